What follows belongs to an exercise in optimizing a design on an open flow for small area, a short achievable clock period and few clock cycles per item; a production flow would make more cautious choices. RTL that was checked went through simulation tests only; none was proved equivalent to the original. Order is by start time. A run may have started before the one above it ended, and the first run may already hold edits. Not every run is shown, and edits may drop behaviour that the tests do not exercise. No functional check of the RTL was part of runs 12 and 13. No activity file was given, so power comes from the tool's default toggle rates.

[flow/run.sh]
#!/bin/bash
# synth_recipe.tcl (not shown) runs the flow's synth.tcl, then flattens the netlist and writes it again
# the make line also repeats each setting of config.mk as NAME=value (left out here)
make -C /OpenROAD-flow-scripts/flow DESIGN_CONFIG=/design/flow/config.mk WORK_HOME=/design/flow/orfs CLKGATE_MAP_FILE= SYNTH_SCRIPT=/design/flow/synth_recipe.tcl finish
[flow/constraint.sdc]
create_clock -name core_clock -period 15.0 [get_ports {clk}]
set_input_delay 3.0000 -clock core_clock [delete_from_list [all_inputs] [get_ports {clk}]]
set_output_delay 3.0000 -clock core_clock [all_outputs]
set_load 0.01 [all_outputs]
[flow/config.mk]
export PLATFORM = sky130hd
export DESIGN_NAME = SNN
export DESIGN_NICKNAME = SNN
export VERILOG_FILES = /design/flow/design.v
export SDC_FILE = /design/flow/constraint.sdc
export NUM_CORES = 4
export LEC_CHECK = 0
export CAP_MARGIN = 20
export CORE_MARGIN = 2
export CORE_UTILIZATION = 40
export SLEW_MARGIN = 20
[flow/design.v]
module SNN(
	clk,
	rst_n,
	in_valid,
	img,
	ker,
	weight,
	out_valid,
	out_data
);
input clk;
input rst_n;
input in_valid;
input [7:0] img;
input [7:0] ker;
input [7:0] weight;
output reg out_valid;
output reg [9:0] out_data;
integer i;
reg [6:0] fsm_cnt_r, fsm_cnt_w;
reg [7:0] img_r [0:17];
reg [7:0] img_w [0:17];
reg [7:0] ker_r [0:8];
reg [7:0] ker_w [0:8];
reg [7:0] weight_r [0:3];
reg [7:0] weight_w [0:3];
reg [4:0] in_img_pr;
always @(*) begin
	if(fsm_cnt_r == 75) begin
		fsm_cnt_w = 0;
	end
	else if(in_valid || fsm_cnt_r != 0) begin
		fsm_cnt_w = fsm_cnt_r + 1;
	end
	else begin 
		fsm_cnt_w = fsm_cnt_r;
	end
end
always @(posedge clk, negedge rst_n) begin
	if(!rst_n) begin
		fsm_cnt_r <= 0;
	end
	else begin
		fsm_cnt_r <= fsm_cnt_w;
	end
end
always @(*) begin
	case(fsm_cnt_r)
		0, 18, 36, 54: in_img_pr = 0;
		1, 19, 37, 55: in_img_pr = 1;
		2, 20, 38, 56: in_img_pr = 2;
		3, 21, 39, 57: in_img_pr = 3;
		4, 22, 40, 58: in_img_pr = 4;
		5, 23, 41, 59: in_img_pr = 5;
		6, 24, 42, 60: in_img_pr = 6;
		7, 25, 43, 61: in_img_pr = 7;
		8, 26, 44, 62: in_img_pr = 8;
		9, 27, 45, 63: in_img_pr = 9;
		10, 28, 46, 64: in_img_pr = 10;
		11, 29, 47, 65: in_img_pr = 11;
		12, 30, 48, 66: in_img_pr = 12;
		13, 31, 49, 67: in_img_pr = 13;
		14, 32, 50, 68: in_img_pr = 14;
		15, 33, 51, 69: in_img_pr = 15;
		16, 34, 52, 70: in_img_pr = 16;
		17, 35, 53, 71: in_img_pr = 17;
		default:  in_img_pr = 0;
	endcase
end
always @(*) begin
	for(i=0; i<18; i=i+1) img_w[i] = img_r[i];
	if(in_valid) begin
		img_w[in_img_pr] = img;
	end
end
always @(*) begin
	for(i=0; i<9; i=i+1) begin
		if(fsm_cnt_r == i && in_valid) begin
			ker_w[i] = ker;
		end
		else begin
			ker_w[i] = ker_r[i];
		end
	end
end
always @(*) begin
	for(i=0; i<4; i=i+1) begin
		if(fsm_cnt_r == i && in_valid) begin
			weight_w[i] = weight;
		end
		else begin
			weight_w[i] = weight_r[i];
		end
	end
end
always @(posedge clk, negedge rst_n) begin
	if(!rst_n) begin
		for(i=0; i<18; i=i+1) img_r[i] <= 0;
		for(i=0; i<9; i=i+1) ker_r[i] <= 0;
		for(i=0; i<4; i=i+1) weight_r[i] <= 0;
	end
	else begin
		for(i=0; i<18; i=i+1) img_r[i] <= img_w[i];
		for(i=0; i<9; i=i+1) ker_r[i] <= ker_w[i];
		for(i=0; i<4; i=i+1) weight_r[i] <= weight_w[i];
	end
end
reg [4:0] conv_pr;
reg [7:0] conv_multi_in [0:8];
wire [15:0] conv_multi [0:8];
wire [16:0] conv_add_1 [0:3];
wire [17:0] conv_add_2 [0:1];
wire [18:0] conv_add_3;
reg [19:0] conv_r, conv_w;
reg [2:0] conv_cnt6_r, conv_cnt6_w;
reg conv_flg_r;
wire conv_flg_w;
always @(*) begin
	if(fsm_cnt_r > 49) begin
		conv_pr =  fsm_cnt_r - 50;
	end
	else begin
		conv_pr = fsm_cnt_r - 14;
	end
end
always @(*) begin
    case(conv_pr) 
		0: conv_multi_in[0] = img_r[0];
        1: conv_multi_in[0] = img_r[1];
        2: conv_multi_in[0] = img_r[2];
        3: conv_multi_in[0] = img_r[3];
        6: conv_multi_in[0] = img_r[6];
        7: conv_multi_in[0] = img_r[7];
        8: conv_multi_in[0] = img_r[8];
        9: conv_multi_in[0] = img_r[9];
        12: conv_multi_in[0] = img_r[12];
        13: conv_multi_in[0] = img_r[13];
        14: conv_multi_in[0] = img_r[14];
        15: conv_multi_in[0] = img_r[15];
		18: conv_multi_in[0] = img_r[0];
        19: conv_multi_in[0] = img_r[1];
        20: conv_multi_in[0] = img_r[2];
        21: conv_multi_in[0] = img_r[3];
		22: conv_multi_in[0] = img_r[0];
		23: conv_multi_in[0] = img_r[1];
		24: conv_multi_in[0] = img_r[0];
		25: conv_multi_in[0] = img_r[1];
		26: conv_multi_in[0] = img_r[0];
		27: conv_multi_in[0] = img_r[1];
		28: conv_multi_in[0] = img_r[0];
		29: conv_multi_in[0] = img_r[1];
		30: conv_multi_in[0] = img_r[0];
		31: conv_multi_in[0] = img_r[1];
		default: conv_multi_in[0] = 0;
    endcase
end
always @(*) begin
    case(conv_pr) 
		0: conv_multi_in[1] = img_r[1];
        1: conv_multi_in[1] = img_r[2];
        2: conv_multi_in[1] = img_r[3];
        3: conv_multi_in[1] = img_r[4];
        6: conv_multi_in[1] = img_r[7];
        7: conv_multi_in[1] = img_r[8];
        8: conv_multi_in[1] = img_r[9];
        9: conv_multi_in[1] = img_r[10];
        12: conv_multi_in[1] = img_r[13];
        13: conv_multi_in[1] = img_r[14];
        14: conv_multi_in[1] = img_r[15];
        15: conv_multi_in[1] = img_r[16];
		18: conv_multi_in[1] = img_r[1];
        19: conv_multi_in[1] = img_r[2];
        20: conv_multi_in[1] = img_r[3];
        21: conv_multi_in[1] = img_r[4];
		22: conv_multi_in[1] = img_r[1];
		23: conv_multi_in[1] = img_r[2];
		24: conv_multi_in[1] = img_r[1];
		25: conv_multi_in[1] = img_r[2];
		26: conv_multi_in[1] = img_r[1];
		27: conv_multi_in[1] = img_r[2];
		28: conv_multi_in[1] = img_r[1];
		29: conv_multi_in[1] = img_r[2];
		30: conv_multi_in[1] = img_r[1];
		31: conv_multi_in[1] = img_r[2];
		default: conv_multi_in[1] = 0;
    endcase
end
always @(*) begin
    case(conv_pr) 
		0: conv_multi_in[2] = img_r[2];
        1: conv_multi_in[2] = img_r[3];
        2: conv_multi_in[2] = img_r[4];
        3: conv_multi_in[2] = img_r[5];
        6: conv_multi_in[2] = img_r[8];
        7: conv_multi_in[2] = img_r[9];
        8: conv_multi_in[2] = img_r[10];
        9: conv_multi_in[2] = img_r[11];
        12: conv_multi_in[2] = img_r[14];
        13: conv_multi_in[2] = img_r[15];
        14: conv_multi_in[2] = img_r[16];
        15: conv_multi_in[2] = img_r[17];
		18: conv_multi_in[2] = img_r[2];
        19: conv_multi_in[2] = img_r[3];
        20: conv_multi_in[2] = img_r[4];
        21: conv_multi_in[2] = img_r[5];
		22: conv_multi_in[2] = img_r[2];
		23: conv_multi_in[2] = img_r[3];
		24: conv_multi_in[2] = img_r[2];
		25: conv_multi_in[2] = img_r[3];
		26: conv_multi_in[2] = img_r[2];
		27: conv_multi_in[2] = img_r[3];
		28: conv_multi_in[2] = img_r[2];
		29: conv_multi_in[2] = img_r[3];
		30: conv_multi_in[2] = img_r[2];
		31: conv_multi_in[2] = img_r[3];
		default: conv_multi_in[2] = 0;
    endcase
end
always @(*) begin
    case(conv_pr) 
		0: conv_multi_in[3] = img_r[6];
        1: conv_multi_in[3] = img_r[7];
        2: conv_multi_in[3] = img_r[8];
        3: conv_multi_in[3] = img_r[9];
        6: conv_multi_in[3] = img_r[12];
        7: conv_multi_in[3] = img_r[13];
        8: conv_multi_in[3] = img_r[14];
        9: conv_multi_in[3] = img_r[15];
        12: conv_multi_in[3] = img_r[0];
        13: conv_multi_in[3] = img_r[1];
        14: conv_multi_in[3] = img_r[2];
        15: conv_multi_in[3] = img_r[3];
		18: conv_multi_in[3] = img_r[6];
        19: conv_multi_in[3] = img_r[7];
        20: conv_multi_in[3] = img_r[8];
        21: conv_multi_in[3] = img_r[9];
		22: conv_multi_in[3] = img_r[6];
		23: conv_multi_in[3] = img_r[7];
		24: conv_multi_in[3] = img_r[6];
		25: conv_multi_in[3] = img_r[7];
		26: conv_multi_in[3] = img_r[6];
		27: conv_multi_in[3] = img_r[7];
		28: conv_multi_in[3] = img_r[6];
		29: conv_multi_in[3] = img_r[7];
		30: conv_multi_in[3] = img_r[6];
		31: conv_multi_in[3] = img_r[7];
		default: conv_multi_in[3] = 0;
    endcase
end
always @(*) begin
    case(conv_pr) 
		0: conv_multi_in[4] = img_r[7];
        1: conv_multi_in[4] = img_r[8];
        2: conv_multi_in[4] = img_r[9];
        3: conv_multi_in[4] = img_r[10];
        6: conv_multi_in[4] = img_r[13];
        7: conv_multi_in[4] = img_r[14];
        8: conv_multi_in[4] = img_r[15];
        9: conv_multi_in[4] = img_r[16];
        12: conv_multi_in[4] = img_r[1];
        13: conv_multi_in[4] = img_r[2];
        14: conv_multi_in[4] = img_r[3];
        15: conv_multi_in[4] = img_r[4];
		18: conv_multi_in[4] = img_r[7];
        19: conv_multi_in[4] = img_r[8];
        20: conv_multi_in[4] = img_r[9];
        21: conv_multi_in[4] = img_r[10];
		22: conv_multi_in[4] = img_r[7];
		23: conv_multi_in[4] = img_r[8];
		24: conv_multi_in[4] = img_r[7];
		25: conv_multi_in[4] = img_r[8];
		26: conv_multi_in[4] = img_r[7];
		27: conv_multi_in[4] = img_r[8];
		28: conv_multi_in[4] = img_r[7];
		29: conv_multi_in[4] = img_r[8];
		30: conv_multi_in[4] = img_r[7];
		31: conv_multi_in[4] = img_r[8];
		default: conv_multi_in[4] = 0;
    endcase
end
always @(*) begin
    case(conv_pr) 
		0: conv_multi_in[5] = img_r[8];
        1: conv_multi_in[5] = img_r[9];
        2: conv_multi_in[5] = img_r[10];
        3: conv_multi_in[5] = img_r[11];
        6: conv_multi_in[5] = img_r[14];
        7: conv_multi_in[5] = img_r[15];
        8: conv_multi_in[5] = img_r[16];
        9: conv_multi_in[5] = img_r[17];
        12: conv_multi_in[5] = img_r[2];
        13: conv_multi_in[5] = img_r[3];
        14: conv_multi_in[5] = img_r[4];
        15: conv_multi_in[5] = img_r[5];
		18: conv_multi_in[5] = img_r[8];
        19: conv_multi_in[5] = img_r[9];
        20: conv_multi_in[5] = img_r[10];
        21: conv_multi_in[5] = img_r[11];
		22: conv_multi_in[5] = img_r[8];
		23: conv_multi_in[5] = img_r[9];
		24: conv_multi_in[5] = img_r[8];
		25: conv_multi_in[5] = img_r[9];
		26: conv_multi_in[5] = img_r[8];
		27: conv_multi_in[5] = img_r[9];
		28: conv_multi_in[5] = img_r[8];
		29: conv_multi_in[5] = img_r[9];
		30: conv_multi_in[5] = img_r[8];
		31: conv_multi_in[5] = img_r[9];
		default: conv_multi_in[5] = 0;
    endcase
end
always @(*) begin
    case(conv_pr) 
		0: conv_multi_in[6] = img_r[12];
        1: conv_multi_in[6] = img_r[13];
        2: conv_multi_in[6] = img_r[14];
        3: conv_multi_in[6] = img_r[15];
        6: conv_multi_in[6] = img_r[0];
        7: conv_multi_in[6] = img_r[1];
        8: conv_multi_in[6] = img_r[2];
        9: conv_multi_in[6] = img_r[3];
        12: conv_multi_in[6] = img_r[6];
        13: conv_multi_in[6] = img_r[7];
        14: conv_multi_in[6] = img_r[8];
        15: conv_multi_in[6] = img_r[9];
		18: conv_multi_in[6] = img_r[12];
        19: conv_multi_in[6] = img_r[13];
        20: conv_multi_in[6] = img_r[14];
        21: conv_multi_in[6] = img_r[15];
		22: conv_multi_in[6] = img_r[12];
		23: conv_multi_in[6] = img_r[13];
		24: conv_multi_in[6] = img_r[12];
		25: conv_multi_in[6] = img_r[13];
		26: conv_multi_in[6] = img_r[12];
		27: conv_multi_in[6] = img_r[13];
		28: conv_multi_in[6] = img_r[12];
		29: conv_multi_in[6] = img_r[13];
		30: conv_multi_in[6] = img_r[12];
		31: conv_multi_in[6] = img_r[13];
		default: conv_multi_in[6] = 0;
    endcase
end
always @(*) begin
    case(conv_pr) 
		0: conv_multi_in[7] = img_r[13];
        1: conv_multi_in[7] = img_r[14];
        2: conv_multi_in[7] = img_r[15];
        3: conv_multi_in[7] = img_r[16];
        6: conv_multi_in[7] = img_r[1];
        7: conv_multi_in[7] = img_r[2];
        8: conv_multi_in[7] = img_r[3];
        9: conv_multi_in[7] = img_r[4];
        12: conv_multi_in[7] = img_r[7];
        13: conv_multi_in[7] = img_r[8];
        14: conv_multi_in[7] = img_r[9];
        15: conv_multi_in[7] = img_r[10];
		18: conv_multi_in[7] = img_r[13];
        19: conv_multi_in[7] = img_r[14];
        20: conv_multi_in[7] = img_r[15];
        21: conv_multi_in[7] = img_r[16];
		22: conv_multi_in[7] = img_r[13];
		23: conv_multi_in[7] = img_r[14];
		24: conv_multi_in[7] = img_r[13];
		25: conv_multi_in[7] = img_r[14];
		26: conv_multi_in[7] = img_r[13];
		27: conv_multi_in[7] = img_r[14];
		28: conv_multi_in[7] = img_r[13];
		29: conv_multi_in[7] = img_r[14];
		30: conv_multi_in[7] = img_r[13];
		31: conv_multi_in[7] = img_r[14];
		default: conv_multi_in[7] = 0;
    endcase
end
always @(*) begin
	conv_multi_in[8] = img;
end
assign conv_multi[0] = conv_multi_in[0] * ker_r[0];
assign conv_multi[1] = conv_multi_in[1] * ker_r[1];
assign conv_multi[2] = conv_multi_in[2] * ker_r[2];
assign conv_multi[3] = conv_multi_in[3] * ker_r[3];
assign conv_multi[4] = conv_multi_in[4] * ker_r[4];
assign conv_multi[5] = conv_multi_in[5] * ker_r[5];
assign conv_multi[6] = conv_multi_in[6] * ker_r[6];
assign conv_multi[7] = conv_multi_in[7] * ker_r[7];
assign conv_multi[8] = conv_multi_in[8] * ker_r[8];
assign conv_add_1[0] = conv_multi[0] + conv_multi[1];
assign conv_add_1[1] = conv_multi[2] + conv_multi[3];
assign conv_add_1[2] = conv_multi[4] + conv_multi[5];
assign conv_add_1[3] = conv_multi[6] + conv_multi[7];
assign conv_add_2[0] = conv_add_1[0] + conv_add_1[1];
assign conv_add_2[1] = conv_add_1[2] + conv_add_1[3];
assign conv_add_3    = conv_add_2[0] + conv_add_2[1];
always @(*) begin
	if(conv_cnt6_r == 5) begin
		conv_cnt6_w = 0;
	end
	else if(in_valid) begin
		conv_cnt6_w = conv_cnt6_r + 1;
	end
	else begin
		conv_cnt6_w = conv_cnt6_r;
	end
end
assign conv_flg_w = (conv_cnt6_r == 2 || conv_cnt6_r == 3 || conv_cnt6_r == 4 || conv_cnt6_r == 5);
always @(*) begin
	if(((fsm_cnt_r > 13 && fsm_cnt_r < 36) || (fsm_cnt_r > 49 && fsm_cnt_r < 72)) && (conv_cnt6_r == 2 || conv_cnt6_r == 3 || conv_cnt6_r == 4 || conv_cnt6_r == 5)) begin
		conv_w = conv_add_3 + conv_multi[8];
	end
	else begin
		conv_w = conv_r;
	end
end
always @(posedge clk, negedge rst_n) begin
	if(!rst_n) begin
		conv_cnt6_r <= 0;
		conv_flg_r <= 0;
	end
	else begin
		conv_cnt6_r <= conv_cnt6_w;
		conv_flg_r <= conv_flg_w;
	end
end
always @(posedge clk, negedge rst_n) begin
	if(!rst_n) begin
		conv_r <= 0;
	end
	else begin
		conv_r <= conv_w;
	end
end
wire [7:0] quan_div_1;
reg [2:0] pool_cnt_r, pool_cnt_w;
reg [7:0] pool_r [0:1];
reg [7:0] pool_w [0:1];
reg pool_flg_r, pool_flg_w;
assign quan_div_1 = conv_r / 2295;
always @(*) begin
	if(conv_flg_r) begin
		pool_cnt_w = pool_cnt_r + 1;
	end
	else begin
		pool_cnt_w = pool_cnt_r;
	end
end
always @(*) begin
	for(i=0; i<2; i=i+1) pool_w[i] = pool_r[i];
	if((fsm_cnt_r > 14 && fsm_cnt_r < 38) || (fsm_cnt_r > 50 && fsm_cnt_r < 74)) begin
		case(pool_cnt_r)
			0: begin
				if(pool_flg_r == 0)  begin
					pool_w[0] = quan_div_1;
				end
			end 
			2: pool_w[1] = quan_div_1;
			1, 4, 5: begin
				if(conv_flg_r && (quan_div_1 > pool_r[0])) begin
					pool_w[0] = quan_div_1;
				end
			end
			3, 6, 7: begin
				if(quan_div_1 > pool_r[1]) begin
					pool_w[1] = quan_div_1;
				end
			end
		endcase
	end
end
always @(*) begin
	if(pool_cnt_r == 5 || pool_cnt_r == 6 || pool_cnt_r == 7 || (pool_cnt_r == 0 && (conv_cnt6_r == 1 || fsm_cnt_r == 73))) begin
		pool_flg_w = 1;
	end
	else begin
		pool_flg_w = 0;
	end
end
always @(posedge clk, negedge rst_n) begin
	if(!rst_n) begin
		pool_cnt_r <= 0;
	end
	else begin
		pool_cnt_r <= pool_cnt_w;
	end
end
always @(posedge clk, negedge rst_n) begin
	if(!rst_n) begin
		for(i=0; i<2; i=i+1) pool_r[i] <= 0;
	end
	else begin
		for(i=0; i<2; i=i+1) pool_r[i] <= pool_w[i];
	end
end
always @(posedge clk, negedge rst_n) begin
	if(!rst_n) begin
		pool_flg_r <= 0;
	end
	else begin
		pool_flg_r <= pool_flg_w;
	end
end
reg [2:0] fc_cnt_r, fc_cnt_w;
reg [7:0] fc_multi_in1, fc_multi_in2;
wire [15:0] fc_add_in1;
reg [15:0] fc_add_in2;
wire [16:0] fc_add;
reg [16:0] fc_tmp_r [0:1];
reg [16:0] fc_tmp_w [0:1];
always @(*) begin
	if(((fsm_cnt_r > 15 && fsm_cnt_r < 39) || fsm_cnt_r > 58) && pool_flg_r) begin
		fc_cnt_w = fc_cnt_r + 1;
	end
	else begin
		fc_cnt_w = fc_cnt_r;
	end
end
always @(*) begin
	case(fc_cnt_r)
		0, 1, 4, 5: fc_multi_in1 = pool_r[0];
		2, 3, 6, 7: fc_multi_in1 = pool_r[1];
	endcase
end
always @(*) begin
	case(fc_cnt_r)
		0, 4: fc_multi_in2 = weight_r[0];
		1, 5: fc_multi_in2 = weight_r[1];
		2, 6: fc_multi_in2 = weight_r[2];
		3, 7: fc_multi_in2 = weight_r[3];
	endcase
end
assign fc_add_in1 = fc_multi_in1 * fc_multi_in2;
always @(*) begin
	case(fc_cnt_r)
		0, 1, 4, 5: fc_add_in2 = 0;
		2, 6: fc_add_in2 = fc_tmp_r[0];
		3, 7: fc_add_in2 = fc_tmp_r[1];
	endcase
end
assign fc_add = fc_add_in1 + fc_add_in2;
always @(*) begin
	for(i=0; i<2; i=i+1) fc_tmp_w[i] = fc_tmp_r[i];
	case(fc_cnt_r)
		0, 2, 4, 6: fc_tmp_w[0] = fc_add;
		1, 3, 5, 7: fc_tmp_w[1] = fc_add;
	endcase
end
always @(posedge clk, negedge rst_n) begin
	if(!rst_n) begin
		fc_cnt_r <= 0;
		for(i=0; i<2; i=i+1) fc_tmp_r[i] <= 0;
	end
	else begin
		fc_cnt_r <= fc_cnt_w;
		for(i=0; i<2; i=i+1) fc_tmp_r[i] <= fc_tmp_w[i];
	end
end
wire [7:0] quan_div_2;
reg [1:0] quan2_cnt_r, quan2_cnt_w;
reg [7:0] sub_1_r [0:3];
reg [7:0] sub_1_w [0:3];
assign quan_div_2 = fc_add / 510;
always @(*) begin
	case(fc_cnt_r)
		2, 3, 6, 7: quan2_cnt_w = quan2_cnt_r + 1;
		0, 1, 4, 5: quan2_cnt_w = quan2_cnt_r;
	endcase
end
always @(*) begin
	for(i=0; i<4; i=i+1) sub_1_w[i] = sub_1_r[i];
	if(fsm_cnt_r < 39) begin
		sub_1_w[quan2_cnt_r] = quan_div_2;
	end
end
always @(posedge clk, negedge rst_n) begin
	if(!rst_n) begin
		quan2_cnt_r <= 0;
		for(i=0; i<4; i=i+1) sub_1_r[i] <= 0;
	end
	else begin
		quan2_cnt_r <= quan2_cnt_w;
		for(i=0; i<4; i=i+1) sub_1_r[i] <= sub_1_w[i];
	end
end
reg [7:0] dist_cmp_in1, dist_cmp_in2;
reg [7:0] dist_sub_in1, dist_sub_in2;
wire [7:0] dist_sub;
wire [9:0] dist_add;
reg [9:0] dist_tmp_r, dist_tmp_w;
always @(*) begin
	case(fc_cnt_r)
		2: dist_cmp_in1 = sub_1_r[0];
		3: dist_cmp_in1 = sub_1_r[1];
		6: dist_cmp_in1 = sub_1_r[2];
		7: dist_cmp_in1 = sub_1_r[3];
		default: dist_cmp_in1 = sub_1_r[0];
	endcase
end
always @(*) begin
	dist_cmp_in2 = quan_div_2;
end
always @(*) begin
	if(dist_cmp_in1 > dist_cmp_in2) begin
		dist_sub_in1 = dist_cmp_in1;
		dist_sub_in2 = dist_cmp_in2;
	end
	else begin
		dist_sub_in1 = dist_cmp_in2;
		dist_sub_in2 = dist_cmp_in1;
	end
end
assign dist_sub = dist_sub_in1 - dist_sub_in2;
assign dist_add = dist_sub + dist_tmp_r;
always @(*) begin
	case(fc_cnt_r)
		7: dist_tmp_w = 0;
		2, 3, 6: dist_tmp_w = dist_add;
		default: dist_tmp_w = dist_tmp_r;
	endcase
end
always @(posedge clk, negedge rst_n) begin
	if(!rst_n) begin
		dist_tmp_r <= 0;
	end
	else begin
		dist_tmp_r <= dist_tmp_w;
	end
end
reg [9:0] act_tmp;
reg out_valid_w;
reg [9:0] out_data_w;
always @(*) begin
	if(dist_add < 16) begin
		act_tmp = 0;
	end
	else begin
		act_tmp = dist_add;
	end
end
always @(*) begin
	if(fsm_cnt_r == 74) begin
		out_valid_w = 1;
		out_data_w = act_tmp;
	end
	else begin
		out_valid_w = 0;
		out_data_w = 0;
	end
end
always @(posedge clk, negedge rst_n) begin
	if(!rst_n) begin
		out_valid <= 0;
		out_data <= 0;
	end
	else begin
		out_valid <= out_valid_w;
		out_data <= out_data_w;
	end
end
endmodule
==> impl_summary.log, run 1 <==
INFO  metric outcome = complete, no violations
INFO  metric worst-slew-pin-transition = 1.12 ns
INFO  metric synthMostInstantiatedCell = sky130_fd_sc_hd__inv_1
INFO  metric path_max_fanout = 7
INFO  metric number_of_standard_cells_after_synthesis = 5393
INFO  metric groute.usage.overall = 23.7%
INFO  metric clockBufferDepth = 3
INFO  metric cts_root_buffer = sky130_fd_sc_hd__clkbuf_16
INFO  metric fp.dieArea = 0.128 mm^2
INFO  metric drt_wl_total = 152 mm
INFO  metric cp_most_frequent_cell = sky130_fd_sc_hd__buf_4
INFO  metric routabilityCongestion = 0.919
INFO  metric fin_crit_sh = 96.2%
INFO  metric syn_area = 0.0503 mm^2
INFO  metric synth_area_per_cell = 9.32 um^2
INFO  metric worstSetupEndpointType = register
INFO  metric synth-async-reset-ratio = 100%
INFO  metric hold_ws = 0.480 ns
INFO  metric cp_slowest_stage_delay = 0.55 ns
INFO  metric wire_length_of_the_first_global_routing_pass = 239 mm
INFO  metric post_drt_via_cell_ratio = 5.59
INFO  metric worst_hold_startpoint = fc_tmp_r[0][5]
INFO  metric setup_viol_count_final = 0
INFO  metric tritoncts.num_buffers = 49
INFO  metric path_clk_slew = 0.06 ns
INFO  metric timing.critical_path.from = fc_cnt_r[1]
INFO  metric synth-edff-count = 0
INFO  metric first_iter_violations = 3728
INFO  metric final_antenna_net_count = 0
INFO  metric worst-setup-path-type = register to register
INFO  metric drc_errors = 0
INFO  metric routed_length_per_placed_instance = 20.7 um
INFO  metric detail_route.first_pass.iterations = 6
INFO  metric effective_utilization_at_floorplan = 40.2%
INFO  metric final_net_count = 6645
INFO  metric die_h = 358 um
INFO  metric synth.top_cells.by_area = sky130_fd_sc_hd__fa_1, sky130_fd_sc_hd__dfrtp_1, sky130_fd_sc_hd__ha_1
INFO  metric grt_overflow = 0
INFO  metric fin_util = 46.6%
INFO  metric portion_of_synthesized_cell_area_occupied_by_the_leading_cell_type = 23.7%
INFO  metric ys_ff_latch = 389
INFO  metric layout-area-overhead-vs-synth = 16.0%
INFO  metric io_pins = 38
INFO  metric critical_path_required = 15.51 ns
INFO  metric port_buffers = 37
INFO  metric yosys_warnings = 14
INFO  metric cts_tree = built
INFO  metric core.rowCount = 130
INFO  metric synth.cells.most_frequent = sky130_fd_sc_hd__inv_1, sky130_fd_sc_hd__fa_1, sky130_fd_sc_hd__dfrtp_1
INFO  metric grt_start_max_net_pins = 94
INFO  metric core-area = 0.125 mm^2
INFO  metric grt_pass1_vias = 41000
INFO  metric cap_violations = 0
INFO  metric critical_path_arrival = 14.93 ns
INFO  metric dieWidth = 358 um
INFO  metric r2r-start = fc_cnt_r[1]
INFO  metric clock_skew = 0.0728 ns
INFO  metric clock_latency = 0.69 ns
INFO  metric number_of_library_cell_types_mapped_by_synthesis = 118
INFO  metric crit_slowest_cell = sky130_fd_sc_hd__or4_4
INFO  metric timing.final.max_slew_violations = 0
INFO  metric netlist.top_cell.by_area = sky130_fd_sc_hd__fa_1
INFO  metric synth.yosys.seq_area_share = 19.4%
INFO  metric slew_margin_rel = 25.2%
INFO  metric min_period = 14.42 ns
INFO  metric number_of_antenna_violations_at_the_first_check_in_global_routing = 4
INFO  metric crit_path_start_kind = register
INFO  metric cts.htree.levels = 2
INFO  metric clock.fmax = 69.3 MHz
INFO  metric cts_num_sinks = 389
INFO  metric final_hold_violation_count = 0
INFO  metric post-dp-hpwl = 118 mm
INFO  metric postSynth.topFlopCell = sky130_fd_sc_hd__dfrtp_1
INFO  metric worst_hold_path_type = register to register
INFO  metric layout-drive-gt1-share = 19.2%
INFO  metric fill_cells = 11800
INFO  metric vias = 41100
[cell type report]
cell class	instances	area, um^2	share of cell area (%)
Inverter	764	2870	4.92
Multi-Input combinational cell	3982	37900	65.1
Sequential cell	389	9730	16.7
Tap cell	1650	2060	3.54
Clock buffer	56	1310	2.25
Antenna cell	1	2.50	0.00429
Clock inverter	36	603	1.03
Timing Repair Buffer	482	3780	6.48
[placed cells by master (no fill, tap or decap), types with 14 or more instances in the layout]
cell and n:
sky130_fd_sc_hd__o21bai_1 22, sky130_fd_sc_hd__o21a_1 21, sky130_fd_sc_hd__a211oi_2 19, sky130_fd_sc_hd__and2_1 65
sky130_fd_sc_hd__a211oi_1 62, sky130_fd_sc_hd__mux2i_1 25, sky130_fd_sc_hd__nor2_1 215, sky130_fd_sc_hd__ha_1 339
sky130_fd_sc_hd__buf_4 431, sky130_fd_sc_hd__a21o_1 32, sky130_fd_sc_hd__dfrtp_1 389, sky130_fd_sc_hd__or2_2 21
sky130_fd_sc_hd__a21oi_1 144, sky130_fd_sc_hd__fa_1 590, sky130_fd_sc_hd__nor2b_1 290, sky130_fd_sc_hd__a22oi_1 335
sky130_fd_sc_hd__nand4_1 22, sky130_fd_sc_hd__nand2_1 287, sky130_fd_sc_hd__clkdlybuf4s50_1 36, sky130_fd_sc_hd__o21ai_0 141
sky130_fd_sc_hd__nand2b_1 268, sky130_fd_sc_hd__a31oi_1 29, sky130_fd_sc_hd__inv_1 745, sky130_fd_sc_hd__nor3_1 29
sky130_fd_sc_hd__mux2_2 267, sky130_fd_sc_hd__nand3b_1 19, sky130_fd_sc_hd__o21ai_1 25, sky130_fd_sc_hd__and3_1 14
sky130_fd_sc_hd__inv_2 16, sky130_fd_sc_hd__nand3_1 177, sky130_fd_sc_hd__xor2_1 24, sky130_fd_sc_hd__xnor2_1 58
sky130_fd_sc_hd__clkbuf_16 49, sky130_fd_sc_hd__a211o_1 14
[final timing paths]
| check | slack, ns | end | cells past startpoint |
|---|---|---|---|
| max | 0.58 | out_data[0] | 73 |
| min | 0.48 | fc_tmp_r[0][5] | 2 |
| max reg2reg | 0.58 | out_data[0] | 73 |
| min reg2reg | 0.48 | fc_tmp_r[0][5] | 2 |
| max in group asynchronous | 10.20 | out_data[3] | 3 |
| min in group asynchronous | 2.31 | ker_r[7][1] | 1 |
[per-layer routing]
| layer | vias up | part of all wire, % | track usage (%) |
|---|---|---|---|
| met3 | 245 | 6.7 | 3.71 |
| met2 | 1420 | 46 | 37.6 |
| met5 | - | 0 | 0 |
| met1 | 20700 | 44 | 33.4 |
| li1 | 18800 | - | - |
| met4 | 0 | 3.2 | 7.18 |
[sequential cells by signal, summed over array words and instances, names as in the netlist, 3 cells and up]
register / count
fsm_cnt_r: 7
out_data: 10
dist_tmp_r: 10
sub_1_r: 32
pool_r: 16
conv_r: 20
fc_tmp_r: 32
weight_r: 32
img_r: 144
ker_r: 72
conv_cnt6_r: 3
pool_cnt_r: 3
fc_cnt_r: 3
[worst max-delay path, delay by kind of cell (launching register included)]
family | cells | cell delay, ns
multiplexers | 2 | 0.42
adder cells (fa/ha/maj) | 10 | 3.31
buffers and inverters | 14 | 1.67
AO/OA/AOI/OAI | 26 | 4.44
flip-flops | 1 | 0.41
AND/OR/NAND/NOR | 18 | 3.62
XOR/XNOR | 3 | 0.41
[what timing repair did]
| item | in CTS | in global routing |
|---|---|---|
| hold buffers | 0 | 0 |
| gates resized for setup | 46 | 215 |
| setup buffers | 1 | 32 |
| setup endpoints to repair | 15 | 18 |
| hold endpoints to repair | 0 | 0 |
| pin swaps | 9 | 115 |
| gates cloned | 0 | 0 |
[metrics by stage]
stage,cells,setup WS (ns),TNS [ns],cell area [um^2]
2_1_floorplan,5393,0.0849,0,50300
4_1_cts,7327,0.00904,0,57100
6_report,7360,0.576,0,58300
3_5_place_dp,7234,-0.593,-5.80,54900
3_3_place_gp,7234,-0.336,-2.55,54900
5_1_grt,7359,-0.169,-0.929,58300
[cell families after synthesis]
| kind of cell | synth area share [%] |
|---|---|
| compound gates | 15.4 |
| xor+xnor | 1.67 |
| fa+ha+maj | 32.7 |
| buf+inv | 7.79 |
| flops | 19.4 |
| mux | 6.59 |
| simple gates | 16.5 |
Testbench counts, summed over its fixed seeds: cycles 24,320, items 320.
Power of run 1 is not shown: the default activity estimate is doubtful for this run.
## Run 2: large edit since run 1, in outline
flow/design.v: 657 -> 1531 lines; modules unchanged: 0
  SNN: edited, 657 -> 1523 lines, shown in part
  FA: new, 4 lines
  HAN: new, 4 lines
==> module SNN, changes in run 2, first 84 of 2176 lines <==
@@ -1,657 +1,1523 @@
 module SNN(
-	clk,
-	rst_n,
-	in_valid,
-	img,
-	ker,
-	weight,
-	out_valid,
-	out_data
+	input clk,
+	input rst_n,
+	input in_valid,
+	input [7:0] img,
+	input [7:0] ker,
+	input [7:0] weight,
+	output reg out_valid,
+	output reg [9:0] out_data
 );
-input clk;
-input rst_n;
-input in_valid;
-input [7:0] img;
-input [7:0] ker;
-input [7:0] weight;
-output reg out_valid;
-output reg [9:0] out_data;
-integer i;
-reg [6:0] fsm_cnt_r, fsm_cnt_w;
-reg [7:0] img_r [0:17];
-reg [7:0] img_w [0:17];
-reg [7:0] ker_r [0:8];
-reg [7:0] ker_w [0:8];
-reg [7:0] weight_r [0:3];
-reg [7:0] weight_w [0:3];
-reg [4:0] in_img_pr;
-always @(*) begin
-	if(fsm_cnt_r == 75) begin
-		fsm_cnt_w = 0;
-	end
-	else if(in_valid || fsm_cnt_r != 0) begin
-		fsm_cnt_w = fsm_cnt_r + 1;
-	end
-	else begin 
-		fsm_cnt_w = fsm_cnt_r;
-	end
-end
-always @(posedge clk, negedge rst_n) begin
-	if(!rst_n) begin
-		fsm_cnt_r <= 0;
-	end
-	else begin
-		fsm_cnt_r <= fsm_cnt_w;
-	end
-end
-always @(*) begin
-	case(fsm_cnt_r)
-		0, 18, 36, 54: in_img_pr = 0;
-		1, 19, 37, 55: in_img_pr = 1;
-		2, 20, 38, 56: in_img_pr = 2;
-		3, 21, 39, 57: in_img_pr = 3;
-		4, 22, 40, 58: in_img_pr = 4;
-		5, 23, 41, 59: in_img_pr = 5;
-		6, 24, 42, 60: in_img_pr = 6;
-		7, 25, 43, 61: in_img_pr = 7;
-		8, 26, 44, 62: in_img_pr = 8;
-		9, 27, 45, 63: in_img_pr = 9;
-		10, 28, 46, 64: in_img_pr = 10;
-		11, 29, 47, 65: in_img_pr = 11;
-		12, 30, 48, 66: in_img_pr = 12;
-		13, 31, 49, 67: in_img_pr = 13;
-		14, 32, 50, 68: in_img_pr = 14;
-		15, 33, 51, 69: in_img_pr = 15;
-		16, 34, 52, 70: in_img_pr = 16;
-		17, 35, 53, 71: in_img_pr = 17;
-		default:  in_img_pr = 0;
-	endcase
-end
-always @(*) begin
-	for(i=0; i<18; i=i+1) img_w[i] = img_r[i];
-	if(in_valid) begin
-		img_w[in_img_pr] = img;
-	end
-end
==> module FA as of run 2 <==
module FA(input a, input b, input c, output s, output co);
  assign s = a ^ b ^ c;
  assign co = (a & b) | (a & c) | (b & c);
endmodule
==> module HAN as of run 2 <==
module HAN(input a, input b, output s, output co);
  assign s = ~(a ^ b);
  assign co = a | b;
endmodule
--- a/flow/config.mk
+++ b/flow/config.mk
@@ -7,5 +7,6 @@
 export LEC_CHECK = 0
 export CAP_MARGIN = 20
 export CORE_MARGIN = 2
-export CORE_UTILIZATION = 40
+export CORE_UTILIZATION = 55
 export SLEW_MARGIN = 20
+export SYNTH_HIERARCHICAL = 1
==> run 2 against run 1 <==
Compared with the run above: still clean; via count decreased by 46%; critical path depth decreased by 52; cell count decreased by 44%; global-route usage increased by 1.5 points; die area decreased by 47%; wire length decreased by 47%; maximum frequency increased by 130%; synthesized area decreased by 28%; critical path type unchanged.
==> impl_summary.log, run 2 <==
INFO  metric final_net_count = 4080
INFO  metric dieWidth = 260 um
INFO  metric clock_skew = 0.0227 ns
INFO  metric worst_hold_path_type = register to register
INFO  metric drt_wl_total = 81.1 mm
INFO  metric cts_root_buffer = sky130_fd_sc_hd__clkbuf_16
INFO  metric synth_area_per_cell = 11.1 um^2
INFO  metric layout_setup_ws = 8.63 ns
INFO  metric min_period = 6.37 ns
INFO  metric crit_family = simple AND/OR/NAND/NOR gates
INFO  metric power_density = 154 mW/mm^2
INFO  metric setup_total_negative_slack = 0 ns
INFO  metric met1_length = 32.9 mm
INFO  metric fill_cells = 5444
INFO  metric post_cts.repair.setup_buffers = 0
INFO  metric worstSetupEndpointType = register
INFO  metric register_area = 0.0116 mm^2
INFO  metric layout-area-overhead-vs-synth = 7.38%
INFO  metric rsz_0062_raised_after_global_routing = no
INFO  metric io_pins = 38
INFO  metric die_h = 260 um
INFO  metric cts_num_sinks = 495
INFO  metric cp_num_buf_inv = 3
INFO  metric effective_utilization_at_floorplan = 55.3%
INFO  metric grt_start_max_net_pins = 34
INFO  metric dp_worst_setup_slack = 8.67 ns
INFO  metric outcome = complete, no violations
INFO  metric cap_violations = 0
INFO  metric post_cts_resized = 0
INFO  metric wl_met3 = 3.71 mm
INFO  metric layout-drive-gt1-share = 4.53%
INFO  metric final_hold_violation_count = 0
INFO  metric fp.dieArea = 0.0678 mm^2
INFO  metric post-dp-hpwl = 65.3 mm
INFO  metric cellLeakagePower = 16.0 nW
INFO  metric clockBufferDepth = 3
INFO  metric route.met2.wl = 41.1 mm
INFO  metric critical_path_arrival = 6.68 ns
INFO  metric post_drt_via_cell_ratio = 5.39
INFO  metric worst-slew-pin-transition = 0.920 ns
INFO  metric drc_errors = 0
INFO  metric groute.usage.overall = 25.3%
INFO  metric path_max_fanout = 15
INFO  metric clock_latency = 0.61 ns
INFO  metric grt_pass1_vias = 24500
INFO  metric clock.fmax = 157 MHz
INFO  metric yosys_warnings = 7
INFO  metric routed_length_per_placed_instance = 19.8 um
INFO  metric antenna_cells_inserted = 0
INFO  metric detail_route.first_pass.iterations = 5
INFO  metric cts.htree.levels = 2
INFO  metric setup_viol_count_final = 0
INFO  metric critical_path_required = 15.31 ns
INFO  metric combined_area_of_the_multi_input_logic_cells = 0.0224 mm^2
INFO  metric grt_overflow = 0
INFO  metric number_of_standard_cells_after_synthesis = 3249
INFO  metric wire_length_of_the_first_global_routing_pass = 132 mm
INFO  metric first_iter_violations = 1414
INFO  metric worst-setup-path-type = register to register
INFO  metric fin_crit_sh = 42.5%
INFO  metric core-area = 0.0654 mm^2
INFO  metric number_of_antenna_violations_at_the_first_check_in_global_routing = 0
INFO  metric timing.final.max_slew_violations = 0
INFO  metric path_clk_slew = 0.06 ns
INFO  metric layout_common_cells = sky130_fd_sc_hd__nand2_1, sky130_fd_sc_hd__fa_1, sky130_fd_sc_hd__inv_1, sky130_fd_sc_hd__dfxtp_1, sky130_fd_sc_hd__ha_1
INFO  metric vias = 22000
INFO  metric cts_tree = built
INFO  metric core.rowCount = 94
INFO  metric timing.critical_path.cells = inv_1, ha_1, a21boi_2, xnor2_1, o21ai_1, xnor2_1, ha_1, xor2_1, a311oi_1, nor2_1, nor2_1, o211ai_1, mux2i_1, nor4_4, and2_1, inv_1, ha_1, or3_1, or4_1, a211oi_1, buf_4
INFO  metric final_common_cell = sky130_fd_sc_hd__nand2_1
INFO  metric port_buffers = 37
INFO  metric slew_margin_rel = 38.5%
INFO  metric worst_ir_drop_vdd = 130 uV
INFO  metric highest-signal-layer = met4
INFO  metric final_antenna_net_count = 0
INFO  metric syn_area = 0.0362 mm^2
INFO  metric crit_slowest_cell = sky130_fd_sc_hd__dfstp_2
INFO  metric cp_slowest_stage_delay = 0.73 ns
INFO  metric cts-hold-fix-buffers = 0
INFO  metric tritoncts.num_buffers = 53
INFO  metric crit_path_start_kind = register
INFO  metric routabilityCongestion = 0.864
INFO  metric cp_most_frequent_cell = sky130_fd_sc_hd__ha_1
run 2: cell count changes in the layout (fill, tap and decap cells not counted), moves of 100 or more:
cell	before	now
sky130_fd_sc_hd__dfrtp_1	389	12
sky130_fd_sc_hd__inv_1	745	409
sky130_fd_sc_hd__edfxtp_1	0	162
sky130_fd_sc_hd__nand2b_1	268	5
sky130_fd_sc_hd__dfxtp_1	0	314
sky130_fd_sc_hd__buf_4	431	4
sky130_fd_sc_hd__nor2_1	215	74
sky130_fd_sc_hd__nand3_1	177	27
sky130_fd_sc_hd__ha_1	339	217
sky130_fd_sc_hd__nor2b_1	290	13
sky130_fd_sc_hd__a22oi_1	335	0
sky130_fd_sc_hd__nand2_1	287	760
sky130_fd_sc_hd__o21ai_0	141	41
sky130_fd_sc_hd__mux2_2	267	22
run 2: cell type report:
class / count / share of cell area (%)
multi-input combinational: 2177 / 57.6
sequential: 495 / 30.0
inverter: 410 / 3.96
clock buffer: 68 / 3.75
tap: 864 / 2.78
timing repair buffer: 41 / 1.03
clock inverter: 32 / 0.925
run 2: final timing paths:
check	depth (start not counted)	end	start	slack, ns
min reg2reg	0	sr9[0]	sr8[0]	0.32
min in group asynchronous	1	out_data[5]	rst_n	2.88
max	21	pm0[0]	s[4]	8.63
min	0	sr9[0]	sr8[0]	0.32
max reg2reg	21	pm0[0]	s[4]	8.63
max in group asynchronous	1	vld_r	rst_n	11.60
run 2: where the power goes:
| group | internal (W) | total, W | switching, W |
|---|---|---|---|
| registers | 0.00167 | 0.00187 | 0.000205 |
| clock network | 0.000810 | 0.00136 | 0.000551 |
| logic | 0.00129 | 0.00273 | 0.00144 |
| total | 0.00377 | 0.00596 | 0.00220 |
run 2: metrics by stage:
stage / utilization [%] / instances / cell area [um^2] / hold slack (ns) / total power (W)
after floorplan: - / 3255 / 36200 / 0.310 / 0.00387
final: 59.4 / 4087 / 38800 / 0.318 / 0.00596
after global placement: 56.6 / 3987 / 37000 / 0.315 / 0.00457
after detailed placement: 56.6 / 3987 / 37000 / 0.312 / 0.00466
after global routing: 59.4 / 4087 / 38800 / 0.329 / 0.00655
after CTS: 59.4 / 4087 / 38800 / 0.311 / 0.00607
run 2: per-layer routing:
layer	GRT usage (%)	vias up
met5	0	-
met4	9.92	0
met3	3.17	174
met2	43.5	628
met1	32.7	11300
li1	-	9909
Testbench counts for the RTL of run 2, summed over its fixed seeds: cycles 26,560, items 320.
--- run 3: outline of the changes from run 2 ---
flow/design.v: 1531 -> 1559 lines; modules unchanged: 1
  SNN: edited, 1523 -> 1555 lines, shown in part
  removed: HAN
==> module SNN as of run 3, first 63 of 1555 lines <==
module SNN(
	input clk,
	input rst_n,
	input in_valid,
	input [7:0] img,
	input [7:0] ker,
	input [7:0] weight,
	output reg out_valid,
	output reg [9:0] out_data
);
localparam [6:0] IDLE = 7'd127;
localparam [6:0] LAST = 7'd81;    
reg [6:0] s;
reg vld_r;
always @(posedge clk or negedge rst_n) begin
	if (!rst_n) begin
		s <= IDLE;
		vld_r <= 1'b0;
	end else begin
		vld_r <= in_valid;
		if (s == IDLE) s <= vld_r ? 7'd1 : IDLE;
		else if (s == LAST) s <= IDLE;
		else s <= s + 7'd1;
	end
end
wire first = (s == IDLE) & vld_r;
reg [7:0] sr0, sr1, sr2, sr3, sr4, sr5, sr6, sr7, sr8, sr9, sr10, sr11, sr12;
always @(posedge clk) begin
	sr0 <= img; sr1 <= sr0; sr2 <= sr1; sr3 <= sr2; sr4 <= sr3; sr5 <= sr4;
	sr6 <= sr5; sr7 <= sr6; sr8 <= sr7; sr9 <= sr8; sr10 <= sr9; sr11 <= sr10; sr12 <= sr11;
end
reg [7:0] k0, k1, k2, k3, k4, k5, k6, k7, k8;
reg [7:0] w0, w1, w2, w3;
wire idle0 = (s == IDLE) & ~vld_r;
always @(posedge clk) begin
	if (idle0) k0 <= ker;
	if (first) k1 <= ker;
	if (s == 7'd1) k2 <= ker;
	if (s == 7'd2) k3 <= ker;
	if (s == 7'd3) k4 <= ker;
	if (s == 7'd4) k5 <= ker;
	if (s == 7'd5) k6 <= ker;
	if (s == 7'd6) k7 <= ker;
	if (s == 7'd7) k8 <= ker;
	if (idle0) w0 <= weight;
	if (first) w1 <= weight;
	if (s == 7'd1) w2 <= weight;
	if (s == 7'd2) w3 <= weight;
end
reg [19:0] r1a, r1b, r2a, r2b, r3a, r3b;
reg [7:0] pm0, pm1;
reg [7:0] fwa, fwb;
wire t1_pp0_0_0 = ~(sr12[0] & k0[0]);
wire t1_pp0_0_1 = ~(sr12[0] & k0[1]);
wire t1_pp0_0_2 = ~(sr12[0] & k0[2]);
wire t1_pp0_0_3 = ~(sr12[0] & k0[3]);
wire t1_pp0_0_4 = ~(sr12[0] & k0[4]);
wire t1_pp0_0_5 = ~(sr12[0] & k0[5]);
wire t1_pp0_0_6 = ~(sr12[0] & k0[6]);
wire t1_pp0_0_7 = ~(sr12[0] & k0[7]);
wire t1_pp0_1_0 = ~(sr12[1] & k0[0]);
wire t1_pp0_1_1 = ~(sr12[1] & k0[1]);
wire t1_pp0_1_2 = ~(sr12[1] & k0[2]);
==> run 3 against run 2 <==
Compared with the run above: still clean on timing, DRC and antenna; cell count fell by 7.8%; critical path depth fell by 2; synthesized area fell by 3.0%; sequential share of layout area rose by 1.7 points; final area fell by 2.3%; wire length fell by 7.3%; first-iteration DRC count rose by 4.7%; via count fell by 7.3%; utilization rose by 0.75 points; critical path type unchanged; critical endpoint is now out_data[2]; highest routed layer unchanged.
==> impl_summary.log, run 3 <==
INFO  metric synth.top_cells.by_area = sky130_fd_sc_hd__fa_1, sky130_fd_sc_hd__dfxtp_1, sky130_fd_sc_hd__edfxtp_1
INFO  metric clock_skew = 0.0280 ns
INFO  metric register_area = 0.0120 mm^2
INFO  metric synth-async-reset-ratio = 4.48%
INFO  metric final_net_count = 3748
INFO  metric ys_ff_latch = 513
INFO  metric synth-edff-count = 162
INFO  metric grt_overflow = 0
INFO  metric layout_top_registers = cs (20), r2a (20), r3a (20)
INFO  metric power_density = 178 mW/mm^2
INFO  metric fp.dieArea = 0.0658 mm^2
INFO  metric worstSetupEndpointType = register
INFO  metric layout_common_cells = sky130_fd_sc_hd__nand2_1, sky130_fd_sc_hd__fa_1, sky130_fd_sc_hd__dfxtp_1, sky130_fd_sc_hd__edfxtp_1, sky130_fd_sc_hd__inv_1
INFO  metric crit_path_start_kind = register
INFO  metric cts-hold-fix-buffers = 0
INFO  metric fill_cells = 5143
INFO  metric cts_num_sinks = 513
INFO  metric timing.critical_path.from = gq0[0]
INFO  metric grt_start_max_net_pins = 33
INFO  metric cp_num_buf_inv = 2
INFO  metric final_hold_violation_count = 0
INFO  metric wire_length_of_the_first_global_routing_pass = 124 mm
INFO  metric first_iter_violations = 1481
INFO  metric yosys_warnings = 7
INFO  metric layout-area-overhead-vs-synth = 8.11%
INFO  metric post_cts.repair.setup_buffers = 0
INFO  metric clockBufferDepth = 3
INFO  metric path_clk_slew = 0.06 ns
INFO  metric grt_pass1_vias = 22700
INFO  metric synthMostInstantiatedCell = sky130_fd_sc_hd__nand2_1
INFO  metric clock.fmax = 218 MHz
INFO  metric cp_slowest_stage_delay = 0.43 ns
INFO  metric placedInstanceArea = 0.0360 mm^2
INFO  metric path_max_fanout = 7
INFO  metric critical_path_arrival = 5.07 ns
INFO  metric vias = 20400
INFO  metric post-dp-hpwl = 61.0 mm
INFO  metric groute.usage.overall = 24.1%
INFO  metric outcome = complete, no violations
INFO  metric routed_length_per_placed_instance = 19.9 um
INFO  metric rr_worst_depth = 19
INFO  metric number_of_library_cell_types_mapped_by_synthesis = 63
INFO  metric worst-setup-path-type = register to register
INFO  metric final_antenna_net_count = 0
INFO  metric effective_utilization_at_floorplan = 55.6%
INFO  metric synth.yosys.seq_area_share = 34.2%
INFO  metric synth.cells.most_frequent = sky130_fd_sc_hd__nand2_1, sky130_fd_sc_hd__fa_1, sky130_fd_sc_hd__dfxtp_1
INFO  metric crit_slowest_cell = sky130_fd_sc_hd__o41ai_4
INFO  metric fin_crit_sh = 30.6%
INFO  metric rrSetupSlack = 10.40 ns
INFO  metric number_of_standard_cells_after_synthesis = 2920
INFO  metric cts.htree.levels = 2
INFO  metric timing.critical_path.cells = inv_1, ha_1, inv_1, fa_1, a21o_1, a21oi_1, nor2_1, o21ai_0, a21oi_1, mux2i_1, xnor2_1, ha_1, and3_1, a221o_1, o21a_1, o211a_1, a211o_1, o41ai_4, nor2b_1
INFO  metric critical_path_required = 15.47 ns
INFO  metric rsz_0062_raised_after_global_routing = no
INFO  metric setup_viol_count_final = 0
INFO  metric cp_num_cells = 19
INFO  metric postSynth.topFlopCell = sky130_fd_sc_hd__dfxtp_1
INFO  metric worst_ir_drop_vdd = 149 uV
INFO  metric core.rowCount = 92
INFO  metric synth_area_per_cell = 12.0 um^2
INFO  metric number_of_antenna_violations_at_the_first_check_in_global_routing = 1
INFO  metric detail_route.first_pass.iterations = 6
INFO  metric routabilityCongestion = 0.880
INFO  metric dieWidth = 257 um
INFO  metric timing.final.max_slew_violations = 0
INFO  metric worst-slew-pin-transition = 1.09 ns
INFO  metric layout-drive-gt1-share = 4.69%
INFO  metric port_buffers = 37
INFO  metric io_pins = 38
INFO  metric worst_hold_path_type = register to register
INFO  metric portion_of_synthesized_cell_area_occupied_by_the_leading_cell_type = 39.9%
INFO  metric slew_margin_rel = 27.3%
INFO  metric clock_latency = 0.63 ns
INFO  metric min_period = 4.60 ns
INFO  metric syn_area = 0.0351 mm^2
INFO  metric antenna_cells_inserted = 0
INFO  metric r2r-start = gq0[0]
INFO  metric cap_violations = 0
INFO  metric setup_total_negative_slack = 0 ns
INFO  metric worstReg2RegEnd = out_data[2]
INFO  metric tritoncts.num_buffers = 54
INFO  metric fin_total_pwr = 0.00676 W
INFO  metric post_cts_resized = 0
INFO  metric combined_area_of_the_multi_input_logic_cells = 0.0220 mm^2
INFO  metric die_h = 257 um
INFO  metric netlist.top_cell.by_area = sky130_fd_sc_hd__fa_1
INFO  metric final_instance_area = 0.0379 mm^2
INFO  metric cellLeakagePower = 14.6 nW
INFO  metric worstSetupEndpoint = out_data[2]
INFO  metric post_drt_via_cell_ratio = 5.42
INFO  metric crit_family = compound AO/OA/AOI/OAI gates
INFO  metric cts_root_buffer = sky130_fd_sc_hd__clkbuf_16
INFO  metric final_common_cell = sky130_fd_sc_hd__nand2_1
INFO  metric drc_errors = 0
INFO  metric core-area = 0.0631 mm^2
INFO  metric cts_tree = built
INFO  metric drt_wl_total = 75.1 mm
-- run 3: how the worst min path moves through the flow --
stage                start      end  slack, ns  cells after the start
finish              sr3[7]   sr4[7]       0.32                      0
CTS                 sr3[6]   sr4[6]       0.32                      0
global route        sr3[6]   sr4[6]       0.33                      0
detailed placement  sr3[6]   sr4[6]       0.31                      0
floorplan           sr9[0]  sr10[0]       0.31                      0
global placement    sr4[1]   sr5[1]       0.31                      0
-- run 3: modules after synthesis, one instance, submodules excluded --
module,times used,area [um^2],cells,flip-flops and latches
SNN,1,21500,2242,513
FA,678,20.0,1,0
-- run 3: cell type report --
class,instances,area share [%]
Multi-Input combinational cell,2108,57.9
Timing Repair Buffer,40,1.02
Tap cell,846,2.79
Clock buffer,68,3.94
Sequential cell,513,31.7
Inverter,158,1.56
Clock inverter,34,1.12
-- run 3: worst reg2reg max path, delay by kind of cell (launching register included) --
| kind | cells | cell delay (ns) |
|---|---|---|
| muxes | 1 | 0.20 |
| buffers and inverters | 2 | 0.13 |
| DFF | 1 | 0.39 |
| adders and majority gates | 3 | 0.91 |
| xor gates and xnor gates | 1 | 0.17 |
| and+or+nand+nor | 3 | 0.34 |
| AOI/OAI and AO/OA | 9 | 2.34 |
-- run 3: kinds of logic after synthesis --
logic type      Yosys count  synth area share, %
compound gates          182                 3.32
xor+xnor                 77                 1.92
fa+ha+maj               846                 45.1
buf+inv                 344                 3.68
flops                   513                 34.2
mux                      27                0.831
other cells               1               0.0107
simple gates            930                 10.9
-- run 3: per-layer routing --
| layer | part of all wire, % | global-route usage [%] | wire, um |
|---|---|---|---|
| met3 | 5.2 | 3.86 | 3940 |
| met2 | 50 | 40.2 | 37800 |
| met5 | 0 | 0 | 0 |
| met1 | 41 | 32.6 | 30900 |
| met4 | 3.3 | 7.96 | 2500 |
-- run 3: power breakdown --
part | switching (W) | leakage (nW) | internal, W
Combinational | 0.00183 | 9.16 | 0.00153
Sequential | 0.000213 | 4.51 | 0.00176
Clock | 0.000582 | 0.928 | 0.000838
-- run 3: per-stage QoR --
step | util, % | hold slack [ns] | worst slack, ns | std cells
after global routing | 60.1 | 0.327 | 10.03 | 3767
after floorplan | - | 0.310 | 10.80 | 2965
after CTS | 60.1 | 0.324 | 10.39 | 3767
final | 60.1 | 0.324 | 10.40 | 3767
after global placement | 57.1 | 0.313 | 10.53 | 3665
after detailed placement | 57.1 | 0.312 | 10.43 | 3665
Testbench counts for the RTL of run 3, summed over its fixed seeds: cycles 26,560, items 320.
==> run 4: changes to the inputs <==
--- a/flow/design.v
+++ b/flow/design.v
@@ -9,7 +9,7 @@
 	output reg [9:0] out_data
 );
 localparam [6:0] IDLE = 7'd127;
-localparam [6:0] LAST = 7'd81;    
+localparam [6:0] LAST = 7'd79;    
 reg [6:0] s;
 reg vld_r;
 always @(posedge clk or negedge rst_n) begin
@@ -380,38 +380,38 @@
 wire t1_271, t1_272; FA ut1_271 (t1_219, t1_221, t1_223, t1_271, t1_272);
 wire t1_273, t1_274; FA ut1_273 (t1_220, t1_222, t1_224, t1_273, t1_274);
 wire t1_275, t1_276; FA ut1_275 (t1_pp0_7_7, t1_pp1_7_7, t1_pp2_7_7, t1_275, t1_276);
-wire t1_277, t1_278; FA ut1_277 (t1_225, t1_pp1_1_0, t1_pp2_0_1, t1_277, t1_278);
-wire t1_279, t1_280; FA ut1_279 (t1_226, t1_227, t1_pp2_1_1, t1_279, t1_280);
-wire t1_281, t1_282; FA ut1_281 (t1_228, t1_229, t1_231, t1_281, t1_282);
-wire t1_283, t1_284; FA ut1_283 (t1_230, t1_232, t1_233, t1_283, t1_284);
-wire t1_285, t1_286; FA ut1_285 (t1_234, t1_236, t1_237, t1_285, t1_286);
-wire t1_287, t1_288; FA ut1_287 (t1_238, t1_240, t1_241, t1_287, t1_288);
-wire t1_289, t1_290; FA ut1_289 (t1_242, t1_244, t1_245, t1_289, t1_290);
-wire t1_291, t1_292; FA ut1_291 (t1_246, t1_248, t1_249, t1_291, t1_292);
-wire t1_293, t1_294; FA ut1_293 (t1_250, t1_252, t1_253, t1_293, t1_294);
-wire t1_295, t1_296; FA ut1_295 (t1_254, t1_256, t1_257, t1_295, t1_296);
-wire t1_297, t1_298; FA ut1_297 (t1_258, t1_260, t1_261, t1_297, t1_298);
-wire t1_299, t1_300; FA ut1_299 (t1_262, t1_264, t1_265, t1_299, t1_300);
-wire t1_301, t1_302; FA ut1_301 (t1_266, t1_268, t1_269, t1_301, t1_302);
-wire t1_303, t1_304; FA ut1_303 (t1_270, t1_272, t1_273, t1_303, t1_304);
-wire t1_305, t1_306; FA ut1_305 (t1_pp0_0_0, t1_pp1_0_0, t1_pp2_0_0, t1_305, t1_306);
-wire t1_307, t1_308; FA ut1_307 (t1_277, t1_pp2_1_0, 1'b1, t1_307, t1_308);
-wire t1_309, t1_310; FA ut1_309 (t1_278, t1_279, t1_pp2_2_0, t1_309, t1_310);
-wire t1_311, t1_312; FA ut1_311 (t1_280, t1_281, 1'b1, t1_311, t1_312);
-wire t1_313, t1_314; FA ut1_313 (t1_282, t1_283, t1_235, t1_313, t1_314);
-wire t1_315, t1_316; FA ut1_315 (t1_284, t1_285, t1_239, t1_315, t1_316);
-wire t1_317, t1_318; FA ut1_317 (t1_286, t1_287, t1_243, t1_317, t1_318);
-wire t1_319, t1_320; FA ut1_319 (t1_288, t1_289, t1_247, t1_319, t1_320);
-wire t1_321, t1_322; FA ut1_321 (t1_290, t1_291, t1_251, t1_321, t1_322);
-wire t1_323, t1_324; FA ut1_323 (t1_292, t1_293, t1_255, t1_323, t1_324);
-wire t1_325, t1_326; FA ut1_325 (t1_294, t1_295, t1_259, t1_325, t1_326);
-wire t1_327, t1_328; FA ut1_327 (t1_296, t1_297, t1_263, t1_327, t1_328);
-wire t1_329, t1_330; FA ut1_329 (t1_298, t1_299, t1_267, t1_329, t1_330);
-wire t1_331, t1_332; FA ut1_331 (t1_300, t1_301, t1_271, t1_331, t1_332);
-wire t1_333, t1_334; FA ut1_333 (t1_302, t1_303, t1_275, t1_333, t1_334);
-wire t1_335, t1_336; FA ut1_335 (t1_304, t1_274, t1_276, t1_335, t1_336);
-wire [19:0] t1_a = {1'b1, 1'b1, 1'b1, t1_336, t1_334, t1_332, t1_330, t1_328, t1_326, t1_324, t1_322, t1_320, t1_318, t1_316, t1_314, t1_312, t1_310, t1_308, t1_306, t1_305};
-wire [19:0] t1_b = {1'b1, 1'b1, 1'b1, 1'b1, t1_335, t1_333, t1_331, t1_329, t1_327, t1_325, t1_323, t1_321, t1_319, t1_317, t1_315, t1_313, t1_311, t1_309, t1_307, 1'b1};
+wire t1_277, t1_278; FA ut1_277 (t1_pp0_0_0, t1_pp1_0_0, t1_pp2_0_0, t1_277, t1_278);
+wire t1_279, t1_280; FA ut1_279 (t1_225, t1_pp1_1_0, t1_pp2_0_1, t1_279, t1_280);
+wire t1_281, t1_282; FA ut1_281 (t1_226, t1_227, t1_pp2_1_1, t1_281, t1_282);
+wire t1_283, t1_284; FA ut1_283 (t1_228, t1_229, t1_231, t1_283, t1_284);
+wire t1_285, t1_286; FA ut1_285 (t1_230, t1_232, t1_233, t1_285, t1_286);
+wire t1_287, t1_288; FA ut1_287 (t1_234, t1_236, t1_237, t1_287, t1_288);
+wire t1_289, t1_290; FA ut1_289 (t1_238, t1_240, t1_241, t1_289, t1_290);
+wire t1_291, t1_292; FA ut1_291 (t1_242, t1_244, t1_245, t1_291, t1_292);
+wire t1_293, t1_294; FA ut1_293 (t1_246, t1_248, t1_249, t1_293, t1_294);
+wire t1_295, t1_296; FA ut1_295 (t1_250, t1_252, t1_253, t1_295, t1_296);
+wire t1_297, t1_298; FA ut1_297 (t1_254, t1_256, t1_257, t1_297, t1_298);
+wire t1_299, t1_300; FA ut1_299 (t1_258, t1_260, t1_261, t1_299, t1_300);
+wire t1_301, t1_302; FA ut1_301 (t1_262, t1_264, t1_265, t1_301, t1_302);
+wire t1_303, t1_304; FA ut1_303 (t1_266, t1_268, t1_269, t1_303, t1_304);
+wire t1_305, t1_306; FA ut1_305 (t1_270, t1_272, t1_273, t1_305, t1_306);
+wire t1_307, t1_308; FA ut1_307 (t1_278, t1_279, t1_pp2_1_0, t1_307, t1_308);
+wire t1_309, t1_310; FA ut1_309 (t1_280, t1_281, t1_pp2_2_0, t1_309, t1_310);
+wire t1_311, t1_312; FA ut1_311 (t1_282, t1_283, 1'b1, t1_311, t1_312);
+wire t1_313, t1_314; FA ut1_313 (t1_284, t1_285, t1_235, t1_313, t1_314);
+wire t1_315, t1_316; FA ut1_315 (t1_286, t1_287, t1_239, t1_315, t1_316);
+wire t1_317, t1_318; FA ut1_317 (t1_288, t1_289, t1_243, t1_317, t1_318);
+wire t1_319, t1_320; FA ut1_319 (t1_290, t1_291, t1_247, t1_319, t1_320);
+wire t1_321, t1_322; FA ut1_321 (t1_292, t1_293, t1_251, t1_321, t1_322);
+wire t1_323, t1_324; FA ut1_323 (t1_294, t1_295, t1_255, t1_323, t1_324);
+wire t1_325, t1_326; FA ut1_325 (t1_296, t1_297, t1_259, t1_325, t1_326);
+wire t1_327, t1_328; FA ut1_327 (t1_298, t1_299, t1_263, t1_327, t1_328);
+wire t1_329, t1_330; FA ut1_329 (t1_300, t1_301, t1_267, t1_329, t1_330);
+wire t1_331, t1_332; FA ut1_331 (t1_302, t1_303, t1_271, t1_331, t1_332);
+wire t1_333, t1_334; FA ut1_333 (t1_304, t1_305, t1_275, t1_333, t1_334);
+wire t1_335, t1_336; FA ut1_335 (t1_306, t1_274, t1_276, t1_335, t1_336);
+wire [19:0] t1_a = {1'b1, 1'b1, 1'b1, t1_336, t1_334, t1_332, t1_330, t1_328, t1_326, t1_324, t1_322, t1_320, t1_318, t1_316, t1_314, t1_312, t1_310, t1_308, t1_307, t1_277};
+wire [19:0] t1_b = {1'b1, 1'b1, 1'b1, 1'b1, t1_335, t1_333, t1_331, t1_329, t1_327, t1_325, t1_323, t1_321, t1_319, t1_317, t1_315, t1_313, t1_311, t1_309, 1'b1, 1'b0};
 wire t2_pp0_0_0 = ~(sr7[0] & k3[0]);
 wire t2_pp0_0_1 = ~(sr7[0] & k3[1]);
 wire t2_pp0_0_2 = ~(sr7[0] & k3[2]);
@@ -1425,71 +1425,769 @@
 wire tf_177, tf_178; FA utf_177 (tf_144, tf_146, tf_147, tf_177, tf_178);
 wire tf_179, tf_180; FA utf_179 (tf_148, tf_150, tf_151, tf_179, tf_180);
 wire tf_181, tf_182; FA utf_181 (tf_152, tf_154, tf_pp0_7_7, tf_181, tf_182);
-wire tf_183, tf_184; FA utf_183 (tf_156, tf_157, tf_pp1_2_0, tf_183, tf_184);
-wire tf_185, tf_186; FA utf_185 (tf_158, tf_159, 1'b1, tf_185, tf_186);
-wire tf_187, tf_188; FA utf_187 (tf_160, tf_161, tf_117, tf_187, tf_188);
-wire tf_189, tf_190; FA utf_189 (tf_162, tf_163, tf_121, tf_189, tf_190);
-wire tf_191, tf_192; FA utf_191 (tf_164, tf_165, tf_125, tf_191, tf_192);
-wire tf_193, tf_194; FA utf_193 (tf_166, tf_167, tf_129, tf_193, tf_194);
-wire tf_195, tf_196; FA utf_195 (tf_168, tf_169, tf_133, tf_195, tf_196);
-wire tf_197, tf_198; FA utf_197 (tf_170, tf_171, tf_137, tf_197, tf_198);
-wire tf_199, tf_200; FA utf_199 (tf_172, tf_173, tf_141, tf_199, tf_200);
-wire tf_201, tf_202; FA utf_201 (tf_174, tf_175, tf_145, tf_201, tf_202);
-wire tf_203, tf_204; FA utf_203 (tf_176, tf_177, tf_149, tf_203, tf_204);
-wire tf_205, tf_206; FA utf_205 (tf_178, tf_179, tf_153, tf_205, tf_206);
-wire tf_207, tf_208; FA utf_207 (tf_180, tf_181, tf_pp1_7_7, tf_207, tf_208);
-wire [16:0] tf_a = {1'b1, tf_208, tf_206, tf_204, tf_202, tf_200, tf_198, tf_196, tf_194, tf_192, tf_190, tf_188, tf_186, tf_184, tf_183, tf_155, tf_pp0_0_0};
-wire [16:0] tf_b = {1'b1, tf_182, tf_207, tf_205, tf_203, tf_201, tf_199, tf_197, tf_195, tf_193, tf_191, tf_189, tf_187, tf_185, 1'b1, tf_pp1_1_0, tf_pp1_0_0};
+wire tf_183, tf_184; FA utf_183 (tf_pp0_0_0, tf_pp1_0_0, 1'b0, tf_183, tf_184);
+wire tf_185, tf_186; FA utf_185 (tf_155, tf_pp1_1_0, 1'b1, tf_185, tf_186);
+wire tf_187, tf_188; FA utf_187 (tf_156, tf_157, tf_pp1_2_0, tf_187, tf_188);
+wire tf_189, tf_190; FA utf_189 (tf_158, tf_159, 1'b1, tf_189, tf_190);
+wire tf_191, tf_192; FA utf_191 (tf_160, tf_161, tf_117, tf_191, tf_192);
+wire tf_193, tf_194; FA utf_193 (tf_162, tf_163, tf_121, tf_193, tf_194);
+wire tf_195, tf_196; FA utf_195 (tf_164, tf_165, tf_125, tf_195, tf_196);
+wire tf_197, tf_198; FA utf_197 (tf_166, tf_167, tf_129, tf_197, tf_198);
+wire tf_199, tf_200; FA utf_199 (tf_168, tf_169, tf_133, tf_199, tf_200);
+wire tf_201, tf_202; FA utf_201 (tf_170, tf_171, tf_137, tf_201, tf_202);
+wire tf_203, tf_204; FA utf_203 (tf_172, tf_173, tf_141, tf_203, tf_204);
+wire tf_205, tf_206; FA utf_205 (tf_174, tf_175, tf_145, tf_205, tf_206);
+wire tf_207, tf_208; FA utf_207 (tf_176, tf_177, tf_149, tf_207, tf_208);
+wire tf_209, tf_210; FA utf_209 (tf_178, tf_179, tf_153, tf_209, tf_210);
+wire tf_211, tf_212; FA utf_211 (tf_180, tf_181, tf_pp1_7_7, tf_211, tf_212);
+wire [16:0] tf_a = {1'b1, tf_212, tf_210, tf_208, tf_206, tf_204, tf_202, tf_200, tf_198, tf_196, tf_194, tf_192, tf_190, tf_188, tf_186, tf_184, tf_183};
+wire [16:0] tf_b = {1'b1, tf_182, tf_211, tf_209, tf_207, tf_205, tf_203, tf_201, tf_199, tf_197, tf_195, tf_193, tf_191, tf_189, tf_187, tf_185, 1'b1};
 always @(posedge clk) begin
 	r1a <= t1_a; r1b <= t1_b;
 	r2a <= t2_a; r2b <= t2_b;
 	r3a <= t3_a; r3b <= t3_b;
 end
-reg [19:0] cs;
-reg [11:0] ys;
+reg [11:0] ys_n;
 reg [7:0] qs;
-wire [27:0] ysum = {cs, 8'd0} + {8'd0, cs} + {16'd0, cs[19:8]} + 28'd9;
-wire [21:0] qsum = {ys, 9'd0} + {7'd0, ys, 3'd0} + ~{4'd0, ys, 6'd0} + ~{10'd0, ys} + 22'd257;
+wire ay_c1 = ~(r3a[0] | r3b[0]);
+wire ay_c2 = ~(r3a[1] | r3b[1]);
+wire ay_c3 = ~(r3a[2] | r3b[2]);
+wire ay_c4 = ~(r3a[3] | r3b[3]);
+wire ay_c5 = ~(r3a[4] | r3b[4]);
+wire ay_c6 = ~(r3a[5] | r3b[5]);
+wire ay_c7 = ~(r3a[6] | r3b[6]);
+wire ay_c8 = ~(r3a[7] | r3b[7]);
+wire ay_c9 = ~(r3a[8] | r3b[8]);
+wire ay_c10 = ~(r3a[9] | r3b[9]);
+wire ay_c11 = ~(r3a[10] | r3b[10]);
+wire ay_c12 = ~(r3a[11] | r3b[11]);
+wire ay_c13 = ~(r3a[12] | r3b[12]);
+wire ay_c14 = ~(r3a[13] | r3b[13]);
+wire ay_c15 = ~(r3a[14] | r3b[14]);
+wire ay_c16 = r3a[0] ^ r3b[0];
+wire ay_c17 = r3a[1] ^ r3b[1];
+wire ay_c18 = r3a[2] ^ r3b[2];
+wire ay_c19 = r3a[3] ^ r3b[3];
+wire ay_c20 = r3a[4] ^ r3b[4];
+wire ay_c21 = r3a[5] ^ r3b[5];
+wire ay_c22 = r3a[6] ^ r3b[6];
+wire ay_c23 = r3a[7] ^ r3b[7];
+wire ay_c24 = r3a[8] ^ r3b[8];
+wire ay_c25 = r3a[9] ^ r3b[9];
+wire ay_c26 = r3a[10] ^ r3b[10];
+wire ay_c27 = r3a[11] ^ r3b[11];
+wire ay_c28 = r3a[12] ^ r3b[12];
+wire ay_c29 = r3a[13] ^ r3b[13];
+wire ay_c30 = r3a[14] ^ r3b[14];
+wire ay_c31 = ay_c2 | (ay_c17 & ay_c1);
+wire ay_c32 = ay_c17 & ay_c16;
+wire ay_c33 = ay_c4 | (ay_c19 & ay_c3);
+wire ay_c34 = ay_c19 & ay_c18;
+wire ay_c35 = ay_c6 | (ay_c21 & ay_c5);
+wire ay_c36 = ay_c21 & ay_c20;
+wire ay_c37 = ay_c3 | (ay_c18 & ay_c31);
+wire ay_c38 = ay_c18 & ay_c32;
+wire ay_c39 = ay_c33 | (ay_c34 & ay_c31);
+wire ay_c40 = ay_c34 & ay_c32;
+wire ay_c41 = ay_c7 | (ay_c22 & ay_c35);
+wire ay_c42 = ay_c22 & ay_c36;
+wire ay_c43 = ay_c5 | (ay_c20 & ay_c39);
+wire ay_c44 = ay_c20 & ay_c40;
+wire ay_c45 = ay_c35 | (ay_c36 & ay_c39);
+wire ay_c46 = ay_c36 & ay_c40;
+wire ay_c47 = ay_c41 | (ay_c42 & ay_c39);
+wire ay_c48 = ay_c42 & ay_c40;
+wire ay_c49 = ay_c2 | (ay_c17 & ay_c1);
+wire ay_c50 = ay_c17 & ay_c16;
+wire ay_c51 = ay_c4 | (ay_c19 & ay_c3);
+wire ay_c52 = ay_c19 & ay_c18;
+wire ay_c53 = ay_c6 | (ay_c21 & ay_c5);
+wire ay_c54 = ay_c21 & ay_c20;
+wire ay_c55 = ay_c8 | (ay_c23 & ay_c7);
+wire ay_c56 = ay_c23 & ay_c22;
+wire ay_c57 = ay_c10 | (ay_c25 & ay_c9);
+wire ay_c58 = ay_c25 & ay_c24;
+wire ay_c59 = ay_c12 | (ay_c27 & ay_c11);
+wire ay_c60 = ay_c27 & ay_c26;
+wire ay_c61 = ay_c14 | (ay_c29 & ay_c13);
+wire ay_c62 = ay_c29 & ay_c28;
+wire ay_c63 = ay_c3 | (ay_c18 & ay_c49);
+wire ay_c64 = ay_c18 & ay_c50;
+wire ay_c65 = ay_c51 | (ay_c52 & ay_c49);
+wire ay_c66 = ay_c52 & ay_c50;
+wire ay_c67 = ay_c7 | (ay_c22 & ay_c53);
+wire ay_c68 = ay_c22 & ay_c54;
+wire ay_c69 = ay_c55 | (ay_c56 & ay_c53);
+wire ay_c70 = ay_c56 & ay_c54;
+wire ay_c71 = ay_c11 | (ay_c26 & ay_c57);
+wire ay_c72 = ay_c26 & ay_c58;
+wire ay_c73 = ay_c59 | (ay_c60 & ay_c57);
+wire ay_c74 = ay_c60 & ay_c58;
+wire ay_c75 = ay_c15 | (ay_c30 & ay_c61);
+wire ay_c76 = ay_c30 & ay_c62;
+wire ay_c77 = ay_c5 | (ay_c20 & ay_c65);
+wire ay_c78 = ay_c20 & ay_c66;
+wire ay_c79 = ay_c53 | (ay_c54 & ay_c65);
+wire ay_c80 = ay_c54 & ay_c66;
+wire ay_c81 = ay_c67 | (ay_c68 & ay_c65);
+wire ay_c82 = ay_c68 & ay_c66;
+wire ay_c83 = ay_c69 | (ay_c70 & ay_c65);
+wire ay_c84 = ay_c70 & ay_c66;
+wire ay_c85 = ay_c13 | (ay_c28 & ay_c73);
+wire ay_c86 = ay_c28 & ay_c74;
+wire ay_c87 = ay_c61 | (ay_c62 & ay_c73);
+wire ay_c88 = ay_c62 & ay_c74;
+wire ay_c89 = ay_c75 | (ay_c76 & ay_c73);
+wire ay_c90 = ay_c76 & ay_c74;
+wire ay_c91 = ay_c9 | (ay_c24 & ay_c83);
+wire ay_c92 = ay_c24 & ay_c84;
+wire ay_c93 = ay_c57 | (ay_c58 & ay_c83);
+wire ay_c94 = ay_c58 & ay_c84;
+wire ay_c95 = ay_c71 | (ay_c72 & ay_c83);
+wire ay_c96 = ay_c72 & ay_c84;
+wire ay_c97 = ay_c73 | (ay_c74 & ay_c83);
+wire ay_c98 = ay_c74 & ay_c84;
+wire ay_c99 = ay_c85 | (ay_c86 & ay_c83);
+wire ay_c100 = ay_c86 & ay_c84;
+wire ay_c101 = ay_c87 | (ay_c88 & ay_c83);
+wire ay_c102 = ay_c88 & ay_c84;
+wire ay_c103 = ay_c89 | (ay_c90 & ay_c83);
+wire ay_c104 = ay_c90 & ay_c84;
+wire ay_c105 = ~ay_c47;
+wire ay_1, ay_2; FA uay_1 (r3a[7], r3a[15], r3b[7], ay_1, ay_2);
+wire ay_3, ay_4; FA uay_3 (r3a[0], r3a[8], r3a[16], ay_3, ay_4);
+wire ay_5, ay_6; FA uay_5 (r3b[0], r3b[8], r3b[16], ay_5, ay_6);
+wire ay_7, ay_8; FA uay_7 (r3a[1], r3a[9], r3a[17], ay_7, ay_8);
+wire ay_9, ay_10; FA uay_9 (r3b[1], r3b[9], r3b[17], ay_9, ay_10);
+wire ay_11, ay_12; FA uay_11 (r3a[2], r3a[10], r3a[18], ay_11, ay_12);
+wire ay_13, ay_14; FA uay_13 (r3b[2], r3b[10], r3b[18], ay_13, ay_14);
+wire ay_15, ay_16; FA uay_15 (r3a[3], r3a[11], r3a[19], ay_15, ay_16);
+wire ay_17, ay_18; FA uay_17 (r3b[3], r3b[11], r3b[19], ay_17, ay_18);
+wire ay_19, ay_20; FA uay_19 (r3a[4], r3a[12], r3b[4], ay_19, ay_20);
+wire ay_21, ay_22; FA uay_21 (r3a[5], r3a[13], r3b[5], ay_21, ay_22);
+wire ay_23, ay_24; FA uay_23 (r3a[6], r3a[14], r3b[6], ay_23, ay_24);
+wire ay_25, ay_26; FA uay_25 (r3a[7], r3a[15], r3b[7], ay_25, ay_26);
+wire ay_27, ay_28; FA uay_27 (r3a[8], r3a[16], r3b[8], ay_27, ay_28);
+wire ay_29, ay_30; FA uay_29 (r3a[9], r3a[17], r3b[9], ay_29, ay_30);
+wire ay_31, ay_32; FA uay_31 (r3a[10], r3a[18], r3b[10], ay_31, ay_32);
+wire ay_33, ay_34; FA uay_33 (r3a[11], r3a[19], r3b[11], ay_33, ay_34);
+wire ay_35, ay_36; FA uay_35 (ay_4, ay_6, ay_7, ay_35, ay_36);
+wire ay_37, ay_38; FA uay_37 (ay_8, ay_10, ay_11, ay_37, ay_38);
+wire ay_39, ay_40; FA uay_39 (ay_12, ay_14, ay_15, ay_39, ay_40);
+wire ay_41, ay_42; FA uay_41 (ay_16, ay_18, ay_19, ay_41, ay_42);
+wire ay_43, ay_44; FA uay_43 (ay_20, ay_21, r3b[13], ay_43, ay_44);
+wire ay_45, ay_46; FA uay_45 (ay_22, ay_23, r3b[14], ay_45, ay_46);
+wire ay_47, ay_48; FA uay_47 (ay_24, ay_25, r3b[15], ay_47, ay_48);
+wire ay_49, ay_50; FA uay_49 (ay_26, ay_27, r3b[16], ay_49, ay_50);
+wire ay_51, ay_52; FA uay_51 (ay_28, ay_29, r3b[17], ay_51, ay_52);
+wire ay_53, ay_54; FA uay_53 (ay_30, ay_31, r3b[18], ay_53, ay_54);
+wire ay_55, ay_56; FA uay_55 (ay_32, ay_33, r3b[19], ay_55, ay_56);
+wire ay_57, ay_58; FA uay_57 (ay_34, r3a[12], r3b[12], ay_57, ay_58);
+wire ay_59, ay_60; FA uay_59 (ay_1, r3b[15], ay_c105, ay_59, ay_60);
+wire ay_61, ay_62; FA uay_61 (ay_2, ay_3, ay_5, ay_61, ay_62);
+wire ay_63, ay_64; FA uay_63 (ay_35, ay_9, 1'b1, ay_63, ay_64);
+wire ay_65, ay_66; FA uay_65 (ay_36, ay_37, ay_13, ay_65, ay_66);
+wire ay_67, ay_68; FA uay_67 (ay_38, ay_39, ay_17, ay_67, ay_68);
+wire ay_69, ay_70; FA uay_69 (ay_40, ay_41, r3b[12], ay_69, ay_70);
+wire ay_71, ay_72; FA uay_71 (ay_42, ay_43, 1'b1, ay_71, ay_72);
+wire ay_73, ay_74; FA uay_73 (ay_44, ay_45, 1'b1, ay_73, ay_74);
+wire ay_75, ay_76; FA uay_75 (ay_46, ay_47, 1'b1, ay_75, ay_76);
+wire ay_77, ay_78; FA uay_77 (ay_48, ay_49, 1'b1, ay_77, ay_78);
+wire ay_79, ay_80; FA uay_79 (ay_50, ay_51, 1'b1, ay_79, ay_80);
+wire ay_81, ay_82; FA uay_81 (ay_52, ay_53, 1'b1, ay_81, ay_82);
+wire ay_83, ay_84; FA uay_83 (ay_54, ay_55, 1'b1, ay_83, ay_84);
+wire ay_85, ay_86; FA uay_85 (ay_56, ay_57, 1'b1, ay_85, ay_86);
+wire ay_87, ay_88; FA uay_87 (ay_58, r3a[13], r3b[13], ay_87, ay_88);
+wire ay_89, ay_90; FA uay_89 (r3a[14], r3b[14], 1'b1, ay_89, ay_90);
+wire ay_91, ay_92; FA uay_91 (r3a[15], r3b[15], 1'b1, ay_91, ay_92);
+wire ay_93, ay_94; FA uay_93 (r3a[16], r3b[16], 1'b1, ay_93, ay_94);
+wire ay_95, ay_96; FA uay_95 (r3a[17], r3b[17], 1'b1, ay_95, ay_96);
+wire ay_97, ay_98; FA uay_97 (r3a[18], r3b[18], 1'b1, ay_97, ay_98);
+wire ay_99, ay_100; FA uay_99 (r3a[19], r3b[19], 1'b1, ay_99, ay_100);
+wire ay_c106 = ~ay_59;
+wire ay_c107 = ~(ay_60 | ay_61);
+wire ay_c108 = ay_60 ^ ay_61;
+wire ay_c109 = ~(ay_62 | ay_63);
+wire ay_c110 = ay_62 ^ ay_63;
+wire ay_c111 = ~(ay_64 | ay_65);
+wire ay_c112 = ay_64 ^ ay_65;
+wire ay_c113 = ~(ay_66 | ay_67);
+wire ay_c114 = ay_66 ^ ay_67;
+wire ay_c115 = ~(ay_68 | ay_69);
+wire ay_c116 = ay_68 ^ ay_69;
+wire ay_c117 = ~(ay_70 | ay_71);
+wire ay_c118 = ay_70 ^ ay_71;
+wire ay_c119 = ~(ay_72 | ay_73);
+wire ay_c120 = ay_72 ^ ay_73;
+wire ay_c121 = ~(ay_74 | ay_75);
+wire ay_c122 = ay_74 ^ ay_75;
+wire ay_c123 = ~(ay_76 | ay_77);
+wire ay_c124 = ay_76 ^ ay_77;
+wire ay_c125 = ~(ay_78 | ay_79);
+wire ay_c126 = ay_78 ^ ay_79;
+wire ay_c127 = ~(ay_80 | ay_81);
+wire ay_c128 = ay_80 ^ ay_81;
+wire ay_c129 = ~(ay_82 | ay_83);
+wire ay_c130 = ay_82 ^ ay_83;
+wire ay_c131 = ~(ay_84 | ay_85);
+wire ay_c132 = ay_84 ^ ay_85;
+wire ay_c133 = ~(ay_86 | ay_87);
+wire ay_c134 = ay_86 ^ ay_87;
+wire ay_c135 = ~(ay_88 | ay_89);
+wire ay_c136 = ay_88 ^ ay_89;
+wire ay_c137 = ~(ay_90 | ay_91);
+wire ay_c138 = ay_90 ^ ay_91;
+wire ay_c139 = ~(ay_92 | ay_93);
+wire ay_c140 = ay_92 ^ ay_93;
+wire ay_c141 = ~(ay_94 | ay_95);
+wire ay_c142 = ay_94 ^ ay_95;
+wire ay_c143 = ~(ay_96 | ay_97);
+wire ay_c144 = ay_96 ^ ay_97;
+wire ay_c145 = ~(ay_98 | ay_99);
+wire ay_c146 = ay_98 ^ ay_99;
+wire ay_c147 = 1'b0 | (ay_c106 & ay_c103);
+wire ay_c148 = ay_c107 | (ay_c108 & ay_c147);
+wire ay_c149 = ay_c108 & ay_c106;
+wire ay_c150 = ay_c111 | (ay_c112 & ay_c109);
+wire ay_c151 = ay_c112 & ay_c110;
+wire ay_c152 = ay_c115 | (ay_c116 & ay_c113);
+wire ay_c153 = ay_c116 & ay_c114;
+wire ay_c154 = ay_c119 | (ay_c120 & ay_c117);
+wire ay_c155 = ay_c120 & ay_c118;
+wire ay_c156 = ay_c123 | (ay_c124 & ay_c121);
+wire ay_c157 = ay_c124 & ay_c122;
+wire ay_c158 = ay_c127 | (ay_c128 & ay_c125);
+wire ay_c159 = ay_c128 & ay_c126;
+wire ay_c160 = ay_c131 | (ay_c132 & ay_c129);
+wire ay_c161 = ay_c132 & ay_c130;
+wire ay_c162 = ay_c135 | (ay_c136 & ay_c133);
+wire ay_c163 = ay_c136 & ay_c134;
+wire ay_c164 = ay_c139 | (ay_c140 & ay_c137);
+wire ay_c165 = ay_c140 & ay_c138;
+wire ay_c166 = ay_c143 | (ay_c144 & ay_c141);
+wire ay_c167 = ay_c144 & ay_c142;
+wire ay_c168 = ay_c150 | (ay_c151 & ay_c148);
+wire ay_c169 = ay_c151 & ay_c149;
+wire ay_c170 = ay_c154 | (ay_c155 & ay_c152);
+wire ay_c171 = ay_c155 & ay_c153;
+wire ay_c172 = ay_c158 | (ay_c159 & ay_c156);
+wire ay_c173 = ay_c159 & ay_c157;
+wire ay_c174 = ay_c162 | (ay_c163 & ay_c160);
+wire ay_c175 = ay_c163 & ay_c161;
+wire ay_c176 = ay_c166 | (ay_c167 & ay_c164);
+wire ay_c177 = ay_c167 & ay_c165;
+wire ay_c178 = ay_c170 | (ay_c171 & ay_c168);
+wire ay_c179 = ay_c171 & ay_c169;
+wire ay_c180 = ay_c174 | (ay_c175 & ay_c172);
+wire ay_c181 = ay_c175 & ay_c173;
+wire ay_c182 = ay_c180 | (ay_c181 & ay_c178);
+wire ay_c183 = ay_c181 & ay_c179;
+wire ay_c184 = ay_c172 | (ay_c173 & ay_c178);
+wire ay_c185 = ay_c173 & ay_c179;
+wire ay_c186 = ay_c176 | (ay_c177 & ay_c182);
+wire ay_c187 = ay_c177 & ay_c183;
+wire ay_c188 = ay_c152 | (ay_c153 & ay_c168);
+wire ay_c189 = ay_c153 & ay_c169;
+wire ay_c190 = ay_c156 | (ay_c157 & ay_c178);
+wire ay_c191 = ay_c157 & ay_c179;
+wire ay_c192 = ay_c160 | (ay_c161 & ay_c184);
+wire ay_c193 = ay_c161 & ay_c185;
+wire ay_c194 = ay_c164 | (ay_c165 & ay_c182);
+wire ay_c195 = ay_c165 & ay_c183;
+wire ay_c196 = ay_c109 | (ay_c110 & ay_c148);
+wire ay_c197 = ay_c110 & ay_c149;
+wire ay_c198 = ay_c113 | (ay_c114 & ay_c168);
+wire ay_c199 = ay_c114 & ay_c169;
+wire ay_c200 = ay_c117 | (ay_c118 & ay_c188);
+wire ay_c201 = ay_c118 & ay_c189;
+wire ay_c202 = ay_c121 | (ay_c122 & ay_c178);
+wire ay_c203 = ay_c122 & ay_c179;
+wire ay_c204 = ay_c125 | (ay_c126 & ay_c190);
+wire ay_c205 = ay_c126 & ay_c191;
+wire ay_c206 = ay_c129 | (ay_c130 & ay_c184);
+wire ay_c207 = ay_c130 & ay_c185;
+wire ay_c208 = ay_c133 | (ay_c134 & ay_c192);
+wire ay_c209 = ay_c134 & ay_c193;
+wire ay_c210 = ay_c137 | (ay_c138 & ay_c182);
+wire ay_c211 = ay_c138 & ay_c183;
+wire ay_c212 = ay_c141 | (ay_c142 & ay_c194);
+wire ay_c213 = ay_c142 & ay_c195;
+wire ay_c214 = ay_c145 | (ay_c146 & ay_c186);
+wire ay_c215 = ay_c146 & ay_c187;
+wire ay_c216 = ay_c106 ^ ay_c103;
+wire ay_c217 = ay_c108 ^ ay_c147;
+wire ay_c218 = ay_c110 ^ ay_c148;
+wire ay_c219 = ay_c112 ^ ay_c196;
+wire ay_c220 = ay_c114 ^ ay_c168;
+wire ay_c221 = ay_c116 ^ ay_c198;
+wire ay_c222 = ay_c118 ^ ay_c188;
+wire ay_c223 = ay_c120 ^ ay_c200;
+wire ay_c224 = ay_c122 ^ ay_c178;
+wire ay_c225 = ay_c124 ^ ay_c202;
+wire ay_c226 = ay_c126 ^ ay_c190;
+wire ay_c227 = ay_c128 ^ ay_c204;
+wire ay_c228 = ay_c130 ^ ay_c184;
+wire ay_c229 = ay_c132 ^ ay_c206;
+wire ay_c230 = ay_c134 ^ ay_c192;
+wire ay_c231 = ay_c136 ^ ay_c208;
+wire ay_c232 = ay_c138 ^ ay_c182;
+wire ay_c233 = ay_c140 ^ ay_c210;
+wire ay_c234 = ay_c142 ^ ay_c194;
+wire ay_c235 = ay_c144 ^ ay_c212;
+wire ay_c236 = ay_c146 ^ ay_c186;
+wire [11:0] ysum = {ay_c236, ay_c235, ay_c234, ay_c233, ay_c232, ay_c231, ay_c230, ay_c229, ay_c228, ay_c227, ay_c226, ay_c225};
+wire aq_c1 = ~ys_n[0];
+wire aq_c2 = ~ys_n[1];
+wire aq_c3 = ~ys_n[2];
+wire aq_c4 = ~ys_n[3];
+wire aq_c5 = ~ys_n[4];
+wire aq_c6 = ~ys_n[5];
+wire aq_c7 = ~ys_n[6];
+wire aq_c8 = ~ys_n[7];
+wire aq_c9 = ~ys_n[8];
+wire aq_c10 = ~ys_n[9];
+wire aq_c11 = ~ys_n[10];
+wire aq_c12 = ~ys_n[11];
+wire aq_1, aq_2; FA uaq_1 (ys_n[3], aq_c1, aq_c7, aq_1, aq_2);
+wire aq_3, aq_4; FA uaq_3 (ys_n[4], aq_c2, aq_c8, aq_3, aq_4);
+wire aq_5, aq_6; FA uaq_5 (ys_n[5], aq_c3, aq_c9, aq_5, aq_6);
+wire aq_7, aq_8; FA uaq_7 (ys_n[0], ys_n[6], aq_c4, aq_7, aq_8);
+wire aq_9, aq_10; FA uaq_9 (ys_n[1], ys_n[7], aq_c5, aq_9, aq_10);
+wire aq_11, aq_12; FA uaq_11 (ys_n[2], ys_n[8], aq_c6, aq_11, aq_12);
+wire aq_13, aq_14; FA uaq_13 (ys_n[3], ys_n[9], aq_c7, aq_13, aq_14);
+wire aq_15, aq_16; FA uaq_15 (ys_n[4], ys_n[10], aq_c8, aq_15, aq_16);
+wire aq_17, aq_18; FA uaq_17 (ys_n[5], ys_n[11], aq_c9, aq_17, aq_18);
+wire aq_19, aq_20; FA uaq_19 (ys_n[6], aq_c10, 1'b0, aq_19, aq_20);
+wire aq_21, aq_22; FA uaq_21 (ys_n[7], aq_c11, 1'b0, aq_21, aq_22);
+wire aq_23, aq_24; FA uaq_23 (ys_n[8], aq_c12, 1'b0, aq_23, aq_24);
+wire aq_25, aq_26; FA uaq_25 (aq_4, aq_5, 1'b0, aq_25, aq_26);
+wire aq_27, aq_28; FA uaq_27 (aq_6, aq_7, aq_c10, aq_27, aq_28);
+wire aq_29, aq_30; FA uaq_29 (aq_8, aq_9, aq_c11, aq_29, aq_30);
+wire aq_31, aq_32; FA uaq_31 (aq_10, aq_11, aq_c12, aq_31, aq_32);
+wire aq_33, aq_34; FA uaq_33 (aq_12, aq_13, 1'b0, aq_33, aq_34);
+wire aq_35, aq_36; FA uaq_35 (aq_14, aq_15, 1'b0, aq_35, aq_36);
+wire aq_37, aq_38; FA uaq_37 (aq_16, aq_17, 1'b0, aq_37, aq_38);
+wire aq_39, aq_40; FA uaq_39 (aq_18, aq_19, 1'b1, aq_39, aq_40);
+wire aq_41, aq_42; FA uaq_41 (aq_20, aq_21, 1'b1, aq_41, aq_42);
+wire aq_43, aq_44; FA uaq_43 (aq_22, aq_23, 1'b1, aq_43, aq_44);
+wire aq_45, aq_46; FA uaq_45 (aq_24, ys_n[9], 1'b1, aq_45, aq_46);
+wire aq_47, aq_48; FA uaq_47 (ys_n[10], 1'b0, 1'b1, aq_47, aq_48);
+wire aq_c13 = ~aq_c1;
+wire aq_c14 = ~aq_c2;
+wire aq_c15 = ~aq_c3;
+wire aq_c16 = ~(ys_n[0] | aq_c4);
+wire aq_c17 = ys_n[0] ^ aq_c4;
+wire aq_c18 = ~(ys_n[1] | aq_c5);
+wire aq_c19 = ys_n[1] ^ aq_c5;
+wire aq_c20 = ~(ys_n[2] | aq_c6);
+wire aq_c21 = ys_n[2] ^ aq_c6;
+wire aq_c22 = ~(aq_1 | 1'b0);
+wire aq_c23 = aq_1 ^ 1'b0;
+wire aq_c24 = ~(aq_2 | aq_3);
+wire aq_c25 = aq_2 ^ aq_3;
+wire aq_c26 = ~aq_25;
+wire aq_c27 = ~(aq_26 | aq_27);
+wire aq_c28 = aq_26 ^ aq_27;
+wire aq_c29 = ~(aq_28 | aq_29);
+wire aq_c30 = aq_28 ^ aq_29;
+wire aq_c31 = ~(aq_30 | aq_31);
+wire aq_c32 = aq_30 ^ aq_31;
+wire aq_c33 = ~(aq_32 | aq_33);
+wire aq_c34 = aq_32 ^ aq_33;
+wire aq_c35 = ~(aq_34 | aq_35);
+wire aq_c36 = aq_34 ^ aq_35;
+wire aq_c37 = ~(aq_36 | aq_37);
+wire aq_c38 = aq_36 ^ aq_37;
+wire aq_c39 = ~(aq_38 | aq_39);
+wire aq_c40 = aq_38 ^ aq_39;
+wire aq_c41 = ~(aq_40 | aq_41);
+wire aq_c42 = aq_40 ^ aq_41;
+wire aq_c43 = ~(aq_42 | aq_43);
+wire aq_c44 = aq_42 ^ aq_43;
+wire aq_c45 = ~(aq_44 | aq_45);
+wire aq_c46 = aq_44 ^ aq_45;
+wire aq_c47 = ~(aq_46 | aq_47);
+wire aq_c48 = aq_46 ^ aq_47;
+wire aq_c49 = 1'b0 | (aq_c14 & 1'b0);
+wire aq_c50 = aq_c14 & aq_c13;
+wire aq_c51 = aq_c16 | (aq_c17 & 1'b0);
+wire aq_c52 = aq_c17 & aq_c15;
+wire aq_c53 = aq_c20 | (aq_c21 & aq_c18);
+wire aq_c54 = aq_c21 & aq_c19;
+wire aq_c55 = aq_c24 | (aq_c25 & aq_c22);
+wire aq_c56 = aq_c25 & aq_c23;
+wire aq_c57 = aq_c27 | (aq_c28 & 1'b0);
+wire aq_c58 = aq_c28 & aq_c26;
+wire aq_c59 = aq_c31 | (aq_c32 & aq_c29);
+wire aq_c60 = aq_c32 & aq_c30;
+wire aq_c61 = aq_c35 | (aq_c36 & aq_c33);
+wire aq_c62 = aq_c36 & aq_c34;
+wire aq_c63 = aq_c39 | (aq_c40 & aq_c37);
+wire aq_c64 = aq_c40 & aq_c38;
+wire aq_c65 = aq_c43 | (aq_c44 & aq_c41);
+wire aq_c66 = aq_c44 & aq_c42;
+wire aq_c67 = aq_c47 | (aq_c48 & aq_c45);
+wire aq_c68 = aq_c48 & aq_c46;
+wire aq_c69 = aq_c51 | (aq_c52 & aq_c49);
+wire aq_c70 = aq_c52 & aq_c50;
+wire aq_c71 = aq_c55 | (aq_c56 & aq_c53);
+wire aq_c72 = aq_c56 & aq_c54;
+wire aq_c73 = aq_c59 | (aq_c60 & aq_c57);
+wire aq_c74 = aq_c60 & aq_c58;
+wire aq_c75 = aq_c63 | (aq_c64 & aq_c61);
+wire aq_c76 = aq_c64 & aq_c62;
+wire aq_c77 = aq_c67 | (aq_c68 & aq_c65);
+wire aq_c78 = aq_c68 & aq_c66;
+wire aq_c79 = aq_c71 | (aq_c72 & aq_c69);
+wire aq_c80 = aq_c72 & aq_c70;
+wire aq_c81 = aq_c75 | (aq_c76 & aq_c73);
+wire aq_c82 = aq_c76 & aq_c74;
+wire aq_c83 = aq_c81 | (aq_c82 & aq_c79);
+wire aq_c84 = aq_c82 & aq_c80;
+wire aq_c85 = aq_c73 | (aq_c74 & aq_c79);
+wire aq_c86 = aq_c74 & aq_c80;
+wire aq_c87 = aq_c77 | (aq_c78 & aq_c83);
+wire aq_c88 = aq_c78 & aq_c84;
+wire aq_c89 = aq_c53 | (aq_c54 & aq_c69);
+wire aq_c90 = aq_c54 & aq_c70;
+wire aq_c91 = aq_c57 | (aq_c58 & aq_c79);
+wire aq_c92 = aq_c58 & aq_c80;
+wire aq_c93 = aq_c61 | (aq_c62 & aq_c85);
+wire aq_c94 = aq_c62 & aq_c86;
+wire aq_c95 = aq_c65 | (aq_c66 & aq_c83);
+wire aq_c96 = aq_c66 & aq_c84;
+wire aq_c97 = 1'b0 | (aq_c15 & aq_c49);
+wire aq_c98 = aq_c15 & aq_c50;
+wire aq_c99 = aq_c18 | (aq_c19 & aq_c69);
+wire aq_c100 = aq_c19 & aq_c70;
+wire aq_c101 = aq_c22 | (aq_c23 & aq_c89);
+wire aq_c102 = aq_c23 & aq_c90;
+wire aq_c103 = 1'b0 | (aq_c26 & aq_c79);
+wire aq_c104 = aq_c26 & aq_c80;
+wire aq_c105 = aq_c29 | (aq_c30 & aq_c91);
+wire aq_c106 = aq_c30 & aq_c92;
+wire aq_c107 = aq_c33 | (aq_c34 & aq_c85);
+wire aq_c108 = aq_c34 & aq_c86;
+wire aq_c109 = aq_c37 | (aq_c38 & aq_c93);
+wire aq_c110 = aq_c38 & aq_c94;
+wire aq_c111 = aq_c41 | (aq_c42 & aq_c83);
+wire aq_c112 = aq_c42 & aq_c84;
+wire aq_c113 = aq_c45 | (aq_c46 & aq_c95);
+wire aq_c114 = aq_c46 & aq_c96;
+wire aq_c115 = aq_c15 ^ aq_c49;
+wire aq_c116 = aq_c17 ^ aq_c97;
+wire aq_c117 = aq_c19 ^ aq_c69;
+wire aq_c118 = aq_c21 ^ aq_c99;
+wire aq_c119 = aq_c23 ^ aq_c89;
+wire aq_c120 = aq_c25 ^ aq_c101;
+wire aq_c121 = aq_c26 ^ aq_c79;
+wire aq_c122 = aq_c28 ^ aq_c103;
+wire aq_c123 = aq_c30 ^ aq_c91;
+wire aq_c124 = aq_c32 ^ aq_c105;
+wire aq_c125 = aq_c34 ^ aq_c85;
+wire aq_c126 = aq_c36 ^ aq_c107;
+wire aq_c127 = aq_c38 ^ aq_c93;
+wire aq_c128 = aq_c40 ^ aq_c109;
+wire aq_c129 = aq_c42 ^ aq_c83;
+wire aq_c130 = aq_c44 ^ aq_c111;
+wire aq_c131 = aq_c46 ^ aq_c95;
+wire aq_c132 = aq_c48 ^ aq_c113;
+wire [7:0] qsum = {aq_c132, aq_c131, aq_c130, aq_c129, aq_c128, aq_c127, aq_c126, aq_c125};
+wire ag_c1 = ~(rfa[0] | rfb[0]);
+wire ag_c2 = ~(rfa[1] | rfb[1]);
+wire ag_c3 = ~(rfa[2] | rfb[2]);
+wire ag_c4 = ~(rfa[3] | rfb[3]);
+wire ag_c5 = ~(rfa[4] | rfb[4]);
+wire ag_c6 = ~(rfa[5] | rfb[5]);
+wire ag_c7 = ~(rfa[6] | rfb[6]);
+wire ag_c8 = ~(rfa[7] | rfb[7]);
+wire ag_c9 = ~(rfa[8] | rfb[8]);
+wire ag_c10 = ~(rfa[9] | rfb[9]);
+wire ag_c11 = ~(rfa[10] | rfb[10]);
+wire ag_c12 = ~(rfa[11] | rfb[11]);
+wire ag_c13 = ~(rfa[12] | rfb[12]);
+wire ag_c14 = ~(rfa[13] | rfb[13]);
+wire ag_c15 = ~(rfa[14] | rfb[14]);
+wire ag_c16 = ~(rfa[15] | rfb[15]);
+wire ag_c17 = ~(rfa[16] | rfb[16]);
+wire ag_c18 = rfa[0] ^ rfb[0];
+wire ag_c19 = rfa[1] ^ rfb[1];
+wire ag_c20 = rfa[2] ^ rfb[2];
+wire ag_c21 = rfa[3] ^ rfb[3];
+wire ag_c22 = rfa[4] ^ rfb[4];
+wire ag_c23 = rfa[5] ^ rfb[5];
+wire ag_c24 = rfa[6] ^ rfb[6];
+wire ag_c25 = rfa[7] ^ rfb[7];
+wire ag_c26 = rfa[8] ^ rfb[8];
+wire ag_c27 = rfa[9] ^ rfb[9];
+wire ag_c28 = rfa[10] ^ rfb[10];
+wire ag_c29 = rfa[11] ^ rfb[11];
+wire ag_c30 = rfa[12] ^ rfb[12];
+wire ag_c31 = rfa[13] ^ rfb[13];
+wire ag_c32 = rfa[14] ^ rfb[14];
+wire ag_c33 = rfa[15] ^ rfb[15];
+wire ag_c34 = rfa[16] ^ rfb[16];
+wire ag_c35 = ag_c2 | (ag_c19 & ag_c1);
+wire ag_c36 = ag_c19 & ag_c18;
+wire ag_c37 = ag_c4 | (ag_c21 & ag_c3);
+wire ag_c38 = ag_c21 & ag_c20;
+wire ag_c39 = ag_c6 | (ag_c23 & ag_c5);
+wire ag_c40 = ag_c23 & ag_c22;
+wire ag_c41 = ag_c8 | (ag_c25 & ag_c7);
+wire ag_c42 = ag_c25 & ag_c24;
+wire ag_c43 = ag_c3 | (ag_c20 & ag_c35);
+wire ag_c44 = ag_c20 & ag_c36;
+wire ag_c45 = ag_c37 | (ag_c38 & ag_c35);
+wire ag_c46 = ag_c38 & ag_c36;
+wire ag_c47 = ag_c7 | (ag_c24 & ag_c39);
+wire ag_c48 = ag_c24 & ag_c40;
+wire ag_c49 = ag_c41 | (ag_c42 & ag_c39);
+wire ag_c50 = ag_c42 & ag_c40;
+wire ag_c51 = ag_c5 | (ag_c22 & ag_c45);
+wire ag_c52 = ag_c22 & ag_c46;
+wire ag_c53 = ag_c39 | (ag_c40 & ag_c45);
+wire ag_c54 = ag_c40 & ag_c46;
+wire ag_c55 = ag_c47 | (ag_c48 & ag_c45);
+wire ag_c56 = ag_c48 & ag_c46;
+wire ag_c57 = ag_c49 | (ag_c50 & ag_c45);
+wire ag_c58 = ag_c50 & ag_c46;
+wire ag_c59 = ag_c2 | (ag_c19 & ag_c1);
+wire ag_c60 = ag_c19 & ag_c18;
+wire ag_c61 = ag_c4 | (ag_c21 & ag_c3);
+wire ag_c62 = ag_c21 & ag_c20;
+wire ag_c63 = ag_c6 | (ag_c23 & ag_c5);
+wire ag_c64 = ag_c23 & ag_c22;
+wire ag_c65 = ag_c8 | (ag_c25 & ag_c7);
+wire ag_c66 = ag_c25 & ag_c24;
+wire ag_c67 = ag_c10 | (ag_c27 & ag_c9);
+wire ag_c68 = ag_c27 & ag_c26;
+wire ag_c69 = ag_c12 | (ag_c29 & ag_c11);
+wire ag_c70 = ag_c29 & ag_c28;
+wire ag_c71 = ag_c14 | (ag_c31 & ag_c13);
+wire ag_c72 = ag_c31 & ag_c30;
+wire ag_c73 = ag_c16 | (ag_c33 & ag_c15);
+wire ag_c74 = ag_c33 & ag_c32;
+wire ag_c75 = ag_c3 | (ag_c20 & ag_c59);
+wire ag_c76 = ag_c20 & ag_c60;
+wire ag_c77 = ag_c61 | (ag_c62 & ag_c59);
+wire ag_c78 = ag_c62 & ag_c60;
+wire ag_c79 = ag_c7 | (ag_c24 & ag_c63);
+wire ag_c80 = ag_c24 & ag_c64;
+wire ag_c81 = ag_c65 | (ag_c66 & ag_c63);
+wire ag_c82 = ag_c66 & ag_c64;
+wire ag_c83 = ag_c11 | (ag_c28 & ag_c67);
+wire ag_c84 = ag_c28 & ag_c68;
+wire ag_c85 = ag_c69 | (ag_c70 & ag_c67);
+wire ag_c86 = ag_c70 & ag_c68;
+wire ag_c87 = ag_c15 | (ag_c32 & ag_c71);
+wire ag_c88 = ag_c32 & ag_c72;
+wire ag_c89 = ag_c73 | (ag_c74 & ag_c71);
+wire ag_c90 = ag_c74 & ag_c72;
+wire ag_c91 = ag_c5 | (ag_c22 & ag_c77);
+wire ag_c92 = ag_c22 & ag_c78;
+wire ag_c93 = ag_c63 | (ag_c64 & ag_c77);
+wire ag_c94 = ag_c64 & ag_c78;
+wire ag_c95 = ag_c79 | (ag_c80 & ag_c77);
+wire ag_c96 = ag_c80 & ag_c78;
+wire ag_c97 = ag_c81 | (ag_c82 & ag_c77);
+wire ag_c98 = ag_c82 & ag_c78;
+wire ag_c99 = ag_c13 | (ag_c30 & ag_c85);
+wire ag_c100 = ag_c30 & ag_c86;
+wire ag_c101 = ag_c71 | (ag_c72 & ag_c85);
+wire ag_c102 = ag_c72 & ag_c86;
+wire ag_c103 = ag_c87 | (ag_c88 & ag_c85);
+wire ag_c104 = ag_c88 & ag_c86;
+wire ag_c105 = ag_c89 | (ag_c90 & ag_c85);
+wire ag_c106 = ag_c90 & ag_c86;
+wire ag_c107 = ag_c9 | (ag_c26 & ag_c97);
+wire ag_c108 = ag_c26 & ag_c98;
+wire ag_c109 = ag_c67 | (ag_c68 & ag_c97);
+wire ag_c110 = ag_c68 & ag_c98;
+wire ag_c111 = ag_c83 | (ag_c84 & ag_c97);
+wire ag_c112 = ag_c84 & ag_c98;
+wire ag_c113 = ag_c85 | (ag_c86 & ag_c97);
+wire ag_c114 = ag_c86 & ag_c98;
+wire ag_c115 = ag_c99 | (ag_c100 & ag_c97);
+wire ag_c116 = ag_c100 & ag_c98;
+wire ag_c117 = ag_c101 | (ag_c102 & ag_c97);
+wire ag_c118 = ag_c102 & ag_c98;
+wire ag_c119 = ag_c103 | (ag_c104 & ag_c97);
+wire ag_c120 = ag_c104 & ag_c98;
+wire ag_c121 = ag_c105 | (ag_c106 & ag_c97);
+wire ag_c122 = ag_c106 & ag_c98;
+wire ag_c123 = ag_c34 ^ ag_c121;
+wire ag_c124 = ~ag_c57;
+wire ag_1, ag_2; FA uag_1 (rfa[0], rfa[8], rfb[0], ag_1, ag_2);
+wire ag_3, ag_4; FA uag_3 (rfa[1], rfa[9], rfb[1], ag_3, ag_4);
+wire ag_5, ag_6; FA uag_5 (rfa[2], rfa[10], rfb[2], ag_5, ag_6);
+wire ag_7, ag_8; FA uag_7 (rfa[3], rfa[11], rfb[3], ag_7, ag_8);
+wire ag_9, ag_10; FA uag_9 (rfa[4], rfa[12], rfb[4], ag_9, ag_10);
+wire ag_11, ag_12; FA uag_11 (rfa[5], rfa[13], rfb[5], ag_11, ag_12);
+wire ag_13, ag_14; FA uag_13 (rfa[6], rfa[14], rfb[6], ag_13, ag_14);
+wire ag_15, ag_16; FA uag_15 (rfa[7], rfa[15], rfb[7], ag_15, ag_16);
+wire ag_17, ag_18; FA uag_17 (rfa[8], rfa[16], rfb[8], ag_17, ag_18);
+wire ag_19, ag_20; FA uag_19 (ag_1, rfb[8], ag_c124, ag_19, ag_20);
+wire ag_21, ag_22; FA uag_21 (ag_2, ag_3, rfb[9], ag_21, ag_22);
+wire ag_23, ag_24; FA uag_23 (ag_4, ag_5, rfb[10], ag_23, ag_24);
+wire ag_25, ag_26; FA uag_25 (ag_6, ag_7, rfb[11], ag_25, ag_26);
+wire ag_27, ag_28; FA uag_27 (ag_8, ag_9, rfb[12], ag_27, ag_28);
+wire ag_29, ag_30; FA uag_29 (ag_10, ag_11, rfb[13], ag_29, ag_30);
+wire ag_31, ag_32; FA uag_31 (ag_12, ag_13, rfb[14], ag_31, ag_32);
+wire ag_33, ag_34; FA uag_33 (ag_14, ag_15, rfb[15], ag_33, ag_34);
+wire ag_35, ag_36; FA uag_35 (ag_16, ag_17, rfb[16], ag_35, ag_36);
+wire ag_37, ag_38; FA uag_37 (ag_18, rfa[9], rfb[9], ag_37, ag_38);
+wire ag_39, ag_40; FA uag_39 (rfa[10], rfb[10], 1'b1, ag_39, ag_40);
+wire ag_41, ag_42; FA uag_41 (rfa[11], rfb[11], 1'b1, ag_41, ag_42);
+wire ag_43, ag_44; FA uag_43 (rfa[12], rfb[12], 1'b1, ag_43, ag_44);
+wire ag_45, ag_46; FA uag_45 (rfa[13], rfb[13], 1'b1, ag_45, ag_46);
+wire ag_47, ag_48; FA uag_47 (rfa[14], rfb[14], 1'b1, ag_47, ag_48);
+wire ag_49, ag_50; FA uag_49 (rfa[15], rfb[15], 1'b1, ag_49, ag_50);
+wire ag_51, ag_52; FA uag_51 (rfa[16], rfb[16], 1'b1, ag_51, ag_52);
+wire ag_c125 = ~ag_19;
+wire ag_c126 = ~(ag_20 | ag_21);
+wire ag_c127 = ag_20 ^ ag_21;
+wire ag_c128 = ~(ag_22 | ag_23);
+wire ag_c129 = ag_22 ^ ag_23;
+wire ag_c130 = ~(ag_24 | ag_25);
+wire ag_c131 = ag_24 ^ ag_25;
+wire ag_c132 = ~(ag_26 | ag_27);
+wire ag_c133 = ag_26 ^ ag_27;
+wire ag_c134 = ~(ag_28 | ag_29);
+wire ag_c135 = ag_28 ^ ag_29;
+wire ag_c136 = ~(ag_30 | ag_31);
+wire ag_c137 = ag_30 ^ ag_31;
+wire ag_c138 = ~(ag_32 | ag_33);
+wire ag_c139 = ag_32 ^ ag_33;
+wire ag_c140 = ~(ag_34 | ag_35);
+wire ag_c141 = ag_34 ^ ag_35;
+wire ag_c142 = ~(ag_36 | ag_37);
+wire ag_c143 = ag_36 ^ ag_37;
+wire ag_c144 = ~(ag_38 | ag_39);
+wire ag_c145 = ag_38 ^ ag_39;
+wire ag_c146 = ~(ag_40 | ag_41);
+wire ag_c147 = ag_40 ^ ag_41;
+wire ag_c148 = ~(ag_42 | ag_43);
+wire ag_c149 = ag_42 ^ ag_43;
+wire ag_c150 = ~(ag_44 | ag_45);
+wire ag_c151 = ag_44 ^ ag_45;
+wire ag_c152 = ~(ag_46 | ag_47);
+wire ag_c153 = ag_46 ^ ag_47;
+wire ag_c154 = ~(ag_48 | ag_49);
+wire ag_c155 = ag_48 ^ ag_49;
+wire ag_c156 = ~(ag_50 | ag_51);
+wire ag_c157 = ag_50 ^ ag_51;
+wire ag_c158 = 1'b0 | (ag_c125 & ag_c123);
+wire ag_c159 = ag_c126 | (ag_c127 & ag_c158);
+wire ag_c160 = ag_c127 & ag_c125;
+wire ag_c161 = ag_c130 | (ag_c131 & ag_c128);
+wire ag_c162 = ag_c131 & ag_c129;
+wire ag_c163 = ag_c134 | (ag_c135 & ag_c132);
+wire ag_c164 = ag_c135 & ag_c133;
+wire ag_c165 = ag_c138 | (ag_c139 & ag_c136);
+wire ag_c166 = ag_c139 & ag_c137;
+wire ag_c167 = ag_c142 | (ag_c143 & ag_c140);
+wire ag_c168 = ag_c143 & ag_c141;
+wire ag_c169 = ag_c146 | (ag_c147 & ag_c144);
+wire ag_c170 = ag_c147 & ag_c145;
+wire ag_c171 = ag_c150 | (ag_c151 & ag_c148);
+wire ag_c172 = ag_c151 & ag_c149;
+wire ag_c173 = ag_c154 | (ag_c155 & ag_c152);
+wire ag_c174 = ag_c155 & ag_c153;
+wire ag_c175 = ag_c161 | (ag_c162 & ag_c159);
+wire ag_c176 = ag_c162 & ag_c160;
+wire ag_c177 = ag_c165 | (ag_c166 & ag_c163);
+wire ag_c178 = ag_c166 & ag_c164;
+wire ag_c179 = ag_c169 | (ag_c170 & ag_c167);
+wire ag_c180 = ag_c170 & ag_c168;
+wire ag_c181 = ag_c173 | (ag_c174 & ag_c171);
+wire ag_c182 = ag_c174 & ag_c172;
+wire ag_c183 = ag_c177 | (ag_c178 & ag_c175);
+wire ag_c184 = ag_c178 & ag_c176;
+wire ag_c185 = ag_c181 | (ag_c182 & ag_c179);
+wire ag_c186 = ag_c182 & ag_c180;
+wire ag_c187 = ag_c185 | (ag_c186 & ag_c183);
+wire ag_c188 = ag_c186 & ag_c184;
+wire ag_c189 = ag_c179 | (ag_c180 & ag_c183);
+wire ag_c190 = ag_c180 & ag_c184;
+wire ag_c191 = ag_c163 | (ag_c164 & ag_c175);
+wire ag_c192 = ag_c164 & ag_c176;
+wire ag_c193 = ag_c167 | (ag_c168 & ag_c183);
+wire ag_c194 = ag_c168 & ag_c184;
+wire ag_c195 = ag_c171 | (ag_c172 & ag_c189);
+wire ag_c196 = ag_c172 & ag_c190;
+wire ag_c197 = ag_c128 | (ag_c129 & ag_c159);
+wire ag_c198 = ag_c129 & ag_c160;
+wire ag_c199 = ag_c132 | (ag_c133 & ag_c175);
+wire ag_c200 = ag_c133 & ag_c176;
+wire ag_c201 = ag_c136 | (ag_c137 & ag_c191);
+wire ag_c202 = ag_c137 & ag_c192;
+wire ag_c203 = ag_c140 | (ag_c141 & ag_c183);
+wire ag_c204 = ag_c141 & ag_c184;
+wire ag_c205 = ag_c144 | (ag_c145 & ag_c193);
+wire ag_c206 = ag_c145 & ag_c194;
+wire ag_c207 = ag_c148 | (ag_c149 & ag_c189);
+wire ag_c208 = ag_c149 & ag_c190;
+wire ag_c209 = ag_c152 | (ag_c153 & ag_c195);
+wire ag_c210 = ag_c153 & ag_c196;
+wire ag_c211 = ag_c156 | (ag_c157 & ag_c187);
+wire ag_c212 = ag_c157 & ag_c188;
+wire ag_c213 = ag_c125 ^ ag_c123;
+wire ag_c214 = ag_c127 ^ ag_c158;
+wire ag_c215 = ag_c129 ^ ag_c159;
+wire ag_c216 = ag_c131 ^ ag_c197;
+wire ag_c217 = ag_c133 ^ ag_c175;
+wire ag_c218 = ag_c135 ^ ag_c199;
+wire ag_c219 = ag_c137 ^ ag_c191;
+wire ag_c220 = ag_c139 ^ ag_c201;
+wire ag_c221 = ag_c141 ^ ag_c183;
+wire ag_c222 = ag_c143 ^ ag_c203;
+wire ag_c223 = ag_c145 ^ ag_c193;
+wire ag_c224 = ag_c147 ^ ag_c205;
+wire ag_c225 = ag_c149 ^ ag_c189;
+wire ag_c226 = ag_c151 ^ ag_c207;
+wire ag_c227 = ag_c153 ^ ag_c195;
+wire ag_c228 = ag_c155 ^ ag_c209;
+wire ag_c229 = ag_c157 ^ ag_c187;
+wire [7:0] gsum = {ag_c229, ag_c228, ag_c227, ag_c226, ag_c225, ag_c224, ag_c223, ag_c222};
 always @(posedge clk) begin
-	cs <= ~r3a + ~r3b;
-	ys <= ysum[27:16];
-	qs <= qsum[19:12];
+	ys_n <= ~ysum;
+	qs <= qsum;
 end
 reg pool_v0, pool_v1, pool_f;
 always @(*) begin
 	case (s)
-		7'd17: {pool_v0, pool_v1, pool_f} = 3'b101;
-		7'd18: {pool_v0, pool_v1, pool_f} = 3'b100;
-		7'd19: {pool_v0, pool_v1, pool_f} = 3'b011;
-		7'd20: {pool_v0, pool_v1, pool_f} = 3'b010;
+		7'd16: {pool_v0, pool_v1, pool_f} = 3'b101;
+		7'd17: {pool_v0, pool_v1, pool_f} = 3'b100;
+		7'd18: {pool_v0, pool_v1, pool_f} = 3'b011;
+		7'd19: {pool_v0, pool_v1, pool_f} = 3'b010;
+		7'd22: {pool_v0, pool_v1, pool_f} = 3'b100;
 		7'd23: {pool_v0, pool_v1, pool_f} = 3'b100;
-		7'd24: {pool_v0, pool_v1, pool_f} = 3'b100;
+		7'd24: {pool_v0, pool_v1, pool_f} = 3'b010;
 		7'd25: {pool_v0, pool_v1, pool_f} = 3'b010;
-		7'd26: {pool_v0, pool_v1, pool_f} = 3'b010;
-		7'd29: {pool_v0, pool_v1, pool_f} = 3'b101;
-		7'd30: {pool_v0, pool_v1, pool_f} = 3'b100;
-		7'd31: {pool_v0, pool_v1, pool_f} = 3'b011;
-		7'd32: {pool_v0, pool_v1, pool_f} = 3'b010;
+		7'd28: {pool_v0, pool_v1, pool_f} = 3'b101;
+		7'd29: {pool_v0, pool_v1, pool_f} = 3'b100;
+		7'd30: {pool_v0, pool_v1, pool_f} = 3'b011;
+		7'd31: {pool_v0, pool_v1, pool_f} = 3'b010;
+		7'd34: {pool_v0, pool_v1, pool_f} = 3'b100;
 		7'd35: {pool_v0, pool_v1, pool_f} = 3'b100;
-		7'd36: {pool_v0, pool_v1, pool_f} = 3'b100;
+		7'd36: {pool_v0, pool_v1, pool_f} = 3'b010;
 		7'd37: {pool_v0, pool_v1, pool_f} = 3'b010;
-		7'd38: {pool_v0, pool_v1, pool_f} = 3'b010;
-		7'd53: {pool_v0, pool_v1, pool_f} = 3'b101;
-		7'd54: {pool_v0, pool_v1, pool_f} = 3'b100;
-		7'd55: {pool_v0, pool_v1, pool_f} = 3'b011;
-		7'd56: {pool_v0, pool_v1, pool_f} = 3'b010;
+		7'd52: {pool_v0, pool_v1, pool_f} = 3'b101;
+		7'd53: {pool_v0, pool_v1, pool_f} = 3'b100;
+		7'd54: {pool_v0, pool_v1, pool_f} = 3'b011;
+		7'd55: {pool_v0, pool_v1, pool_f} = 3'b010;
+		7'd58: {pool_v0, pool_v1, pool_f} = 3'b100;
 		7'd59: {pool_v0, pool_v1, pool_f} = 3'b100;
-		7'd60: {pool_v0, pool_v1, pool_f} = 3'b100;
+		7'd60: {pool_v0, pool_v1, pool_f} = 3'b010;
 		7'd61: {pool_v0, pool_v1, pool_f} = 3'b010;
-		7'd62: {pool_v0, pool_v1, pool_f} = 3'b010;
-		7'd65: {pool_v0, pool_v1, pool_f} = 3'b101;
-		7'd66: {pool_v0, pool_v1, pool_f} = 3'b100;
-		7'd67: {pool_v0, pool_v1, pool_f} = 3'b011;
-		7'd68: {pool_v0, pool_v1, pool_f} = 3'b010;
+		7'd64: {pool_v0, pool_v1, pool_f} = 3'b101;
+		7'd65: {pool_v0, pool_v1, pool_f} = 3'b100;
+		7'd66: {pool_v0, pool_v1, pool_f} = 3'b011;
+		7'd67: {pool_v0, pool_v1, pool_f} = 3'b010;
+		7'd70: {pool_v0, pool_v1, pool_f} = 3'b100;
 		7'd71: {pool_v0, pool_v1, pool_f} = 3'b100;
-		7'd72: {pool_v0, pool_v1, pool_f} = 3'b100;
+		7'd72: {pool_v0, pool_v1, pool_f} = 3'b010;
 		7'd73: {pool_v0, pool_v1, pool_f} = 3'b010;
-		7'd74: {pool_v0, pool_v1, pool_f} = 3'b010;
 		default: {pool_v0, pool_v1, pool_f} = 3'b000;
 	endcase
 end
@@ -1503,40 +2201,40 @@
 	if (pv0) pm0 <= (pfirst || qs > pm0) ? qs : pm0;
 	if (pv1) pm1 <= (pfirst || qs > pm1) ? qs : pm1;
 end
-wire fc_even_n = (s == 7'd27) || (s == 7'd39) || (s == 7'd63) || (s == 7'd75);
+wire fc_even_n = (s == 7'd26) || (s == 7'd38) || (s == 7'd62) || (s == 7'd74);
 always @(posedge clk) begin
 	fwa <= fc_even_n ? w0 : w1;
 	fwb <= fc_even_n ? w2 : w3;
 end
 reg [16:0] rfa, rfb;
-reg [16:0] fs;
 reg [7:0] gs;
-wire [15:0] fh = fs[16:1];
-wire [24:0] gsum = {1'b0, fh, 8'd0} + {9'd0, fh} + 25'd256;
 always @(posedge clk) begin
 	rfa <= tf_a; rfb <= tf_b;
-	fs <= ~rfa + ~rfb;
-	gs <= gsum[23:16];
+	gs <= gsum;
 end
 reg [7:0] gq0, gq1, gq2, gq3;
 reg [9:0] dacc;
-wire g_v_n = (s == 7'd30) || (s == 7'd31) || (s == 7'd42) || (s == 7'd43) ||
-             (s == 7'd66) || (s == 7'd67) || (s == 7'd78) || (s == 7'd79);
+wire g_v_n = (s == 7'd28) || (s == 7'd29) || (s == 7'd40) || (s == 7'd41) ||
+             (s == 7'd64) || (s == 7'd65) || (s == 7'd76) || (s == 7'd77);
 reg g_v, g_img1, g_first, fin;
 always @(posedge clk or negedge rst_n) begin
 	if (!rst_n) begin
 		g_v <= 1'b0; g_img1 <= 1'b0; g_first <= 1'b0; fin <= 1'b0;
 	end else begin
 		g_v <= g_v_n;
-		g_img1 <= g_v_n && (s >= 7'd66) && (s != IDLE);
-		g_first <= (s == 7'd66);
-		fin <= (s == 7'd79);
+		g_img1 <= g_v_n && (s >= 7'd64) && (s != IDLE);
+		g_first <= (s == 7'd64);
+		fin <= (s == 7'd77);
 	end
 end
-wire [8:0] d1 = {1'b0, gq0} - {1'b0, gs};
-wire [8:0] d2 = {1'b0, gs} - {1'b0, gq0};
-wire [7:0] dabs = d1[8] ? d2[7:0] : d1[7:0];
-wire [9:0] dnew = (g_first ? 10'd0 : dacc) + {2'd0, dabs};
+wire [9:0] dbase = g_first ? 10'd0 : dacc;
+wire [9:0] dp = dbase + {2'd0, gq0} - {2'd0, gs};
+wire [9:0] dm = dbase + {2'd0, gs} - {2'd0, gq0};
+wire dge = gq0 >= gs;
+wire [9:0] dnew = dge ? dp : dm;
+wire big_p = dp[9:4] != 6'd0;
+wire big_m = dm[9:4] != 6'd0;
+wire dbig = dge ? big_p : big_m;
 always @(posedge clk) begin
 	if (g_v) begin
 		gq0 <= gq1; gq1 <= gq2; gq2 <= gq3; gq3 <= gs;
@@ -1549,7 +2247,7 @@
 		out_data <= 10'd0;
 	end else begin
 		out_valid <= fin;
-		out_data <= (fin && (dnew[9:4] != 6'd0)) ? dnew : 10'd0;
+		out_data <= (fin && dbig) ? dnew : 10'd0;
 	end
 end
 endmodule
==> run 4 against run 3 <==
Compared with the run above: sequential share of layout area decreased by 2.5 points; largest cell class unchanged; still clean on timing, DRC and antenna; flip-flop and latch count decreased by 37; cell count increased by 0.82%; non-clock buffer count increased by 1.
==> impl_summary.log, run 4 <==
INFO  metric syn_area = 0.0357 mm^2
INFO  metric rsz_0062_raised_after_global_routing = no
INFO  metric timing.final.max_slew_violations = 0
INFO  metric clock_skew = 0.0344 ns
INFO  metric synth.cells.most_frequent = sky130_fd_sc_hd__fa_1, sky130_fd_sc_hd__nand2_1, sky130_fd_sc_hd__dfxtp_1
INFO  metric final_hold_violation_count = 0
INFO  metric layout_setup_ws = 10.49 ns
INFO  metric post_drt_via_cell_ratio = 5.39
INFO  metric cts_num_sinks = 476
INFO  metric detail_route.first_pass.iterations = 7
INFO  metric antenna_cells_inserted = 0
INFO  metric netlist.top_cell.by_area = sky130_fd_sc_hd__fa_1
INFO  metric clock_latency = 0.61 ns
INFO  metric post_cts_resized = 0
INFO  metric dp_worst_setup_slack = 10.54 ns
INFO  metric die_h = 259 um
INFO  metric worst-slew-pin-transition = 1.02 ns
INFO  metric post_cts.repair.setup_buffers = 0
INFO  metric grt_overflow = 0
INFO  metric drc_errors = 0
INFO  metric rr_worst_depth = 12
INFO  metric number_of_library_cell_types_mapped_by_synthesis = 63
INFO  metric ys_ff_latch = 476
INFO  metric final_common_cell = sky130_fd_sc_hd__fa_1
INFO  metric synth-async-reset-ratio = 4.83%
INFO  metric outcome = complete, no violations
INFO  metric setup_viol_count_final = 0
INFO  metric final_antenna_net_count = 0
INFO  metric path_max_fanout = 4
INFO  metric first_iter_violations = 1248
INFO  metric cts.htree.levels = 2
INFO  metric layout_top_registers = r2a (20), r3a (20)
INFO  metric drt_wl_total = 81.3 mm
INFO  metric final_net_count = 3858
INFO  metric synth.yosys.seq_area_share = 31.6%
INFO  metric layout-drive-gt1-share = 4.89%
INFO  metric clockBufferDepth = 3
INFO  metric grt_pass1_vias = 23500
INFO  metric yosys_warnings = 7
INFO  metric grt_start_max_net_pins = 33
INFO  metric rrSetupSlack = 10.49 ns
INFO  metric fill_cells = 5168
INFO  metric post-dp-hpwl = 67.0 mm
INFO  metric fin_crit_sh = 30.0%
INFO  metric synth.top_cells.by_area = sky130_fd_sc_hd__fa_1, sky130_fd_sc_hd__dfxtp_1, sky130_fd_sc_hd__edfxtp_1
INFO  metric synth_area_per_cell = 12.3 um^2
INFO  metric synthMostInstantiatedCell = sky130_fd_sc_hd__fa_1
INFO  metric number_of_antenna_violations_at_the_first_check_in_global_routing = 1
INFO  metric path_clk_slew = 0.07 ns
INFO  metric worstHoldPathCells = 0
INFO  metric number_of_standard_cells_after_synthesis = 2901
INFO  metric min_period = 4.51 ns
INFO  metric layout_common_cells = sky130_fd_sc_hd__fa_1, sky130_fd_sc_hd__nand2_1, sky130_fd_sc_hd__dfxtp_1, sky130_fd_sc_hd__inv_1, sky130_fd_sc_hd__edfxtp_1
INFO  metric io_pins = 38
INFO  metric fp.dieArea = 0.0669 mm^2
INFO  metric vias = 20500
INFO  metric cts_root_buffer = sky130_fd_sc_hd__clkbuf_16
INFO  metric routabilityCongestion = 0.905
INFO  metric cts_tree = built
INFO  metric groute.usage.overall = 25.8%
INFO  metric core-area = 0.0643 mm^2
INFO  metric dieWidth = 259 um
INFO  metric portion_of_synthesized_cell_area_occupied_by_the_leading_cell_type = 45.3%
INFO  metric core.rowCount = 93
INFO  metric power_density = 199 mW/mm^2
INFO  metric critical_path_arrival = 5.00 ns
INFO  metric timing.critical_path.from = r3a[13]
INFO  metric worst-setup-path-type = register to register
INFO  metric tritoncts.num_buffers = 53
INFO  metric cellLeakagePower = 15.0 nW
INFO  metric slew_margin_rel = 31.9%
INFO  metric postSynth.topFlopCell = sky130_fd_sc_hd__dfxtp_1
INFO  metric setup_total_negative_slack = 0 ns
INFO  metric critical_path_required = 15.49 ns
INFO  metric worstSetupEndpoint = ys_n[5]
INFO  metric layout-area-overhead-vs-synth = 8.25%
INFO  metric routed_length_per_placed_instance = 21.4 um
INFO  metric worst_hold_path_type = register to register
INFO  metric crit_path_start_kind = register
INFO  metric clock.fmax = 222 MHz
INFO  metric worstSetupEndpointType = register
INFO  metric worstReg2RegEnd = ys_n[5]
INFO  metric port_buffers = 37
INFO  metric synth-edff-count = 162
INFO  metric worst_ir_drop_vdd = 253 uV
INFO  metric r2r-start = r3a[13]
INFO  metric effective_utilization_at_floorplan = 55.4%
INFO  metric wire_length_of_the_first_global_routing_pass = 131 mm
INFO  metric cts-hold-fix-buffers = 0
INFO  metric cap_violations = 0
run 4: cell types whose count changed after synthesis, sizes merged, moves of 10 or more:
cell and delta:
xnor2 -25, nor2 -15, ha -22, inv +68, a21oi -17, dfxtp -37
nor2b -12, xor2 -10, fa +109, nor3 -10
run 4: how the worst min path moves through the flow:
stage / start / endpoint
after floorplan: sr9[0] / sr10[0]
after global placement: sr8[4] / sr9[4]
after detailed placement: sr4[6] / sr5[6]
after CTS: sr9[3] / sr10[3]
after global routing: sr9[3] / sr10[3]
final: sr9[3] / sr10[3]
run 4: cell type report:
class                      instances  area [um^2]  area share (%)
sequential                       476        11300            29.2
clock inverter                    34          378           0.978
inverter                         226          848            2.20
clock buffer                      66         1470            3.80
timing repair buffer              41          400            1.04
tap                              855         1070            2.77
multi-input combinational       2100        23200            60.0
run 4: power breakdown:
| part | switching, W | internal, W |
|---|---|---|
| Clock | 0.000564 | 0.000791 |
| Combinational | 0.00237 | 0.00207 |
| Sequential | 0.000248 | 0.00165 |
run 4: through the flow:
stage / instance area, um^2 / hold WS (ns) / std cells / total power (W) / util [%]
after global placement: 36800 / 0.313 / 3698 / 0.00630 / 57.1
after CTS: 38600 / 0.289 / 3798 / 0.00784 / 60.0
after floorplan: 36000 / 0.310 / 2988 / 0.00510 / -
after global routing: 38600 / 0.312 / 3798 / 0.00858 / 60.0
after detailed placement: 36800 / 0.313 / 3698 / 0.00646 / 57.2
final: 38600 / 0.305 / 3798 / 0.00769 / 60.0
run 4: worst max-delay path, stage by stage (launching register included):
cell                       delay, ns
sky130_fd_sc_hd__dfxtp_1        0.55
sky130_fd_sc_hd__fa_1           0.53
sky130_fd_sc_hd__fa_1           0.49
sky130_fd_sc_hd__fa_1           0.51
sky130_fd_sc_hd__inv_1          0.04
sky130_fd_sc_hd__ha_1           0.26
sky130_fd_sc_hd__o21ai_0        0.23
sky130_fd_sc_hd__o22ai_1        0.12
sky130_fd_sc_hd__a211oi_1       0.50
sky130_fd_sc_hd__o21ai_0        0.28
sky130_fd_sc_hd__a21o_1         0.23
sky130_fd_sc_hd__a21oi_1        0.19
sky130_fd_sc_hd__fa_1           0.43
run 4: metal layers:
layer	wire length (um)	share of wire [%]	up-vias	global-route usage, %
met5	0	0	-	0
met2	42400	52	559	45.2
met1	32500	40	11000	33.6
met3	3830	4.7	139	3.36
li1	-	-	8839	-
met4	2540	3.1	0	8.14
run 4: kinds of logic (layout without fill, tap and decap cells):
family | count (synthesis) | in the layout | synth area share [%]
AO/OA/AOI/OAI | 140 | 140 | 2.57
XOR/XNOR | 42 | 42 | 1.03
adder cells (fa/ha/maj) | 933 | 933 | 49.7
buffers and inverters | 412 | 367 | 4.34
flip-flops | 476 | 476 | 31.6
multiplexers | 26 | 26 | 0.817
other | 2 | 89 | 0.0210
AND/OR/NAND/NOR | 870 | 870 | 9.90
run 4: modules after synthesis, one instance, submodules excluded:
module  flops+latches  area, um^2  cells inside  copies in the design
SNN               476       20100          2121                     1
FA                  0        20.0             1                   780
Testbench counts for the RTL of run 4, summed over its fixed seeds: cycles 25,920, items 320.
==> run 5: changes to the inputs <==
==> flow/flow/run.sh (new file) <==
#!/bin/bash
set -euo pipefail
export BUFFER_PORTS_ARGS="-buffer_cell sky130_fd_sc_hd__buf_4"
bash standard.sh > standard_flow.log 2>&1
==> flow/standard.sh (new file) <==
#!/bin/bash
# synth_recipe.tcl (not shown) runs the flow's synth.tcl, then flattens the netlist and writes it again
# the make line also repeats each setting of config.mk as NAME=value (left out here)
make -C /OpenROAD-flow-scripts/flow DESIGN_CONFIG=/design/flow/config.mk WORK_HOME=/design/flow/orfs CLKGATE_MAP_FILE= SYNTH_SCRIPT=/design/flow/synth_recipe.tcl "${@:-finish}"
removed: flow/run.sh
==> run 5 against run 4 <==
Compared with the run above: highest routed layer unchanged; sequential power barely moved; still clean; wire length fell by 1.0%; sequential share of layout area rose by 0.12 points; synthesized area did not move; power fell by 0.98%.
==> impl_summary.log, run 5 <==
INFO  metric routed_length_per_placed_instance = 21.2 um
INFO  metric cap_violations = 0
INFO  metric clockBufferDepth = 3
INFO  metric wire_length_of_the_first_global_routing_pass = 130 mm
INFO  metric grt_pass1_vias = 23700
INFO  metric worst_ir_drop_vdd = 200 uV
INFO  metric detail_route.first_pass.iterations = 5
INFO  metric worstHoldPathCells = 0
INFO  metric rrSetupSlack = 10.61 ns
INFO  metric post_cts.repair.setup_buffers = 0
INFO  metric synthMostInstantiatedCell = sky130_fd_sc_hd__fa_1
INFO  metric first_iter_violations = 1308
INFO  metric drt_wl_total = 80.5 mm
INFO  metric number_of_standard_cells_after_synthesis = 2901
INFO  metric outcome = complete, no violations
INFO  metric worstHoldEndpoint = sr5[1]
INFO  metric worst_hold_startpoint = sr4[1]
INFO  metric synth.cells.most_frequent = sky130_fd_sc_hd__fa_1, sky130_fd_sc_hd__nand2_1, sky130_fd_sc_hd__dfxtp_1
INFO  metric final_hold_violation_count = 0
INFO  metric number_of_library_cell_types_mapped_by_synthesis = 63
INFO  metric power_density = 198 mW/mm^2
INFO  metric crit_path_start_kind = register
INFO  metric final_antenna_net_count = 0
INFO  metric port_buffers = 37
INFO  metric post_drt_via_cell_ratio = 5.38
INFO  metric worstSetupEndpointType = register
INFO  metric cts_root_buffer = sky130_fd_sc_hd__clkbuf_16
INFO  metric clock_skew = 0.0272 ns
INFO  metric layout_common_cells = sky130_fd_sc_hd__fa_1, sky130_fd_sc_hd__nand2_1, sky130_fd_sc_hd__dfxtp_1, sky130_fd_sc_hd__inv_1, sky130_fd_sc_hd__edfxtp_1
INFO  metric rsz_0062_raised_after_global_routing = no
INFO  metric final_common_cell = sky130_fd_sc_hd__fa_1
INFO  metric routabilityCongestion = 0.919
INFO  metric grt_start_max_net_pins = 33
INFO  metric layout-drive-gt1-share = 5.75%
INFO  metric clock.fmax = 228 MHz
INFO  metric yosys_warnings = 7
INFO  metric postSynth.topFlopCell = sky130_fd_sc_hd__dfxtp_1
INFO  metric layout_top_registers = r2a (20), r3a (20)
INFO  metric cts_num_sinks = 476
INFO  metric fin_util = 59.8%
INFO  metric synth-edff-count = 162
INFO  metric synth_area_per_cell = 12.3 um^2
INFO  metric r2r-start = r3a[13]
INFO  metric timing.final.max_slew_violations = 0
INFO  metric min_period = 4.39 ns
INFO  metric worstReg2RegEnd = ys_n[9]
INFO  metric path_clk_slew = 0.06 ns
INFO  metric timing.critical_path.from = r3a[13]
INFO  metric synth.top_cells.by_area = sky130_fd_sc_hd__fa_1, sky130_fd_sc_hd__dfxtp_1, sky130_fd_sc_hd__edfxtp_1
INFO  metric hold_ws = 0.313 ns
INFO  metric final_net_count = 3856
INFO  metric tritoncts.num_buffers = 52
INFO  metric die_h = 259 um
INFO  metric cts-hold-fix-buffers = 0
INFO  metric post_cts_resized = 0
INFO  metric setup_total_negative_slack = 0 ns
INFO  metric critical_path_required = 15.56 ns
INFO  metric io_pins = 38
INFO  metric slew_margin_rel = 33.3%
INFO  metric setup_viol_count_final = 0
INFO  metric post-dp-hpwl = 66.4 mm
INFO  metric cellLeakagePower = 15.0 nW
INFO  metric fin_crit_sh = 29.3%
INFO  metric path_max_fanout = 3
INFO  metric fill_cells = 5270
INFO  metric synth.yosys.seq_area_share = 31.6%
INFO  metric syn_area = 0.0357 mm^2
INFO  metric portion_of_synthesized_cell_area_occupied_by_the_leading_cell_type = 45.3%
INFO  metric effective_utilization_at_floorplan = 55.4%
INFO  metric core.rowCount = 93
INFO  metric dp_cells = 3697
INFO  metric core-area = 0.0643 mm^2
INFO  metric ys_ff_latch = 476
INFO  metric groute.usage.overall = 25.6%
INFO  metric worst_hold_path_type = register to register
INFO  metric vias = 20400
INFO  metric synth-async-reset-ratio = 4.83%
INFO  metric cts_tree = built
INFO  metric dieWidth = 259 um
INFO  metric layout-area-overhead-vs-synth = 7.82%
INFO  metric number_of_antenna_violations_at_the_first_check_in_global_routing = 1
INFO  metric clock_latency = 0.62 ns
INFO  metric worst-slew-pin-transition = 1.00 ns
INFO  metric post_layout_nonfiller_instances = 3795
INFO  metric fp.dieArea = 0.0669 mm^2
INFO  metric cts.htree.levels = 2
INFO  metric critical_path_arrival = 4.95 ns
INFO  metric netlist.top_cell.by_area = sky130_fd_sc_hd__fa_1
INFO  metric worst-setup-path-type = register to register
INFO  metric grt_overflow = 0
INFO  metric drc_errors = 0
INFO  metric rr_worst_depth = 13
INFO  metric antenna_cells_inserted = 0
==> run 5: cell families (layout without fill, tap and decap cells) <==
kind of cell               count (synthesis)  after routing  synth area share (%)
other                                      2             89                0.0210
xor gates and xnor gates                  42             42                  1.03
and+or+nand+nor                          870            870                  9.90
AOI/OAI and AO/OA                        140            140                  2.57
DFF                                      476            476                  31.6
muxes                                     26             26                 0.817
adders and majority gates                933            933                  49.7
buffers and inverters                    412            364                  4.34
==> run 5: critical path: stages, from the launching register on <==
cell,delay [ns]
sky130_fd_sc_hd__dfxtp_1,0.54
sky130_fd_sc_hd__fa_1,0.52
sky130_fd_sc_hd__fa_1,0.49
sky130_fd_sc_hd__fa_1,0.51
sky130_fd_sc_hd__inv_1,0.04
sky130_fd_sc_hd__ha_1,0.26
sky130_fd_sc_hd__o21ai_0,0.11
sky130_fd_sc_hd__a21oi_1,0.13
sky130_fd_sc_hd__o21ai_0,0.13
sky130_fd_sc_hd__or2_2,0.34
sky130_fd_sc_hd__o311ai_0,0.56
sky130_fd_sc_hd__and2_1,0.23
sky130_fd_sc_hd__fa_1,0.41
sky130_fd_sc_hd__inv_1,0.06
==> run 5: worst max-delay path by stage <==
stage                    to  slack [ns]  cells after the start
floorplan            r2b[6]       10.87                      9
global placement    ys_n[7]       10.60                     12
detailed placement  ys_n[9]       10.57                     13
CTS                 ys_n[9]       10.56                     13
global route        ys_n[5]       10.30                     12
finish              ys_n[9]       10.61                     13
==> run 5: per-layer routing <==
| metal | global-route usage, % | part of all wire [%] | up-vias |
|---|---|---|---|
| met3 | 4.83 | 5.9 | 148 |
| met4 | 8.49 | 3.4 | 0 |
| met1 | 32.2 | 39 | 10800 |
| met2 | 44.7 | 52 | 606 |
| met5 | 0 | 0 | - |
| li1 | - | - | 8848 |
==> run 5: power by group <==
part	total, W	internal (W)	leakage, nW	switching [W]
logic	0.00439	0.00205	9.92	0.00234
registers	0.00190	0.00165	4.20	0.000246
clock network	0.00133	0.000796	0.876	0.000535
==> run 5: area by class of cell <==
class / instances / area, um^2 / area share, %
multi-input combinational: 2100 / 23200 / 60.3
sequential: 476 / 11300 / 29.3
clock buffer: 64 / 1420 / 3.69
inverter: 226 / 848 / 2.21
timing repair buffer: 40 / 300 / 0.781
tap: 855 / 1070 / 2.78
clock inverter: 34 / 373 / 0.969
==> run 5: per-module statistics from Yosys, one instance, submodules excluded <==
module,area (um^2),flip-flops and latches
SNN,20100,476
FA,20.0,0
==> run 5: per-stage QoR <==
stage               cell area (um^2)  worst slack, ns  power [W]
detailed placement             36700            10.57    0.00641
CTS                            38500            10.56    0.00778
global route                   38500            10.30    0.00851
finish                         38500            10.61    0.00762
floorplan                      36000            10.87    0.00510
global placement               36700            10.60    0.00624
==> run 6: changes to the inputs <==
==> flow/flow/run.sh (replaced) <==
#!/bin/bash
set -euo pipefail
export BUFFER_PORTS_ARGS="-buffer_cell sky130_fd_sc_hd__buf_4"
export SETUP_SLACK_MARGIN=11
bash standard.sh > standard_flow.log 2>&1
==> run 6 against run 5 <==
Compared with the run above: utilization rose by 3.1 points; cell count rose by 2.8%; sequential share of layout area decreased by 1.1 points; synthesized area is the same; flip-flop and latch count unchanged; final area increased by 5.2%; largest cell class unchanged; wire length is 2.0% higher; clock skew is 0.0021 ns lower; register-to-register slack gained 0.23 ns; still clean; critical endpoint is now r1b[8]; clock power is 4% higher; synthesized cell count stayed put; sequential power hardly changed.
==> impl_summary.log, run 6 <==
INFO  metric outcome = complete, no violations
INFO  metric postSynth.topFlopCell = sky130_fd_sc_hd__dfxtp_1
INFO  metric antenna_cells_inserted = 0
INFO  metric post-dp-hpwl = 65.5 mm
INFO  metric clock_skew = 0.0251 ns
INFO  metric final_antenna_net_count = 0
INFO  metric register_area = 0.0114 mm^2
INFO  metric routabilityCongestion = 0.902
INFO  metric p_clk_share = 16.1%
INFO  metric routed_length_per_placed_instance = 21.0 um
INFO  metric rr_worst_depth = 9
INFO  metric layout_top_registers = r2a (20), r3a (20)
INFO  metric slew_margin_rel = 28.8%
INFO  metric fp.dieArea = 0.0669 mm^2
INFO  metric p_seq_share = 22.3%
INFO  metric layout-area-overhead-vs-synth = 13.4%
INFO  metric final_net_count = 3961
INFO  metric number_of_library_cell_types_mapped_by_synthesis = 63
INFO  metric crit_family = adder cells
INFO  metric fin_crit_sh = 27.8%
INFO  metric setup_viol_count_final = 0
INFO  metric synth-async-reset-ratio = 4.83%
INFO  metric timing.critical_path.cells = buf_4, nand2_2, fa_1, fa_2, fa_1, fa_2, fa_2, fa_1, fa_2
INFO  metric switching_component_of_the_power = 0.00352 W
INFO  metric detail_route.first_pass.iterations = 5
INFO  metric cap_violations = 0
INFO  metric worst-slew-pin-transition = 1.07 ns
INFO  metric fill_cells = 4959
INFO  metric synth.yosys.seq_area_share = 31.6%
INFO  metric crit_path_start_kind = register
INFO  metric cts.htree.levels = 2
INFO  metric clockBufferDepth = 3
INFO  metric worst_hold_startpoint = sr4[6]
INFO  metric io_pins = 38
INFO  metric effective_utilization_at_floorplan = 55.4%
INFO  metric synth-edff-count = 162
INFO  metric yosys_warnings = 7
INFO  metric vias = 20900
INFO  metric path_max_fanout = 5
INFO  metric rrSetupSlack = 10.83 ns
INFO  metric placedInstanceArea = 0.0367 mm^2
INFO  metric worstReg2RegEnd = r1b[8]
INFO  metric core.rowCount = 93
INFO  metric cell_internal_pwr = 0.00505 W
INFO  metric number_of_standard_cells_after_synthesis = 2901
INFO  metric grt_pass1_vias = 23800
INFO  metric number_of_antenna_violations_at_the_first_check_in_global_routing = 1
INFO  metric timing.final.max_slew_violations = 0
INFO  metric layout_common_cells = sky130_fd_sc_hd__nand2_1, sky130_fd_sc_hd__fa_1, sky130_fd_sc_hd__inv_1, sky130_fd_sc_hd__dfxtp_1, sky130_fd_sc_hd__fa_2
INFO  metric worstSetupEndpointType = register
INFO  metric die_h = 259 um
INFO  metric cts_num_sinks = 476
INFO  metric netlist.top_cell.by_area = sky130_fd_sc_hd__fa_1
INFO  metric worstHoldEndpoint = sr5[6]
INFO  metric post_drt_via_cell_ratio = 5.37
INFO  metric grt_start_max_net_pins = 33
INFO  metric grt_overflow = 0
INFO  metric cp_slowest_stage_delay = 0.58 ns
INFO  metric worst_hold_path_type = register to register
INFO  metric synth.cells.most_frequent = sky130_fd_sc_hd__fa_1, sky130_fd_sc_hd__nand2_1, sky130_fd_sc_hd__dfxtp_1
INFO  metric synth_area_per_cell = 12.3 um^2
INFO  metric cts-hold-fix-buffers = 0
INFO  metric wire_length_of_the_first_global_routing_pass = 131 mm
INFO  metric first_iter_violations = 1269
INFO  metric path_clk_slew = 0.06 ns
INFO  metric dieWidth = 259 um
INFO  metric portion_of_synthesized_cell_area_occupied_by_the_leading_cell_type = 45.3%
INFO  metric cts_tree = built
INFO  metric crit_slowest_cell = sky130_fd_sc_hd__fa_2
INFO  metric final_hold_violation_count = 0
INFO  metric drc_errors = 0
INFO  metric power_density = 212 mW/mm^2
INFO  metric cellLeakagePower = 15.6 nW
INFO  metric netSwitchingFraction = 41.1%
INFO  metric core-area = 0.0643 mm^2
INFO  metric layout-drive-gt1-share = 19.5%
INFO  metric worst_ir_drop_vdd = 375 uV
INFO  metric setup_total_negative_slack = 0 ns
INFO  metric critical_path_required = 15.54 ns
INFO  metric synthMostInstantiatedCell = sky130_fd_sc_hd__fa_1
INFO  metric port_buffers = 37
INFO  metric final_common_cell = sky130_fd_sc_hd__nand2_1
INFO  metric critical_path_arrival = 4.70 ns
INFO  metric combPwrFrac = 61.6%
INFO  metric groute.usage.overall = 25.7%
INFO  metric final_instance_area = 0.0405 mm^2
INFO  metric drt_wl_total = 82.1 mm
INFO  metric synth.top_cells.by_area = sky130_fd_sc_hd__fa_1, sky130_fd_sc_hd__dfxtp_1, sky130_fd_sc_hd__edfxtp_1
INFO  metric r2r-start = k0[5]
INFO  metric clock_latency = 0.62 ns
INFO  metric ys_ff_latch = 476
INFO  metric combined_area_of_the_multi_input_logic_cells = 0.0240 mm^2
INFO  metric cp_num_buf_inv = 1
INFO  metric clock.fmax = 240 MHz
INFO  metric cts_root_buffer = sky130_fd_sc_hd__clkbuf_16
INFO  metric syn_area = 0.0357 mm^2
INFO  metric cp_most_frequent_cell = sky130_fd_sc_hd__fa_2
INFO  metric min_period = 4.17 ns
INFO  metric worst-setup-path-type = register to register
INFO  metric worstHoldPathCells = 0
INFO  metric rsz_0062_raised_after_global_routing = yes
INFO  metric tritoncts.num_buffers = 52
[run 6: cell counts after synthesis]
No cell type changed its count.
[run 6: power by group through the flow]
| stage | registers, W | clock network [W] | logic (W) |
|---|---|---|---|
| after floorplan | 0.00180 | 0 | 0.00330 |
| after global placement | 0.00194 | 0 | 0.00438 |
| after detailed placement | 0.00194 | 0 | 0.00455 |
| after CTS | 0.00192 | 0.00142 | 0.00485 |
| after global routing | 0.00194 | 0.00147 | 0.00606 |
| final | 0.00192 | 0.00138 | 0.00528 |
[run 6: Yosys stat by module (local to each module, per instance)]
module  area, um^2  flip-flops and latches  times used
SNN          20100                     476           1
FA            20.0                       0         780
[run 6: final cells by class]
cell class | count | share of cell area, %
clock buffers | 72 | 3.90
inverters | 226 | 2.10
multi-input cells | 2100 | 59.2
flip-flops and latches | 476 | 28.2
clock inverters | 26 | 0.788
repair buffers | 145 | 3.10
well taps | 855 | 2.64
[run 6: cell families after synthesis]
family	count (synthesis)	share of synthesized area [%]
AND/OR/NAND/NOR	870	9.90
buffers and inverters	412	4.34
AO/OA/AOI/OAI	140	2.57
other	2	0.0210
flip-flops	476	31.6
adder cells (fa/ha/maj)	933	49.7
multiplexers	26	0.817
XOR/XNOR	42	1.03
[run 6: layer usage]
| layer | global-route usage (%) | share of wire (%) | vias up |
|---|---|---|---|
| li1 | - | - | 9048 |
| met1 | 34.3 | 40 | 11200 |
| met2 | 44.8 | 52 | 600 |
| met3 | 3.67 | 5.5 | 106 |
| met4 | 6.68 | 2.1 | 0 |
| met5 | 0 | 0 | - |
[run 6: worst max-delay path by stage]
stage | cells past startpoint | endpoint | from
final | 9 | r1b[8] | k0[5]
after global routing | 8 | r1b[9] | k0[5]
after CTS | 8 | r1b[8] | k0[1]
after detailed placement | 8 | r1b[9] | k0[7]
after global placement | 8 | r1b[9] | k0[7]
after floorplan | 9 | r2b[6] | k3[5]
[run 6: metrics by stage]
step	util (%)	hold WS [ns]	cells	power, W	setup WS (ns)
after global placement	57.0	0.315	3698	0.00632	10.70
final	62.9	0.325	3900	0.00858	10.83
after detailed placement	57.0	0.313	3698	0.00649	10.62
after floorplan	-	0.310	2988	0.00510	10.99
after global routing	62.9	0.324	3900	0.00946	10.73
after CTS	61.7	0.324	3869	0.00818	10.85
[run 6: what timing repair did]
| item | in CTS | in global routing |
|---|---|---|
| buffers inserted | 73 | 31 |
| endpoints found under the setup margin | 85 | 102 |
| resized for setup | 237 | 150 |
| pin swaps | 131 | 132 |
==> run 7: changes to the inputs <==
==> flow/flow/run.sh (replaced) <==
#!/bin/bash
set -euo pipefail
export BUFFER_PORTS_ARGS="-buffer_cell sky130_fd_sc_hd__buf_4"
bash standard.sh > standard_flow.log 2>&1
--- a/flow/config.mk
+++ b/flow/config.mk
@@ -7,6 +7,6 @@
 export LEC_CHECK = 0
 export CAP_MARGIN = 20
 export CORE_MARGIN = 2
-export CORE_UTILIZATION = 55
+export CORE_UTILIZATION = 70
 export SLEW_MARGIN = 20
 export SYNTH_HIERARCHICAL = 1
==> run 7 against run 6 <==
Compared with the run above: power down 11%; register-to-register slack worse by 0.44 ns; worst setup slack got worse by 0.44 ns; critical endpoint is now ys_n[5]; highest routed layer unchanged; die area is 21% lower; final area shrank 5.7%; worst hold slack worse by 0.013 ns; largest power group unchanged; non-clock buffer count decreased by 106; clock-buffer cell count down 8.
==> impl_summary.log, run 7 <==
INFO  metric outcome = complete, no violations
INFO  metric core-area = 0.0503 mm^2
INFO  metric syn_area = 0.0357 mm^2
INFO  metric timing.critical_path.cells = fa_1, fa_1, fa_1, inv_1, ha_1, o21ai_0, o22ai_1, a211oi_1, o21ai_0, a21o_1, a21oi_1, fa_1
INFO  metric synthMostInstantiatedCell = sky130_fd_sc_hd__fa_1
INFO  metric path_clk_slew = 0.07 ns
INFO  metric postSynth.topFlopCell = sky130_fd_sc_hd__dfxtp_1
INFO  metric critical_path_required = 15.49 ns
INFO  metric synth-async-reset-ratio = 4.83%
INFO  metric combined_area_of_the_multi_input_logic_cells = 0.0232 mm^2
INFO  metric groute.usage.overall = 32.3%
INFO  metric fin_crit_sh = 30.7%
INFO  metric worst_hold_path_type = register to register
INFO  metric cts_num_sinks = 476
INFO  metric netlist.top_cell.by_area = sky130_fd_sc_hd__fa_1
INFO  metric register_area = 0.0113 mm^2
INFO  metric worst-slew-pin-transition = 1.07 ns
INFO  metric rr_worst_depth = 12
INFO  metric layout_common_cells = sky130_fd_sc_hd__fa_1, sky130_fd_sc_hd__nand2_1, sky130_fd_sc_hd__dfxtp_1, sky130_fd_sc_hd__inv_1, sky130_fd_sc_hd__edfxtp_1
INFO  metric drt_wl_total = 79.1 mm
INFO  metric synth-edff-count = 162
INFO  metric worstSetupEndpointType = register
INFO  metric power_density = 200 mW/mm^2
INFO  metric crit_slowest_cell = sky130_fd_sc_hd__a211oi_1
INFO  metric dieWidth = 230 um
INFO  metric synth.yosys.seq_area_share = 31.6%
INFO  metric yosys_warnings = 7
INFO  metric rsz_0062_raised_after_global_routing = no
INFO  metric crit_path_start_kind = register
INFO  metric post-dp-hpwl = 64.0 mm
INFO  metric clock_skew = 0.0299 ns
INFO  metric number_of_antenna_violations_at_the_first_check_in_global_routing = 1
INFO  metric core.rowCount = 82
INFO  metric routed_length_per_placed_instance = 21.9 um
INFO  metric post_cts_resized = 0
INFO  metric final_antenna_net_count = 0
INFO  metric cts-hold-fix-buffers = 0
INFO  metric drc_errors = 0
INFO  metric layout-drive-gt1-share = 6.00%
INFO  metric detail_route.first_pass.iterations = 6
INFO  metric final_net_count = 3854
INFO  metric grt_start_max_net_pins = 33
INFO  metric number_of_standard_cells_after_synthesis = 2901
INFO  metric cts_tree = built
INFO  metric layout_top_registers = r2a (20), r3a (20)
INFO  metric io_pins = 38
INFO  metric ys_ff_latch = 476
INFO  metric cts.htree.levels = 2
INFO  metric path_max_fanout = 4
INFO  metric tritoncts.num_buffers = 51
INFO  metric effective_utilization_at_floorplan = 71.0%
INFO  metric grt_pass1_vias = 24000
INFO  metric cp_slowest_stage_delay = 0.58 ns
INFO  metric synth.top_cells.by_area = sky130_fd_sc_hd__fa_1, sky130_fd_sc_hd__dfxtp_1, sky130_fd_sc_hd__edfxtp_1
INFO  metric first_iter_violations = 1547
INFO  metric cts_root_buffer = sky130_fd_sc_hd__clkbuf_16
INFO  metric wire_length_of_the_first_global_routing_pass = 129 mm
INFO  metric timing.critical_path.from = r3a[13]
INFO  metric fin_total_pwr = 0.00761 W
INFO  metric routabilityCongestion = 0.975
INFO  metric fp.dieArea = 0.0528 mm^2
INFO  metric setup_viol_count_final = 0
INFO  metric final_hold_violation_count = 0
INFO  metric synth.cells.most_frequent = sky130_fd_sc_hd__fa_1, sky130_fd_sc_hd__nand2_1, sky130_fd_sc_hd__dfxtp_1
INFO  metric cap_violations = 0
INFO  metric post_cts.repair.setup_buffers = 0
INFO  metric worst_ir_drop_vdd = 195 uV
INFO  metric worst-setup-path-type = register to register
INFO  metric critical_path_arrival = 5.09 ns
INFO  metric fill_cells = 3198
INFO  metric antenna_cells_inserted = 0
INFO  metric clock.fmax = 217 MHz
INFO  metric worst_hold_startpoint = sr8[3]
INFO  metric min_period = 4.61 ns
INFO  metric setup_total_negative_slack = 0 ns
INFO  metric post_drt_via_cell_ratio = 5.80
INFO  metric slew_margin_rel = 27.9%
INFO  metric clockBufferDepth = 3
INFO  metric cp_most_frequent_cell = sky130_fd_sc_hd__fa_1
INFO  metric clock_latency = 0.61 ns
INFO  metric synth_area_per_cell = 12.3 um^2
INFO  metric die_h = 230 um
INFO  metric portion_of_synthesized_cell_area_occupied_by_the_leading_cell_type = 45.3%
INFO  metric vias = 20900
INFO  metric number_of_library_cell_types_mapped_by_synthesis = 63
INFO  metric layout-area-overhead-vs-synth = 6.95%
INFO  metric timing.final.max_slew_violations = 0
INFO  metric r2r-start = r3a[13]
INFO  metric worstHoldPathCells = 0
INFO  metric final_common_cell = sky130_fd_sc_hd__fa_1
INFO  metric cellLeakagePower = 15.0 nW
INFO  metric port_buffers = 37
INFO  metric grt_overflow = 0
==> run 7: cell counts after synthesis <==
No cell type changed its count.
==> run 7: cell type report <==
type	count	share of cell area, %
Tap cell	672	2.20
Clock inverter	30	0.728
Inverter	226	2.22
Multi-Input combinational cell	2100	60.8
Timing Repair Buffer	39	0.767
Sequential cell	476	29.5
Clock buffer	64	3.76
==> run 7: per-stage QoR <==
stage	setup WS [ns]	hold WS (ns)	cells	utilization [%]	area, um^2
CTS	10.39	0.321	3607	75.9	38200
global placement	10.61	0.311	3513	72.5	36400
global route	10.01	0.331	3607	75.9	38200
detailed placement	10.45	0.312	3513	72.5	36400
floorplan	10.87	0.310	2988	-	36000
finish	10.39	0.312	3607	75.9	38200
==> run 7: path summary, 6_finish.rpt <==
| path | end | slack [ns] |
|---|---|---|
| worst max-delay path | ys_n[5] | 10.39 |
| worst min-delay path | sr9[3] | 0.31 |
| worst max register to register | ys_n[5] | 10.39 |
| worst min register to register | sr9[3] | 0.31 |
| max in group asynchronous | s[6] | 12.36 |
| min in group asynchronous | out_data[4] | 2.30 |
==> run 7: cells by family after synthesis <==
group                      count (synthesis)  share of synthesized area, %
AOI/OAI and AO/OA                        140                          2.57
muxes                                     26                         0.817
adders and majority gates                933                          49.7
DFF                                      476                          31.6
and+or+nand+nor                          870                          9.90
other                                      2                        0.0210
xor gates and xnor gates                  42                          1.03
buffers and inverters                    412                          4.34
==> run 7: power by group <==
part,switching (W),internal (W)
Clock,0.000548,0.000738
Sequential,0.000246,0.00165
Combinational,0.00237,0.00206
==> run 7: per-module statistics from Yosys, one instance, submodules excluded <==
module / times used / cells inside / cell area (um^2) / flops+latches
SNN: 1 / 2121 / 20100 / 476
FA: 780 / 1 / 20.0 / 0
==> run 7: worst max-delay path, delay by kind of cell (launching register included) <==
family | cells | cell delay [ns]
AO/OA/AOI/OAI | 6 | 1.77
adder cells (fa/ha/maj) | 5 | 2.18
buffers and inverters | 1 | 0.04
flip-flops | 1 | 0.49
==> run 7: routing by layer <==
metal  up-vias  track usage, %  routed length, um  part of all wire, %
met3       206            5.79               5360                  6.8
met4         0            13.2               3390                  4.3
met1     11000            41.8              29700                   38
li1       8819               -                  -                    -
met5         -               0                  0                    0
met2       858            54.7              40700                   51
==> run 8: changes to the inputs <==
==> flow/flow/run.sh (replaced) <==
#!/bin/bash
set -euo pipefail
export BUFFER_PORTS_ARGS="-buffer_cell sky130_fd_sc_hd__buf_4"
export SETUP_SLACK_MARGIN=10.6
bash standard.sh > standard_flow.log 2>&1
--- a/flow/config.mk
+++ b/flow/config.mk
@@ -7,6 +7,6 @@
 export LEC_CHECK = 0
 export CAP_MARGIN = 20
 export CORE_MARGIN = 2
-export CORE_UTILIZATION = 70
+export CORE_UTILIZATION = 55
 export SLEW_MARGIN = 20
 export SYNTH_HIERARCHICAL = 1
==> run 8 against run 7 <==
Compared with the run above: clock power increased by 3%; maximum frequency increased by 6.9%; wire length increased by 1.9%; power increased by 0.41%; combinational power about the same; register-to-register slack improved by 0.30 ns; via count decreased by 2.0%; sequential share of layout area decreased by 0.34 points; die area increased by 27%; critical path depth decreased by 4; worst hold slack about the same; final area increased by 1.5%.
==> impl_summary.log, run 8 <==
INFO  metric worstReg2RegEnd = r3b[9]
INFO  metric cts-hold-fix-buffers = 0
INFO  metric vias = 20500
INFO  metric clockBufferDepth = 3
INFO  metric core.rowCount = 93
INFO  metric worstHoldPathCells = 0
INFO  metric die_h = 259 um
INFO  metric worst-slew-pin-transition = 0.990 ns
INFO  metric combined_area_of_the_multi_input_logic_cells = 0.0232 mm^2
INFO  metric ys_ff_latch = 476
INFO  metric clock.fmax = 232 MHz
INFO  metric setup_total_negative_slack = 0 ns
INFO  metric cap_violations = 0
INFO  metric cts_tree = built
INFO  metric layout_top_registers = r2a (20), r3a (20)
INFO  metric effective_utilization_at_floorplan = 55.4%
INFO  metric grt_pass1_vias = 23700
INFO  metric worst_hold_startpoint = sr4[1]
INFO  metric worst-setup-path-type = register to register
INFO  metric port_buffers = 37
INFO  metric synth.top_cells.by_area = sky130_fd_sc_hd__fa_1, sky130_fd_sc_hd__dfxtp_1, sky130_fd_sc_hd__edfxtp_1
INFO  metric groute.usage.overall = 25.6%
INFO  metric power_density = 197 mW/mm^2
INFO  metric portion_of_synthesized_cell_area_occupied_by_the_leading_cell_type = 45.3%
INFO  metric first_iter_violations = 1269
INFO  metric crit_path_start_kind = register
INFO  metric routed_length_per_placed_instance = 21.1 um
INFO  metric routabilityCongestion = 0.919
INFO  metric rrSetupSlack = 10.69 ns
INFO  metric detail_route.first_pass.iterations = 5
INFO  metric number_of_antenna_violations_at_the_first_check_in_global_routing = 1
INFO  metric clock_skew = 0.0272 ns
INFO  metric postSynth.topFlopCell = sky130_fd_sc_hd__dfxtp_1
INFO  metric rr_worst_depth = 8
INFO  metric register_area = 0.0113 mm^2
INFO  metric synthMostInstantiatedCell = sky130_fd_sc_hd__fa_1
INFO  metric yosys_warnings = 7
INFO  metric final_common_cell = sky130_fd_sc_hd__fa_1
INFO  metric layout-drive-gt1-share = 7.62%
INFO  metric fill_cells = 5253
INFO  metric wire_length_of_the_first_global_routing_pass = 130 mm
INFO  metric cts_root_buffer = sky130_fd_sc_hd__clkbuf_16
INFO  metric rsz_0062_raised_after_global_routing = yes
INFO  metric post-dp-hpwl = 66.4 mm
INFO  metric cellLeakagePower = 15.1 nW
INFO  metric final_hold_violation_count = 0
INFO  metric setup_viol_count_final = 0
INFO  metric number_of_standard_cells_after_synthesis = 2901
INFO  metric worst_ir_drop_vdd = 200 uV
INFO  metric tritoncts.num_buffers = 52
INFO  metric fp.dieArea = 0.0669 mm^2
INFO  metric grt_start_max_net_pins = 33
INFO  metric final_antenna_net_count = 0
INFO  metric grt_overflow = 0
INFO  metric synth.yosys.seq_area_share = 31.6%
INFO  metric fin_crit_sh = 28.7%
INFO  metric number_of_library_cell_types_mapped_by_synthesis = 63
INFO  metric synth.cells.most_frequent = sky130_fd_sc_hd__fa_1, sky130_fd_sc_hd__nand2_1, sky130_fd_sc_hd__dfxtp_1
INFO  metric hold_ws = 0.312 ns
INFO  metric min_period = 4.31 ns
INFO  metric io_pins = 38
INFO  metric worst_hold_path_type = register to register
INFO  metric post_drt_via_cell_ratio = 5.37
INFO  metric synth_area_per_cell = 12.3 um^2
INFO  metric core-area = 0.0643 mm^2
INFO  metric antenna_cells_inserted = 0
INFO  metric layout-area-overhead-vs-synth = 8.54%
INFO  metric clock_latency = 0.62 ns
INFO  metric drt_wl_total = 80.7 mm
INFO  metric synth-edff-count = 162
INFO  metric critical_path_arrival = 4.80 ns
INFO  metric outcome = complete, no violations
INFO  metric final_net_count = 3880
INFO  metric cts_num_sinks = 476
INFO  metric worstSetupEndpointType = register
INFO  metric r2r-start = sr0[1]
INFO  metric synth-async-reset-ratio = 4.83%
INFO  metric critical_path_required = 15.49 ns
INFO  metric drc_errors = 0
INFO  metric netlist.top_cell.by_area = sky130_fd_sc_hd__fa_1
INFO  metric path_max_fanout = 9
INFO  metric path_clk_slew = 0.06 ns
INFO  metric worstHoldEndpoint = sr5[1]
INFO  metric cts.htree.levels = 2
INFO  metric dieWidth = 259 um
INFO  metric syn_area = 0.0357 mm^2
INFO  metric timing.final.max_slew_violations = 0
INFO  metric layout_common_cells = sky130_fd_sc_hd__fa_1, sky130_fd_sc_hd__nand2_1, sky130_fd_sc_hd__dfxtp_1, sky130_fd_sc_hd__inv_1, sky130_fd_sc_hd__edfxtp_1
INFO  metric slew_margin_rel = 34.0%
## run 8: how the worst max path moves through the flow
stage | from | endpoint | slack [ns] | depth (start not counted)
after global placement | r3a[13] | ys_n[7] | 10.60 | 12
after global routing | rfb[3] | gs[6] | 10.52 | 19
after detailed placement | r3a[13] | ys_n[9] | 10.57 | 13
after floorplan | sr7[0] | r2b[6] | 10.87 | 9
final | sr0[1] | r3b[9] | 10.69 | 8
after CTS | rfa[5] | gs[6] | 10.62 | 19
## run 8: worst max-delay path: stages, from the launching register on
cell                      delay [ns]
sky130_fd_sc_hd__dfxtp_1        0.63
sky130_fd_sc_hd__nand2_1        0.13
sky130_fd_sc_hd__fa_1           0.49
sky130_fd_sc_hd__fa_1           0.52
sky130_fd_sc_hd__fa_1           0.58
sky130_fd_sc_hd__fa_1           0.46
sky130_fd_sc_hd__fa_1           0.43
sky130_fd_sc_hd__fa_1           0.55
sky130_fd_sc_hd__fa_1           0.42
## run 8: timing repair
item	4_1_cts	5_1_grt
setup buffers	0	24
setup endpoints to repair	4	31
resized for setup	2	34
pin swaps	0	2
## run 8: kinds of logic after synthesis
group | share of synthesized area [%]
xor+xnor | 1.03
mux | 0.817
fa+ha+maj | 49.7
buf+inv | 4.34
other cells | 0.0210
compound gates | 2.57
flops | 31.6
simple gates | 9.90
## run 8: layout make-up
type	instances	area share, %
sequential	476	29.2
multi-input combinational	2100	59.9
clock buffer	64	3.67
clock inverter	34	0.963
inverter	226	2.19
tap	855	2.76
timing repair buffer	64	1.31
## run 8: modules after synthesis, one instance, submodules excluded
module / area (um^2) / cells inside / flops+latches
SNN: 20100 / 2121 / 476
FA: 20.0 / 1 / 0
## run 8: through the flow
step	worst slack (ns)	power, W	instance area (um^2)	utilization (%)	cells
CTS	10.62	0.00780	38500	59.8	3795
global placement	10.60	0.00624	36700	57.0	3697
finish	10.69	0.00764	38700	60.2	3819
detailed placement	10.57	0.00641	36700	57.0	3697
floorplan	10.87	0.00510	36000	-	2988
global route	10.52	0.00855	38700	60.2	3819
## run 8: report_power, final
part	leakage, nW	switching [W]	internal, W	total [W]
registers	4.20	0.000246	0.00165	0.00190
logic	10.0	0.00235	0.00207	0.00441
clock network	0.876	0.000536	0.000796	0.00133
total	15.1	0.00313	0.00451	0.00764
## run 8: routing by layer
layer / global-route usage, % / part of all wire [%] / vias to the layer above / routed length, um
met5: 0 / 0 / - / 0
met4: 8.49 / 3.3 / 0 / 2650
met3: 4.83 / 5.6 / 140 / 4530
met2: 44.7 / 52 / 567 / 42000
met1: 32.2 / 39 / 10900 / 31500
li1: - / - / 8897 / -
## Run 9: large edit since run 8, in outline
flow/design.v: 2257 -> 2038 lines; modules unchanged: 1
  SNN: edited, 2253 -> 2034 lines, shown in part
==> module SNN, changes in run 9, first 41 of 1080 lines <==
@@ -48,8 +48,10 @@
 	if (s == 7'd2) w3 <= weight;
 end
 reg [19:0] r1a, r1b, r2a, r2b, r3a, r3b;
-reg [7:0] pm0, pm1;
-reg [7:0] fwa, fwb;
+reg [7:0] opa, opb, ka, kb, kc;
+reg fcz;
+wire [19:0] r2ga = {r2a[19:1] | {19{fcz}}, r2a[0] & ~fcz};
+wire [19:0] r2gb = r2b | {20{fcz}};
 wire t1_pp0_0_0 = ~(sr12[0] & k0[0]);
 wire t1_pp0_0_1 = ~(sr12[0] & k0[1]);
 wire t1_pp0_0_2 = ~(sr12[0] & k0[2]);
@@ -809,198 +811,198 @@
 wire t2_405, t2_406; FA ut2_405 (r1a[19], r1b[19], 1'b1, t2_405, t2_406);
 wire [19:0] t2_a = {t2_404, t2_402, t2_400, t2_398, t2_396, t2_394, t2_392, t2_390, t2_388, t2_386, t2_384, t2_382, t2_380, t2_378, t2_376, t2_374, t2_372, t2_370, t2_368, t2_367};
 wire [19:0] t2_b = {t2_405, t2_403, t2_401, t2_399, t2_397, t2_395, t2_393, t2_391, t2_389, t2_387, t2_385, t2_383, t2_381, t2_379, t2_377, t2_375, t2_373, t2_371, t2_369, 1'b1};
-wire t3_pp0_0_0 = ~(sr2[0] & k6[0]);
-wire t3_pp0_0_1 = ~(sr2[0] & k6[1]);
-wire t3_pp0_0_2 = ~(sr2[0] & k6[2]);
-wire t3_pp0_0_3 = ~(sr2[0] & k6[3]);
-wire t3_pp0_0_4 = ~(sr2[0] & k6[4]);
-wire t3_pp0_0_5 = ~(sr2[0] & k6[5]);
-wire t3_pp0_0_6 = ~(sr2[0] & k6[6]);
-wire t3_pp0_0_7 = ~(sr2[0] & k6[7]);
-wire t3_pp0_1_0 = ~(sr2[1] & k6[0]);
-wire t3_pp0_1_1 = ~(sr2[1] & k6[1]);
-wire t3_pp0_1_2 = ~(sr2[1] & k6[2]);
-wire t3_pp0_1_3 = ~(sr2[1] & k6[3]);
-wire t3_pp0_1_4 = ~(sr2[1] & k6[4]);
-wire t3_pp0_1_5 = ~(sr2[1] & k6[5]);
-wire t3_pp0_1_6 = ~(sr2[1] & k6[6]);
-wire t3_pp0_1_7 = ~(sr2[1] & k6[7]);
-wire t3_pp0_2_0 = ~(sr2[2] & k6[0]);
-wire t3_pp0_2_1 = ~(sr2[2] & k6[1]);
-wire t3_pp0_2_2 = ~(sr2[2] & k6[2]);
-wire t3_pp0_2_3 = ~(sr2[2] & k6[3]);
-wire t3_pp0_2_4 = ~(sr2[2] & k6[4]);
-wire t3_pp0_2_5 = ~(sr2[2] & k6[5]);
-wire t3_pp0_2_6 = ~(sr2[2] & k6[6]);
-wire t3_pp0_2_7 = ~(sr2[2] & k6[7]);
==> run 9 against run 8 <==
Compared with the run above: maximum frequency is 0.25% lower; worst setup slack worse by 0.011 ns; sequential share of layout area is 1.7 points higher; via count is 1.0% lower; non-clock buffer count is 4 higher; cell count is 1.9% lower; highest routed layer is now met5; die area is 3.9% lower; final area is 3.3% lower; utilization is 0.51 points higher; clock skew is 0.034 ns higher; register-to-register slack hardly changed.
==> impl_summary.log, run 9 <==
INFO  metric clock.fmax = 231 MHz
INFO  metric grt_pass1_vias = 22700
INFO  metric drc_errors = 0
INFO  metric critical_path_arrival = 4.83 ns
INFO  metric rr_worst_depth = 8
INFO  metric number_of_standard_cells_after_synthesis = 2830
INFO  metric routabilityCongestion = 0.940
INFO  metric setup_total_negative_slack = 0 ns
INFO  metric r2r-start = sr7[4]
INFO  metric layout_top_registers = r2a (20), r3a (20)
INFO  metric ys_ff_latch = 488
INFO  metric io_pins = 38
INFO  metric core.rowCount = 91
INFO  metric wire_length_of_the_first_global_routing_pass = 130 mm
INFO  metric final_common_cell = sky130_fd_sc_hd__fa_1
INFO  metric timing.final.max_slew_violations = 0
INFO  metric yosys_warnings = 7
INFO  metric netlist.top_cell.by_area = sky130_fd_sc_hd__fa_1
INFO  metric cts_tree = built
INFO  metric path_max_fanout = 9
INFO  metric post_drt_via_cell_ratio = 5.42
INFO  metric first_iter_violations = 1262
INFO  metric layout-drive-gt1-share = 9.46%
INFO  metric setup_viol_count_final = 0
INFO  metric min_period = 4.32 ns
INFO  metric number_of_antenna_violations_at_the_first_check_in_global_routing = 3
INFO  metric die_h = 254 um
INFO  metric dp_cells = 3613
INFO  metric effective_utilization_at_floorplan = 55.5%
INFO  metric outcome = complete, no violations
INFO  metric synth-async-reset-ratio = 4.71%
INFO  metric worst_hold_startpoint = sr8[4]
INFO  metric synth.cells.most_frequent = sky130_fd_sc_hd__fa_1, sky130_fd_sc_hd__nand2_1, sky130_fd_sc_hd__dfxtp_1
INFO  metric detail_route.first_pass.iterations = 5
INFO  metric worstHoldEndpoint = sr9[4]
INFO  metric fp.dieArea = 0.0643 mm^2
INFO  metric syn_area = 0.0343 mm^2
INFO  metric final_antenna_net_count = 0
INFO  metric clock_latency = 0.65 ns
INFO  metric cts-hold-fix-buffers = 0
INFO  metric grt_start_max_net_pins = 41
INFO  metric cap_violations = 0
INFO  metric worstReg2RegEnd = r2b[11]
INFO  metric post-dp-hpwl = 65.6 mm
INFO  metric synth-edff-count = 162
INFO  metric worstSetupEndpointType = register
INFO  metric core-area = 0.0617 mm^2
INFO  metric tritoncts.num_buffers = 56
INFO  metric layout-area-overhead-vs-synth = 9.27%
INFO  metric cts_num_sinks = 488
INFO  metric grt_overflow = 0
INFO  metric crit_path_start_kind = register
INFO  metric vias = 20300
INFO  metric final_net_count = 3715
INFO  metric layout_common_cells = sky130_fd_sc_hd__fa_1, sky130_fd_sc_hd__nand2_1, sky130_fd_sc_hd__dfxtp_1, sky130_fd_sc_hd__inv_1, sky130_fd_sc_hd__edfxtp_1
INFO  metric fin_crit_sh = 28.8%
INFO  metric portion_of_synthesized_cell_area_occupied_by_the_leading_cell_type = 41.0%
INFO  metric synth.top_cells.by_area = sky130_fd_sc_hd__fa_1, sky130_fd_sc_hd__dfxtp_1, sky130_fd_sc_hd__edfxtp_1
INFO  metric synthMostInstantiatedCell = sky130_fd_sc_hd__fa_1
INFO  metric groute.usage.overall = 27.0%
INFO  metric slew_margin_rel = 30.2%
INFO  metric port_buffers = 37
INFO  metric postSynth.topFlopCell = sky130_fd_sc_hd__dfxtp_1
INFO  metric rrSetupSlack = 10.68 ns
INFO  metric final_hold_violation_count = 0
INFO  metric synth_area_per_cell = 12.1 um^2
INFO  metric number_of_library_cell_types_mapped_by_synthesis = 65
INFO  metric clockBufferDepth = 3
INFO  metric routed_length_per_placed_instance = 22.0 um
INFO  metric cts.htree.levels = 2
INFO  metric drt_wl_total = 82.6 mm
INFO  metric worst-setup-path-type = register to register
INFO  metric worstHoldPathCells = 0
INFO  metric clock_skew = 0.0614 ns
INFO  metric dieWidth = 254 um
INFO  metric path_clk_slew = 0.06 ns
INFO  metric rsz_0062_raised_after_global_routing = yes
INFO  metric post_layout_nonfiller_instances = 3745
INFO  metric worst-slew-pin-transition = 1.05 ns
INFO  metric worst_hold_path_type = register to register
INFO  metric cts_root_buffer = sky130_fd_sc_hd__clkbuf_16
INFO  metric critical_path_required = 15.51 ns
INFO  metric synth.yosys.seq_area_share = 33.6%
-- run 9: cell count changes in the layout (fill, tap and decap cells not counted), moves of 14 or more --
cell / change
sky130_fd_sc_hd__dfxtp_2: +14
sky130_fd_sc_hd__fa_1: -107
sky130_fd_sc_hd__or2_2: +36
sky130_fd_sc_hd__mux2i_1: +35
sky130_fd_sc_hd__o21ai_0: +18
sky130_fd_sc_hd__nand2_1: -117
sky130_fd_sc_hd__mux2_2: -17
-- run 9: modules after synthesis, one instance, submodules excluded --
module	area, um^2	cells inside	copies in the design	flip-flops and latches
FA	20.0	1	674	0
SNN	20800	2156	1	488
-- run 9: worst max-delay path by stage --
| stage | from | endpoint | cells past startpoint |
|---|---|---|---|
| after detailed placement | r3a[13] | ys_n[9] | 15 |
| after global placement | r3a[13] | ys_n[9] | 15 |
| after floorplan | sr7[0] | r2b[6] | 9 |
| after CTS | sr0[1] | r3b[9] | 8 |
| after global routing | r3a[5] | ys_n[9] | 15 |
| final | sr7[4] | r2b[11] | 8 |
-- run 9: what timing repair did --
| item | in CTS | in global routing |
|---|---|---|
| endpoints found under the setup margin | 1 | 40 |
| resized for setup | 1 | 49 |
| setup buffers | 0 | 24 |
| endpoints found under the hold margin | 0 | 0 |
| cloned | 0 | 0 |
| pin swaps | 0 | 2 |
-- run 9: routing by layer --
layer	track usage [%]	wire [um]
met1	33.8	32500
met2	47.2	41900
met3	4.14	4440
met4	11.2	3730
met5	0	12
-- run 9: cell families (layout without fill, tap and decap cells) --
family | after synthesis | after routing | share of synthesized area (%)
simple gates | 833 | 833 | 10.4
compound gates | 186 | 186 | 3.52
flops | 488 | 488 | 33.6
other cells | 2 | 78 | 0.0219
xor+xnor | 40 | 40 | 1.02
mux | 44 | 44 | 1.31
fa+ha+maj | 830 | 830 | 45.7
buf+inv | 407 | 409 | 4.46
-- run 9: layout make-up --
cell class,instances,area (um^2)
antenna,2,5.00
clock buffer,82,1610
clock inverter,24,280
fill,5055,24300
inverter,235,882
multi-input combinational,2009,21500
sequential,488,11600
tap,837,1050
timing repair buffer,68,510
-- run 9: through the flow --
step	setup WS (ns)	hold WS (ns)	util [%]	cell area (um^2)
2_1_floorplan	10.87	0.310	-	34600
3_3_place_gp	10.65	0.311	57.2	35300
3_5_place_dp	10.64	0.312	57.2	35300
4_1_cts	10.61	0.317	60.3	37200
5_1_grt	10.59	0.316	60.7	37500
6_report	10.68	0.315	60.7	37500
-- run 9: worst max-delay path, stage by stage, from the launching register on --
cell,delay [ns]
sky130_fd_sc_hd__dfxtp_1,0.57
sky130_fd_sc_hd__nand2_1,0.15
sky130_fd_sc_hd__fa_1,0.50
sky130_fd_sc_hd__fa_1,0.59
sky130_fd_sc_hd__fa_1,0.47
sky130_fd_sc_hd__fa_1,0.52
sky130_fd_sc_hd__fa_1,0.41
sky130_fd_sc_hd__fa_1,0.56
sky130_fd_sc_hd__fa_1,0.42
Testbench counts for the RTL of run 9, summed over its fixed seeds: cycles 25,920, items 320.
Power of run 9 is not shown: the default activity estimate is doubtful for this run.
==> run 10: changes to the inputs <==
==> flow/flow/run.sh (replaced) <==
#!/bin/bash
set -euo pipefail
export BUFFER_PORTS_ARGS="-buffer_cell sky130_fd_sc_hd__buf_4"
export SETUP_SLACK_MARGIN=11
bash standard.sh > standard_flow.log 2>&1
==> run 10 against run 9 <==
Compared with the run above: largest cell class unchanged; wire length rose by 5.9%; clock skew rose by 0.0029 ns; first-iteration DRC count rose by 12%.
==> impl_summary.log, run 10 <==
INFO  metric fp.dieArea = 0.0643 mm^2
INFO  metric layout_common_cells = sky130_fd_sc_hd__nand2_1, sky130_fd_sc_hd__fa_1, sky130_fd_sc_hd__inv_1, sky130_fd_sc_hd__dfxtp_1, sky130_fd_sc_hd__fa_2
INFO  metric clock_skew = 0.0643 ns
INFO  metric cts_tree = built
INFO  metric cap_violations = 0
INFO  metric worst-slew-pin-transition = 1.09 ns
INFO  metric use_met1 = 36.8%
INFO  metric worst-setup-path-type = register to register
INFO  metric clock.fmax = 238 MHz
INFO  metric synth.top_cells.by_area = sky130_fd_sc_hd__fa_1, sky130_fd_sc_hd__dfxtp_1, sky130_fd_sc_hd__edfxtp_1
INFO  metric cp_most_frequent_cell = sky130_fd_sc_hd__fa_2
INFO  metric clockBufferDepth = 3
INFO  metric cp_slowest_stage_delay = 0.57 ns
INFO  metric detail_route.first_pass.iterations = 5
INFO  metric synth-async-reset-ratio = 4.71%
INFO  metric final_net_count = 3779
INFO  metric synth-edff-count = 162
INFO  metric groute.usage.overall = 28.6%
INFO  metric final_common_cell = sky130_fd_sc_hd__nand2_1
INFO  metric met3_usage = 3.86%
INFO  metric layout-area-overhead-vs-synth = 13.5%
INFO  metric clock_latency = 0.65 ns
INFO  metric number_of_antenna_violations_at_the_first_check_in_global_routing = 4
INFO  metric number_of_library_cell_types_mapped_by_synthesis = 65
INFO  metric yosys_warnings = 7
INFO  metric port_buffers = 37
INFO  metric min_period = 4.21 ns
INFO  metric wire_length_of_the_first_global_routing_pass = 136 mm
INFO  metric cts_root_buffer = sky130_fd_sc_hd__clkbuf_16
INFO  metric routed_length_per_placed_instance = 23.0 um
INFO  metric grt_pass1_vias = 23500
INFO  metric crit_slowest_cell = sky130_fd_sc_hd__fa_2
INFO  metric cts.htree.levels = 2
INFO  metric cp_num_buf_inv = 2
INFO  metric grt_overflow = 0
INFO  metric vias = 20800
INFO  metric synth_area_per_cell = 12.1 um^2
INFO  metric worstSetupEndpointType = register
INFO  metric die_h = 254 um
INFO  metric dieWidth = 254 um
INFO  metric grt_start_max_net_pins = 40
INFO  metric core.rowCount = 91
INFO  metric critical_path_arrival = 4.68 ns
INFO  metric netlist.top_cell.by_area = sky130_fd_sc_hd__fa_1
INFO  metric layout_top_registers = r2a (20), r3a (20)
INFO  metric routabilityCongestion = 0.970
INFO  metric core-area = 0.0617 mm^2
INFO  metric cts_num_sinks = 488
INFO  metric synthMostInstantiatedCell = sky130_fd_sc_hd__fa_1
INFO  metric final_antenna_net_count = 0
INFO  metric post_drt_via_cell_ratio = 5.47
INFO  metric syn_area = 0.0343 mm^2
INFO  metric post-dp-hpwl = 68.1 mm
INFO  metric critical_path_required = 15.48 ns
INFO  metric placedInstanceArea = 0.0353 mm^2
INFO  metric effective_utilization_at_floorplan = 55.5%
INFO  metric timing.final.max_slew_violations = 0
INFO  metric number_of_standard_cells_after_synthesis = 2830
INFO  metric path_clk_slew = 0.06 ns
INFO  metric postSynth.topFlopCell = sky130_fd_sc_hd__dfxtp_1
INFO  metric ys_ff_latch = 488
INFO  metric rsz_0062_raised_after_global_routing = yes
INFO  metric first_iter_violations = 1409
INFO  metric grt_util_met2 = 49.9%
INFO  metric io_pins = 38
INFO  metric drc_errors = 0
INFO  metric setup_total_negative_slack = 0 ns
INFO  metric portion_of_synthesized_cell_area_occupied_by_the_leading_cell_type = 41.0%
INFO  metric busiest_layer = met2
INFO  metric tritoncts.num_buffers = 53
INFO  metric slew_margin_rel = 27.2%
INFO  metric timing.critical_path.cells = buf_6, buf_6, nand2_4, fa_2, fa_2, fa_2, fa_2, fa_2, fa_2, fa_2
INFO  metric final_instance_area = 0.0389 mm^2
INFO  metric antenna_cells_inserted = 0
INFO  metric outcome = complete, no violations
INFO  metric fin_crit_sh = 28.0%
INFO  metric drt_wl_total = 87.4 mm
INFO  metric crit_family = adder cells
INFO  metric synth.cells.most_frequent = sky130_fd_sc_hd__fa_1, sky130_fd_sc_hd__nand2_1, sky130_fd_sc_hd__dfxtp_1
INFO  metric setup_viol_count_final = 0
INFO  metric worst_hold_path_type = register to register
INFO  metric crit_path_start_kind = register
INFO  metric layout-drive-gt1-share = 20.8%
INFO  metric path_max_fanout = 3
INFO  metric synth.yosys.seq_area_share = 33.6%
INFO  metric final_hold_violation_count = 0
[run 10: cell types whose count changed in the layout (fill, tap and decap cells not counted), moves of 8 or more]
cell and delta:
sky130_fd_sc_hd__dfxtp_2 -10, sky130_fd_sc_hd__buf_6 +24, sky130_fd_sc_hd__buf_4 +42, sky130_fd_sc_hd__fa_1 -190
sky130_fd_sc_hd__clkbuf_1 -8, sky130_fd_sc_hd__nand2_4 +11, sky130_fd_sc_hd__nand2_2 +14, sky130_fd_sc_hd__fa_2 +190
sky130_fd_sc_hd__nand2_1 -25, sky130_fd_sc_hd__dfxtp_4 +52, sky130_fd_sc_hd__dfxtp_1 -42
[run 10: Yosys stat by module (local to each module, per instance)]
module  cells inside  flip-flops and latches  copies in the design  area (um^2)
SNN             2156                     488                     1        20800
FA                 1                       0                   674         20.0
[run 10: worst register-to-register path, cell delays in order, from the launching register on]
cell and delay [ns]:
sky130_fd_sc_hd__edfxtp_1 0.40, sky130_fd_sc_hd__buf_6 0.14, sky130_fd_sc_hd__buf_6 0.11, sky130_fd_sc_hd__nand2_4 0.04
sky130_fd_sc_hd__fa_2 0.54, sky130_fd_sc_hd__fa_2 0.45, sky130_fd_sc_hd__fa_2 0.55, sky130_fd_sc_hd__fa_2 0.44
sky130_fd_sc_hd__fa_2 0.36, sky130_fd_sc_hd__fa_2 0.57, sky130_fd_sc_hd__fa_2 0.43
[run 10: final timing paths]
path	startpoint	end	slack (ns)	cells after the start
max	k3[5]	r2b[6]	10.79	10
min	sr2[7]	sr3[7]	0.32	0
max reg2reg	k3[5]	r2b[6]	10.79	10
min reg2reg	sr2[7]	sr3[7]	0.32	0
max in group asynchronous	rst_n	g_first	12.43	1
min in group asynchronous	rst_n	vld_r	2.26	1
[run 10: routing by layer]
layer	wire length [um]	vias to the layer above	share of wire, %
met4	3590	0	4.1
li1	-	8971	-
met1	34300	11000	39
met5	0	-	0
met3	4720	196	5.4
met2	44800	681	51
[run 10: cell families (layout without fill, tap and decap cells)]
family	count (synthesis)	in the layout	share of synthesized area [%]
buf+inv	407	470	4.46
compound gates	186	186	3.52
other cells	2	76	0.0219
mux	44	44	1.31
simple gates	833	833	10.4
flops	488	488	33.6
xor+xnor	40	40	1.02
fa+ha+maj	830	830	45.7
[run 10: what timing repair did]
action | 4_1_cts | 5_1_grt
gates resized for setup | 293 | 121
setup endpoints to repair | 97 | 85
pin swaps | 153 | 78
gates cloned | 0 | 0
buffers inserted | 76 | 16
hold buffers | 0 | 0
[run 10: layout make-up]
| cell class | count | area (um^2) |
|---|---|---|
| Clock inverter | 29 | 327 |
| Inverter | 235 | 882 |
| Clock buffer | 71 | 1530 |
| Timing Repair Buffer | 135 | 1120 |
| Fill cell | 4755 | 22800 |
| Tap cell | 837 | 1050 |
| Multi-Input combinational cell | 2009 | 22300 |
| Sequential cell | 488 | 11800 |
[run 10: through the flow]
step / util, % / cells / worst slack (ns) / hold slack [ns]
after floorplan: - / 2904 / 10.99 / 0.310
after global placement: 57.2 / 3612 / 10.54 / 0.313
after detailed placement: 57.2 / 3612 / 10.54 / 0.312
after CTS: 62.2 / 3788 / 10.84 / 0.323
after global routing: 63.1 / 3804 / 10.71 / 0.330
final: 63.1 / 3804 / 10.79 / 0.321
Power of run 10 is not shown: the default activity estimate is doubtful for this run.
==> run 11: changes to the inputs <==
--- a/flow/design.v
+++ b/flow/design.v
@@ -47,11 +47,13 @@
 	if (s == 7'd1) w2 <= weight;
 	if (s == 7'd2) w3 <= weight;
 end
-reg [19:0] r1a, r1b, r2a, r2b, r3a, r3b;
+reg [17:0] r1a, r1b;
+reg [18:0] r2a, r2b;
+reg [19:0] r3a, r3b;
 reg [7:0] opa, opb, ka, kb, kc;
 reg fcz;
-wire [19:0] r2ga = {r2a[19:1] | {19{fcz}}, r2a[0] & ~fcz};
-wire [19:0] r2gb = r2b | {20{fcz}};
+wire [18:0] r2ga = {r2a[18:1] | {18{fcz}}, r2a[0] & ~fcz};
+wire [18:0] r2gb = r2b | {19{fcz}};
 wire t1_pp0_0_0 = ~(sr12[0] & k0[0]);
 wire t1_pp0_0_1 = ~(sr12[0] & k0[1]);
 wire t1_pp0_0_2 = ~(sr12[0] & k0[2]);
@@ -412,8 +414,8 @@
 wire t1_331, t1_332; FA ut1_331 (t1_302, t1_303, t1_271, t1_331, t1_332);
 wire t1_333, t1_334; FA ut1_333 (t1_304, t1_305, t1_275, t1_333, t1_334);
 wire t1_335, t1_336; FA ut1_335 (t1_306, t1_274, t1_276, t1_335, t1_336);
-wire [19:0] t1_a = {1'b1, 1'b1, 1'b1, t1_336, t1_334, t1_332, t1_330, t1_328, t1_326, t1_324, t1_322, t1_320, t1_318, t1_316, t1_314, t1_312, t1_310, t1_308, t1_307, t1_277};
-wire [19:0] t1_b = {1'b1, 1'b1, 1'b1, 1'b1, t1_335, t1_333, t1_331, t1_329, t1_327, t1_325, t1_323, t1_321, t1_319, t1_317, t1_315, t1_313, t1_311, t1_309, 1'b1, 1'b0};
+wire [17:0] t1_a = {1'b1, t1_336, t1_334, t1_332, t1_330, t1_328, t1_326, t1_324, t1_322, t1_320, t1_318, t1_316, t1_314, t1_312, t1_310, t1_308, t1_307, t1_277};
+wire [17:0] t1_b = {1'b1, 1'b1, t1_335, t1_333, t1_331, t1_329, t1_327, t1_325, t1_323, t1_321, t1_319, t1_317, t1_315, t1_313, t1_311, t1_309, 1'b1, 1'b0};
 wire t2_pp0_0_0 = ~(sr7[0] & k3[0]);
 wire t2_pp0_0_1 = ~(sr7[0] & k3[1]);
 wire t2_pp0_0_2 = ~(sr7[0] & k3[2]);
@@ -807,10 +809,8 @@
 wire t2_397, t2_398; FA ut2_397 (t2_362, t2_363, r1b[15], t2_397, t2_398);
 wire t2_399, t2_400; FA ut2_399 (t2_364, t2_365, 1'b1, t2_399, t2_400);
 wire t2_401, t2_402; FA ut2_401 (t2_366, r1a[17], r1b[17], t2_401, t2_402);
-wire t2_403, t2_404; FA ut2_403 (r1a[18], r1b[18], 1'b1, t2_403, t2_404);
-wire t2_405, t2_406; FA ut2_405 (r1a[19], r1b[19], 1'b1, t2_405, t2_406);
-wire [19:0] t2_a = {t2_404, t2_402, t2_400, t2_398, t2_396, t2_394, t2_392, t2_390, t2_388, t2_386, t2_384, t2_382, t2_380, t2_378, t2_376, t2_374, t2_372, t2_370, t2_368, t2_367};
-wire [19:0] t2_b = {t2_405, t2_403, t2_401, t2_399, t2_397, t2_395, t2_393, t2_391, t2_389, t2_387, t2_385, t2_383, t2_381, t2_379, t2_377, t2_375, t2_373, t2_371, t2_369, 1'b1};
+wire [18:0] t2_a = {t2_402, t2_400, t2_398, t2_396, t2_394, t2_392, t2_390, t2_388, t2_386, t2_384, t2_382, t2_380, t2_378, t2_376, t2_374, t2_372, t2_370, t2_368, t2_367};
+wire [18:0] t2_b = {1'b1, t2_401, t2_399, t2_397, t2_395, t2_393, t2_391, t2_389, t2_387, t2_385, t2_383, t2_381, t2_379, t2_377, t2_375, t2_373, t2_371, t2_369, 1'b1};
 wire t3_pp0_0_0 = ~(opa[0] & ka[0]);
 wire t3_pp0_0_1 = ~(opa[0] & ka[1]);
 wire t3_pp0_0_2 = ~(opa[0] & ka[2]);
@@ -1205,9 +1205,8 @@
 wire t3_399, t3_400; FA ut3_399 (t3_364, t3_365, 1'b1, t3_399, t3_400);
 wire t3_401, t3_402; FA ut3_401 (t3_366, r2ga[17], r2gb[17], t3_401, t3_402);
 wire t3_403, t3_404; FA ut3_403 (r2ga[18], r2gb[18], 1'b1, t3_403, t3_404);
-wire t3_405, t3_406; FA ut3_405 (r2ga[19], r2gb[19], 1'b1, t3_405, t3_406);
 wire [19:0] t3_a = {t3_404, t3_402, t3_400, t3_398, t3_396, t3_394, t3_392, t3_390, t3_388, t3_386, t3_384, t3_382, t3_380, t3_378, t3_376, t3_374, t3_372, t3_370, t3_368, t3_367};
-wire [19:0] t3_b = {t3_405, t3_403, t3_401, t3_399, t3_397, t3_395, t3_393, t3_391, t3_389, t3_387, t3_385, t3_383, t3_381, t3_379, t3_377, t3_375, t3_373, t3_371, t3_369, 1'b1};
+wire [19:0] t3_b = {1'b1, t3_403, t3_401, t3_399, t3_397, t3_395, t3_393, t3_391, t3_389, t3_387, t3_385, t3_383, t3_381, t3_379, t3_377, t3_375, t3_373, t3_371, t3_369, 1'b1};
 always @(posedge clk) begin
 	r1a <= t1_a; r1b <= t1_b;
 	r2a <= t2_a; r2b <= t2_b;
@@ -1973,10 +1972,10 @@
 	if (pv2) pm2 <= (pfirst || qs > pm2) ? qs : pm2;
 	pm3 <= pm3_nx;
 end
-wire fcl = (s == 7'd29) || (s == 7'd30) || (s == 7'd38) || (s == 7'd39) ||
-           (s == 7'd65) || (s == 7'd66) || (s == 7'd74) || (s == 7'd75);
+wire fcl = (s == 7'd29) || (s == 7'd36) || (s == 7'd38) || (s == 7'd39) ||
+           (s == 7'd65) || (s == 7'd72) || (s == 7'd74) || (s == 7'd75);
 wire fc_row1 = (s == 7'd38) || (s == 7'd39) || (s == 7'd74) || (s == 7'd75);
-wire fc_odd = (s == 7'd30) || (s == 7'd39) || (s == 7'd66) || (s == 7'd75);
+wire fc_odd = (s == 7'd36) || (s == 7'd39) || (s == 7'd72) || (s == 7'd75);
 always @(posedge clk) begin
 	fcz <= fcl;
 	if (fcl) begin
@@ -1995,15 +1994,15 @@
 end
 reg [7:0] gq0, gq1, gq2, gq3;
 reg [9:0] dacc;
-wire g_v_n = (s == 7'd31) || (s == 7'd32) || (s == 7'd40) || (s == 7'd41) ||
-             (s == 7'd67) || (s == 7'd68) || (s == 7'd76) || (s == 7'd77);
-reg g_v, g_img1, g_first, fin;
+wire ins_n = (s == 7'd31) || (s == 7'd38) || (s == 7'd40) || (s == 7'd41);
+wire acc_n = (s == 7'd67) || (s == 7'd74) || (s == 7'd76) || (s == 7'd77);
+reg g_ins, g_img1, g_first, fin;
 always @(posedge clk or negedge rst_n) begin
 	if (!rst_n) begin
-		g_v <= 1'b0; g_img1 <= 1'b0; g_first <= 1'b0; fin <= 1'b0;
+		g_ins <= 1'b0; g_img1 <= 1'b0; g_first <= 1'b0; fin <= 1'b0;
 	end else begin
-		g_v <= g_v_n;
-		g_img1 <= g_v_n && (s >= 7'd67) && (s != IDLE);
+		g_ins <= ins_n;
+		g_img1 <= acc_n;
 		g_first <= (s == 7'd67);
 		fin <= (s == 7'd77);
 	end
@@ -2017,9 +2016,7 @@
 wire big_m = dm[9:4] != 6'd0;
 wire dbig = dge ? big_p : big_m;
 always @(posedge clk) begin
-	if (g_v) begin
-		gq0 <= gq1; gq1 <= gq2; gq2 <= gq3; gq3 <= gs;
-	end
+	gq0 <= gq1; gq1 <= gq2; gq2 <= gq3; gq3 <= g_ins ? gs : gq0;
 	if (g_img1) dacc <= dnew;
 end
 always @(posedge clk or negedge rst_n) begin
==> flow/flow/run.sh (replaced) <==
#!/bin/bash
set -euo pipefail
export BUFFER_PORTS_ARGS="-buffer_cell sky130_fd_sc_hd__buf_4"
export SETUP_SLACK_MARGIN=10.6
bash standard.sh > standard_flow.log 2>&1
==> run 11 against run 10 <==
Compared with the run above: clock-buffer cell count increased by 5; register-to-register slack got worse by 0.12 ns; wire length decreased by 5.1%; final area decreased by 4.6%; first-iteration DRC count increased by 3.4%; critical path type unchanged; critical endpoint is now r2b[9]; largest cell class unchanged.
==> impl_summary.log, run 11 <==
INFO  metric outcome = complete, no violations
INFO  metric layout_common_cells = sky130_fd_sc_hd__fa_1, sky130_fd_sc_hd__nand2_1, sky130_fd_sc_hd__dfxtp_1, sky130_fd_sc_hd__inv_1, sky130_fd_sc_hd__edfxtp_1
INFO  metric cts_root_buffer = sky130_fd_sc_hd__clkbuf_16
INFO  metric antenna_cells_inserted = 0
INFO  metric path_max_fanout = 9
INFO  metric effective_utilization_at_floorplan = 55.4%
INFO  metric synth.cells.most_frequent = sky130_fd_sc_hd__fa_1, sky130_fd_sc_hd__nand2_1, sky130_fd_sc_hd__dfxtp_1
INFO  metric timing.final.max_slew_violations = 0
INFO  metric combined_area_of_the_multi_input_logic_cells = 0.0217 mm^2
INFO  metric synth_area_per_cell = 11.9 um^2
INFO  metric grt_start_max_net_pins = 43
INFO  metric post_synth_xor_area_fraction = 0.927%
INFO  metric layout_top_registers = r3a (20), r2a (19), r3b (18)
INFO  metric synth-adder-area-share = 45.9%
INFO  metric flip_flop_count_of_the_largest_register_after_layout = 20
INFO  metric final_antenna_net_count = 0
INFO  metric routed_length_per_placed_instance = 22.4 um
INFO  metric number_of_standard_cells_after_synthesis = 2846
INFO  metric post_drt_via_cell_ratio = 5.49
INFO  metric grt_overflow = 0
INFO  metric postSynth.topFlopCell = sky130_fd_sc_hd__dfxtp_1
INFO  metric synth_simple_gate_area_share = 10.8%
INFO  metric io_pins = 38
INFO  metric clock.fmax = 231 MHz
INFO  metric timing.critical_path.cells = nand2_1, fa_1, fa_1, fa_1, fa_1, fa_1, fa_1, fa_1
INFO  metric fp.dieArea = 0.0638 mm^2
INFO  metric registers.top_by_ff_count = r3a
INFO  metric wire_length_of_the_first_global_routing_pass = 130 mm
INFO  metric layout-drive-gt1-share = 10.1%
INFO  metric yosys_warnings = 7
INFO  metric clockBufferDepth = 3
INFO  metric final_hold_violation_count = 0
INFO  metric worst_hold_path_type = register to register
INFO  metric port_buffers = 37
INFO  metric path_clk_slew = 0.06 ns
INFO  metric vias = 20300
INFO  metric detail_route.first_pass.iterations = 5
INFO  metric clock_latency = 0.65 ns
INFO  metric syn_area = 0.0340 mm^2
INFO  metric fin_crit_sh = 28.8%
INFO  metric critical_path_required = 15.48 ns
INFO  metric cp_most_frequent_cell = sky130_fd_sc_hd__fa_1
INFO  metric clock_skew = 0.0521 ns
INFO  metric synth-edff-count = 130
INFO  metric critical_path_arrival = 4.80 ns
INFO  metric hold_ws = 0.325 ns
INFO  metric layout_setup_ws = 10.68 ns
INFO  metric dominant_combinational_cell_family_by_area_after_synthesis = adder cells
INFO  metric fin_util = 60.5%
INFO  metric synth.top_cells.by_area = sky130_fd_sc_hd__fa_1, sky130_fd_sc_hd__dfxtp_1, sky130_fd_sc_hd__edfxtp_1
INFO  metric synth.yosys.seq_area_share = 32.7%
INFO  metric worst-slew-pin-transition = 1.07 ns
INFO  metric core-area = 0.0614 mm^2
INFO  metric cts.htree.levels = 2
INFO  metric synth-compound-area-share = 4.08%
INFO  metric die_h = 253 um
INFO  metric crit_path_start_kind = register
INFO  metric crit_slowest_cell = sky130_fd_sc_hd__dfxtp_1
INFO  metric portion_of_synthesized_cell_area_occupied_by_the_leading_cell_type = 41.2%
INFO  metric worst-setup-path-type = register to register
INFO  metric rsz_0062_raised_after_global_routing = yes
INFO  metric worstSetupEndpointType = register
INFO  metric dieWidth = 253 um
INFO  metric cts-hold-fix-buffers = 0
INFO  metric cap_violations = 0
INFO  metric dp_worst_setup_slack = 10.42 ns
INFO  metric setup_viol_count_final = 0
INFO  metric drt_wl_total = 83.0 mm
INFO  metric number_of_library_cell_types_mapped_by_synthesis = 70
INFO  metric setup_total_negative_slack = 0 ns
INFO  metric grt_pass1_vias = 22700
INFO  metric slew_margin_rel = 28.5%
INFO  metric cts_tree = built
INFO  metric cts_num_sinks = 484
INFO  metric fill_cells = 4922
INFO  metric drc_errors = 0
INFO  metric register_area = 0.0112 mm^2
INFO  metric cp_slowest_stage_delay = 0.59 ns
INFO  metric synth.area.mux_share = 1.29%
INFO  metric netlist.top_cell.by_area = sky130_fd_sc_hd__fa_1
INFO  metric post-dp-hpwl = 67.3 mm
INFO  metric final_common_cell = sky130_fd_sc_hd__fa_1
INFO  metric layout-area-overhead-vs-synth = 9.16%
INFO  metric ys_ff_latch = 484
INFO  metric synthMostInstantiatedCell = sky130_fd_sc_hd__fa_1
INFO  metric tritoncts.num_buffers = 54
INFO  metric first_iter_violations = 1457
INFO  metric core.rowCount = 91
INFO  metric synth-async-reset-ratio = 4.75%
INFO  metric groute.usage.overall = 27.2%
INFO  metric routabilityCongestion = 0.949
INFO  metric min_period = 4.32 ns
INFO  metric final_net_count = 3721
INFO  metric number_of_antenna_violations_at_the_first_check_in_global_routing = 1
run 11: cell types whose count changed after synthesis, moves of 13 or more:
cell / previous run / this run
sky130_fd_sc_hd__inv_1: 235 / 220
sky130_fd_sc_hd__edfxtp_1: 162 / 130
sky130_fd_sc_hd__dfxtp_1: 303 / 331
sky130_fd_sc_hd__mux2_2: 8 / 21
sky130_fd_sc_hd__nand2_1: 617 / 643
sky130_fd_sc_hd__mux2i_1: 36 / 18
run 11: worst paths after layout:
kind                                to  slack (ns)    from  depth (start not counted)
max                             r2b[9]       10.68  sr7[5]                          8
min                             sr4[4]        0.33  sr3[4]                          0
min in group asynchronous        vld_r        2.26   rst_n                          1
max in group asynchronous  out_data[0]       12.42   rst_n                          1
max reg2reg                     r2b[9]       10.68  sr7[5]                          8
min reg2reg                     sr4[4]        0.33  sr3[4]                          0
run 11: repair_timing:
item	in CTS	in global routing
gates resized for setup	7	45
setup buffers	0	23
endpoints found under the setup margin	11	42
cloned	0	0
pin swaps	0	1
hold endpoints to repair	0	0
run 11: cell families (layout without fill, tap and decap cells):
| group | after synthesis | after routing |
|---|---|---|
| AND/OR/NAND/NOR | 863 | 863 |
| XOR/XNOR | 36 | 36 |
| AO/OA/AOI/OAI | 205 | 205 |
| flip-flops | 484 | 484 |
| other | 2 | 73 |
| adder cells (fa/ha/maj) | 827 | 827 |
| buffers and inverters | 389 | 385 |
| multiplexers | 40 | 40 |
run 11: final cells by class:
type / instances / area share, %
Inverter: 221 / 2.24
Clock buffer: 76 / 4.26
Timing Repair Buffer: 62 / 1.25
Multi-Input combinational cell: 2044 / 58.5
Tap cell: 790 / 2.66
Sequential cell: 484 / 30.1
Clock inverter: 26 / 0.951
run 11: modules after synthesis (local to each module, per instance):
module / cells / cell area (um^2)
FA: 1 / 20.0
SNN: 2175 / 20600
run 11: critical path: cells and delay by family, from the launching register on:
| family | cells | cell delay, ns |
|---|---|---|
| fa+ha+maj | 7 | 3.42 |
| flops | 1 | 0.59 |
| simple gates | 1 | 0.17 |
run 11: per-stage QoR:
| step | cell area (um^2) | std cells |
|---|---|---|
| after floorplan | 34300 | 2917 |
| after global placement | 34900 | 3578 |
| after detailed placement | 34900 | 3578 |
| after CTS | 36900 | 3680 |
| after global routing | 37100 | 3703 |
| final | 37100 | 3703 |
run 11: layer usage:
layer	global-route usage (%)	vias to the layer above	part of all wire, %
met5	0	-	0
met4	7.98	0	2.9
met3	3.43	133	4.6
met2	48.0	596	52
met1	35.3	10700	41
li1	-	8865	-
Testbench counts for the RTL of run 11, summed over its fixed seeds: cycles 25,920, items 320.
Power of run 11 is not shown: the default activity estimate is doubtful for this run.
==> run 12: changes to the inputs <==
--- a/flow/design.v
+++ b/flow/design.v
@@ -333,22 +333,22 @@
 wire t1_169, t1_170; FA ut1_169 (t1_pp2_2_2, t1_pp2_3_1, t1_pp2_4_0, t1_169, t1_170);
 wire t1_171, t1_172; FA ut1_171 (t1_90, t1_92, t1_94, t1_171, t1_172);
 wire t1_173, t1_174; FA ut1_173 (t1_95, t1_97, t1_99, t1_173, t1_174);
-wire t1_175, t1_176; FA ut1_175 (t1_101, t1_pp2_5_0, 1'b1, t1_175, t1_176);
+wire t1_175, t1_176; XNM ut1_175 (t1_101, t1_pp2_5_0, t1_175); ORM ut1_176 (t1_101, t1_pp2_5_0, t1_176);
 wire t1_177, t1_178; FA ut1_177 (t1_96, t1_98, t1_100, t1_177, t1_178);
 wire t1_179, t1_180; FA ut1_179 (t1_102, t1_103, t1_105, t1_179, t1_180);
-wire t1_181, t1_182; FA ut1_181 (t1_107, t1_109, 1'b1, t1_181, t1_182);
+wire t1_181, t1_182; XNM ut1_181 (t1_107, t1_109, t1_181); ORM ut1_182 (t1_107, t1_109, t1_182);
 wire t1_183, t1_184; FA ut1_183 (t1_104, t1_106, t1_108, t1_183, t1_184);
 wire t1_185, t1_186; FA ut1_185 (t1_110, t1_111, t1_113, t1_185, t1_186);
-wire t1_187, t1_188; FA ut1_187 (t1_115, t1_117, 1'b1, t1_187, t1_188);
+wire t1_187, t1_188; XNM ut1_187 (t1_115, t1_117, t1_187); ORM ut1_188 (t1_115, t1_117, t1_188);
 wire t1_189, t1_190; FA ut1_189 (t1_112, t1_114, t1_116, t1_189, t1_190);
 wire t1_191, t1_192; FA ut1_191 (t1_118, t1_119, t1_121, t1_191, t1_192);
-wire t1_193, t1_194; FA ut1_193 (t1_123, t1_125, 1'b1, t1_193, t1_194);
+wire t1_193, t1_194; XNM ut1_193 (t1_123, t1_125, t1_193); ORM ut1_194 (t1_123, t1_125, t1_194);
 wire t1_195, t1_196; FA ut1_195 (t1_120, t1_122, t1_124, t1_195, t1_196);
 wire t1_197, t1_198; FA ut1_197 (t1_126, t1_127, t1_129, t1_197, t1_198);
 wire t1_199, t1_200; FA ut1_199 (t1_131, t1_133, t1_pp2_7_2, t1_199, t1_200);
 wire t1_201, t1_202; FA ut1_201 (t1_128, t1_130, t1_132, t1_201, t1_202);
 wire t1_203, t1_204; FA ut1_203 (t1_134, t1_135, t1_137, t1_203, t1_204);
-wire t1_205, t1_206; FA ut1_205 (t1_139, t1_141, 1'b1, t1_205, t1_206);
+wire t1_205, t1_206; XNM ut1_205 (t1_139, t1_141, t1_205); ORM ut1_206 (t1_139, t1_141, t1_206);
 wire t1_207, t1_208; FA ut1_207 (t1_136, t1_138, t1_140, t1_207, t1_208);
 wire t1_209, t1_210; FA ut1_209 (t1_142, t1_143, t1_145, t1_209, t1_210);
 wire t1_211, t1_212; FA ut1_211 (t1_147, t1_149, t1_pp2_7_4, t1_211, t1_212);
@@ -363,7 +363,7 @@
 wire t1_229, t1_230; FA ut1_229 (t1_158, t1_160, t1_161, t1_229, t1_230);
 wire t1_231, t1_232; FA ut1_231 (t1_163, t1_pp2_2_1, t1_pp2_3_0, t1_231, t1_232);
 wire t1_233, t1_234; FA ut1_233 (t1_162, t1_164, t1_165, t1_233, t1_234);
-wire t1_235, t1_236; FA ut1_235 (t1_167, t1_169, 1'b1, t1_235, t1_236);
+wire t1_235, t1_236; XNM ut1_235 (t1_167, t1_169, t1_235); ORM ut1_236 (t1_167, t1_169, t1_236);
 wire t1_237, t1_238; FA ut1_237 (t1_166, t1_168, t1_170, t1_237, t1_238);
 wire t1_239, t1_240; FA ut1_239 (t1_171, t1_173, t1_175, t1_239, t1_240);
 wire t1_241, t1_242; FA ut1_241 (t1_172, t1_174, t1_176, t1_241, t1_242);
@@ -401,7 +401,7 @@
 wire t1_305, t1_306; FA ut1_305 (t1_270, t1_272, t1_273, t1_305, t1_306);
 wire t1_307, t1_308; FA ut1_307 (t1_278, t1_279, t1_pp2_1_0, t1_307, t1_308);
 wire t1_309, t1_310; FA ut1_309 (t1_280, t1_281, t1_pp2_2_0, t1_309, t1_310);
-wire t1_311, t1_312; FA ut1_311 (t1_282, t1_283, 1'b1, t1_311, t1_312);
+wire t1_311, t1_312; XNM ut1_311 (t1_282, t1_283, t1_311); ORM ut1_312 (t1_282, t1_283, t1_312);
 wire t1_313, t1_314; FA ut1_313 (t1_284, t1_285, t1_235, t1_313, t1_314);
 wire t1_315, t1_316; FA ut1_315 (t1_286, t1_287, t1_239, t1_315, t1_316);
 wire t1_317, t1_318; FA ut1_317 (t1_288, t1_289, t1_243, t1_317, t1_318);
@@ -716,25 +716,25 @@
 wire t2_211, t2_212; FA ut2_211 (t2_pp2_3_0, r1a[3], r1b[3], t2_211, t2_212);
 wire t2_213, t2_214; FA ut2_213 (t2_124, t2_126, t2_127, t2_213, t2_214);
 wire t2_215, t2_216; FA ut2_215 (t2_129, t2_131, t2_pp2_4_0, t2_215, t2_216);
-wire t2_217, t2_218; FA ut2_217 (r1a[4], r1b[4], 1'b1, t2_217, t2_218);
+wire t2_217, t2_218; XNM ut2_217 (r1a[4], r1b[4], t2_217); ORM ut2_218 (r1a[4], r1b[4], t2_218);
 wire t2_219, t2_220; FA ut2_219 (t2_128, t2_130, t2_132, t2_219, t2_220);
 wire t2_221, t2_222; FA ut2_221 (t2_133, t2_135, t2_137, t2_221, t2_222);
-wire t2_223, t2_224; FA ut2_223 (t2_139, r1b[5], 1'b1, t2_223, t2_224);
+wire t2_223, t2_224; XNM ut2_223 (t2_139, r1b[5], t2_223); ORM ut2_224 (t2_139, r1b[5], t2_224);
 wire t2_225, t2_226; FA ut2_225 (t2_134, t2_136, t2_138, t2_225, t2_226);
 wire t2_227, t2_228; FA ut2_227 (t2_140, t2_141, t2_143, t2_227, t2_228);
-wire t2_229, t2_230; FA ut2_229 (t2_145, t2_147, 1'b1, t2_229, t2_230);
+wire t2_229, t2_230; XNM ut2_229 (t2_145, t2_147, t2_229); ORM ut2_230 (t2_145, t2_147, t2_230);
 wire t2_231, t2_232; FA ut2_231 (t2_142, t2_144, t2_146, t2_231, t2_232);
 wire t2_233, t2_234; FA ut2_233 (t2_148, t2_149, t2_151, t2_233, t2_234);
-wire t2_235, t2_236; FA ut2_235 (t2_153, t2_155, 1'b1, t2_235, t2_236);
+wire t2_235, t2_236; XNM ut2_235 (t2_153, t2_155, t2_235); ORM ut2_236 (t2_153, t2_155, t2_236);
 wire t2_237, t2_238; FA ut2_237 (t2_150, t2_152, t2_154, t2_237, t2_238);
 wire t2_239, t2_240; FA ut2_239 (t2_156, t2_157, t2_159, t2_239, t2_240);
-wire t2_241, t2_242; FA ut2_241 (t2_161, t2_163, 1'b1, t2_241, t2_242);
+wire t2_241, t2_242; XNM ut2_241 (t2_161, t2_163, t2_241); ORM ut2_242 (t2_161, t2_163, t2_242);
 wire t2_243, t2_244; FA ut2_243 (t2_158, t2_160, t2_162, t2_243, t2_244);
 wire t2_245, t2_246; FA ut2_245 (t2_164, t2_165, t2_167, t2_245, t2_246);
 wire t2_247, t2_248; FA ut2_247 (t2_169, t2_171, r1b[9], t2_247, t2_248);
 wire t2_249, t2_250; FA ut2_249 (t2_166, t2_168, t2_170, t2_249, t2_250);
 wire t2_251, t2_252; FA ut2_251 (t2_172, t2_173, t2_175, t2_251, t2_252);
-wire t2_253, t2_254; FA ut2_253 (t2_177, t2_179, 1'b1, t2_253, t2_254);
+wire t2_253, t2_254; XNM ut2_253 (t2_177, t2_179, t2_253); ORM ut2_254 (t2_177, t2_179, t2_254);
 wire t2_255, t2_256; FA ut2_255 (t2_174, t2_176, t2_178, t2_255, t2_256);
 wire t2_257, t2_258; FA ut2_257 (t2_180, t2_181, t2_183, t2_257, t2_258);
 wire t2_259, t2_260; FA ut2_259 (t2_185, t2_187, r1b[11], t2_259, t2_260);
@@ -752,7 +752,7 @@
 wire t2_283, t2_284; FA ut2_283 (t2_202, t2_203, t2_205, t2_283, t2_284);
 wire t2_285, t2_286; FA ut2_285 (t2_pp2_2_0, r1a[2], r1b[2], t2_285, t2_286);
 wire t2_287, t2_288; FA ut2_287 (t2_204, t2_206, t2_207, t2_287, t2_288);
-wire t2_289, t2_290; FA ut2_289 (t2_209, t2_211, 1'b1, t2_289, t2_290);
+wire t2_289, t2_290; XNM ut2_289 (t2_209, t2_211, t2_289); ORM ut2_290 (t2_209, t2_211, t2_290);
 wire t2_291, t2_292; FA ut2_291 (t2_208, t2_210, t2_212, t2_291, t2_292);
 wire t2_293, t2_294; FA ut2_293 (t2_213, t2_215, t2_217, t2_293, t2_294);
 wire t2_295, t2_296; FA ut2_295 (t2_214, t2_216, t2_218, t2_295, t2_296);
@@ -793,7 +793,7 @@
 wire t2_365, t2_366; FA ut2_365 (t2_336, r1a[16], r1b[16], t2_365, t2_366);
 wire t2_367, t2_368; FA ut2_367 (t2_277, r1a[0], r1b[0], t2_367, t2_368);
 wire t2_369, t2_370; FA ut2_369 (t2_278, t2_279, t2_281, t2_369, t2_370);
-wire t2_371, t2_372; FA ut2_371 (t2_337, t2_285, 1'b1, t2_371, t2_372);
+wire t2_371, t2_372; XNM ut2_371 (t2_337, t2_285, t2_371); ORM ut2_372 (t2_337, t2_285, t2_372);
 wire t2_373, t2_374; FA ut2_373 (t2_338, t2_339, t2_289, t2_373, t2_374);
 wire t2_375, t2_376; FA ut2_375 (t2_340, t2_341, t2_293, t2_375, t2_376);
 wire t2_377, t2_378; FA ut2_377 (t2_342, t2_343, t2_297, t2_377, t2_378);
@@ -807,7 +807,7 @@
 wire t2_393, t2_394; FA ut2_393 (t2_358, t2_359, t2_329, t2_393, t2_394);
 wire t2_395, t2_396; FA ut2_395 (t2_360, t2_361, t2_333, t2_395, t2_396);
 wire t2_397, t2_398; FA ut2_397 (t2_362, t2_363, r1b[15], t2_397, t2_398);
-wire t2_399, t2_400; FA ut2_399 (t2_364, t2_365, 1'b1, t2_399, t2_400);
+wire t2_399, t2_400; XNM ut2_399 (t2_364, t2_365, t2_399); ORM ut2_400 (t2_364, t2_365, t2_400);
 wire t2_401, t2_402; FA ut2_401 (t2_366, r1a[17], r1b[17], t2_401, t2_402);
 wire [18:0] t2_a = {t2_402, t2_400, t2_398, t2_396, t2_394, t2_392, t2_390, t2_388, t2_386, t2_384, t2_382, t2_380, t2_378, t2_376, t2_374, t2_372, t2_370, t2_368, t2_367};
 wire [18:0] t2_b = {1'b1, t2_401, t2_399, t2_397, t2_395, t2_393, t2_391, t2_389, t2_387, t2_385, t2_383, t2_381, t2_379, t2_377, t2_375, t2_373, t2_371, t2_369, 1'b1};
@@ -1111,25 +1111,25 @@
 wire t3_211, t3_212; FA ut3_211 (t3_pp2_3_0, r2ga[3], r2gb[3], t3_211, t3_212);
 wire t3_213, t3_214; FA ut3_213 (t3_124, t3_126, t3_127, t3_213, t3_214);
 wire t3_215, t3_216; FA ut3_215 (t3_129, t3_131, t3_pp2_4_0, t3_215, t3_216);
-wire t3_217, t3_218; FA ut3_217 (r2ga[4], r2gb[4], 1'b1, t3_217, t3_218);
+wire t3_217, t3_218; XNM ut3_217 (r2ga[4], r2gb[4], t3_217); ORM ut3_218 (r2ga[4], r2gb[4], t3_218);
 wire t3_219, t3_220; FA ut3_219 (t3_128, t3_130, t3_132, t3_219, t3_220);
 wire t3_221, t3_222; FA ut3_221 (t3_133, t3_135, t3_137, t3_221, t3_222);
-wire t3_223, t3_224; FA ut3_223 (t3_139, r2gb[5], 1'b1, t3_223, t3_224);
+wire t3_223, t3_224; XNM ut3_223 (t3_139, r2gb[5], t3_223); ORM ut3_224 (t3_139, r2gb[5], t3_224);
 wire t3_225, t3_226; FA ut3_225 (t3_134, t3_136, t3_138, t3_225, t3_226);
 wire t3_227, t3_228; FA ut3_227 (t3_140, t3_141, t3_143, t3_227, t3_228);
-wire t3_229, t3_230; FA ut3_229 (t3_145, t3_147, 1'b1, t3_229, t3_230);
+wire t3_229, t3_230; XNM ut3_229 (t3_145, t3_147, t3_229); ORM ut3_230 (t3_145, t3_147, t3_230);
 wire t3_231, t3_232; FA ut3_231 (t3_142, t3_144, t3_146, t3_231, t3_232);
 wire t3_233, t3_234; FA ut3_233 (t3_148, t3_149, t3_151, t3_233, t3_234);
-wire t3_235, t3_236; FA ut3_235 (t3_153, t3_155, 1'b1, t3_235, t3_236);
+wire t3_235, t3_236; XNM ut3_235 (t3_153, t3_155, t3_235); ORM ut3_236 (t3_153, t3_155, t3_236);
 wire t3_237, t3_238; FA ut3_237 (t3_150, t3_152, t3_154, t3_237, t3_238);
 wire t3_239, t3_240; FA ut3_239 (t3_156, t3_157, t3_159, t3_239, t3_240);
-wire t3_241, t3_242; FA ut3_241 (t3_161, t3_163, 1'b1, t3_241, t3_242);
+wire t3_241, t3_242; XNM ut3_241 (t3_161, t3_163, t3_241); ORM ut3_242 (t3_161, t3_163, t3_242);
 wire t3_243, t3_244; FA ut3_243 (t3_158, t3_160, t3_162, t3_243, t3_244);
 wire t3_245, t3_246; FA ut3_245 (t3_164, t3_165, t3_167, t3_245, t3_246);
 wire t3_247, t3_248; FA ut3_247 (t3_169, t3_171, r2gb[9], t3_247, t3_248);
 wire t3_249, t3_250; FA ut3_249 (t3_166, t3_168, t3_170, t3_249, t3_250);
 wire t3_251, t3_252; FA ut3_251 (t3_172, t3_173, t3_175, t3_251, t3_252);
-wire t3_253, t3_254; FA ut3_253 (t3_177, t3_179, 1'b1, t3_253, t3_254);
+wire t3_253, t3_254; XNM ut3_253 (t3_177, t3_179, t3_253); ORM ut3_254 (t3_177, t3_179, t3_254);
 wire t3_255, t3_256; FA ut3_255 (t3_174, t3_176, t3_178, t3_255, t3_256);
 wire t3_257, t3_258; FA ut3_257 (t3_180, t3_181, t3_183, t3_257, t3_258);
 wire t3_259, t3_260; FA ut3_259 (t3_185, t3_187, r2gb[11], t3_259, t3_260);
@@ -1147,7 +1147,7 @@
 wire t3_283, t3_284; FA ut3_283 (t3_202, t3_203, t3_205, t3_283, t3_284);
 wire t3_285, t3_286; FA ut3_285 (t3_pp2_2_0, r2ga[2], r2gb[2], t3_285, t3_286);
 wire t3_287, t3_288; FA ut3_287 (t3_204, t3_206, t3_207, t3_287, t3_288);
-wire t3_289, t3_290; FA ut3_289 (t3_209, t3_211, 1'b1, t3_289, t3_290);
+wire t3_289, t3_290; XNM ut3_289 (t3_209, t3_211, t3_289); ORM ut3_290 (t3_209, t3_211, t3_290);
 wire t3_291, t3_292; FA ut3_291 (t3_208, t3_210, t3_212, t3_291, t3_292);
 wire t3_293, t3_294; FA ut3_293 (t3_213, t3_215, t3_217, t3_293, t3_294);
 wire t3_295, t3_296; FA ut3_295 (t3_214, t3_216, t3_218, t3_295, t3_296);
@@ -1188,7 +1188,7 @@
 wire t3_365, t3_366; FA ut3_365 (t3_336, r2ga[16], r2gb[16], t3_365, t3_366);
 wire t3_367, t3_368; FA ut3_367 (t3_277, r2ga[0], r2gb[0], t3_367, t3_368);
 wire t3_369, t3_370; FA ut3_369 (t3_278, t3_279, t3_281, t3_369, t3_370);
-wire t3_371, t3_372; FA ut3_371 (t3_337, t3_285, 1'b1, t3_371, t3_372);
+wire t3_371, t3_372; XNM ut3_371 (t3_337, t3_285, t3_371); ORM ut3_372 (t3_337, t3_285, t3_372);
 wire t3_373, t3_374; FA ut3_373 (t3_338, t3_339, t3_289, t3_373, t3_374);
 wire t3_375, t3_376; FA ut3_375 (t3_340, t3_341, t3_293, t3_375, t3_376);
 wire t3_377, t3_378; FA ut3_377 (t3_342, t3_343, t3_297, t3_377, t3_378);
@@ -1202,9 +1202,9 @@
 wire t3_393, t3_394; FA ut3_393 (t3_358, t3_359, t3_329, t3_393, t3_394);
 wire t3_395, t3_396; FA ut3_395 (t3_360, t3_361, t3_333, t3_395, t3_396);
 wire t3_397, t3_398; FA ut3_397 (t3_362, t3_363, r2gb[15], t3_397, t3_398);
-wire t3_399, t3_400; FA ut3_399 (t3_364, t3_365, 1'b1, t3_399, t3_400);
+wire t3_399, t3_400; XNM ut3_399 (t3_364, t3_365, t3_399); ORM ut3_400 (t3_364, t3_365, t3_400);
 wire t3_401, t3_402; FA ut3_401 (t3_366, r2ga[17], r2gb[17], t3_401, t3_402);
-wire t3_403, t3_404; FA ut3_403 (r2ga[18], r2gb[18], 1'b1, t3_403, t3_404);
+wire t3_403, t3_404; XNM ut3_403 (r2ga[18], r2gb[18], t3_403); ORM ut3_404 (r2ga[18], r2gb[18], t3_404);
 wire [19:0] t3_a = {t3_404, t3_402, t3_400, t3_398, t3_396, t3_394, t3_392, t3_390, t3_388, t3_386, t3_384, t3_382, t3_380, t3_378, t3_376, t3_374, t3_372, t3_370, t3_368, t3_367};
 wire [19:0] t3_b = {1'b1, t3_403, t3_401, t3_399, t3_397, t3_395, t3_393, t3_391, t3_389, t3_387, t3_385, t3_383, t3_381, t3_379, t3_377, t3_375, t3_373, t3_371, t3_369, 1'b1};
 always @(posedge clk) begin
@@ -1351,25 +1351,25 @@
 wire ay_57, ay_58; FA uay_57 (ay_34, r3a[12], r3b[12], ay_57, ay_58);
 wire ay_59, ay_60; FA uay_59 (ay_1, r3b[15], ay_c105, ay_59, ay_60);
 wire ay_61, ay_62; FA uay_61 (ay_2, ay_3, ay_5, ay_61, ay_62);
-wire ay_63, ay_64; FA uay_63 (ay_35, ay_9, 1'b1, ay_63, ay_64);
+wire ay_63, ay_64; XNM uay_63 (ay_35, ay_9, ay_63); ORM uay_64 (ay_35, ay_9, ay_64);
 wire ay_65, ay_66; FA uay_65 (ay_36, ay_37, ay_13, ay_65, ay_66);
 wire ay_67, ay_68; FA uay_67 (ay_38, ay_39, ay_17, ay_67, ay_68);
 wire ay_69, ay_70; FA uay_69 (ay_40, ay_41, r3b[12], ay_69, ay_70);
-wire ay_71, ay_72; FA uay_71 (ay_42, ay_43, 1'b1, ay_71, ay_72);
-wire ay_73, ay_74; FA uay_73 (ay_44, ay_45, 1'b1, ay_73, ay_74);
-wire ay_75, ay_76; FA uay_75 (ay_46, ay_47, 1'b1, ay_75, ay_76);
-wire ay_77, ay_78; FA uay_77 (ay_48, ay_49, 1'b1, ay_77, ay_78);
-wire ay_79, ay_80; FA uay_79 (ay_50, ay_51, 1'b1, ay_79, ay_80);
-wire ay_81, ay_82; FA uay_81 (ay_52, ay_53, 1'b1, ay_81, ay_82);
-wire ay_83, ay_84; FA uay_83 (ay_54, ay_55, 1'b1, ay_83, ay_84);
-wire ay_85, ay_86; FA uay_85 (ay_56, ay_57, 1'b1, ay_85, ay_86);
+wire ay_71, ay_72; XNM uay_71 (ay_42, ay_43, ay_71); ORM uay_72 (ay_42, ay_43, ay_72);
+wire ay_73, ay_74; XNM uay_73 (ay_44, ay_45, ay_73); ORM uay_74 (ay_44, ay_45, ay_74);
+wire ay_75, ay_76; XNM uay_75 (ay_46, ay_47, ay_75); ORM uay_76 (ay_46, ay_47, ay_76);
+wire ay_77, ay_78; XNM uay_77 (ay_48, ay_49, ay_77); ORM uay_78 (ay_48, ay_49, ay_78);
+wire ay_79, ay_80; XNM uay_79 (ay_50, ay_51, ay_79); ORM uay_80 (ay_50, ay_51, ay_80);
+wire ay_81, ay_82; XNM uay_81 (ay_52, ay_53, ay_81); ORM uay_82 (ay_52, ay_53, ay_82);
+wire ay_83, ay_84; XNM uay_83 (ay_54, ay_55, ay_83); ORM uay_84 (ay_54, ay_55, ay_84);
+wire ay_85, ay_86; XNM uay_85 (ay_56, ay_57, ay_85); ORM uay_86 (ay_56, ay_57, ay_86);
 wire ay_87, ay_88; FA uay_87 (ay_58, r3a[13], r3b[13], ay_87, ay_88);
-wire ay_89, ay_90; FA uay_89 (r3a[14], r3b[14], 1'b1, ay_89, ay_90);
-wire ay_91, ay_92; FA uay_91 (r3a[15], r3b[15], 1'b1, ay_91, ay_92);
-wire ay_93, ay_94; FA uay_93 (r3a[16], r3b[16], 1'b1, ay_93, ay_94);
-wire ay_95, ay_96; FA uay_95 (r3a[17], r3b[17], 1'b1, ay_95, ay_96);
-wire ay_97, ay_98; FA uay_97 (r3a[18], r3b[18], 1'b1, ay_97, ay_98);
-wire ay_99, ay_100; FA uay_99 (r3a[19], r3b[19], 1'b1, ay_99, ay_100);
+wire ay_89, ay_90; XNM uay_89 (r3a[14], r3b[14], ay_89); ORM uay_90 (r3a[14], r3b[14], ay_90);
+wire ay_91, ay_92; XNM uay_91 (r3a[15], r3b[15], ay_91); ORM uay_92 (r3a[15], r3b[15], ay_92);
+wire ay_93, ay_94; XNM uay_93 (r3a[16], r3b[16], ay_93); ORM uay_94 (r3a[16], r3b[16], ay_94);
+wire ay_95, ay_96; XNM uay_95 (r3a[17], r3b[17], ay_95); ORM uay_96 (r3a[17], r3b[17], ay_96);
+wire ay_97, ay_98; XNM uay_97 (r3a[18], r3b[18], ay_97); ORM uay_98 (r3a[18], r3b[18], ay_98);
+wire ay_99, ay_100; XNM uay_99 (r3a[19], r3b[19], ay_99); ORM uay_100 (r3a[19], r3b[19], ay_100);
 wire ay_c106 = ~ay_59;
 wire ay_c107 = ~(ay_60 | ay_61);
 wire ay_c108 = ay_60 ^ ay_61;
@@ -1523,21 +1523,21 @@
 wire aq_13, aq_14; FA uaq_13 (ys_n[3], ys_n[9], aq_c7, aq_13, aq_14);
 wire aq_15, aq_16; FA uaq_15 (ys_n[4], ys_n[10], aq_c8, aq_15, aq_16);
 wire aq_17, aq_18; FA uaq_17 (ys_n[5], ys_n[11], aq_c9, aq_17, aq_18);
-wire aq_19, aq_20; FA uaq_19 (ys_n[6], aq_c10, 1'b0, aq_19, aq_20);
-wire aq_21, aq_22; FA uaq_21 (ys_n[7], aq_c11, 1'b0, aq_21, aq_22);
-wire aq_23, aq_24; FA uaq_23 (ys_n[8], aq_c12, 1'b0, aq_23, aq_24);
-wire aq_25, aq_26; FA uaq_25 (aq_4, aq_5, 1'b0, aq_25, aq_26);
+wire aq_19, aq_20; XRM uaq_19 (ys_n[6], aq_c10, aq_19); ANM uaq_20 (ys_n[6], aq_c10, aq_20);
+wire aq_21, aq_22; XRM uaq_21 (ys_n[7], aq_c11, aq_21); ANM uaq_22 (ys_n[7], aq_c11, aq_22);
+wire aq_23, aq_24; XRM uaq_23 (ys_n[8], aq_c12, aq_23); ANM uaq_24 (ys_n[8], aq_c12, aq_24);
+wire aq_25, aq_26; XRM uaq_25 (aq_4, aq_5, aq_25); ANM uaq_26 (aq_4, aq_5, aq_26);
 wire aq_27, aq_28; FA uaq_27 (aq_6, aq_7, aq_c10, aq_27, aq_28);
 wire aq_29, aq_30; FA uaq_29 (aq_8, aq_9, aq_c11, aq_29, aq_30);
 wire aq_31, aq_32; FA uaq_31 (aq_10, aq_11, aq_c12, aq_31, aq_32);
-wire aq_33, aq_34; FA uaq_33 (aq_12, aq_13, 1'b0, aq_33, aq_34);
-wire aq_35, aq_36; FA uaq_35 (aq_14, aq_15, 1'b0, aq_35, aq_36);
-wire aq_37, aq_38; FA uaq_37 (aq_16, aq_17, 1'b0, aq_37, aq_38);
-wire aq_39, aq_40; FA uaq_39 (aq_18, aq_19, 1'b1, aq_39, aq_40);
-wire aq_41, aq_42; FA uaq_41 (aq_20, aq_21, 1'b1, aq_41, aq_42);
-wire aq_43, aq_44; FA uaq_43 (aq_22, aq_23, 1'b1, aq_43, aq_44);
-wire aq_45, aq_46; FA uaq_45 (aq_24, ys_n[9], 1'b1, aq_45, aq_46);
-wire aq_47, aq_48; FA uaq_47 (ys_n[10], 1'b0, 1'b1, aq_47, aq_48);
+wire aq_33, aq_34; XRM uaq_33 (aq_12, aq_13, aq_33); ANM uaq_34 (aq_12, aq_13, aq_34);
+wire aq_35, aq_36; XRM uaq_35 (aq_14, aq_15, aq_35); ANM uaq_36 (aq_14, aq_15, aq_36);
+wire aq_37, aq_38; XRM uaq_37 (aq_16, aq_17, aq_37); ANM uaq_38 (aq_16, aq_17, aq_38);
+wire aq_39, aq_40; XNM uaq_39 (aq_18, aq_19, aq_39); ORM uaq_40 (aq_18, aq_19, aq_40);
+wire aq_41, aq_42; XNM uaq_41 (aq_20, aq_21, aq_41); ORM uaq_42 (aq_20, aq_21, aq_42);
+wire aq_43, aq_44; XNM uaq_43 (aq_22, aq_23, aq_43); ORM uaq_44 (aq_22, aq_23, aq_44);
+wire aq_45, aq_46; XNM uaq_45 (aq_24, ys_n[9], aq_45); ORM uaq_46 (aq_24, ys_n[9], aq_46);
+wire aq_47 = ~ys_n[10];
 wire aq_c13 = ~aq_c1;
 wire aq_c14 = ~aq_c2;
 wire aq_c15 = ~aq_c3;
@@ -1802,13 +1802,13 @@
 wire ag_33, ag_34; FA uag_33 (ag_14, ag_15, r3b[15], ag_33, ag_34);
 wire ag_35, ag_36; FA uag_35 (ag_16, ag_17, r3b[16], ag_35, ag_36);
 wire ag_37, ag_38; FA uag_37 (ag_18, r3a[9], r3b[9], ag_37, ag_38);
-wire ag_39, ag_40; FA uag_39 (r3a[10], r3b[10], 1'b1, ag_39, ag_40);
-wire ag_41, ag_42; FA uag_41 (r3a[11], r3b[11], 1'b1, ag_41, ag_42);
-wire ag_43, ag_44; FA uag_43 (r3a[12], r3b[12], 1'b1, ag_43, ag_44);
-wire ag_45, ag_46; FA uag_45 (r3a[13], r3b[13], 1'b1, ag_45, ag_46);
-wire ag_47, ag_48; FA uag_47 (r3a[14], r3b[14], 1'b1, ag_47, ag_48);
-wire ag_49, ag_50; FA uag_49 (r3a[15], r3b[15], 1'b1, ag_49, ag_50);
-wire ag_51, ag_52; FA uag_51 (r3a[16], r3b[16], 1'b1, ag_51, ag_52);
+wire ag_39, ag_40; XNM uag_39 (r3a[10], r3b[10], ag_39); ORM uag_40 (r3a[10], r3b[10], ag_40);
+wire ag_41, ag_42; XNM uag_41 (r3a[11], r3b[11], ag_41); ORM uag_42 (r3a[11], r3b[11], ag_42);
+wire ag_43, ag_44; XNM uag_43 (r3a[12], r3b[12], ag_43); ORM uag_44 (r3a[12], r3b[12], ag_44);
+wire ag_45, ag_46; XNM uag_45 (r3a[13], r3b[13], ag_45); ORM uag_46 (r3a[13], r3b[13], ag_46);
+wire ag_47, ag_48; XNM uag_47 (r3a[14], r3b[14], ag_47); ORM uag_48 (r3a[14], r3b[14], ag_48);
+wire ag_49, ag_50; XNM uag_49 (r3a[15], r3b[15], ag_49); ORM uag_50 (r3a[15], r3b[15], ag_50);
+wire ag_51, ag_52; XNM uag_51 (r3a[16], r3b[16], ag_51); ORM uag_52 (r3a[16], r3b[16], ag_52);
 wire ag_c125 = ~ag_19;
 wire ag_c126 = ~(ag_20 | ag_21);
 wire ag_c127 = ag_20 ^ ag_21;
@@ -1958,18 +1958,22 @@
 		default: {pool_v0, pool_v1, pool_v2, pool_v3, pool_f} = 5'b00000;
 	endcase
 end
-reg pv0, pv1, pv2, pv3, pfirst;
+reg pv, pfirst;
+reg [1:0] pidx;
 always @(posedge clk) begin
-	pv0 <= pool_v0; pv1 <= pool_v1; pv2 <= pool_v2; pv3 <= pool_v3;
+	pv <= pool_v0 | pool_v1 | pool_v2 | pool_v3;
+	pidx <= {pool_v2 | pool_v3, pool_v1 | pool_v3};
 	pfirst <= pool_f;
 end
 reg [7:0] pm0, pm1, pm2, pm3;
-wire [7:0] pm1_nx = (pv1 && (pfirst || qs > pm1)) ? qs : pm1;
-wire [7:0] pm3_nx = (pv3 && (pfirst || qs > pm3)) ? qs : pm3;
+wire [7:0] pcur = pidx[1] ? (pidx[0] ? pm3 : pm2) : (pidx[0] ? pm1 : pm0);
+wire [7:0] pnew = (pfirst || qs > pcur) ? qs : pcur;
+wire [7:0] pm1_nx = (pv && pidx == 2'd1) ? pnew : pm1;
+wire [7:0] pm3_nx = (pv && pidx == 2'd3) ? pnew : pm3;
 always @(posedge clk) begin
-	if (pv0) pm0 <= (pfirst || qs > pm0) ? qs : pm0;
+	if (pv && pidx == 2'd0) pm0 <= pnew;
 	pm1 <= pm1_nx;
-	if (pv2) pm2 <= (pfirst || qs > pm2) ? qs : pm2;
+	if (pv && pidx == 2'd2) pm2 <= pnew;
 	pm3 <= pm3_nx;
 end
 wire fcl = (s == 7'd29) || (s == 7'd36) || (s == 7'd38) || (s == 7'd39) ||
@@ -2033,3 +2037,15 @@
   assign s = a ^ b ^ c;
   assign co = (a & b) | (a & c) | (b & c);
 endmodule
+module XNM(input a, input b, output y);
+  assign y = ~(a ^ b);
+endmodule
+module ORM(input a, input b, output y);
+  assign y = a | b;
+endmodule
+module XRM(input a, input b, output y);
+  assign y = a ^ b;
+endmodule
+module ANM(input a, input b, output y);
+  assign y = a & b;
+endmodule
--- a/flow/config.mk
+++ b/flow/config.mk
@@ -8,5 +8,8 @@
 export CAP_MARGIN = 20
 export CORE_MARGIN = 2
 export CORE_UTILIZATION = 55
+export CTS_BUF_LIST = sky130_fd_sc_hd__clkbuf_8 sky130_fd_sc_hd__clkbuf_16
+export CTS_CLUSTER_DIAMETER = 80
+export CTS_CLUSTER_SIZE = 25
 export SLEW_MARGIN = 20
 export SYNTH_HIERARCHICAL = 1
==> run 12 against run 11 <==
Compared with the run above: final area shrank 4.1%; non-clock buffer count shrank 10; largest cell class unchanged; wire length shrank 3.0%; synthesized cell count grew 0.91%; global-route usage shrank 0.27 points; first-iteration DRC count shrank 25%; critical path depth is the same; maximum frequency shrank 0.20%; clock-buffer cell count shrank 40; still clean.
==> impl_summary.log, run 12 <==
INFO  metric worstHoldPathCells = 0
INFO  metric portion_of_synthesized_cell_area_occupied_by_the_leading_cell_type = 38.2%
INFO  metric worst_hold_path_type = register to register
INFO  metric clock_latency = 0.60 ns
INFO  metric fill_cells = 4977
INFO  metric timing.final.max_slew_violations = 0
INFO  metric worst-slew-pin-transition = 1.08 ns
INFO  metric grt_pass1_vias = 22300
INFO  metric setup_viol_count_final = 0
INFO  metric rsz_0062_raised_after_global_routing = yes
INFO  metric io_pins = 38
INFO  metric slew_margin_rel = 28.1%
INFO  metric clock.fmax = 231 MHz
INFO  metric fin_crit_sh = 28.9%
INFO  metric first_iter_violations = 1096
INFO  metric synth.cells.most_frequent = sky130_fd_sc_hd__nand2_1, sky130_fd_sc_hd__fa_1, sky130_fd_sc_hd__dfxtp_1
INFO  metric rr_worst_depth = 8
INFO  metric synthMostInstantiatedCell = sky130_fd_sc_hd__nand2_1
INFO  metric port_buffers = 37
INFO  metric worstHoldEndpoint = gq1[2]
INFO  metric synth.area.mux_share = 1.92%
INFO  metric postSynth.topFlopCell = sky130_fd_sc_hd__dfxtp_1
INFO  metric crit_slowest_cell = sky130_fd_sc_hd__dfxtp_1
INFO  metric fp.dieArea = 0.0629 mm^2
INFO  metric synth-async-reset-ratio = 4.76%
INFO  metric synth_simple_gate_area_share = 12.0%
INFO  metric r2r-start = kc[7]
INFO  metric cp_slowest_stage_delay = 0.63 ns
INFO  metric setup_total_negative_slack = 0 ns
INFO  metric core.rowCount = 90
INFO  metric layout_common_cells = sky130_fd_sc_hd__nand2_1, sky130_fd_sc_hd__fa_1, sky130_fd_sc_hd__dfxtp_1, sky130_fd_sc_hd__inv_1, sky130_fd_sc_hd__edfxtp_1
INFO  metric layout-area-overhead-vs-synth = 6.25%
INFO  metric min_period = 4.33 ns
INFO  metric post_drt_via_cell_ratio = 5.54
INFO  metric final_common_cell = sky130_fd_sc_hd__nand2_1
INFO  metric number_of_standard_cells_after_synthesis = 2872
INFO  metric routabilityCongestion = 0.931
INFO  metric dominant_combinational_cell_family_by_area_after_synthesis = adder cells
INFO  metric die_h = 251 um
INFO  metric vias = 20000
INFO  metric layout_top_registers = r3a (20), r2a (19), r3b (18)
INFO  metric worstReg2RegEnd = r3b[11]
INFO  metric worst-setup-path-type = register to register
INFO  metric syn_area = 0.0335 mm^2
INFO  metric outcome = complete, no violations
INFO  metric cp_num_buf_inv = 0
INFO  metric synth_area_per_cell = 11.7 um^2
INFO  metric synth-compound-area-share = 4.00%
INFO  metric drc_errors = 0
INFO  metric final_net_count = 3564
INFO  metric number_of_library_cell_types_mapped_by_synthesis = 70
INFO  metric flip_flop_count_of_the_largest_register_after_layout = 20
INFO  metric path_max_fanout = 8
INFO  metric core-area = 0.0602 mm^2
INFO  metric synth.top_cells.by_area = sky130_fd_sc_hd__fa_1, sky130_fd_sc_hd__dfxtp_1, sky130_fd_sc_hd__edfxtp_1
INFO  metric netlist.top_cell.by_area = sky130_fd_sc_hd__fa_1
INFO  metric final_hold_violation_count = 0
INFO  metric cts_root_buffer = sky130_fd_sc_hd__clkbuf_16
INFO  metric synth-edff-count = 130
INFO  metric cts_num_sinks = 483
INFO  metric critical_path_required = 15.44 ns
INFO  metric timing.critical_path.cells = nand2_1, fa_1, fa_1, fa_1, fa_1, fa_1, fa_1, fa_1
INFO  metric cp_most_frequent_cell = sky130_fd_sc_hd__fa_1
INFO  metric dieWidth = 251 um
INFO  metric rrSetupSlack = 10.67 ns
INFO  metric critical_path_arrival = 4.77 ns
INFO  metric routed_length_per_placed_instance = 22.3 um
INFO  metric post-dp-hpwl = 65.1 mm
INFO  metric effective_utilization_at_floorplan = 55.6%
INFO  metric placedInstanceArea = 0.0341 mm^2
INFO  metric registers.top_by_ff_count = r3a
INFO  metric post_synth_xor_area_fraction = 2.56%
INFO  metric grt_overflow = 0
INFO  metric final_instance_area = 0.0356 mm^2
INFO  metric crit_family = adder cells
INFO  metric cts.htree.levels = 2
INFO  metric layout-drive-gt1-share = 7.98%
INFO  metric path_clk_slew = 0.10 ns
INFO  metric fin_util = 59.1%
INFO  metric worstSetupEndpointType = register
INFO  metric synth.yosys.seq_area_share = 33.1%
INFO  metric grt_start_max_net_pins = 53
INFO  metric clock_skew = 0.0453 ns
INFO  metric tritoncts.num_buffers = 35
INFO  metric cap_violations = 0
INFO  metric cts_tree = built
INFO  metric yosys_warnings = 7
INFO  metric synth-adder-area-share = 42.1%
INFO  metric groute.usage.overall = 26.9%
INFO  metric number_of_antenna_violations_at_the_first_check_in_global_routing = 2
INFO  metric drt_wl_total = 80.5 mm
INFO  metric dp_cells = 3528
INFO  metric post_layout_nonfiller_instances = 3604
INFO  metric ys_ff_latch = 483
INFO  metric worst_hold_startpoint = gq2[2]
INFO  metric detail_route.first_pass.iterations = 5
INFO  metric final_antenna_net_count = 0
INFO  metric wire_length_of_the_first_global_routing_pass = 128 mm
INFO  metric crit_path_start_kind = register
INFO  metric clockBufferDepth = 3
[run 12: cell families (layout without fill, tap and decap cells)]
kind of cell	count (synthesis)	after routing
multiplexers	53	53
other	2	14
AND/OR/NAND/NOR	907	907
AO/OA/AOI/OAI	203	203
adder cells (fa/ha/maj)	743	743
flip-flops	483	483
buffers and inverters	383	321
XOR/XNOR	98	98
[run 12: metal layers]
metal | track usage [%] | up-vias | routed length [um]
met4 | 11.1 | 0 | 3450
met1 | 34.4 | 10400 | 32800
met5 | 0 | - | 0
met2 | 46.9 | 543 | 40800
met3 | 3.28 | 176 | 3420
li1 | - | 8827 | -
[run 12: timing repair]
item,in CTS,in global routing
endpoints found under the hold margin,0,0
hold buffers,0,0
setup buffers,0,11
gates resized for setup,3,42
endpoints found under the setup margin,5,39
pin swaps,0,2
[run 12: worst max-delay path by stage]
stage	depth (start not counted)	end	start	slack, ns
2_1_floorplan	9	r2b[6]	sr7[0]	10.87
3_3_place_gp	14	gs[5]	r3a[3]	10.60
5_1_grt	8	r3a[14]	opb[1]	10.60
6_report	8	r3b[11]	kc[7]	10.67
4_1_cts	8	r3b[11]	sr0[1]	10.60
3_5_place_dp	8	r3b[7]	opa[0]	10.57
[run 12: area by class of cell]
cell class,count,area (um^2),area share [%]
Sequential cell,483,11100,31.3
Clock inverter,28,375,1.05
Multi-Input combinational cell,2017,21000,59.0
Tap cell,782,978,2.75
Inverter,205,769,2.16
Timing Repair Buffer,52,403,1.13
Clock buffer,36,901,2.53
Antenna cell,1,2.50,0.00703
[run 12: through the flow]
step                      hold slack (ns)  setup slack (ns)
after floorplan                     0.310             10.87
after global placement              0.311             10.60
after detailed placement            0.312             10.57
after CTS                           0.331             10.60
after global routing                0.333             10.60
final                               0.328             10.67
[run 12: Yosys stat by module, one instance, submodules excluded]
| module | times used | cell area, um^2 | flip-flops and latches |
|---|---|---|---|
| ORM | 50 | 6.26 | 0 |
| ANM | 7 | 6.26 | 0 |
| XRM | 7 | 8.76 | 0 |
| SNN | 1 | 20400 | 483 |
| FA | 611 | 20.0 | 0 |
| XNM | 52 | 8.76 | 0 |
Power of run 12 is not shown: the default activity estimate is doubtful for this run.
==> run 13: changes to the inputs <==
--- a/flow/config.mk
+++ b/flow/config.mk
@@ -8,8 +8,8 @@
 export CAP_MARGIN = 20
 export CORE_MARGIN = 2
 export CORE_UTILIZATION = 55
-export CTS_BUF_LIST = sky130_fd_sc_hd__clkbuf_8 sky130_fd_sc_hd__clkbuf_16
-export CTS_CLUSTER_DIAMETER = 80
-export CTS_CLUSTER_SIZE = 25
+export CTS_BUF_LIST = sky130_fd_sc_hd__clkbuf_8
+export CTS_CLUSTER_DIAMETER = 60
+export CTS_CLUSTER_SIZE = 20
 export SLEW_MARGIN = 20
 export SYNTH_HIERARCHICAL = 1
==> run 13 against run 12 <==
Compared with the run above: still clean; first-iteration DRC count rose by 4.1%; maximum frequency fell by 0.23%; critical path depth fell by 1; cell count rose by 0.33%; global-route usage fell by 0.11 points; non-clock buffer count did not move; sequential share of layout area rose by 0.31 points; highest routed layer unchanged.
==> impl_summary.log, run 13 <==
INFO  metric fill_cells = 5006
INFO  metric worstReg2RegEnd = r3a[14]
INFO  metric worst-setup-path-type = register to register
INFO  metric final_antenna_net_count = 0
INFO  metric path_max_fanout = 11
INFO  metric slew_margin_rel = 28.9%
INFO  metric cap_violations = 0
INFO  metric layout-area-overhead-vs-synth = 5.25%
INFO  metric synth.cells.most_frequent = sky130_fd_sc_hd__nand2_1, sky130_fd_sc_hd__fa_1, sky130_fd_sc_hd__dfxtp_1
INFO  metric final_hold_violation_count = 0
INFO  metric r2r-start = sr0[4]
INFO  metric worstSetupEndpointType = register
INFO  metric clockBufferDepth = 3
INFO  metric grt_start_max_net_pins = 53
INFO  metric post_drt_via_cell_ratio = 5.52
INFO  metric fin_crit_sh = 28.9%
INFO  metric met3_usage = 3.22%
INFO  metric syn_area = 0.0335 mm^2
INFO  metric final_common_cell = sky130_fd_sc_hd__nand2_1
INFO  metric layout-drive-gt1-share = 8.44%
INFO  metric wire_length_of_the_first_global_routing_pass = 127 mm
INFO  metric synth.yosys.seq_area_share = 33.1%
INFO  metric cts.htree.levels = 2
INFO  metric drt_wl_total = 80.3 mm
INFO  metric grt_overflow = 0
INFO  metric synthMostInstantiatedCell = sky130_fd_sc_hd__nand2_1
INFO  metric synth-edff-count = 130
INFO  metric cts_root_buffer = sky130_fd_sc_hd__clkbuf_8
INFO  metric worst_hold_startpoint = sr4[1]
INFO  metric core.rowCount = 90
INFO  metric vias = 20000
INFO  metric tritoncts.num_buffers = 41
INFO  metric busiest_layer = met2
INFO  metric flip_flop_count_of_the_largest_register_after_layout = 20
INFO  metric number_of_antenna_violations_at_the_first_check_in_global_routing = 3
INFO  metric routabilityCongestion = 0.931
INFO  metric cts_num_sinks = 483
INFO  metric io_pins = 38
INFO  metric yosys_warnings = 7
INFO  metric fp.dieArea = 0.0629 mm^2
INFO  metric worst_hold_path_type = register to register
INFO  metric layout_common_cells = sky130_fd_sc_hd__nand2_1, sky130_fd_sc_hd__fa_1, sky130_fd_sc_hd__dfxtp_1, sky130_fd_sc_hd__inv_1, sky130_fd_sc_hd__edfxtp_1
INFO  metric rr_worst_depth = 7
INFO  metric drc_errors = 0
INFO  metric registers.top_by_ff_count = r3a
INFO  metric grt_pass1_vias = 22400
INFO  metric clock_skew = 0.0794 ns
INFO  metric detail_route.first_pass.iterations = 5
INFO  metric rsz_0062_raised_after_global_routing = yes
INFO  metric worstHoldEndpoint = sr5[1]
INFO  metric synth-async-reset-ratio = 4.76%
INFO  metric post-dp-hpwl = 65.1 mm
INFO  metric layout_top_registers = r3a (20), r2a (19), r3b (18)
INFO  metric grt_util_met2 = 46.8%
INFO  metric effective_utilization_at_floorplan = 55.6%
INFO  metric critical_path_arrival = 4.80 ns
INFO  metric first_iter_violations = 1141
INFO  metric cts_tree = built
INFO  metric number_of_standard_cells_after_synthesis = 2872
INFO  metric core-area = 0.0602 mm^2
INFO  metric worst-slew-pin-transition = 1.07 ns
INFO  metric postSynth.topFlopCell = sky130_fd_sc_hd__dfxtp_1
INFO  metric outcome = complete, no violations
INFO  metric setup_total_negative_slack = 0 ns
INFO  metric critical_path_required = 15.46 ns
INFO  metric worstHoldPathCells = 0
INFO  metric min_period = 4.34 ns
INFO  metric clock_latency = 0.68 ns
INFO  metric path_clk_slew = 0.11 ns
INFO  metric use_met1 = 34.1%
INFO  metric rrSetupSlack = 10.66 ns
INFO  metric synth_area_per_cell = 11.7 um^2
INFO  metric timing.final.max_slew_violations = 0
INFO  metric crit_path_start_kind = register
INFO  metric clock.fmax = 230 MHz
INFO  metric portion_of_synthesized_cell_area_occupied_by_the_leading_cell_type = 38.2%
INFO  metric port_buffers = 37
INFO  metric die_h = 251 um
INFO  metric number_of_library_cell_types_mapped_by_synthesis = 70
INFO  metric netlist.top_cell.by_area = sky130_fd_sc_hd__fa_1
INFO  metric ys_ff_latch = 483
INFO  metric final_net_count = 3570
INFO  metric setup_viol_count_final = 0
INFO  metric routed_length_per_placed_instance = 22.2 um
INFO  metric groute.usage.overall = 26.8%
INFO  metric synth.top_cells.by_area = sky130_fd_sc_hd__fa_1, sky130_fd_sc_hd__dfxtp_1, sky130_fd_sc_hd__edfxtp_1
INFO  metric dieWidth = 251 um
run 13: cell counts after synthesis:
No cell type changed its count.
run 13: per-stage QoR:
step                setup slack (ns)  std cells  util [%]  hold slack (ns)  instance area (um^2)
floorplan                      10.87       2883         -            0.310                 33500
global placement               10.60       3528      56.7            0.311                 34100
detailed placement             10.57       3528      56.7            0.312                 34100
CTS                            10.60       3603      58.2            0.328                 35100
global route                   10.57       3615      58.5            0.337                 35200
finish                         10.66       3616      58.5            0.333                 35200
run 13: worst max path at each step:
stage          startpoint  endpoint  slack [ns]  cells after the start
6_report           sr0[4]   r3a[14]       10.66                      7
5_1_grt           r3a[12]  ys_n[10]       10.57                     15
4_1_cts           r3a[11]  ys_n[10]       10.60                     15
3_5_place_dp       opa[0]    r3b[7]       10.57                      8
3_3_place_gp       r3a[3]     gs[5]       10.60                     14
2_1_floorplan      sr7[0]    r2b[6]       10.87                      9
run 13: cell type report:
class | instances | area (um^2) | share of cell area (%)
Clock inverter | 32 | 352 | 0.997
Sequential cell | 483 | 11100 | 31.6
Inverter | 205 | 769 | 2.18
Timing Repair Buffer | 52 | 390 | 1.11
Antenna cell | 2 | 5.00 | 0.0142
Tap cell | 782 | 978 | 2.78
Multi-Input combinational cell | 2017 | 21000 | 59.6
Clock buffer | 43 | 592 | 1.68
run 13: metal layers:
metal / vias up / wire (um)
li1: 8832 / -
met1: 10400 / 32600
met2: 560 / 40900
met3: 169 / 3480
met4: 0 / 3340
met5: - / 0
run 13: kinds of logic (layout without fill, tap and decap cells):
group           count (synthesis)  in the layout  share of synthesized area (%)
simple gates                  907            907                           12.0
fa+ha+maj                     743            743                           42.1
flops                         483            483                           33.1
buf+inv                       383            332                           4.33
compound gates                203            203                           4.00
xor+xnor                       98             98                           2.56
mux                            53             53                           1.92
other cells                     2             15                         0.0224
run 13: critical path, stage by stage, from the launching register on:
cell	delay [ns]
sky130_fd_sc_hd__dfxtp_1	0.92
sky130_fd_sc_hd__nand2_1	0.18
sky130_fd_sc_hd__fa_1	0.55
sky130_fd_sc_hd__fa_1	0.46
sky130_fd_sc_hd__fa_1	0.52
sky130_fd_sc_hd__fa_1	0.44
sky130_fd_sc_hd__fa_1	0.52
sky130_fd_sc_hd__fa_1	0.50
run 13: per-module statistics from Yosys (local to each module, per instance):
module / times used / flip-flops and latches
ANM: 7 / 0
FA: 611 / 0
ORM: 50 / 0
SNN: 1 / 483
XNM: 52 / 0
XRM: 7 / 0
run 13: timing repair:
action / 4_1_cts / 5_1_grt
setup endpoints to repair: 2 / 37
pin swaps: 0 / 2
setup buffers: 0 / 11
resized for setup: 2 / 49
hold buffers: 0 / 0
Power of run 13 is not shown: the default activity estimate is doubtful for this run.
==> run 14: too many edits to list; what changed since run 13 <==
flow/design.v: 2051 -> 2051 lines; modules unchanged: 5
  SNN: edited, 2035 -> 2035 lines, shown in part
==> module SNN as of run 14, first 64 of 2035 lines <==
module SNN(
	input clk,
	input rst_n,
	input in_valid,
	input [7:0] img,
	input [7:0] ker,
	input [7:0] weight,
	output reg out_valid,
	output reg [9:0] out_data
);
localparam [6:0] IDLE = 7'd127;
localparam [6:0] LAST = 7'd79;    
reg [6:0] s;
reg vld_r;
always @(posedge clk or negedge rst_n) begin
	if (!rst_n) begin
		s <= IDLE;
		vld_r <= 1'b0;
	end else begin
		vld_r <= in_valid;
		if (s == IDLE) s <= vld_r ? 7'd1 : IDLE;
		else if (s == LAST) s <= IDLE;
		else s <= s + 7'd1;
	end
end
wire first = (s == IDLE) & vld_r;
reg [7:0] sr0, sr1, sr2, sr3, sr4, sr5, sr6, sr7, sr8, sr9, sr10, sr11, sr12;
always @(posedge clk) begin
	sr0 <= img; sr1 <= sr0; sr2 <= sr1; sr3 <= sr2; sr4 <= sr3; sr5 <= sr4;
	sr6 <= sr5; sr7 <= sr6; sr8 <= sr7; sr9 <= sr8; sr10 <= sr9; sr11 <= sr10; sr12 <= sr11;
end
reg [7:0] k0, k1, k2, k3, k4, k5, k6, k7, k8;
reg [7:0] w0, w1, w2, w3;
wire idle0 = (s == IDLE) & ~vld_r;
always @(posedge clk) begin
	if (idle0) k0 <= ker;
	if (first) k1 <= ker;
	if (s == 7'd1) k2 <= ker;
	if (s == 7'd2) k3 <= ker;
	if (s == 7'd3) k4 <= ker;
	if (s == 7'd4) k5 <= ker;
	if (s == 7'd5) k6 <= ker;
	if (s == 7'd6) k7 <= ker;
	if (s == 7'd7) k8 <= ker;
	if (idle0) w0 <= weight;
	if (first) w1 <= weight;
	if (s == 7'd1) w2 <= weight;
	if (s == 7'd2) w3 <= weight;
end
reg [17:0] r1a, r1b;
reg [18:0] r2a, r2b;
reg [19:0] r3a, r3b;
reg [7:0] opa, opb, ka, kb, kc;
reg fcz;
wire [18:0] r2ga = {r2a[18:1] | {18{fcz}}, r2a[0] & ~fcz};
wire [18:0] r2gb = r2b | {19{fcz}};
wire t1_pp0_0_0 = ~(sr12[0] & k0[0]);
wire t1_pp0_0_1 = ~(sr12[0] & k0[1]);
wire t1_pp0_0_2 = ~(sr12[0] & k0[2]);
wire t1_pp0_0_3 = ~(sr12[0] & k0[3]);
wire t1_pp0_0_4 = ~(sr12[0] & k0[4]);
wire t1_pp0_0_5 = ~(sr12[0] & k0[5]);
wire t1_pp0_0_6 = ~(sr12[0] & k0[6]);
wire t1_pp0_0_7 = ~(sr12[0] & k0[7]);
--- a/flow/config.mk
+++ b/flow/config.mk
@@ -8,8 +8,8 @@
 export CAP_MARGIN = 20
 export CORE_MARGIN = 2
 export CORE_UTILIZATION = 55
-export CTS_BUF_LIST = sky130_fd_sc_hd__clkbuf_8
-export CTS_CLUSTER_DIAMETER = 60
-export CTS_CLUSTER_SIZE = 20
+export CTS_BUF_LIST = sky130_fd_sc_hd__clkbuf_8 sky130_fd_sc_hd__clkbuf_16
+export CTS_CLUSTER_DIAMETER = 80
+export CTS_CLUSTER_SIZE = 25
 export SLEW_MARGIN = 20
 export SYNTH_HIERARCHICAL = 1
==> run 14 against run 13 <==
Compared with the run above: non-clock buffer count is 11 lower; first-iteration DRC count grew 6.8%; utilization is 0.11 points higher; worst setup slack improved by 0.11 ns; critical path depth up 1; synthesized area increased by 0.31%; register-to-register slack improved by 0.11 ns.
==> impl_summary.log, run 14 <==
INFO  metric outcome = complete, no violations
INFO  metric io_pins = 38
INFO  metric worstReg2RegEnd = r2b[10]
INFO  metric path_max_fanout = 9
INFO  metric cp_slowest_stage_delay = 0.64 ns
INFO  metric grt_pass1_vias = 22000
INFO  metric synth.cells.most_frequent = sky130_fd_sc_hd__nand2_1, sky130_fd_sc_hd__fa_1, sky130_fd_sc_hd__dfxtp_1
INFO  metric timing.final.max_slew_violations = 0
INFO  metric dominant_combinational_cell_family_by_area_after_synthesis = adder cells
INFO  metric groute.usage.overall = 27.1%
INFO  metric synth.top_cells.by_area = sky130_fd_sc_hd__fa_1, sky130_fd_sc_hd__dfxtp_1, sky130_fd_sc_hd__edfxtp_1
INFO  metric rr_worst_depth = 8
INFO  metric clock.fmax = 236 MHz
INFO  metric post_synth_xor_area_fraction = 2.66%
INFO  metric routabilityCongestion = 0.932
INFO  metric grt_start_max_net_pins = 59
INFO  metric synth-compound-area-share = 3.85%
INFO  metric layout_common_cells = sky130_fd_sc_hd__nand2_1, sky130_fd_sc_hd__fa_1, sky130_fd_sc_hd__dfxtp_1, sky130_fd_sc_hd__inv_1, sky130_fd_sc_hd__edfxtp_1
INFO  metric postSynth.topFlopCell = sky130_fd_sc_hd__dfxtp_1
INFO  metric rsz_0062_raised_after_global_routing = no
INFO  metric synth.area.mux_share = 2.44%
INFO  metric crit_path_start_kind = register
INFO  metric synth.yosys.seq_area_share = 33.1%
INFO  metric dieWidth = 251 um
INFO  metric synth-edff-count = 130
INFO  metric fill_cells = 4994
INFO  metric cap_violations = 0
INFO  metric wire_length_of_the_first_global_routing_pass = 129 mm
INFO  metric post_drt_via_cell_ratio = 5.56
INFO  metric portion_of_synthesized_cell_area_occupied_by_the_leading_cell_type = 38.0%
INFO  metric post-dp-hpwl = 66.2 mm
INFO  metric antenna_cells_inserted = 0
INFO  metric final_net_count = 3531
INFO  metric r2r-start = sr7[3]
INFO  metric netlist.top_cell.by_area = sky130_fd_sc_hd__fa_1
INFO  metric synth-adder-area-share = 41.9%
INFO  metric hold_ws = 0.326 ns
INFO  metric registers.top_by_ff_count = r3a
INFO  metric drc_errors = 0
INFO  metric port_buffers = 37
INFO  metric cp_most_frequent_cell = sky130_fd_sc_hd__fa_1
INFO  metric layout_top_registers = r3a (20), r2a (19), r3b (18)
INFO  metric worst-setup-path-type = register to register
INFO  metric cts_root_buffer = sky130_fd_sc_hd__clkbuf_16
INFO  metric syn_area = 0.0336 mm^2
INFO  metric critical_path_required = 15.50 ns
INFO  metric flip_flop_count_of_the_largest_register_after_layout = 20
INFO  metric fp.dieArea = 0.0631 mm^2
INFO  metric crit_family = adder cells
INFO  metric number_of_library_cell_types_mapped_by_synthesis = 80
INFO  metric layout-drive-gt1-share = 7.32%
INFO  metric crit_slowest_cell = sky130_fd_sc_hd__dfxtp_1
INFO  metric synth_simple_gate_area_share = 11.9%
INFO  metric path_clk_slew = 0.10 ns
INFO  metric fin_crit_sh = 28.2%
INFO  metric synth-async-reset-ratio = 4.75%
INFO  metric setup_viol_count_final = 0
INFO  metric number_of_standard_cells_after_synthesis = 2849
INFO  metric cts-hold-fix-buffers = 0
INFO  metric yosys_warnings = 7
INFO  metric setup_total_negative_slack = 0 ns
INFO  metric tritoncts.num_buffers = 31
INFO  metric number_of_antenna_violations_at_the_first_check_in_global_routing = 2
INFO  metric worst-slew-pin-transition = 1.10 ns
INFO  metric worstSetupEndpointType = register
INFO  metric worstSetupEndpoint = r2b[10]
INFO  metric final_hold_violation_count = 0
INFO  metric layout-area-overhead-vs-synth = 5.31%
INFO  metric cts_tree = built
INFO  metric vias = 19900
INFO  metric drt_wl_total = 82.1 mm
INFO  metric ys_ff_latch = 484
INFO  metric synthMostInstantiatedCell = sky130_fd_sc_hd__nand2_1
INFO  metric effective_utilization_at_floorplan = 55.7%
INFO  metric rrSetupSlack = 10.77 ns
INFO  metric core-area = 0.0604 mm^2
INFO  metric first_iter_violations = 1219
INFO  metric critical_path_arrival = 4.73 ns
INFO  metric clockBufferDepth = 3
INFO  metric core.rowCount = 90
INFO  metric worst_hold_path_type = register to register
INFO  metric slew_margin_rel = 27.0%
INFO  metric routed_length_per_placed_instance = 23.0 um
INFO  metric synth_area_per_cell = 11.8 um^2
INFO  metric clock_skew = 0.0353 ns
INFO  metric die_h = 251 um
INFO  metric timing.critical_path.from = sr7[3]
INFO  metric clock_latency = 0.63 ns
INFO  metric timing.critical_path.cells = nand2_1, fa_1, fa_1, fa_1, fa_1, fa_1, fa_1, fa_1
INFO  metric cp_num_cells = 8
INFO  metric final_antenna_net_count = 0
INFO  metric detail_route.first_pass.iterations = 5
INFO  metric min_period = 4.23 ns
INFO  metric grt_overflow = 0
INFO  metric cts_num_sinks = 484
INFO  metric cts.htree.levels = 1
INFO  metric final_common_cell = sky130_fd_sc_hd__nand2_1
INFO  metric cp_num_buf_inv = 0
[run 14: worst min-delay path by stage]
stage	startpoint	to	cells after the start
3_5_place_dp	sr8[1]	sr9[1]	0
3_3_place_gp	gq3[4]	gq2[4]	0
4_1_cts	gq3[4]	gq2[4]	0
5_1_grt	sr3[3]	sr4[3]	0
6_report	sr2[1]	sr3[1]	0
2_1_floorplan	gq1[0]	gq0[0]	0
[run 14: Yosys stat by module, one instance, submodules excluded]
| module | copies in the design | area (um^2) | cells inside | flip-flops and latches |
|---|---|---|---|---|
| SNN | 1 | 20500 | 2120 | 484 |
| FA | 609 | 20.0 | 1 | 0 |
| XNM | 52 | 8.76 | 1 | 0 |
| XRM | 9 | 8.76 | 1 | 0 |
| ANM | 9 | 6.26 | 1 | 0 |
| ORM | 50 | 6.26 | 1 | 0 |
[run 14: kinds of logic (layout without fill, tap and decap cells)]
| family | Yosys count | count (layout) |
|---|---|---|
| AND/OR/NAND/NOR | 890 | 890 |
| flip-flops | 484 | 484 |
| adder cells (fa/ha/maj) | 742 | 742 |
| multiplexers | 65 | 65 |
| other | 1 | 12 |
| buffers and inverters | 374 | 301 |
| XOR/XNOR | 102 | 102 |
| AO/OA/AOI/OAI | 191 | 191 |
[run 14: timing repair]
| item | in CTS | in global routing |
|---|---|---|
| setup buffers | 0 | 0 |
| endpoints found under the setup margin | 0 | 8 |
| gates resized for setup | 0 | 5 |
[run 14: per-stage QoR]
step           cells  cell area [um^2]  util, %  setup WS (ns)
2_1_floorplan   2860             33600        -          11.07
3_3_place_gp    3511             34300     56.8          10.80
3_5_place_dp    3511             34300     56.8          10.78
4_1_cts         3569             35400     58.6          10.75
5_1_grt         3569             35400     58.6          10.65
6_report        3569             35400     58.6          10.77
[run 14: metal layers]
metal	share of wire, %	GRT usage (%)	vias up
li1	-	-	8723
met1	41	34.9	10500
met4	2.9	7.06	0
met5	0	0	-
met3	4.4	3.29	124
met2	52	48.6	528
[run 14: worst register-to-register path, stage by stage, from the launching register on]
cell and delay [ns]:
sky130_fd_sc_hd__dfxtp_1 0.64, sky130_fd_sc_hd__nand2_1 0.15, sky130_fd_sc_hd__fa_1 0.60, sky130_fd_sc_hd__fa_1 0.45, sky130_fd_sc_hd__fa_1 0.43, sky130_fd_sc_hd__fa_1 0.49
sky130_fd_sc_hd__fa_1 0.40, sky130_fd_sc_hd__fa_1 0.52, sky130_fd_sc_hd__fa_1 0.42
[run 14: layout make-up]
| cell class | instances | area, um^2 | area share, % |
|---|---|---|---|
| well taps | 782 | 978 | 2.77 |
| multi-input cells | 2002 | 21100 | 59.7 |
| flip-flops and latches | 484 | 11100 | 31.4 |
| repair buffers | 41 | 308 | 0.870 |
| inverters | 202 | 758 | 2.14 |
| clock inverters | 26 | 310 | 0.877 |
| clock buffers | 32 | 801 | 2.26 |
Testbench counts for the RTL of run 14, summed over its fixed seeds: cycles 25,920, items 320.
Power of run 14 is not shown: the default activity estimate is doubtful for this run.
==> run 15: changes to the inputs <==
==> flow/flow/run.sh (replaced) <==
#!/bin/bash
set -euo pipefail
export BUFFER_PORTS_ARGS="-buffer_cell sky130_fd_sc_hd__buf_4"
export SETUP_SLACK_MARGIN=10.85
bash standard.sh > standard_flow.log 2>&1
==> run 15 against run 14 <==
Compared with the run above: worst hold slack better by 0.00094 ns; flip-flop and latch count stayed put; global-route usage hardly changed; first-iteration DRC count is 0.41% higher; still clean on timing, DRC and antenna; final area is 1.4% higher.
==> impl_summary.log, run 15 <==
INFO  metric outcome = complete, no violations
INFO  metric cts_root_buffer = sky130_fd_sc_hd__clkbuf_16
INFO  metric cts.htree.levels = 1
INFO  metric layout-area-overhead-vs-synth = 6.80%
INFO  metric crit_family = flip-flops
INFO  metric portion_of_synthesized_cell_area_occupied_by_the_leading_cell_type = 38.0%
INFO  metric number_of_library_cell_types_mapped_by_synthesis = 80
INFO  metric cts_tree = built
INFO  metric cap_violations = 0
INFO  metric crit_slowest_cell = sky130_fd_sc_hd__dfrtp_1
INFO  metric synthMostInstantiatedCell = sky130_fd_sc_hd__nand2_1
INFO  metric slew_margin_rel = 25.9%
INFO  metric rsz_0062_raised_after_global_routing = yes
INFO  metric routed_length_per_placed_instance = 22.8 um
INFO  metric layout_setup_ws = 10.86 ns
INFO  metric cp_num_buf_inv = 1
INFO  metric synth_area_per_cell = 11.8 um^2
INFO  metric post_drt_via_cell_ratio = 5.54
INFO  metric cts_num_sinks = 484
INFO  metric layout_top_registers = r3a (20), r2a (19), r3b (18)
INFO  metric die_h = 251 um
INFO  metric registers.top_by_ff_count = r3a
INFO  metric timing.final.max_slew_violations = 0
INFO  metric postSynth.topFlopCell = sky130_fd_sc_hd__dfxtp_1
INFO  metric dieWidth = 251 um
INFO  metric worst_hold_path_type = register to register
INFO  metric crit_path_start_kind = register
INFO  metric post-dp-hpwl = 66.2 mm
INFO  metric clock.fmax = 242 MHz
INFO  metric syn_area = 0.0336 mm^2
INFO  metric layout-drive-gt1-share = 10.9%
INFO  metric final_common_cell = sky130_fd_sc_hd__nand2_1
INFO  metric effective_utilization_at_floorplan = 55.7%
INFO  metric min_period = 4.14 ns
INFO  metric fin_crit_sh = 27.6%
INFO  metric layout_common_cells = sky130_fd_sc_hd__nand2_1, sky130_fd_sc_hd__fa_1, sky130_fd_sc_hd__dfxtp_1, sky130_fd_sc_hd__inv_1, sky130_fd_sc_hd__edfxtp_1
INFO  metric antenna_cells_inserted = 0
INFO  metric path_max_fanout = 1
INFO  metric groute.usage.overall = 27.1%
INFO  metric critical_path_required = 12.00 ns
INFO  metric yosys_warnings = 7
INFO  metric post_layout_nonfiller_instances = 3610
INFO  metric tritoncts.num_buffers = 31
INFO  metric core-area = 0.0604 mm^2
INFO  metric cp_slowest_stage_delay = 0.40 ns
INFO  metric routabilityCongestion = 0.932
INFO  metric grt_start_max_net_pins = 59
INFO  metric drt_wl_total = 82.4 mm
INFO  metric netlist.top_cell.by_area = sky130_fd_sc_hd__fa_1
INFO  metric clockBufferDepth = 3
INFO  metric dominant_combinational_cell_family_by_area_after_synthesis = adder cells
INFO  metric synth.top_cells.by_area = sky130_fd_sc_hd__fa_1, sky130_fd_sc_hd__dfxtp_1, sky130_fd_sc_hd__edfxtp_1
INFO  metric setup_viol_count_final = 0
INFO  metric core.rowCount = 90
INFO  metric path_clk_slew = 0.10 ns
INFO  metric setup_total_negative_slack = 0 ns
INFO  metric final_hold_violation_count = 0
INFO  metric fp.dieArea = 0.0631 mm^2
INFO  metric clock_latency = 0.63 ns
INFO  metric post_synth_xor_area_fraction = 2.66%
INFO  metric final_net_count = 3572
INFO  metric flip_flop_count_of_the_largest_register_after_layout = 20
INFO  metric dp_cells = 3511
INFO  metric clock_skew = 0.0346 ns
INFO  metric critical_path_arrival = 1.14 ns
INFO  metric grt_overflow = 0
INFO  metric worst-setup-path-type = register to output port
INFO  metric cts-hold-fix-buffers = 0
INFO  metric number_of_standard_cells_after_synthesis = 2849
INFO  metric io_pins = 38
INFO  metric final_antenna_net_count = 0
INFO  metric synth.yosys.seq_area_share = 33.1%
INFO  metric worstSetupEndpointType = output port
INFO  metric drc_errors = 0
INFO  metric number_of_antenna_violations_at_the_first_check_in_global_routing = 2
INFO  metric synth-compound-area-share = 3.85%
INFO  metric grt_pass1_vias = 22100
INFO  metric first_iter_violations = 1224
INFO  metric synth-adder-area-share = 41.9%
INFO  metric port_buffers = 37
INFO  metric synth-async-reset-ratio = 4.75%
INFO  metric synth_simple_gate_area_share = 11.9%
INFO  metric detail_route.first_pass.iterations = 5
INFO  metric dp_worst_setup_slack = 10.78 ns
INFO  metric synth-edff-count = 130
INFO  metric synth.cells.most_frequent = sky130_fd_sc_hd__nand2_1, sky130_fd_sc_hd__fa_1, sky130_fd_sc_hd__dfxtp_1
INFO  metric worst-slew-pin-transition = 1.11 ns
INFO  metric vias = 20000
INFO  metric timing.critical_path.cells = buf_6
INFO  metric ys_ff_latch = 484
INFO  metric wire_length_of_the_first_global_routing_pass = 129 mm
INFO  metric synth.area.mux_share = 2.44%
-- run 15: layer usage --
metal	vias up	wire, um	part of all wire (%)	GRT usage, %
met1	10600	33300	40	34.9
met4	0	2440	3.0	7.14
met5	-	0	0	0
met3	128	3680	4.5	3.43
met2	524	42900	52	48.5
li1	8806	-	-	-
-- run 15: cell type report --
| class | instances | area [um^2] |
|---|---|---|
| fill | 4970 | 24500 |
| multi-input combinational | 2002 | 21100 |
| sequential | 484 | 11200 |
| tap | 782 | 978 |
| clock buffer | 32 | 801 |
| inverter | 202 | 758 |
| timing repair buffer | 82 | 691 |
| clock inverter | 26 | 310 |
-- run 15: cells by family (layout without fill, tap and decap cells) --
kind of cell | count (synthesis) | after routing
flops | 484 | 484
xor+xnor | 102 | 102
fa+ha+maj | 742 | 742
compound gates | 191 | 191
buf+inv | 374 | 342
other cells | 1 | 12
mux | 65 | 65
simple gates | 890 | 890
-- run 15: Yosys stat by module, one instance, submodules excluded --
module / copies in the design / cells / cell area (um^2) / flops+latches
ANM: 9 / 1 / 6.26 / 0
FA: 609 / 1 / 20.0 / 0
ORM: 50 / 1 / 6.26 / 0
SNN: 1 / 2120 / 20500 / 484
XNM: 52 / 1 / 8.76 / 0
XRM: 9 / 1 / 8.76 / 0
-- run 15: path summary, 6_finish.rpt --
path | from | to | slack (ns) | cells after the start
min in group asynchronous | rst_n | out_data[6] | 2.27 | 1
max in group asynchronous | rst_n | s[2] | 12.45 | 1
min | sr2[1] | sr3[1] | 0.33 | 0
max reg2reg | k3[6] | r2b[10] | 10.92 | 9
max | out_data[0] | out_data[0] | 10.86 | 1
min reg2reg | sr2[1] | sr3[1] | 0.33 | 0
-- run 15: per-stage QoR --
step / hold WS (ns) / utilization (%) / instance area (um^2)
2_1_floorplan: 0.310 / - / 33600
3_3_place_gp: 0.311 / 56.8 / 34300
3_5_place_dp: 0.312 / 56.8 / 34300
4_1_cts: 0.334 / 58.7 / 35500
5_1_grt: 0.335 / 59.4 / 35900
6_report: 0.327 / 59.4 / 35900
-- run 15: what timing repair did --
action / 4_1_cts / 5_1_grt
cloned: 0 / 0
gates resized for setup: 17 / 67
setup endpoints to repair: 22 / 50
pin swaps: 0 / 3
buffers inserted: 6 / 35
Power of run 15 is not shown: the default activity estimate is doubtful for this run.
==> run 16: changes to the inputs <==
--- a/flow/design.v
+++ b/flow/design.v
@@ -1370,138 +1370,140 @@
 wire ay_95, ay_96; XNM uay_95 (r3a[17], r3b[17], ay_95); ORM uay_96 (r3a[17], r3b[17], ay_96);
 wire ay_97, ay_98; XNM uay_97 (r3a[18], r3b[18], ay_97); ORM uay_98 (r3a[18], r3b[18], ay_98);
 wire ay_99, ay_100; XNM uay_99 (r3a[19], r3b[19], ay_99); ORM uay_100 (r3a[19], r3b[19], ay_100);
-wire ay_c106 = ~ay_59;
-wire ay_c107 = ~(ay_60 | ay_61);
-wire ay_c108 = ay_60 ^ ay_61;
-wire ay_c109 = ~(ay_62 | ay_63);
-wire ay_c110 = ay_62 ^ ay_63;
-wire ay_c111 = ~(ay_64 | ay_65);
-wire ay_c112 = ay_64 ^ ay_65;
-wire ay_c113 = ~(ay_66 | ay_67);
-wire ay_c114 = ay_66 ^ ay_67;
-wire ay_c115 = ~(ay_68 | ay_69);
-wire ay_c116 = ay_68 ^ ay_69;
-wire ay_c117 = ~(ay_70 | ay_71);
-wire ay_c118 = ay_70 ^ ay_71;
-wire ay_c119 = ~(ay_72 | ay_73);
-wire ay_c120 = ay_72 ^ ay_73;
-wire ay_c121 = ~(ay_74 | ay_75);
-wire ay_c122 = ay_74 ^ ay_75;
-wire ay_c123 = ~(ay_76 | ay_77);
-wire ay_c124 = ay_76 ^ ay_77;
-wire ay_c125 = ~(ay_78 | ay_79);
-wire ay_c126 = ay_78 ^ ay_79;
-wire ay_c127 = ~(ay_80 | ay_81);
-wire ay_c128 = ay_80 ^ ay_81;
-wire ay_c129 = ~(ay_82 | ay_83);
-wire ay_c130 = ay_82 ^ ay_83;
-wire ay_c131 = ~(ay_84 | ay_85);
-wire ay_c132 = ay_84 ^ ay_85;
-wire ay_c133 = ~(ay_86 | ay_87);
-wire ay_c134 = ay_86 ^ ay_87;
-wire ay_c135 = ~(ay_88 | ay_89);
-wire ay_c136 = ay_88 ^ ay_89;
-wire ay_c137 = ~(ay_90 | ay_91);
-wire ay_c138 = ay_90 ^ ay_91;
-wire ay_c139 = ~(ay_92 | ay_93);
-wire ay_c140 = ay_92 ^ ay_93;
-wire ay_c141 = ~(ay_94 | ay_95);
-wire ay_c142 = ay_94 ^ ay_95;
-wire ay_c143 = ~(ay_96 | ay_97);
-wire ay_c144 = ay_96 ^ ay_97;
-wire ay_c145 = ~(ay_98 | ay_99);
-wire ay_c146 = ay_98 ^ ay_99;
-wire ay_c147 = 1'b0 | (ay_c106 & ay_c103);
-wire ay_c148 = ay_c107 | (ay_c108 & ay_c147);
-wire ay_c149 = ay_c108 & ay_c106;
-wire ay_c150 = ay_c111 | (ay_c112 & ay_c109);
-wire ay_c151 = ay_c112 & ay_c110;
-wire ay_c152 = ay_c115 | (ay_c116 & ay_c113);
-wire ay_c153 = ay_c116 & ay_c114;
-wire ay_c154 = ay_c119 | (ay_c120 & ay_c117);
-wire ay_c155 = ay_c120 & ay_c118;
-wire ay_c156 = ay_c123 | (ay_c124 & ay_c121);
-wire ay_c157 = ay_c124 & ay_c122;
-wire ay_c158 = ay_c127 | (ay_c128 & ay_c125);
-wire ay_c159 = ay_c128 & ay_c126;
-wire ay_c160 = ay_c131 | (ay_c132 & ay_c129);
-wire ay_c161 = ay_c132 & ay_c130;
-wire ay_c162 = ay_c135 | (ay_c136 & ay_c133);
-wire ay_c163 = ay_c136 & ay_c134;
-wire ay_c164 = ay_c139 | (ay_c140 & ay_c137);
-wire ay_c165 = ay_c140 & ay_c138;
-wire ay_c166 = ay_c143 | (ay_c144 & ay_c141);
-wire ay_c167 = ay_c144 & ay_c142;
-wire ay_c168 = ay_c150 | (ay_c151 & ay_c148);
-wire ay_c169 = ay_c151 & ay_c149;
-wire ay_c170 = ay_c154 | (ay_c155 & ay_c152);
-wire ay_c171 = ay_c155 & ay_c153;
-wire ay_c172 = ay_c158 | (ay_c159 & ay_c156);
-wire ay_c173 = ay_c159 & ay_c157;
-wire ay_c174 = ay_c162 | (ay_c163 & ay_c160);
-wire ay_c175 = ay_c163 & ay_c161;
-wire ay_c176 = ay_c166 | (ay_c167 & ay_c164);
-wire ay_c177 = ay_c167 & ay_c165;
-wire ay_c178 = ay_c170 | (ay_c171 & ay_c168);
-wire ay_c179 = ay_c171 & ay_c169;
-wire ay_c180 = ay_c174 | (ay_c175 & ay_c172);
-wire ay_c181 = ay_c175 & ay_c173;
-wire ay_c182 = ay_c180 | (ay_c181 & ay_c178);
-wire ay_c183 = ay_c181 & ay_c179;
-wire ay_c184 = ay_c172 | (ay_c173 & ay_c178);
-wire ay_c185 = ay_c173 & ay_c179;
-wire ay_c186 = ay_c176 | (ay_c177 & ay_c182);
-wire ay_c187 = ay_c177 & ay_c183;
-wire ay_c188 = ay_c152 | (ay_c153 & ay_c168);
-wire ay_c189 = ay_c153 & ay_c169;
-wire ay_c190 = ay_c156 | (ay_c157 & ay_c178);
-wire ay_c191 = ay_c157 & ay_c179;
-wire ay_c192 = ay_c160 | (ay_c161 & ay_c184);
-wire ay_c193 = ay_c161 & ay_c185;
-wire ay_c194 = ay_c164 | (ay_c165 & ay_c182);
-wire ay_c195 = ay_c165 & ay_c183;
-wire ay_c196 = ay_c109 | (ay_c110 & ay_c148);
-wire ay_c197 = ay_c110 & ay_c149;
-wire ay_c198 = ay_c113 | (ay_c114 & ay_c168);
-wire ay_c199 = ay_c114 & ay_c169;
-wire ay_c200 = ay_c117 | (ay_c118 & ay_c188);
-wire ay_c201 = ay_c118 & ay_c189;
-wire ay_c202 = ay_c121 | (ay_c122 & ay_c178);
-wire ay_c203 = ay_c122 & ay_c179;
-wire ay_c204 = ay_c125 | (ay_c126 & ay_c190);
-wire ay_c205 = ay_c126 & ay_c191;
-wire ay_c206 = ay_c129 | (ay_c130 & ay_c184);
-wire ay_c207 = ay_c130 & ay_c185;
-wire ay_c208 = ay_c133 | (ay_c134 & ay_c192);
-wire ay_c209 = ay_c134 & ay_c193;
-wire ay_c210 = ay_c137 | (ay_c138 & ay_c182);
-wire ay_c211 = ay_c138 & ay_c183;
-wire ay_c212 = ay_c141 | (ay_c142 & ay_c194);
-wire ay_c213 = ay_c142 & ay_c195;
-wire ay_c214 = ay_c145 | (ay_c146 & ay_c186);
-wire ay_c215 = ay_c146 & ay_c187;
-wire ay_c216 = ay_c106 ^ ay_c103;
-wire ay_c217 = ay_c108 ^ ay_c147;
-wire ay_c218 = ay_c110 ^ ay_c148;
-wire ay_c219 = ay_c112 ^ ay_c196;
-wire ay_c220 = ay_c114 ^ ay_c168;
-wire ay_c221 = ay_c116 ^ ay_c198;
-wire ay_c222 = ay_c118 ^ ay_c188;
-wire ay_c223 = ay_c120 ^ ay_c200;
-wire ay_c224 = ay_c122 ^ ay_c178;
-wire ay_c225 = ay_c124 ^ ay_c202;
-wire ay_c226 = ay_c126 ^ ay_c190;
-wire ay_c227 = ay_c128 ^ ay_c204;
-wire ay_c228 = ay_c130 ^ ay_c184;
-wire ay_c229 = ay_c132 ^ ay_c206;
-wire ay_c230 = ay_c134 ^ ay_c192;
-wire ay_c231 = ay_c136 ^ ay_c208;
-wire ay_c232 = ay_c138 ^ ay_c182;
-wire ay_c233 = ay_c140 ^ ay_c210;
-wire ay_c234 = ay_c142 ^ ay_c194;
-wire ay_c235 = ay_c144 ^ ay_c212;
-wire ay_c236 = ay_c146 ^ ay_c186;
-wire [11:0] ysum = {ay_c236, ay_c235, ay_c234, ay_c233, ay_c232, ay_c231, ay_c230, ay_c229, ay_c228, ay_c227, ay_c226, ay_c225};
+wire ay_c106 = ay_59 & 1'b1;
+wire ay_c107 = ay_60 & ay_61;
+wire ay_c108 = ay_62 & ay_63;
+wire ay_c109 = ay_64 & ay_65;
+wire ay_c110 = ay_66 & ay_67;
+wire ay_c111 = ay_68 & ay_69;
+wire ay_c112 = ay_70 & ay_71;
+wire ay_c113 = ay_72 & ay_73;
+wire ay_c114 = ay_74 & ay_75;
+wire ay_c115 = ay_76 & ay_77;
+wire ay_c116 = ay_78 & ay_79;
+wire ay_c117 = ay_80 & ay_81;
+wire ay_c118 = ay_82 & ay_83;
+wire ay_c119 = ay_84 & ay_85;
+wire ay_c120 = ay_86 & ay_87;
+wire ay_c121 = ay_88 & ay_89;
+wire ay_c122 = ay_90 & ay_91;
+wire ay_c123 = ay_92 & ay_93;
+wire ay_c124 = ay_94 & ay_95;
+wire ay_c125 = ay_96 & ay_97;
+wire ay_c126 = ay_98 & ay_99;
+wire ay_c127 = ay_59 ^ 1'b1;
+wire ay_c128 = ay_60 ^ ay_61;
+wire ay_c129 = ay_62 ^ ay_63;
+wire ay_c130 = ay_64 ^ ay_65;
+wire ay_c131 = ay_66 ^ ay_67;
+wire ay_c132 = ay_68 ^ ay_69;
+wire ay_c133 = ay_70 ^ ay_71;
+wire ay_c134 = ay_72 ^ ay_73;
+wire ay_c135 = ay_74 ^ ay_75;
+wire ay_c136 = ay_76 ^ ay_77;
+wire ay_c137 = ay_78 ^ ay_79;
+wire ay_c138 = ay_80 ^ ay_81;
+wire ay_c139 = ay_82 ^ ay_83;
+wire ay_c140 = ay_84 ^ ay_85;
+wire ay_c141 = ay_86 ^ ay_87;
+wire ay_c142 = ay_88 ^ ay_89;
+wire ay_c143 = ay_90 ^ ay_91;
+wire ay_c144 = ay_92 ^ ay_93;
+wire ay_c145 = ay_94 ^ ay_95;
+wire ay_c146 = ay_96 ^ ay_97;
+wire ay_c147 = ay_98 ^ ay_99;
+wire ay_c148 = ~ay_c103;
+wire ay_c149 = ay_c106 | (ay_c127 & ay_c148);
+wire ay_c150 = ay_c107 | (ay_c128 & ay_c149);
+wire ay_c151 = ay_c128 & ay_c127;
+wire ay_c152 = ay_c109 | (ay_c130 & ay_c108);
+wire ay_c153 = ay_c130 & ay_c129;
+wire ay_c154 = ay_c111 | (ay_c132 & ay_c110);
+wire ay_c155 = ay_c132 & ay_c131;
+wire ay_c156 = ay_c113 | (ay_c134 & ay_c112);
+wire ay_c157 = ay_c134 & ay_c133;
+wire ay_c158 = ay_c115 | (ay_c136 & ay_c114);
+wire ay_c159 = ay_c136 & ay_c135;
+wire ay_c160 = ay_c117 | (ay_c138 & ay_c116);
+wire ay_c161 = ay_c138 & ay_c137;
+wire ay_c162 = ay_c119 | (ay_c140 & ay_c118);
+wire ay_c163 = ay_c140 & ay_c139;
+wire ay_c164 = ay_c121 | (ay_c142 & ay_c120);
+wire ay_c165 = ay_c142 & ay_c141;
+wire ay_c166 = ay_c123 | (ay_c144 & ay_c122);
+wire ay_c167 = ay_c144 & ay_c143;
+wire ay_c168 = ay_c125 | (ay_c146 & ay_c124);
+wire ay_c169 = ay_c146 & ay_c145;
+wire ay_c170 = ay_c152 | (ay_c153 & ay_c150);
+wire ay_c171 = ay_c153 & ay_c151;
+wire ay_c172 = ay_c156 | (ay_c157 & ay_c154);
+wire ay_c173 = ay_c157 & ay_c155;
+wire ay_c174 = ay_c160 | (ay_c161 & ay_c158);
+wire ay_c175 = ay_c161 & ay_c159;
+wire ay_c176 = ay_c164 | (ay_c165 & ay_c162);
+wire ay_c177 = ay_c165 & ay_c163;
+wire ay_c178 = ay_c168 | (ay_c169 & ay_c166);
+wire ay_c179 = ay_c169 & ay_c167;
+wire ay_c180 = ay_c172 | (ay_c173 & ay_c170);
+wire ay_c181 = ay_c173 & ay_c171;
+wire ay_c182 = ay_c176 | (ay_c177 & ay_c174);
+wire ay_c183 = ay_c177 & ay_c175;
+wire ay_c184 = ay_c182 | (ay_c183 & ay_c180);
+wire ay_c185 = ay_c183 & ay_c181;
+wire ay_c186 = ay_c174 | (ay_c175 & ay_c180);
+wire ay_c187 = ay_c175 & ay_c181;
+wire ay_c188 = ay_c178 | (ay_c179 & ay_c184);
+wire ay_c189 = ay_c179 & ay_c185;
+wire ay_c190 = ay_c154 | (ay_c155 & ay_c170);
+wire ay_c191 = ay_c155 & ay_c171;
+wire ay_c192 = ay_c158 | (ay_c159 & ay_c180);
+wire ay_c193 = ay_c159 & ay_c181;
+wire ay_c194 = ay_c162 | (ay_c163 & ay_c186);
+wire ay_c195 = ay_c163 & ay_c187;
+wire ay_c196 = ay_c166 | (ay_c167 & ay_c184);
+wire ay_c197 = ay_c167 & ay_c185;
+wire ay_c198 = ay_c108 | (ay_c129 & ay_c150);
+wire ay_c199 = ay_c129 & ay_c151;
+wire ay_c200 = ay_c110 | (ay_c131 & ay_c170);
+wire ay_c201 = ay_c131 & ay_c171;
+wire ay_c202 = ay_c112 | (ay_c133 & ay_c190);
+wire ay_c203 = ay_c133 & ay_c191;
+wire ay_c204 = ay_c114 | (ay_c135 & ay_c180);
+wire ay_c205 = ay_c135 & ay_c181;
+wire ay_c206 = ay_c116 | (ay_c137 & ay_c192);
+wire ay_c207 = ay_c137 & ay_c193;
+wire ay_c208 = ay_c118 | (ay_c139 & ay_c186);
+wire ay_c209 = ay_c139 & ay_c187;
+wire ay_c210 = ay_c120 | (ay_c141 & ay_c194);
+wire ay_c211 = ay_c141 & ay_c195;
+wire ay_c212 = ay_c122 | (ay_c143 & ay_c184);
+wire ay_c213 = ay_c143 & ay_c185;
+wire ay_c214 = ay_c124 | (ay_c145 & ay_c196);
+wire ay_c215 = ay_c145 & ay_c197;
+wire ay_c216 = ay_c126 | (ay_c147 & ay_c188);
+wire ay_c217 = ay_c147 & ay_c189;
+wire ay_c218 = ~(ay_c127 ^ ay_c148);
+wire ay_c219 = ~(ay_c128 ^ ay_c149);
+wire ay_c220 = ~(ay_c129 ^ ay_c150);
+wire ay_c221 = ~(ay_c130 ^ ay_c198);
+wire ay_c222 = ~(ay_c131 ^ ay_c170);
+wire ay_c223 = ~(ay_c132 ^ ay_c200);
+wire ay_c224 = ~(ay_c133 ^ ay_c190);
+wire ay_c225 = ~(ay_c134 ^ ay_c202);
+wire ay_c226 = ~(ay_c135 ^ ay_c180);
+wire ay_c227 = ~(ay_c136 ^ ay_c204);
+wire ay_c228 = ~(ay_c137 ^ ay_c192);
+wire ay_c229 = ~(ay_c138 ^ ay_c206);
+wire ay_c230 = ~(ay_c139 ^ ay_c186);
+wire ay_c231 = ~(ay_c140 ^ ay_c208);
+wire ay_c232 = ~(ay_c141 ^ ay_c194);
+wire ay_c233 = ~(ay_c142 ^ ay_c210);
+wire ay_c234 = ~(ay_c143 ^ ay_c184);
+wire ay_c235 = ~(ay_c144 ^ ay_c212);
+wire ay_c236 = ~(ay_c145 ^ ay_c196);
+wire ay_c237 = ~(ay_c146 ^ ay_c214);
+wire ay_c238 = ~(ay_c147 ^ ay_c188);
+wire [11:0] ysum = {ay_c238, ay_c237, ay_c236, ay_c235, ay_c234, ay_c233, ay_c232, ay_c231, ay_c230, ay_c229, ay_c228, ay_c227};
 wire aq_c1 = ~ys_n[0];
 wire aq_c2 = ~ys_n[1];
 wire aq_c3 = ~ys_n[2];
@@ -1538,127 +1540,134 @@
 wire aq_43, aq_44; XNM uaq_43 (aq_22, aq_23, aq_43); ORM uaq_44 (aq_22, aq_23, aq_44);
 wire aq_45, aq_46; XNM uaq_45 (ys_n[9], aq_24, aq_45); ORM uaq_46 (ys_n[9], aq_24, aq_46);
 wire aq_47 = ~ys_n[10];
-wire aq_c13 = ~aq_c1;
-wire aq_c14 = ~aq_c2;
-wire aq_c15 = ~aq_c3;
-wire aq_c16 = ~(ys_n[0] | aq_c4);
-wire aq_c17 = ys_n[0] ^ aq_c4;
-wire aq_c18 = ~(ys_n[1] | aq_c5);
-wire aq_c19 = ys_n[1] ^ aq_c5;
-wire aq_c20 = ~(ys_n[2] | aq_c6);
-wire aq_c21 = ys_n[2] ^ aq_c6;
-wire aq_c22 = ~(aq_c7 | aq_1);
-wire aq_c23 = aq_c7 ^ aq_1;
-wire aq_c24 = ~(aq_2 | aq_3);
-wire aq_c25 = aq_2 ^ aq_3;
-wire aq_c26 = ~aq_25;
-wire aq_c27 = ~(aq_26 | aq_27);
-wire aq_c28 = aq_26 ^ aq_27;
-wire aq_c29 = ~(aq_28 | aq_29);
-wire aq_c30 = aq_28 ^ aq_29;
-wire aq_c31 = ~(aq_30 | aq_31);
-wire aq_c32 = aq_30 ^ aq_31;
-wire aq_c33 = ~(aq_32 | aq_33);
-wire aq_c34 = aq_32 ^ aq_33;
-wire aq_c35 = ~(aq_34 | aq_35);
-wire aq_c36 = aq_34 ^ aq_35;
-wire aq_c37 = ~(aq_36 | aq_37);
-wire aq_c38 = aq_36 ^ aq_37;
-wire aq_c39 = ~(aq_38 | aq_39);
-wire aq_c40 = aq_38 ^ aq_39;
-wire aq_c41 = ~(aq_40 | aq_41);
-wire aq_c42 = aq_40 ^ aq_41;
-wire aq_c43 = ~(aq_42 | aq_43);
-wire aq_c44 = aq_42 ^ aq_43;
-wire aq_c45 = ~(aq_44 | aq_45);
-wire aq_c46 = aq_44 ^ aq_45;
-wire aq_c47 = ~(aq_46 | aq_47);
-wire aq_c48 = aq_46 ^ aq_47;
-wire aq_c49 = 1'b0 | (aq_c14 & 1'b0);
-wire aq_c50 = aq_c14 & aq_c13;
-wire aq_c51 = aq_c16 | (aq_c17 & 1'b0);
-wire aq_c52 = aq_c17 & aq_c15;
-wire aq_c53 = aq_c20 | (aq_c21 & aq_c18);
-wire aq_c54 = aq_c21 & aq_c19;
-wire aq_c55 = aq_c24 | (aq_c25 & aq_c22);
-wire aq_c56 = aq_c25 & aq_c23;
-wire aq_c57 = aq_c27 | (aq_c28 & 1'b0);
-wire aq_c58 = aq_c28 & aq_c26;
-wire aq_c59 = aq_c31 | (aq_c32 & aq_c29);
-wire aq_c60 = aq_c32 & aq_c30;
-wire aq_c61 = aq_c35 | (aq_c36 & aq_c33);
-wire aq_c62 = aq_c36 & aq_c34;
-wire aq_c63 = aq_c39 | (aq_c40 & aq_c37);
-wire aq_c64 = aq_c40 & aq_c38;
-wire aq_c65 = aq_c43 | (aq_c44 & aq_c41);
-wire aq_c66 = aq_c44 & aq_c42;
-wire aq_c67 = aq_c47 | (aq_c48 & aq_c45);
-wire aq_c68 = aq_c48 & aq_c46;
-wire aq_c69 = aq_c51 | (aq_c52 & aq_c49);
-wire aq_c70 = aq_c52 & aq_c50;
-wire aq_c71 = aq_c55 | (aq_c56 & aq_c53);
-wire aq_c72 = aq_c56 & aq_c54;
-wire aq_c73 = aq_c59 | (aq_c60 & aq_c57);
-wire aq_c74 = aq_c60 & aq_c58;
-wire aq_c75 = aq_c63 | (aq_c64 & aq_c61);
-wire aq_c76 = aq_c64 & aq_c62;
-wire aq_c77 = aq_c67 | (aq_c68 & aq_c65);
-wire aq_c78 = aq_c68 & aq_c66;
-wire aq_c79 = aq_c71 | (aq_c72 & aq_c69);
-wire aq_c80 = aq_c72 & aq_c70;
-wire aq_c81 = aq_c75 | (aq_c76 & aq_c73);
-wire aq_c82 = aq_c76 & aq_c74;
-wire aq_c83 = aq_c81 | (aq_c82 & aq_c79);
-wire aq_c84 = aq_c82 & aq_c80;
-wire aq_c85 = aq_c73 | (aq_c74 & aq_c79);
-wire aq_c86 = aq_c74 & aq_c80;
-wire aq_c87 = aq_c77 | (aq_c78 & aq_c83);
-wire aq_c88 = aq_c78 & aq_c84;
-wire aq_c89 = aq_c53 | (aq_c54 & aq_c69);
-wire aq_c90 = aq_c54 & aq_c70;
-wire aq_c91 = aq_c57 | (aq_c58 & aq_c79);
-wire aq_c92 = aq_c58 & aq_c80;
-wire aq_c93 = aq_c61 | (aq_c62 & aq_c85);
-wire aq_c94 = aq_c62 & aq_c86;
-wire aq_c95 = aq_c65 | (aq_c66 & aq_c83);
-wire aq_c96 = aq_c66 & aq_c84;
-wire aq_c97 = 1'b0 | (aq_c15 & aq_c49);
-wire aq_c98 = aq_c15 & aq_c50;
-wire aq_c99 = aq_c18 | (aq_c19 & aq_c69);
-wire aq_c100 = aq_c19 & aq_c70;
-wire aq_c101 = aq_c22 | (aq_c23 & aq_c89);
-wire aq_c102 = aq_c23 & aq_c90;
-wire aq_c103 = 1'b0 | (aq_c26 & aq_c79);
-wire aq_c104 = aq_c26 & aq_c80;
-wire aq_c105 = aq_c29 | (aq_c30 & aq_c91);
-wire aq_c106 = aq_c30 & aq_c92;
-wire aq_c107 = aq_c33 | (aq_c34 & aq_c85);
-wire aq_c108 = aq_c34 & aq_c86;
-wire aq_c109 = aq_c37 | (aq_c38 & aq_c93);
-wire aq_c110 = aq_c38 & aq_c94;
-wire aq_c111 = aq_c41 | (aq_c42 & aq_c83);
-wire aq_c112 = aq_c42 & aq_c84;
-wire aq_c113 = aq_c45 | (aq_c46 & aq_c95);
-wire aq_c114 = aq_c46 & aq_c96;
-wire aq_c115 = aq_c15 ^ aq_c49;
-wire aq_c116 = aq_c17 ^ aq_c97;
-wire aq_c117 = aq_c19 ^ aq_c69;
-wire aq_c118 = aq_c21 ^ aq_c99;
-wire aq_c119 = aq_c23 ^ aq_c89;
-wire aq_c120 = aq_c25 ^ aq_c101;
-wire aq_c121 = aq_c26 ^ aq_c79;
-wire aq_c122 = aq_c28 ^ aq_c103;
-wire aq_c123 = aq_c30 ^ aq_c91;
-wire aq_c124 = aq_c32 ^ aq_c105;
-wire aq_c125 = aq_c34 ^ aq_c85;
-wire aq_c126 = aq_c36 ^ aq_c107;
-wire aq_c127 = aq_c38 ^ aq_c93;
-wire aq_c128 = aq_c40 ^ aq_c109;
-wire aq_c129 = aq_c42 ^ aq_c83;
-wire aq_c130 = aq_c44 ^ aq_c111;
-wire aq_c131 = aq_c46 ^ aq_c95;
-wire aq_c132 = aq_c48 ^ aq_c113;
-wire [7:0] qsum = {aq_c132, aq_c131, aq_c130, aq_c129, aq_c128, aq_c127, aq_c126, aq_c125};
+wire aq_c13 = aq_c1 & 1'b1;
+wire aq_c14 = aq_c2 & 1'b1;
+wire aq_c15 = aq_c3 & 1'b1;
+wire aq_c16 = ys_n[0] & aq_c4;
+wire aq_c17 = ys_n[1] & aq_c5;
+wire aq_c18 = ys_n[2] & aq_c6;
+wire aq_c19 = aq_c7 & aq_1;
+wire aq_c20 = aq_2 & aq_3;
+wire aq_c21 = aq_25 & 1'b1;
+wire aq_c22 = aq_26 & aq_27;
+wire aq_c23 = aq_28 & aq_29;
+wire aq_c24 = aq_30 & aq_31;
+wire aq_c25 = aq_32 & aq_33;
+wire aq_c26 = aq_34 & aq_35;
+wire aq_c27 = aq_36 & aq_37;
+wire aq_c28 = aq_38 & aq_39;
+wire aq_c29 = aq_40 & aq_41;
+wire aq_c30 = aq_42 & aq_43;
+wire aq_c31 = aq_44 & aq_45;
+wire aq_c32 = aq_46 & aq_47;
+wire aq_c33 = aq_c1 ^ 1'b1;
+wire aq_c34 = aq_c2 ^ 1'b1;
+wire aq_c35 = aq_c3 ^ 1'b1;
+wire aq_c36 = ys_n[0] ^ aq_c4;
+wire aq_c37 = ys_n[1] ^ aq_c5;
+wire aq_c38 = ys_n[2] ^ aq_c6;
+wire aq_c39 = aq_c7 ^ aq_1;
+wire aq_c40 = aq_2 ^ aq_3;
+wire aq_c41 = aq_25 ^ 1'b1;
+wire aq_c42 = aq_26 ^ aq_27;
+wire aq_c43 = aq_28 ^ aq_29;
+wire aq_c44 = aq_30 ^ aq_31;
+wire aq_c45 = aq_32 ^ aq_33;
+wire aq_c46 = aq_34 ^ aq_35;
+wire aq_c47 = aq_36 ^ aq_37;
+wire aq_c48 = aq_38 ^ aq_39;
+wire aq_c49 = aq_40 ^ aq_41;
+wire aq_c50 = aq_42 ^ aq_43;
+wire aq_c51 = aq_44 ^ aq_45;
+wire aq_c52 = aq_46 ^ aq_47;
+wire aq_c53 = aq_c13 | (aq_c33 & 1'b1);
+wire aq_c54 = aq_c14 | (aq_c34 & aq_c53);
+wire aq_c55 = aq_c34 & aq_c33;
+wire aq_c56 = aq_c16 | (aq_c36 & aq_c15);
+wire aq_c57 = aq_c36 & aq_c35;
+wire aq_c58 = aq_c18 | (aq_c38 & aq_c17);
+wire aq_c59 = aq_c38 & aq_c37;
+wire aq_c60 = aq_c20 | (aq_c40 & aq_c19);
+wire aq_c61 = aq_c40 & aq_c39;
+wire aq_c62 = aq_c22 | (aq_c42 & aq_c21);
+wire aq_c63 = aq_c42 & aq_c41;
+wire aq_c64 = aq_c24 | (aq_c44 & aq_c23);
+wire aq_c65 = aq_c44 & aq_c43;
+wire aq_c66 = aq_c26 | (aq_c46 & aq_c25);
+wire aq_c67 = aq_c46 & aq_c45;
+wire aq_c68 = aq_c28 | (aq_c48 & aq_c27);
+wire aq_c69 = aq_c48 & aq_c47;
+wire aq_c70 = aq_c30 | (aq_c50 & aq_c29);
+wire aq_c71 = aq_c50 & aq_c49;
+wire aq_c72 = aq_c32 | (aq_c52 & aq_c31);
+wire aq_c73 = aq_c52 & aq_c51;
+wire aq_c74 = aq_c56 | (aq_c57 & aq_c54);
+wire aq_c75 = aq_c57 & aq_c55;
+wire aq_c76 = aq_c60 | (aq_c61 & aq_c58);
+wire aq_c77 = aq_c61 & aq_c59;
+wire aq_c78 = aq_c64 | (aq_c65 & aq_c62);
+wire aq_c79 = aq_c65 & aq_c63;
+wire aq_c80 = aq_c68 | (aq_c69 & aq_c66);
+wire aq_c81 = aq_c69 & aq_c67;
+wire aq_c82 = aq_c72 | (aq_c73 & aq_c70);
+wire aq_c83 = aq_c73 & aq_c71;
+wire aq_c84 = aq_c76 | (aq_c77 & aq_c74);
+wire aq_c85 = aq_c77 & aq_c75;
+wire aq_c86 = aq_c80 | (aq_c81 & aq_c78);
+wire aq_c87 = aq_c81 & aq_c79;
+wire aq_c88 = aq_c86 | (aq_c87 & aq_c84);
+wire aq_c89 = aq_c87 & aq_c85;
+wire aq_c90 = aq_c78 | (aq_c79 & aq_c84);
+wire aq_c91 = aq_c79 & aq_c85;
+wire aq_c92 = aq_c82 | (aq_c83 & aq_c88);
+wire aq_c93 = aq_c83 & aq_c89;
+wire aq_c94 = aq_c58 | (aq_c59 & aq_c74);
+wire aq_c95 = aq_c59 & aq_c75;
+wire aq_c96 = aq_c62 | (aq_c63 & aq_c84);
+wire aq_c97 = aq_c63 & aq_c85;
+wire aq_c98 = aq_c66 | (aq_c67 & aq_c90);
+wire aq_c99 = aq_c67 & aq_c91;
+wire aq_c100 = aq_c70 | (aq_c71 & aq_c88);
+wire aq_c101 = aq_c71 & aq_c89;
+wire aq_c102 = aq_c15 | (aq_c35 & aq_c54);
+wire aq_c103 = aq_c35 & aq_c55;
+wire aq_c104 = aq_c17 | (aq_c37 & aq_c74);
+wire aq_c105 = aq_c37 & aq_c75;
+wire aq_c106 = aq_c19 | (aq_c39 & aq_c94);
+wire aq_c107 = aq_c39 & aq_c95;
+wire aq_c108 = aq_c21 | (aq_c41 & aq_c84);
+wire aq_c109 = aq_c41 & aq_c85;
+wire aq_c110 = aq_c23 | (aq_c43 & aq_c96);
+wire aq_c111 = aq_c43 & aq_c97;
+wire aq_c112 = aq_c25 | (aq_c45 & aq_c90);
+wire aq_c113 = aq_c45 & aq_c91;
+wire aq_c114 = aq_c27 | (aq_c47 & aq_c98);
+wire aq_c115 = aq_c47 & aq_c99;
+wire aq_c116 = aq_c29 | (aq_c49 & aq_c88);
+wire aq_c117 = aq_c49 & aq_c89;
+wire aq_c118 = aq_c31 | (aq_c51 & aq_c100);
+wire aq_c119 = aq_c51 & aq_c101;
+wire aq_c120 = ~(aq_c33 ^ 1'b1);
+wire aq_c121 = ~(aq_c34 ^ aq_c53);
+wire aq_c122 = ~(aq_c35 ^ aq_c54);
+wire aq_c123 = ~(aq_c36 ^ aq_c102);
+wire aq_c124 = ~(aq_c37 ^ aq_c74);
+wire aq_c125 = ~(aq_c38 ^ aq_c104);
+wire aq_c126 = ~(aq_c39 ^ aq_c94);
+wire aq_c127 = ~(aq_c40 ^ aq_c106);
+wire aq_c128 = ~(aq_c41 ^ aq_c84);
+wire aq_c129 = ~(aq_c42 ^ aq_c108);
+wire aq_c130 = ~(aq_c43 ^ aq_c96);
+wire aq_c131 = ~(aq_c44 ^ aq_c110);
+wire aq_c132 = ~(aq_c45 ^ aq_c90);
+wire aq_c133 = ~(aq_c46 ^ aq_c112);
+wire aq_c134 = ~(aq_c47 ^ aq_c98);
+wire aq_c135 = ~(aq_c48 ^ aq_c114);
+wire aq_c136 = ~(aq_c49 ^ aq_c88);
+wire aq_c137 = ~(aq_c50 ^ aq_c116);
+wire aq_c138 = ~(aq_c51 ^ aq_c100);
+wire aq_c139 = ~(aq_c52 ^ aq_c118);
+wire [7:0] qsum = {aq_c139, aq_c138, aq_c137, aq_c136, aq_c135, aq_c134, aq_c133, aq_c132};
 wire ag_c1 = ~(r3a[0] | r3b[0]);
 wire ag_c2 = ~(r3a[1] | r3b[1]);
 wire ag_c3 = ~(r3a[2] | r3b[2]);
@@ -1809,112 +1818,114 @@
 wire ag_47, ag_48; XNM uag_47 (r3a[14], r3b[14], ag_47); ORM uag_48 (r3a[14], r3b[14], ag_48);
 wire ag_49, ag_50; XNM uag_49 (r3a[15], r3b[15], ag_49); ORM uag_50 (r3a[15], r3b[15], ag_50);
 wire ag_51, ag_52; XNM uag_51 (r3a[16], r3b[16], ag_51); ORM uag_52 (r3a[16], r3b[16], ag_52);
-wire ag_c125 = ~ag_19;
-wire ag_c126 = ~(ag_20 | ag_21);
-wire ag_c127 = ag_20 ^ ag_21;
-wire ag_c128 = ~(ag_22 | ag_23);
-wire ag_c129 = ag_22 ^ ag_23;
-wire ag_c130 = ~(ag_24 | ag_25);
-wire ag_c131 = ag_24 ^ ag_25;
-wire ag_c132 = ~(ag_26 | ag_27);
-wire ag_c133 = ag_26 ^ ag_27;
-wire ag_c134 = ~(ag_28 | ag_29);
-wire ag_c135 = ag_28 ^ ag_29;
-wire ag_c136 = ~(ag_30 | ag_31);
-wire ag_c137 = ag_30 ^ ag_31;
-wire ag_c138 = ~(ag_32 | ag_33);
-wire ag_c139 = ag_32 ^ ag_33;
-wire ag_c140 = ~(ag_34 | ag_35);
-wire ag_c141 = ag_34 ^ ag_35;
-wire ag_c142 = ~(ag_36 | ag_37);
-wire ag_c143 = ag_36 ^ ag_37;
-wire ag_c144 = ~(ag_38 | ag_39);
-wire ag_c145 = ag_38 ^ ag_39;
-wire ag_c146 = ~(ag_40 | ag_41);
-wire ag_c147 = ag_40 ^ ag_41;
-wire ag_c148 = ~(ag_42 | ag_43);
-wire ag_c149 = ag_42 ^ ag_43;
-wire ag_c150 = ~(ag_44 | ag_45);
-wire ag_c151 = ag_44 ^ ag_45;
-wire ag_c152 = ~(ag_46 | ag_47);
-wire ag_c153 = ag_46 ^ ag_47;
-wire ag_c154 = ~(ag_48 | ag_49);
-wire ag_c155 = ag_48 ^ ag_49;
-wire ag_c156 = ~(ag_50 | ag_51);
-wire ag_c157 = ag_50 ^ ag_51;
-wire ag_c158 = 1'b0 | (ag_c125 & ag_c123);
-wire ag_c159 = ag_c126 | (ag_c127 & ag_c158);
-wire ag_c160 = ag_c127 & ag_c125;
-wire ag_c161 = ag_c130 | (ag_c131 & ag_c128);
-wire ag_c162 = ag_c131 & ag_c129;
-wire ag_c163 = ag_c134 | (ag_c135 & ag_c132);
-wire ag_c164 = ag_c135 & ag_c133;
-wire ag_c165 = ag_c138 | (ag_c139 & ag_c136);
-wire ag_c166 = ag_c139 & ag_c137;
-wire ag_c167 = ag_c142 | (ag_c143 & ag_c140);
-wire ag_c168 = ag_c143 & ag_c141;
-wire ag_c169 = ag_c146 | (ag_c147 & ag_c144);
-wire ag_c170 = ag_c147 & ag_c145;
-wire ag_c171 = ag_c150 | (ag_c151 & ag_c148);
-wire ag_c172 = ag_c151 & ag_c149;
-wire ag_c173 = ag_c154 | (ag_c155 & ag_c152);
-wire ag_c174 = ag_c155 & ag_c153;
-wire ag_c175 = ag_c161 | (ag_c162 & ag_c159);
-wire ag_c176 = ag_c162 & ag_c160;
-wire ag_c177 = ag_c165 | (ag_c166 & ag_c163);
-wire ag_c178 = ag_c166 & ag_c164;
-wire ag_c179 = ag_c169 | (ag_c170 & ag_c167);
-wire ag_c180 = ag_c170 & ag_c168;
-wire ag_c181 = ag_c173 | (ag_c174 & ag_c171);
-wire ag_c182 = ag_c174 & ag_c172;
-wire ag_c183 = ag_c177 | (ag_c178 & ag_c175);
-wire ag_c184 = ag_c178 & ag_c176;
-wire ag_c185 = ag_c181 | (ag_c182 & ag_c179);
-wire ag_c186 = ag_c182 & ag_c180;
-wire ag_c187 = ag_c185 | (ag_c186 & ag_c183);
-wire ag_c188 = ag_c186 & ag_c184;
-wire ag_c189 = ag_c179 | (ag_c180 & ag_c183);
-wire ag_c190 = ag_c180 & ag_c184;
-wire ag_c191 = ag_c163 | (ag_c164 & ag_c175);
-wire ag_c192 = ag_c164 & ag_c176;
-wire ag_c193 = ag_c167 | (ag_c168 & ag_c183);
-wire ag_c194 = ag_c168 & ag_c184;
-wire ag_c195 = ag_c171 | (ag_c172 & ag_c189);
-wire ag_c196 = ag_c172 & ag_c190;
-wire ag_c197 = ag_c128 | (ag_c129 & ag_c159);
-wire ag_c198 = ag_c129 & ag_c160;
-wire ag_c199 = ag_c132 | (ag_c133 & ag_c175);
-wire ag_c200 = ag_c133 & ag_c176;
-wire ag_c201 = ag_c136 | (ag_c137 & ag_c191);
-wire ag_c202 = ag_c137 & ag_c192;
-wire ag_c203 = ag_c140 | (ag_c141 & ag_c183);
-wire ag_c204 = ag_c141 & ag_c184;
-wire ag_c205 = ag_c144 | (ag_c145 & ag_c193);
-wire ag_c206 = ag_c145 & ag_c194;
-wire ag_c207 = ag_c148 | (ag_c149 & ag_c189);
-wire ag_c208 = ag_c149 & ag_c190;
-wire ag_c209 = ag_c152 | (ag_c153 & ag_c195);
-wire ag_c210 = ag_c153 & ag_c196;
-wire ag_c211 = ag_c156 | (ag_c157 & ag_c187);
-wire ag_c212 = ag_c157 & ag_c188;
-wire ag_c213 = ag_c125 ^ ag_c123;
-wire ag_c214 = ag_c127 ^ ag_c158;
-wire ag_c215 = ag_c129 ^ ag_c159;
-wire ag_c216 = ag_c131 ^ ag_c197;
-wire ag_c217 = ag_c133 ^ ag_c175;
-wire ag_c218 = ag_c135 ^ ag_c199;
-wire ag_c219 = ag_c137 ^ ag_c191;
-wire ag_c220 = ag_c139 ^ ag_c201;
-wire ag_c221 = ag_c141 ^ ag_c183;
-wire ag_c222 = ag_c143 ^ ag_c203;
-wire ag_c223 = ag_c145 ^ ag_c193;
-wire ag_c224 = ag_c147 ^ ag_c205;
-wire ag_c225 = ag_c149 ^ ag_c189;
-wire ag_c226 = ag_c151 ^ ag_c207;
-wire ag_c227 = ag_c153 ^ ag_c195;
-wire ag_c228 = ag_c155 ^ ag_c209;
-wire ag_c229 = ag_c157 ^ ag_c187;
-wire [7:0] gsum = {ag_c229, ag_c228, ag_c227, ag_c226, ag_c225, ag_c224, ag_c223, ag_c222};
+wire ag_c125 = ag_19 & 1'b1;
+wire ag_c126 = ag_20 & ag_21;
+wire ag_c127 = ag_22 & ag_23;
+wire ag_c128 = ag_24 & ag_25;
+wire ag_c129 = ag_26 & ag_27;
+wire ag_c130 = ag_28 & ag_29;
+wire ag_c131 = ag_30 & ag_31;
+wire ag_c132 = ag_32 & ag_33;
+wire ag_c133 = ag_34 & ag_35;
+wire ag_c134 = ag_36 & ag_37;
+wire ag_c135 = ag_38 & ag_39;
+wire ag_c136 = ag_40 & ag_41;
+wire ag_c137 = ag_42 & ag_43;
+wire ag_c138 = ag_44 & ag_45;
+wire ag_c139 = ag_46 & ag_47;
+wire ag_c140 = ag_48 & ag_49;
+wire ag_c141 = ag_50 & ag_51;
+wire ag_c142 = ag_19 ^ 1'b1;
+wire ag_c143 = ag_20 ^ ag_21;
+wire ag_c144 = ag_22 ^ ag_23;
+wire ag_c145 = ag_24 ^ ag_25;
+wire ag_c146 = ag_26 ^ ag_27;
+wire ag_c147 = ag_28 ^ ag_29;
+wire ag_c148 = ag_30 ^ ag_31;
+wire ag_c149 = ag_32 ^ ag_33;
+wire ag_c150 = ag_34 ^ ag_35;
+wire ag_c151 = ag_36 ^ ag_37;
+wire ag_c152 = ag_38 ^ ag_39;
+wire ag_c153 = ag_40 ^ ag_41;
+wire ag_c154 = ag_42 ^ ag_43;
+wire ag_c155 = ag_44 ^ ag_45;
+wire ag_c156 = ag_46 ^ ag_47;
+wire ag_c157 = ag_48 ^ ag_49;
+wire ag_c158 = ag_50 ^ ag_51;
+wire ag_c159 = ~ag_c123;
+wire ag_c160 = ag_c125 | (ag_c142 & ag_c159);
+wire ag_c161 = ag_c126 | (ag_c143 & ag_c160);
+wire ag_c162 = ag_c143 & ag_c142;
+wire ag_c163 = ag_c128 | (ag_c145 & ag_c127);
+wire ag_c164 = ag_c145 & ag_c144;
+wire ag_c165 = ag_c130 | (ag_c147 & ag_c129);
+wire ag_c166 = ag_c147 & ag_c146;
+wire ag_c167 = ag_c132 | (ag_c149 & ag_c131);
+wire ag_c168 = ag_c149 & ag_c148;
+wire ag_c169 = ag_c134 | (ag_c151 & ag_c133);
+wire ag_c170 = ag_c151 & ag_c150;
+wire ag_c171 = ag_c136 | (ag_c153 & ag_c135);
+wire ag_c172 = ag_c153 & ag_c152;
+wire ag_c173 = ag_c138 | (ag_c155 & ag_c137);
+wire ag_c174 = ag_c155 & ag_c154;
+wire ag_c175 = ag_c140 | (ag_c157 & ag_c139);
+wire ag_c176 = ag_c157 & ag_c156;
+wire ag_c177 = ag_c163 | (ag_c164 & ag_c161);
+wire ag_c178 = ag_c164 & ag_c162;
+wire ag_c179 = ag_c167 | (ag_c168 & ag_c165);
+wire ag_c180 = ag_c168 & ag_c166;
+wire ag_c181 = ag_c171 | (ag_c172 & ag_c169);
+wire ag_c182 = ag_c172 & ag_c170;
+wire ag_c183 = ag_c175 | (ag_c176 & ag_c173);
+wire ag_c184 = ag_c176 & ag_c174;
+wire ag_c185 = ag_c179 | (ag_c180 & ag_c177);
+wire ag_c186 = ag_c180 & ag_c178;
+wire ag_c187 = ag_c183 | (ag_c184 & ag_c181);
+wire ag_c188 = ag_c184 & ag_c182;
+wire ag_c189 = ag_c187 | (ag_c188 & ag_c185);
+wire ag_c190 = ag_c188 & ag_c186;
+wire ag_c191 = ag_c181 | (ag_c182 & ag_c185);
+wire ag_c192 = ag_c182 & ag_c186;
+wire ag_c193 = ag_c165 | (ag_c166 & ag_c177);
+wire ag_c194 = ag_c166 & ag_c178;
+wire ag_c195 = ag_c169 | (ag_c170 & ag_c185);
+wire ag_c196 = ag_c170 & ag_c186;
+wire ag_c197 = ag_c173 | (ag_c174 & ag_c191);
+wire ag_c198 = ag_c174 & ag_c192;
+wire ag_c199 = ag_c127 | (ag_c144 & ag_c161);
+wire ag_c200 = ag_c144 & ag_c162;
+wire ag_c201 = ag_c129 | (ag_c146 & ag_c177);
+wire ag_c202 = ag_c146 & ag_c178;
+wire ag_c203 = ag_c131 | (ag_c148 & ag_c193);
+wire ag_c204 = ag_c148 & ag_c194;
+wire ag_c205 = ag_c133 | (ag_c150 & ag_c185);
+wire ag_c206 = ag_c150 & ag_c186;
+wire ag_c207 = ag_c135 | (ag_c152 & ag_c195);
+wire ag_c208 = ag_c152 & ag_c196;
+wire ag_c209 = ag_c137 | (ag_c154 & ag_c191);
+wire ag_c210 = ag_c154 & ag_c192;
+wire ag_c211 = ag_c139 | (ag_c156 & ag_c197);
+wire ag_c212 = ag_c156 & ag_c198;
+wire ag_c213 = ag_c141 | (ag_c158 & ag_c189);
+wire ag_c214 = ag_c158 & ag_c190;
+wire ag_c215 = ~(ag_c142 ^ ag_c159);
+wire ag_c216 = ~(ag_c143 ^ ag_c160);
+wire ag_c217 = ~(ag_c144 ^ ag_c161);
+wire ag_c218 = ~(ag_c145 ^ ag_c199);
+wire ag_c219 = ~(ag_c146 ^ ag_c177);
+wire ag_c220 = ~(ag_c147 ^ ag_c201);
+wire ag_c221 = ~(ag_c148 ^ ag_c193);
+wire ag_c222 = ~(ag_c149 ^ ag_c203);
+wire ag_c223 = ~(ag_c150 ^ ag_c185);
+wire ag_c224 = ~(ag_c151 ^ ag_c205);
+wire ag_c225 = ~(ag_c152 ^ ag_c195);
+wire ag_c226 = ~(ag_c153 ^ ag_c207);
+wire ag_c227 = ~(ag_c154 ^ ag_c191);
+wire ag_c228 = ~(ag_c155 ^ ag_c209);
+wire ag_c229 = ~(ag_c156 ^ ag_c197);
+wire ag_c230 = ~(ag_c157 ^ ag_c211);
+wire ag_c231 = ~(ag_c158 ^ ag_c189);
+wire [7:0] gsum = {ag_c231, ag_c230, ag_c229, ag_c228, ag_c227, ag_c226, ag_c225, ag_c224};
 always @(posedge clk) begin
 	ys_n <= ~ysum;
 	qs <= qsum;
==> flow/flow/run.sh (replaced) <==
#!/bin/bash
set -euo pipefail
export BUFFER_PORTS_ARGS="-buffer_cell sky130_fd_sc_hd__buf_4"
export SETUP_SLACK_MARGIN=10.85
export CTS_ARGS="-sink_clustering_enable -repair_clock_nets -dont_use_dummy_load -sink_clustering_size 25 -sink_clustering_max_diameter 80 -buf_list {sky130_fd_sc_hd__clkbuf_8 sky130_fd_sc_hd__clkbuf_16}"
bash standard.sh > standard_flow.log 2>&1
==> run 16 against run 15 <==
Compared with the run above: cell count down 3.2%; maximum frequency up 1.1%; register-to-register slack about the same; worst hold slack worse by 0.043 ns; first-iteration DRC count up 17%; global-route usage up 1.2 points; clock skew up 0.073 ns.
==> impl_summary.log, run 16 <==
INFO  metric worst-setup-path-type = register to output port
INFO  metric tritoncts.num_buffers = 34
INFO  metric yosys_warnings = 7
INFO  metric syn_area = 0.0332 mm^2
INFO  metric registers.top_by_ff_count = r3a
INFO  metric core.rowCount = 90
INFO  metric synth_area_per_cell = 12.0 um^2
INFO  metric timing.final.max_slew_violations = 0
INFO  metric layout_top_registers = r3a (20), r2a (19), r3b (18)
INFO  metric final_antenna_net_count = 0
INFO  metric crit_path_start_kind = register
INFO  metric outcome = complete, no violations
INFO  metric die_h = 250 um
INFO  metric vias = 19700
INFO  metric core-area = 0.0600 mm^2
INFO  metric final_net_count = 3484
INFO  metric routed_length_per_placed_instance = 24.2 um
INFO  metric layout-area-overhead-vs-synth = 6.03%
INFO  metric slew_margin_rel = 40.0%
INFO  metric grt_pass1_vias = 22100
INFO  metric rrSetupSlack = 10.93 ns
INFO  metric flip_flop_count_of_the_largest_register_after_layout = 20
INFO  metric routabilityCongestion = 0.914
INFO  metric io_pins = 38
INFO  metric synth.top_cells.by_area = sky130_fd_sc_hd__fa_1, sky130_fd_sc_hd__dfxtp_1, sky130_fd_sc_hd__edfxtp_1
INFO  metric min_period = 4.09 ns
INFO  metric cts_tree = built
INFO  metric dieWidth = 250 um
INFO  metric setup_total_negative_slack = 0 ns
INFO  metric first_iter_violations = 1427
INFO  metric effective_utilization_at_floorplan = 55.3%
INFO  metric synth.yosys.seq_area_share = 33.5%
INFO  metric cts.htree.levels = 2
INFO  metric layout_common_cells = sky130_fd_sc_hd__fa_1, sky130_fd_sc_hd__nand2_1, sky130_fd_sc_hd__dfxtp_1, sky130_fd_sc_hd__edfxtp_1, sky130_fd_sc_hd__inv_1
INFO  metric number_of_library_cell_types_mapped_by_synthesis = 70
INFO  metric hold_ws = 0.284 ns
INFO  metric cp_num_buf_inv = 1
INFO  metric wire_length_of_the_first_global_routing_pass = 131 mm
INFO  metric cp_slowest_stage_delay = 0.39 ns
INFO  metric setup_viol_count_final = 0
INFO  metric final_common_cell = sky130_fd_sc_hd__fa_1
INFO  metric fp.dieArea = 0.0623 mm^2
INFO  metric critical_path_required = 12.00 ns
INFO  metric worst-slew-pin-transition = 0.896 ns
INFO  metric antenna_cells_inserted = 0
INFO  metric drc_errors = 0
INFO  metric drt_wl_total = 84.5 mm
INFO  metric clock_latency = 0.60 ns
INFO  metric netlist.top_cell.by_area = sky130_fd_sc_hd__fa_1
INFO  metric layout-drive-gt1-share = 10.5%
INFO  metric synth.cells.most_frequent = sky130_fd_sc_hd__fa_1, sky130_fd_sc_hd__nand2_1, sky130_fd_sc_hd__dfxtp_1
INFO  metric final_hold_violation_count = 0
INFO  metric crit_family = flip-flops
INFO  metric synthMostInstantiatedCell = sky130_fd_sc_hd__fa_1
INFO  metric worstSetupEndpointType = output port
INFO  metric post-dp-hpwl = 68.3 mm
INFO  metric fill_cells = 4926
INFO  metric post_drt_via_cell_ratio = 5.64
INFO  metric ys_ff_latch = 484
INFO  metric path_max_fanout = 1
INFO  metric rsz_0062_raised_after_global_routing = yes
INFO  metric critical_path_arrival = 1.09 ns
INFO  metric synth-edff-count = 130
INFO  metric cts_num_sinks = 484
INFO  metric clock.fmax = 244 MHz
INFO  metric crit_slowest_cell = sky130_fd_sc_hd__dfrtp_1
INFO  metric port_buffers = 37
INFO  metric postSynth.topFlopCell = sky130_fd_sc_hd__dfxtp_1
INFO  metric groute.usage.overall = 28.2%
INFO  metric clock_skew = 0.107 ns
INFO  metric path_clk_slew = 0.09 ns
INFO  metric cap_violations = 0
INFO  metric timing.critical_path.cells = buf_4
INFO  metric number_of_antenna_violations_at_the_first_check_in_global_routing = 4
INFO  metric number_of_standard_cells_after_synthesis = 2765
INFO  metric cts_root_buffer = sky130_fd_sc_hd__clkbuf_16
INFO  metric detail_route.first_pass.iterations = 6
INFO  metric synth-async-reset-ratio = 4.75%
INFO  metric fin_crit_sh = 27.3%
INFO  metric worst_hold_path_type = register to register
INFO  metric portion_of_synthesized_cell_area_occupied_by_the_leading_cell_type = 38.5%
INFO  metric grt_start_max_net_pins = 58
INFO  metric clockBufferDepth = 3
INFO  metric grt_overflow = 0
INFO  metric cts-hold-fix-buffers = 0
==> run 16: cell types whose count changed after synthesis, moves of 11 or more <==
cell	before	now
sky130_fd_sc_hd__inv_1	201	115
sky130_fd_sc_hd__o21ai_0	56	17
sky130_fd_sc_hd__o21ai_1	6	42
sky130_fd_sc_hd__nor2_1	19	41
sky130_fd_sc_hd__mux2_1	3	18
sky130_fd_sc_hd__mux2i_1	26	38
sky130_fd_sc_hd__nand2_1	641	630
sky130_fd_sc_hd__nand3_1	20	9
==> run 16: per-module statistics from Yosys (local to each module, per instance) <==
| module | cell area (um^2) | copies in the design | flip-flops and latches | cells inside |
|---|---|---|---|---|
| XRM | 8.76 | 9 | 0 | 1 |
| FA | 20.0 | 609 | 0 | 1 |
| XNM | 8.76 | 52 | 0 | 1 |
| SNN | 20100 | 1 | 484 | 2036 |
| ANM | 6.26 | 9 | 0 | 1 |
| ORM | 6.26 | 50 | 0 | 1 |
==> run 16: repair_timing <==
| action | in CTS | in global routing |
|---|---|---|
| endpoints found under the setup margin | 14 | 45 |
| resized for setup | 24 | 78 |
| pin swaps | 0 | 2 |
| buffers inserted | 0 | 32 |
| gates cloned | 0 | 0 |
==> run 16: cell families (layout without fill, tap and decap cells) <==
family          count (synthesis)  count (layout)  share of synthesized area [%]
other cells                     1              12                         0.0113
compound gates                184             184                           3.67
mux                            75              75                           2.68
xor+xnor                       99              99                           2.61
buf+inv                       290             226                           3.29
fa+ha+maj                     743             743                           42.5
flops                         484             484                           33.5
simple gates                  889             889                           11.8
==> run 16: final timing paths <==
| path | from | end | cells past startpoint |
|---|---|---|---|
| min reg2reg | gq1[7] | gq0[7] | 0 |
| max reg2reg | sr12[2] | r1b[10] | 8 |
| max | out_data[5] | out_data[5] | 1 |
| min | gq1[7] | gq0[7] | 0 |
| min in group asynchronous | rst_n | vld_r | 1 |
| max in group asynchronous | rst_n | s[2] | 1 |
==> run 16: layer usage <==
| metal | global-route usage [%] | up-vias | wire, um |
|---|---|---|---|
| met3 | 3.94 | 192 | 4520 |
| li1 | - | 8578 | - |
| met4 | 11.4 | 4 | 3710 |
| met5 | 0 | - | 27 |
| met2 | 50.1 | 663 | 43500 |
| met1 | 35.0 | 10300 | 32700 |
==> run 16: stage by stage <==
step,util [%],std cells,worst slack (ns),cell area (um^2)
6_report,58.6,3494,10.91,35200
5_1_grt,58.6,3494,10.81,35200
4_1_cts,57.9,3462,10.82,34800
3_5_place_dp,56.4,3428,10.66,33900
3_3_place_gp,56.4,3428,10.68,33900
2_1_floorplan,-,2776,10.95,33200
==> run 16: final cells by class <==
cell class	count	area [um^2]	share of cell area (%)
timing repair buffer	75	576	1.64
sequential	484	11200	31.9
clock buffer	34	851	2.42
inverter	117	439	1.25
multi-input combinational	2002	21100	60.0
tap	782	978	2.78
Testbench counts for the RTL of run 16, summed over its fixed seeds: cycles 25,920, items 320.
Power of run 16 is not shown: the default activity estimate is doubtful for this run.
==> run 17: changes to the inputs <==
==> flow/flow/run.sh (replaced) <==
#!/bin/bash
set -euo pipefail
export BUFFER_PORTS_ARGS="-buffer_cell sky130_fd_sc_hd__buf_4"
export SETUP_SLACK_MARGIN=11.05
export CTS_ARGS="-sink_clustering_enable -repair_clock_nets -dont_use_dummy_load -sink_clustering_size 25 -sink_clustering_max_diameter 80 -buf_list {sky130_fd_sc_hd__clkbuf_8 sky130_fd_sc_hd__clkbuf_16}"
bash standard.sh > standard_flow.log 2>&1
==> run 17 against run 16 <==
Compared with the run above: still clean; worst setup slack worse by 0.038 ns; final area up 3.2%; register-to-register slack worse by 0.06 ns; global-route usage about the same; critical path depth up 12; highest routed layer unchanged.
==> impl_summary.log, run 17 <==
INFO  metric ys_ff_latch = 484
INFO  metric cts_tree = built
INFO  metric outcome = complete, no violations
INFO  metric flip_flop_count_of_the_largest_register_after_layout = 20
INFO  metric setup_total_negative_slack = 0 ns
INFO  metric timing.final.max_slew_violations = 0
INFO  metric worst-setup-path-type = register to register
INFO  metric min_period = 4.13 ns
INFO  metric routed_length_per_placed_instance = 23.9 um
INFO  metric worst_hold_startpoint = sr2[7]
INFO  metric grt_start_max_net_pins = 58
INFO  metric port_buffers = 37
INFO  metric dp_worst_setup_slack = 10.65 ns
INFO  metric drc_errors = 0
INFO  metric cts.htree.levels = 1
INFO  metric clockBufferDepth = 3
INFO  metric timing.critical_path.from = r3a[10]
INFO  metric critical_path_required = 15.45 ns
INFO  metric syn_area = 0.0332 mm^2
INFO  metric grt_pass1_vias = 22500
INFO  metric final_hold_violation_count = 0
INFO  metric path_max_fanout = 5
INFO  metric first_iter_violations = 1246
INFO  metric fin_crit_sh = 27.5%
INFO  metric synth-edff-count = 130
INFO  metric clock_skew = 0.0924 ns
INFO  metric synth.yosys.seq_area_share = 33.5%
INFO  metric layout-drive-gt1-share = 17.3%
INFO  metric registers.top_by_ff_count = r3a
INFO  metric critical_path_arrival = 4.58 ns
INFO  metric core-area = 0.0600 mm^2
INFO  metric number_of_antenna_violations_at_the_first_check_in_global_routing = 2
INFO  metric yosys_warnings = 7
INFO  metric fp.dieArea = 0.0623 mm^2
INFO  metric worst-slew-pin-transition = 0.911 ns
INFO  metric layout-area-overhead-vs-synth = 9.46%
INFO  metric post_layout_nonfiller_instances = 3575
INFO  metric effective_utilization_at_floorplan = 55.3%
INFO  metric synth_area_per_cell = 12.0 um^2
INFO  metric post_drt_via_cell_ratio = 5.65
INFO  metric synthMostInstantiatedCell = sky130_fd_sc_hd__fa_1
INFO  metric routabilityCongestion = 0.951
INFO  metric die_h = 250 um
INFO  metric detail_route.first_pass.iterations = 5
INFO  metric worstSetupEndpointType = register
INFO  metric crit_path_start_kind = register
INFO  metric number_of_library_cell_types_mapped_by_synthesis = 70
INFO  metric synth.cells.most_frequent = sky130_fd_sc_hd__fa_1, sky130_fd_sc_hd__nand2_1, sky130_fd_sc_hd__dfxtp_1
INFO  metric post-dp-hpwl = 67.9 mm
INFO  metric final_common_cell = sky130_fd_sc_hd__nand2_1
INFO  metric layout_top_registers = r3a (20), r2a (19), r3b (18)
INFO  metric slew_margin_rel = 39.0%
INFO  metric cts_root_buffer = sky130_fd_sc_hd__clkbuf_16
INFO  metric rsz_0062_raised_after_global_routing = yes
INFO  metric grt_overflow = 0
INFO  metric postSynth.topFlopCell = sky130_fd_sc_hd__dfxtp_1
INFO  metric groute.usage.overall = 28.2%
INFO  metric tritoncts.num_buffers = 31
INFO  metric clock_latency = 0.64 ns
INFO  metric portion_of_synthesized_cell_area_occupied_by_the_leading_cell_type = 38.5%
INFO  metric r2r-start = r3a[10]
INFO  metric wire_length_of_the_first_global_routing_pass = 132 mm
INFO  metric layout_common_cells = sky130_fd_sc_hd__nand2_1, sky130_fd_sc_hd__fa_1, sky130_fd_sc_hd__dfxtp_1, sky130_fd_sc_hd__buf_4, sky130_fd_sc_hd__edfxtp_1
INFO  metric final_net_count = 3562
INFO  metric layout_setup_ws = 10.87 ns
INFO  metric synth-async-reset-ratio = 4.75%
INFO  metric setup_viol_count_final = 0
INFO  metric fill_cells = 4754
INFO  metric final_antenna_net_count = 0
INFO  metric netlist.top_cell.by_area = sky130_fd_sc_hd__fa_1
INFO  metric fin_util = 60.5%
INFO  metric io_pins = 38
INFO  metric clock.fmax = 242 MHz
INFO  metric vias = 20200
INFO  metric drt_wl_total = 85.5 mm
INFO  metric core.rowCount = 90
INFO  metric synth.top_cells.by_area = sky130_fd_sc_hd__fa_1, sky130_fd_sc_hd__dfxtp_1, sky130_fd_sc_hd__edfxtp_1
INFO  metric cap_violations = 0
INFO  metric cts_num_sinks = 484
INFO  metric number_of_standard_cells_after_synthesis = 2765
INFO  metric dp_cells = 3428
INFO  metric dieWidth = 250 um
INFO  metric worst_hold_path_type = register to register
INFO  metric path_clk_slew = 0.09 ns
[run 17: cell counts after synthesis]
No cell type changed its count.
[run 17: routing by layer]
layer,part of all wire (%),up-vias,track usage [%]
met5,0.0094,-,0
li1,-,8742,-
met4,4.6,2,10.9
met2,52,663,50.0
met1,39,10600,35.8
met3,4.4,190,3.10
[run 17: final cells by class]
class                      count  area (um^2)  area share (%)
antenna                        3         7.51          0.0207
clock buffer                  31          776            2.14
inverter                     117          439            1.21
multi-input combinational   2002        21500            59.1
sequential                   484        11300            31.3
tap                          782          978            2.70
timing repair buffer         156         1280            3.53
[run 17: through the flow]
step / instance area [um^2] / hold slack [ns]
finish: 36300 / 0.317
global route: 36300 / 0.322
CTS: 35600 / 0.315
detailed placement: 33900 / 0.312
global placement: 33900 / 0.310
floorplan: 33200 / 0.310
[run 17: timing repair]
action / in CTS / in global routing
resized for setup: 178 / 111
endpoints found under the setup margin: 66 / 85
hold buffers: 0 / 0
setup buffers: 71 / 42
pin swaps: 31 / 69
[run 17: logic make-up (layout without fill, tap and decap cells)]
family / Yosys count / count (layout) / synth area share (%)
AOI/OAI and AO/OA: 184 / 184 / 3.67
and+or+nand+nor: 889 / 889 / 11.8
DFF: 484 / 484 / 33.5
other: 1 / 15 / 0.0113
xor gates and xnor gates: 99 / 99 / 2.61
muxes: 75 / 75 / 2.68
adders and majority gates: 743 / 743 / 42.5
buffers and inverters: 290 / 304 / 3.29
[run 17: worst paths after layout]
path / end / slack [ns] / cells past startpoint
max: ys_n[10] / 10.87 / 13
min: sr3[7] / 0.32 / 0
max reg2reg: ys_n[10] / 10.87 / 13
min reg2reg: sr3[7] / 0.32 / 0
max in group asynchronous: s[1] / 12.41 / 1
min in group asynchronous: vld_r / 2.30 / 1
[run 17: worst max-delay path: stages (launching register included)]
cell and delay, ns:
sky130_fd_sc_hd__dfxtp_4 0.36, sky130_fd_sc_hd__fa_2 0.57, sky130_fd_sc_hd__fa_1 0.45, sky130_fd_sc_hd__fa_2 0.58, sky130_fd_sc_hd__ha_4 0.21, sky130_fd_sc_hd__a21oi_2 0.13
sky130_fd_sc_hd__o21ai_2 0.08, sky130_fd_sc_hd__a221oi_2 0.27, sky130_fd_sc_hd__a21bo_2 0.29, sky130_fd_sc_hd__a22o_4 0.26, sky130_fd_sc_hd__a41oi_2 0.20, sky130_fd_sc_hd__nand2b_1 0.11
sky130_fd_sc_hd__fa_2 0.34, sky130_fd_sc_hd__xor2_1 0.16
[run 17: Yosys stat by module, one instance, submodules excluded]
module  cell area (um^2)  times used  flip-flops and latches
SNN                20100           1                     484
ORM                 6.26          50                       0
ANM                 6.26           9                       0
XRM                 8.76           9                       0
FA                  20.0         609                       0
XNM                 8.76          52                       0
Power of run 17 is not shown: the default activity estimate is doubtful for this run.
==> run 18: changes to the inputs <==
==> flow/flow/run.sh (replaced) <==
#!/bin/bash
set -euo pipefail
export BUFFER_PORTS_ARGS="-buffer_cell sky130_fd_sc_hd__buf_4"
export SETUP_SLACK_MARGIN=10.85
export CTS_ARGS="-sink_clustering_enable -repair_clock_nets -dont_use_dummy_load -sink_clustering_size 25 -sink_clustering_max_diameter 80 -buf_list {sky130_fd_sc_hd__clkbuf_8 sky130_fd_sc_hd__clkbuf_16}"
bash standard.sh > standard_flow.log 2>&1
--- a/flow/config.mk
+++ b/flow/config.mk
@@ -7,7 +7,7 @@
 export LEC_CHECK = 0
 export CAP_MARGIN = 20
 export CORE_MARGIN = 2
-export CORE_UTILIZATION = 55
+export CORE_UTILIZATION = 45
 export CTS_BUF_LIST = sky130_fd_sc_hd__clkbuf_8 sky130_fd_sc_hd__clkbuf_16
 export CTS_CLUSTER_DIAMETER = 80
 export CTS_CLUSTER_SIZE = 25
==> run 18 against run 17 <==
Compared with the run above: worst hold slack worse by 0.043 ns; clock skew is 0.016 ns lower; synthesized area stayed put; die area is 22% higher; critical path type unchanged; cell count is 2.7% higher; synthesized cell count stayed put; register-to-register slack better by 0.04 ns.
==> impl_summary.log, run 18 <==
INFO  metric cts_root_buffer = sky130_fd_sc_hd__clkbuf_16
INFO  metric synth.yosys.seq_area_share = 33.5%
INFO  metric cts.htree.levels = 2
INFO  metric ys_ff_latch = 484
INFO  metric yosys_warnings = 7
INFO  metric layout-drive-gt1-share = 10.4%
INFO  metric netlist.top_cell.by_area = sky130_fd_sc_hd__fa_1
INFO  metric layout-area-overhead-vs-synth = 6.80%
INFO  metric grt_pass1_vias = 22000
INFO  metric core.rowCount = 99
INFO  metric final_antenna_net_count = 0
INFO  metric effective_utilization_at_floorplan = 45.5%
INFO  metric io_pins = 38
INFO  metric number_of_standard_cells_after_synthesis = 2765
INFO  metric number_of_library_cell_types_mapped_by_synthesis = 70
INFO  metric worst_hold_path_type = register to register
INFO  metric post-dp-hpwl = 64.3 mm
INFO  metric wire_length_of_the_first_global_routing_pass = 127 mm
INFO  metric final_hold_violation_count = 0
INFO  metric path_clk_slew = 0.10 ns
INFO  metric drc_errors = 0
INFO  metric clock_skew = 0.0761 ns
INFO  metric routabilityCongestion = 0.907
INFO  metric drt_wl_total = 80.9 mm
INFO  metric portion_of_synthesized_cell_area_occupied_by_the_leading_cell_type = 38.5%
INFO  metric grt_start_max_net_pins = 57
INFO  metric flip_flop_count_of_the_largest_register_after_layout = 20
INFO  metric number_of_antenna_violations_at_the_first_check_in_global_routing = 3
INFO  metric worstSetupEndpointType = register
INFO  metric outcome = complete, no violations
INFO  metric synth.top_cells.by_area = sky130_fd_sc_hd__fa_1, sky130_fd_sc_hd__dfxtp_1, sky130_fd_sc_hd__edfxtp_1
INFO  metric cts_num_sinks = 484
INFO  metric routed_length_per_placed_instance = 22.0 um
INFO  metric cts-hold-fix-buffers = 0
INFO  metric layout_common_cells = sky130_fd_sc_hd__fa_1, sky130_fd_sc_hd__nand2_1, sky130_fd_sc_hd__dfxtp_1, sky130_fd_sc_hd__edfxtp_1, sky130_fd_sc_hd__inv_1
INFO  metric worst-setup-path-type = register to register
INFO  metric cts_tree = built
INFO  metric port_buffers = 37
INFO  metric clock.fmax = 244 MHz
INFO  metric crit_path_start_kind = register
INFO  metric syn_area = 0.0332 mm^2
INFO  metric die_h = 275 um
INFO  metric groute.usage.overall = 22.3%
INFO  metric tritoncts.num_buffers = 35
INFO  metric fill_cells = 6451
INFO  metric setup_total_negative_slack = 0 ns
INFO  metric dieWidth = 275 um
INFO  metric clock_latency = 0.59 ns
INFO  metric registers.top_by_ff_count = r3a
INFO  metric first_iter_violations = 1408
INFO  metric fin_util = 48.5%
INFO  metric detail_route.first_pass.iterations = 5
INFO  metric setup_viol_count_final = 0
INFO  metric path_max_fanout = 8
INFO  metric critical_path_arrival = 4.55 ns
INFO  metric critical_path_required = 15.46 ns
INFO  metric core-area = 0.0730 mm^2
INFO  metric final_common_cell = sky130_fd_sc_hd__fa_1
INFO  metric fin_crit_sh = 27.3%
INFO  metric rsz_0062_raised_after_global_routing = yes
INFO  metric synth-async-reset-ratio = 4.75%
INFO  metric cap_violations = 0
INFO  metric fp.dieArea = 0.0759 mm^2
INFO  metric grt_overflow = 0
INFO  metric final_net_count = 3485
INFO  metric slew_margin_rel = 28.8%
INFO  metric synthMostInstantiatedCell = sky130_fd_sc_hd__fa_1
INFO  metric min_period = 4.09 ns
INFO  metric layout_top_registers = r3a (20), r2a (19), r3b (18)
INFO  metric worst-slew-pin-transition = 1.07 ns
INFO  metric synth_area_per_cell = 12.0 um^2
INFO  metric synth-edff-count = 130
INFO  metric vias = 19700
INFO  metric post_drt_via_cell_ratio = 5.36
INFO  metric postSynth.topFlopCell = sky130_fd_sc_hd__dfxtp_1
INFO  metric timing.final.max_slew_violations = 0
INFO  metric synth.cells.most_frequent = sky130_fd_sc_hd__fa_1, sky130_fd_sc_hd__nand2_1, sky130_fd_sc_hd__dfxtp_1
INFO  metric clockBufferDepth = 3
-- run 18: cell counts after synthesis --
Identical to the previous run, type by type.
-- run 18: what timing repair did --
action | CTS | global route
setup endpoints to repair | 23 | 37
setup buffers | 9 | 27
pin swaps | 0 | 10
gates resized for setup | 21 | 82
-- run 18: cell type report --
type	count	area [um^2]	area share, %
inverters	117	439	1.24
multi-input cells	2002	21100	59.6
well taps	959	1200	3.39
flip-flops and latches	484	11200	31.7
clock buffers	35	876	2.47
repair buffers	75	564	1.59
diodes	1	2.50	0.00707
-- run 18: through the flow --
stage	instances	hold WS, ns	setup slack, ns	instance area [um^2]
after floorplan	2776	0.310	10.95	33200
after global placement	3601	0.311	10.69	34100
after detailed placement	3601	0.312	10.55	34100
after CTS	3645	0.273	10.77	35000
after global routing	3672	0.272	10.77	35400
final	3673	0.273	10.91	35400
-- run 18: routing by layer --
metal / GRT usage (%) / vias to the layer above / share of wire [%]
met5: 0 / - / 0
met4: 8.69 / 0 / 4.0
met3: 3.37 / 179 / 5.2
met2: 39.9 / 603 / 52
met1: 27.1 / 10300 / 39
li1: - / 8588 / -
-- run 18: cell families (layout without fill, tap and decap cells) --
family                   count (synthesis)  count (layout)  share of synthesized area (%)
buffers and inverters                  290             227                           3.29
adder cells (fa/ha/maj)                743             743                           42.5
XOR/XNOR                                99              99                           2.61
multiplexers                            75              75                           2.68
other                                    1              13                         0.0113
AND/OR/NAND/NOR                        889             889                           11.8
AO/OA/AOI/OAI                          184             184                           3.67
flip-flops                             484             484                           33.5
-- run 18: path summary, 6_finish.rpt --
kind	start	to	slack [ns]	cells after the start
setup / recovery	k0[2]	r1b[10]	10.91	8
min in group asynchronous	rst_n	fin	2.29	1
setup reg to reg	k0[2]	r1b[10]	10.91	8
hold / removal	sr3[4]	sr4[4]	0.27	0
max in group asynchronous	rst_n	s[2]	12.42	1
hold reg to reg	sr3[4]	sr4[4]	0.27	0
-- run 18: critical path, stage by stage (launching register included) --
cell and delay, ns:
sky130_fd_sc_hd__edfxtp_1 0.58, sky130_fd_sc_hd__nand2_1 0.13, sky130_fd_sc_hd__fa_1 0.53, sky130_fd_sc_hd__fa_1 0.45
sky130_fd_sc_hd__fa_1 0.43, sky130_fd_sc_hd__fa_1 0.53, sky130_fd_sc_hd__fa_1 0.40, sky130_fd_sc_hd__fa_1 0.51
sky130_fd_sc_hd__fa_1 0.40
-- run 18: Yosys stat by module, one instance, submodules excluded --
module / copies in the design / area (um^2) / cells / flip-flops and latches
SNN: 1 / 20100 / 2036 / 484
FA: 609 / 20.0 / 1 / 0
XNM: 52 / 8.76 / 1 / 0
XRM: 9 / 8.76 / 1 / 0
ANM: 9 / 6.26 / 1 / 0
ORM: 50 / 6.26 / 1 / 0
Power of run 18 is not shown: the default activity estimate is doubtful for this run.
==> run 19: changes to the inputs <==
--- a/flow/config.mk
+++ b/flow/config.mk
@@ -7,7 +7,7 @@
 export LEC_CHECK = 0
 export CAP_MARGIN = 20
 export CORE_MARGIN = 2
-export CORE_UTILIZATION = 45
+export CORE_UTILIZATION = 65
 export CTS_BUF_LIST = sky130_fd_sc_hd__clkbuf_8 sky130_fd_sc_hd__clkbuf_16
 export CTS_CLUSTER_DIAMETER = 80
 export CTS_CLUSTER_SIZE = 25
==> run 19 against run 18 <==
Compared with the run above: critical endpoint is now out_data[0]; critical path type is now register to output port; worst setup slack got worse by 0.029 ns; flip-flop and latch count unchanged; highest routed layer is now met5; via count rose by 2.6%.
==> impl_summary.log, run 19 <==
INFO  metric outcome = complete, no violations
INFO  metric rrSetupSlack = 10.89 ns
INFO  metric synth-adder-area-share = 42.5%
INFO  metric timing.final.max_slew_violations = 0
INFO  metric wire_length_of_the_first_global_routing_pass = 131 mm
INFO  metric post_layout_nonfiller_instances = 3401
INFO  metric worst-slew-pin-transition = 0.910 ns
INFO  metric cts-hold-fix-buffers = 0
INFO  metric final_common_cell = sky130_fd_sc_hd__fa_1
INFO  metric cp_slowest_stage_delay = 0.40 ns
INFO  metric crit_family = flip-flops
INFO  metric dp_cells = 3318
INFO  metric synth.yosys.seq_area_share = 33.5%
INFO  metric drc_errors = 0
INFO  metric crit_slowest_cell = sky130_fd_sc_hd__dfrtp_1
INFO  metric critical_path_arrival = 1.12 ns
INFO  metric registers.top_by_ff_count = r3a
INFO  metric synth-async-reset-ratio = 4.75%
INFO  metric synth.top_cells.by_area = sky130_fd_sc_hd__fa_1, sky130_fd_sc_hd__dfxtp_1, sky130_fd_sc_hd__edfxtp_1
INFO  metric core-area = 0.0503 mm^2
INFO  metric layout-area-overhead-vs-synth = 5.90%
INFO  metric final_net_count = 3501
INFO  metric clock.fmax = 243 MHz
INFO  metric core.rowCount = 82
INFO  metric drt_wl_total = 83.1 mm
INFO  metric fp.dieArea = 0.0528 mm^2
INFO  metric final_antenna_net_count = 0
INFO  metric synth.area.mux_share = 2.68%
INFO  metric first_iter_violations = 1463
INFO  metric cts_num_sinks = 484
INFO  metric fin_crit_sh = 27.5%
INFO  metric postSynth.topFlopCell = sky130_fd_sc_hd__dfxtp_1
INFO  metric portion_of_synthesized_cell_area_occupied_by_the_leading_cell_type = 38.5%
INFO  metric setup_total_negative_slack = 0 ns
INFO  metric met3_usage = 4.99%
INFO  metric worst-setup-path-type = register to output port
INFO  metric detail_route.first_pass.iterations = 5
INFO  metric crit_path_start_kind = register
INFO  metric grt_overflow = 0
INFO  metric final_hold_violation_count = 0
INFO  metric synth_simple_gate_area_share = 11.8%
INFO  metric grt_start_max_net_pins = 58
INFO  metric vias = 20200
INFO  metric worst_hold_path_type = register to register
INFO  metric effective_utilization_at_floorplan = 66.0%
INFO  metric clock_latency = 0.63 ns
INFO  metric cp_num_buf_inv = 1
INFO  metric slew_margin_rel = 39.3%
INFO  metric min_period = 4.12 ns
INFO  metric groute.usage.overall = 33.1%
INFO  metric flip_flop_count_of_the_largest_register_after_layout = 20
INFO  metric cts.htree.levels = 1
INFO  metric layout_top_registers = r3a (20), r2a (19), r3b (18)
INFO  metric cap_violations = 0
INFO  metric syn_area = 0.0332 mm^2
INFO  metric clock_skew = 0.0658 ns
INFO  metric synth-edff-count = 130
INFO  metric io_pins = 38
INFO  metric routed_length_per_placed_instance = 24.4 um
INFO  metric use_met1 = 41.2%
INFO  metric fin_util = 69.9%
INFO  metric synth-compound-area-share = 3.67%
INFO  metric grt_pass1_vias = 22500
INFO  metric cts_root_buffer = sky130_fd_sc_hd__clkbuf_16
INFO  metric post-dp-hpwl = 66.4 mm
INFO  metric port_buffers = 37
INFO  metric post_drt_via_cell_ratio = 5.94
INFO  metric number_of_standard_cells_after_synthesis = 2765
INFO  metric dieWidth = 230 um
INFO  metric die_h = 230 um
INFO  metric rsz_0062_raised_after_global_routing = yes
INFO  metric synthMostInstantiatedCell = sky130_fd_sc_hd__fa_1
INFO  metric setup_viol_count_final = 0
INFO  metric netlist.top_cell.by_area = sky130_fd_sc_hd__fa_1
INFO  metric ys_ff_latch = 484
INFO  metric routabilityCongestion = 0.941
INFO  metric worstSetupEndpointType = output port
INFO  metric synth.cells.most_frequent = sky130_fd_sc_hd__fa_1, sky130_fd_sc_hd__nand2_1, sky130_fd_sc_hd__dfxtp_1
INFO  metric cts_tree = built
INFO  metric busiest_layer = met2
INFO  metric number_of_library_cell_types_mapped_by_synthesis = 70
INFO  metric path_clk_slew = 0.09 ns
INFO  metric timing.critical_path.cells = buf_6
INFO  metric synth_area_per_cell = 12.0 um^2
INFO  metric post_synth_xor_area_fraction = 2.61%
INFO  metric yosys_warnings = 7
INFO  metric clockBufferDepth = 3
INFO  metric path_max_fanout = 1
INFO  metric dominant_combinational_cell_family_by_area_after_synthesis = adder cells
INFO  metric critical_path_required = 12.00 ns
INFO  metric number_of_antenna_violations_at_the_first_check_in_global_routing = 1
INFO  metric layout_common_cells = sky130_fd_sc_hd__fa_1, sky130_fd_sc_hd__nand2_1, sky130_fd_sc_hd__dfxtp_1, sky130_fd_sc_hd__edfxtp_1, sky130_fd_sc_hd__inv_1
INFO  metric tritoncts.num_buffers = 29
INFO  metric grt_util_met2 = 58.2%
INFO  metric layout-drive-gt1-share = 11.4%
INFO  metric antenna_cells_inserted = 0
## run 19: final cells by class
type                    instances  area (um^2)
clock buffers                  29          726
fillers                      3597        15200
inverters                     117          439
multi-input cells            2002        21100
flip-flops and latches        484        11200
well taps                     672          841
repair buffers                 97          739
## run 19: per-module statistics from Yosys (local to each module, per instance)
module	flip-flops and latches	area, um^2	times used
ORM	0	6.26	50
XNM	0	8.76	52
XRM	0	8.76	9
FA	0	20.0	609
SNN	484	20100	1
ANM	0	6.26	9
## run 19: kinds of logic (layout without fill, tap and decap cells)
logic type / Yosys count / count (layout)
buffers and inverters: 290 / 243
xor gates and xnor gates: 99 / 99
muxes: 75 / 75
other: 1 / 12
and+or+nand+nor: 889 / 889
AOI/OAI and AO/OA: 184 / 184
DFF: 484 / 484
adders and majority gates: 743 / 743
## run 19: layer usage
metal	routed length (um)	up-vias
met5	14	-
met2	42300	842
li1	-	8600
met3	5230	241
met4	4580	2
met1	31000	10500
## run 19: through the flow
| stage | instance area (um^2) | worst slack, ns | hold slack, ns |
|---|---|---|---|
| floorplan | 33200 | 10.95 | 0.310 |
| finish | 35100 | 10.88 | 0.293 |
| global placement | 33700 | 10.70 | 0.310 |
| detailed placement | 33700 | 10.57 | 0.312 |
| CTS | 34600 | 10.76 | 0.289 |
| global route | 35100 | 10.79 | 0.288 |
## run 19: what timing repair did
action,4_1_cts,5_1_grt
pin swaps,0,11
resized for setup,31,88
buffers inserted,5,49
endpoints found under the setup margin,20,46
## run 19: worst reg2reg max path: stages (launching register included)
cell	delay (ns)
sky130_fd_sc_hd__dfxtp_1	0.51
sky130_fd_sc_hd__nand2_1	0.15
sky130_fd_sc_hd__fa_1	0.57
sky130_fd_sc_hd__fa_1	0.44
sky130_fd_sc_hd__fa_1	0.47
sky130_fd_sc_hd__fa_1	0.48
sky130_fd_sc_hd__fa_1	0.40
sky130_fd_sc_hd__fa_1	0.52
sky130_fd_sc_hd__fa_1	0.46
## run 19: worst paths after layout
kind | from | endpoint | cells after the start
max | out_data[0] | out_data[0] | 1
min | gq1[7] | gq0[7] | 0
max reg2reg | kb[6] | r3b[9] | 8
min reg2reg | gq1[7] | gq0[7] | 0
max in group asynchronous | rst_n | s[6] | 1
min in group asynchronous | rst_n | out_data[5] | 1
Power of run 19 is not shown: the default activity estimate is doubtful for this run.
==> run 20: changes to the inputs <==
==> flow/run.sh (new file) <==
#!/bin/bash
# synth_recipe.tcl (not shown) runs the flow's synth.tcl, then flattens the netlist and writes it again
# the make line also repeats each setting of config.mk as NAME=value (left out here)
make -C /OpenROAD-flow-scripts/flow DESIGN_CONFIG=/design/flow/config.mk WORK_HOME=/design/flow/orfs CLKGATE_MAP_FILE= SYNTH_SCRIPT=/design/flow/synth_recipe.tcl finish
--- a/flow/config.mk
+++ b/flow/config.mk
@@ -7,7 +7,7 @@
 export LEC_CHECK = 0
 export CAP_MARGIN = 20
 export CORE_MARGIN = 2
-export CORE_UTILIZATION = 65
+export CORE_UTILIZATION = 55
 export CTS_BUF_LIST = sky130_fd_sc_hd__clkbuf_8 sky130_fd_sc_hd__clkbuf_16
 export CTS_CLUSTER_DIAMETER = 80
 export CTS_CLUSTER_SIZE = 25
removed: flow/flow/run.sh
removed: flow/standard.sh
==> run 20 against run 19 <==
Compared with the run above: global-route usage is 4.8 points lower; clock-buffer cell count increased by 3; utilization shrank 11 points.
==> impl_summary.log, run 20 <==
INFO  metric final_common_cell = sky130_fd_sc_hd__fa_1
INFO  metric cap_violations = 0
INFO  metric timing.final.max_slew_violations = 0
INFO  metric fp.dieArea = 0.0623 mm^2
INFO  metric synthMostInstantiatedCell = sky130_fd_sc_hd__fa_1
INFO  metric cts_root_buffer = sky130_fd_sc_hd__clkbuf_16
INFO  metric post_drt_via_cell_ratio = 5.64
INFO  metric clock_latency = 0.64 ns
INFO  metric clock_skew = 0.0381 ns
INFO  metric number_of_standard_cells_after_synthesis = 2765
INFO  metric final_net_count = 3451
INFO  metric effective_utilization_at_floorplan = 55.3%
INFO  metric post_cts_resized = 0
INFO  metric antenna_cells_inserted = 0
INFO  metric flip_flop_count_of_the_largest_register_after_layout = 20
INFO  metric synth.cells.most_frequent = sky130_fd_sc_hd__fa_1, sky130_fd_sc_hd__nand2_1, sky130_fd_sc_hd__dfxtp_1
INFO  metric first_iter_violations = 1253
INFO  metric synth-async-reset-ratio = 4.75%
INFO  metric worstSetupEndpointType = output port
INFO  metric cp_num_cells = 1
INFO  metric worstReg2RegEnd = ys_n[10]
INFO  metric crit_family = buffers and inverters
INFO  metric routed_length_per_placed_instance = 24.2 um
INFO  metric fin_crit_sh = 30.1%
INFO  metric worst-setup-path-type = register to output port
INFO  metric worstHoldEndpoint = sr10[0]
INFO  metric worst_hold_path_type = register to register
INFO  metric cts_tree = built
INFO  metric postSynth.topFlopCell = sky130_fd_sc_hd__dfxtp_1
INFO  metric layout_top_registers = r3a (20), r2a (19), r3b (18)
INFO  metric layout-drive-gt1-share = 5.10%
INFO  metric worstHoldPathCells = 0
INFO  metric core-area = 0.0600 mm^2
INFO  metric core.rowCount = 90
INFO  metric grt_start_max_net_pins = 58
INFO  metric netlist.top_cell.by_area = sky130_fd_sc_hd__fa_1
INFO  metric setup_total_negative_slack = 0 ns
INFO  metric crit_path_start_kind = register
INFO  metric use_met1 = 35.2%
INFO  metric setup_viol_count_final = 0
INFO  metric critical_path_required = 12.00 ns
INFO  metric fill_cells = 4961
INFO  metric number_of_library_cell_types_mapped_by_synthesis = 70
INFO  metric syn_area = 0.0332 mm^2
INFO  metric worst-slew-pin-transition = 0.907 ns
INFO  metric synth.yosys.seq_area_share = 33.5%
INFO  metric final_hold_violation_count = 0
INFO  metric post-dp-hpwl = 68.2 mm
INFO  metric post_cts.repair.setup_buffers = 0
INFO  metric grt_overflow = 0
INFO  metric cts-hold-fix-buffers = 0
INFO  metric drt_wl_total = 84.5 mm
INFO  metric busiest_layer = met2
INFO  metric grt_pass1_vias = 22200
INFO  metric synth_area_per_cell = 12.0 um^2
INFO  metric registers.top_by_ff_count = r3a
INFO  metric synth-edff-count = 130
INFO  metric rsz_0062_raised_after_global_routing = no
INFO  metric groute.usage.overall = 28.3%
INFO  metric die_h = 250 um
INFO  metric io_pins = 38
INFO  metric clockBufferDepth = 3
INFO  metric cp_num_buf_inv = 1
INFO  metric rrSetupSlack = 10.57 ns
INFO  metric cts.htree.levels = 1
INFO  metric path_clk_slew = 0.10 ns
INFO  metric port_buffers = 37
INFO  metric vias = 19700
INFO  metric outcome = complete, no violations
INFO  metric cp_slowest_stage_delay = 0.55 ns
INFO  metric tritoncts.num_buffers = 31
INFO  metric crit_slowest_cell = sky130_fd_sc_hd__clkdlybuf4s50_1
INFO  metric grt_util_met2 = 50.4%
INFO  metric dieWidth = 250 um
INFO  metric min_period = 4.52 ns
INFO  metric ys_ff_latch = 484
INFO  metric routabilityCongestion = 0.934
INFO  metric final_antenna_net_count = 0
INFO  metric slew_margin_rel = 39.5%
INFO  metric clock.fmax = 221 MHz
INFO  metric layout-area-overhead-vs-synth = 5.79%
INFO  metric yosys_warnings = 7
INFO  metric r2r-start = r3a[3]
INFO  metric number_of_antenna_violations_at_the_first_check_in_global_routing = 0
INFO  metric portion_of_synthesized_cell_area_occupied_by_the_leading_cell_type = 38.5%
INFO  metric drc_errors = 0
INFO  metric layout_common_cells = sky130_fd_sc_hd__fa_1, sky130_fd_sc_hd__nand2_1, sky130_fd_sc_hd__dfxtp_1, sky130_fd_sc_hd__edfxtp_1, sky130_fd_sc_hd__inv_1
INFO  metric wire_length_of_the_first_global_routing_pass = 132 mm
INFO  metric detail_route.first_pass.iterations = 11
INFO  metric path_max_fanout = 1
INFO  metric rr_worst_depth = 17
INFO  metric synth.top_cells.by_area = sky130_fd_sc_hd__fa_1, sky130_fd_sc_hd__dfxtp_1, sky130_fd_sc_hd__edfxtp_1
INFO  metric timing.critical_path.cells = clkdlybuf4s50_1
INFO  metric cts_num_sinks = 484
INFO  metric met3_usage = 3.54%
INFO  metric critical_path_arrival = 1.52 ns
INFO  metric worst_hold_startpoint = sr9[0]
==> run 20: cell counts after synthesis <==
No cell type changed its count.
==> run 20: per-layer routing <==
| layer | wire length (um) | vias up | share of wire [%] |
|---|---|---|---|
| met5 | 0 | - | 0 |
| met4 | 4030 | 0 | 4.8 |
| met3 | 4230 | 192 | 5.0 |
| met2 | 43600 | 670 | 52 |
| met1 | 32600 | 10300 | 39 |
| li1 | - | 8539 | - |
==> run 20: cells by family after synthesis <==
| kind of cell | after synthesis | synth area share, % |
|---|---|---|
| simple gates | 889 | 11.8 |
| fa+ha+maj | 743 | 42.5 |
| flops | 484 | 33.5 |
| buf+inv | 290 | 3.29 |
| compound gates | 184 | 3.67 |
| xor+xnor | 99 | 2.61 |
| mux | 75 | 2.68 |
| other cells | 1 | 0.0113 |
==> run 20: cell type report <==
cell class | instances | area [um^2] | share of cell area, %
well taps | 782 | 978 | 2.79
flip-flops and latches | 484 | 11100 | 31.7
clock inverters | 26 | 329 | 0.938
multi-input cells | 2002 | 21000 | 59.9
clock buffers | 32 | 790 | 2.25
inverters | 117 | 439 | 1.25
repair buffers | 45 | 425 | 1.21
==> run 20: per-stage QoR <==
| step | instance area (um^2) | hold slack, ns | setup WS (ns) | cells | utilization [%] |
|---|---|---|---|---|---|
| 5_1_grt | 35100 | 0.335 | 10.13 | 3488 | 58.4 |
| 3_5_place_dp | 34000 | 0.312 | 10.62 | 3430 | 56.6 |
| 6_report | 35100 | 0.328 | 10.48 | 3488 | 58.4 |
| 4_1_cts | 35100 | 0.329 | 10.44 | 3488 | 58.5 |
| 2_1_floorplan | 33200 | 0.310 | 10.95 | 2776 | - |
| 3_3_place_gp | 34000 | 0.311 | 10.72 | 3430 | 56.6 |
==> run 20: how the worst max path moves through the flow <==
stage	slack, ns	endpoint	startpoint
6_report	10.48	out_data[8]	out_data[8]
5_1_grt	10.13	ys_n[10]	r3a[2]
4_1_cts	10.44	out_data[3]	out_data[3]
3_5_place_dp	10.62	ys_n[10]	r3a[2]
3_3_place_gp	10.72	ys_n[10]	r3a[2]
2_1_floorplan	10.95	ys_n[10]	r3a[10]
==> run 20: modules after synthesis, one instance, submodules excluded <==
| module | copies in the design | cell area [um^2] |
|---|---|---|
| SNN | 1 | 20100 |
| ANM | 9 | 6.26 |
| XNM | 52 | 8.76 |
| ORM | 50 | 6.26 |
| FA | 609 | 20.0 |
| XRM | 9 | 8.76 |
Power of run 20 is not shown: the default activity estimate is doubtful for this run.
==> run 21: changes to the inputs <==
--- a/flow/design.v
+++ b/flow/design.v
@@ -8,7 +8,7 @@
 	output reg out_valid,
 	output reg [9:0] out_data
 );
-localparam [6:0] IDLE = 7'd127;
+localparam [6:0] IDLE = 7'd0;
 localparam [6:0] LAST = 7'd79;    
 reg [6:0] s;
 reg vld_r;
@@ -2023,13 +2023,11 @@
 	end
 end
 wire [9:0] dbase = g_first ? 10'd0 : dacc;
-wire [9:0] dp = dbase + {2'd0, gq0} - {2'd0, gs};
-wire [9:0] dm = dbase + {2'd0, gs} - {2'd0, gq0};
-wire dge = gq0 >= gs;
-wire [9:0] dnew = dge ? dp : dm;
-wire big_p = dp[9:4] != 6'd0;
-wire big_m = dm[9:4] != 6'd0;
-wire dbig = dge ? big_p : big_m;
+wire [8:0] de = {1'b0, gq0} - {1'b0, gs};
+wire dneg = de[8];
+wire [7:0] dmag = de[7:0] ^ {8{dneg}};
+wire [9:0] dnew = dbase + {2'd0, dmag} + {9'd0, dneg};
+wire dbig = dnew[9:4] != 6'd0;
 always @(posedge clk) begin
 	gq0 <= gq1; gq1 <= gq2; gq2 <= gq3; gq3 <= g_ins ? gs : gq0;
 	if (g_img1) dacc <= dnew;
==> flow/flow/run.sh (new file) <==
#!/bin/bash
set -euo pipefail
export BUFFER_PORTS_ARGS="-buffer_cell sky130_fd_sc_hd__buf_4"
export SETUP_SLACK_MARGIN=10.85
export CTS_ARGS="-sink_clustering_enable -repair_clock_nets -dont_use_dummy_load -sink_clustering_size 25 -sink_clustering_max_diameter 80 -buf_list {sky130_fd_sc_hd__clkbuf_8 sky130_fd_sc_hd__clkbuf_16}"
bash standard.sh > standard_flow.log 2>&1
==> flow/standard.sh (new file) <==
#!/bin/bash
# synth_recipe.tcl (not shown) runs the flow's synth.tcl, then flattens the netlist and writes it again
# the make line also repeats each setting of config.mk as NAME=value (left out here)
make -C /OpenROAD-flow-scripts/flow DESIGN_CONFIG=/design/flow/config.mk WORK_HOME=/design/flow/orfs CLKGATE_MAP_FILE= SYNTH_SCRIPT=/design/flow/synth_recipe.tcl "${@:-finish}"
removed: flow/run.sh
==> run 21 against run 20 <==
Compared with the run above: still clean; global-route usage shrank 0.76 points; synthesized cell count shrank 3.6%; worst setup slack gained 0.40 ns; utilization grew 1.4 points; register-to-register slack gained 0.31 ns; clock skew grew 0.0082 ns; synthesized area shrank 2.4%; worst hold slack lost 0.028 ns; non-clock buffer count grew 62; sequential share of layout area grew 0.70 points; die area shrank 2.3%; critical endpoint is now r1b[10]; largest cell class unchanged; highest routed layer unchanged.
==> impl_summary.log, run 21 <==
INFO  metric critical_path_required = 15.48 ns
INFO  metric synth-async-reset-ratio = 4.75%
INFO  metric syn_area = 0.0324 mm^2
INFO  metric cap_violations = 0
INFO  metric effective_utilization_at_floorplan = 55.9%
INFO  metric setup_total_negative_slack = 0 ns
INFO  metric drc_errors = 0
INFO  metric portion_of_synthesized_cell_area_occupied_by_the_leading_cell_type = 38.5%
INFO  metric slew_margin_rel = 26.0%
INFO  metric post_synth_xor_area_fraction = 2.68%
INFO  metric path_max_fanout = 9
INFO  metric placedInstanceArea = 0.0331 mm^2
INFO  metric io_pins = 38
INFO  metric synth-adder-area-share = 42.1%
INFO  metric routabilityCongestion = 0.906
INFO  metric timing.critical_path.cells = nand2_1, fa_1, fa_1, fa_1, fa_1, fa_1, fa_1, fa_1
INFO  metric cts.htree.levels = 1
INFO  metric crit_slowest_cell = sky130_fd_sc_hd__dfxtp_1
INFO  metric core-area = 0.0579 mm^2
INFO  metric layout-drive-gt1-share = 12.4%
INFO  metric timing.final.max_slew_violations = 0
INFO  metric worst_hold_path_type = register to register
INFO  metric number_of_library_cell_types_mapped_by_synthesis = 70
INFO  metric drt_wl_total = 79.9 mm
INFO  metric worst-slew-pin-transition = 1.11 ns
INFO  metric final_common_cell = sky130_fd_sc_hd__nand2_1
INFO  metric groute.usage.overall = 27.5%
INFO  metric die_h = 247 um
INFO  metric wire_length_of_the_first_global_routing_pass = 125 mm
INFO  metric layout_top_registers = r3a (20), r2a (19), r3b (18)
INFO  metric cts_num_sinks = 484
INFO  metric worstSetupEndpointType = register
INFO  metric synth_simple_gate_area_share = 11.8%
INFO  metric first_iter_violations = 1186
INFO  metric dieWidth = 247 um
INFO  metric synth.yosys.seq_area_share = 34.3%
INFO  metric synth.top_cells.by_area = sky130_fd_sc_hd__fa_1, sky130_fd_sc_hd__dfxtp_1, sky130_fd_sc_hd__edfxtp_1
INFO  metric grt_start_max_net_pins = 59
INFO  metric min_period = 4.12 ns
INFO  metric fp.dieArea = 0.0608 mm^2
INFO  metric setup_viol_count_final = 0
INFO  metric cts_tree = built
INFO  metric cts-hold-fix-buffers = 0
INFO  metric ys_ff_latch = 484
INFO  metric clock.fmax = 243 MHz
INFO  metric rsz_0062_raised_after_global_routing = yes
INFO  metric final_antenna_net_count = 0
INFO  metric detail_route.first_pass.iterations = 5
INFO  metric post-dp-hpwl = 63.5 mm
INFO  metric flip_flop_count_of_the_largest_register_after_layout = 20
INFO  metric registers.top_by_ff_count = r3a
INFO  metric synth-edff-count = 130
INFO  metric vias = 19100
INFO  metric netlist.top_cell.by_area = sky130_fd_sc_hd__fa_1
INFO  metric postSynth.topFlopCell = sky130_fd_sc_hd__dfxtp_1
INFO  metric routed_length_per_placed_instance = 23.4 um
INFO  metric grt_overflow = 0
INFO  metric crit_path_start_kind = register
INFO  metric synthMostInstantiatedCell = sky130_fd_sc_hd__nand2_1
INFO  metric worst-setup-path-type = register to register
INFO  metric layout_common_cells = sky130_fd_sc_hd__nand2_1, sky130_fd_sc_hd__fa_1, sky130_fd_sc_hd__dfxtp_1, sky130_fd_sc_hd__edfxtp_1, sky130_fd_sc_hd__buf_4
INFO  metric synth.cells.most_frequent = sky130_fd_sc_hd__nand2_1, sky130_fd_sc_hd__fa_1, sky130_fd_sc_hd__dfxtp_1
INFO  metric core.rowCount = 88
INFO  metric final_net_count = 3390
INFO  metric synth_area_per_cell = 12.1 um^2
INFO  metric crit_family = adder cells
INFO  metric synth.area.mux_share = 2.38%
INFO  metric post_drt_via_cell_ratio = 5.60
INFO  metric clock_latency = 0.60 ns
INFO  metric fill_cells = 4732
INFO  metric cp_slowest_stage_delay = 0.58 ns
INFO  metric cts_root_buffer = sky130_fd_sc_hd__clkbuf_16
INFO  metric yosys_warnings = 7
INFO  metric synth-compound-area-share = 3.71%
INFO  metric layout-area-overhead-vs-synth = 7.14%
INFO  metric final_instance_area = 0.0347 mm^2
INFO  metric number_of_standard_cells_after_synthesis = 2665
INFO  metric port_buffers = 37
INFO  metric outcome = complete, no violations
INFO  metric cp_num_buf_inv = 0
INFO  metric tritoncts.num_buffers = 29
INFO  metric final_hold_violation_count = 0
INFO  metric number_of_antenna_violations_at_the_first_check_in_global_routing = 0
INFO  metric antenna_cells_inserted = 0
INFO  metric clock_skew = 0.0463 ns
INFO  metric critical_path_arrival = 4.59 ns
INFO  metric grt_pass1_vias = 21200
INFO  metric clockBufferDepth = 3
INFO  metric path_clk_slew = 0.09 ns
INFO  metric fin_crit_sh = 27.4%
INFO  metric cp_most_frequent_cell = sky130_fd_sc_hd__fa_1
INFO  metric dominant_combinational_cell_family_by_area_after_synthesis = adder cells
[run 21: cell count changes after synthesis, moves of 8 or more]
cell / previous run / this run
sky130_fd_sc_hd__nor2b_1: 7 / 24
sky130_fd_sc_hd__mux2_1: 18 / 8
sky130_fd_sc_hd__inv_1: 115 / 90
sky130_fd_sc_hd__nor2_1: 41 / 33
sky130_fd_sc_hd__o21ai_1: 42 / 11
sky130_fd_sc_hd__o21ai_0: 17 / 45
sky130_fd_sc_hd__mux2_2: 11 / 22
sky130_fd_sc_hd__fa_1: 637 / 623
sky130_fd_sc_hd__mux2i_1: 38 / 24
sky130_fd_sc_hd__ha_1: 106 / 93
sky130_fd_sc_hd__a31oi_1: 1 / 9
sky130_fd_sc_hd__or3b_1: 0 / 8
sky130_fd_sc_hd__a21oi_1: 41 / 28
[run 21: layer usage]
metal / GRT usage, % / vias to the layer above / share of wire [%]
li1: - / 8338 / -
met1: 35.3 / 10100 / 40
met4: 9.87 / 0 / 4.0
met5: 0 / - / 0
met3: 2.94 / 149 / 4.1
met2: 48.6 / 563 / 52
[run 21: path summary, 6_finish.rpt]
| kind | start | to | slack (ns) | cells past startpoint |
|---|---|---|---|---|
| max reg2reg | sr11[2] | r1b[10] | 10.88 | 8 |
| min reg2reg | gq3[4] | gq2[4] | 0.30 | 0 |
| min in group asynchronous | rst_n | out_data[2] | 2.29 | 1 |
| max in group asynchronous | rst_n | out_data[4] | 12.45 | 1 |
| max | sr11[2] | r1b[10] | 10.88 | 8 |
| min | gq3[4] | gq2[4] | 0.30 | 0 |
[run 21: area by class of cell]
cell class | instances | area, um^2 | share of cell area [%]
multi-input cells | 1934 | 20600 | 59.3
inverters | 91 | 342 | 0.985
repair buffers | 107 | 858 | 2.47
flip-flops and latches | 484 | 11200 | 32.4
clock buffers | 29 | 726 | 2.09
well taps | 765 | 957 | 2.76
[run 21: Yosys stat by module, one instance, submodules excluded]
module	times used	cell area (um^2)	cells	flip-flops and latches
ANM	9	6.26	1	0
FA	609	20.0	1	0
ORM	50	6.26	1	0
SNN	1	19300	1936	484
XNM	52	8.76	1	0
XRM	9	8.76	1	0
[run 21: cells by family (layout without fill, tap and decap cells)]
| group | Yosys count | after routing |
|---|---|---|
| AND/OR/NAND/NOR | 873 | 873 |
| adder cells (fa/ha/maj) | 716 | 716 |
| flip-flops | 484 | 484 |
| buffers and inverters | 258 | 227 |
| AO/OA/AOI/OAI | 171 | 171 |
| XOR/XNOR | 99 | 99 |
| multiplexers | 63 | 63 |
| other | 1 | 12 |
[run 21: through the flow]
stage / worst slack (ns) / util [%] / hold WS [ns] / std cells
2_1_floorplan: 10.91 / - / 0.310 / 2676
3_3_place_gp: 10.45 / 57.1 / 0.310 / 3315
3_5_place_dp: 10.32 / 57.1 / 0.312 / 3315
4_1_cts: 10.85 / 59.0 / 0.305 / 3372
5_1_grt: 10.76 / 59.9 / 0.298 / 3410
6_report: 10.88 / 59.9 / 0.300 / 3410
[run 21: what timing repair did]
item	4_1_cts	5_1_grt
gates resized for setup	65	79
endpoints found under the hold margin	0	0
cloned	0	0
setup endpoints to repair	34	57
setup buffers	28	38
pin swaps	14	28
Testbench counts for the RTL of run 21, summed over its fixed seeds: cycles 25,920, items 320.
Power of run 21 is left out: the tool's default activity adds up to more than one toggle a clock period on the data nets, which glitch-free logic cannot reach.
==> run 22: changes to the inputs <==
--- a/flow/design.v
+++ b/flow/design.v
@@ -1214,7 +1214,6 @@
 end
 reg [11:0] ys_n;
 reg [7:0] qs;
-reg [7:0] gs;
 wire ay_c1 = ~(r3a[0] | r3b[0]);
 wire ay_c2 = ~(r3a[1] | r3b[1]);
 wire ay_c3 = ~(r3a[2] | r3b[2]);
@@ -1668,269 +1667,11 @@
 wire aq_c138 = ~(aq_c51 ^ aq_c100);
 wire aq_c139 = ~(aq_c52 ^ aq_c118);
 wire [7:0] qsum = {aq_c139, aq_c138, aq_c137, aq_c136, aq_c135, aq_c134, aq_c133, aq_c132};
-wire ag_c1 = ~(r3a[0] | r3b[0]);
-wire ag_c2 = ~(r3a[1] | r3b[1]);
-wire ag_c3 = ~(r3a[2] | r3b[2]);
-wire ag_c4 = ~(r3a[3] | r3b[3]);
-wire ag_c5 = ~(r3a[4] | r3b[4]);
-wire ag_c6 = ~(r3a[5] | r3b[5]);
-wire ag_c7 = ~(r3a[6] | r3b[6]);
-wire ag_c8 = ~(r3a[7] | r3b[7]);
-wire ag_c9 = ~(r3a[8] | r3b[8]);
-wire ag_c10 = ~(r3a[9] | r3b[9]);
-wire ag_c11 = ~(r3a[10] | r3b[10]);
-wire ag_c12 = ~(r3a[11] | r3b[11]);
-wire ag_c13 = ~(r3a[12] | r3b[12]);
-wire ag_c14 = ~(r3a[13] | r3b[13]);
-wire ag_c15 = ~(r3a[14] | r3b[14]);
-wire ag_c16 = ~(r3a[15] | r3b[15]);
-wire ag_c17 = ~(r3a[16] | r3b[16]);
-wire ag_c18 = r3a[0] ^ r3b[0];
-wire ag_c19 = r3a[1] ^ r3b[1];
-wire ag_c20 = r3a[2] ^ r3b[2];
-wire ag_c21 = r3a[3] ^ r3b[3];
-wire ag_c22 = r3a[4] ^ r3b[4];
-wire ag_c23 = r3a[5] ^ r3b[5];
-wire ag_c24 = r3a[6] ^ r3b[6];
-wire ag_c25 = r3a[7] ^ r3b[7];
-wire ag_c26 = r3a[8] ^ r3b[8];
-wire ag_c27 = r3a[9] ^ r3b[9];
-wire ag_c28 = r3a[10] ^ r3b[10];
-wire ag_c29 = r3a[11] ^ r3b[11];
-wire ag_c30 = r3a[12] ^ r3b[12];
-wire ag_c31 = r3a[13] ^ r3b[13];
-wire ag_c32 = r3a[14] ^ r3b[14];
-wire ag_c33 = r3a[15] ^ r3b[15];
-wire ag_c34 = r3a[16] ^ r3b[16];
-wire ag_c35 = ag_c2 | (ag_c19 & ag_c1);
-wire ag_c36 = ag_c19 & ag_c18;
-wire ag_c37 = ag_c4 | (ag_c21 & ag_c3);
-wire ag_c38 = ag_c21 & ag_c20;
-wire ag_c39 = ag_c6 | (ag_c23 & ag_c5);
-wire ag_c40 = ag_c23 & ag_c22;
-wire ag_c41 = ag_c8 | (ag_c25 & ag_c7);
-wire ag_c42 = ag_c25 & ag_c24;
-wire ag_c43 = ag_c3 | (ag_c20 & ag_c35);
-wire ag_c44 = ag_c20 & ag_c36;
-wire ag_c45 = ag_c37 | (ag_c38 & ag_c35);
-wire ag_c46 = ag_c38 & ag_c36;
-wire ag_c47 = ag_c7 | (ag_c24 & ag_c39);
-wire ag_c48 = ag_c24 & ag_c40;
-wire ag_c49 = ag_c41 | (ag_c42 & ag_c39);
-wire ag_c50 = ag_c42 & ag_c40;
-wire ag_c51 = ag_c5 | (ag_c22 & ag_c45);
-wire ag_c52 = ag_c22 & ag_c46;
-wire ag_c53 = ag_c39 | (ag_c40 & ag_c45);
-wire ag_c54 = ag_c40 & ag_c46;
-wire ag_c55 = ag_c47 | (ag_c48 & ag_c45);
-wire ag_c56 = ag_c48 & ag_c46;
-wire ag_c57 = ag_c49 | (ag_c50 & ag_c45);
-wire ag_c58 = ag_c50 & ag_c46;
-wire ag_c59 = ag_c2 | (ag_c19 & ag_c1);
-wire ag_c60 = ag_c19 & ag_c18;
-wire ag_c61 = ag_c4 | (ag_c21 & ag_c3);
-wire ag_c62 = ag_c21 & ag_c20;
-wire ag_c63 = ag_c6 | (ag_c23 & ag_c5);
-wire ag_c64 = ag_c23 & ag_c22;
-wire ag_c65 = ag_c8 | (ag_c25 & ag_c7);
-wire ag_c66 = ag_c25 & ag_c24;
-wire ag_c67 = ag_c10 | (ag_c27 & ag_c9);
-wire ag_c68 = ag_c27 & ag_c26;
-wire ag_c69 = ag_c12 | (ag_c29 & ag_c11);
-wire ag_c70 = ag_c29 & ag_c28;
-wire ag_c71 = ag_c14 | (ag_c31 & ag_c13);
-wire ag_c72 = ag_c31 & ag_c30;
-wire ag_c73 = ag_c16 | (ag_c33 & ag_c15);
-wire ag_c74 = ag_c33 & ag_c32;
-wire ag_c75 = ag_c3 | (ag_c20 & ag_c59);
-wire ag_c76 = ag_c20 & ag_c60;
-wire ag_c77 = ag_c61 | (ag_c62 & ag_c59);
-wire ag_c78 = ag_c62 & ag_c60;
-wire ag_c79 = ag_c7 | (ag_c24 & ag_c63);
-wire ag_c80 = ag_c24 & ag_c64;
-wire ag_c81 = ag_c65 | (ag_c66 & ag_c63);
-wire ag_c82 = ag_c66 & ag_c64;
-wire ag_c83 = ag_c11 | (ag_c28 & ag_c67);
-wire ag_c84 = ag_c28 & ag_c68;
-wire ag_c85 = ag_c69 | (ag_c70 & ag_c67);
-wire ag_c86 = ag_c70 & ag_c68;
-wire ag_c87 = ag_c15 | (ag_c32 & ag_c71);
-wire ag_c88 = ag_c32 & ag_c72;
-wire ag_c89 = ag_c73 | (ag_c74 & ag_c71);
-wire ag_c90 = ag_c74 & ag_c72;
-wire ag_c91 = ag_c5 | (ag_c22 & ag_c77);
-wire ag_c92 = ag_c22 & ag_c78;
-wire ag_c93 = ag_c63 | (ag_c64 & ag_c77);
-wire ag_c94 = ag_c64 & ag_c78;
-wire ag_c95 = ag_c79 | (ag_c80 & ag_c77);
-wire ag_c96 = ag_c80 & ag_c78;
-wire ag_c97 = ag_c81 | (ag_c82 & ag_c77);
-wire ag_c98 = ag_c82 & ag_c78;
-wire ag_c99 = ag_c13 | (ag_c30 & ag_c85);
-wire ag_c100 = ag_c30 & ag_c86;
-wire ag_c101 = ag_c71 | (ag_c72 & ag_c85);
-wire ag_c102 = ag_c72 & ag_c86;
-wire ag_c103 = ag_c87 | (ag_c88 & ag_c85);
-wire ag_c104 = ag_c88 & ag_c86;
-wire ag_c105 = ag_c89 | (ag_c90 & ag_c85);
-wire ag_c106 = ag_c90 & ag_c86;
-wire ag_c107 = ag_c9 | (ag_c26 & ag_c97);
-wire ag_c108 = ag_c26 & ag_c98;
-wire ag_c109 = ag_c67 | (ag_c68 & ag_c97);
-wire ag_c110 = ag_c68 & ag_c98;
-wire ag_c111 = ag_c83 | (ag_c84 & ag_c97);
-wire ag_c112 = ag_c84 & ag_c98;
-wire ag_c113 = ag_c85 | (ag_c86 & ag_c97);
-wire ag_c114 = ag_c86 & ag_c98;
-wire ag_c115 = ag_c99 | (ag_c100 & ag_c97);
-wire ag_c116 = ag_c100 & ag_c98;
-wire ag_c117 = ag_c101 | (ag_c102 & ag_c97);
-wire ag_c118 = ag_c102 & ag_c98;
-wire ag_c119 = ag_c103 | (ag_c104 & ag_c97);
-wire ag_c120 = ag_c104 & ag_c98;
-wire ag_c121 = ag_c105 | (ag_c106 & ag_c97);
-wire ag_c122 = ag_c106 & ag_c98;
-wire ag_c123 = ag_c34 ^ ag_c121;
-wire ag_c124 = ~ag_c57;
-wire ag_1, ag_2; FA uag_1 (r3a[0], r3a[8], r3b[0], ag_1, ag_2);
-wire ag_3, ag_4; FA uag_3 (r3a[1], r3a[9], r3b[1], ag_3, ag_4);
-wire ag_5, ag_6; FA uag_5 (r3a[2], r3a[10], r3b[2], ag_5, ag_6);
-wire ag_7, ag_8; FA uag_7 (r3a[3], r3a[11], r3b[3], ag_7, ag_8);
-wire ag_9, ag_10; FA uag_9 (r3a[4], r3a[12], r3b[4], ag_9, ag_10);
-wire ag_11, ag_12; FA uag_11 (r3a[5], r3a[13], r3b[5], ag_11, ag_12);
-wire ag_13, ag_14; FA uag_13 (r3a[6], r3a[14], r3b[6], ag_13, ag_14);
-wire ag_15, ag_16; FA uag_15 (r3a[7], r3a[15], r3b[7], ag_15, ag_16);
-wire ag_17, ag_18; FA uag_17 (r3a[8], r3a[16], r3b[8], ag_17, ag_18);
-wire ag_19, ag_20; FA uag_19 (r3b[8], ag_1, ag_c124, ag_19, ag_20);
-wire ag_21, ag_22; FA uag_21 (r3b[9], ag_2, ag_3, ag_21, ag_22);
-wire ag_23, ag_24; FA uag_23 (r3b[10], ag_4, ag_5, ag_23, ag_24);
-wire ag_25, ag_26; FA uag_25 (r3b[11], ag_6, ag_7, ag_25, ag_26);
-wire ag_27, ag_28; FA uag_27 (r3b[12], ag_8, ag_9, ag_27, ag_28);
-wire ag_29, ag_30; FA uag_29 (r3b[13], ag_10, ag_11, ag_29, ag_30);
-wire ag_31, ag_32; FA uag_31 (r3b[14], ag_12, ag_13, ag_31, ag_32);
-wire ag_33, ag_34; FA uag_33 (r3b[15], ag_14, ag_15, ag_33, ag_34);
-wire ag_35, ag_36; FA uag_35 (r3b[16], ag_16, ag_17, ag_35, ag_36);
-wire ag_37, ag_38; FA uag_37 (r3a[9], r3b[9], ag_18, ag_37, ag_38);
-wire ag_39, ag_40; XNM uag_39 (r3a[10], r3b[10], ag_39); ORM uag_40 (r3a[10], r3b[10], ag_40);
-wire ag_41, ag_42; XNM uag_41 (r3a[11], r3b[11], ag_41); ORM uag_42 (r3a[11], r3b[11], ag_42);
-wire ag_43, ag_44; XNM uag_43 (r3a[12], r3b[12], ag_43); ORM uag_44 (r3a[12], r3b[12], ag_44);
-wire ag_45, ag_46; XNM uag_45 (r3a[13], r3b[13], ag_45); ORM uag_46 (r3a[13], r3b[13], ag_46);
-wire ag_47, ag_48; XNM uag_47 (r3a[14], r3b[14], ag_47); ORM uag_48 (r3a[14], r3b[14], ag_48);
-wire ag_49, ag_50; XNM uag_49 (r3a[15], r3b[15], ag_49); ORM uag_50 (r3a[15], r3b[15], ag_50);
-wire ag_51, ag_52; XNM uag_51 (r3a[16], r3b[16], ag_51); ORM uag_52 (r3a[16], r3b[16], ag_52);
-wire ag_c125 = ag_19 & 1'b1;
-wire ag_c126 = ag_20 & ag_21;
-wire ag_c127 = ag_22 & ag_23;
-wire ag_c128 = ag_24 & ag_25;
-wire ag_c129 = ag_26 & ag_27;
-wire ag_c130 = ag_28 & ag_29;
-wire ag_c131 = ag_30 & ag_31;
-wire ag_c132 = ag_32 & ag_33;
-wire ag_c133 = ag_34 & ag_35;
-wire ag_c134 = ag_36 & ag_37;
-wire ag_c135 = ag_38 & ag_39;
-wire ag_c136 = ag_40 & ag_41;
-wire ag_c137 = ag_42 & ag_43;
-wire ag_c138 = ag_44 & ag_45;
-wire ag_c139 = ag_46 & ag_47;
-wire ag_c140 = ag_48 & ag_49;
-wire ag_c141 = ag_50 & ag_51;
-wire ag_c142 = ag_19 ^ 1'b1;
-wire ag_c143 = ag_20 ^ ag_21;
-wire ag_c144 = ag_22 ^ ag_23;
-wire ag_c145 = ag_24 ^ ag_25;
-wire ag_c146 = ag_26 ^ ag_27;
-wire ag_c147 = ag_28 ^ ag_29;
-wire ag_c148 = ag_30 ^ ag_31;
-wire ag_c149 = ag_32 ^ ag_33;
-wire ag_c150 = ag_34 ^ ag_35;
-wire ag_c151 = ag_36 ^ ag_37;
-wire ag_c152 = ag_38 ^ ag_39;
-wire ag_c153 = ag_40 ^ ag_41;
-wire ag_c154 = ag_42 ^ ag_43;
-wire ag_c155 = ag_44 ^ ag_45;
-wire ag_c156 = ag_46 ^ ag_47;
-wire ag_c157 = ag_48 ^ ag_49;
-wire ag_c158 = ag_50 ^ ag_51;
-wire ag_c159 = ~ag_c123;
-wire ag_c160 = ag_c125 | (ag_c142 & ag_c159);
-wire ag_c161 = ag_c126 | (ag_c143 & ag_c160);
-wire ag_c162 = ag_c143 & ag_c142;
-wire ag_c163 = ag_c128 | (ag_c145 & ag_c127);
-wire ag_c164 = ag_c145 & ag_c144;
-wire ag_c165 = ag_c130 | (ag_c147 & ag_c129);
-wire ag_c166 = ag_c147 & ag_c146;
-wire ag_c167 = ag_c132 | (ag_c149 & ag_c131);
-wire ag_c168 = ag_c149 & ag_c148;
-wire ag_c169 = ag_c134 | (ag_c151 & ag_c133);
-wire ag_c170 = ag_c151 & ag_c150;
-wire ag_c171 = ag_c136 | (ag_c153 & ag_c135);
-wire ag_c172 = ag_c153 & ag_c152;
-wire ag_c173 = ag_c138 | (ag_c155 & ag_c137);
-wire ag_c174 = ag_c155 & ag_c154;
-wire ag_c175 = ag_c140 | (ag_c157 & ag_c139);
-wire ag_c176 = ag_c157 & ag_c156;
-wire ag_c177 = ag_c163 | (ag_c164 & ag_c161);
-wire ag_c178 = ag_c164 & ag_c162;
-wire ag_c179 = ag_c167 | (ag_c168 & ag_c165);
-wire ag_c180 = ag_c168 & ag_c166;
-wire ag_c181 = ag_c171 | (ag_c172 & ag_c169);
-wire ag_c182 = ag_c172 & ag_c170;
-wire ag_c183 = ag_c175 | (ag_c176 & ag_c173);
-wire ag_c184 = ag_c176 & ag_c174;
-wire ag_c185 = ag_c179 | (ag_c180 & ag_c177);
-wire ag_c186 = ag_c180 & ag_c178;
-wire ag_c187 = ag_c183 | (ag_c184 & ag_c181);
-wire ag_c188 = ag_c184 & ag_c182;
-wire ag_c189 = ag_c187 | (ag_c188 & ag_c185);
-wire ag_c190 = ag_c188 & ag_c186;
-wire ag_c191 = ag_c181 | (ag_c182 & ag_c185);
-wire ag_c192 = ag_c182 & ag_c186;
-wire ag_c193 = ag_c165 | (ag_c166 & ag_c177);
-wire ag_c194 = ag_c166 & ag_c178;
-wire ag_c195 = ag_c169 | (ag_c170 & ag_c185);
-wire ag_c196 = ag_c170 & ag_c186;
-wire ag_c197 = ag_c173 | (ag_c174 & ag_c191);
-wire ag_c198 = ag_c174 & ag_c192;
-wire ag_c199 = ag_c127 | (ag_c144 & ag_c161);
-wire ag_c200 = ag_c144 & ag_c162;
-wire ag_c201 = ag_c129 | (ag_c146 & ag_c177);
-wire ag_c202 = ag_c146 & ag_c178;
-wire ag_c203 = ag_c131 | (ag_c148 & ag_c193);
-wire ag_c204 = ag_c148 & ag_c194;
-wire ag_c205 = ag_c133 | (ag_c150 & ag_c185);
-wire ag_c206 = ag_c150 & ag_c186;
-wire ag_c207 = ag_c135 | (ag_c152 & ag_c195);
-wire ag_c208 = ag_c152 & ag_c196;
-wire ag_c209 = ag_c137 | (ag_c154 & ag_c191);
-wire ag_c210 = ag_c154 & ag_c192;
-wire ag_c211 = ag_c139 | (ag_c156 & ag_c197);
-wire ag_c212 = ag_c156 & ag_c198;
-wire ag_c213 = ag_c141 | (ag_c158 & ag_c189);
-wire ag_c214 = ag_c158 & ag_c190;
-wire ag_c215 = ~(ag_c142 ^ ag_c159);
-wire ag_c216 = ~(ag_c143 ^ ag_c160);
-wire ag_c217 = ~(ag_c144 ^ ag_c161);
-wire ag_c218 = ~(ag_c145 ^ ag_c199);
-wire ag_c219 = ~(ag_c146 ^ ag_c177);
-wire ag_c220 = ~(ag_c147 ^ ag_c201);
-wire ag_c221 = ~(ag_c148 ^ ag_c193);
-wire ag_c222 = ~(ag_c149 ^ ag_c203);
-wire ag_c223 = ~(ag_c150 ^ ag_c185);
-wire ag_c224 = ~(ag_c151 ^ ag_c205);
-wire ag_c225 = ~(ag_c152 ^ ag_c195);
-wire ag_c226 = ~(ag_c153 ^ ag_c207);
-wire ag_c227 = ~(ag_c154 ^ ag_c191);
-wire ag_c228 = ~(ag_c155 ^ ag_c209);
-wire ag_c229 = ~(ag_c156 ^ ag_c197);
-wire ag_c230 = ~(ag_c157 ^ ag_c211);
-wire ag_c231 = ~(ag_c158 ^ ag_c189);
-wire [7:0] gsum = {ag_c231, ag_c230, ag_c229, ag_c228, ag_c227, ag_c226, ag_c225, ag_c224};
 always @(posedge clk) begin
 	ys_n <= ~ysum;
 	qs <= qsum;
-	gs <= gsum;
 end
+wire [7:0] gs = ~ys_n[8:1];
 reg pool_v0, pool_v1, pool_v2, pool_v3, pool_f;
 always @(*) begin
 	case (s)
==> run 22 against run 21 <==
Compared with the run above: via count is 3.3% lower; maximum frequency down 2.2%; register-to-register slack got worse by 0.09 ns; utilization down 0.45 points; critical path depth rose by 9; final area fell by 3.6%; worst setup slack lost 0.092 ns; flip-flop and latch count is 8 lower; wire length decreased by 2.0%; critical path type unchanged; clock skew rose by 0.026 ns; cell count is 2.7% lower; still clean on timing, DRC and antenna; first-iteration DRC count rose by 22%.
==> impl_summary.log, run 22 <==
INFO  metric number_of_standard_cells_after_synthesis = 2590
INFO  metric first_iter_violations = 1450
INFO  metric groute.usage.overall = 27.7%
INFO  metric port_buffers = 37
INFO  metric rr_worst_depth = 17
INFO  metric grt_util_met2 = 48.4%
INFO  metric worstSetupEndpoint = out_data[3]
INFO  metric setup_viol_count_final = 0
INFO  metric fp.dieArea = 0.0588 mm^2
INFO  metric setup_total_negative_slack = 0 ns
INFO  metric routed_length_per_placed_instance = 23.6 um
INFO  metric portion_of_synthesized_cell_area_occupied_by_the_leading_cell_type = 38.5%
INFO  metric clock_skew = 0.0718 ns
INFO  metric drt_wl_total = 78.3 mm
INFO  metric worst_hold_startpoint = gq3[5]
INFO  metric path_clk_slew = 0.09 ns
INFO  metric critical_path_required = 15.52 ns
INFO  metric tritoncts.num_buffers = 29
INFO  metric final_net_count = 3269
INFO  metric postSynth.topFlopCell = sky130_fd_sc_hd__dfxtp_1
INFO  metric ys_ff_latch = 476
INFO  metric slew_margin_rel = 27.8%
INFO  metric combined_area_of_the_multi_input_logic_cells = 0.0196 mm^2
INFO  metric final_hold_violation_count = 0
INFO  metric min_period = 4.21 ns
INFO  metric outcome = complete, no violations
INFO  metric clock_latency = 0.62 ns
INFO  metric dp_worst_setup_slack = 10.54 ns
INFO  metric timing.critical_path.from = ys_n[1]
INFO  metric crit_path_start_kind = register
INFO  metric busiest_layer = met2
INFO  metric synth-edff-count = 130
INFO  metric registers.top_by_ff_count = r3a
INFO  metric layout-area-overhead-vs-synth = 7.00%
INFO  metric cts_tree = built
INFO  metric antenna_cells_inserted = 0
INFO  metric r2r-start = ys_n[1]
INFO  metric cts.htree.levels = 1
INFO  metric clock.fmax = 238 MHz
INFO  metric wire_length_of_the_first_global_routing_pass = 122 mm
INFO  metric effective_utilization_at_floorplan = 55.5%
INFO  metric grt_overflow = 0
INFO  metric layout_common_cells = sky130_fd_sc_hd__nand2_1, sky130_fd_sc_hd__fa_1, sky130_fd_sc_hd__dfxtp_1, sky130_fd_sc_hd__edfxtp_1, sky130_fd_sc_hd__buf_4
INFO  metric cts-hold-fix-buffers = 0
INFO  metric worst_hold_path_type = register to register
INFO  metric vias = 18500
INFO  metric synth.yosys.seq_area_share = 35.0%
INFO  metric synth-async-reset-ratio = 4.83%
INFO  metric final_common_cell = sky130_fd_sc_hd__nand2_1
INFO  metric netlist.top_cell.by_area = sky130_fd_sc_hd__fa_1
INFO  metric number_of_library_cell_types_mapped_by_synthesis = 71
INFO  metric clockBufferDepth = 3
INFO  metric io_pins = 38
INFO  metric post-dp-hpwl = 61.9 mm
INFO  metric met3_usage = 5.32%
INFO  metric layout_setup_ws = 10.79 ns
INFO  metric layout_top_registers = r3a (20), r2a (19), r3b (18)
INFO  metric worstReg2RegEnd = out_data[3]
INFO  metric grt_pass1_vias = 20800
INFO  metric worstSetupEndpointType = register
INFO  metric fill_cells = 4588
INFO  metric timing.final.max_slew_violations = 0
INFO  metric flip_flop_count_of_the_largest_register_after_layout = 20
INFO  metric core-area = 0.0563 mm^2
INFO  metric critical_path_arrival = 4.73 ns
INFO  metric drc_errors = 0
INFO  metric layout-drive-gt1-share = 12.8%
INFO  metric dieWidth = 242 um
INFO  metric yosys_warnings = 7
INFO  metric cap_violations = 0
INFO  metric worst-slew-pin-transition = 1.07 ns
INFO  metric detail_route.first_pass.iterations = 8
INFO  metric cts_num_sinks = 476
INFO  metric use_met1 = 34.4%
INFO  metric synth.cells.most_frequent = sky130_fd_sc_hd__nand2_1, sky130_fd_sc_hd__fa_1, sky130_fd_sc_hd__dfxtp_1
INFO  metric grt_start_max_net_pins = 58
INFO  metric worst-setup-path-type = register to register
INFO  metric synth_area_per_cell = 12.1 um^2
INFO  metric fin_crit_sh = 28.1%
INFO  metric synth.top_cells.by_area = sky130_fd_sc_hd__fa_1, sky130_fd_sc_hd__dfxtp_1, sky130_fd_sc_hd__edfxtp_1
INFO  metric rsz_0062_raised_after_global_routing = yes
INFO  metric cts_root_buffer = sky130_fd_sc_hd__clkbuf_16
INFO  metric rrSetupSlack = 10.79 ns
INFO  metric number_of_antenna_violations_at_the_first_check_in_global_routing = 1
INFO  metric die_h = 242 um
INFO  metric register_area = 0.0111 mm^2
INFO  metric path_max_fanout = 5
INFO  metric synthMostInstantiatedCell = sky130_fd_sc_hd__nand2_1
INFO  metric routabilityCongestion = 0.909
INFO  metric core.rowCount = 87
INFO  metric syn_area = 0.0313 mm^2
INFO  metric final_antenna_net_count = 0
INFO  metric post_drt_via_cell_ratio = 5.57
[run 22: cell count changes after synthesis, sizes merged, moves of 9 or more]
cell	delta
fa	-22
nor2	+16
a31oi	-9
a21o	-9
mux2	-9
nor2b	-12
xnor2	-13
ha	-16
inv	-13
[run 22: cell families after synthesis]
logic type | share of synthesized area, %
xor gates and xnor gates | 2.35
muxes | 2.39
adders and majority gates | 41.6
DFF | 35.0
and+or+nand+nor | 12.2
buffers and inverters | 3.02
AOI/OAI and AO/OA | 3.41
other | 0.0120
[run 22: area by class of cell]
class / count / area share [%]
clock buffers: 29 / 2.17
multi-input cells: 1876 / 58.6
flip-flops and latches: 476 / 33.1
well taps: 756 / 2.83
inverters: 77 / 0.872
repair buffers: 104 / 2.49
[run 22: metal layers]
metal | vias to the layer above | part of all wire (%)
met2 | 627 | 51
met1 | 9607 | 38
met4 | 0 | 4.0
met3 | 147 | 6.6
met5 | - | 0
li1 | 8087 | -
[run 22: how the worst min path moves through the flow]
stage | endpoint | slack [ns] | cells past startpoint
after floorplan | gq0[0] | 0.31 | 0
after global placement | gq0[1] | 0.31 | 0
after detailed placement | sr10[4] | 0.31 | 0
after CTS | sr9[3] | 0.29 | 0
after global routing | sr9[3] | 0.28 | 0
final | gq2[5] | 0.29 | 0
[run 22: timing repair]
item                                    4_1_cts  5_1_grt
setup buffers                                22       39
resized for setup                            36       97
endpoints found under the setup margin       34       46
pin swaps                                    11       25
[run 22: per-module statistics from Yosys, one instance, submodules excluded]
module,cells inside,flip-flops and latches
FA,1,0
SNN,1893,476
ANM,1,0
XNM,1,0
XRM,1,0
ORM,1,0
[run 22: worst max-delay path, cell delays in order (launching register included)]
cell and delay [ns]:
sky130_fd_sc_hd__dfxtp_4 0.36, sky130_fd_sc_hd__inv_4 0.06, sky130_fd_sc_hd__ha_4 0.13, sky130_fd_sc_hd__inv_2 0.03, sky130_fd_sc_hd__fa_2 0.34, sky130_fd_sc_hd__a211oi_2 0.27, sky130_fd_sc_hd__o21ai_1 0.12, sky130_fd_sc_hd__o211ai_1 0.26
sky130_fd_sc_hd__buf_4 0.23, sky130_fd_sc_hd__xnor2_1 0.09, sky130_fd_sc_hd__ha_1 0.35, sky130_fd_sc_hd__a21oi_2 0.09, sky130_fd_sc_hd__o21bai_2 0.19, sky130_fd_sc_hd__a2111oi_4 0.10, sky130_fd_sc_hd__or4_4 0.56, sky130_fd_sc_hd__a2111o_1 0.42
sky130_fd_sc_hd__a211o_1 0.31, sky130_fd_sc_hd__and3_1 0.19
[run 22: metrics by stage]
step / std cells / hold slack (ns) / area, um^2 / util [%]
5_1_grt: 3318 / 0.284 / 33500 / 59.4
3_5_place_dp: 3228 / 0.313 / 31900 / 56.7
2_1_floorplan: 2600 / 0.310 / 31300 / -
3_3_place_gp: 3228 / 0.310 / 31900 / 56.7
6_report: 3318 / 0.289 / 33500 / 59.4
4_1_cts: 3279 / 0.287 / 32900 / 58.5
Testbench counts for the RTL of run 22, summed over its fixed seeds: cycles 25,920, items 320.
Power of run 22 is left out for the same reason.
==> run 23: changes to the inputs <==
--- a/flow/design.v
+++ b/flow/design.v
@@ -1667,6 +1667,196 @@
 wire aq_c138 = ~(aq_c51 ^ aq_c100);
 wire aq_c139 = ~(aq_c52 ^ aq_c118);
 wire [7:0] qsum = {aq_c139, aq_c138, aq_c137, aq_c136, aq_c135, aq_c134, aq_c133, aq_c132};
+wire al_c1 = ~ys_n[1];
+wire al_c2 = ~ys_n[2];
+wire al_c3 = ~ys_n[3];
+wire al_c4 = ~ys_n[4];
+wire al_c5 = ~ys_n[5];
+wire al_c6 = ~ys_n[6];
+wire al_c7 = ~ys_n[7];
+wire al_c8 = ~ys_n[8];
+wire al_1, al_2; XRM ual_1 (dbn[0], gq0n[0], al_1); ANM ual_2 (dbn[0], gq0n[0], al_2);
+wire al_3, al_4; FA ual_3 (dbn[1], gq0n[1], al_c2, al_3, al_4);
+wire al_5, al_6; FA ual_5 (dbn[2], gq0n[2], al_c3, al_5, al_6);
+wire al_7, al_8; FA ual_7 (dbn[3], gq0n[3], al_c4, al_7, al_8);
+wire al_9, al_10; FA ual_9 (dbn[4], gq0n[4], al_c5, al_9, al_10);
+wire al_11, al_12; FA ual_11 (dbn[5], gq0n[5], al_c6, al_11, al_12);
+wire al_13, al_14; FA ual_13 (dbn[6], gq0n[6], al_c7, al_13, al_14);
+wire al_15, al_16; FA ual_15 (dbn[7], gq0n[7], al_c8, al_15, al_16);
+wire al_17, al_18; XRM ual_17 (dbn[8], al_16, al_17); ANM ual_18 (dbn[8], al_16, al_18);
+wire al_19 = ~dbn[9];
+wire al_c9 = al_c1 & al_1;
+wire al_c10 = al_2 & al_3;
+wire al_c11 = al_4 & al_5;
+wire al_c12 = al_6 & al_7;
+wire al_c13 = al_8 & al_9;
+wire al_c14 = al_10 & al_11;
+wire al_c15 = al_12 & al_13;
+wire al_c16 = al_14 & al_15;
+wire al_c17 = al_17 & 1'b1;
+wire al_c18 = al_18 & al_19;
+wire al_c19 = al_c1 ^ al_1;
+wire al_c20 = al_2 ^ al_3;
+wire al_c21 = al_4 ^ al_5;
+wire al_c22 = al_6 ^ al_7;
+wire al_c23 = al_8 ^ al_9;
+wire al_c24 = al_10 ^ al_11;
+wire al_c25 = al_12 ^ al_13;
+wire al_c26 = al_14 ^ al_15;
+wire al_c27 = al_17 ^ 1'b1;
+wire al_c28 = al_18 ^ al_19;
+wire al_c29 = al_c9 | (al_c19 & 1'b1);
+wire al_c30 = al_c10 | (al_c20 & al_c29);
+wire al_c31 = al_c20 & al_c19;
+wire al_c32 = al_c12 | (al_c22 & al_c11);
+wire al_c33 = al_c22 & al_c21;
+wire al_c34 = al_c14 | (al_c24 & al_c13);
+wire al_c35 = al_c24 & al_c23;
+wire al_c36 = al_c16 | (al_c26 & al_c15);
+wire al_c37 = al_c26 & al_c25;
+wire al_c38 = al_c18 | (al_c28 & al_c17);
+wire al_c39 = al_c28 & al_c27;
+wire al_c40 = al_c32 | (al_c33 & al_c30);
+wire al_c41 = al_c33 & al_c31;
+wire al_c42 = al_c36 | (al_c37 & al_c34);
+wire al_c43 = al_c37 & al_c35;
+wire al_c44 = al_c42 | (al_c43 & al_c40);
+wire al_c45 = al_c43 & al_c41;
+wire al_c46 = al_c34 | (al_c35 & al_c40);
+wire al_c47 = al_c35 & al_c41;
+wire al_c48 = al_c38 | (al_c39 & al_c44);
+wire al_c49 = al_c39 & al_c45;
+wire al_c50 = al_c11 | (al_c21 & al_c30);
+wire al_c51 = al_c21 & al_c31;
+wire al_c52 = al_c13 | (al_c23 & al_c40);
+wire al_c53 = al_c23 & al_c41;
+wire al_c54 = al_c15 | (al_c25 & al_c46);
+wire al_c55 = al_c25 & al_c47;
+wire al_c56 = al_c17 | (al_c27 & al_c44);
+wire al_c57 = al_c27 & al_c45;
+wire al_c58 = ~(al_c19 ^ 1'b1);
+wire al_c59 = ~(al_c20 ^ al_c29);
+wire al_c60 = ~(al_c21 ^ al_c30);
+wire al_c61 = ~(al_c22 ^ al_c50);
+wire al_c62 = ~(al_c23 ^ al_c40);
+wire al_c63 = ~(al_c24 ^ al_c52);
+wire al_c64 = ~(al_c25 ^ al_c46);
+wire al_c65 = ~(al_c26 ^ al_c54);
+wire al_c66 = ~(al_c27 ^ al_c44);
+wire al_c67 = ~(al_c28 ^ al_c56);
+wire al_20, al_21; XRM ual_20 (dbn[0], ys_n[1], al_20); ANM ual_21 (dbn[0], ys_n[1], al_21);
+wire al_22, al_23; FA ual_22 (dbn[1], ys_n[2], gq0[1], al_22, al_23);
+wire al_24, al_25; FA ual_24 (dbn[2], ys_n[3], gq0[2], al_24, al_25);
+wire al_26, al_27; FA ual_26 (dbn[3], ys_n[4], gq0[3], al_26, al_27);
+wire al_28, al_29; FA ual_28 (dbn[4], ys_n[5], gq0[4], al_28, al_29);
+wire al_30, al_31; FA ual_30 (dbn[5], ys_n[6], gq0[5], al_30, al_31);
+wire al_32, al_33; FA ual_32 (dbn[6], ys_n[7], gq0[6], al_32, al_33);
+wire al_34, al_35; FA ual_34 (dbn[7], ys_n[8], gq0[7], al_34, al_35);
+wire al_36, al_37; XRM ual_36 (dbn[8], al_35, al_36); ANM ual_37 (dbn[8], al_35, al_37);
+wire al_38 = ~dbn[9];
+wire al_c68 = gq0[0] & al_20;
+wire al_c69 = al_21 & al_22;
+wire al_c70 = al_23 & al_24;
+wire al_c71 = al_25 & al_26;
+wire al_c72 = al_27 & al_28;
+wire al_c73 = al_29 & al_30;
+wire al_c74 = al_31 & al_32;
+wire al_c75 = al_33 & al_34;
+wire al_c76 = al_36 & 1'b1;
+wire al_c77 = al_37 & al_38;
+wire al_c78 = gq0[0] ^ al_20;
+wire al_c79 = al_21 ^ al_22;
+wire al_c80 = al_23 ^ al_24;
+wire al_c81 = al_25 ^ al_26;
+wire al_c82 = al_27 ^ al_28;
+wire al_c83 = al_29 ^ al_30;
+wire al_c84 = al_31 ^ al_32;
+wire al_c85 = al_33 ^ al_34;
+wire al_c86 = al_36 ^ 1'b1;
+wire al_c87 = al_37 ^ al_38;
+wire al_c88 = al_c68 | (al_c78 & 1'b1);
+wire al_c89 = al_c69 | (al_c79 & al_c88);
+wire al_c90 = al_c79 & al_c78;
+wire al_c91 = al_c71 | (al_c81 & al_c70);
+wire al_c92 = al_c81 & al_c80;
+wire al_c93 = al_c73 | (al_c83 & al_c72);
+wire al_c94 = al_c83 & al_c82;
+wire al_c95 = al_c75 | (al_c85 & al_c74);
+wire al_c96 = al_c85 & al_c84;
+wire al_c97 = al_c77 | (al_c87 & al_c76);
+wire al_c98 = al_c87 & al_c86;
+wire al_c99 = al_c91 | (al_c92 & al_c89);
+wire al_c100 = al_c92 & al_c90;
+wire al_c101 = al_c95 | (al_c96 & al_c93);
+wire al_c102 = al_c96 & al_c94;
+wire al_c103 = al_c101 | (al_c102 & al_c99);
+wire al_c104 = al_c102 & al_c100;
+wire al_c105 = al_c93 | (al_c94 & al_c99);
+wire al_c106 = al_c94 & al_c100;
+wire al_c107 = al_c97 | (al_c98 & al_c103);
+wire al_c108 = al_c98 & al_c104;
+wire al_c109 = al_c70 | (al_c80 & al_c89);
+wire al_c110 = al_c80 & al_c90;
+wire al_c111 = al_c72 | (al_c82 & al_c99);
+wire al_c112 = al_c82 & al_c100;
+wire al_c113 = al_c74 | (al_c84 & al_c105);
+wire al_c114 = al_c84 & al_c106;
+wire al_c115 = al_c76 | (al_c86 & al_c103);
+wire al_c116 = al_c86 & al_c104;
+wire al_c117 = ~(al_c78 ^ 1'b1);
+wire al_c118 = ~(al_c79 ^ al_c88);
+wire al_c119 = ~(al_c80 ^ al_c89);
+wire al_c120 = ~(al_c81 ^ al_c109);
+wire al_c121 = ~(al_c82 ^ al_c99);
+wire al_c122 = ~(al_c83 ^ al_c111);
+wire al_c123 = ~(al_c84 ^ al_c105);
+wire al_c124 = ~(al_c85 ^ al_c113);
+wire al_c125 = ~(al_c86 ^ al_c103);
+wire al_c126 = ~(al_c87 ^ al_c115);
+wire al_c127 = gq0[0] & ys_n[1];
+wire al_c128 = gq0[1] & ys_n[2];
+wire al_c129 = gq0[2] & ys_n[3];
+wire al_c130 = gq0[3] & ys_n[4];
+wire al_c131 = gq0[4] & ys_n[5];
+wire al_c132 = gq0[5] & ys_n[6];
+wire al_c133 = gq0[6] & ys_n[7];
+wire al_c134 = gq0[7] & ys_n[8];
+wire al_c135 = gq0[0] ^ ys_n[1];
+wire al_c136 = gq0[1] ^ ys_n[2];
+wire al_c137 = gq0[2] ^ ys_n[3];
+wire al_c138 = gq0[3] ^ ys_n[4];
+wire al_c139 = gq0[4] ^ ys_n[5];
+wire al_c140 = gq0[5] ^ ys_n[6];
+wire al_c141 = gq0[6] ^ ys_n[7];
+wire al_c142 = gq0[7] ^ ys_n[8];
+wire al_c143 = al_c127 | al_c135;
+wire al_c144 = al_c128 | (al_c136 & al_c143);
+wire al_c145 = al_c136 & al_c135;
+wire al_c146 = al_c130 | (al_c138 & al_c129);
+wire al_c147 = al_c138 & al_c137;
+wire al_c148 = al_c132 | (al_c140 & al_c131);
+wire al_c149 = al_c140 & al_c139;
+wire al_c150 = al_c134 | (al_c142 & al_c133);
+wire al_c151 = al_c142 & al_c141;
+wire al_c152 = al_c129 | (al_c137 & al_c144);
+wire al_c153 = al_c137 & al_c145;
+wire al_c154 = al_c146 | (al_c147 & al_c144);
+wire al_c155 = al_c147 & al_c145;
+wire al_c156 = al_c133 | (al_c141 & al_c148);
+wire al_c157 = al_c141 & al_c149;
+wire al_c158 = al_c150 | (al_c151 & al_c148);
+wire al_c159 = al_c151 & al_c149;
+wire al_c160 = al_c131 | (al_c139 & al_c154);
+wire al_c161 = al_c139 & al_c155;
+wire al_c162 = al_c148 | (al_c149 & al_c154);
+wire al_c163 = al_c149 & al_c155;
+wire al_c164 = al_c156 | (al_c157 & al_c154);
+wire al_c165 = al_c157 & al_c155;
+wire al_c166 = al_c158 | (al_c159 & al_c154);
+wire al_c167 = al_c159 & al_c155;
+wire [9:0] dp = {al_c67, al_c66, al_c65, al_c64, al_c63, al_c62, al_c61, al_c60, al_c59, al_c58};
+wire [9:0] dm = {al_c126, al_c125, al_c124, al_c123, al_c122, al_c121, al_c120, al_c119, al_c118, al_c117};
+wire dge = al_c166;
 always @(posedge clk) begin
 	ys_n <= ~ysum;
 	qs <= qsum;
@@ -1764,11 +1954,10 @@
 	end
 end
 wire [9:0] dbase = g_first ? 10'd0 : dacc;
-wire [8:0] de = {1'b0, gq0} - {1'b0, gs};
-wire dneg = de[8];
-wire [7:0] dmag = de[7:0] ^ {8{dneg}};
-wire [9:0] dnew = dbase + {2'd0, dmag} + {9'd0, dneg};
-wire dbig = dnew[9:4] != 6'd0;
+wire [9:0] dbn = ~dbase;
+wire [7:0] gq0n = ~gq0;
+wire [9:0] dnew = dge ? dp : dm;
+wire dbig = dge ? (dp[9:4] != 6'd0) : (dm[9:4] != 6'd0);
 always @(posedge clk) begin
 	gq0 <= gq1; gq1 <= gq2; gq2 <= gq3; gq3 <= g_ins ? gs : gq0;
 	if (g_img1) dacc <= dnew;
==> run 23 against run 22 <==
Compared with the run above: still clean; clock-buffer cell count fell by 1; sequential share of layout area decreased by 0.23 points; flip-flop and latch count is the same; global-route usage up 0.79 points; clock skew fell by 0.015 ns; critical path type is now register to output port.
==> impl_summary.log, run 23 <==
INFO  metric outcome = complete, no violations
INFO  metric setup_viol_count_final = 0
INFO  metric crit_family = flip-flops
INFO  metric clock.fmax = 243 MHz
INFO  metric fin_crit_sh = 27.5%
INFO  metric layout_top_registers = r3a (20), r2a (19), r3b (18)
INFO  metric port_buffers = 37
INFO  metric number_of_library_cell_types_mapped_by_synthesis = 70
INFO  metric vias = 18500
INFO  metric core-area = 0.0575 mm^2
INFO  metric post_layout_nonfiller_instances = 3333
INFO  metric core.rowCount = 88
INFO  metric rr_worst_depth = 8
INFO  metric dominant_combinational_cell_family_by_area_after_synthesis = adder cells
INFO  metric layout-area-overhead-vs-synth = 5.59%
INFO  metric timing.critical_path.cells = buf_6
INFO  metric yosys_warnings = 7
INFO  metric worst-slew-pin-transition = 1.00 ns
INFO  metric clock_latency = 0.61 ns
INFO  metric dieWidth = 245 um
INFO  metric worst-setup-path-type = register to output port
INFO  metric path_max_fanout = 1
INFO  metric setup_total_negative_slack = 0 ns
INFO  metric worstHoldPathCells = 0
INFO  metric clock_skew = 0.0565 ns
INFO  metric final_antenna_net_count = 0
INFO  metric io_pins = 38
INFO  metric cp_num_buf_inv = 1
INFO  metric synth_area_per_cell = 12.1 um^2
INFO  metric synth-edff-count = 130
INFO  metric critical_path_required = 12.00 ns
INFO  metric synth_simple_gate_area_share = 11.4%
INFO  metric flip_flop_count_of_the_largest_register_after_layout = 20
INFO  metric die_h = 245 um
INFO  metric timing.critical_path.from = out_data[6]
INFO  metric layout-drive-gt1-share = 9.74%
INFO  metric syn_area = 0.0318 mm^2
INFO  metric hold_ws = 0.309 ns
INFO  metric critical_path_arrival = 1.12 ns
INFO  metric fp.dieArea = 0.0598 mm^2
INFO  metric cp_num_cells = 1
INFO  metric tritoncts.num_buffers = 28
INFO  metric drt_wl_total = 81.1 mm
INFO  metric post-dp-hpwl = 64.7 mm
INFO  metric final_hold_violation_count = 0
INFO  metric rsz_0062_raised_after_global_routing = yes
INFO  metric first_iter_violations = 1168
INFO  metric cts-hold-fix-buffers = 0
INFO  metric effective_utilization_at_floorplan = 55.4%
INFO  metric detail_route.first_pass.iterations = 5
INFO  metric slew_margin_rel = 33.3%
INFO  metric synth.top_cells.by_area = sky130_fd_sc_hd__fa_1, sky130_fd_sc_hd__dfxtp_1, sky130_fd_sc_hd__edfxtp_1
INFO  metric cap_violations = 0
INFO  metric wire_length_of_the_first_global_routing_pass = 126 mm
INFO  metric synth.area.mux_share = 2.17%
INFO  metric cts_num_sinks = 476
INFO  metric registers.top_by_ff_count = r3a
INFO  metric timing.final.max_slew_violations = 0
INFO  metric grt_overflow = 0
INFO  metric cts_tree = built
INFO  metric final_common_cell = sky130_fd_sc_hd__nand2_1
INFO  metric groute.usage.overall = 28.5%
INFO  metric synth.cells.most_frequent = sky130_fd_sc_hd__nand2_1, sky130_fd_sc_hd__fa_1, sky130_fd_sc_hd__dfxtp_1
INFO  metric grt_pass1_vias = 21000
INFO  metric final_instance_area = 0.0336 mm^2
INFO  metric path_clk_slew = 0.09 ns
INFO  metric r2r-start = kb[5]
INFO  metric layout_common_cells = sky130_fd_sc_hd__nand2_1, sky130_fd_sc_hd__fa_1, sky130_fd_sc_hd__dfxtp_1, sky130_fd_sc_hd__edfxtp_1, sky130_fd_sc_hd__inv_1
INFO  metric postSynth.topFlopCell = sky130_fd_sc_hd__dfxtp_1
INFO  metric worstSetupEndpointType = output port
INFO  metric synth.yosys.seq_area_share = 34.4%
INFO  metric drc_errors = 0
INFO  metric grt_start_max_net_pins = 67
INFO  metric cp_slowest_stage_delay = 0.39 ns
INFO  metric synth-compound-area-share = 3.68%
INFO  metric cts.htree.levels = 1
INFO  metric post_drt_via_cell_ratio = 5.56
INFO  metric crit_slowest_cell = sky130_fd_sc_hd__dfrtp_1
INFO  metric cts_root_buffer = sky130_fd_sc_hd__clkbuf_16
INFO  metric number_of_standard_cells_after_synthesis = 2621
INFO  metric worst_hold_path_type = register to register
INFO  metric crit_path_start_kind = register
INFO  metric worst_hold_startpoint = sr9[5]
INFO  metric portion_of_synthesized_cell_area_occupied_by_the_leading_cell_type = 39.1%
INFO  metric synthMostInstantiatedCell = sky130_fd_sc_hd__nand2_1
INFO  metric clockBufferDepth = 3
INFO  metric synth-adder-area-share = 42.4%
INFO  metric dp_cells = 3262
INFO  metric routed_length_per_placed_instance = 24.3 um
INFO  metric synth-async-reset-ratio = 4.83%
INFO  metric routabilityCongestion = 0.911
INFO  metric ys_ff_latch = 476
INFO  metric post_synth_xor_area_fraction = 2.37%
INFO  metric placedInstanceArea = 0.0324 mm^2
INFO  metric final_net_count = 3302
INFO  metric number_of_antenna_violations_at_the_first_check_in_global_routing = 2
INFO  metric netlist.top_cell.by_area = sky130_fd_sc_hd__fa_1
INFO  metric min_period = 4.12 ns
run 23: cell families after synthesis:
family                   count (synthesis)
buffers and inverters                  290
other                                    1
AND/OR/NAND/NOR                        832
flip-flops                             476
XOR/XNOR                                86
adder cells (fa/ha/maj)                706
multiplexers                            58
AO/OA/AOI/OAI                          172
run 23: layout make-up:
| class | instances | area [um^2] |
|---|---|---|
| Fill cell | 4740 | 23900 |
| Multi-Input combinational cell | 1865 | 19800 |
| Sequential cell | 476 | 11000 |
| Tap cell | 765 | 957 |
| Clock buffer | 28 | 701 |
| Timing Repair Buffer | 85 | 677 |
| Inverter | 113 | 424 |
| Antenna cell | 1 | 2.50 |
run 23: stage by stage:
step	setup slack [ns]	util, %
final	10.88	58.4
after global routing	10.84	58.4
after CTS	10.82	57.8
after detailed placement	10.75	56.4
after global placement	10.79	56.4
after floorplan	11.07	-
run 23: final timing paths:
check | end | slack (ns)
setup reg to reg | r3b[10] | 10.95
hold / removal | sr10[5] | 0.31
min in group asynchronous | out_data[2] | 2.27
max in group asynchronous | s[5] | 12.49
setup / recovery | out_data[6] | 10.88
hold reg to reg | sr10[5] | 0.31
run 23: per-module statistics from Yosys (local to each module, per instance):
module / times used / cells inside / cell area, um^2 / flip-flops and latches
ANM: 13 / 1 / 6.26 / 0
FA: 604 / 1 / 20.0 / 0
ORM: 44 / 1 / 6.26 / 0
SNN: 1 / 1902 / 18900 / 476
XNM: 45 / 1 / 8.76 / 0
XRM: 13 / 1 / 8.76 / 0
run 23: layer usage:
layer | track usage (%) | vias to the layer above | wire length, um
li1 | - | 8074 | -
met1 | 35.5 | 9805 | 31600
met2 | 52.0 | 506 | 43000
met3 | 2.88 | 156 | 3160
met4 | 9.70 | 0 | 3310
met5 | 0 | - | 0
run 23: repair_timing:
| item | in CTS | in global routing |
|---|---|---|
| gates resized for setup | 21 | 55 |
| hold endpoints to repair | 0 | 0 |
| buffers inserted | 8 | 34 |
| pin swaps | 0 | 2 |
| endpoints found under the setup margin | 19 | 39 |
| cloned | 0 | 0 |
Testbench counts for the RTL of run 23, summed over its fixed seeds: cycles 25,920, items 320.
Power of run 23 is left out for the same reason.
==> run 24: changes to the inputs <==
--- a/flow/design.v
+++ b/flow/design.v
@@ -1675,188 +1675,102 @@
 wire al_c6 = ~ys_n[6];
 wire al_c7 = ~ys_n[7];
 wire al_c8 = ~ys_n[8];
-wire al_1, al_2; XRM ual_1 (dbn[0], gq0n[0], al_1); ANM ual_2 (dbn[0], gq0n[0], al_2);
-wire al_3, al_4; FA ual_3 (dbn[1], gq0n[1], al_c2, al_3, al_4);
-wire al_5, al_6; FA ual_5 (dbn[2], gq0n[2], al_c3, al_5, al_6);
-wire al_7, al_8; FA ual_7 (dbn[3], gq0n[3], al_c4, al_7, al_8);
-wire al_9, al_10; FA ual_9 (dbn[4], gq0n[4], al_c5, al_9, al_10);
-wire al_11, al_12; FA ual_11 (dbn[5], gq0n[5], al_c6, al_11, al_12);
-wire al_13, al_14; FA ual_13 (dbn[6], gq0n[6], al_c7, al_13, al_14);
-wire al_15, al_16; FA ual_15 (dbn[7], gq0n[7], al_c8, al_15, al_16);
-wire al_17, al_18; XRM ual_17 (dbn[8], al_16, al_17); ANM ual_18 (dbn[8], al_16, al_18);
-wire al_19 = ~dbn[9];
-wire al_c9 = al_c1 & al_1;
-wire al_c10 = al_2 & al_3;
-wire al_c11 = al_4 & al_5;
-wire al_c12 = al_6 & al_7;
-wire al_c13 = al_8 & al_9;
-wire al_c14 = al_10 & al_11;
-wire al_c15 = al_12 & al_13;
-wire al_c16 = al_14 & al_15;
-wire al_c17 = al_17 & 1'b1;
-wire al_c18 = al_18 & al_19;
-wire al_c19 = al_c1 ^ al_1;
-wire al_c20 = al_2 ^ al_3;
-wire al_c21 = al_4 ^ al_5;
-wire al_c22 = al_6 ^ al_7;
-wire al_c23 = al_8 ^ al_9;
-wire al_c24 = al_10 ^ al_11;
-wire al_c25 = al_12 ^ al_13;
-wire al_c26 = al_14 ^ al_15;
-wire al_c27 = al_17 ^ 1'b1;
-wire al_c28 = al_18 ^ al_19;
-wire al_c29 = al_c9 | (al_c19 & 1'b1);
-wire al_c30 = al_c10 | (al_c20 & al_c29);
-wire al_c31 = al_c20 & al_c19;
-wire al_c32 = al_c12 | (al_c22 & al_c11);
-wire al_c33 = al_c22 & al_c21;
-wire al_c34 = al_c14 | (al_c24 & al_c13);
-wire al_c35 = al_c24 & al_c23;
-wire al_c36 = al_c16 | (al_c26 & al_c15);
-wire al_c37 = al_c26 & al_c25;
-wire al_c38 = al_c18 | (al_c28 & al_c17);
-wire al_c39 = al_c28 & al_c27;
-wire al_c40 = al_c32 | (al_c33 & al_c30);
-wire al_c41 = al_c33 & al_c31;
-wire al_c42 = al_c36 | (al_c37 & al_c34);
-wire al_c43 = al_c37 & al_c35;
-wire al_c44 = al_c42 | (al_c43 & al_c40);
-wire al_c45 = al_c43 & al_c41;
-wire al_c46 = al_c34 | (al_c35 & al_c40);
-wire al_c47 = al_c35 & al_c41;
-wire al_c48 = al_c38 | (al_c39 & al_c44);
-wire al_c49 = al_c39 & al_c45;
-wire al_c50 = al_c11 | (al_c21 & al_c30);
-wire al_c51 = al_c21 & al_c31;
-wire al_c52 = al_c13 | (al_c23 & al_c40);
-wire al_c53 = al_c23 & al_c41;
-wire al_c54 = al_c15 | (al_c25 & al_c46);
-wire al_c55 = al_c25 & al_c47;
-wire al_c56 = al_c17 | (al_c27 & al_c44);
-wire al_c57 = al_c27 & al_c45;
-wire al_c58 = ~(al_c19 ^ 1'b1);
-wire al_c59 = ~(al_c20 ^ al_c29);
-wire al_c60 = ~(al_c21 ^ al_c30);
-wire al_c61 = ~(al_c22 ^ al_c50);
-wire al_c62 = ~(al_c23 ^ al_c40);
-wire al_c63 = ~(al_c24 ^ al_c52);
-wire al_c64 = ~(al_c25 ^ al_c46);
-wire al_c65 = ~(al_c26 ^ al_c54);
-wire al_c66 = ~(al_c27 ^ al_c44);
-wire al_c67 = ~(al_c28 ^ al_c56);
-wire al_20, al_21; XRM ual_20 (dbn[0], ys_n[1], al_20); ANM ual_21 (dbn[0], ys_n[1], al_21);
-wire al_22, al_23; FA ual_22 (dbn[1], ys_n[2], gq0[1], al_22, al_23);
-wire al_24, al_25; FA ual_24 (dbn[2], ys_n[3], gq0[2], al_24, al_25);
-wire al_26, al_27; FA ual_26 (dbn[3], ys_n[4], gq0[3], al_26, al_27);
-wire al_28, al_29; FA ual_28 (dbn[4], ys_n[5], gq0[4], al_28, al_29);
-wire al_30, al_31; FA ual_30 (dbn[5], ys_n[6], gq0[5], al_30, al_31);
-wire al_32, al_33; FA ual_32 (dbn[6], ys_n[7], gq0[6], al_32, al_33);
-wire al_34, al_35; FA ual_34 (dbn[7], ys_n[8], gq0[7], al_34, al_35);
-wire al_36, al_37; XRM ual_36 (dbn[8], al_35, al_36); ANM ual_37 (dbn[8], al_35, al_37);
-wire al_38 = ~dbn[9];
-wire al_c68 = gq0[0] & al_20;
-wire al_c69 = al_21 & al_22;
-wire al_c70 = al_23 & al_24;
-wire al_c71 = al_25 & al_26;
-wire al_c72 = al_27 & al_28;
-wire al_c73 = al_29 & al_30;
-wire al_c74 = al_31 & al_32;
-wire al_c75 = al_33 & al_34;
-wire al_c76 = al_36 & 1'b1;
-wire al_c77 = al_37 & al_38;
-wire al_c78 = gq0[0] ^ al_20;
-wire al_c79 = al_21 ^ al_22;
-wire al_c80 = al_23 ^ al_24;
-wire al_c81 = al_25 ^ al_26;
-wire al_c82 = al_27 ^ al_28;
-wire al_c83 = al_29 ^ al_30;
-wire al_c84 = al_31 ^ al_32;
-wire al_c85 = al_33 ^ al_34;
-wire al_c86 = al_36 ^ 1'b1;
-wire al_c87 = al_37 ^ al_38;
-wire al_c88 = al_c68 | (al_c78 & 1'b1);
-wire al_c89 = al_c69 | (al_c79 & al_c88);
-wire al_c90 = al_c79 & al_c78;
-wire al_c91 = al_c71 | (al_c81 & al_c70);
-wire al_c92 = al_c81 & al_c80;
-wire al_c93 = al_c73 | (al_c83 & al_c72);
-wire al_c94 = al_c83 & al_c82;
-wire al_c95 = al_c75 | (al_c85 & al_c74);
-wire al_c96 = al_c85 & al_c84;
-wire al_c97 = al_c77 | (al_c87 & al_c76);
-wire al_c98 = al_c87 & al_c86;
-wire al_c99 = al_c91 | (al_c92 & al_c89);
-wire al_c100 = al_c92 & al_c90;
-wire al_c101 = al_c95 | (al_c96 & al_c93);
-wire al_c102 = al_c96 & al_c94;
-wire al_c103 = al_c101 | (al_c102 & al_c99);
-wire al_c104 = al_c102 & al_c100;
-wire al_c105 = al_c93 | (al_c94 & al_c99);
-wire al_c106 = al_c94 & al_c100;
-wire al_c107 = al_c97 | (al_c98 & al_c103);
-wire al_c108 = al_c98 & al_c104;
-wire al_c109 = al_c70 | (al_c80 & al_c89);
-wire al_c110 = al_c80 & al_c90;
-wire al_c111 = al_c72 | (al_c82 & al_c99);
-wire al_c112 = al_c82 & al_c100;
-wire al_c113 = al_c74 | (al_c84 & al_c105);
-wire al_c114 = al_c84 & al_c106;
-wire al_c115 = al_c76 | (al_c86 & al_c103);
-wire al_c116 = al_c86 & al_c104;
-wire al_c117 = ~(al_c78 ^ 1'b1);
-wire al_c118 = ~(al_c79 ^ al_c88);
-wire al_c119 = ~(al_c80 ^ al_c89);
-wire al_c120 = ~(al_c81 ^ al_c109);
-wire al_c121 = ~(al_c82 ^ al_c99);
-wire al_c122 = ~(al_c83 ^ al_c111);
-wire al_c123 = ~(al_c84 ^ al_c105);
-wire al_c124 = ~(al_c85 ^ al_c113);
-wire al_c125 = ~(al_c86 ^ al_c103);
-wire al_c126 = ~(al_c87 ^ al_c115);
-wire al_c127 = gq0[0] & ys_n[1];
-wire al_c128 = gq0[1] & ys_n[2];
-wire al_c129 = gq0[2] & ys_n[3];
-wire al_c130 = gq0[3] & ys_n[4];
-wire al_c131 = gq0[4] & ys_n[5];
-wire al_c132 = gq0[5] & ys_n[6];
-wire al_c133 = gq0[6] & ys_n[7];
-wire al_c134 = gq0[7] & ys_n[8];
-wire al_c135 = gq0[0] ^ ys_n[1];
-wire al_c136 = gq0[1] ^ ys_n[2];
-wire al_c137 = gq0[2] ^ ys_n[3];
-wire al_c138 = gq0[3] ^ ys_n[4];
-wire al_c139 = gq0[4] ^ ys_n[5];
-wire al_c140 = gq0[5] ^ ys_n[6];
-wire al_c141 = gq0[6] ^ ys_n[7];
-wire al_c142 = gq0[7] ^ ys_n[8];
-wire al_c143 = al_c127 | al_c135;
-wire al_c144 = al_c128 | (al_c136 & al_c143);
-wire al_c145 = al_c136 & al_c135;
-wire al_c146 = al_c130 | (al_c138 & al_c129);
-wire al_c147 = al_c138 & al_c137;
-wire al_c148 = al_c132 | (al_c140 & al_c131);
-wire al_c149 = al_c140 & al_c139;
-wire al_c150 = al_c134 | (al_c142 & al_c133);
-wire al_c151 = al_c142 & al_c141;
-wire al_c152 = al_c129 | (al_c137 & al_c144);
-wire al_c153 = al_c137 & al_c145;
-wire al_c154 = al_c146 | (al_c147 & al_c144);
-wire al_c155 = al_c147 & al_c145;
-wire al_c156 = al_c133 | (al_c141 & al_c148);
-wire al_c157 = al_c141 & al_c149;
-wire al_c158 = al_c150 | (al_c151 & al_c148);
-wire al_c159 = al_c151 & al_c149;
-wire al_c160 = al_c131 | (al_c139 & al_c154);
-wire al_c161 = al_c139 & al_c155;
-wire al_c162 = al_c148 | (al_c149 & al_c154);
-wire al_c163 = al_c149 & al_c155;
-wire al_c164 = al_c156 | (al_c157 & al_c154);
-wire al_c165 = al_c157 & al_c155;
-wire al_c166 = al_c158 | (al_c159 & al_c154);
-wire al_c167 = al_c159 & al_c155;
-wire [9:0] dp = {al_c67, al_c66, al_c65, al_c64, al_c63, al_c62, al_c61, al_c60, al_c59, al_c58};
-wire [9:0] dm = {al_c126, al_c125, al_c124, al_c123, al_c122, al_c121, al_c120, al_c119, al_c118, al_c117};
-wire dge = al_c166;
+wire al_c9 = gq0n[0] & al_c1;
+wire al_c10 = gq0n[1] & al_c2;
+wire al_c11 = gq0n[2] & al_c3;
+wire al_c12 = gq0n[3] & al_c4;
+wire al_c13 = gq0n[4] & al_c5;
+wire al_c14 = gq0n[5] & al_c6;
+wire al_c15 = gq0n[6] & al_c7;
+wire al_c16 = gq0n[7] & al_c8;
+wire al_c17 = 1'b0 & 1'b1;
+wire al_c18 = gq0n[0] ^ al_c1;
+wire al_c19 = gq0n[1] ^ al_c2;
+wire al_c20 = gq0n[2] ^ al_c3;
+wire al_c21 = gq0n[3] ^ al_c4;
+wire al_c22 = gq0n[4] ^ al_c5;
+wire al_c23 = gq0n[5] ^ al_c6;
+wire al_c24 = gq0n[6] ^ al_c7;
+wire al_c25 = gq0n[7] ^ al_c8;
+wire al_c26 = 1'b0 ^ 1'b1;
+wire al_c27 = ~1'b1;
+wire al_c28 = al_c9 | (al_c18 & al_c27);
+wire al_c29, al_c30; PGN ual_c29 (al_c10, al_c19, al_c28, al_c18, al_c29, al_c30);
+wire al_c31, al_c32; PGN ual_c31 (al_c12, al_c21, al_c11, al_c20, al_c31, al_c32);
+wire al_c33, al_c34; PGN ual_c33 (al_c14, al_c23, al_c13, al_c22, al_c33, al_c34);
+wire al_c35, al_c36; PGN ual_c35 (al_c16, al_c25, al_c15, al_c24, al_c35, al_c36);
+wire al_c37, al_c38; PGN ual_c37 (al_c31, al_c32, al_c29, al_c30, al_c37, al_c38);
+wire al_c39, al_c40; PGN ual_c39 (al_c35, al_c36, al_c33, al_c34, al_c39, al_c40);
+wire al_c41, al_c42; PGN ual_c41 (al_c39, al_c40, al_c37, al_c38, al_c41, al_c42);
+wire al_c43, al_c44; PGN ual_c43 (al_c33, al_c34, al_c37, al_c38, al_c43, al_c44);
+wire al_c45, al_c46; PGN ual_c45 (al_c11, al_c20, al_c29, al_c30, al_c45, al_c46);
+wire al_c47, al_c48; PGN ual_c47 (al_c13, al_c22, al_c37, al_c38, al_c47, al_c48);
+wire al_c49, al_c50; PGN ual_c49 (al_c15, al_c24, al_c43, al_c44, al_c49, al_c50);
+wire al_c51, al_c52; PGN ual_c51 (al_c17, al_c26, al_c41, al_c42, al_c51, al_c52);
+wire al_c53 = ~(al_c18 ^ al_c27);
+wire al_c54 = ~(al_c19 ^ al_c28);
+wire al_c55 = ~(al_c20 ^ al_c29);
+wire al_c56 = ~(al_c21 ^ al_c45);
+wire al_c57 = ~(al_c22 ^ al_c37);
+wire al_c58 = ~(al_c23 ^ al_c47);
+wire al_c59 = ~(al_c24 ^ al_c43);
+wire al_c60 = ~(al_c25 ^ al_c49);
+wire al_c61 = ~(al_c26 ^ al_c41);
+wire al_c62 = ~(al_c53 ^ al_c61);
+wire al_c63 = ~(al_c54 ^ al_c61);
+wire al_c64 = ~(al_c55 ^ al_c61);
+wire al_c65 = ~(al_c56 ^ al_c61);
+wire al_c66 = ~(al_c57 ^ al_c61);
+wire al_c67 = ~(al_c58 ^ al_c61);
+wire al_c68 = ~(al_c59 ^ al_c61);
+wire al_c69 = ~(al_c60 ^ al_c61);
+wire al_c70 = dbn[0] & al_c62;
+wire al_c71 = dbn[1] & al_c63;
+wire al_c72 = dbn[2] & al_c64;
+wire al_c73 = dbn[3] & al_c65;
+wire al_c74 = dbn[4] & al_c66;
+wire al_c75 = dbn[5] & al_c67;
+wire al_c76 = dbn[6] & al_c68;
+wire al_c77 = dbn[7] & al_c69;
+wire al_c78 = dbn[8] & 1'b1;
+wire al_c79 = dbn[9] & 1'b1;
+wire al_c80 = dbn[0] ^ al_c62;
+wire al_c81 = dbn[1] ^ al_c63;
+wire al_c82 = dbn[2] ^ al_c64;
+wire al_c83 = dbn[3] ^ al_c65;
+wire al_c84 = dbn[4] ^ al_c66;
+wire al_c85 = dbn[5] ^ al_c67;
+wire al_c86 = dbn[6] ^ al_c68;
+wire al_c87 = dbn[7] ^ al_c69;
+wire al_c88 = dbn[8] ^ 1'b1;
+wire al_c89 = dbn[9] ^ 1'b1;
+wire al_c90 = ~al_c61;
+wire al_c91 = al_c70 | (al_c80 & al_c90);
+wire al_c92, al_c93; PGN ual_c92 (al_c71, al_c81, al_c91, al_c80, al_c92, al_c93);
+wire al_c94, al_c95; PGN ual_c94 (al_c73, al_c83, al_c72, al_c82, al_c94, al_c95);
+wire al_c96, al_c97; PGN ual_c96 (al_c75, al_c85, al_c74, al_c84, al_c96, al_c97);
+wire al_c98, al_c99; PGN ual_c98 (al_c77, al_c87, al_c76, al_c86, al_c98, al_c99);
+wire al_c100, al_c101; PGN ual_c100 (al_c79, al_c89, al_c78, al_c88, al_c100, al_c101);
+wire al_c102, al_c103; PGN ual_c102 (al_c94, al_c95, al_c92, al_c93, al_c102, al_c103);
+wire al_c104, al_c105; PGN ual_c104 (al_c98, al_c99, al_c96, al_c97, al_c104, al_c105);
+wire al_c106, al_c107; PGN ual_c106 (al_c104, al_c105, al_c102, al_c103, al_c106, al_c107);
+wire al_c108, al_c109; PGN ual_c108 (al_c96, al_c97, al_c102, al_c103, al_c108, al_c109);
+wire al_c110, al_c111; PGN ual_c110 (al_c100, al_c101, al_c106, al_c107, al_c110, al_c111);
+wire al_c112, al_c113; PGN ual_c112 (al_c72, al_c82, al_c92, al_c93, al_c112, al_c113);
+wire al_c114, al_c115; PGN ual_c114 (al_c74, al_c84, al_c102, al_c103, al_c114, al_c115);
+wire al_c116, al_c117; PGN ual_c116 (al_c76, al_c86, al_c108, al_c109, al_c116, al_c117);
+wire al_c118, al_c119; PGN ual_c118 (al_c78, al_c88, al_c106, al_c107, al_c118, al_c119);
+wire al_c120 = ~(al_c80 ^ al_c90);
+wire al_c121 = ~(al_c81 ^ al_c91);
+wire al_c122 = ~(al_c82 ^ al_c92);
+wire al_c123 = ~(al_c83 ^ al_c112);
+wire al_c124 = ~(al_c84 ^ al_c102);
+wire al_c125 = ~(al_c85 ^ al_c114);
+wire al_c126 = ~(al_c86 ^ al_c108);
+wire al_c127 = ~(al_c87 ^ al_c116);
+wire al_c128 = ~(al_c88 ^ al_c106);
+wire al_c129 = ~(al_c89 ^ al_c118);
+wire [9:0] dnew = {al_c129, al_c128, al_c127, al_c126, al_c125, al_c124, al_c123, al_c122, al_c121, al_c120};
 always @(posedge clk) begin
 	ys_n <= ~ysum;
 	qs <= qsum;
@@ -1956,8 +1870,7 @@
 wire [9:0] dbase = g_first ? 10'd0 : dacc;
 wire [9:0] dbn = ~dbase;
 wire [7:0] gq0n = ~gq0;
-wire [9:0] dnew = dge ? dp : dm;
-wire dbig = dge ? (dp[9:4] != 6'd0) : (dm[9:4] != 6'd0);
+wire dbig = dnew[9:4] != 6'd0;
 always @(posedge clk) begin
 	gq0 <= gq1; gq1 <= gq2; gq2 <= gq3; gq3 <= g_ins ? gs : gq0;
 	if (g_img1) dacc <= dnew;
@@ -1976,6 +1889,10 @@
   assign s = a ^ b ^ c;
   assign co = (a & b) | (a & c) | (b & c);
 endmodule
+module PGN(input g, input p, input gl, input pl, output go, output po);
+  assign go = g | (p & gl);
+  assign po = p & pl;
+endmodule
 module XNM(input a, input b, output y);
   assign y = ~(a ^ b);
 endmodule
==> run 24 against run 23 <==
Compared with the run above: sequential share of layout area grew 0.59 points; worst setup slack better by 0.011 ns; cell count shrank 2.0%; maximum frequency rose by 0.28%; synthesized cell count is 2.5% lower; non-clock buffer count is 6 higher; first-iteration DRC count increased by 8.5%; worst hold slack got worse by 0.0049 ns; highest routed layer unchanged.
==> impl_summary.log, run 24 <==
INFO  metric outcome = complete, no violations
INFO  metric cts.htree.levels = 1
INFO  metric grt_start_max_net_pins = 56
INFO  metric placedInstanceArea = 0.0317 mm^2
INFO  metric rsz_0062_raised_after_global_routing = no
INFO  metric syn_area = 0.0311 mm^2
INFO  metric dp_cells = 3186
INFO  metric path_max_fanout = 1
INFO  metric vias = 18300
INFO  metric post_drt_via_cell_ratio = 5.60
INFO  metric crit_path_start_kind = register
INFO  metric rrSetupSlack = 10.93 ns
INFO  metric timing.critical_path.cells = buf_6
INFO  metric drc_errors = 0
INFO  metric number_of_antenna_violations_at_the_first_check_in_global_routing = 1
INFO  metric layout-drive-gt1-share = 10.7%
INFO  metric met3_usage = 3.68%
INFO  metric rr_worst_depth = 8
INFO  metric layout_top_registers = r3a (20), r2a (19), r3b (18)
INFO  metric cp_slowest_stage_delay = 0.39 ns
INFO  metric final_common_cell = sky130_fd_sc_hd__nand2_1
INFO  metric grt_util_met2 = 51.2%
INFO  metric first_iter_violations = 1267
INFO  metric die_h = 242 um
INFO  metric worst-slew-pin-transition = 0.935 ns
INFO  metric dieWidth = 242 um
INFO  metric min_period = 4.11 ns
INFO  metric grt_overflow = 0
INFO  metric effective_utilization_at_floorplan = 55.3%
INFO  metric cap_violations = 0
INFO  metric worstReg2RegEnd = r2b[9]
INFO  metric worstHoldPathCells = 0
INFO  metric worst-setup-path-type = register to output port
INFO  metric post-dp-hpwl = 62.7 mm
INFO  metric layout-area-overhead-vs-synth = 6.24%
INFO  metric clock_skew = 0.0495 ns
INFO  metric detail_route.first_pass.iterations = 6
INFO  metric slew_margin_rel = 37.7%
INFO  metric core.rowCount = 87
INFO  metric fp.dieArea = 0.0584 mm^2
INFO  metric io_pins = 38
INFO  metric setup_total_negative_slack = 0 ns
INFO  metric post_layout_nonfiller_instances = 3266
INFO  metric cp_num_buf_inv = 1
INFO  metric final_net_count = 3215
INFO  metric critical_path_arrival = 1.11 ns
INFO  metric grt_pass1_vias = 20600
INFO  metric synth_area_per_cell = 12.2 um^2
INFO  metric use_met1 = 35.3%
INFO  metric registers.top_by_ff_count = r3a
INFO  metric port_buffers = 37
INFO  metric critical_path_required = 12.00 ns
INFO  metric groute.usage.overall = 28.2%
INFO  metric yosys_warnings = 7
INFO  metric cts_num_sinks = 476
INFO  metric timing.critical_path.from = out_valid
INFO  metric path_clk_slew = 0.09 ns
INFO  metric r2r-start = k3[3]
INFO  metric wire_length_of_the_first_global_routing_pass = 124 mm
INFO  metric fill_cells = 4709
INFO  metric routabilityCongestion = 0.925
INFO  metric hold_ws = 0.304 ns
INFO  metric drt_wl_total = 79.2 mm
INFO  metric crit_family = flip-flops
INFO  metric number_of_standard_cells_after_synthesis = 2555
INFO  metric fin_crit_sh = 27.4%
INFO  metric layout_common_cells = sky130_fd_sc_hd__nand2_1, sky130_fd_sc_hd__fa_1, sky130_fd_sc_hd__dfxtp_1, sky130_fd_sc_hd__edfxtp_1, sky130_fd_sc_hd__buf_4
INFO  metric cts_root_buffer = sky130_fd_sc_hd__clkbuf_16
INFO  metric clock.fmax = 243 MHz
INFO  metric clock_latency = 0.62 ns
INFO  metric clockBufferDepth = 3
INFO  metric core-area = 0.0562 mm^2
INFO  metric cts-hold-fix-buffers = 0
INFO  metric busiest_layer = met2
INFO  metric cts_tree = built
INFO  metric timing.final.max_slew_violations = 0
INFO  metric final_instance_area = 0.0330 mm^2
INFO  metric antenna_cells_inserted = 0
INFO  metric tritoncts.num_buffers = 31
INFO  metric cp_num_cells = 1
INFO  metric worstSetupEndpoint = out_valid
INFO  metric final_hold_violation_count = 0
INFO  metric routed_length_per_placed_instance = 24.3 um
INFO  metric flip_flop_count_of_the_largest_register_after_layout = 20
INFO  metric worst_hold_path_type = register to register
INFO  metric setup_viol_count_final = 0
INFO  metric final_antenna_net_count = 0
INFO  metric crit_slowest_cell = sky130_fd_sc_hd__dfrtp_1
INFO  metric worstSetupEndpointType = output port
[run 24: worst min-delay path by stage]
stage | endpoint | startpoint | slack (ns)
after floorplan | gq0[0] | gq1[0] | 0.31
after global placement | gq0[6] | gq1[6] | 0.31
after detailed placement | gq2[7] | gq3[7] | 0.31
after CTS | sr9[0] | sr8[0] | 0.30
after global routing | sr9[0] | sr8[0] | 0.32
final | sr9[0] | sr8[0] | 0.30
[run 24: final cells by class]
| cell class | count | area (um^2) | area share, % |
|---|---|---|---|
| well taps | 756 | 946 | 2.87 |
| flip-flops and latches | 476 | 11000 | 33.4 |
| multi-input cells | 1841 | 19300 | 58.4 |
| clock buffers | 31 | 776 | 2.35 |
| inverters | 71 | 267 | 0.807 |
| repair buffers | 91 | 714 | 2.16 |
[run 24: routing by layer]
metal,share of wire (%),vias to the layer above
met5,0,-
met4,3.5,0
met3,4.8,146
met2,53,597
met1,39,9635
li1,-,7912
[run 24: timing repair]
action,CTS,global route
pin swaps,2,8
setup endpoints to repair,17,45
buffers inserted,13,36
gates resized for setup,17,70
[run 24: metrics by stage]
stage	utilization, %	worst slack (ns)
2_1_floorplan	-	11.07
3_3_place_gp	56.4	10.80
3_5_place_dp	56.4	10.77
4_1_cts	58.1	10.84
5_1_grt	58.8	10.83
6_report	58.8	10.89
Testbench counts for the RTL of run 24, summed over its fixed seeds: cycles 25,920, items 320.
Power of run 24 is left out for the same reason.
==> run 25: changes to the inputs <==
==> flow/run.sh (new file) <==
#!/bin/bash
# synth_recipe.tcl (not shown) runs the flow's synth.tcl, then flattens the netlist and writes it again
# the make line also repeats each setting of config.mk as NAME=value (left out here)
make -C /OpenROAD-flow-scripts/flow DESIGN_CONFIG=/design/flow/config.mk WORK_HOME=/design/flow/orfs CLKGATE_MAP_FILE= SYNTH_SCRIPT=/design/flow/synth_recipe.tcl finish
removed: flow/flow/run.sh
removed: flow/standard.sh
==> run 25 against run 24 <==
Compared with the run above: die area is the same; critical endpoint unchanged; worst setup slack worse by 0.38 ns; flip-flop and latch count unchanged; worst hold slack gained 0.027 ns; cell count shrank 0.86%; non-clock buffer count shrank 50; synthesized cell count stayed put.
==> impl_summary.log, run 25 <==
INFO  metric grt_start_max_net_pins = 56
INFO  metric effective_utilization_at_floorplan = 55.3%
INFO  metric worstHoldPathCells = 0
INFO  metric layout-area-overhead-vs-synth = 5.56%
INFO  metric crit_family = buffers and inverters
INFO  metric wire_length_of_the_first_global_routing_pass = 120 mm
INFO  metric final_net_count = 3163
INFO  metric slew_margin_rel = 31.9%
INFO  metric crit_slowest_cell = sky130_fd_sc_hd__clkdlybuf4s50_1
INFO  metric cts-hold-fix-buffers = 0
INFO  metric drc_errors = 0
INFO  metric worst-slew-pin-transition = 1.02 ns
INFO  metric setup_viol_count_final = 0
INFO  metric setup_total_negative_slack = 0 ns
INFO  metric post_cts.repair.setup_buffers = 0
INFO  metric cp_slowest_stage_delay = 0.54 ns
INFO  metric post-dp-hpwl = 60.7 mm
INFO  metric final_hold_violation_count = 0
INFO  metric outcome = complete, no violations
INFO  metric busiest_layer = met2
INFO  metric number_of_antenna_violations_at_the_first_check_in_global_routing = 3
INFO  metric rsz_0062_raised_after_global_routing = no
INFO  metric met3_usage = 3.23%
INFO  metric syn_area = 0.0311 mm^2
INFO  metric timing.critical_path.cells = clkdlybuf4s50_1
INFO  metric routabilityCongestion = 0.952
INFO  metric post_cts_resized = 0
INFO  metric grt_util_met2 = 47.7%
INFO  metric synth_area_per_cell = 12.2 um^2
INFO  metric final_antenna_net_count = 0
INFO  metric groute.usage.overall = 27.3%
INFO  metric dieWidth = 242 um
INFO  metric cts_root_buffer = sky130_fd_sc_hd__clkbuf_16
INFO  metric io_pins = 38
INFO  metric cp_num_buf_inv = 1
INFO  metric tritoncts.num_buffers = 29
INFO  metric cp_num_cells = 1
INFO  metric port_buffers = 37
INFO  metric fp.dieArea = 0.0584 mm^2
INFO  metric number_of_standard_cells_after_synthesis = 2555
INFO  metric layout-drive-gt1-share = 4.75%
INFO  metric layout_top_registers = r3a (20), r2a (19), r3b (18)
INFO  metric use_met1 = 35.3%
INFO  metric registers.top_by_ff_count = r3a
INFO  metric layout_common_cells = sky130_fd_sc_hd__nand2_1, sky130_fd_sc_hd__fa_1, sky130_fd_sc_hd__dfxtp_1, sky130_fd_sc_hd__edfxtp_1, sky130_fd_sc_hd__xnor2_1
INFO  metric flip_flop_count_of_the_largest_register_after_layout = 20
INFO  metric first_iter_violations = 1027
INFO  metric fin_crit_sh = 29.9%
INFO  metric clockBufferDepth = 3
INFO  metric final_common_cell = sky130_fd_sc_hd__nand2_1
INFO  metric critical_path_required = 12.00 ns
INFO  metric cts_tree = built
INFO  metric core-area = 0.0562 mm^2
INFO  metric cts_num_sinks = 476
INFO  metric critical_path_arrival = 1.49 ns
INFO  metric worst-setup-path-type = register to output port
INFO  metric rr_worst_depth = 8
INFO  metric timing.final.max_slew_violations = 0
INFO  metric vias = 18000
INFO  metric core.rowCount = 87
INFO  metric cap_violations = 0
INFO  metric detail_route.first_pass.iterations = 8
INFO  metric antenna_cells_inserted = 0
INFO  metric worst_hold_path_type = register to register
INFO  metric clock_skew = 0.0236 ns
INFO  metric yosys_warnings = 7
INFO  metric min_period = 4.49 ns
INFO  metric crit_path_start_kind = register
INFO  metric die_h = 242 um
INFO  metric grt_overflow = 0
INFO  metric grt_pass1_vias = 20200
INFO  metric path_max_fanout = 1
INFO  metric clock_latency = 0.61 ns
INFO  metric cts.htree.levels = 1
INFO  metric clock.fmax = 223 MHz
INFO  metric path_clk_slew = 0.10 ns
INFO  metric drt_wl_total = 76.1 mm
INFO  metric worstSetupEndpointType = output port
INFO  metric post_drt_via_cell_ratio = 5.55
INFO  metric routed_length_per_placed_instance = 23.5 um
==> run 25: changes by cell type in the layout (fill, tap and decap cells not counted), sizes merged <==
cell	before	now
buf	91	5
clkdlybuf4s50	0	36
inv	71	88
clkinv	0	5
bufinv	0	2
clkbuf	31	29
==> run 25: final cells by class <==
cell class / count / area, um^2
fillers: 4661 / 23400
multi-input cells: 1841 / 19200
flip-flops and latches: 476 / 10900
well taps: 756 / 946
clock buffers: 29 / 726
repair buffers: 41 / 395
clock inverters: 24 / 288
inverters: 71 / 267
==> run 25: path summary, 6_finish.rpt <==
| kind | from | endpoint | slack [ns] |
|---|---|---|---|
| hold / removal | sr3[3] | sr4[3] | 0.33 |
| setup / recovery | out_valid | out_valid | 10.51 |
| max in group asynchronous | rst_n | g_first | 12.30 |
| min in group asynchronous | rst_n | out_data[8] | 2.35 |
| hold reg to reg | sr3[3] | sr4[3] | 0.33 |
| setup reg to reg | opb[3] | r3b[10] | 10.76 |
==> run 25: per-layer routing <==
metal / part of all wire, % / up-vias
met1: 39 / 9408
met5: 0 / -
li1: - / 7844
met4: 4.2 / 0
met3: 4.9 / 145
met2: 51 / 562
==> run 25: metrics by stage <==
step                cells  util, %  setup WS, ns  hold WS, ns  cell area [um^2]
floorplan            2565        -         11.07        0.310             31100
global placement     3185     56.6         10.77        0.310             31800
detailed placement   3185     56.6         10.71        0.312             31800
CTS                  3238     58.4         10.48        0.325             32800
global route         3238     58.4         10.46        0.337             32800
finish               3238     58.4         10.51        0.331             32800
Power of run 25 is left out for the same reason.

==> what the ideal ports hide <==
Ports are ideal in the flow. The routed layouts listed here were re-timed in OpenROAD. Step 1, drivers: a clkbuf_16 drives clk and a buf_2 each remaining input, both assumed. Step 2 moves the port delays by t, midway between the first and last clock arrival at a register: inputs arrive t later, outputs are due t later. That takes back most of the time a late clock gives input paths. Three values: ideal ports, drivers, drivers and shift; two values: the first two.
| run | t, ns | slack for setup (ns) | slew at the worst register clock pin (ns) | pins driven straight from the clock port |
|---|---|---|---|---|
| run 1 | 0.738 | 0.576 / 0.576 / 0.576 | 0.07 / 0.07 | 1 |
| run 2 | 0.662 | 8.631 / 8.631 / 8.631 | 0.07 / 0.07 | 1 |
| run 3 | 0.679 | 10.404 / 10.397 / 10.404 | 0.07 / 0.07 | 1 |
| run 4 | 0.659 | 10.495 / 10.440 / 10.495 | 0.07 / 0.07 | 1 |
| run 5 | 0.669 | 10.609 / 10.609 / 10.609 | 0.06 / 0.06 | 1 |
| run 6 | 0.669 | 10.835 / 10.835 / 10.835 | 0.07 / 0.07 | 1 |
| run 7 | 0.661 | 10.394 / 10.394 / 10.394 | 0.07 / 0.07 | 1 |
| run 8 | 0.669 | 10.689 / 10.689 / 10.689 | 0.06 / 0.06 | 1 |
| run 9 | 0.677 | 10.678 / 10.678 / 10.678 | 0.07 / 0.07 | 1 |
| run 10 | 0.685 | 10.794 / 10.794 / 10.794 | 0.07 / 0.07 | 1 |
| run 11 | 0.682 | 10.679 / 10.679 / 10.679 | 0.07 / 0.07 | 1 |
| run 12 | 0.639 | 10.670 / 10.670 / 10.670 | 0.10 / 0.10 | 1 |
| run 13 | 0.699 | 10.660 / 10.660 / 10.660 | 0.13 / 0.13 | 1 |
| run 14 | 0.676 | 10.771 / 10.771 / 10.771 | 0.10 / 0.10 | 1 |
| run 15 | 0.677 | 10.864 / 10.798 / 10.924 | 0.10 / 0.10 | 1 |
| run 16 | 0.614 | 10.908 / 10.842 / 10.934 | 0.09 / 0.09 | 1 |
| run 17 | 0.656 | 10.870 / 10.839 / 10.870 | 0.10 / 0.10 | 1 |
| run 18 | 0.611 | 10.907 / 10.846 / 10.907 | 0.10 / 0.10 | 1 |
| run 19 | 0.654 | 10.878 / 10.818 / 10.888 | 0.10 / 0.10 | 1 |
| run 20 | 0.683 | 10.479 / 10.417 / 10.568 | 0.10 / 0.10 | 1 |
| run 21 | 0.641 | 10.883 / 10.831 / 10.883 | 0.10 / 0.10 | 1 |
| run 22 | 0.649 | 10.791 / 10.791 / 10.791 | 0.10 / 0.10 | 1 |
| run 23 | 0.644 | 10.879 / 10.818 / 10.950 | 0.10 / 0.10 | 1 |
| run 24 | 0.654 | 10.890 / 10.830 / 10.934 | 0.10 / 0.10 | 1 |
| run 25 | 0.660 | 10.514 / 10.453 / 10.760 | 0.10 / 0.10 | 1 |
After both steps setup and hold are still met in every run listed.
